This is an optimization exercise on Yosys and OpenROAD, whose aim is small area, a short achievable clock period and few clock cycles, not a production implementation.
RTL that was checked went through simulation tests only; none was proved equivalent to the original.
Order is by start time. A run may have started before the one above it ended, and the first run may already hold edits.
Some runs may be left out. An edit can pass the tests and still lose a function that they never use.
Function not checked in runs 4 to 15, 18 to 24, 27, 28, 40 and 52 to 57: the RTL went through the layout flow alone.

==> flow/config.mk <==
export PLATFORM = sky130hd
export DESIGN_NAME = peak_finder_fp
export DESIGN_NICKNAME = peak_finder_fp
export VERILOG_FILES = /design/flow/design.v
export SDC_FILE = /design/flow/constraint.sdc
export NUM_CORES = 4
export LEC_CHECK = 0
export CAP_MARGIN = 20
export CORE_MARGIN = 2
export CORE_UTILIZATION = 40
export SLEW_MARGIN = 20
==> flow/constraint.sdc <==
create_clock -name core_clock -period 5.0 [get_ports {clk}]
set_input_delay 1.0000 -clock core_clock [delete_from_list [all_inputs] [get_ports {clk}]]
set_output_delay 1.0000 -clock core_clock [all_outputs]
set_load 0.01 [all_outputs]
==> flow/design.v <==
module fp_gt (
    input wire clk,
    input wire [31:0] a,
    input wire [31:0] b,
    input wire in_valid,
    output reg result
);
    wire a_nan = (a[30:23] == 8'hff) && (a[22:0] != 0);
    wire b_nan = (b[30:23] == 8'hff) && (b[22:0] != 0);
    wire a_zero = (a[30:23] == 8'h00);
    wire b_zero = (b[30:23] == 8'h00);
    wire [31:0] a_key = a_zero ? 32'h80000000 :
                        (a[31] ? ~a : {1'b1, a[30:0]});
    wire [31:0] b_key = b_zero ? 32'h80000000 :
                        (b[31] ? ~b : {1'b1, b[30:0]});
    wire gt_comb = !a_nan && !b_nan && (a_key > b_key);
    reg [2:0] v_pipe;
    reg [2:0] r_pipe;
    always @(posedge clk) begin
        v_pipe <= {v_pipe[1:0], in_valid};
        r_pipe <= {r_pipe[1:0], gt_comb};
        if (v_pipe[2])
            result <= r_pipe[2];
    end
endmodule
module peak_finder_fp (
    input clk,
    input rst_n,
    output reg [12:0] bram_addr,
    input wire [31 : 0] bram_data,
    output reg [0 : 0] web,
    output reg [6 : 0] addrb,
    output reg [44 : 0] dinb,
    input wire [31:0] threshold,
    input wire        start,
    output reg        done
);
    localparam IDLE = 4'd0, FETCH1 = 4'd1, FETCH2 = 4'd2, FETCH3 = 4'd3, WAIT_CMP = 4'd4,  CMP = 4'd5,
               STORE1 = 4'd6, STORE2 = 4'd7, NEXT = 4'd8, FINISH = 4'd9;
    reg [3:0] state;
    reg [5:0] peak_count;
    reg [13:0] a;
    reg [13:0] b;
    reg [2:0] offset;
    reg [2:0] load_bram_counter;
    reg [2:0] compare_counter;
    reg [12:0] current_index;
    reg [31:0] prev_val, curr_val, next_val;
    reg inputs_valid;
    wire gt1_result, gt2_result, gt_thresh_result;
    reg [2:0] ready;
    fp_gt cmp1 (.clk(clk), .a(curr_val), .b(prev_val), .in_valid(inputs_valid), .result(gt1_result));
    fp_gt cmp2 (.clk(clk), .a(curr_val), .b(next_val), .in_valid(inputs_valid), .result(gt2_result));
    fp_gt cmp3 (.clk(clk), .a(curr_val), .b(threshold), .in_valid(inputs_valid), .result(gt_thresh_result));
    always @(posedge clk) begin
        if (!rst_n) begin
            state <= IDLE;
            peak_count <= 0;
            a <= 14'd899;
            b <= 14'd904;
            prev_val <= 0;
            curr_val <= 0;
            next_val <= 0;
            offset <= 0;
            inputs_valid <=0;
            ready <= 3'b000;
            done <= 1'b0;
            load_bram_counter <= 0;
            compare_counter <= 0;
            web <= 1'b0;
            bram_addr <= 13'd0;
        end else begin
            case (state)
                IDLE: begin
                    peak_count <= 0;
                    a <= 14'd899;
                    b <= 14'd904;
                    prev_val <= 0;
                    curr_val <= 0;
                    next_val <= 0;
                    offset <= 0;
                    inputs_valid <=0;
                    ready <= 3'b000;
                    done <= 1'b0;
                    web <= 1'b0;
                    if (start) begin
                    current_index <= 13'd899;  
                    state <= FETCH1;
                    end
                end
                FETCH1: begin
                    if(load_bram_counter == 0) begin
                        bram_addr <= current_index -1;  
                        load_bram_counter <= load_bram_counter + 1'b1;
                    end 
                    else if(load_bram_counter == 1)
                        begin
                        load_bram_counter <= load_bram_counter + 1'b1;  
                        end
                    else if(load_bram_counter == 2)
                        begin
                        load_bram_counter <= load_bram_counter + 1'b1;  
                        end
                    else if(load_bram_counter == 3)
                        begin
                        prev_val <= bram_data;  
                        state <= FETCH2;  
                        load_bram_counter <= 0;  
                        end        
                end
                FETCH2: begin
                    if(load_bram_counter == 0) begin
                        bram_addr <= current_index;  
                        load_bram_counter <= load_bram_counter + 1'b1;
                    end 
                    else if(load_bram_counter == 1)
                        begin
                        load_bram_counter <= load_bram_counter + 1'b1;  
                        end
                    else if(load_bram_counter == 2)
                        begin
                        load_bram_counter <= load_bram_counter + 1'b1;  
                        end
                    else if(load_bram_counter == 3)
                        begin
                        curr_val <= bram_data;  
                        state <= FETCH3;  
                        load_bram_counter <= 0;  
                        end        
                end
                FETCH3: begin
                    if(load_bram_counter == 0) begin
                        bram_addr <= current_index+1;  
                        load_bram_counter <= load_bram_counter + 1'b1;
                    end 
                    else if(load_bram_counter == 1)
                        begin
                        load_bram_counter <= load_bram_counter + 1'b1;  
                        end
                    else if(load_bram_counter == 2)
                        begin
                        load_bram_counter <= load_bram_counter + 1'b1;  
                        end
                    else if(load_bram_counter == 3)
                        begin
                        next_val <= bram_data;  
                        load_bram_counter <= load_bram_counter + 1'b1;
                        end
                    else if(load_bram_counter == 4)
                        begin  
                        load_bram_counter <= 0;  
                        inputs_valid <= 1'b1;
                        ready <= 3'b111;
                        state <= WAIT_CMP;
                    end      
                end
                WAIT_CMP: begin
                    inputs_valid <= 1'b0;
                    if(compare_counter == 5) begin
                    compare_counter <= 0;
                    state <= CMP;
                    end
                    else begin
                    compare_counter <= compare_counter +1;
                    end
                end
                CMP: begin
                ready <= 3'b000;
                    if (gt1_result && gt2_result && gt_thresh_result) begin
                        inputs_valid <=0;
                        state <= STORE1;
                    end else begin
                        inputs_valid <=0;
                        state <= NEXT;
                        offset <= offset + 1;
                    end
                end
                STORE1: begin
                    addrb <= peak_count;
                    peak_count <= peak_count + 1;
                    if (peak_count == 6'd34) state <= FINISH;
                    else state <= STORE2;
                end
                STORE2: begin
                    dinb <= {current_index,curr_val};
                    web <= 1'b1;
                    state <= NEXT;
                    offset <= offset + 1;
                end
                NEXT: begin
                    web <= 1'b0;
                    if (a + offset == b) begin
                        a <= a + 14'd53;
                        b <= b + 14'd53;
                        current_index <= a;
                        offset <= 0;
                    end
                    if (a > 8187 || peak_count == 35) state <= FINISH;
                    else begin
                    current_index <= a + offset;
                    state <= FETCH1;
                    end
                end
                FINISH: begin
                        done <= 1'b1;
                        state <= IDLE;
                    end
            endcase
        end
    end
endmodule
==> flow/run.sh <==
#!/bin/bash
# synth_recipe.tcl (not shown) runs the flow's synth.tcl, then flattens the netlist and writes it again
# the make line also repeats each setting of config.mk as NAME=value (left out here)
make -C /OpenROAD-flow-scripts/flow DESIGN_CONFIG=/design/flow/config.mk WORK_HOME=/design/flow/orfs CLKGATE_MAP_FILE= SYNTH_SCRIPT=/design/flow/synth_recipe.tcl finish
==> flow_summary.ini, run 1 <==
[outcome]
status = complete, no violations

[setup_path]
rrSetupSlack_ps = 840
worstRegToRegCells = 12
cp_top_family = simple AND/OR/NAND/NOR gates
cp_cell_sequence = or4_1 -> nor2_2 -> buf_4 -> nor2_1 -> ha_1 -> nand4_1 -> nor3_1 -> nand4_1 -> or4_1 -> or2_2 -> o311ai_0 -> nor2_1
cp_data_arrival_time_ps = 4600
crit_type = reg -> reg
slowest_stage = or4_1
timing.rr.end = cmp2.r_pipe[0]
critPathMaxStageDelay_ps = 610
cp.required_ps = 5440
crit_path_max_fanout = 30
cp-start-kind = flip-flop
r2r_start = curr_val[27]
cp-end-kind = flip-flop
crit_buf_inv = 1

[hold_path]
min_path_type = reg -> reg
holdPathEnd = cmp1.v_pipe[2]
worstHoldPathCells = 0
min_from = cmp3.v_pipe[1]

[sta]
worstMarginPinSlew_ps = 1060
min_period_ps = 4160
finalSetupViolCount = 0
rsz0062_at_grt = false
finalSetupTns_ps = 0
max_freq_mhz = 241
finalHoldViolCount = 0
skew_ps = 14.4
timing.slew.headroom = 0.292
slew_viol_final = 0
fin_crit_sh = 0.831
setup_slack_ps = 845

[final_layout]
drive_above_1_share = 0.0601
multi_input_area_um2 = 8510
fillers = 3428
fin_util = 0.480
fin_area_um2 = 17100
nets = 1978
area_growth_pct = 18.3
seqCellArea_um2 = 5440

[clocking]
root_buffer = clkbuf_16
tritoncts = yes
cts_buffer_depth = 3
cts_sinks = 238
clk_latency_ps = 560
clk_pin_slew_ps = 70
numCtsBuffers = 27
h-tree-depth = 1
ctsHoldBuffers = 0
postCtsSetupBuffers = 0
cts_resized = 0

[drt]
post_drt_via_cell_ratio = 5.63
finalWirelength_um = 43400
drc = 0
wl_per_cell_um = 19.1
dr_total_vias = 12800
postRouteAntennaNets = 0
dr.pass1.iters = 5
first_iter_violations = 1046

[place]
place_area_um2 = 16200
place_ws_ps = 600
place_hpwl_um = 31700
numPortBuffers = 132
place_congestion = 0.893

[floorplan]
die_y_um = 194
row_count = 69
core_area_um2 = 35600
dieArea_um2 = 37600
io_pins = 134
initial_utilization = 0.406
die_w_um = 194

[yosys]
synth_nets = 1895
yosysUniqueCellTypes = 75
synth_area_um2 = 14400
synth.ff_latch_count = 238
synth.top_cell.area_share = 0.237
yosys.area.top_type = dfxtp_1
synth_edf_count = 67
ys_seq_area_frac = 0.377
ys.flop_type = dfxtp_1
netlist_instances = 1709
synthTopCellsByArea = dfxtp_1 24%, edfxtp_1 14%, ha_1 10%, nand2_1 6.7%, xor2_1 6.4%
syn_area_per_cell_um2 = 8.45
ys.warnings.count = 2
async_flop_share = 0

[run]
drv_cap = 0

[grt]
grt_pass1_wl_um = 68900
grt_pass1_vias = 12200
track_usage = 0.225
antenna_found_initial = 3
grt_max_degree = 99
grt_remaining_overflow = 0
## placed cells by master, fill, tap and decap left out, drive strengths merged, types with 45 or more instances in the layout
cell type and n:
nand3 129, o21ai 57, xor2 105, dfxtp 171, nand2 256, edfxtp 67
a21oi 180, clkdlybuf4s50 131, nor2 115, xnor2 59, ha 117, a21o 45
## worst max path at each step
stage,startpoint,end,slack (ps),depth (start not counted)
detailed placement,threshold[27],cmp3.r_pipe[0],600,14
CTS,curr_val[27],cmp2.r_pipe[0],870,12
floorplan,threshold[31],cmp3.r_pipe[0],1180,13
global placement,threshold[27],cmp3.r_pipe[0],670,14
finish,curr_val[27],cmp2.r_pipe[0],840,12
global route,curr_val[27],cmp2.r_pipe[0],650,12
## cell type report
| class | count | share of cell area |
|---|---|---|
| diodes | 3 | 0.000440 |
| clock buffers | 32 | 0.0418 |
| flip-flops and latches | 238 | 0.318 |
| multi-input cells | 1338 | 0.499 |
| well taps | 461 | 0.0338 |
| repair buffers | 158 | 0.0893 |
| inverters | 29 | 0.00652 |
| clock inverters | 18 | 0.0112 |
## synth_stat cells (all sizes together), types with 6 or more instances
| cell type | instances |
|---|---|
| a211oi | 12 |
| a21o | 45 |
| a21oi | 180 |
| a22o | 6 |
| a31oi | 19 |
| and2 | 10 |
| and3 | 13 |
| buf | 30 |
| clkbuf | 74 |
| dfxtp | 171 |
| edfxtp | 67 |
| ha | 117 |
| inv | 28 |
| mux2i | 7 |
| nand2 | 256 |
| nand2b | 7 |
| nand3 | 129 |
| nand4 | 39 |
| nor2 | 115 |
| nor2b | 7 |
| nor3 | 21 |
| nor4 | 37 |
| o21a | 11 |
| o21ai | 57 |
| or2 | 9 |
| xnor2 | 59 |
| xor2 | 105 |
## through the flow
| step | hold WS (ps) | std cells |
|---|---|---|
| 3_3_place_gp | 311 | 2224 |
| 3_5_place_dp | 312 | 2224 |
| 4_1_cts | 326 | 2274 |
| 6_report | 325 | 2277 |
| 2_1_floorplan | 310 | 1709 |
| 5_1_grt | 337 | 2275 |
## worst register-to-register path: stages, from the launching register on
cell,delay (ps)
dfxtp_1,350
or4_1,600
nor2_2,130
buf_4,330
nor2_1,190
ha_1,340
nand4_1,160
nor3_1,380
nand4_1,160
or4_1,610
or2_2,330
o311ai_0,390
nor2_1,70
## kinds of logic (layout without fill, tap and decap cells)
group,count (synthesis),count (layout),synth area share
AOI/OAI and AO/OA,381,381,0.161
muxes,8,8,0.00564
adders and majority gates,122,122,0.106
and+or+nand+nor,662,662,0.214
other,1,4,0.000260
buffers and inverters,133,237,0.0365
xor gates and xnor gates,164,164,0.0995
DFF,238,238,0.377
## per-layer routing
layer  up-vias  track usage  share of wire
met3        57       0.0320          0.057
met4         0       0.0609          0.021
li1       6265            -              -
met2       373        0.336           0.43
met1      6114        0.338           0.49
met5         -            0              0
## state kept, by name, summed over array words and instances (netlist names), 2 cells and up
name / cells
compare_counter: 3
next_val: 32
a: 14
load_bram_counter: 3
prev_val: 32
cmp2.r_pipe: 3
b: 14
bram_addr: 13
current_index: 13
cmp3.v_pipe: 2
addrb: 6
curr_val: 32
cmp3.r_pipe: 3
dinb: 45
cmp1.r_pipe: 3
offset: 3
state: 4
peak_count: 6
Testbench counts, summed over its fixed seeds: cycles 384,358.
Power of run 1 is not shown: the default activity estimate is doubtful for this run.
==> run 2, diff against run 1 <==
==> flow/design.v (replaced) <==
module fp_gt (
    input  wire [31:0] a,
    input  wire [31:0] b,
    output wire        a_gt_b,
    output wire        b_gt_a
);
    wire a_nan = (a[30:23] == 8'hff) && (a[22:0] != 0);
    wire b_nan = (b[30:23] == 8'hff) && (b[22:0] != 0);
    wire zz    = (a[30:23] == 8'h00) && (b[30:23] == 8'h00);
    wire ok    = !a_nan && !b_nan;
    wire mg = a[30:0] > b[30:0];
    wire ml = a[30:0] < b[30:0];
    wire mgt = mg && !zz;
    wire mlt = ml && !zz;
    wire sa = a[31], sb = b[31];
    assign a_gt_b = ok && ((!sa && !sb && mgt) || (!sa && sb && !zz) || (sa && sb && mlt));
    assign b_gt_a = ok && ((!sa && !sb && mlt) || (sa && !sb && !zz) || (sa && sb && mgt));
endmodule
module peak_finder_fp (
    input clk,
    input rst_n,
    output reg [12:0] bram_addr,
    input wire [31:0] bram_data,
    output reg [0:0]  web,
    output wire [6:0] addrb,
    output wire [44:0] dinb,
    input wire [31:0] threshold,
    input wire        start,
    output reg        done
);
    localparam T_NONE = 3'd0, T_BF = 3'd1, T_BM = 3'd2, T_BL = 3'd3,
               T_TS = 3'd4, T_TP = 3'd5, T_FIN = 3'd6;
    localparam S_IDLE = 3'd0, S_BASE = 3'd1, S_RR = 3'd2, S_RRT = 3'd3, S_FINW = 3'd4;
    reg [2:0] st;
    reg [2:0] tA, tB, tC;
    reg [2:0] bc;           
    reg [1:0] cd;           
    reg       fb, m0, pg0;  
    reg       last, phantom;
    reg [3:0] fo;           
    reg       rrt_last;     
    reg [31:0] r1;          
    reg [12:0] widx;
    reg [5:0]  cnt;         
    reg        cand;
    reg [4:0]  S;           
    reg        lastc;
    reg [4:0]  PS;          
    reg        PL;
    assign addrb = {1'b0, cnt};
    assign dinb  = {widx, r1};
    wire gwr, grw, gwt, gtw;
    fp_gt c_pair (.a(bram_data), .b(r1),        .a_gt_b(gwr), .b_gt_a(grw));
    fp_gt c_thr  (.a(bram_data), .b(threshold), .a_gt_b(gwt), .b_gt_a(gtw));
    wire is_tgt  = (tC == T_TS) || (tC == T_TP);
    wire confirm = (tC == T_TS) || ((tC == T_TP) && gwr);
    wire term    = confirm && (cnt == 6'd34);
    wire hasS = |PS;
    reg [2:0] j;
    always @(*) begin
        casez (PS)
            5'b1????: j = 3'd4;
            5'b01???: j = 3'd3;
            5'b001??: j = 3'd2;
            5'b0001?: j = 3'd1;
            default:  j = 3'd0;
        endcase
    end
    wire isfirst = (j == 3'd4) || ((j == 3'd3) && !pg0);
    reg signed [8:0] from_off;
    always @(*) begin
        case (fo)
            4'd0: from_off = 9'sd0;
            4'd1: from_off = -9'sd1;
            4'd2: from_off = -9'sd2;
            4'd3: from_off = -9'sd3;
            4'd4: from_off = -9'sd4;
            4'd5: from_off = -9'sd5;
            default: from_off = 9'sd53;
        endcase
    end
    reg signed [8:0] to_off;
    reg [2:0] op;  
    always @(*) begin
        op = 3'd0;
        to_off = 9'sd0;
        if (hasS) begin
            if (isfirst) begin
                to_off = -9'sd2 - {6'd0, j};
                if (cd <= 2'd1) op = 3'd1;
            end else begin
                to_off = -9'sd1 - {6'd0, j};
                if (cd == 2'd0) op = 3'd2;
            end
        end else if (PL) begin
            to_off = 9'sd1;
            if (cd <= 2'd1) op = 3'd3;
        end else if (phantom) begin
            op = 3'd5;
        end else begin
            to_off = 9'sd102;
            op = 3'd4;
        end
    end
    wire signed [8:0] delta = to_off - from_off;
    wire [12:0] jump_addr = bram_addr + {{4{delta[8]}}, delta};
    always @(posedge clk) begin
        r1 <= bram_data;
        if (!rst_n) begin
            st <= S_IDLE;
            tA <= T_NONE; tB <= T_NONE; tC <= T_NONE;
            web <= 1'b0;
            done <= 1'b0;
            bram_addr <= 13'd0;
            cd <= 2'd0;
        end else begin
            tB <= tA;
            tC <= tB;
            web <= 1'b0;
            done <= 1'b0;
            if (cd != 2'd0) cd <= cd - 2'd1;
            if (tA == T_TS || tA == T_TP) widx <= bram_addr;
            case (tC)
                T_BF: begin
                    PS <= S; PL <= lastc;
                    S <= 5'd0;
                    cand <= gwt;
                end
                T_BM: begin
                    S <= {S[3:0], cand & grw};
                    cand <= gwt & gwr;
                end
                T_BL: begin
                    S <= {S[3:0], cand & grw};
                    lastc <= gwt & gwr;
                end
                T_FIN: done <= 1'b1;
                default: ;
            endcase
            if (confirm) begin
                if (cnt == 6'd34) done <= 1'b1;
                else web <= 1'b1;
            end
            if (web) cnt <= cnt + 6'd1;
            tA <= T_NONE;
            case (st)
                S_IDLE: begin
                    if (start) begin
                        bram_addr <= 13'd899;
                        tA <= T_BF;
                        bc <= 3'd5;
                        st <= S_BASE;
                        fb <= 1'b1; m0 <= 1'b0; pg0 <= 1'b0;
                        last <= 1'b0; phantom <= 1'b0;
                        S <= 5'd0; lastc <= 1'b0; PS <= 5'd0; PL <= 1'b0;
                        cnt <= 6'd0;
                    end
                end
                S_BASE: begin
                    bram_addr <= bram_addr + 13'd1;
                    bc <= bc - 3'd1;
                    if (bc == 3'd1) begin
                        tA <= T_BL;
                        st <= S_RR;
                        fo <= 4'd8;
                        {pg0, m0} <= {m0, fb};
                        fb <= 1'b0;
                        if (bram_addr == 13'd8164) last <= 1'b1;
                    end else
                        tA <= T_BM;
                end
                S_RR: begin
                    case (op)
                        3'd1: begin  
                            bram_addr <= jump_addr;
                            PS[j] <= 1'b0;
                            rrt_last <= 1'b0;
                            fo <= {1'b0, j} + 4'd1;
                            st <= S_RRT;
                        end
                        3'd2: begin
                            bram_addr <= jump_addr;
                            PS[j] <= 1'b0;
                            tA <= T_TS;
                            cd <= 2'd2;
                            fo <= {1'b0, j} + 4'd1;
                        end
                        3'd3: begin  
                            bram_addr <= jump_addr;
                            PL <= 1'b0;
                            rrt_last <= 1'b1;
                            fo <= 4'd0;
                            st <= S_RRT;
                        end
                        3'd4: begin
                            bram_addr <= jump_addr;
                            tA <= T_BF;
                            bc <= 3'd4;
                            st <= S_BASE;
                            if (last) phantom <= 1'b1;
                        end
                        3'd5: begin
                            tA <= T_FIN;
                            st <= S_FINW;
                        end
                        default: ;
                    endcase
                end
                S_RRT: begin
                    bram_addr <= rrt_last ? bram_addr - 13'd1 : bram_addr + 13'd1;
                    tA <= T_TP;
                    cd <= 2'd2;
                    st <= S_RR;
                end
                S_FINW: begin
                    if (tC == T_FIN) st <= S_IDLE;
                end
                default: st <= S_IDLE;
            endcase
            if (term) begin
                st <= S_IDLE;
                tA <= T_NONE; tB <= T_NONE; tC <= T_NONE;
            end
        end
    end
endmodule
==> flow_summary.ini, run 2 <==
[setup_path]
cp_data_arrival_time_ps = 4860
cp_cell_sequence = or4_4 -> nor2_1 -> inv_1 -> o211ai_1 -> nand2_1 -> fa_1 -> nor2b_1 -> o21ai_0 -> a21oi_1 -> a21o_1 -> nor2_1 -> xnor2_1 -> ha_1 -> nor3_1 -> o2111ai_1 -> a31o_2 -> a21oi_1 -> xor2_1 -> nor2_1 -> o221a_1
timing.rr.end = bram_addr[9]
cp_top_family = compound AO/OA/AOI/OAI gates
cp-start-kind = flip-flop
cp-end-kind = flip-flop
crit_path_max_fanout = 7
path_depth = 20
worstRegToRegCells = 20
crit_buf_inv = 1
crit_end = bram_addr[9]
cp.required_ps = 5250
critPathMaxStageDelay_ps = 610
cp_common_cell = nor2_1
crit_start = PS[4]
rrSetupSlack_ps = 390
r2r_start = PS[4]
slowest_stage = or4_4
crit_type = reg -> reg

[sta]
min_period_ps = 4610
skew_ps = 8.40
setup_slack_ps = 389
finalHoldViolCount = 0
finalSetupTns_ps = 0
finalSetupViolCount = 0
slew_viol_final = 0
timing.slew.headroom = 0.414
worstMarginPinSlew_ps = 878
rsz0062_at_grt = false
max_freq_mhz = 217
fin_crit_sh = 0.922

[place]
place_ws_ps = 243
numPortBuffers = 132
place_hpwl_um = 16100
place_congestion = 0.864

[grt]
grt_pass1_wl_um = 33100
grt_remaining_overflow = 0
grt_pass1_vias = 6445
antenna_found_initial = 0
grt_max_degree = 29
track_usage = 0.210

[clocking]
clk_latency_ps = 360
h-tree-depth = 3
cts_sinks = 106
clk_pin_slew_ps = 80
cts_buffer_depth = 2
root_buffer = clkbuf_16
numCtsBuffers = 9
tritoncts = yes

[final_layout]
largestRegisters = r1: 32 flops, bram_addr: 13 flops, widx: 13 flops
top_register = r1
diodes = 0
drive_above_1_share = 0.0450
fillers = 1738
seqCellArea_um2 = 2570
mostFrequentLayoutCell = clkdlybuf4s50_1
final_cell_mix = 132 x clkdlybuf4s50_1, 96 x inv_1, 93 x ha_1, 72 x nand2_1, 61 x dfxtp_1
area_growth_pct = 25.6
largest_reg_flops = 32
nets = 1135
multi_input_area_um2 = 4330

[hold_path]
holdPathEnd = tC[0]
min_path_type = reg -> reg
worstHoldPathCells = 1
min_from = tB[0]

[yosys]
synth.cells.most_frequent = 97 x inv_1, 93 x ha_1, 72 x nand2_1
ys_seq_area_frac = 0.350
netlist_instances = 849
ys.flop_type = dfxtp_1
synth.ff_latch_count = 106
synth_area_um2 = 7350
synth.top_cell.area_share = 0.184
yosysUniqueCellTypes = 69
ys.warnings.count = 1
yosysMostFrequentCell = inv_1
synth_edf_count = 45
async_flop_share = 0
synth_nets = 1011
synthTopCellsByArea = edfxtp_1 18%, dfxtp_1 17%, ha_1 16%, inv_1 5.0%, a21oi_1 4.1%
syn_area_per_cell_um2 = 8.66
yosys.area.top_type = edfxtp_1

[floorplan]
initial_utilization = 0.408
dieArea_um2 = 19500
row_count = 49
die_w_um = 140
die_y_um = 140
io_pins = 134
core_area_um2 = 18000

[drt]
dr.pass1.iters = 5
first_iter_violations = 347
finalWirelength_um = 20600
post_drt_via_cell_ratio = 5.51
dr_total_vias = 6656
postRouteAntennaNets = 0
wl_per_cell_um = 17.1
drc = 0

[outcome]
status = complete, no violations

[run]
drv_cap = 0
-- run 2: worst reg2reg max path, stage by stage (launching register included) --
cell,delay [ps]
edfxtp_1,480
or4_4,610
nor2_1,240
inv_1,190
o211ai_1,130
nand2_1,120
fa_1,490
nor2b_1,120
o21ai_0,110
a21oi_1,210
a21o_1,150
nor2_1,60
xnor2_1,130
ha_1,230
nor3_1,210
o2111ai_1,170
a31o_2,270
a21oi_1,180
xor2_1,160
nor2_1,50
o221a_1,220
-- run 2: kinds of logic (layout without fill, tap and decap cells) --
| group | after synthesis | count (layout) | share of synthesized area |
|---|---|---|---|
| and+or+nand+nor | 296 | 296 | 0.209 |
| AOI/OAI and AO/OA | 193 | 193 | 0.169 |
| buffers and inverters | 122 | 251 | 0.0638 |
| DFF | 106 | 106 | 0.350 |
| adders and majority gates | 95 | 95 | 0.164 |
| xor gates and xnor gates | 31 | 31 | 0.0369 |
| muxes | 5 | 5 | 0.00681 |
| other | 1 | 1 | 0.000510 |
-- run 2: layout make-up --
cell class              instances  area share
clock inverters                 5     0.00393
clock buffers                  11      0.0298
multi-input cells             621       0.469
inverters                      97      0.0395
flip-flops and latches        106       0.279
well taps                     229      0.0310
repair buffers                138       0.148
-- run 2: routing by layer --
layer | part of all wire | track usage | wire length [µm] | vias up
met1 | 0.47 | 0.286 | 9730 | 3123
met5 | 0 | 0 | 0 | -
met2 | 0.47 | 0.350 | 9780 | 162
met4 | 0.015 | 0.0611 | 308 | 0
met3 | 0.040 | 0.0275 | 822 | 22
li1 | - | - | - | 3349
-- run 2: per-stage QoR --
stage | cells | instance area (µm²) | hold slack [ps] | util
after floorplan | 849 | 7350 | 406 | -
after global placement | 1189 | 8890 | 421 | 0.493
after detailed placement | 1189 | 8890 | 419 | 0.493
after CTS | 1205 | 9200 | 443 | 0.510
after global routing | 1207 | 9230 | 459 | 0.512
final | 1207 | 9230 | 440 | 0.512
-- run 2: timing repair --
action | CTS | global route
hold buffers | 0 | 0
endpoints found under the setup margin | 0 | 5
resized for setup | 0 | 6
setup buffers | 0 | 2
Testbench counts for the RTL of run 2, summed over its fixed seeds: cycles 19,939.
Power of run 2 is not shown: the default activity estimate is doubtful for this run.
==> run 3, diff against run 2 <==
--- a/flow/config.mk
+++ b/flow/config.mk
@@ -8,4 +8,5 @@
 export CAP_MARGIN = 20
 export CORE_MARGIN = 2
 export CORE_UTILIZATION = 40
+export SETUP_SLACK_MARGIN = 2.5
 export SLEW_MARGIN = 20
==> flow_summary.ini, run 3 <==
[grt]
grt_util_met2 = 0.391
grt_pass1_vias = 7045
use_met1 = 0.302
track_usage = 0.231
antenna_found_initial = 1
gr-max-usage-layer = met2
grt_use_met3 = 0.0420
grt_remaining_overflow = 0
grt_pass1_wl_um = 36300
grt_max_degree = 30

[drt]
postRouteAntennaNets = 0
post_drt_via_cell_ratio = 5.60
drc = 0
finalWirelength_um = 22800
wl_per_cell_um = 18.2
dr.pass1.iters = 5
first_iter_violations = 378
dr_total_vias = 7036

[setup_path]
timing.rr.end = bram_addr[9]
crit_type = reg -> reg
cp-end-kind = flip-flop
r2r_start = PS[1]
cp-start-kind = flip-flop
rrSetupSlack_ps = 870
crit_end = bram_addr[9]
crit_start = PS[1]
cp_data_arrival_time_ps = 4380
cp.required_ps = 5250
crit_path_max_fanout = 4
worstRegToRegCells = 20

[yosys]
ys_seq_area_frac = 0.350
synth_compound_area_frac = 0.169
synth_top_family_by_area = simple AND/OR/NAND/NOR gates
synth.ff_latch_count = 106
synth_area_um2 = 7350
syn_area_per_cell_um2 = 8.66
synth_nets = 1011
yosys.area_share.adder = 0.164
synthTopCellsByArea = edfxtp_1 18%, dfxtp_1 17%, ha_1 16%, inv_1 5.0%, a21oi_1 4.1%
synthXorXnorAreaFrac = 0.0369
ys.warnings.count = 1
async_flop_share = 0
synth_mux_area_frac = 0.00681
yosysUniqueCellTypes = 69
yosys.area.top_type = edfxtp_1
yosys.area_share.simple = 0.209
netlist_instances = 849
yosysMostFrequentCell = inv_1
synth_edf_count = 45
synth.top_cell.area_share = 0.184
ys.flop_type = dfxtp_1
synth.cells.most_frequent = 97 x inv_1, 93 x ha_1, 72 x nand2_1

[place]
place_congestion = 0.884
place_hpwl_um = 16600
numPortBuffers = 132

[hold_path]
worstHoldPathCells = 1
min_path_type = reg -> reg
min_from = tB[0]

[final_layout]
area_growth_pct = 45.5
mostFrequentLayoutCell = inv_1
top_register = r1
final_cell_mix = 85 x inv_1, 79 x clkdlybuf4s50_1, 63 x nand2_1, 53 x buf_4, 50 x nor2_1
nets = 1183
fillers = 1582
largest_reg_flops = 32
drive_above_1_share = 0.280
fin_util = 0.593
largestRegisters = r1: 32 flops, bram_addr: 13 flops, widx: 13 flops

[clocking]
cts_sinks = 106
clk_latency_ps = 350
h-tree-depth = 3
clk_pin_slew_ps = 80
cts_buffer_depth = 2
tritoncts = yes
root_buffer = clkbuf_16
numCtsBuffers = 9

[sta]
min_period_ps = 4130
timing.slew.headroom = 0.393
worstMarginPinSlew_ps = 909
skew_ps = 13.0
fin_crit_sh = 0.826
finalSetupViolCount = 0
finalHoldViolCount = 0
slew_viol_final = 0
finalSetupTns_ps = 0
rsz0062_at_grt = true
max_freq_mhz = 242

[run]
drv_cap = 0

[floorplan]
initial_utilization = 0.408
die_y_um = 140
die_w_um = 140
dieArea_um2 = 19500
row_count = 49
core_area_um2 = 18000
io_pins = 134

[outcome]
status = complete, no violations
[run 3: cell counts after synthesis]
No cell type changed its count.
[run 3: metrics by stage]
stage / cell area, µm² / hold WS [ps] / setup slack, ps / cells
floorplan: 7780 / 412 / 1050 / 849
global placement: 9300 / 423 / 718 / 1187
detailed placement: 9300 / 424 / 643 / 1187
CTS: 10400 / 435 / 931 / 1242
global route: 10700 / 466 / 628 / 1256
finish: 10700 / 435 / 868 / 1256
[run 3: timing repair]
action | CTS | global route
pin swaps | 68 | 33
cloned | 1 | 1
gates resized for setup | 264 | 53
setup endpoints to repair | 78 | 56
setup buffers | 38 | 12
hold buffers | 0 | 0
[run 3: kinds of logic after synthesis]
group           after synthesis
xor+xnor                     31
simple gates                296
other cells                   1
flops                       106
buf+inv                     122
fa+ha+maj                    95
mux                           5
compound gates              193
[run 3: critical path: stages, from the launching register on]
cell,delay [ps]
edfxtp_1,440
or4_4,590
nor2_4,180
nand2_1,80
a21boi_1,140
ha_2,200
fa_2,350
nor2b_2,140
o21ai_2,80
a21oi_2,150
a21o_1,180
nor2_2,50
xnor2_1,130
ha_2,220
nor3_1,210
nor2_1,90
a31o_2,260
a21oi_2,120
xor2_1,150
nor2_1,50
o221a_1,210
[run 3: cell type report]
cell class / instances / area, µm² / area share
Inverter: 97 / 368 / 0.0344
Multi-Input combinational cell: 622 / 5450 / 0.509
Timing Repair Buffer: 185 / 1710 / 0.160
Sequential cell: 106 / 2590 / 0.242
Tap cell: 229 / 287 / 0.0268
Antenna cell: 1 / 2.50 / 0.000234
Clock buffer: 12 / 259 / 0.0242
Clock inverter: 4 / 32.5 / 0.00304
[run 3: worst min path at each step]
stage | end | slack, ps
after floorplan | tB[0] | 410
after global placement | tC[0] | 420
after detailed placement | tC[2] | 420
after CTS | tC[0] | 440
after global routing | tC[0] | 470
final | tC[0] | 440
[run 3: metal layers]
layer | vias to the layer above | part of all wire | routed length, µm
met5 | - | 0 | 0
met4 | 0 | 0.018 | 415
met3 | 28 | 0.048 | 1110
met2 | 190 | 0.49 | 11200
met1 | 3371 | 0.44 | 10200
li1 | 3447 | - | -
Power of run 3 is not shown: the default activity estimate is doubtful for this run.
==> run 4, diff against run 3 <==
==> flow/design.v (replaced) <==
module fp_gt (
    input  wire [31:0] a,
    input  wire [31:0] b,
    output wire        a_gt_b,
    output wire        b_gt_a
);
    wire a_nan = (a[30:23] == 8'hff) && (a[22:0] != 0);
    wire b_nan = (b[30:23] == 8'hff) && (b[22:0] != 0);
    wire zz    = (a[30:23] == 8'h00) && (b[30:23] == 8'h00);
    wire ok    = !a_nan && !b_nan;
    wire mg = a[30:0] > b[30:0];
    wire ml = a[30:0] < b[30:0];
    wire mgt = mg && !zz;
    wire mlt = ml && !zz;
    wire sa = a[31], sb = b[31];
    assign a_gt_b = ok && ((!sa && !sb && mgt) || (!sa && sb && !zz) || (sa && sb && mlt));
    assign b_gt_a = ok && ((!sa && !sb && mlt) || (sa && !sb && !zz) || (sa && sb && mgt));
endmodule
module peak_finder_fp (
    input clk,
    input rst_n,
    output reg [12:0] bram_addr,
    input wire [31:0] bram_data,
    output reg [0:0]  web,
    output wire [6:0] addrb,
    output wire [44:0] dinb,
    input wire [31:0] threshold,
    input wire        start,
    output reg        done
);
    localparam T_NONE = 3'd0, T_BF = 3'd1, T_BM = 3'd2, T_BL = 3'd3,
               T_TS = 3'd4, T_TP = 3'd5, T_FIN = 3'd6;
    localparam S_IDLE = 3'd0, S_BASE = 3'd1, S_RR = 3'd2, S_RRT = 3'd3,
               S_REP = 3'd4, S_FINW = 3'd5;
    localparam D_NB = 3'd0, D_TS = 3'd1, D_LNB = 3'd2, D_BF = 3'd3, D_FIN = 3'd4;
    reg [2:0] st;
    reg [2:0] tA, tB, tC, tD;
    reg [2:0] bc;           
    reg [1:0] cd;           
    reg       fb, m0, pg0;  
    reg       last, phantom;
    reg [3:0] fo;           
    reg       rrt_last;
    reg [2:0] dt, dj;       
    reg [31:0] r1;          
    reg        f_wr, f_rw, f_wt;
    reg [12:0] widx;
    reg [5:0]  cnt;         
    reg        cand;
    reg [4:0]  S;           
    reg        lastc;
    reg [4:0]  PS;          
    reg        PL;
    assign addrb = {1'b0, cnt};
    assign dinb  = {widx, r1};
    wire gwr, grw, gwt, gtw;
    fp_gt c_pair (.a(bram_data), .b(r1),        .a_gt_b(gwr), .b_gt_a(grw));
    fp_gt c_thr  (.a(bram_data), .b(threshold), .a_gt_b(gwt), .b_gt_a(gtw));
    wire confirm = (tD == T_TS) || ((tD == T_TP) && f_wr);
    wire term    = confirm && (cnt == 6'd34);
    wire start_run = (st == S_IDLE) && start;
    wire bl_issue  = (st == S_BASE) && (bc == 3'd1);
    wire op_ok     = (dt == D_TS) ? (cd == 2'd0) :
                     (dt == D_NB || dt == D_LNB) ? (cd != 2'd2) : 1'b1;
    wire rr_go     = (st == S_RR) && op_ok;
    reg [4:0] PS_n;
    reg       PL_n;
    always @(*) begin
        PS_n = PS;
        PL_n = PL;
        if (tD == T_BF) begin
            PS_n = S;
            PL_n = lastc;
        end
        if (rr_go && (dt == D_NB || dt == D_TS)) PS_n[dj] = 1'b0;
        if (rr_go && dt == D_LNB) PL_n = 1'b0;
        if (start_run) begin
            PS_n = 5'd0;
            PL_n = 1'b0;
        end
    end
    wire pg0_n = bl_issue ? m0 : pg0;
    reg [2:0] j_n;
    always @(*) begin
        casez (PS_n)
            5'b1????: j_n = 3'd4;
            5'b01???: j_n = 3'd3;
            5'b001??: j_n = 3'd2;
            5'b0001?: j_n = 3'd1;
            default:  j_n = 3'd0;
        endcase
    end
    wire [2:0] dt_n = (|PS_n) ? (((j_n == 3'd4) || ((j_n == 3'd3) && !pg0_n)) ? D_NB : D_TS) :
                      PL_n ? D_LNB : phantom ? D_FIN : D_BF;
    reg signed [8:0] from_off, to_off;
    always @(*) begin
        case (fo)
            4'd0: from_off = 9'sd0;
            4'd1: from_off = -9'sd1;
            4'd2: from_off = -9'sd2;
            4'd3: from_off = -9'sd3;
            4'd4: from_off = -9'sd4;
            4'd5: from_off = -9'sd5;
            default: from_off = 9'sd53;
        endcase
        case (dt)
            D_NB:  to_off = -9'sd2 - {6'd0, dj};
            D_TS:  to_off = -9'sd1 - {6'd0, dj};
            D_LNB: to_off = 9'sd1;
            default: to_off = 9'sd102;
        endcase
    end
    wire signed [8:0] delta = to_off - from_off;
    wire [12:0] jump_addr = bram_addr + {{4{delta[8]}}, delta};
    always @(posedge clk) begin
        r1 <= bram_data;
        f_wr <= gwr;
        f_rw <= grw;
        f_wt <= gwt;
        PS <= PS_n;
        PL <= PL_n;
        pg0 <= pg0_n;
        dt <= dt_n;
        dj <= j_n;
        if (!rst_n) begin
            st <= S_IDLE;
            tA <= T_NONE; tB <= T_NONE; tC <= T_NONE; tD <= T_NONE;
            web <= 1'b0;
            done <= 1'b0;
            bram_addr <= 13'd0;
            cd <= 2'd0;
        end else begin
            tB <= tA;
            tC <= tB;
            tD <= tC;
            web <= 1'b0;
            done <= 1'b0;
            if (cd != 2'd0) cd <= cd - 2'd1;
            if (tB == T_TS || tB == T_TP) widx <= bram_addr;
            case (tD)
                T_BF: begin
                    S <= 5'd0;
                    cand <= f_wt;
                end
                T_BM: begin
                    S <= {S[3:0], cand & f_rw};
                    cand <= f_wt & f_wr;
                end
                T_BL: begin
                    S <= {S[3:0], cand & f_rw};
                    lastc <= f_wt & f_wr;
                end
                T_FIN: done <= 1'b1;
                default: ;
            endcase
            if (confirm) begin
                if (cnt == 6'd34) done <= 1'b1;
                else web <= 1'b1;
            end
            if (web) cnt <= cnt + 6'd1;
            tA <= T_NONE;
            case (st)
                S_IDLE: begin
                    if (start) begin
                        bram_addr <= 13'd899;
                        tA <= T_BF;
                        bc <= 3'd5;
                        st <= S_BASE;
                        fb <= 1'b1; m0 <= 1'b0;
                        last <= 1'b0; phantom <= 1'b0;
                        S <= 5'd0; lastc <= 1'b0;
                        cnt <= 6'd0;
                    end
                end
                S_BASE: begin
                    bram_addr <= bram_addr + 13'd1;
                    bc <= bc - 3'd1;
                    if (bc == 3'd1) begin
                        tA <= T_BL;
                        st <= S_RR;
                        fo <= 4'd8;
                        m0 <= fb;
                        fb <= 1'b0;
                        if (bram_addr == 13'd8164) last <= 1'b1;
                    end else
                        tA <= T_BM;
                end
                S_RR: begin
                    if (op_ok) begin
                        case (dt)
                            D_NB: begin  
                                bram_addr <= jump_addr;
                                rrt_last <= 1'b0;
                                fo <= {1'b0, dj} + 4'd1;
                                st <= S_RRT;
                            end
                            D_TS: begin
                                bram_addr <= jump_addr;
                                tA <= T_TS;
                                cd <= 2'd2;
                                fo <= {1'b0, dj} + 4'd1;
                                st <= S_REP;
                            end
                            D_LNB: begin  
                                bram_addr <= jump_addr;
                                rrt_last <= 1'b1;
                                fo <= 4'd0;
                                st <= S_RRT;
                            end
                            D_BF: begin
                                bram_addr <= jump_addr;
                                tA <= T_BF;
                                bc <= 3'd4;
                                st <= S_BASE;
                                if (last) phantom <= 1'b1;
                            end
                            default: begin
                                tA <= T_FIN;
                                st <= S_FINW;
                            end
                        endcase
                    end
                end
                S_RRT: begin
                    bram_addr <= rrt_last ? bram_addr - 13'd1 : bram_addr + 13'd1;
                    tA <= T_TP;
                    cd <= 2'd2;
                    st <= S_REP;
                end
                S_REP: st <= S_RR;
                S_FINW: begin
                    if (tD == T_FIN) st <= S_IDLE;
                end
                default: st <= S_IDLE;
            endcase
            if (term) begin
                st <= S_IDLE;
                tA <= T_NONE; tB <= T_NONE; tC <= T_NONE; tD <= T_NONE;
            end
        end
    end
endmodule
--- a/flow/config.mk
+++ b/flow/config.mk
@@ -8,5 +8,4 @@
 export CAP_MARGIN = 20
 export CORE_MARGIN = 2
 export CORE_UTILIZATION = 40
-export SETUP_SLACK_MARGIN = 2.5
 export SLEW_MARGIN = 20
==> flow_summary.ini, run 4 <==
[drt]
postRouteAntennaNets = 0
first_iter_violations = 475
finalWirelength_um = 20800
drc = 0
post_drt_via_cell_ratio = 5.49
dr.pass1.iters = 4
dr_total_vias = 6733
wl_per_cell_um = 17.0

[setup_path]
cp-end-kind = flip-flop
cp.required_ps = 5260
cp_data_arrival_time_ps = 4540
crit_type = reg -> reg
cp-start-kind = flip-flop
crit_path_max_fanout = 8

[sta]
max_freq_mhz = 234
slew_viol_final = 0
skew_ps = 9.95
min_period_ps = 4280
finalHoldViolCount = 0
timing.slew.headroom = 0.392
rsz0062_at_grt = false
worstMarginPinSlew_ps = 899
finalSetupViolCount = 0
fin_crit_sh = 0.856
finalSetupTns_ps = 0

[yosys]
synthXorXnorAreaFrac = 0.0403
synth_area_um2 = 7610
netlist_instances = 847
yosys.area_share.simple = 0.200
ys_seq_area_frac = 0.358
synth.ff_latch_count = 117
synth_mux_area_frac = 0.0145
ys.warnings.count = 1
synth.cells.most_frequent = 95 x ha_1, 85 x inv_1, 79 x dfxtp_1
yosys.area_share.adder = 0.161
yosysMostFrequentCell = ha_1
synth_nets = 1011
syn_area_per_cell_um2 = 8.98
async_flop_share = 0
synth.top_cell.area_share = 0.208
ys.flop_type = dfxtp_1
synth_top_family_by_area = simple AND/OR/NAND/NOR gates
yosysUniqueCellTypes = 79
yosys.area.top_type = dfxtp_1
synth_compound_area_frac = 0.167
synth_edf_count = 38
synthTopCellsByArea = dfxtp_1 21%, ha_1 16%, edfxtp_1 15%, inv_1 4.2%, a21oi_1 4.0%

[floorplan]
die_w_um = 142
initial_utilization = 0.407
io_pins = 134
core_area_um2 = 18700
row_count = 50
dieArea_um2 = 20100
die_y_um = 142

[place]
numPortBuffers = 132
place_congestion = 0.868
place_hpwl_um = 16000

[clocking]
cts_sinks = 117
cts_buffer_depth = 2
numCtsBuffers = 17
h-tree-depth = 4
postCtsSetupBuffers = 0
clk_pin_slew_ps = 60
root_buffer = clkbuf_16
clk_latency_ps = 420
cts_resized = 0
ctsHoldBuffers = 0
tritoncts = yes

[grt]
grt_pass1_vias = 6549
grt_max_degree = 26
track_usage = 0.212
grt_pass1_wl_um = 33500
grt_remaining_overflow = 0
antenna_found_initial = 0

[final_layout]
diodes = 0
area_growth_pct = 27.7
drive_above_1_share = 0.0544
mostFrequentLayoutCell = clkdlybuf4s50_1
largestRegisters = r1: 32 flops, bram_addr: 13 flops, widx: 13 flops
largest_reg_flops = 32
nets = 1143
fillers = 1717
final_cell_mix = 132 x clkdlybuf4s50_1, 95 x ha_1, 85 x inv_1, 79 x dfxtp_1, 61 x a21oi_1
top_register = r1

[outcome]
status = complete, no violations

[hold_path]
min_path_type = reg -> reg

[run]
drv_cap = 0
run 4: cell count changes after synthesis, sizes merged, moves of 6 or more:
cell	previous run	this run
inv	97	89
clkbuf	21	14
mux2i	5	11
nand2b	4	10
dfxtp	61	79
and3	3	9
edfxtp	45	38
a21o	7	18
nand2	72	47
run 4: path summary, 6_finish.rpt:
check             depth (start not counted)  startpoint  slack (ps)       endpoint
hold reg to reg                           1       tC[0]         420          tD[0]
setup reg to reg                         20       dj[0]         720  bram_addr[12]
setup / recovery                         20       dj[0]         720  bram_addr[12]
hold / removal                            1       tC[0]         420          tD[0]
run 4: critical path, stage by stage, from the launching register on:
cell	delay, ps
dfxtp_1	460
inv_1	100
ha_1	370
nor2_1	70
o22ai_1	140
nand2b_1	140
ha_1	310
a21o_1	180
a21o_1	190
a21oi_1	130
o21ai_0	140
a31oi_1	240
xnor2_1	190
ha_1	300
a21oi_1	220
nand2_1	70
o21ai_0	280
a31oi_1	150
xnor2_1	150
a221oi_1	240
a211oi_1	80
run 4: per-stage QoR:
stage	std cells	setup WS [ps]	util	area (µm²)	hold WS [ps]
after floorplan	847	1200	-	7610	406
after global placement	1194	831	0.488	9140	409
after detailed placement	1194	763	0.488	9140	414
after CTS	1226	733	0.520	9720	427
after global routing	1226	338	0.520	9720	435
final	1226	722	0.520	9720	423
run 4: layout make-up:
class	instances	area [µm²]	area share
inverters	89	334	0.0344
repair buffers	135	1340	0.138
flip-flops and latches	117	2720	0.280
well taps	234	293	0.0301
multi-input cells	619	4440	0.457
clock buffers	26	520	0.0536
clock inverters	6	63.8	0.00657
run 4: metal layers:
| metal | up-vias | GRT usage | share of wire |
|---|---|---|---|
| met4 | 0 | 0.0742 | 0.019 |
| met5 | - | 0 | 0 |
| met3 | 34 | 0.0510 | 0.049 |
| li1 | 3359 | - | - |
| met1 | 3170 | 0.275 | 0.46 |
| met2 | 170 | 0.348 | 0.47 |
Power of run 4 is not shown: the default activity estimate is doubtful for this run.
==> run 5, diff against run 4 <==
--- a/flow/design.v
+++ b/flow/design.v
@@ -8,13 +8,50 @@
     wire b_nan = (b[30:23] == 8'hff) && (b[22:0] != 0);
     wire zz    = (a[30:23] == 8'h00) && (b[30:23] == 8'h00);
     wire ok    = !a_nan && !b_nan;
-    wire mg = a[30:0] > b[30:0];
-    wire ml = a[30:0] < b[30:0];
+    wire mg, meq;
+    mag_cmp u_mag (.a(a[30:0]), .b(b[30:0]), .gt(mg), .eq(meq));
     wire mgt = mg && !zz;
-    wire mlt = ml && !zz;
+    wire mlt = !mg && !meq && !zz;
     wire sa = a[31], sb = b[31];
     assign a_gt_b = ok && ((!sa && !sb && mgt) || (!sa && sb && !zz) || (sa && sb && mlt));
     assign b_gt_a = ok && ((!sa && !sb && mlt) || (sa && !sb && !zz) || (sa && sb && mgt));
+endmodule
+module mag_cmp (
+    input  wire [30:0] a,
+    input  wire [30:0] b,
+    output wire gt,
+    output wire eq
+);
+    function [1:0] node(input [1:0] h, input [1:0] l);
+        node = {h[1] | (h[0] & l[1]), h[0] & l[0]};
+    endfunction
+    wire [1:0] lv0 [0:31];
+    wire [1:0] lv1 [0:15];
+    wire [1:0] lv2 [0:7];
+    wire [1:0] lv3 [0:3];
+    wire [1:0] lv4 [0:1];
+    genvar i;
+    generate
+        for (i = 0; i < 32; i = i + 1) begin : g0
+            if (i < 31) assign lv0[i] = {a[i] & ~b[i], ~(a[i] ^ b[i])};
+            else        assign lv0[i] = 2'b01;
+        end
+        for (i = 0; i < 16; i = i + 1) begin : g1
+            assign lv1[i] = node(lv0[2*i+1], lv0[2*i]);
+        end
+        for (i = 0; i < 8; i = i + 1) begin : g2
+            assign lv2[i] = node(lv1[2*i+1], lv1[2*i]);
+        end
+        for (i = 0; i < 4; i = i + 1) begin : g3
+            assign lv3[i] = node(lv2[2*i+1], lv2[2*i]);
+        end
+        for (i = 0; i < 2; i = i + 1) begin : g4
+            assign lv4[i] = node(lv3[2*i+1], lv3[2*i]);
+        end
+    endgenerate
+    wire [1:0] r = node(lv4[1], lv4[0]);
+    assign gt = r[1];
+    assign eq = r[0];
 endmodule
 module peak_finder_fp (
     input clk,
==> flow_summary.ini, run 5 <==
[final_layout]
largestRegisters = r1: 32 flops, bram_addr: 13 flops, widx: 13 flops
drive_above_1_share = 0.0603
layoutNonFillerInstCount = 1309
fin_util = 0.517
area_growth_pct = 26.6
mostFrequentLayoutCell = clkdlybuf4s50_1
final_cell_mix = 132 x clkdlybuf4s50_1, 95 x ha_1, 89 x inv_1, 79 x dfxtp_1, 64 x nand2_1
largest_reg_flops = 32
fin_area_um2 = 10100
top_register = r1
diodes = 0
nets = 1195

[drt]
wl_met1_um = 10500
wl_per_cell_um = 17.3
post_drt_via_cell_ratio = 5.56
dr_wl_met3_um = 1040
dr_total_vias = 7282
first_iter_violations = 322
drc = 0
finalWirelength_um = 22700
met2_length_um = 10500
dr.pass1.iters = 5
postRouteAntennaNets = 0
top_layer_used = met4

[yosys]
synth.ff_latch_count = 117
ys.flop_type = dfxtp_1
ys_seq_area_frac = 0.342
async_flop_share = 0
synth.cells.most_frequent = 95 x ha_1, 89 x inv_1, 79 x dfxtp_1
synth.top_cell.area_share = 0.198
synth_edf_count = 38
synth_nets = 1071
ys.warnings.count = 2
netlist_instances = 907
synth_area_um2 = 7970
yosysMostFrequentCell = ha_1
yosysUniqueCellTypes = 84
syn_area_per_cell_um2 = 8.79
synthTopCellsByArea = dfxtp_1 20%, ha_1 15%, edfxtp_1 14%, inv_1 4.2%, a21oi_1 3.6%
yosys.area.top_type = dfxtp_1

[floorplan]
dieArea_um2 = 21100
initial_utilization = 0.408
die_w_um = 145
row_count = 51
io_pins = 134
die_y_um = 145
core_area_um2 = 19500

[setup_path]
slowest_stage = dfxtp_1
cp_cell_sequence = inv_1 -> ha_1 -> nor3_1 -> a211o_1 -> fa_1 -> a21o_1 -> a221o_1 -> o21a_1 -> o21ai_0 -> buf_4 -> ha_1 -> a21o_1 -> a21oi_1 -> nand4_1 -> a41oi_1 -> xnor2_1 -> o32ai_1
crit_buf_inv = 2
cp.required_ps = 5270
cp-start-kind = flip-flop
critPathMaxStageDelay_ps = 530
cp_data_arrival_time_ps = 4720
cp_top_family = compound AO/OA/AOI/OAI gates
crit_type = reg -> reg
crit_path_max_fanout = 9
cp-end-kind = flip-flop

[clocking]
cts_sinks = 117
clk_latency_ps = 420
postCtsSetupBuffers = 0
cts_resized = 0
ctsHoldBuffers = 0
numCtsBuffers = 17
cts_buffer_depth = 2
root_buffer = clkbuf_16
tritoncts = yes
clk_pin_slew_ps = 60
h-tree-depth = 4

[sta]
max_freq_mhz = 225
worstMarginPinSlew_ps = 854
rsz0062_at_grt = false
fin_crit_sh = 0.889
slew_viol_final = 0
finalHoldViolCount = 0
skew_ps = 9.55
finalSetupTns_ps = 0
timing.slew.headroom = 0.430
finalSetupViolCount = 0
min_period_ps = 4450

[place]
numPortBuffers = 132
place_area_um2 = 9520
placed_cells = 1277
place_congestion = 0.845
place_hpwl_um = 17200

[outcome]
status = complete, no violations

[grt]
antenna_found_initial = 0
grt_pass1_vias = 7038
track_usage = 0.218
grt_pass1_wl_um = 36900
grt_max_degree = 24
grt_remaining_overflow = 0

[run]
drv_cap = 0

[hold_path]
min_path_type = reg -> reg
-- run 5: changes by cell type in the layout (fill, tap and decap cells not counted), sizes merged, moves of 5 or more --
cell,before,now
mux2i,11,5
o21ai,40,47
a221oi,6,11
a2111oi,1,6
nor3,19,26
a21o,18,8
nand2,47,64
or2,3,8
nor2,62,54
a21boi,1,6
-- run 5: layout make-up --
type	instances	area, µm²
clock buffer	23	510
clock inverter	9	61.3
fill	1883	9440
inverter	90	338
multi-input combinational	668	4770
sequential	117	2720
tap	265	332
timing repair buffer	137	1360
-- run 5: worst register-to-register path: cells and delay by family (launching register included) --
kind            cells  cell delay, ps
compound gates      9            2000
fa+ha+maj           3            1140
flops               1             530
xor+xnor            1             140
simple gates        2             230
buf+inv             2             250
-- run 5: worst paths after layout --
check,start,end,slack (ps),cells past startpoint
setup / recovery,dj[0],bram_addr[12],550,17
hold / removal,tA[2],tB[2],430,1
setup reg to reg,dj[0],bram_addr[12],550,17
hold reg to reg,tA[2],tB[2],430,1
-- run 5: logic make-up (layout without fill, tap and decap cells) --
family	Yosys count	count (layout)	share of synthesized area
AND/OR/NAND/NOR	316	316	0.216
AO/OA/AOI/OAI	219	219	0.187
buffers and inverters	122	259	0.0612
flip-flops	117	117	0.342
adder cells (fa/ha/maj)	97	97	0.154
XOR/XNOR	29	29	0.0319
multiplexers	6	6	0.00769
other	1	1	0.000470
-- run 5: stage by stage --
stage          worst slack [ps]  hold WS [ps]
2_1_floorplan               800           406
3_3_place_gp                708           412
3_5_place_dp                601           420
4_1_cts                     596           431
5_1_grt                     233           451
6_report                    554           426
-- run 5: metal layers --
metal  vias to the layer above  track usage
met3                        47       0.0384
met1                      3418        0.284
li1                       3612            -
met2                       205        0.357
met5                         -            0
met4                         0       0.0887
Power of run 5 is not shown: the default activity estimate is doubtful for this run.
==> run 6, diff against run 5 <==
==> flow/design.v (replaced) <==
module fp_gt_s1 (
    input  wire [31:0] a,
    input  wire [31:0] b,
    output wire [7:0]  p
);
    wire a_nan = (a[30:23] == 8'hff) && (a[22:0] != 0);
    wire b_nan = (b[30:23] == 8'hff) && (b[22:0] != 0);
    wire zz    = (a[30:23] == 8'h00) && (b[30:23] == 8'h00);
    wire ok    = !a_nan && !b_nan && !zz;
    wire sa = a[31], sb = b[31];
    wire gh = a[30:15] > b[30:15];
    wire lh = a[30:15] < b[30:15];
    wire gl = a[14:0] > b[14:0];
    wire ll = a[14:0] < b[14:0];
    assign p = {ok && !sa && !sb,    
                ok && sa && sb,      
                ok && !sa && sb,     
                ok && sa && !sb,     
                gh, lh, gl, ll};
endmodule
module fp_gt_s2 (
    input  wire [7:0] p,
    output wire       a_gt_b,
    output wire       b_gt_a
);
    wire pp = p[7], nn = p[6], pn = p[5], np = p[4];
    wire gh = p[3], lh = p[2], gl = p[1], ll = p[0];
    wire mg = gh || (!lh && gl);
    wire ml = lh || (!gh && ll);
    assign a_gt_b = pn || (pp && mg) || (nn && ml);
    assign b_gt_a = np || (pp && ml) || (nn && mg);
endmodule
module peak_finder_fp (
    input clk,
    input rst_n,
    output reg [12:0] bram_addr,
    input wire [31:0] bram_data,
    output reg [0:0]  web,
    output wire [6:0] addrb,
    output wire [44:0] dinb,
    input wire [31:0] threshold,
    input wire        start,
    output reg        done
);
    localparam T_NONE = 3'd0, T_BF = 3'd1, T_B1 = 3'd2, T_BM = 3'd3, T_BL = 3'd4,
               T_TS = 3'd5, T_TP = 3'd6, T_FIN = 3'd7;
    localparam S_IDLE = 3'd0, S_BASE = 3'd1, S_RR = 3'd2, S_RRT = 3'd3,
               S_REP = 3'd4, S_FINW = 3'd5;
    localparam D_NB = 3'd0, D_TS = 3'd1, D_LNB = 3'd2, D_BF = 3'd3, D_FIN = 3'd4;
    reg [2:0] st;
    reg [2:0] tA, tB, tC, tD;
    reg [2:0] bc;           
    reg [1:0] cd;           
    reg       fb, m0, pg0;  
    reg       last, phantom;
    reg       rrt_last;
    reg [2:0] dt, dj;       
    reg [6:0] off;          
    reg [12:0] E;           
    reg [31:0] r1;          
    reg [7:0]  pw, pt;      
    reg [12:0] widx;
    reg [5:0]  cnt;         
    reg        cand;
    reg        SF;          
    reg [4:0]  S;           
    reg        lastc;       
    reg        PF, PL;      
    reg [4:0]  PS;
    assign addrb = {1'b0, cnt};
    assign dinb  = {widx, r1};
    wire [7:0] pw_n, pt_n;
    fp_gt_s1 c1w (.a(bram_data), .b(r1),        .p(pw_n));
    fp_gt_s1 c1t (.a(bram_data), .b(threshold), .p(pt_n));
    wire f_wr, f_rw, f_wt, f_tw;
    fp_gt_s2 c2w (.p(pw), .a_gt_b(f_wr), .b_gt_a(f_rw));
    fp_gt_s2 c2t (.p(pt), .a_gt_b(f_wt), .b_gt_a(f_tw));
    wire confirm = (tD == T_TS) || ((tD == T_TP) && f_wr);
    wire term    = confirm && (cnt == 6'd34);
    wire bl_issue  = (st == S_BASE) && (bc == 3'd1);
    wire op_ok     = (dt == D_TS) ? (cd == 2'd0) :
                     (dt == D_NB || dt == D_LNB) ? (cd != 2'd2) : 1'b1;
    wire rr_go     = (st == S_RR) && op_ok;
    wire xfer      = (tD == T_BF);
    function [2:0] top5(input [4:0] x);
        casez (x)
            5'b1????: top5 = 3'd4;
            5'b01???: top5 = 3'd3;
            5'b001??: top5 = 3'd2;
            5'b0001?: top5 = 3'd1;
            default:  top5 = 3'd0;
        endcase
    endfunction
    function [2:0] optype(input f, input [4:0] s, input l, input ph);
        optype = f ? D_NB : (|s) ? D_TS : l ? D_LNB : ph ? D_FIN : D_BF;
    endfunction
    wire [4:0] PS_clr = PS & ~(5'd1 << dj);
    reg        PF_n, PL_n;
    reg [4:0]  PS_n;
    always @(*) begin
        PF_n = PF; PS_n = PS; PL_n = PL;
        if (xfer) begin
            PF_n = SF; PS_n = S; PL_n = lastc;
        end else if (rr_go) begin
            case (dt)
                D_NB:  PF_n = 1'b0;
                D_TS:  PS_n = PS_clr;
                D_LNB: PL_n = 1'b0;
                default: ;
            endcase
        end
    end
    wire [2:0] dt_x = optype(SF, S, lastc, phantom);
    wire [2:0] dj_x = top5(S);
    wire [4:0] PS_c = (dt == D_TS) ? PS_clr : PS;
    wire [2:0] dt_c = optype(1'b0, PS_c, (dt == D_LNB) ? 1'b0 : PL, phantom);
    wire [2:0] dj_c = top5(PS_c);
    wire [2:0] dt_n = xfer ? dt_x : rr_go ? dt_c : dt;
    wire [2:0] dj_n = xfer ? dj_x : rr_go ? dj_c : dj;
    wire pg0_n = bl_issue ? m0 : pg0;
    wire st_rrt_n = rr_go && (dt == D_NB || dt == D_LNB);
    reg [6:0] off_n;
    always @(*) begin
        if (st_rrt_n) off_n = -7'sd53;
        else case (dt_n)
            D_NB:  off_n = pg0_n ? -7'sd59 : -7'sd58;
            D_TS:  off_n = -7'sd54 - {4'd0, dj_n};
            D_LNB: off_n = -7'sd52;
            default: off_n = 7'sd49;
        endcase
    end
    wire [12:0] rel_addr = E + {{6{off[6]}}, off};
    wire [12:0] inc_addr = bram_addr + 13'd1;
    always @(posedge clk) begin
        r1 <= bram_data;
        pw <= pw_n;
        pt <= pt_n;
        PF <= PF_n;
        PS <= PS_n;
        PL <= PL_n;
        pg0 <= pg0_n;
        dt <= dt_n;
        dj <= dj_n;
        off <= off_n;
        if (!rst_n) begin
            st <= S_IDLE;
            tA <= T_NONE; tB <= T_NONE; tC <= T_NONE; tD <= T_NONE;
            web <= 1'b0;
            done <= 1'b0;
            bram_addr <= 13'd0;
            cd <= 2'd0;
        end else begin
            tB <= tA;
            tC <= tB;
            tD <= tC;
            web <= 1'b0;
            done <= 1'b0;
            if (cd != 2'd0) cd <= cd - 2'd1;
            if (tB == T_TS || tB == T_TP) widx <= bram_addr;
            case (tD)
                T_BF: begin
                    S <= 5'd0;
                    cand <= f_wt;
                end
                T_B1: begin
                    SF <= cand & f_rw;
                    cand <= f_wt & f_wr;
                end
                T_BM: begin
                    S <= {S[3:0], cand & f_rw};
                    cand <= f_wt & f_wr;
                end
                T_BL: begin
                    S <= {S[3:0], cand & f_rw};
                    lastc <= f_wt & f_wr;
                end
                T_FIN: done <= 1'b1;
                default: ;
            endcase
            if (confirm) begin
                if (cnt == 6'd34) done <= 1'b1;
                else web <= 1'b1;
            end
            if (web) cnt <= cnt + 6'd1;
            tA <= T_NONE;
            case (st)
                S_IDLE: begin
                    if (start) begin
                        bram_addr <= 13'd899;
                        tA <= T_BF;
                        bc <= 3'd5;
                        st <= S_BASE;
                        fb <= 1'b1; m0 <= 1'b0;
                        last <= 1'b0; phantom <= 1'b0;
                        SF <= 1'b0; S <= 5'd0; lastc <= 1'b0;
                        cnt <= 6'd0;
                    end
                end
                S_BASE: begin
                    bram_addr <= inc_addr;
                    bc <= bc - 3'd1;
                    tA <= (bc == 3'd1) ? T_BL : (tA == T_BF) ? T_B1 : T_BM;
                    if (bc == 3'd1) begin
                        st <= S_RR;
                        E <= inc_addr;
                        m0 <= fb;
                        fb <= 1'b0;
                        if (bram_addr == 13'd8164) last <= 1'b1;
                    end
                end
                S_RR: begin
                    if (op_ok) begin
                        case (dt)
                            D_NB: begin  
                                bram_addr <= rel_addr;
                                rrt_last <= 1'b0;
                                st <= S_RRT;
                            end
                            D_TS: begin
                                bram_addr <= rel_addr;
                                tA <= T_TS;
                                cd <= 2'd2;
                                st <= S_REP;
                            end
                            D_LNB: begin  
                                bram_addr <= rel_addr;
                                rrt_last <= 1'b1;
                                st <= S_RRT;
                            end
                            D_BF: begin
                                bram_addr <= rel_addr;
                                tA <= T_BF;
                                bc <= 3'd4;
                                st <= S_BASE;
                                if (last) phantom <= 1'b1;
                            end
                            default: begin
                                tA <= T_FIN;
                                st <= S_FINW;
                            end
                        endcase
                    end
                end
                S_RRT: begin
                    bram_addr <= rrt_last ? rel_addr : inc_addr;
                    tA <= T_TP;
                    cd <= 2'd2;
                    st <= S_REP;
                end
                S_REP: st <= S_RR;
                S_FINW: begin
                    if (tD == T_FIN) st <= S_IDLE;
                end
                default: st <= S_IDLE;
            endcase
            if (term) begin
                st <= S_IDLE;
                tA <= T_NONE; tB <= T_NONE; tC <= T_NONE; tD <= T_NONE;
            end
        end
    end
endmodule
==> flow_summary.ini, run 6 <==
[grt]
grt_max_degree = 22
track_usage = 0.205
grt_pass1_vias = 6834
antenna_found_initial = 0
grt_remaining_overflow = 0
grt_pass1_wl_um = 35100

[yosys]
ys_seq_area_frac = 0.425
synth_mux_area_frac = 0.0152
syn_area_per_cell_um2 = 9.34
synth.cells.most_frequent = 92 x dfxtp_1, 84 x inv_1, 81 x ha_1
synthTopCellsByArea = dfxtp_1 23%, edfxtp_1 20%, ha_1 12%, inv_1 3.9%, nand2_1 3.1%
yosysMostFrequentCell = dfxtp_1
synth_edf_count = 54
yosys.area_share.adder = 0.127
synth.top_cell.area_share = 0.226
synthXorXnorAreaFrac = 0.0312
synth.ff_latch_count = 146
async_flop_share = 0
synth_compound_area_frac = 0.160
synth_area_um2 = 8150
synth_top_family_by_area = simple AND/OR/NAND/NOR gates
ys.flop_type = dfxtp_1
ys.warnings.count = 1
netlist_instances = 872
synth_nets = 1021
yosys.area.top_type = dfxtp_1
yosys.area_share.simple = 0.191
yosysUniqueCellTypes = 77

[final_layout]
nets = 1153
diodes = 0
drive_above_1_share = 0.0501
fin_area_um2 = 10400
largest_reg_flops = 32
top_register = r1
area_growth_pct = 27.3
mostFrequentLayoutCell = clkdlybuf4s50_1
final_cell_mix = 132 x clkdlybuf4s50_1, 92 x dfxtp_1, 84 x inv_1, 81 x ha_1, 68 x nand2_1

[clocking]
postCtsSetupBuffers = 0
root_buffer = clkbuf_16
clk_pin_slew_ps = 60
cts_buffer_depth = 2
cts_resized = 0
clk_latency_ps = 420
cts_sinks = 146
ctsHoldBuffers = 0
numCtsBuffers = 17
h-tree-depth = 4
tritoncts = yes

[floorplan]
io_pins = 134
initial_utilization = 0.405
dieArea_um2 = 21500
core_area_um2 = 20100
die_w_um = 147
row_count = 52
die_y_um = 147

[sta]
rsz0062_at_grt = false
skew_ps = 10.2
max_freq_mhz = 332
finalSetupViolCount = 0
finalHoldViolCount = 0
fin_crit_sh = 0.602
finalSetupTns_ps = 0
hold_slack_ps = 464
slew_viol_final = 0
worstMarginPinSlew_ps = 779
timing.slew.headroom = 0.479
min_period_ps = 3010

[setup_path]
r2r_start = st[1]
cp-start-kind = flip-flop
crit_start = st[1]
crit_end = off[1]
cp-end-kind = flip-flop
rrSetupSlack_ps = 1990
cp.required_ps = 5330
worstRegToRegCells = 9
crit_path_max_fanout = 14
crit_type = reg -> reg
timing.rr.end = off[1]
cp_data_arrival_time_ps = 3340

[place]
place_hpwl_um = 16500
place_area_um2 = 9740
place_congestion = 0.885
numPortBuffers = 132

[drt]
post_drt_via_cell_ratio = 5.35
drc = 0
dr_total_vias = 6890
first_iter_violations = 338
dr.pass1.iters = 5
postRouteAntennaNets = 0
wl_per_cell_um = 16.6
finalWirelength_um = 21300

[hold_path]
min_path_type = reg -> reg

[run]
drv_cap = 0

[outcome]
status = complete, no violations
run 6: cell types whose count changed in the layout (fill, tap and decap cells not counted), moves of 5 or more:
cell      delta
or2_2        -5
edfxtp_1    +16
dfxtp_1     +13
inv_1        -5
nor2b_1      +6
ha_1        -14
nor2_1       +9
o22ai_1      -6
and3_1       +6
a21o_1       +9
nand3_1     -11
a21oi_1     -15
and2_1       -6
run 6: layer usage:
metal,vias up,track usage,share of wire
li1,3446,-,-
met1,3231,0.275,0.47
met2,193,0.327,0.46
met3,20,0.0500,0.055
met4,0,0.0621,0.015
met5,-,0,0
run 6: worst min path at each step:
stage	slack [ps]	cells after the start	to	from
floorplan	440	1	tD[0]	tC[0]
global placement	440	1	tD[2]	tC[2]
detailed placement	450	1	tD[0]	tC[0]
CTS	470	1	tD[0]	tC[0]
global route	490	1	tC[2]	tB[2]
finish	460	1	tD[0]	tC[0]
run 6: final cells by class:
class                   instances  area (µm²)
fillers                      1876        9730
inverters                      87         327
multi-input cells             618        4290
repair buffers                134        1340
clock buffers                  23         510
well taps                     270         338
flip-flops and latches        146        3460
clock inverters                 9         115
run 6: worst max-delay path, cell delays in order, from the launching register on:
cell,delay [ps]
dfxtp_1,590
and2b_1,330
nand2_1,150
inv_2,140
o31ai_4,140
or3_4,440
o221ai_1,350
ha_1,300
mux2_1,280
o31ai_1,210
run 6: cells by family (layout without fill, tap and decap cells):
kind of cell,count (synthesis),after routing
other cells,1,1
mux,12,12
fa+ha+maj,82,82
compound gates,194,194
simple gates,300,300
flops,146,146
xor+xnor,29,29
buf+inv,108,253
run 6: metrics by stage:
stage | setup WS [ps] | cells | util
global route | 1760 | 1287 | 0.516
CTS | 2000 | 1287 | 0.516
finish | 1990 | 1287 | 0.516
detailed placement | 1760 | 1255 | 0.484
floorplan | 2400 | 872 | -
global placement | 1810 | 1255 | 0.484
Power of run 6 is not shown: the default activity estimate is doubtful for this run.
==> run 7, diff against run 6 <==
==> flow/flow/run.sh (new file) <==
#!/bin/bash
# The standard layout (standard.sh, standard synthesis unchanged), with
# the port buffers that placement inserts made of sky130_fd_sc_hd__buf_1
# instead of the resizer's default pick. Every port still gets its buffer.
set -euo pipefail
bash standard.sh "BUFFER_PORTS_ARGS=-buffer_cell sky130_fd_sc_hd__buf_1" finish > standard.log 2>&1
==> flow/standard.sh (new file) <==
#!/bin/bash
# synth_recipe.tcl (not shown) runs the flow's synth.tcl, then flattens the netlist and writes it again
# the make line also repeats each setting of config.mk as NAME=value (left out here)
make -C /OpenROAD-flow-scripts/flow DESIGN_CONFIG=/design/flow/config.mk WORK_HOME=/design/flow/orfs CLKGATE_MAP_FILE= SYNTH_SCRIPT=/design/flow/synth_recipe.tcl "${@:-finish}"
removed: flow/run.sh
==> flow_summary.ini, run 7 <==
[yosys]
ys.flop_type = dfxtp_1
ys.warnings.count = 1
async_flop_share = 0
synth_edf_count = 54
netlist_instances = 872
synth.ff_latch_count = 146
yosys.area_share.simple = 0.191
yosys.area_share.adder = 0.127
synth.cells.most_frequent = 92 x dfxtp_1, 84 x inv_1, 81 x ha_1
synth_top_family_by_area = simple AND/OR/NAND/NOR gates
synth.top_cell.area_share = 0.226
synth_area_um2 = 8150
yosysMostFrequentCell = dfxtp_1
synth_nets = 1021
synth_compound_area_frac = 0.160
synthTopCellsByArea = dfxtp_1 23%, edfxtp_1 20%, ha_1 12%, inv_1 3.9%, nand2_1 3.1%
yosysUniqueCellTypes = 77
synthXorXnorAreaFrac = 0.0312
ys_seq_area_frac = 0.425
syn_area_per_cell_um2 = 9.34
synth_mux_area_frac = 0.0152
yosys.area.top_type = dfxtp_1

[drt]
top_layer_used = met4
first_iter_violations = 289
wl_met1_um = 9630
finalWirelength_um = 20800
postRouteAntennaNets = 0
dr_wl_met3_um = 1140
dr_total_vias = 6928
dr.pass1.iters = 4
drc = 0
post_drt_via_cell_ratio = 5.38
wl_per_cell_um = 16.2
met2_length_um = 9750

[hold_path]
min_path_type = reg -> reg
holdPathEnd = tD[1]
min_from = tC[1]
worstHoldPathCells = 1

[floorplan]
dieArea_um2 = 21500
die_y_um = 147
die_w_um = 147
initial_utilization = 0.405
row_count = 52
io_pins = 134
core_area_um2 = 20100

[sta]
timing.slew.headroom = 0.465
fin_crit_sh = 0.604
worstMarginPinSlew_ps = 793
skew_ps = 9.55
rsz0062_at_grt = false
finalSetupTns_ps = 0
min_period_ps = 3020
finalHoldViolCount = 0
hold_slack_ps = 460
max_freq_mhz = 331
slew_viol_final = 0
finalSetupViolCount = 0

[run]
drv_cap = 0

[setup_path]
cp_cell_sequence = and2b_1 -> nand2_1 -> inv_2 -> o31ai_4 -> or3_4 -> o311ai_4 -> ha_1 -> mux2_1 -> o31ai_1
slowest_stage = dfxtp_1
cp-start-kind = flip-flop
cp_data_arrival_time_ps = 3350
crit_type = reg -> reg
rrSetupSlack_ps = 1980
cp.required_ps = 5330
critPathMaxStageDelay_ps = 590
worstRegToRegCells = 9
timing.rr.end = off[1]
cp-end-kind = flip-flop
r2r_start = st[1]
crit_path_max_fanout = 14

[place]
numPortBuffers = 132
place_congestion = 0.868
place_hpwl_um = 16000
placed_cells = 1255
place_area_um2 = 8910

[clocking]
root_buffer = clkbuf_16
cts_sinks = 146
cts_resized = 0
postCtsSetupBuffers = 0
cts_buffer_depth = 2
clk_latency_ps = 430
clk_pin_slew_ps = 60
tritoncts = yes
h-tree-depth = 4
ctsHoldBuffers = 0
numCtsBuffers = 17

[final_layout]
final_cell_mix = 131 x buf_1, 92 x dfxtp_1, 84 x inv_1, 81 x ha_1, 68 x nand2_1
mostFrequentLayoutCell = buf_1
diodes = 0
area_growth_pct = 17.1
layoutNonFillerInstCount = 1287
largest_reg_flops = 32
nets = 1153
drive_above_1_share = 0.0511
fillers = 1930
top_register = r1
fin_area_um2 = 9540

[outcome]
status = complete, no violations

[grt]
grt_remaining_overflow = 0
grt_max_degree = 25
track_usage = 0.198
antenna_found_initial = 0
grt_pass1_wl_um = 34200
grt_pass1_vias = 6666
==> run 7: cell counts after synthesis <==
No cell type changed its count.
==> run 7: area by class of cell <==
class	instances	area (µm²)	share of cell area
clock buffer	18	429	0.0450
clock inverter	14	189	0.0198
timing repair buffer	134	512	0.0536
tap	270	338	0.0354
inverter	87	327	0.0342
multi-input combinational	618	4280	0.449
sequential	146	3460	0.363
==> run 7: logic make-up (layout without fill, tap and decap cells) <==
logic type / count (synthesis) / count (layout)
adders and majority gates: 82 / 82
AOI/OAI and AO/OA: 194 / 194
other: 1 / 1
DFF: 146 / 146
xor gates and xnor gates: 29 / 29
muxes: 12 / 12
buffers and inverters: 108 / 253
and+or+nand+nor: 300 / 300
==> run 7: worst max path at each step <==
stage,startpoint,to,cells after the start
3_3_place_gp,bram_data[24],pw[3],9
2_1_floorplan,dt[0],off[1],8
4_1_cts,st[1],off[1],9
5_1_grt,st[1],off[1],9
6_report,st[1],off[1],9
3_5_place_dp,st[1],off[1],9
==> run 7: critical path: cells and delay by family, from the launching register on <==
kind                     cells  cell delay [ps]
AND/OR/NAND/NOR              3              890
adder cells (fa/ha/maj)      1              300
flip-flops                   1              590
AO/OA/AOI/OAI                3              710
multiplexers                 1              290
buffers and inverters        1              140
==> run 7: per-stage QoR <==
stage,setup WS [ps],util
after CTS,2020,0.474
after floorplan,2400,-
after detailed placement,2050,0.443
after global placement,2170,0.443
after global routing,1780,0.474
final,1980,0.474
==> run 7: metal layers <==
| layer | track usage | vias up |
|---|---|---|
| met5 | 0 | - |
| met4 | 0.0670 | 0 |
| met3 | 0.0422 | 19 |
| met2 | 0.323 | 215 |
| met1 | 0.263 | 3249 |
| li1 | - | 3445 |
Power of run 7 is not shown: the default activity estimate is doubtful for this run.
==> run 8, diff against run 7 <==
==> flow/design.v (replaced) <==
module mag_cmp2 (
    input  wire [30:0] a,
    input  wire [30:0] b,
    output wire [3:0]  p       
);
    assign p = {a[30:15] > b[30:15], a[30:15] < b[30:15],
                a[14:0]  > b[14:0],  a[14:0]  < b[14:0]};
endmodule
module fp_class (
    input  wire [31:0] x,
    output wire [2:0]  c
);
    assign c = {x[31], (x[30:23] == 8'hff) && (x[22:0] != 0), x[30:23] == 8'h00};
endmodule
module fp_gt_s2 (
    input  wire [3:0] p,
    input  wire [2:0] ca,
    input  wire [2:0] cb,
    output wire       a_gt_b,
    output wire       b_gt_a
);
    wire gh = p[3], lh = p[2], gl = p[1], ll = p[0];
    wire mg = gh || (!lh && gl);
    wire ml = lh || (!gh && ll);
    wire sa = ca[2], sb = cb[2];
    wire ok = !ca[1] && !cb[1] && !(ca[0] && cb[0]);
    assign a_gt_b = ok && ((!sa && sb) || (!sa && !sb && mg) || (sa && sb && ml));
    assign b_gt_a = ok && ((sa && !sb) || (!sa && !sb && ml) || (sa && sb && mg));
endmodule
module peak_finder_fp (
    input clk,
    input rst_n,
    output reg [12:0] bram_addr,
    input wire [31:0] bram_data,
    output reg [0:0]  web,
    output wire [6:0] addrb,
    output wire [44:0] dinb,
    input wire [31:0] threshold,
    input wire        start,
    output reg        done
);
    localparam T_NONE = 3'd0, T_BF = 3'd1, T_B1 = 3'd2, T_BM = 3'd3, T_BL = 3'd4,
               T_TS = 3'd5, T_TP = 3'd6, T_FIN = 3'd7;
    localparam S_IDLE = 3'd0, S_BASE = 3'd1, S_RR = 3'd2, S_RRT = 3'd3,
               S_REP = 3'd4, S_FINW = 3'd5;
    localparam D_NB = 2'd0, D_TS = 2'd1, D_LNB = 2'd2, D_BF = 2'd3;
    reg [2:0] st;
    reg [2:0] tA, tB, tC, tD;
    reg [2:0] bc;           
    reg [1:0] cd;           
    reg       fb, m0, pg0;  
    reg       last, phantom;
    reg       rrt_last;
    reg [1:0] dt;           
    reg [6:0] off;          
    reg [12:0] E;           
    reg [31:0] r1;          
    reg [3:0]  pw, pt;      
    reg [2:0]  cp, ct;      
    reg [12:0] widx;
    reg [5:0]  cnt;         
    reg        cand;
    reg        SF;          
    reg [4:0]  S;           
    reg        lastc;       
    reg        PF, PL;      
    reg [4:0]  PS;
    assign addrb = {1'b0, cnt};
    assign dinb  = {widx, r1};
    wire [3:0] pw_n, pt_n;
    mag_cmp2 m1w (.a(bram_data[30:0]), .b(r1[30:0]),        .p(pw_n));
    mag_cmp2 m1t (.a(bram_data[30:0]), .b(threshold[30:0]), .p(pt_n));
    wire [2:0] cw, ct_n;
    fp_class kw (.x(r1), .c(cw));
    fp_class kt (.x(threshold), .c(ct_n));
    wire f_wr, f_rw, f_wt, f_tw;
    fp_gt_s2 c2w (.p(pw), .ca(cw), .cb(cp), .a_gt_b(f_wr), .b_gt_a(f_rw));
    fp_gt_s2 c2t (.p(pt), .ca(cw), .cb(ct), .a_gt_b(f_wt), .b_gt_a(f_tw));
    wire confirm = (tD == T_TS) || ((tD == T_TP) && f_wr);
    wire term    = confirm && (cnt == 6'd34);
    wire bl_issue = (st == S_BASE) && (bc == 3'd1);
    wire op_ok    = (dt == D_TS) ? (cd == 2'd0) :
                    (dt == D_NB || dt == D_LNB) ? (cd != 2'd2) : 1'b1;
    wire rr_go    = (st == S_RR) && op_ok;
    wire xfer     = (tD == T_BF);
    wire pg0_n    = bl_issue ? m0 : pg0;
    wire [4:0] PS_clr = {1'b0, PS[3] & PS[4], PS[2] & (|PS[4:3]),
                         PS[1] & (|PS[4:2]), PS[0] & (|PS[4:1])};
    function [8:0] desc(input f, input [4:0] s, input l, input g0);
        casez ({f, s, l})
            7'b1??????: desc = {D_NB, g0 ? -7'sd59 : -7'sd58};
            7'b01?????: desc = {D_TS, -7'sd58};
            7'b001????: desc = {D_TS, -7'sd57};
            7'b0001???: desc = {D_TS, -7'sd56};
            7'b00001??: desc = {D_TS, -7'sd55};
            7'b000001?: desc = {D_TS, -7'sd54};
            7'b0000001: desc = {D_LNB, -7'sd52};
            default:    desc = {D_BF, 7'sd49};
        endcase
    endfunction
    reg        PF_n, PL_n;
    reg [4:0]  PS_n;
    reg [1:0]  dt_n;
    reg [6:0]  off_n;
    always @(*) begin
        PF_n = PF; PS_n = PS; PL_n = PL;
        dt_n = dt; off_n = off;
        if (xfer) begin
            PF_n = SF; PS_n = S; PL_n = lastc;
            {dt_n, off_n} = desc(SF, S, lastc, pg0_n);
        end else if (rr_go) begin
            case (dt)
                D_NB: begin
                    PF_n = 1'b0;
                    dt_n = desc(1'b0, PS, PL, 1'b0) >> 7;
                    off_n = -7'sd53;
                end
                D_TS: begin
                    PS_n = PS_clr;
                    {dt_n, off_n} = desc(1'b0, PS_clr, PL, 1'b0);
                end
                D_LNB: begin
                    PL_n = 1'b0;
                    dt_n = D_BF;
                    off_n = -7'sd53;
                end
                default: ;
            endcase
        end else if (st == S_RRT) begin
            {dt_n, off_n} = desc(1'b0, PS, PL, 1'b0);
        end
    end
    wire [12:0] rel_addr = E + {{6{off[6]}}, off};
    wire [12:0] inc_addr = bram_addr + 13'd1;
    always @(posedge clk) begin
        r1 <= bram_data;
        pw <= pw_n;
        pt <= pt_n;
        cp <= cw;
        ct <= ct_n;
        PF <= PF_n;
        PS <= PS_n;
        PL <= PL_n;
        pg0 <= pg0_n;
        dt <= dt_n;
        off <= off_n;
        if (cd != 2'd0) cd <= cd - 2'd1;
        if (tB == T_TS || tB == T_TP) widx <= bram_addr;
        if (web) cnt <= cnt + 6'd1;
        case (tD)
            T_BF: begin
                S <= 5'd0;
                cand <= f_wt;
            end
            T_B1: begin
                SF <= cand & f_rw;
                cand <= f_wt & f_wr;
            end
            T_BM: begin
                S <= {S[3:0], cand & f_rw};
                cand <= f_wt & f_wr;
            end
            T_BL: begin
                S <= {S[3:0], cand & f_rw};
                lastc <= f_wt & f_wr;
            end
            default: ;
        endcase
        case (st)
            S_IDLE: begin
                if (start) begin
                    bram_addr <= 13'd899;
                    bc <= 3'd5;
                    fb <= 1'b1; m0 <= 1'b0;
                    last <= 1'b0; phantom <= 1'b0;
                    SF <= 1'b0; S <= 5'd0; lastc <= 1'b0;
                    cnt <= 6'd0;
                end
            end
            S_BASE: begin
                bram_addr <= inc_addr;
                bc <= bc - 3'd1;
                if (bc == 3'd1) begin
                    E <= inc_addr;
                    m0 <= fb;
                    fb <= 1'b0;
                    if (bram_addr == 13'd8164) last <= 1'b1;
                end
            end
            S_RR: begin
                if (op_ok) begin
                    case (dt)
                        D_NB: begin  
                            bram_addr <= rel_addr;
                            rrt_last <= 1'b0;
                        end
                        D_TS: begin
                            bram_addr <= rel_addr;
                            cd <= 2'd2;
                        end
                        D_LNB: begin  
                            bram_addr <= rel_addr;
                            rrt_last <= 1'b1;
                        end
                        default: begin
                            if (!phantom) begin
                                bram_addr <= rel_addr;
                                bc <= 3'd4;
                                if (last) phantom <= 1'b1;
                            end
                        end
                    endcase
                end
            end
            S_RRT: begin
                bram_addr <= rrt_last ? rel_addr : inc_addr;
                cd <= 2'd2;
            end
            default: ;
        endcase
        if (!rst_n) begin
            st <= S_IDLE;
            tA <= T_NONE; tB <= T_NONE; tC <= T_NONE; tD <= T_NONE;
            web <= 1'b0;
            done <= 1'b0;
        end else begin
            tB <= tA;
            tC <= tB;
            tD <= tC;
            web <= confirm && (cnt != 6'd34);
            done <= (tD == T_FIN) || term;
            tA <= T_NONE;
            case (st)
                S_IDLE: begin
                    if (start) begin
                        tA <= T_BF;
                        st <= S_BASE;
                    end
                end
                S_BASE: begin
                    tA <= (bc == 3'd1) ? T_BL : (tA == T_BF) ? T_B1 : T_BM;
                    if (bc == 3'd1) st <= S_RR;
                end
                S_RR: begin
                    if (op_ok) begin
                        case (dt)
                            D_NB:  st <= S_RRT;
                            D_TS: begin
                                tA <= T_TS;
                                st <= S_REP;
                            end
                            D_LNB: st <= S_RRT;
                            default: begin
                                if (phantom) begin
                                    tA <= T_FIN;
                                    st <= S_FINW;
                                end else begin
                                    tA <= T_BF;
                                    st <= S_BASE;
                                end
                            end
                        endcase
                    end
                end
                S_RRT: begin
                    tA <= T_TP;
                    st <= S_REP;
                end
                S_REP: st <= S_RR;
                S_FINW: begin
                    if (tD == T_FIN) st <= S_IDLE;
                end
                default: st <= S_IDLE;
            endcase
            if (term) begin
                st <= S_IDLE;
                tA <= T_NONE; tB <= T_NONE; tC <= T_NONE; tD <= T_NONE;
            end
        end
    end
endmodule
==> flow_summary.ini, run 8 <==
[final_layout]
area_growth_pct = 17.0
final_cell_mix = 132 x buf_1, 86 x inv_1, 85 x ha_1, 79 x dfxtp_1, 67 x nor2_1
mostFrequentLayoutCell = buf_1
drive_above_1_share = 0.0559
largest_reg_flops = 32
fillers = 1907
top_register = r1
diodes = 0
nets = 1124

[setup_path]
critPathMaxStageDelay_ps = 440
cp_cell_sequence = inv_1 -> ha_1 -> inv_1 -> a21o_1 -> nand2_1 -> a21oi_1 -> or4_1 -> a31o_1
cp.required_ps = 5180
slowest_stage = edfxtp_1
cp-start-kind = flip-flop
cp_common_cell = inv_1
crit_path_max_fanout = 8
cp-end-kind = flip-flop
cp_data_arrival_time_ps = 2640
crit_type = reg -> reg

[sta]
finalSetupViolCount = 0
fin_crit_sh = 0.493
hold_slack_ps = 423
timing.slew.headroom = 0.412
finalHoldViolCount = 0
max_freq_mhz = 405
finalSetupTns_ps = 0
min_period_ps = 2470
slew_viol_final = 0
worstMarginPinSlew_ps = 873
skew_ps = 11.3
rsz0062_at_grt = false

[grt]
antenna_found_initial = 0
grt_max_degree = 23
grt_remaining_overflow = 0
gr-max-usage-layer = met2
grt_pass1_wl_um = 31500
grt_pass1_vias = 6232
use_met1 = 0.244
track_usage = 0.184
grt_use_met3 = 0.0384
grt_util_met2 = 0.302

[floorplan]
io_pins = 134
dieArea_um2 = 21100
die_y_um = 145
row_count = 51
core_area_um2 = 19500
die_w_um = 145
initial_utilization = 0.408

[yosys]
ys.flop_type = dfxtp_1
synthXorXnorAreaFrac = 0.0275
ys_seq_area_frac = 0.432
synth_top_family_by_area = simple AND/OR/NAND/NOR gates
synth_mux_area_frac = 0.00832
synth.ff_latch_count = 141
async_flop_share = 0
synth_compound_area_frac = 0.162
yosys.area.top_type = edfxtp_1
yosys.area_share.simple = 0.176
synth_area_um2 = 7970
synth.cells.most_frequent = 86 x inv_1, 85 x ha_1, 79 x dfxtp_1
synth.top_cell.area_share = 0.234
yosysUniqueCellTypes = 77
yosys.area_share.adder = 0.137
netlist_instances = 842
syn_area_per_cell_um2 = 9.47
synth_edf_count = 62
yosysMostFrequentCell = inv_1
synth_nets = 995
ys.warnings.count = 1
synthTopCellsByArea = edfxtp_1 23%, dfxtp_1 20%, ha_1 13%, inv_1 4.0%, a21oi_1 3.2%

[drt]
finalWirelength_um = 18900
drc = 0
post_drt_via_cell_ratio = 5.16
postRouteAntennaNets = 0
dr_wl_met3_um = 968
wl_met1_um = 8860
dr_total_vias = 6450
dr.pass1.iters = 7
met2_length_um = 8720
top_layer_used = met4
wl_per_cell_um = 15.1
first_iter_violations = 416

[clocking]
clk_pin_slew_ps = 60
tritoncts = yes
clk_latency_ps = 430
h-tree-depth = 4
root_buffer = clkbuf_16
cts_sinks = 141
ctsHoldBuffers = 0
postCtsSetupBuffers = 0
numCtsBuffers = 17
cts_buffer_depth = 2
cts_resized = 0

[place]
numPortBuffers = 132
place_hpwl_um = 14800
place_congestion = 0.869

[outcome]
status = complete, no violations

[hold_path]
min_path_type = reg -> reg

[run]
drv_cap = 0
run 8: cell count changes after synthesis, sizes merged, moves of 6 or more:
cell | previous run | this run
nor4 | 27 | 15
o21ai | 52 | 45
dfxtp | 92 | 79
o21a | 8 | 16
nand2b | 12 | 5
a21oi | 43 | 51
edfxtp | 54 | 62
a21o | 17 | 11
nor3 | 27 | 20
nor2 | 62 | 68
xnor2 | 18 | 11
and2 | 9 | 16
and3 | 12 | 4
run 8: through the flow:
stage | util | instance area (µm²) | std cells | worst slack [ps]
floorplan | - | 7970 | 842 | 2440
global placement | 0.446 | 8700 | 1217 | 2330
detailed placement | 0.446 | 8700 | 1217 | 2190
CTS | 0.478 | 9330 | 1249 | 2470
global route | 0.478 | 9330 | 1249 | 2300
finish | 0.478 | 9330 | 1249 | 2530
run 8: cells by family (layout without fill, tap and decap cells):
| group | count (synthesis) | in the layout |
|---|---|---|
| AND/OR/NAND/NOR | 275 | 275 |
| other | 1 | 1 |
| multiplexers | 6 | 6 |
| flip-flops | 141 | 141 |
| XOR/XNOR | 25 | 25 |
| AO/OA/AOI/OAI | 195 | 195 |
| buffers and inverters | 112 | 254 |
| adder cells (fa/ha/maj) | 87 | 87 |
run 8: area by class of cell:
class / count / area [µm²] / share of cell area
Clock inverter: 10 / 95.1 / 0.0102
Clock buffer: 22 / 531 / 0.0569
Tap cell: 265 / 332 / 0.0355
Timing Repair Buffer: 134 / 510 / 0.0547
Multi-Input combinational cell: 589 / 4080 / 0.437
Sequential cell: 141 / 3440 / 0.369
Inverter: 88 / 338 / 0.0362
run 8: critical path: cells and delay by family (launching register included):
family	cells	cell delay, ps
AO/OA/AOI/OAI	3	560
adder cells (fa/ha/maj)	1	330
buffers and inverters	2	250
flip-flops	1	440
AND/OR/NAND/NOR	2	650
run 8: final timing paths:
kind / startpoint / endpoint / slack, ps / cells past startpoint
min: r1[31] / cp[2] / 420 / 0
max reg2reg: dt[1] / off[6] / 2530 / 8
min reg2reg: r1[31] / cp[2] / 420 / 0
max: dt[1] / off[6] / 2530 / 8
Power of run 8 is not shown: the default activity estimate is doubtful for this run.
==> run 9, diff against run 8 <==
--- a/flow/design.v
+++ b/flow/design.v
@@ -76,11 +76,11 @@
     wire f_wr, f_rw, f_wt, f_tw;
     fp_gt_s2 c2w (.p(pw), .ca(cw), .cb(cp), .a_gt_b(f_wr), .b_gt_a(f_rw));
     fp_gt_s2 c2t (.p(pt), .ca(cw), .cb(ct), .a_gt_b(f_wt), .b_gt_a(f_tw));
-    wire confirm = (tD == T_TS) || ((tD == T_TP) && f_wr);
+    wire confirm = (tC == T_TS) || ((tD == T_TP) && f_wr);
     wire term    = confirm && (cnt == 6'd34);
     wire bl_issue = (st == S_BASE) && (bc == 3'd1);
     wire op_ok    = (dt == D_TS) ? (cd == 2'd0) :
-                    (dt == D_NB || dt == D_LNB) ? (cd != 2'd2) : 1'b1;
+                    (dt == D_NB || dt == D_LNB) ? (cd[1] == 1'b0) : 1'b1;
     wire rr_go    = (st == S_RR) && op_ok;
     wire xfer     = (tD == T_BF);
     wire pg0_n    = bl_issue ? m0 : pg0;
@@ -145,7 +145,7 @@
         dt <= dt_n;
         off <= off_n;
         if (cd != 2'd0) cd <= cd - 2'd1;
-        if (tB == T_TS || tB == T_TP) widx <= bram_addr;
+        if (tA == T_TS || tB == T_TP) widx <= bram_addr;
         if (web) cnt <= cnt + 6'd1;
         case (tD)
             T_BF: begin
@@ -214,7 +214,7 @@
             end
             S_RRT: begin
                 bram_addr <= rrt_last ? rel_addr : inc_addr;
-                cd <= 2'd2;
+                cd <= 2'd3;
             end
             default: ;
         endcase
@@ -245,10 +245,7 @@
                     if (op_ok) begin
                         case (dt)
                             D_NB:  st <= S_RRT;
-                            D_TS: begin
-                                tA <= T_TS;
-                                st <= S_REP;
-                            end
+                            D_TS: tA <= T_TS;
                             D_LNB: st <= S_RRT;
                             default: begin
                                 if (phantom) begin
==> flow_summary.ini, run 9 <==
[floorplan]
die_y_um = 145
core_area_um2 = 19500
die_w_um = 145
dieArea_um2 = 21000
initial_utilization = 0.408
io_pins = 134
row_count = 51

[yosys]
synth_top_family_by_area = compound AO/OA/AOI/OAI gates
synthXorXnorAreaFrac = 0.0286
synth.cells.most_frequent = 90 x inv_1, 84 x ha_1, 79 x dfxtp_1
yosys.area_share.simple = 0.161
ys_seq_area_frac = 0.433
yosysUniqueCellTypes = 71
yosys.area_share.adder = 0.136
synth_nets = 992
ys.warnings.count = 1
async_flop_share = 0
synth.top_cell.area_share = 0.234
synthTopCellsByArea = edfxtp_1 23%, dfxtp_1 20%, ha_1 13%, inv_1 4.2%, o21ai_0 3.8%
synth_mux_area_frac = 0.00817
synth_area_um2 = 7960
synth_compound_area_frac = 0.174
syn_area_per_cell_um2 = 9.48
synth.ff_latch_count = 141
netlist_instances = 840
yosysMostFrequentCell = inv_1
ys.flop_type = dfxtp_1
synth_edf_count = 62
yosys.area.top_type = edfxtp_1

[clocking]
clk_latency_ps = 430
clk_pin_slew_ps = 60
numCtsBuffers = 17
root_buffer = clkbuf_16
cts_buffer_depth = 2
postCtsSetupBuffers = 0
ctsHoldBuffers = 0
cts_sinks = 141
h-tree-depth = 4
cts_resized = 0
tritoncts = yes

[final_layout]
diodes = 0
fin_util = 0.474
largest_reg_flops = 32
final_cell_mix = 132 x buf_1, 90 x inv_1, 84 x ha_1, 79 x dfxtp_1, 62 x edfxtp_1
top_register = r1
drive_above_1_share = 0.0530
mostFrequentLayoutCell = buf_1
fillers = 1911
area_growth_pct = 16.4
multi_input_area_um2 = 4040
seqCellArea_um2 = 3440
fin_area_um2 = 9270
nets = 1121

[drt]
postRouteAntennaNets = 0
drc = 0
dr_total_vias = 6467
wl_per_cell_um = 14.8
post_drt_via_cell_ratio = 5.19
first_iter_violations = 337
dr.pass1.iters = 5
finalWirelength_um = 18400

[setup_path]
worstRegToRegCells = 8
crit_path_max_fanout = 17
timing.rr.end = dt[0]
cp.required_ps = 5180
cp-end-kind = flip-flop
rrSetupSlack_ps = 2330
r2r_start = dt[0]
crit_type = reg -> reg
cp_data_arrival_time_ps = 2840
cp-start-kind = flip-flop

[sta]
rsz0062_at_grt = false
min_period_ps = 2670
fin_crit_sh = 0.533
skew_ps = 8.77
finalSetupViolCount = 0
worstMarginPinSlew_ps = 996
slew_viol_final = 0
finalHoldViolCount = 0
timing.slew.headroom = 0.333
max_freq_mhz = 375
finalSetupTns_ps = 0
setup_slack_ps = 2330

[hold_path]
worstHoldPathCells = 2
min_path_type = reg -> reg
holdPathEnd = tD[1]
min_from = tC[1]

[grt]
grt_max_degree = 20
grt_pass1_vias = 6066
grt_remaining_overflow = 0
antenna_found_initial = 0
grt_pass1_wl_um = 29800
track_usage = 0.175

[outcome]
status = complete, no violations

[place]
place_ws_ps = 2340
place_area_um2 = 8690
place_congestion = 0.839
numPortBuffers = 132
place_hpwl_um = 14300

[run]
drv_cap = 0
run 9: cell type report:
type | instances | area share
inverter | 91 | 0.0369
clock inverter | 8 | 0.00567
timing repair buffer | 137 | 0.0575
multi-input combinational | 581 | 0.436
tap | 265 | 0.0358
sequential | 141 | 0.372
clock buffer | 24 | 0.0566
run 9: per-layer routing:
layer	track usage	share of wire	up-vias
li1	-	-	3301
met5	0	0	-
met4	0.0569	0.017	0
met2	0.287	0.46	164
met3	0.0365	0.046	26
met1	0.231	0.47	2976
run 9: worst max path at each step:
| stage | start | to | slack, ps | cells after the start |
|---|---|---|---|---|
| floorplan | dt[0] | bram_addr[0] | 2610 | 6 |
| global placement | dt[0] | dt[0] | 2390 | 8 |
| detailed placement | dt[0] | dt[0] | 2340 | 8 |
| CTS | dt[0] | dt[0] | 2330 | 8 |
| global route | dt[0] | dt[0] | 2130 | 8 |
| finish | dt[0] | dt[0] | 2330 | 8 |
run 9: logic make-up after synthesis:
group | count (synthesis)
xor+xnor | 26
buf+inv | 118
compound gates | 209
simple gates | 253
fa+ha+maj | 86
mux | 6
other cells | 1
flops | 141
run 9: metrics by stage:
step	hold slack [ps]	std cells
5_1_grt	463	1247
3_3_place_gp	421	1215
4_1_cts	429	1247
2_1_floorplan	382	840
6_report	423	1247
3_5_place_dp	420	1215
run 9: critical path: stages, from the launching register on:
cell	delay [ps]
edfxtp_1	400
inv_1	80
ha_1	270
or2_1	320
a21oi_2	210
and2_1	510
nand2_1	140
a211o_1	280
a22o_1	210
Power of run 9 is not shown: the default activity estimate is doubtful for this run.
==> run 10, diff against run 9 <==
--- a/flow/config.mk
+++ b/flow/config.mk
@@ -8,4 +8,5 @@
 export CAP_MARGIN = 20
 export CORE_MARGIN = 2
 export CORE_UTILIZATION = 40
+export SETUP_SLACK_MARGIN = 2.8
 export SLEW_MARGIN = 20
==> flow_summary.ini, run 10 <==
[outcome]
status = complete, no violations

[final_layout]
nets = 1134
top_register = r1
drive_above_1_share = 0.109
fillers = 1876
largest_reg_flops = 32
area_growth_pct = 22.1
fin_area_um2 = 9720
layoutNonFillerInstCount = 1261
seqCellArea_um2 = 3450
final_cell_mix = 129 x buf_1, 84 x inv_1, 77 x dfxtp_1, 72 x ha_1, 62 x edfxtp_1
mostFrequentLayoutCell = buf_1
multi_input_area_um2 = 4260

[yosys]
synth.cells.most_frequent = 90 x inv_1, 84 x ha_1, 79 x dfxtp_1
syn_area_per_cell_um2 = 9.48
yosysMostFrequentCell = inv_1
synthTopCellsByArea = edfxtp_1 23%, dfxtp_1 20%, ha_1 13%, inv_1 4.2%, o21ai_0 3.8%
ys.warnings.count = 1
synth.ff_latch_count = 141
ys.flop_type = dfxtp_1
synth_edf_count = 62
synth_area_um2 = 7960
synth.top_cell.area_share = 0.234
netlist_instances = 840
yosys.area.top_type = edfxtp_1
yosysUniqueCellTypes = 71
synth_nets = 992
ys_seq_area_frac = 0.433
async_flop_share = 0

[drt]
drc = 0
post_drt_via_cell_ratio = 5.18
wl_per_cell_um = 14.8
first_iter_violations = 295
dr_total_vias = 6536
finalWirelength_um = 18700
dr.pass1.iters = 5
postRouteAntennaNets = 0

[place]
placed_cells = 1213
place_congestion = 0.892
numPortBuffers = 132
place_hpwl_um = 14200
place_area_um2 = 8770

[setup_path]
cp_top_family = compound AO/OA/AOI/OAI gates
cp.required_ps = 5160
crit_buf_inv = 1
slowest_stage = edfxtp_1
cp_cell_sequence = inv_2 -> ha_2 -> nand2b_4 -> or3_4 -> mux2_4 -> a211o_1 -> o21a_1
cp-start-kind = flip-flop
cp_data_arrival_time_ps = 2330
cp-end-kind = flip-flop
critPathMaxStageDelay_ps = 380
crit_path_max_fanout = 4
crit_type = reg -> reg

[sta]
max_freq_mhz = 462
finalSetupTns_ps = 0
finalSetupViolCount = 0
fin_crit_sh = 0.433
worstMarginPinSlew_ps = 881
min_period_ps = 2160
skew_ps = 8.35
finalHoldViolCount = 0
timing.slew.headroom = 0.410
slew_viol_final = 0
rsz0062_at_grt = true

[floorplan]
dieArea_um2 = 21000
initial_utilization = 0.408
io_pins = 134
die_y_um = 145
die_w_um = 145
row_count = 51
core_area_um2 = 19500

[clocking]
h-tree-depth = 4
numCtsBuffers = 17
cts_buffer_depth = 2
tritoncts = yes
clk_latency_ps = 420
clk_pin_slew_ps = 60
root_buffer = clkbuf_16
cts_sinks = 141

[run]
drv_cap = 0

[grt]
track_usage = 0.174
grt_pass1_vias = 6124
antenna_found_initial = 1
grt_remaining_overflow = 0
grt_max_degree = 20
grt_pass1_wl_um = 29800

[hold_path]
min_path_type = reg -> reg
-- run 10: cells by family after synthesis --
logic type | after synthesis | share of synthesized area
flops | 141 | 0.433
compound gates | 209 | 0.174
fa+ha+maj | 86 | 0.136
xor+xnor | 26 | 0.0286
buf+inv | 118 | 0.0600
mux | 6 | 0.00817
simple gates | 253 | 0.161
other cells | 1 | 0.000471
-- run 10: final timing paths --
check | start | to | slack [ps] | depth (start not counted)
worst max-delay path | bc[1] | off[0] | 2840 | 7
worst min-delay path | tC[1] | tD[1] | 430 | 2
worst max register to register | bc[1] | off[0] | 2840 | 7
worst min register to register | tC[1] | tD[1] | 430 | 2
-- run 10: metal layers --
layer | GRT usage | part of all wire | vias to the layer above
li1 | - | - | 3330
met2 | 0.300 | 0.48 | 171
met4 | 0.0436 | 0.013 | 0
met5 | 0 | 0 | -
met1 | 0.219 | 0.45 | 3013
met3 | 0.0447 | 0.053 | 22
-- run 10: final cells by class --
cell class	count	share of cell area
multi-input cells	581	0.438
flip-flops and latches	141	0.354
repair buffers	150	0.0665
clock buffers	18	0.0441
inverters	91	0.0377
well taps	265	0.0341
clock inverters	14	0.0246
diodes	1	0.000257
-- run 10: worst register-to-register path: stages, from the launching register on --
cell and delay (ps):
edfxtp_1 380, inv_2 70, ha_2 180, nand2b_4 70, or3_4 370, mux2_4 350, a211o_1 290, o21a_1 210
-- run 10: what timing repair did --
| action | CTS | global route |
|---|---|---|
| setup endpoints to repair | 42 | 39 |
| buffers inserted | 8 | 7 |
| resized for setup | 14 | 32 |
| hold buffers | 0 | 0 |
| pin swaps | 3 | 9 |
-- run 10: metrics by stage --
stage / util / worst slack (ps) / hold WS (ps)
final: 0.498 / 2840 / 434
after CTS: 0.488 / 2780 / 434
after detailed placement: 0.449 / 2320 / 422
after global placement: 0.449 / 2340 / 426
after global routing: 0.498 / 2760 / 447
after floorplan: - / 2730 / 382
Power of run 10 is not shown: the default activity estimate is doubtful for this run.
==> run 11, diff against run 10 <==
--- a/flow/config.mk
+++ b/flow/config.mk
@@ -8,5 +8,5 @@
 export CAP_MARGIN = 20
 export CORE_MARGIN = 2
 export CORE_UTILIZATION = 40
-export SETUP_SLACK_MARGIN = 2.8
+export SETUP_SLACK_MARGIN = 3.0
 export SLEW_MARGIN = 20
==> flow_summary.ini, run 11 <==
[setup_path]
cp_data_arrival_time_ps = 2330
slowest_stage = edfxtp_1
cp-end-kind = flip-flop
timing.rr.end = bram_addr[8]
crit_start = E[0]
crit_end = bram_addr[8]
critPathMaxStageDelay_ps = 360
crit_type = reg -> reg
cp-start-kind = flip-flop
rrSetupSlack_ps = 2840
r2r_start = E[0]
crit_path_max_fanout = 3
cp_cell_sequence = ha_2 -> inv_2 -> fa_2 -> nor2b_2 -> o31a_1 -> o211ai_1 -> and4b_1 -> a31oi_1 -> o21ai_1
worstRegToRegCells = 9
cp.required_ps = 5170

[clocking]
numCtsBuffers = 17
clk_pin_slew_ps = 60
root_buffer = clkbuf_16
cts_buffer_depth = 2
ctsHoldBuffers = 0
cts_sinks = 141
h-tree-depth = 4
clk_latency_ps = 430
tritoncts = yes

[grt]
grt_pass1_vias = 6559
grt_pass1_wl_um = 32600
grt_remaining_overflow = 0
grt_max_degree = 20
antenna_found_initial = 0
track_usage = 0.190

[yosys]
synth_edf_count = 62
synth_area_um2 = 7960
yosys.area_share.simple = 0.161
netlist_instances = 840
async_flop_share = 0
synth_compound_area_frac = 0.174
synth_nets = 992
yosysMostFrequentCell = inv_1
synthTopCellsByArea = edfxtp_1 23%, dfxtp_1 20%, ha_1 13%, inv_1 4.2%, o21ai_0 3.8%
ys_seq_area_frac = 0.433
syn_area_per_cell_um2 = 9.48
synth_top_family_by_area = compound AO/OA/AOI/OAI gates
synth.top_cell.area_share = 0.234
ys.flop_type = dfxtp_1
yosys.area_share.adder = 0.136
synthXorXnorAreaFrac = 0.0286
synth.ff_latch_count = 141
synth.cells.most_frequent = 90 x inv_1, 84 x ha_1, 79 x dfxtp_1
yosysUniqueCellTypes = 71
synth_mux_area_frac = 0.00817
ys.warnings.count = 1
yosys.area.top_type = edfxtp_1

[drt]
dr.pass1.iters = 4
post_drt_via_cell_ratio = 5.28
postRouteAntennaNets = 0
dr_total_vias = 6876
first_iter_violations = 353
drc = 0
finalWirelength_um = 20400
wl_per_cell_um = 15.7

[place]
place_area_um2 = 8950
place_hpwl_um = 14700
place_congestion = 0.824
numPortBuffers = 132

[sta]
finalSetupTns_ps = 0
worstMarginPinSlew_ps = 655
max_freq_mhz = 463
timing.slew.headroom = 0.562
skew_ps = 10.7
fin_crit_sh = 0.432
finalSetupViolCount = 0
finalHoldViolCount = 0
min_period_ps = 2160
rsz0062_at_grt = true
slew_viol_final = 0

[run]
drv_cap = 0

[floorplan]
row_count = 51
die_w_um = 145
io_pins = 134
die_y_um = 145
dieArea_um2 = 21000
initial_utilization = 0.408
core_area_um2 = 19500

[final_layout]
top_register = r1
nets = 1176
diodes = 0
fin_area_um2 = 10600
area_growth_pct = 32.7
largest_reg_flops = 32
drive_above_1_share = 0.255
mostFrequentLayoutCell = buf_1
final_cell_mix = 84 x buf_1, 78 x inv_1, 62 x edfxtp_1, 57 x nor2_1, 57 x ha_1

[outcome]
status = complete, no violations

[hold_path]
min_path_type = reg -> reg
-- run 11: changes by cell type in the layout (fill, tap and decap cells not counted), moves of 18 or more --
cell / change
clkbuf_2: +30
dfxtp_2: +22
dfxtp_1: -25
buf_1: -45
ha_4: +18
buf_4: +31
-- run 11: worst min-delay path by stage --
| stage | startpoint | to | depth (start not counted) |
|---|---|---|---|
| 2_1_floorplan | r1[31] | cp[2] | 0 |
| 3_3_place_gp | tC[1] | tD[1] | 2 |
| 3_5_place_dp | tC[1] | tD[1] | 2 |
| 4_1_cts | r1[31] | cp[2] | 0 |
| 5_1_grt | r1[31] | cp[2] | 0 |
| 6_report | r1[31] | cp[2] | 0 |
-- run 11: critical path, delay by kind of cell, from the launching register on --
| family | cells | cell delay, ps |
|---|---|---|
| AO/OA/AOI/OAI | 4 | 620 |
| adder cells (fa/ha/maj) | 2 | 540 |
| flip-flops | 1 | 360 |
| AND/OR/NAND/NOR | 2 | 340 |
| buffers and inverters | 1 | 40 |
-- run 11: layer usage --
metal	vias up	GRT usage	wire length (µm)
met5	-	0	0
met2	193	0.313	9840
met4	0	0.0623	281
met1	3236	0.250	9330
met3	27	0.0409	994
li1	3420	-	-
-- run 11: area by class of cell --
cell class	instances	area, µm²
clock buffer	20	468
multi-input combinational	582	4680
tap	265	332
timing repair buffer	191	1090
inverter	91	373
fill	1801	8960
clock inverter	12	143
sequential	141	3480
-- run 11: per-stage QoR --
stage               instances  utilization  hold WS [ps]  setup slack, ps
floorplan                 840            -           382             2730
global placement         1214        0.458           422             2340
detailed placement       1214        0.458           426             2320
CTS                      1288        0.520           414             2830
global route             1302        0.541           428             2740
finish                   1302        0.541           417             2840
-- run 11: cells by family after synthesis --
family,after synthesis
other,1
adder cells (fa/ha/maj),86
AO/OA/AOI/OAI,209
flip-flops,141
XOR/XNOR,26
AND/OR/NAND/NOR,253
multiplexers,6
buffers and inverters,118
-- run 11: repair_timing --
item | CTS | global route
endpoints found under the setup margin | 101 | 110
gates cloned | 2 | 0
setup buffers | 40 | 14
gates resized for setup | 74 | 104
hold endpoints to repair | 0 | 0
pin swaps | 21 | 33
Power of run 11 is not shown: the default activity estimate is doubtful for this run.
==> run 12, diff against run 11 <==
--- a/flow/config.mk
+++ b/flow/config.mk
@@ -8,5 +8,5 @@
 export CAP_MARGIN = 20
 export CORE_MARGIN = 2
 export CORE_UTILIZATION = 40
-export SETUP_SLACK_MARGIN = 3.0
+export SETUP_SLACK_MARGIN = 3.2
 export SLEW_MARGIN = 20
==> flow_summary.ini, run 12 <==
[drt]
met2_length_um = 11300
wl_met1_um = 9680
postRouteAntennaNets = 0
dr_wl_met3_um = 855
first_iter_violations = 347
post_drt_via_cell_ratio = 5.30
top_layer_used = met4
wl_per_cell_um = 16.6
dr_total_vias = 7144
drc = 0
dr.pass1.iters = 5
finalWirelength_um = 22300

[final_layout]
largest_reg_flops = 32
diodes = 0
final_cell_mix = 90 x buf_4, 77 x inv_1, 65 x buf_6, 62 x edfxtp_1, 53 x nor2_1
drive_above_1_share = 0.396
area_growth_pct = 48.6
mostFrequentLayoutCell = buf_4
fin_util = 0.606
top_register = r1
nets = 1222

[setup_path]
cp.required_ps = 5180
cp_data_arrival_time_ps = 2310
rrSetupSlack_ps = 2880
crit_type = reg -> reg
cp-start-kind = flip-flop
crit_path_max_fanout = 5
cp-end-kind = flip-flop

[outcome]
status = complete, no violations

[grt]
grt_pass1_wl_um = 35000
track_usage = 0.205
grt_remaining_overflow = 0
grt_max_degree = 20
antenna_found_initial = 0
grt_pass1_vias = 7169

[yosys]
yosys.area_share.simple = 0.161
synth_mux_area_frac = 0.00817
synth_edf_count = 62
ys.warnings.count = 1
ys.flop_type = dfxtp_1
netlist_instances = 840
ys_seq_area_frac = 0.433
syn_area_per_cell_um2 = 9.48
synthXorXnorAreaFrac = 0.0286
yosysUniqueCellTypes = 71
yosys.area_share.adder = 0.136
synth.cells.most_frequent = 90 x inv_1, 84 x ha_1, 79 x dfxtp_1
async_flop_share = 0
synth.top_cell.area_share = 0.234
synth_nets = 992
synthTopCellsByArea = edfxtp_1 23%, dfxtp_1 20%, ha_1 13%, inv_1 4.2%, o21ai_0 3.8%
yosysMostFrequentCell = inv_1
synth_area_um2 = 7960
synth_compound_area_frac = 0.174
synth.ff_latch_count = 141
yosys.area.top_type = edfxtp_1
synth_top_family_by_area = compound AO/OA/AOI/OAI gates

[place]
place_congestion = 0.830
numPortBuffers = 132
place_hpwl_um = 14800

[sta]
finalSetupViolCount = 0
skew_ps = 9.96
finalSetupTns_ps = 0
min_period_ps = 2120
finalHoldViolCount = 0
worstMarginPinSlew_ps = 642
timing.slew.headroom = 0.570
rsz0062_at_grt = true
hold_slack_ps = 434
slew_viol_final = 0
fin_crit_sh = 0.424
max_freq_mhz = 471

[hold_path]
min_path_type = reg -> reg

[floorplan]
die_y_um = 145
row_count = 51
io_pins = 134
core_area_um2 = 19500
die_w_um = 145
dieArea_um2 = 21000
initial_utilization = 0.408

[clocking]
cts_buffer_depth = 2
cts_sinks = 141
clk_pin_slew_ps = 60
ctsHoldBuffers = 0
h-tree-depth = 4
tritoncts = yes
root_buffer = clkbuf_16
numCtsBuffers = 17
clk_latency_ps = 430

[run]
drv_cap = 0
[run 12: changes by cell type in the layout (fill, tap and decap cells not counted), sizes merged]
cell and delta:
bufinv -3, clkbuf -5, clkinv -3, buf +54, clkinvlp -1, inv +3
[run 12: per-stage QoR]
stage | area (µm²) | std cells | worst slack [ps]
3_5_place_dp | 9070 | 1214 | 2320
2_1_floorplan | 8360 | 840 | 2730
5_1_grt | 11800 | 1347 | 2810
4_1_cts | 11200 | 1319 | 2900
6_report | 11800 | 1347 | 2880
3_3_place_gp | 9070 | 1214 | 2340
[run 12: cell families (layout without fill, tap and decap cells)]
kind of cell | after synthesis | count (layout)
and+or+nand+nor | 253 | 254
AOI/OAI and AO/OA | 209 | 209
DFF | 141 | 141
buffers and inverters | 118 | 359
adders and majority gates | 86 | 86
xor gates and xnor gates | 26 | 26
muxes | 6 | 6
other | 1 | 1
[run 12: area by class of cell]
class	count	area [µm²]
flip-flops and latches	141	3540
well taps	265	332
clock buffers	23	512
clock inverters	8	53.8
repair buffers	237	1890
fillers	1637	7690
multi-input cells	582	5140
inverters	91	373
[run 12: what timing repair did]
| item | 4_1_cts | 5_1_grt |
|---|---|---|
| resized for setup | 268 | 111 |
| endpoints found under the setup margin | 165 | 165 |
| pin swaps | 82 | 43 |
| buffers inserted | 73 | 27 |
| cloned | 1 | 1 |
[run 12: critical path, cell delays in order (launching register included)]
cell and delay, ps:
edfxtp_1 430, inv_2 90, ha_4 170, or2_4 240, a21oi_4 210, and2_4 240
nand2_2 60, a211o_1 220, a22o_1 210
[run 12: final timing paths]
| path | start | to | cells past startpoint |
|---|---|---|---|
| min reg2reg | tC[1] | tD[1] | 2 |
| max | dt[1] | dt[0] | 8 |
| min | tC[1] | tD[1] | 2 |
| max reg2reg | dt[1] | dt[0] | 8 |
[run 12: metal layers]
metal,track usage,vias to the layer above
li1,-,3516
met1,0.251,3410
met2,0.359,183
met3,0.0390,35
met4,0.0750,0
met5,0,-
Power of run 12 is not shown: the default activity estimate is doubtful for this run.
==> run 13, diff against run 12 <==
--- a/flow/design.v
+++ b/flow/design.v
@@ -47,7 +47,7 @@
     reg [2:0] st;
     reg [2:0] tA, tB, tC, tD;
     reg [2:0] bc;           
-    reg [1:0] cd;           
+    reg [2:0] cd;           
     reg       fb, m0, pg0;  
     reg       last, phantom;
     reg       rrt_last;
@@ -79,8 +79,8 @@
     wire confirm = (tC == T_TS) || ((tD == T_TP) && f_wr);
     wire term    = confirm && (cnt == 6'd34);
     wire bl_issue = (st == S_BASE) && (bc == 3'd1);
-    wire op_ok    = (dt == D_TS) ? (cd == 2'd0) :
-                    (dt == D_NB || dt == D_LNB) ? (cd[1] == 1'b0) : 1'b1;
+    wire op_ok    = (dt == D_TS) ? !cd[0] :
+                    (dt == D_NB || dt == D_LNB) ? !cd[1] : 1'b1;
     wire rr_go    = (st == S_RR) && op_ok;
     wire xfer     = (tD == T_BF);
     wire pg0_n    = bl_issue ? m0 : pg0;
@@ -144,7 +144,7 @@
         pg0 <= pg0_n;
         dt <= dt_n;
         off <= off_n;
-        if (cd != 2'd0) cd <= cd - 2'd1;
+        cd <= {1'b0, cd[2:1]};
         if (tA == T_TS || tB == T_TP) widx <= bram_addr;
         if (web) cnt <= cnt + 6'd1;
         case (tD)
@@ -196,7 +196,7 @@
                         end
                         D_TS: begin
                             bram_addr <= rel_addr;
-                            cd <= 2'd2;
+                            cd <= 3'b011;
                         end
                         D_LNB: begin  
                             bram_addr <= rel_addr;
@@ -214,7 +214,7 @@
             end
             S_RRT: begin
                 bram_addr <= rrt_last ? rel_addr : inc_addr;
-                cd <= 2'd3;
+                cd <= 3'b111;
             end
             default: ;
         endcase
@@ -224,11 +224,17 @@
             web <= 1'b0;
             done <= 1'b0;
         end else begin
-            tB <= tA;
-            tC <= tB;
-            tD <= tC;
+            if (st == S_IDLE) begin
+                tB <= T_NONE;
+                tC <= T_NONE;
+                tD <= T_NONE;
+            end else begin
+                tB <= tA;
+                tC <= tB;
+                tD <= tC;
+            end
             web <= confirm && (cnt != 6'd34);
-            done <= (tD == T_FIN) || term;
+            done <= ((st == S_FINW) && (tD == T_FIN)) || term;
             tA <= T_NONE;
             case (st)
                 S_IDLE: begin
@@ -271,7 +277,7 @@
             endcase
             if (term) begin
                 st <= S_IDLE;
-                tA <= T_NONE; tB <= T_NONE; tC <= T_NONE; tD <= T_NONE;
+                tA <= T_NONE;
             end
         end
     end
--- a/flow/config.mk
+++ b/flow/config.mk
@@ -8,5 +8,5 @@
 export CAP_MARGIN = 20
 export CORE_MARGIN = 2
 export CORE_UTILIZATION = 40
-export SETUP_SLACK_MARGIN = 3.2
+export SETUP_SLACK_MARGIN = 2.8
 export SLEW_MARGIN = 20
==> flow_summary.ini, run 13 <==
[place]
numPortBuffers = 132
place_congestion = 0.850
place_hpwl_um = 14400
placed_cells = 1203
place_area_um2 = 8700

[outcome]
status = complete, no violations

[final_layout]
layoutNonFillerInstCount = 1244
diodes = 0
fillers = 1881
mostFrequentLayoutCell = buf_1
top_register = r1
multi_input_area_um2 = 4230
area_growth_pct = 20.4
fin_area_um2 = 9520
final_cell_mix = 132 x buf_1, 81 x inv_1, 78 x ha_1, 77 x dfxtp_1
nets = 1118
seqCellArea_um2 = 3470
drive_above_1_share = 0.0919
largest_reg_flops = 32

[yosys]
synth_nets = 979
yosys.area.top_type = edfxtp_1
synth_edf_count = 62
async_flop_share = 0
synthTopCellsByArea = edfxtp_1 24%, dfxtp_1 20%, ha_1 13%, inv_1 3.9%, nand2_1 2.9%
ys.flop_type = dfxtp_1
synth.cells.most_frequent = 84 x ha_1, 83 x inv_1, 80 x dfxtp_1
netlist_instances = 827
yosysUniqueCellTypes = 73
syn_area_per_cell_um2 = 9.56
synth.ff_latch_count = 142
synth.top_cell.area_share = 0.235
synth_area_um2 = 7910
yosysMostFrequentCell = ha_1
ys.warnings.count = 1
ys_seq_area_frac = 0.438

[sta]
finalHoldViolCount = 0
timing.slew.headroom = 0.550
finalSetupTns_ps = 0
min_period_ps = 2170
worstMarginPinSlew_ps = 670
hold_slack_ps = 418
skew_ps = 12.1
fin_crit_sh = 0.434
max_freq_mhz = 460
slew_viol_final = 0
finalSetupViolCount = 0
rsz0062_at_grt = true

[grt]
antenna_found_initial = 0
grt_pass1_wl_um = 30400
grt_remaining_overflow = 0
grt_pass1_vias = 6260
track_usage = 0.185
grt_max_degree = 20

[drt]
post_drt_via_cell_ratio = 5.21
postRouteAntennaNets = 0
dr_total_vias = 6484
drc = 0
finalWirelength_um = 18600
first_iter_violations = 345
wl_per_cell_um = 15.0
dr.pass1.iters = 4

[clocking]
clk_latency_ps = 420
h-tree-depth = 4
numCtsBuffers = 17
ctsHoldBuffers = 0
cts_buffer_depth = 2
cts_sinks = 142
clk_pin_slew_ps = 60
tritoncts = yes
root_buffer = clkbuf_16

[setup_path]
crit_path_max_fanout = 3
cp-start-kind = flip-flop
crit_type = reg -> reg
cp_data_arrival_time_ps = 2350
rrSetupSlack_ps = 2830
cp-end-kind = flip-flop
cp.required_ps = 5180

[floorplan]
dieArea_um2 = 20900
row_count = 51
core_area_um2 = 19400
initial_utilization = 0.408
die_y_um = 145
io_pins = 134
die_w_um = 145

[hold_path]
min_path_type = reg -> reg

[run]
drv_cap = 0
run 13: cell count changes after synthesis, moves of 6 or more:
cell / previous run / this run
a2111oi_0: 7 / 1
o21ai_0: 60 / 37
nand2b_1: 7 / 15
o22ai_1: 1 / 9
inv_1: 90 / 83
nor2_1: 58 / 51
run 13: worst max-delay path: stages (launching register included):
cell and delay, ps:
edfxtp_1 380, ha_2 210, inv_2 60, fa_2 200, nand2b_4 140, a21oi_4 60
o41a_1 380, buf_4 170, xor2_2 150, o22ai_2 120, nand2b_1 60
run 13: path summary, 6_finish.rpt:
path | from | to | cells past startpoint
max | E[0] | bram_addr[8] | 10
min reg2reg | cd[2] | cd[1] | 1
min | cd[2] | cd[1] | 1
max reg2reg | E[0] | bram_addr[8] | 10
run 13: timing repair:
action | 4_1_cts | 5_1_grt
pin swaps | 11 | 7
endpoints found under the setup margin | 46 | 42
setup buffers | 5 | 4
resized for setup | 18 | 19
run 13: area by class of cell:
type | count | share of cell area
timing repair buffer | 144 | 0.0628
clock buffer | 19 | 0.0499
inverter | 84 | 0.0331
clock inverter | 13 | 0.0106
multi-input combinational | 577 | 0.444
sequential | 142 | 0.365
tap | 265 | 0.0348
run 13: routing by layer:
layer  wire [µm]  track usage  up-vias
li1            -            -     3291
met1        8720        0.240     3009
met2        8710        0.307      163
met3         872       0.0384       21
met4         345       0.0659        0
met5           0            0        -
run 13: cell families (layout without fill, tap and decap cells):
group / Yosys count / in the layout / synth area share
buffers and inverters: 108 / 260 / 0.0525
AOI/OAI and AO/OA: 194 / 194 / 0.164
muxes: 7 / 7 / 0.00981
and+or+nand+nor: 264 / 264 / 0.171
other: 1 / 1 / 0.000474
xor gates and xnor gates: 25 / 25 / 0.0277
DFF: 142 / 142 / 0.438
adders and majority gates: 86 / 86 / 0.137
run 13: stage by stage:
| stage | util | setup WS, ps |
|---|---|---|
| 5_1_grt | 0.491 | 2720 |
| 3_3_place_gp | 0.449 | 2480 |
| 2_1_floorplan | - | 2800 |
| 4_1_cts | 0.484 | 2750 |
| 6_report | 0.491 | 2830 |
| 3_5_place_dp | 0.449 | 2370 |
Power of run 13 is not shown: the default activity estimate is doubtful for this run.
==> run 14, diff against run 13 <==
--- a/flow/config.mk
+++ b/flow/config.mk
@@ -8,5 +8,5 @@
 export CAP_MARGIN = 20
 export CORE_MARGIN = 2
 export CORE_UTILIZATION = 40
-export SETUP_SLACK_MARGIN = 2.8
+export SETUP_SLACK_MARGIN = 3.0
 export SLEW_MARGIN = 20
==> flow_summary.ini, run 14 <==
[setup_path]
cp.required_ps = 5170
crit_path_max_fanout = 3
crit_type = reg -> reg
cp-end-kind = flip-flop
cp-start-kind = flip-flop
cp_data_arrival_time_ps = 2400
worstRegToRegCells = 9

[yosys]
synth.top_cell.area_share = 0.235
syn_area_per_cell_um2 = 9.56
async_flop_share = 0
netlist_instances = 827
synth_area_um2 = 7910
synth.cells.most_frequent = 84 x ha_1, 83 x inv_1, 80 x dfxtp_1
ys.flop_type = dfxtp_1
synthTopCellsByArea = edfxtp_1 24%, dfxtp_1 20%, ha_1 13%, inv_1 3.9%, nand2_1 2.9%
synth.ff_latch_count = 142
synth_edf_count = 62
ys.warnings.count = 1
yosysMostFrequentCell = ha_1
yosysUniqueCellTypes = 73
synth_nets = 979
ys_seq_area_frac = 0.438
yosys.area.top_type = edfxtp_1

[sta]
finalSetupTns_ps = 0
skew_ps = 11.1
hold_slack_ps = 401
fin_crit_sh = 0.447
finalSetupViolCount = 0
max_freq_mhz = 447
slew_viol_final = 0
worstMarginPinSlew_ps = 898
timing.slew.headroom = 0.398
finalHoldViolCount = 0
rsz0062_at_grt = true
min_period_ps = 2240

[floorplan]
row_count = 51
dieArea_um2 = 20900
initial_utilization = 0.408
die_w_um = 145
io_pins = 134
die_y_um = 145
core_area_um2 = 19400

[grt]
antenna_found_initial = 0
grt_pass1_wl_um = 33600
grt_pass1_vias = 6596
grt_max_degree = 20
grt_remaining_overflow = 0
track_usage = 0.207

[drt]
wl_per_cell_um = 16.3
dr_total_vias = 6765
finalWirelength_um = 21100
postRouteAntennaNets = 0
drc = 0
dr.pass1.iters = 4
first_iter_violations = 287
post_drt_via_cell_ratio = 5.24

[clocking]
tritoncts = yes
cts_buffer_depth = 2
numCtsBuffers = 17
clk_latency_ps = 430
cts_sinks = 142
root_buffer = clkbuf_16
h-tree-depth = 4
clk_pin_slew_ps = 60

[final_layout]
final_cell_mix = 70 x inv_1, 67 x buf_1, 62 x edfxtp_1, 62 x ha_1, 53 x clkbuf_2
fillers = 1817
drive_above_1_share = 0.285
nets = 1165
diodes = 0
mostFrequentLayoutCell = inv_1
fin_util = 0.544
area_growth_pct = 33.5
largest_reg_flops = 32
top_register = r1
layoutNonFillerInstCount = 1291

[place]
place_congestion = 0.862
numPortBuffers = 132
place_hpwl_um = 15200
placed_cells = 1202

[run]
drv_cap = 0

[hold_path]
min_path_type = reg -> reg
worstHoldPathCells = 0

[outcome]
status = complete, no violations
==> run 14: per-stage QoR <==
stage / setup slack [ps] / area (µm²)
2_1_floorplan: 2870 / 8220
3_3_place_gp: 2460 / 8950
3_5_place_dp: 2420 / 8950
4_1_cts: 2710 / 10100
5_1_grt: 2710 / 10600
6_report: 2760 / 10600
==> run 14: logic make-up after synthesis <==
logic type               share of synthesized area
flip-flops                                   0.438
adder cells (fa/ha/maj)                      0.137
buffers and inverters                       0.0525
other                                     0.000474
XOR/XNOR                                    0.0277
AND/OR/NAND/NOR                              0.171
multiplexers                               0.00981
AO/OA/AOI/OAI                                0.164
==> run 14: layout make-up <==
| cell class | count | area [µm²] | share of cell area |
|---|---|---|---|
| Clock buffer | 17 | 425 | 0.0403 |
| Inverter | 84 | 353 | 0.0334 |
| Multi-Input combinational cell | 577 | 4640 | 0.440 |
| Clock inverter | 15 | 194 | 0.0184 |
| Tap cell | 265 | 332 | 0.0314 |
| Timing Repair Buffer | 191 | 1100 | 0.104 |
| Sequential cell | 142 | 3510 | 0.333 |
==> run 14: what timing repair did <==
item,4_1_cts,5_1_grt
endpoints found under the setup margin,100,106
pin swaps,23,35
hold buffers,0,0
gates cloned,1,0
setup buffers,45,11
resized for setup,60,127
==> run 14: final timing paths <==
kind	start	to	slack, ps
max	E[0]	bram_addr[12]	2760
min	r1[31]	cp[2]	400
max reg2reg	E[0]	bram_addr[12]	2760
min reg2reg	r1[31]	cp[2]	400
==> run 14: layer usage <==
metal | global-route usage | part of all wire | vias to the layer above
met2 | 0.352 | 0.49 | 156
li1 | - | - | 3397
met5 | 0 | 0 | -
met3 | 0.0546 | 0.043 | 29
met4 | 0.0588 | 0.018 | 0
met1 | 0.260 | 0.45 | 3183
==> run 14: critical path, stage by stage (launching register included) <==
cell and delay, ps:
edfxtp_1 390, ha_2 210, inv_2 60, fa_2 200, nand2b_4 140, a21oi_4 50
o41a_1 390, a311oi_2 290, xnor2_1 170, o21ai_1 80
Power of run 14 is not shown: the default activity estimate is doubtful for this run.
==> run 15, diff against run 14 <==
--- a/flow/design.v
+++ b/flow/design.v
@@ -50,7 +50,6 @@
     reg [2:0] cd;           
     reg       fb, m0, pg0;  
     reg       last, phantom;
-    reg       rrt_last;
     reg [1:0] dt;           
     reg [6:0] off;          
     reg [12:0] E;           
@@ -113,7 +112,7 @@
                 D_NB: begin
                     PF_n = 1'b0;
                     dt_n = desc(1'b0, PS, PL, 1'b0) >> 7;
-                    off_n = -7'sd53;
+                    off_n = pg0 ? -7'sd58 : -7'sd57;
                 end
                 D_TS: begin
                     PS_n = PS_clr;
@@ -126,7 +125,7 @@
                 end
                 default: ;
             endcase
-        end else if (st == S_RRT) begin
+        end else if (st == S_REP) begin
             {dt_n, off_n} = desc(1'b0, PS, PL, 1'b0);
         end
     end
@@ -166,10 +165,10 @@
             end
             default: ;
         endcase
+        bram_addr <= (st == S_IDLE) ? 13'd899 : (st == S_BASE) ? inc_addr : rel_addr;
         case (st)
             S_IDLE: begin
                 if (start) begin
-                    bram_addr <= 13'd899;
                     bc <= 3'd5;
                     fb <= 1'b1; m0 <= 1'b0;
                     last <= 1'b0; phantom <= 1'b0;
@@ -178,7 +177,6 @@
                 end
             end
             S_BASE: begin
-                bram_addr <= inc_addr;
                 bc <= bc - 3'd1;
                 if (bc == 3'd1) begin
                     E <= inc_addr;
@@ -190,21 +188,9 @@
             S_RR: begin
                 if (op_ok) begin
                     case (dt)
-                        D_NB: begin  
-                            bram_addr <= rel_addr;
-                            rrt_last <= 1'b0;
-                        end
-                        D_TS: begin
-                            bram_addr <= rel_addr;
-                            cd <= 3'b011;
-                        end
-                        D_LNB: begin  
-                            bram_addr <= rel_addr;
-                            rrt_last <= 1'b1;
-                        end
-                        default: begin
+                        D_TS: cd <= 3'b011;
+                        D_BF: begin
                             if (!phantom) begin
-                                bram_addr <= rel_addr;
                                 bc <= 3'd4;
                                 if (last) phantom <= 1'b1;
                             end
@@ -212,10 +198,7 @@
                     endcase
                 end
             end
-            S_RRT: begin
-                bram_addr <= rrt_last ? rel_addr : inc_addr;
-                cd <= 3'b111;
-            end
+            S_RRT: cd <= 3'b111;
             default: ;
         endcase
         if (!rst_n) begin
--- a/flow/config.mk
+++ b/flow/config.mk
@@ -8,5 +8,5 @@
 export CAP_MARGIN = 20
 export CORE_MARGIN = 2
 export CORE_UTILIZATION = 40
-export SETUP_SLACK_MARGIN = 3.0
+export SETUP_SLACK_MARGIN = 2.8
 export SLEW_MARGIN = 20
==> flow_summary.ini, run 15 <==
[floorplan]
initial_utilization = 0.411
die_w_um = 143
core_area_um2 = 18900
die_y_um = 143
row_count = 50
dieArea_um2 = 20500
io_pins = 134

[setup_path]
r2r_start = dt[0]
cp.required_ps = 5160
crit_buf_inv = 1
cp_top_family = compound AO/OA/AOI/OAI gates
cp-end-kind = flip-flop
rrSetupSlack_ps = 2810
cp-start-kind = flip-flop
crit_path_max_fanout = 11
worstRegToRegCells = 7
timing.rr.end = dt[1]
crit_type = reg -> reg
cp_cell_sequence = ha_4 -> buf_4 -> a2111oi_4 -> nand2_2 -> or2_1 -> a31oi_1 -> o22ai_1
slowest_stage = edfxtp_1
critPathMaxStageDelay_ps = 470
cp_data_arrival_time_ps = 2350

[place]
place_congestion = 0.864
place_hpwl_um = 14000
numPortBuffers = 132

[clocking]
cts_sinks = 141
clk_latency_ps = 420
cts_buffer_depth = 2
root_buffer = clkbuf_16
clk_pin_slew_ps = 60
tritoncts = yes
numCtsBuffers = 17
h-tree-depth = 4
ctsHoldBuffers = 0

[sta]
slew_viol_final = 0
finalSetupViolCount = 0
timing.slew.headroom = 0.509
skew_ps = 6.61
min_period_ps = 2190
fin_crit_sh = 0.438
max_freq_mhz = 456
finalSetupTns_ps = 0
finalHoldViolCount = 0
worstMarginPinSlew_ps = 730
rsz0062_at_grt = true

[yosys]
ys.warnings.count = 1
synthTopCellsByArea = dfxtp_1 24%, edfxtp_1 19%, ha_1 14%, inv_1 3.9%, a21oi_1 3.1%
ys.flop_type = dfxtp_1
async_flop_share = 0
synth.ff_latch_count = 141
ys_seq_area_frac = 0.425
synth_edf_count = 48
yosysMostFrequentCell = dfxtp_1
synth.top_cell.area_share = 0.240
synth_area_um2 = 7760
synth_nets = 972
netlist_instances = 820
synth.cells.most_frequent = 93 x dfxtp_1, 84 x ha_1, 81 x inv_1
syn_area_per_cell_um2 = 9.47
yosys.area.top_type = dfxtp_1
yosysUniqueCellTypes = 75

[drt]
finalWirelength_um = 18200
first_iter_violations = 370
drc = 0
postRouteAntennaNets = 0
dr_total_vias = 6312
dr.pass1.iters = 5
wl_per_cell_um = 14.8
post_drt_via_cell_ratio = 5.13

[hold_path]
worstHoldPathCells = 1
min_from = cd[2]
min_path_type = reg -> reg
holdPathEnd = cd[1]

[final_layout]
top_register = r1
final_cell_mix = 130 x buf_1, 91 x dfxtp_1, 80 x inv_1, 76 x ha_1, 56 x nor2_1
largest_reg_flops = 32
diodes = 0
area_growth_pct = 19.5
nets = 1109
drive_above_1_share = 0.0794
fillers = 1830
mostFrequentLayoutCell = buf_1

[grt]
grt_pass1_vias = 5937
grt_pass1_wl_um = 28800
grt_max_degree = 22
grt_remaining_overflow = 0
antenna_found_initial = 1
track_usage = 0.178

[run]
drv_cap = 0

[outcome]
status = complete, no violations
==> run 15: cell types whose count changed in the layout (fill, tap and decap cells not counted), moves of 15 or more <==
cell and change:
dfxtp_1 +40, dfxtp_2 -22, ha_4 -15, clkbuf_2 -52, buf_4 -42, buf_1 +63
==> run 15: cells by family (layout without fill, tap and decap cells) <==
family          count (synthesis)  in the layout  share of synthesized area
flops                         141            141                      0.425
fa+ha+maj                      87             87                      0.141
xor+xnor                       25             25                     0.0282
mux                             9              9                     0.0122
buf+inv                       108            258                     0.0559
compound gates                187            187                      0.159
other cells                     1              1                   0.000483
simple gates                  262            262                      0.178
==> run 15: stage by stage <==
stage	util	instance area, µm²	hold WS, ps	worst slack [ps]	instances
2_1_floorplan	-	7830	386	2760	820
3_3_place_gp	0.452	8540	391	2250	1189
3_5_place_dp	0.452	8540	398	2150	1189
4_1_cts	0.486	9180	427	2770	1223
5_1_grt	0.491	9280	438	2730	1230
6_report	0.491	9280	421	2810	1230
==> run 15: layout make-up <==
type                            count  area [µm²]  area share
Clock buffer                       18         429      0.0463
Clock inverter                     14         176      0.0190
Inverter                           83         327      0.0352
Multi-Input combinational cell    571        4130       0.445
Sequential cell                   141        3310       0.356
Tap cell                          260         325      0.0351
Timing Repair Buffer              143         584      0.0630
==> run 15: worst max-delay path by stage <==
stage	slack, ps	end	depth (start not counted)	startpoint
2_1_floorplan	2760	pt[1]	8	threshold[1]
6_report	2810	dt[1]	7	dt[0]
3_3_place_gp	2250	dt[1]	8	dt[1]
4_1_cts	2770	dt[1]	8	dt[1]
5_1_grt	2730	dt[1]	7	dt[0]
3_5_place_dp	2150	dt[1]	8	dt[1]
==> run 15: per-layer routing <==
metal,vias up,GRT usage,routed length [µm]
li1,3228,-,-
met1,2879,0.236,8460
met2,177,0.289,8460
met3,26,0.0417,941
met4,2,0.0568,289
met5,-,0,15
==> run 15: repair_timing <==
item                                    4_1_cts  5_1_grt
setup buffers                                 2        7
resized for setup                             4       15
pin swaps                                     2        2
endpoints found under the setup margin       38       28
Power of run 15 is not shown: the default activity estimate is doubtful for this run.
==> run 16, diff against run 15 <==
--- a/flow/design.v
+++ b/flow/design.v
@@ -48,14 +48,12 @@
     reg [2:0] tA, tB, tC, tD;
     reg [2:0] bc;           
     reg [2:0] cd;           
-    reg       fb, m0, pg0;  
-    reg       last, phantom;
     reg [1:0] dt;           
     reg [6:0] off;          
     reg [12:0] E;           
     reg [31:0] r1;          
     reg [3:0]  pw, pt;      
-    reg [2:0]  cp, ct;      
+    reg [2:0]  cp;          
     reg [12:0] widx;
     reg [5:0]  cnt;         
     reg        cand;
@@ -69,9 +67,9 @@
     wire [3:0] pw_n, pt_n;
     mag_cmp2 m1w (.a(bram_data[30:0]), .b(r1[30:0]),        .p(pw_n));
     mag_cmp2 m1t (.a(bram_data[30:0]), .b(threshold[30:0]), .p(pt_n));
-    wire [2:0] cw, ct_n;
+    wire [2:0] cw, ct;
     fp_class kw (.x(r1), .c(cw));
-    fp_class kt (.x(threshold), .c(ct_n));
+    fp_class kt (.x(threshold), .c(ct));
     wire f_wr, f_rw, f_wt, f_tw;
     fp_gt_s2 c2w (.p(pw), .ca(cw), .cb(cp), .a_gt_b(f_wr), .b_gt_a(f_rw));
     fp_gt_s2 c2t (.p(pt), .ca(cw), .cb(ct), .a_gt_b(f_wt), .b_gt_a(f_tw));
@@ -82,7 +80,9 @@
                     (dt == D_NB || dt == D_LNB) ? !cd[1] : 1'b1;
     wire rr_go    = (st == S_RR) && op_ok;
     wire xfer     = (tD == T_BF);
-    wire pg0_n    = bl_issue ? m0 : pg0;
+    wire pg0      = (E == 13'd957);
+    wire pg0_n    = bl_issue ? (bram_addr == 13'd956) : pg0;
+    wire phantom  = (E == 13'd26);
     wire [4:0] PS_clr = {1'b0, PS[3] & PS[4], PS[2] & (|PS[4:3]),
                          PS[1] & (|PS[4:2]), PS[0] & (|PS[4:1])};
     function [8:0] desc(input f, input [4:0] s, input l, input g0);
@@ -136,11 +136,9 @@
         pw <= pw_n;
         pt <= pt_n;
         cp <= cw;
-        ct <= ct_n;
         PF <= PF_n;
         PS <= PS_n;
         PL <= PL_n;
-        pg0 <= pg0_n;
         dt <= dt_n;
         off <= off_n;
         cd <= {1'b0, cd[2:1]};
@@ -170,30 +168,20 @@
             S_IDLE: begin
                 if (start) begin
                     bc <= 3'd5;
-                    fb <= 1'b1; m0 <= 1'b0;
-                    last <= 1'b0; phantom <= 1'b0;
                     SF <= 1'b0; S <= 5'd0; lastc <= 1'b0;
                     cnt <= 6'd0;
                 end
             end
             S_BASE: begin
                 bc <= bc - 3'd1;
-                if (bc == 3'd1) begin
-                    E <= inc_addr;
-                    m0 <= fb;
-                    fb <= 1'b0;
-                    if (bram_addr == 13'd8164) last <= 1'b1;
-                end
+                if (bc == 3'd1) E <= inc_addr;
             end
             S_RR: begin
                 if (op_ok) begin
                     case (dt)
                         D_TS: cd <= 3'b011;
                         D_BF: begin
-                            if (!phantom) begin
-                                bc <= 3'd4;
-                                if (last) phantom <= 1'b1;
-                            end
+                            if (!phantom) bc <= 3'd4;
                         end
                     endcase
                 end
==> flow_summary.ini, run 16 <==
[grt]
grt_pass1_vias = 6265
grt_max_degree = 18
grt_pass1_wl_um = 31700
track_usage = 0.201
grt_remaining_overflow = 0
antenna_found_initial = 0

[final_layout]
final_cell_mix = 126 x buf_1, 87 x dfxtp_1, 74 x inv_1, 71 x ha_1, 55 x nand2_1
mostFrequentLayoutCell = buf_1
fin_util = 0.514
fillers = 1744
diodes = 0
largest_reg_flops = 32
drive_above_1_share = 0.129
area_growth_pct = 24.9
nets = 1115
top_register = r1

[yosys]
ys_seq_area_frac = 0.415
synth.cells.most_frequent = 89 x dfxtp_1, 85 x ha_1, 85 x inv_1
async_flop_share = 0
synth.ff_latch_count = 133
synth_nets = 965
ys.warnings.count = 1
ys.flop_type = dfxtp_1
yosysMostFrequentCell = dfxtp_1
yosysUniqueCellTypes = 72
synth_area_um2 = 7470
syn_area_per_cell_um2 = 9.20
synth.top_cell.area_share = 0.238
yosys.area.top_type = dfxtp_1
netlist_instances = 812
synthTopCellsByArea = dfxtp_1 24%, edfxtp_1 18%, ha_1 14%, inv_1 4.3%, a21oi_1 3.3%
synth_edf_count = 44

[clocking]
numCtsBuffers = 17
tritoncts = yes
h-tree-depth = 4
clk_latency_ps = 420
cts_buffer_depth = 2
clk_pin_slew_ps = 60
cts_sinks = 133
root_buffer = clkbuf_16
ctsHoldBuffers = 0

[drt]
dr.pass1.iters = 5
post_drt_via_cell_ratio = 5.48
postRouteAntennaNets = 0
first_iter_violations = 403
wl_per_cell_um = 16.4
finalWirelength_um = 19700
drc = 0
dr_total_vias = 6594

[setup_path]
cp.required_ps = 5150
crit_start = E[12]
r2r_start = E[12]
crit_type = reg -> reg
timing.rr.end = off[1]
cp-end-kind = flip-flop
cp_data_arrival_time_ps = 2330
cp-start-kind = flip-flop
crit_path_max_fanout = 2
cp_cell_sequence = nor4bb_1 -> nand4_1 -> nor2_1 -> a41oi_1 -> o21ai_1 -> o32ai_2
worstRegToRegCells = 6
critPathMaxStageDelay_ps = 540
slowest_stage = nor4bb_1
rrSetupSlack_ps = 2820
crit_end = off[1]

[hold_path]
min_from = cd[2]
min_path_type = reg -> reg

[outcome]
status = complete, no violations

[floorplan]
core_area_um2 = 18100
io_pins = 134
dieArea_um2 = 19800
die_w_um = 141
row_count = 49
initial_utilization = 0.412
die_y_um = 141

[place]
place_hpwl_um = 14800
place_congestion = 0.895
numPortBuffers = 132

[sta]
timing.slew.headroom = 0.560
slew_viol_final = 0
finalSetupTns_ps = 0
finalHoldViolCount = 0
finalSetupViolCount = 0
rsz0062_at_grt = true
skew_ps = 8.92
worstMarginPinSlew_ps = 659
min_period_ps = 2180
max_freq_mhz = 458
fin_crit_sh = 0.437

[run]
drv_cap = 0
==> run 16: cell types whose count changed in the layout (fill, tap and decap cells not counted), moves of 7 or more <==
| cell | before | now |
|---|---|---|
| ha_4 | 5 | 13 |
| nand3_1 | 12 | 21 |
| nor2_1 | 56 | 48 |
| o21ai_0 | 35 | 42 |
| and2_1 | 19 | 3 |
| and3_1 | 9 | 22 |
| buf_4 | 10 | 22 |
==> run 16: critical path, delay by kind of cell (launching register included) <==
kind | cells | cell delay (ps)
flip-flops | 1 | 430
AND/OR/NAND/NOR | 3 | 1020
AO/OA/AOI/OAI | 3 | 460
==> run 16: metal layers <==
metal,part of all wire,GRT usage,vias up
li1,-,-,3241
met1,0.45,0.260,3112
met2,0.48,0.331,212
met3,0.054,0.0472,29
met4,0.021,0.0684,0
met5,0,0,-
==> run 16: per-stage QoR <==
step,setup slack (ps),cell area (µm²),hold WS [ps],instances
after floorplan,2660,7640,386,812
after CTS,2800,9090,407,1188
after global placement,2250,8330,389,1151
final,2820,9330,408,1204
after global routing,2710,9330,408,1204
after detailed placement,2230,8330,394,1151
==> run 16: cell families after synthesis <==
logic type	synth area share
buffers and inverters	0.0564
multiplexers	0.00268
adder cells (fa/ha/maj)	0.146
flip-flops	0.415
AND/OR/NAND/NOR	0.191
other	0.000502
AO/OA/AOI/OAI	0.161
XOR/XNOR	0.0270
==> run 16: what timing repair did <==
action / CTS / global route
setup endpoints to repair: 28 / 17
buffers inserted: 5 / 16
resized for setup: 23 / 32
pin swaps: 4 / 17
hold endpoints to repair: 0 / 0
==> run 16: cell type report <==
type,instances,area (µm²),area share
sequential,133,3110,0.333
clock inverter,8,106,0.0114
clock buffer,24,534,0.0572
multi-input combinational,571,4280,0.458
timing repair buffer,154,677,0.0725
inverter,85,344,0.0369
tap,229,287,0.0307
==> run 16: worst min path at each step <==
stage	endpoint	slack [ps]	cells past startpoint
2_1_floorplan	cd[1]	390	1
3_3_place_gp	cd[1]	390	1
3_5_place_dp	cd[1]	390	1
4_1_cts	cd[1]	410	1
5_1_grt	cd[1]	410	1
6_report	cd[1]	410	1
Testbench counts for the RTL of run 16, summed over its fixed seeds: cycles 20,406.
Power of run 16 is not shown: the default activity estimate is doubtful for this run.
==> run 17, diff against run 16 <==
--- a/flow/config.mk
+++ b/flow/config.mk
@@ -8,5 +8,6 @@
 export CAP_MARGIN = 20
 export CORE_MARGIN = 2
 export CORE_UTILIZATION = 40
+export CTS_BUF_LIST = sky130_fd_sc_hd__clkbuf_8
 export SETUP_SLACK_MARGIN = 2.8
 export SLEW_MARGIN = 20
==> flow_summary.ini, run 17 <==
[setup_path]
cp-start-kind = primary input
critPathMaxStageDelay_ps = 370
cp-end-kind = flip-flop
cp_common_cell = nand4_1
crit_path_max_fanout = 2
cp.required_ps = 5380
cp_top_family = simple AND/OR/NAND/NOR gates
cp_data_arrival_time_ps = 2520
cp_cell_sequence = buf_1 -> nor4_1 -> nand4_1 -> o21ai_2 -> nand4_1 -> or3_1 -> a21oi_1
crit_buf_inv = 1
slowest_stage = or3_1
crit_type = in -> reg

[yosys]
syn_area_per_cell_um2 = 9.20
synth_area_um2 = 7470
synthTopCellsByArea = dfxtp_1 24%, edfxtp_1 18%, ha_1 14%, inv_1 4.3%, a21oi_1 3.3%
synth.cells.most_frequent = 89 x dfxtp_1, 85 x ha_1, 85 x inv_1
yosys.area.top_type = dfxtp_1
synth.ff_latch_count = 133
ys.flop_type = dfxtp_1
synth_edf_count = 44
ys_seq_area_frac = 0.415
netlist_instances = 812
synth.top_cell.area_share = 0.238
async_flop_share = 0
ys.warnings.count = 1
synth_nets = 965
yosysUniqueCellTypes = 72
yosysMostFrequentCell = dfxtp_1

[final_layout]
drive_above_1_share = 0.120
seqCellArea_um2 = 3110
multi_input_area_um2 = 4260
final_cell_mix = 126 x buf_1, 87 x dfxtp_1, 76 x inv_1, 72 x ha_1, 55 x nand2_1
fillers = 1776
mostFrequentLayoutCell = buf_1
top_register = r1
nets = 1111
largest_reg_flops = 32
diodes = 0
area_growth_pct = 21.7

[clocking]
h-tree-depth = 4
numCtsBuffers = 17
clk_pin_slew_ps = 80
tritoncts = yes
clk_latency_ps = 450
cts_buffer_depth = 2
cts_sinks = 133
root_buffer = clkbuf_8

[floorplan]
core_area_um2 = 18100
row_count = 49
dieArea_um2 = 19800
die_w_um = 141
initial_utilization = 0.412
io_pins = 134
die_y_um = 141

[drt]
dr.pass1.iters = 5
wl_per_cell_um = 16.3
drc = 0
first_iter_violations = 487
finalWirelength_um = 19500
postRouteAntennaNets = 0
post_drt_via_cell_ratio = 5.43
dr_total_vias = 6516

[sta]
finalSetupViolCount = 0
skew_ps = 14.6
hold_slack_ps = 412
finalHoldViolCount = 0
finalSetupTns_ps = 0
slew_viol_final = 0
timing.slew.headroom = 0.560
min_period_ps = 2140
rsz0062_at_grt = true
max_freq_mhz = 466
worstMarginPinSlew_ps = 659
fin_crit_sh = 0.429

[grt]
antenna_found_initial = 0
track_usage = 0.198
grt_max_degree = 18
grt_pass1_vias = 6221
grt_pass1_wl_um = 31400
grt_remaining_overflow = 0

[place]
place_hpwl_um = 14800
numPortBuffers = 132
place_congestion = 0.895

[hold_path]
min_path_type = reg -> reg

[run]
drv_cap = 0

[outcome]
status = complete, no violations
## run 17: logic make-up after synthesis
group / after synthesis / synth area share
simple gates: 269 / 0.191
compound gates: 189 / 0.161
flops: 133 / 0.415
buf+inv: 108 / 0.0564
fa+ha+maj: 87 / 0.146
xor+xnor: 23 / 0.0270
mux: 2 / 0.00268
other cells: 1 / 0.000502
## run 17: repair_timing
| item | CTS | global route |
|---|---|---|
| hold buffers | 0 | 0 |
| pin swaps | 3 | 8 |
| gates resized for setup | 18 | 27 |
| setup buffers | 5 | 12 |
| setup endpoints to repair | 28 | 18 |
## run 17: through the flow
stage                     instances  instance area (µm²)  worst slack (ps)   util
final                          1200                 9090              2860  0.501
after global routing           1200                 9090              2760  0.501
after CTS                      1188                 8880              2730  0.489
after detailed placement       1151                 8330              2230  0.459
after global placement         1151                 8330              2250  0.459
after floorplan                 812                 7640              2660      -
## run 17: worst paths after layout
path / start / to / slack (ps) / cells past startpoint
setup / recovery: threshold[6] / lastc / 2860 / 7
hold / removal: cd[2] / cd[1] / 410 / 1
setup reg to reg: dt[0] / off[1] / 2860 / 6
hold reg to reg: cd[2] / cd[1] / 410 / 1
## run 17: layer usage
layer	GRT usage	wire, µm	up-vias
met5	0	0	-
met4	0.0811	461	0
met3	0.0367	1020	29
met2	0.323	9130	193
met1	0.261	8900	3070
li1	-	-	3224
## run 17: final cells by class
class                   count  area share
clock inverters            11      0.0187
flip-flops and latches    133       0.342
clock buffers              21      0.0318
inverters                  85      0.0378
well taps                 229      0.0315
repair buffers            150      0.0704
multi-input cells         571       0.468
## run 17: worst reg2reg max path, stage by stage, from the launching register on
cell and delay, ps:
edfxtp_1 480, ha_4 260, nor3b_1 240, and3b_2 310
buf_4 170, a211oi_1 270, o32ai_2 140
Power of run 17 is not shown: the default activity estimate is doubtful for this run.
==> run 18, diff against run 17 <==
--- a/flow/design.v
+++ b/flow/design.v
@@ -46,7 +46,6 @@
     localparam D_NB = 2'd0, D_TS = 2'd1, D_LNB = 2'd2, D_BF = 2'd3;
     reg [2:0] st;
     reg [2:0] tA, tB, tC, tD;
-    reg [2:0] bc;           
     reg [2:0] cd;           
     reg [1:0] dt;           
     reg [6:0] off;          
@@ -75,13 +74,13 @@
     fp_gt_s2 c2t (.p(pt), .ca(cw), .cb(ct), .a_gt_b(f_wt), .b_gt_a(f_tw));
     wire confirm = (tC == T_TS) || ((tD == T_TP) && f_wr);
     wire term    = confirm && (cnt == 6'd34);
-    wire bl_issue = (st == S_BASE) && (bc == 3'd1);
+    wire bl_issue = (st == S_BASE) && (off == 7'd53);
     wire op_ok    = (dt == D_TS) ? !cd[0] :
                     (dt == D_NB || dt == D_LNB) ? !cd[1] : 1'b1;
     wire rr_go    = (st == S_RR) && op_ok;
     wire xfer     = (tD == T_BF);
     wire pg0      = (E == 13'd957);
-    wire pg0_n    = bl_issue ? (bram_addr == 13'd956) : pg0;
+    wire pg0_n    = bl_issue ? (E == 13'd904) : pg0;
     wire phantom  = (E == 13'd26);
     wire [4:0] PS_clr = {1'b0, PS[3] & PS[4], PS[2] & (|PS[4:3]),
                          PS[1] & (|PS[4:2]), PS[0] & (|PS[4:1])};
@@ -106,7 +105,12 @@
         dt_n = dt; off_n = off;
         if (xfer) begin
             PF_n = SF; PS_n = S; PL_n = lastc;
-            {dt_n, off_n} = desc(SF, S, lastc, pg0_n);
+        end
+        if (st == S_IDLE) begin
+            off_n = 7'd49;
+        end else if (st == S_BASE) begin
+            if (bl_issue) {dt_n, off_n} = xfer ? desc(SF, S, lastc, pg0_n) : {D_BF, 7'sd49};
+            else off_n = off + 7'd1;
         end else if (rr_go) begin
             case (dt)
                 D_NB: begin
@@ -123,14 +127,13 @@
                     dt_n = D_BF;
                     off_n = -7'sd53;
                 end
-                default: ;
+                default: off_n = off + 7'd1;
             endcase
         end else if (st == S_REP) begin
             {dt_n, off_n} = desc(1'b0, PS, PL, 1'b0);
         end
     end
     wire [12:0] rel_addr = E + {{6{off[6]}}, off};
-    wire [12:0] inc_addr = bram_addr + 13'd1;
     always @(posedge clk) begin
         r1 <= bram_data;
         pw <= pw_n;
@@ -163,26 +166,20 @@
             end
             default: ;
         endcase
-        bram_addr <= (st == S_IDLE) ? 13'd899 : (st == S_BASE) ? inc_addr : rel_addr;
+        bram_addr <= (st == S_IDLE) ? 13'd899 : rel_addr;
         case (st)
             S_IDLE: begin
                 if (start) begin
-                    bc <= 3'd5;
+                    E <= 13'd851;
                     SF <= 1'b0; S <= 5'd0; lastc <= 1'b0;
                     cnt <= 6'd0;
                 end
             end
-            S_BASE: begin
-                bc <= bc - 3'd1;
-                if (bc == 3'd1) E <= inc_addr;
-            end
+            S_BASE: if (bl_issue) E <= rel_addr;
             S_RR: begin
                 if (op_ok) begin
                     case (dt)
                         D_TS: cd <= 3'b011;
-                        D_BF: begin
-                            if (!phantom) bc <= 3'd4;
-                        end
                     endcase
                 end
             end
@@ -215,8 +212,8 @@
                     end
                 end
                 S_BASE: begin
-                    tA <= (bc == 3'd1) ? T_BL : (tA == T_BF) ? T_B1 : T_BM;
-                    if (bc == 3'd1) st <= S_RR;
+                    tA <= bl_issue ? T_BL : (tA == T_BF) ? T_B1 : T_BM;
+                    if (bl_issue) st <= S_RR;
                 end
                 S_RR: begin
                     if (op_ok) begin
==> flow_summary.ini, run 18 <==
[drt]
drc = 0
post_drt_via_cell_ratio = 5.46
first_iter_violations = 354
finalWirelength_um = 19400
dr_total_vias = 6604
wl_per_cell_um = 16.0
postRouteAntennaNets = 0
dr.pass1.iters = 5

[final_layout]
nets = 1113
largest_reg_flops = 32
drive_above_1_share = 0.102
top_register = r1
final_cell_mix = 130 x buf_1, 97 x dfxtp_1, 79 x inv_1, 71 x ha_1, 60 x nor2_1
fin_area_um2 = 8890
mostFrequentLayoutCell = buf_1
fin_util = 0.479
area_growth_pct = 17.8
diodes = 0

[setup_path]
crit_type = reg -> reg
rrSetupSlack_ps = 2740
r2r_start = E[0]
cp_top_family = compound AO/OA/AOI/OAI gates
cp_data_arrival_time_ps = 2440
crit_path_max_fanout = 3
worstRegToRegCells = 9
timing.rr.end = E[12]
cp-start-kind = flip-flop
critPathMaxStageDelay_ps = 360
cp-end-kind = flip-flop
crit_buf_inv = 1
cp.required_ps = 5180
cp_cell_sequence = ha_2 -> inv_2 -> fa_2 -> nor2b_2 -> o31a_1 -> o21a_1 -> o221a_4 -> mux2i_1 -> a21oi_1
slowest_stage = edfxtp_1

[clocking]
numCtsBuffers = 17
clk_pin_slew_ps = 90
clk_latency_ps = 450
tritoncts = yes
h-tree-depth = 4
cts_sinks = 131
cts_buffer_depth = 2
root_buffer = clkbuf_8
ctsHoldBuffers = 0

[grt]
antenna_found_initial = 0
grt_remaining_overflow = 0
grt_pass1_vias = 6414
grt_max_degree = 20
grt_pass1_wl_um = 31200
track_usage = 0.195

[floorplan]
die_w_um = 141
core_area_um2 = 18600
row_count = 50
io_pins = 134
die_y_um = 141
initial_utilization = 0.406
dieArea_um2 = 20000

[yosys]
ys.warnings.count = 1
yosys.area.top_type = dfxtp_1
yosysUniqueCellTypes = 73
netlist_instances = 835
synthTopCellsByArea = dfxtp_1 27%, ha_1 14%, edfxtp_1 12%, inv_1 4.0%, o21ai_0 3.2%
ys_seq_area_frac = 0.386
synth_nets = 985
synth.cells.most_frequent = 102 x dfxtp_1, 82 x ha_1, 80 x inv_1
async_flop_share = 0
synth_area_um2 = 7550
synth_edf_count = 29
synth.ff_latch_count = 131
syn_area_per_cell_um2 = 9.04
yosysMostFrequentCell = dfxtp_1
synth.top_cell.area_share = 0.271
ys.flop_type = dfxtp_1

[sta]
setup_slack_ps = 2740
slew_viol_final = 0
finalSetupTns_ps = 0
fin_crit_sh = 0.452
min_period_ps = 2260
worstMarginPinSlew_ps = 657
finalSetupViolCount = 0
skew_ps = 13.4
finalHoldViolCount = 0
rsz0062_at_grt = true
max_freq_mhz = 442
timing.slew.headroom = 0.561

[outcome]
status = complete, no violations

[place]
place_area_um2 = 8200
numPortBuffers = 132
place_ws_ps = 2390
place_congestion = 0.852
place_hpwl_um = 14900

[run]
drv_cap = 0

[hold_path]
holdPathEnd = cd[1]
min_from = cd[2]
worstHoldPathCells = 1
min_path_type = reg -> reg
run 18: how the worst max path moves through the flow:
stage,from,to,slack [ps],cells after the start
floorplan,threshold[20],pt[3],2730,8
global placement,bram_data[16],pt[3],2430,8
detailed placement,bram_data[16],pt[3],2390,8
CTS,E[0],E[12],2760,9
global route,E[0],E[12],2660,9
finish,E[0],E[12],2740,9
run 18: area by class of cell:
cell class              count  area [µm²]
multi-input cells         592        4390
fillers                  1816        9690
repair buffers            141         566
clock buffers              17         234
well taps                 234         293
clock inverters            15         181
inverters                  80         300
flip-flops and latches    131        2920
run 18: through the flow:
stage               hold WS [ps]  cells
floorplan                    391    835
global placement             394   1170
detailed placement           405   1170
CTS                          427   1207
global route                 445   1210
finish                       423   1210
run 18: routing by layer:
| metal | vias up | global-route usage | part of all wire |
|---|---|---|---|
| met5 | - | 0 | 0 |
| met4 | 0 | 0.0563 | 0.014 |
| met3 | 24 | 0.0442 | 0.048 |
| met2 | 177 | 0.336 | 0.49 |
| met1 | 3081 | 0.245 | 0.45 |
| li1 | 3322 | - | - |
run 18: what timing repair did:
item                                    CTS  global route
gates cloned                              0             0
resized for setup                        33            29
pin swaps                                 9             8
buffers inserted                          5             3
endpoints found under the setup margin   42            43
run 18: worst reg2reg max path: stages, from the launching register on:
cell and delay [ps]:
edfxtp_1 360, ha_2 200, inv_2 40, fa_2 350
nor2b_2 150, o31a_1 190, o21a_1 170, o221a_4 210
mux2i_1 230, a21oi_1 90
run 18: kinds of logic (layout without fill, tap and decap cells):
kind of cell               after synthesis  count (layout)  synth area share
and+or+nand+nor                        270             270             0.189
xor gates and xnor gates                19              19            0.0221
other                                    1               1          0.000497
DFF                                    131             131             0.386
muxes                                    8               8            0.0108
AOI/OAI and AO/OA                      210             210             0.187
adders and majority gates               84              84             0.140
buffers and inverters                  112             253            0.0652
Power of run 18 is not shown: the default activity estimate is doubtful for this run.
==> run 19, diff against run 18 <==
--- a/flow/design.v
+++ b/flow/design.v
@@ -52,7 +52,7 @@
     reg [12:0] E;           
     reg [31:0] r1;          
     reg [3:0]  pw, pt;      
-    reg [2:0]  cp;          
+    reg [2:0]  cw, cp;      
     reg [12:0] widx;
     reg [5:0]  cnt;         
     reg        cand;
@@ -66,8 +66,8 @@
     wire [3:0] pw_n, pt_n;
     mag_cmp2 m1w (.a(bram_data[30:0]), .b(r1[30:0]),        .p(pw_n));
     mag_cmp2 m1t (.a(bram_data[30:0]), .b(threshold[30:0]), .p(pt_n));
-    wire [2:0] cw, ct;
-    fp_class kw (.x(r1), .c(cw));
+    wire [2:0] cw_n, ct;
+    fp_class kw (.x(bram_data), .c(cw_n));
     fp_class kt (.x(threshold), .c(ct));
     wire f_wr, f_rw, f_wt, f_tw;
     fp_gt_s2 c2w (.p(pw), .ca(cw), .cb(cp), .a_gt_b(f_wr), .b_gt_a(f_rw));
@@ -138,6 +138,7 @@
         r1 <= bram_data;
         pw <= pw_n;
         pt <= pt_n;
+        cw <= cw_n;
         cp <= cw;
         PF <= PF_n;
         PS <= PS_n;
==> flow_summary.ini, run 19 <==
[grt]
antenna_found_initial = 0
grt_pass1_vias = 6295
grt_max_degree = 21
grt_pass1_wl_um = 31800
grt_remaining_overflow = 0
track_usage = 0.201

[clocking]
root_buffer = clkbuf_8
clk_latency_ps = 460
cts_sinks = 133
h-tree-depth = 4
cts_buffer_depth = 2
ctsHoldBuffers = 0
clk_pin_slew_ps = 80
numCtsBuffers = 17
tritoncts = yes

[place]
place_hpwl_um = 14500
place_congestion = 0.891
numPortBuffers = 132

[final_layout]
largest_reg_flops = 32
area_growth_pct = 20.3
top_register = r1
diodes = 0
drive_above_1_share = 0.120
nets = 1101
final_cell_mix = 129 x buf_1, 99 x dfxtp_1, 68 x inv_1, 65 x ha_1, 63 x nand2_1
mostFrequentLayoutCell = buf_1

[drt]
dr_total_vias = 6523
post_drt_via_cell_ratio = 5.47
finalWirelength_um = 19200
postRouteAntennaNets = 0
dr.pass1.iters = 17
first_iter_violations = 457
drc = 0
wl_per_cell_um = 16.1

[yosys]
netlist_instances = 818
ys_seq_area_frac = 0.399
yosysUniqueCellTypes = 72
synth_edf_count = 29
syn_area_per_cell_um2 = 9.06
synth_area_um2 = 7410
synth.cells.most_frequent = 104 x dfxtp_1, 82 x ha_1, 79 x inv_1
yosys.area.top_type = dfxtp_1
synthTopCellsByArea = dfxtp_1 28%, ha_1 14%, edfxtp_1 12%, inv_1 4.0%, a21oi_1 3.2%
ys.flop_type = dfxtp_1
synth.top_cell.area_share = 0.281
async_flop_share = 0
yosysMostFrequentCell = dfxtp_1
ys.warnings.count = 1
synth_nets = 968
synth.ff_latch_count = 133

[sta]
slew_viol_final = 0
rsz0062_at_grt = true
timing.slew.headroom = 0.490
finalSetupTns_ps = 0
fin_crit_sh = 0.449
finalSetupViolCount = 0
finalHoldViolCount = 0
min_period_ps = 2240
worstMarginPinSlew_ps = 762
max_freq_mhz = 446
skew_ps = 10.5

[setup_path]
cp_data_arrival_time_ps = 2540
timing.rr.end = E[12]
cp-end-kind = flip-flop
r2r_start = E[0]
path_depth = 9
cp.required_ps = 5300
cp_common_cell = a21oi_2
rrSetupSlack_ps = 2760
crit_start = E[0]
cp-start-kind = flip-flop
crit_end = E[12]
cp_cell_sequence = ha_2 -> inv_2 -> fa_2 -> nor2b_2 -> o31a_1 -> o2111ai_2 -> a21oi_2 -> or3_4 -> a21oi_2
cp_top_family = compound AO/OA/AOI/OAI gates
crit_type = reg -> reg
crit_buf_inv = 1
worstRegToRegCells = 9
critPathMaxStageDelay_ps = 400
crit_path_max_fanout = 2
slowest_stage = edfxtp_1

[floorplan]
dieArea_um2 = 19600
io_pins = 134
die_w_um = 140
initial_utilization = 0.410
core_area_um2 = 18100
row_count = 49
die_y_um = 140

[hold_path]
min_path_type = reg -> reg

[outcome]
status = complete, no violations

[run]
drv_cap = 0
-- run 19: logic make-up (layout without fill, tap and decap cells) --
kind of cell             after synthesis  count (layout)  synth area share
other                                  1               1          0.000506
adder cells (fa/ha/maj)               84              84             0.143
AND/OR/NAND/NOR                      258             258             0.178
AO/OA/AOI/OAI                        203             204             0.186
flip-flops                           133             133             0.399
buffers and inverters                112             257            0.0615
multiplexers                           6               6           0.00811
XOR/XNOR                              21              21            0.0248
-- run 19: final cells by class --
type                            count  area, µm²
Fill cell                        1758       9170
Clock inverter                     15        156
Timing Repair Buffer              145        597
Tap cell                          229        287
Inverter                           80        333
Clock buffer                       17        234
Sequential cell                   133       2960
Multi-Input combinational cell    574       4350
-- run 19: worst min path at each step --
stage	from	endpoint	cells past startpoint
floorplan	cw[1]	cp[1]	0
global placement	cw[1]	cp[1]	0
detailed placement	cw[0]	cp[0]	0
CTS	cw[0]	cp[0]	0
global route	cw[1]	cp[1]	0
finish	cw[1]	cp[1]	0
-- run 19: through the flow --
step	setup slack, ps	hold WS, ps	cells	area [µm²]	util
global route	2670	394	1193	8920	0.493
detailed placement	2330	376	1148	8260	0.457
floorplan	2730	350	818	7630	-
finish	2760	380	1193	8920	0.493
CTS	2780	382	1189	8820	0.488
global placement	2380	374	1148	8260	0.457
-- run 19: what timing repair did --
| item | in CTS | in global routing |
|---|---|---|
| endpoints found under the setup margin | 33 | 39 |
| pin swaps | 8 | 8 |
| buffers inserted | 8 | 4 |
| gates cloned | 1 | 0 |
| resized for setup | 24 | 22 |
-- run 19: metal layers --
| metal | track usage | up-vias | wire length (µm) |
|---|---|---|---|
| li1 | - | 3251 | - |
| met1 | 0.258 | 3064 | 8840 |
| met2 | 0.337 | 189 | 9200 |
| met3 | 0.0441 | 19 | 968 |
| met4 | 0.0627 | 0 | 201 |
| met5 | 0 | - | 0 |
Power of run 19 is not shown: the default activity estimate is doubtful for this run.
==> run 20, diff against run 19 <==
--- a/flow/design.v
+++ b/flow/design.v
@@ -52,7 +52,7 @@
     reg [12:0] E;           
     reg [31:0] r1;          
     reg [3:0]  pw, pt;      
-    reg [2:0]  cw, cp;      
+    reg [2:0]  cp;          
     reg [12:0] widx;
     reg [5:0]  cnt;         
     reg        cand;
@@ -66,8 +66,8 @@
     wire [3:0] pw_n, pt_n;
     mag_cmp2 m1w (.a(bram_data[30:0]), .b(r1[30:0]),        .p(pw_n));
     mag_cmp2 m1t (.a(bram_data[30:0]), .b(threshold[30:0]), .p(pt_n));
-    wire [2:0] cw_n, ct;
-    fp_class kw (.x(bram_data), .c(cw_n));
+    wire [2:0] cw, ct;
+    fp_class kw (.x(r1), .c(cw));
     fp_class kt (.x(threshold), .c(ct));
     wire f_wr, f_rw, f_wt, f_tw;
     fp_gt_s2 c2w (.p(pw), .ca(cw), .cb(cp), .a_gt_b(f_wr), .b_gt_a(f_rw));
@@ -138,7 +138,6 @@
         r1 <= bram_data;
         pw <= pw_n;
         pt <= pt_n;
-        cw <= cw_n;
         cp <= cw;
         PF <= PF_n;
         PS <= PS_n;
--- a/flow/config.mk
+++ b/flow/config.mk
@@ -7,7 +7,7 @@
 export LEC_CHECK = 0
 export CAP_MARGIN = 20
 export CORE_MARGIN = 2
-export CORE_UTILIZATION = 40
+export CORE_UTILIZATION = 60
 export CTS_BUF_LIST = sky130_fd_sc_hd__clkbuf_8
 export SETUP_SLACK_MARGIN = 2.8
 export SLEW_MARGIN = 20
==> flow_summary.ini, run 20 <==
[drt]
wl_per_cell_um = 17.3
dr_total_vias = 6945
post_drt_via_cell_ratio = 6.04
first_iter_violations = 598
drc = 0
dr.pass1.iters = 7
postRouteAntennaNets = 0
finalWirelength_um = 19900

[final_layout]
layoutNonFillerInstCount = 1150
area_growth_pct = 18.9
diodes = 0
largest_reg_flops = 32
drive_above_1_share = 0.115
final_cell_mix = 132 x buf_1, 96 x dfxtp_1, 80 x inv_1, 71 x ha_1, 59 x nor2_1
top_register = r1
mostFrequentLayoutCell = buf_1
nets = 1119

[yosys]
synth_compound_area_frac = 0.187
yosys.area.top_type = dfxtp_1
yosysMostFrequentCell = dfxtp_1
yosysUniqueCellTypes = 73
ys_seq_area_frac = 0.386
synth_edf_count = 29
synth_area_um2 = 7550
synth.ff_latch_count = 131
synth_top_family_by_area = simple AND/OR/NAND/NOR gates
ys.flop_type = dfxtp_1
netlist_instances = 835
synthTopCellsByArea = dfxtp_1 27%, ha_1 14%, edfxtp_1 12%, inv_1 4.0%, o21ai_0 3.2%
async_flop_share = 0
synth.cells.most_frequent = 102 x dfxtp_1, 82 x ha_1, 80 x inv_1
yosys.area_share.adder = 0.140
syn_area_per_cell_um2 = 9.04
ys.warnings.count = 1
synthXorXnorAreaFrac = 0.0221
synth_mux_area_frac = 0.0108
synth_nets = 985
synth.top_cell.area_share = 0.271
yosys.area_share.simple = 0.189

[sta]
skew_ps = 8.49
min_period_ps = 2270
finalSetupViolCount = 0
slew_viol_final = 0
max_freq_mhz = 440
setup_slack_ps = 2730
timing.slew.headroom = 0.608
finalHoldViolCount = 0
rsz0062_at_grt = true
finalSetupTns_ps = 0
hold_slack_ps = 418
worstMarginPinSlew_ps = 587
fin_crit_sh = 0.454

[outcome]
status = complete, no violations

[setup_path]
cp-end-kind = flip-flop
timing.rr.end = E[12]
critPathMaxStageDelay_ps = 360
cp_cell_sequence = ha_2 -> inv_2 -> fa_2 -> nor2b_2 -> o31a_1 -> o21a_1 -> o221a_4 -> mux2i_4 -> a21oi_2
rrSetupSlack_ps = 2730
r2r_start = E[0]
slowest_stage = edfxtp_1
cp_data_arrival_time_ps = 2460
crit_type = reg -> reg
cp-start-kind = flip-flop
crit_path_max_fanout = 3
worstRegToRegCells = 9
cp.required_ps = 5180

[floorplan]
die_y_um = 116
io_pins = 134
core_area_um2 = 12200
die_w_um = 116
row_count = 40
dieArea_um2 = 13500
initial_utilization = 0.620

[clocking]
clk_latency_ps = 450
cts_buffer_depth = 2
root_buffer = clkbuf_8
cts_sinks = 131
numCtsBuffers = 17
tritoncts = yes
h-tree-depth = 4
clk_pin_slew_ps = 80

[place]
numPortBuffers = 132
place_congestion = 0.911
placed_cells = 1104
place_hpwl_um = 14700
place_ws_ps = 2350

[hold_path]
holdPathEnd = cd[1]
min_from = cd[2]
min_path_type = reg -> reg
worstHoldPathCells = 1

[grt]
grt_pass1_wl_um = 31400
track_usage = 0.297
antenna_found_initial = 0
grt_max_degree = 20
grt_remaining_overflow = 0
grt_pass1_vias = 6663

[run]
drv_cap = 0
-- run 20: cell types whose count changed after synthesis, moves of 4 or more --
cell	change
a21oi_1	-8
xnor2_1	-5
nand3_1	+6
o21a_1	+11
nor4_1	+4
clkbuf_1	-5
clkbuf_8	+4
o21ai_1	-4
or3_1	+5
nor2_1	+4
a31oi_1	+6
o21ai_0	+10
nand2_1	-14
-- run 20: final cells by class --
type                            instances  area (µm²)
Clock buffer                           19         262
Clock inverter                         13         229
Fill cell                             924        3190
Inverter                               80         300
Multi-Input combinational cell        592        4430
Sequential cell                       131        2930
Tap cell                              168         210
Timing Repair Buffer                  147         608
-- run 20: how the worst max path moves through the flow --
stage,from,end,depth (start not counted)
finish,E[0],E[12],9
floorplan,threshold[20],pt[3],8
detailed placement,bram_data[20],pt[3],8
global placement,bram_data[16],pt[3],8
CTS,E[0],E[12],9
global route,E[0],E[12],9
-- run 20: worst max-delay path: cells and delay by family (launching register included) --
family | cells | cell delay [ps]
buffers and inverters | 1 | 40
muxes | 1 | 240
adders and majority gates | 2 | 550
AOI/OAI and AO/OA | 4 | 670
DFF | 1 | 360
and+or+nand+nor | 1 | 130
-- run 20: repair_timing --
action	CTS	global route
pin swaps	8	16
hold buffers	0	0
gates cloned	0	0
buffers inserted	8	6
resized for setup	28	38
setup endpoints to repair	40	38
-- run 20: stage by stage --
| stage | instance area [µm²] | utilization |
|---|---|---|
| detailed placement | 8110 | 0.667 |
| floorplan | 7590 | - |
| CTS | 8760 | 0.720 |
| global route | 8970 | 0.737 |
| finish | 8970 | 0.737 |
| global placement | 8110 | 0.667 |
-- run 20: per-layer routing --
| layer | part of all wire | vias to the layer above | GRT usage |
|---|---|---|---|
| met5 | 0 | - | 0 |
| met4 | 0.040 | 0 | 0.157 |
| met3 | 0.058 | 60 | 0.0602 |
| met2 | 0.50 | 288 | 0.512 |
| met1 | 0.41 | 3263 | 0.351 |
| li1 | - | 3334 | - |
Power of run 20 is not shown: the default activity estimate is doubtful for this run.
==> run 21, diff against run 20 <==
--- a/flow/design.v
+++ b/flow/design.v
@@ -52,7 +52,7 @@
     reg [12:0] E;           
     reg [31:0] r1;          
     reg [3:0]  pw, pt;      
-    reg [2:0]  cp;          
+    reg [2:0]  cw, cp;      
     reg [12:0] widx;
     reg [5:0]  cnt;         
     reg        cand;
@@ -66,8 +66,8 @@
     wire [3:0] pw_n, pt_n;
     mag_cmp2 m1w (.a(bram_data[30:0]), .b(r1[30:0]),        .p(pw_n));
     mag_cmp2 m1t (.a(bram_data[30:0]), .b(threshold[30:0]), .p(pt_n));
-    wire [2:0] cw, ct;
-    fp_class kw (.x(r1), .c(cw));
+    wire [2:0] cw_n, ct;
+    fp_class kw (.x(bram_data), .c(cw_n));
     fp_class kt (.x(threshold), .c(ct));
     wire f_wr, f_rw, f_wt, f_tw;
     fp_gt_s2 c2w (.p(pw), .ca(cw), .cb(cp), .a_gt_b(f_wr), .b_gt_a(f_rw));
@@ -138,6 +138,7 @@
         r1 <= bram_data;
         pw <= pw_n;
         pt <= pt_n;
+        cw <= cw_n;
         cp <= cw;
         PF <= PF_n;
         PS <= PS_n;
==> flow/flow/run.sh (replaced) <==
#!/bin/bash
# The standard layout (standard.sh) with two changes:
# - synthesis maps the combinational logic with flow/abc.script
#   (area-oriented) instead of ORFS's speed script; the rest of the
#   synthesis, registers included, is synth_recipe.tcl unchanged;
# - the port buffers that placement inserts are sky130_fd_sc_hd__buf_1.
#   Every port still gets its buffer.
set -euo pipefail
W=$PWD
bash standard.sh "BUFFER_PORTS_ARGS=-buffer_cell sky130_fd_sc_hd__buf_1" \
  "SYNTH_SCRIPT=$W/flow/my_synth.tcl" "FLOW_SYNTH=$W/synth_recipe.tcl" \
  "MYABC=$W/flow/abc.script" finish > standard.log 2>&1
==> flow/flow/abc.script (new file) <==
strash
&get -n
&fraig -x
&put
scorr
dc2
strash
&get -n
&dch -f
&nf -a
&put
==> flow/flow/my_synth.tcl (new file) <==
# Standard synthesis (synth_recipe.tcl) with a different ABC script for the
# combinational mapping: abc is called with MYABC as its -script. Registers
# are mapped before abc runs, so they are the standard synthesis's.
proc abc {args} {
  set i [lsearch -exact $args -script]
  if {$i >= 0} {
    lset args [expr {$i+1}] $::env(MYABC)
  }
  yosys abc {*}$args
}
source $::env(FLOW_SYNTH)
--- a/flow/config.mk
+++ b/flow/config.mk
@@ -7,7 +7,7 @@
 export LEC_CHECK = 0
 export CAP_MARGIN = 20
 export CORE_MARGIN = 2
-export CORE_UTILIZATION = 60
+export CORE_UTILIZATION = 40
 export CTS_BUF_LIST = sky130_fd_sc_hd__clkbuf_8
 export SETUP_SLACK_MARGIN = 2.8
 export SLEW_MARGIN = 20
==> flow_summary.ini, run 21 <==
[grt]
grt_pass1_vias = 6058
antenna_found_initial = 0
grt_remaining_overflow = 0
grt_max_degree = 21
track_usage = 0.210
grt_pass1_wl_um = 30200

[final_layout]
diodes = 0
largest_reg_flops = 32
area_growth_pct = 31.3
drive_above_1_share = 0.180
fin_area_um2 = 9050
nets = 1113
final_cell_mix = 119 x buf_1, 102 x dfxtp_1, 72 x clkinv_1, 62 x ha_1, 60 x nand2_1
mostFrequentLayoutCell = buf_1
top_register = r1
layoutNonFillerInstCount = 1196

[yosys]
synth.top_cell.area_share = 0.302
yosys.area.top_type = dfxtp_1
synth_nets = 921
yosysUniqueCellTypes = 52
syn_area_per_cell_um2 = 8.94
ys_seq_area_frac = 0.429
netlist_instances = 771
yosysMostFrequentCell = dfxtp_1
synth.cells.most_frequent = 104 x dfxtp_1, 84 x clkinv_1, 82 x ha_1
ys.flop_type = dfxtp_1
synthTopCellsByArea = dfxtp_1 30%, ha_1 15%, edfxtp_1 13%, a21oi_1 5.3%, clkinv_1 4.6%
synth.ff_latch_count = 133
synth_edf_count = 29
async_flop_share = 0
ys.warnings.count = 1
synth_area_um2 = 6890

[hold_path]
min_path_type = reg -> reg

[setup_path]
crit_buf_inv = 3
cp_data_arrival_time_ps = 2940
cp.required_ps = 5190
crit_type = reg -> reg
cp-start-kind = flip-flop
critPathMaxStageDelay_ps = 410
crit_path_max_fanout = 2
cp_top_family = compound AO/OA/AOI/OAI gates
cp_cell_sequence = ha_2 -> clkinv_2 -> fa_2 -> nor2b_1 -> o21ai_1 -> a21oi_2 -> o21ai_2 -> a21oi_2 -> o21ai_1 -> nand2b_1 -> a31o_1 -> buf_4 -> buf_4 -> xnor2_2 -> nor2_1
cp-end-kind = flip-flop
slowest_stage = edfxtp_1

[sta]
finalSetupTns_ps = 0
rsz0062_at_grt = true
skew_ps = 19.0
slew_viol_final = 0
finalSetupViolCount = 0
min_period_ps = 2750
fin_crit_sh = 0.550
timing.slew.headroom = 0.558
finalHoldViolCount = 0
worstMarginPinSlew_ps = 662
setup_slack_ps = 2250
max_freq_mhz = 364

[place]
placed_cells = 1124
numPortBuffers = 132
place_area_um2 = 7960
place_congestion = 0.905
place_hpwl_um = 13800
place_ws_ps = 2250

[clocking]
clk_latency_ps = 460
ctsHoldBuffers = 0
clk_pin_slew_ps = 80
cts_buffer_depth = 2
tritoncts = yes
h-tree-depth = 4
cts_sinks = 133
numCtsBuffers = 17
root_buffer = clkbuf_8

[floorplan]
die_w_um = 135
row_count = 47
initial_utilization = 0.413
io_pins = 134
dieArea_um2 = 18300
core_area_um2 = 16700
die_y_um = 135

[drt]
finalWirelength_um = 19000
wl_per_cell_um = 15.9
first_iter_violations = 407
dr.pass1.iters = 5
postRouteAntennaNets = 0
drc = 0
dr_total_vias = 6280
post_drt_via_cell_ratio = 5.25

[run]
drv_cap = 0

[outcome]
status = complete, no violations
-- run 21: cell types whose count changed after synthesis, sizes merged, moves of 9 or more --
cell,change
buf,-9
o21a,-20
a21oi,+33
nor3,+10
clkinv,+84
nand2,+12
inv,-80
nor2b,-9
clkbuf,-21
-- run 21: cell families after synthesis --
group,Yosys count,share of synthesized area
other cells,1,0.000544
buf+inv,86,0.0479
flops,133,0.429
simple gates,272,0.195
xor+xnor,16,0.0203
mux,3,0.00436
compound gates,177,0.151
fa+ha+maj,83,0.152
-- run 21: per-stage QoR --
step,hold WS (ps),utilization
2_1_floorplan,350,-
3_3_place_gp,363,0.477
3_5_place_dp,364,0.477
4_1_cts,376,0.518
5_1_grt,385,0.542
6_report,374,0.542
-- run 21: metal layers --
metal / vias up / global-route usage / routed length, µm
met5: - / 0 / 0
met4: 0 / 0.0602 / 267
met3: 27 / 0.0505 / 992
met2: 207 / 0.336 / 8910
met1: 2889 / 0.282 / 8800
li1: 3157 / - / -
-- run 21: repair_timing --
action,4_1_cts,5_1_grt
cloned,0,0
pin swaps,19,37
buffers inserted,29,11
setup endpoints to repair,41,59
endpoints found under the hold margin,0,0
gates resized for setup,26,82
-- run 21: final timing paths --
check	from	end	slack (ps)	cells past startpoint
setup / recovery	E[0]	E[10]	2250	15
hold / removal	cw[1]	cp[1]	370	0
setup reg to reg	E[0]	E[10]	2250	15
hold reg to reg	cw[1]	cp[1]	370	0
-- run 21: final cells by class --
cell class                      count  area, µm²
Clock inverter                     15        153
Fill cell                        1553       7650
Timing Repair Buffer              175        902
Inverter                           84        359
Tap cell                          220        275
Multi-Input combinational cell    552       4170
Sequential cell                   133       2960
Clock buffer                       17        234
-- run 21: worst register-to-register path: stages (launching register included) --
cell and delay (ps):
edfxtp_1 410, ha_2 210, clkinv_2 60, fa_2 200, nor2b_1 50, o21ai_1 240, a21oi_2 110, o21ai_2 190
a21oi_2 80, o21ai_1 140, nand2b_1 90, a31o_1 190, buf_4 130, buf_4 130, xnor2_2 210, nor2_1 70
Power of run 21 is not shown: the default activity estimate is doubtful for this run.
==> run 22, diff against run 21 <==
==> flow/flow/abc.script (replaced) <==
strash
&get -n
&fraig -x
&put
scorr
dc2
strash
&get -n
&dch -f
&nf -a -p
&put
==> flow_summary.ini, run 22 <==
[final_layout]
largest_reg_flops = 32
nets = 1121
diodes = 0
drive_above_1_share = 0.190
mostFrequentLayoutCell = buf_1
final_cell_mix = 120 x buf_1, 102 x dfxtp_1, 71 x clkinv_1, 64 x ha_1, 61 x nand2_1
area_growth_pct = 32.4
top_register = r1

[floorplan]
io_pins = 134
initial_utilization = 0.412
die_y_um = 135
dieArea_um2 = 18300
die_w_um = 135
row_count = 47
core_area_um2 = 16700

[setup_path]
crit_type = reg -> reg
critPathMaxStageDelay_ps = 380
cp_common_cell = a21oi_2
cp_cell_sequence = ha_2 -> clkinv_2 -> fa_2 -> clkinv_2 -> a21oi_2 -> o21ai_2 -> a21oi_2 -> o21ai_2 -> a21oi_1 -> o21bai_1 -> a31o_1 -> a21o_1 -> a21oi_2 -> xnor2_2 -> nor2_1
cp_data_arrival_time_ps = 2880
slowest_stage = fa_2
cp-end-kind = flip-flop
crit_path_max_fanout = 2
worstRegToRegCells = 15
cp-start-kind = flip-flop
cp.required_ps = 5200

[yosys]
synth.top_cell.area_share = 0.303
synth_nets = 918
synth.cells.most_frequent = 104 x dfxtp_1, 83 x clkinv_1, 82 x ha_1
synth_area_um2 = 6880
ys_seq_area_frac = 0.429
ys.warnings.count = 1
syn_area_per_cell_um2 = 8.95
synth.ff_latch_count = 133
netlist_instances = 768
ys.flop_type = dfxtp_1
yosys.area.top_type = dfxtp_1
yosysMostFrequentCell = dfxtp_1
async_flop_share = 0
yosysUniqueCellTypes = 53
synthTopCellsByArea = dfxtp_1 30%, ha_1 15%, edfxtp_1 13%, a21oi_1 5.4%, clkinv_1 4.5%
synth_edf_count = 29

[clocking]
cts_sinks = 133
tritoncts = yes
numCtsBuffers = 17
root_buffer = clkbuf_8
h-tree-depth = 4
clk_pin_slew_ps = 90
clk_latency_ps = 450
cts_buffer_depth = 2

[place]
numPortBuffers = 132
place_congestion = 0.930
place_hpwl_um = 13700

[sta]
timing.slew.headroom = 0.559
min_period_ps = 2690
skew_ps = 15.4
rsz0062_at_grt = true
fin_crit_sh = 0.537
finalHoldViolCount = 0
finalSetupTns_ps = 0
finalSetupViolCount = 0
slew_viol_final = 0
worstMarginPinSlew_ps = 662
max_freq_mhz = 372

[outcome]
status = complete, no violations

[drt]
postRouteAntennaNets = 0
wl_per_cell_um = 16.0
post_drt_via_cell_ratio = 5.27
first_iter_violations = 351
dr.pass1.iters = 5
dr_total_vias = 6348
finalWirelength_um = 19300
drc = 0

[run]
drv_cap = 0

[grt]
grt_remaining_overflow = 0
grt_pass1_vias = 6212
grt_max_degree = 21
antenna_found_initial = 0
track_usage = 0.213
grt_pass1_wl_um = 30700

[hold_path]
min_path_type = reg -> reg
worstHoldPathCells = 0
run 22: stage by stage:
stage / utilization / cell area, µm² / hold WS [ps] / instances / setup WS (ps)
4_1_cts: 0.524 / 8750 / 381 / 1190 / 2390
6_report: 0.545 / 9110 / 371 / 1204 / 2310
3_5_place_dp: 0.475 / 7940 / 370 / 1120 / 2170
2_1_floorplan: - / 7160 / 350 / 768 / 2390
5_1_grt: 0.545 / 9110 / 392 / 1204 / 2150
3_3_place_gp: 0.475 / 7940 / 366 / 1120 / 2240
run 22: what timing repair did:
item / in CTS / in global routing
hold buffers: 0 / 0
pin swaps: 21 / 26
buffers inserted: 37 / 14
setup endpoints to repair: 41 / 38
gates resized for setup: 33 / 69
cloned: 1 / 0
run 22: area by class of cell:
class,instances,area (µm²)
multi-input cells,551,4150
clock inverters,15,195
well taps,220,275
clock buffers,17,234
flip-flops and latches,133,2960
inverters,83,357
fillers,1575,7590
repair buffers,185,940
run 22: logic make-up after synthesis:
group                    synth area share
other                            0.000545
flip-flops                          0.429
adder cells (fa/ha/maj)             0.152
buffers and inverters              0.0475
multiplexers                      0.00437
XOR/XNOR                           0.0229
AND/OR/NAND/NOR                     0.191
AO/OA/AOI/OAI                       0.152
run 22: metal layers:
metal / wire length, µm / track usage
met5: 0 / 0
met4: 389 / 0.0683
met3: 1270 / 0.0571
met2: 9010 / 0.352
met1: 8640 / 0.273
run 22: path summary, 6_finish.rpt:
kind              startpoint     to  slack [ps]
setup reg to reg        E[0]  E[12]        2310
hold reg to reg        cw[0]  cp[0]         370
setup / recovery        E[0]  E[12]        2310
hold / removal         cw[0]  cp[0]         370
run 22: critical path: cells and delay by family, from the launching register on:
family	cells	cell delay [ps]
AOI/OAI and AO/OA	9	1170
adders and majority gates	2	580
and+or+nand+nor	1	50
DFF	1	370
xor gates and xnor gates	1	150
buffers and inverters	2	120
Power of run 22 is not shown: the default activity estimate is doubtful for this run.
==> run 23, diff against run 22 <==
--- a/flow/design.v
+++ b/flow/design.v
@@ -52,7 +52,7 @@
     reg [12:0] E;           
     reg [31:0] r1;          
     reg [3:0]  pw, pt;      
-    reg [2:0]  cw, cp;      
+    reg [2:0]  cw, cp, ct;  
     reg [12:0] widx;
     reg [5:0]  cnt;         
     reg        cand;
@@ -66,15 +66,16 @@
     wire [3:0] pw_n, pt_n;
     mag_cmp2 m1w (.a(bram_data[30:0]), .b(r1[30:0]),        .p(pw_n));
     mag_cmp2 m1t (.a(bram_data[30:0]), .b(threshold[30:0]), .p(pt_n));
-    wire [2:0] cw_n, ct;
+    wire [2:0] cw_n, ct_n;
     fp_class kw (.x(bram_data), .c(cw_n));
-    fp_class kt (.x(threshold), .c(ct));
+    fp_class kt (.x(threshold), .c(ct_n));
     wire f_wr, f_rw, f_wt, f_tw;
     fp_gt_s2 c2w (.p(pw), .ca(cw), .cb(cp), .a_gt_b(f_wr), .b_gt_a(f_rw));
     fp_gt_s2 c2t (.p(pt), .ca(cw), .cb(ct), .a_gt_b(f_wt), .b_gt_a(f_tw));
     wire confirm = (tC == T_TS) || ((tD == T_TP) && f_wr);
     wire term    = confirm && (cnt == 6'd34);
-    wire bl_issue = (st == S_BASE) && (off == 7'd53);
+    reg  at_bl;             
+    wire bl_issue = at_bl;
     wire op_ok    = (dt == D_TS) ? !cd[0] :
                     (dt == D_NB || dt == D_LNB) ? !cd[1] : 1'b1;
     wire rr_go    = (st == S_RR) && op_ok;
@@ -139,12 +140,14 @@
         pw <= pw_n;
         pt <= pt_n;
         cw <= cw_n;
+        ct <= ct_n;
         cp <= cw;
         PF <= PF_n;
         PS <= PS_n;
         PL <= PL_n;
         dt <= dt_n;
         off <= off_n;
+        at_bl <= (st == S_BASE) && (off == 7'd52);
         cd <= {1'b0, cd[2:1]};
         if (tA == T_TS || tB == T_TP) widx <= bram_addr;
         if (web) cnt <= cnt + 6'd1;
@@ -169,12 +172,10 @@
         endcase
         bram_addr <= (st == S_IDLE) ? 13'd899 : rel_addr;
         case (st)
-            S_IDLE: begin
-                if (start) begin
-                    E <= 13'd851;
-                    SF <= 1'b0; S <= 5'd0; lastc <= 1'b0;
-                    cnt <= 6'd0;
-                end
+            S_IDLE: begin  
+                E <= 13'd851;
+                SF <= 1'b0; S <= 5'd0; lastc <= 1'b0;
+                cnt <= 6'd0;
             end
             S_BASE: if (bl_issue) E <= rel_addr;
             S_RR: begin
==> flow/flow/run.sh (replaced) <==
#!/bin/bash
# The standard layout (standard.sh, standard synthesis unchanged), with
# the port buffers that placement inserts made of sky130_fd_sc_hd__buf_1
# instead of the resizer's default pick. Every port still gets its buffer.
set -euo pipefail
bash standard.sh "BUFFER_PORTS_ARGS=-buffer_cell sky130_fd_sc_hd__buf_1" finish > standard.log 2>&1
removed: flow/flow/abc.script
removed: flow/flow/my_synth.tcl
==> flow_summary.ini, run 23 <==
[place]
place_ws_ps = 2350
place_hpwl_um = 14000
place_area_um2 = 8250
place_congestion = 0.874
numPortBuffers = 132

[yosys]
synth_compound_area_frac = 0.174
synth.top_cell.area_share = 0.288
ys.warnings.count = 1
yosysMostFrequentCell = dfxtp_1
yosysUniqueCellTypes = 77
synth_nets = 977
yosys.area.top_type = dfxtp_1
async_flop_share = 0
synthTopCellsByArea = dfxtp_1 29%, ha_1 14%, edfxtp_1 12%, inv_1 3.7%, nor2_1 3.4%
syn_area_per_cell_um2 = 9.09
synth_area_um2 = 7510
ys_seq_area_frac = 0.404
synth.cells.most_frequent = 108 x dfxtp_1, 83 x ha_1, 74 x inv_1
yosys.area_share.adder = 0.142
synth_mux_area_frac = 0.00667
netlist_instances = 826
yosys.area_share.simple = 0.195
synth_top_family_by_area = simple AND/OR/NAND/NOR gates
ys.flop_type = dfxtp_1
synth.ff_latch_count = 137
synth_edf_count = 29
synthXorXnorAreaFrac = 0.0233

[sta]
finalSetupTns_ps = 0
worstMarginPinSlew_ps = 624
timing.slew.headroom = 0.583
rsz0062_at_grt = true
min_period_ps = 2420
skew_ps = 13.1
finalHoldViolCount = 0
fin_crit_sh = 0.484
slew_viol_final = 0
max_freq_mhz = 413
setup_slack_ps = 2580
finalSetupViolCount = 0

[clocking]
clk_pin_slew_ps = 90
clk_latency_ps = 460
h-tree-depth = 4
cts_buffer_depth = 2
numCtsBuffers = 17
tritoncts = yes
root_buffer = clkbuf_8
ctsHoldBuffers = 0
cts_sinks = 137

[drt]
wl_per_cell_um = 15.5
dr.pass1.iters = 5
finalWirelength_um = 18800
dr_total_vias = 6453
first_iter_violations = 405
postRouteAntennaNets = 0
drc = 0
post_drt_via_cell_ratio = 5.32

[setup_path]
cp_data_arrival_time_ps = 2730
crit_type = reg -> reg
cp-start-kind = flip-flop
cp.required_ps = 5310
cp-end-kind = flip-flop
crit_path_max_fanout = 4

[floorplan]
die_w_um = 141
core_area_um2 = 18600
row_count = 50
dieArea_um2 = 19900
io_pins = 134
die_y_um = 141
initial_utilization = 0.404

[final_layout]
largest_reg_flops = 32
mostFrequentLayoutCell = buf_1
area_growth_pct = 18.1
drive_above_1_share = 0.0941
fillers = 1793
top_register = r1
multi_input_area_um2 = 4240
fin_area_um2 = 8860
seqCellArea_um2 = 3040
final_cell_mix = 131 x buf_1, 102 x dfxtp_1, 77 x ha_1, 72 x inv_1, 67 x nor2_1
diodes = 0
nets = 1116

[grt]
grt_pass1_vias = 6205
grt_pass1_wl_um = 30300
antenna_found_initial = 0
gr-max-usage-layer = met2
grt_use_met3 = 0.0411
grt_remaining_overflow = 0
use_met1 = 0.246
grt_util_met2 = 0.309
track_usage = 0.189
grt_max_degree = 21

[outcome]
status = complete, no violations

[run]
drv_cap = 0

[hold_path]
min_path_type = reg -> reg
## run 23: cell count changes after synthesis, moves of 9 or more
| cell | previous run | this run |
|---|---|---|
| clkbuf_1 | 0 | 16 |
| nor3_1 | 33 | 17 |
| o21ai_1 | 0 | 13 |
| nand2_1 | 64 | 55 |
| nor2b_1 | 8 | 20 |
| clkinv_1 | 83 | 0 |
| a21oi_1 | 74 | 47 |
| o21ai_0 | 46 | 35 |
| o21a_1 | 0 | 13 |
| inv_1 | 0 | 74 |
## run 23: path summary, 6_finish.rpt
kind	from	to	slack, ps	cells after the start
max	E[0]	E[12]	2580	9
min	cw[0]	cp[0]	380	0
max reg2reg	E[0]	E[12]	2580	9
min reg2reg	cw[0]	cp[0]	380	0
## run 23: cell type report
cell class | count | share of cell area
Clock inverter | 15 | 0.0181
Tap cell | 234 | 0.0330
Multi-Input combinational cell | 587 | 0.478
Sequential cell | 137 | 0.343
Timing Repair Buffer | 148 | 0.0696
Inverter | 74 | 0.0319
Clock buffer | 17 | 0.0264
## run 23: metrics by stage
stage	std cells	hold WS, ps	util
after floorplan	826	351	-
after global placement	1167	363	0.444
after detailed placement	1167	367	0.444
after CTS	1205	389	0.470
after global routing	1212	389	0.477
final	1212	383	0.477
## run 23: routing by layer
layer | part of all wire | vias to the layer above
li1 | - | 3271
met2 | 0.46 | 158
met1 | 0.47 | 2999
met5 | 0 | -
met4 | 0.018 | 0
met3 | 0.043 | 25
## run 23: critical path: stages, from the launching register on
cell and delay [ps]:
edfxtp_1 440, ha_4 200, inv_2 50, fa_2 200, nor2b_2 50, o31a_1 360, o311ai_4 330, a31oi_2 160
or3_4 360, a21oi_2 120
## run 23: kinds of logic (layout without fill, tap and decap cells)
kind of cell	count (synthesis)	count (layout)
buffers and inverters	102	254
multiplexers	5	5
flip-flops	137	137
AND/OR/NAND/NOR	280	280
AO/OA/AOI/OAI	196	196
adder cells (fa/ha/maj)	85	85
XOR/XNOR	20	20
other	1	1
## run 23: timing repair
item,4_1_cts,5_1_grt
pin swaps,4,10
buffers inserted,6,7
gates resized for setup,15,15
cloned,0,0
endpoints found under the setup margin,42,35
Power of run 23 is not shown: the default activity estimate is doubtful for this run.
==> run 24, diff against run 23 <==
--- a/flow/config.mk
+++ b/flow/config.mk
@@ -9,5 +9,5 @@
 export CORE_MARGIN = 2
 export CORE_UTILIZATION = 40
 export CTS_BUF_LIST = sky130_fd_sc_hd__clkbuf_8
-export SETUP_SLACK_MARGIN = 2.8
+export SETUP_SLACK_MARGIN = 2.9
 export SLEW_MARGIN = 20
==> flow_summary.ini, run 24 <==
[sta]
min_period_ps = 2390
finalSetupViolCount = 0
skew_ps = 15.5
fin_crit_sh = 0.477
finalSetupTns_ps = 0
rsz0062_at_grt = true
max_freq_mhz = 419
hold_slack_ps = 374
setup_slack_ps = 2610
slew_viol_final = 0
finalHoldViolCount = 0
timing.slew.headroom = 0.563
worstMarginPinSlew_ps = 655

[floorplan]
io_pins = 134
die_w_um = 141
initial_utilization = 0.404
row_count = 50
core_area_um2 = 18600
dieArea_um2 = 19900
die_y_um = 141

[final_layout]
largest_reg_flops = 32
drive_above_1_share = 0.168
top_register = r1
nets = 1133
mostFrequentLayoutCell = buf_1
diodes = 0
layoutNonFillerInstCount = 1229
fillers = 1786
final_cell_mix = 116 x buf_1, 94 x dfxtp_1, 66 x nor2_1, 66 x ha_1, 61 x inv_1
area_growth_pct = 24.3

[yosys]
synth_compound_area_frac = 0.174
synth.cells.most_frequent = 108 x dfxtp_1, 83 x ha_1, 74 x inv_1
synth_area_um2 = 7510
async_flop_share = 0
ys.flop_type = dfxtp_1
yosys.area.top_type = dfxtp_1
synth_edf_count = 29
netlist_instances = 826
syn_area_per_cell_um2 = 9.09
yosysUniqueCellTypes = 77
synth_nets = 977
yosysMostFrequentCell = dfxtp_1
synthTopCellsByArea = dfxtp_1 29%, ha_1 14%, edfxtp_1 12%, inv_1 3.7%, nor2_1 3.4%
ys_seq_area_frac = 0.404
ys.warnings.count = 1
yosys.area_share.adder = 0.142
synth_top_family_by_area = simple AND/OR/NAND/NOR gates
synth_mux_area_frac = 0.00667
synth.ff_latch_count = 137
synthXorXnorAreaFrac = 0.0233
yosys.area_share.simple = 0.195
synth.top_cell.area_share = 0.288

[place]
placed_cells = 1167
place_congestion = 0.853
numPortBuffers = 132
place_hpwl_um = 14300
place_ws_ps = 2350

[drt]
dr_total_vias = 6560
finalWirelength_um = 19200
post_drt_via_cell_ratio = 5.34
first_iter_violations = 345
wl_per_cell_um = 15.7
dr.pass1.iters = 5
drc = 0
postRouteAntennaNets = 0

[clocking]
tritoncts = yes
clk_latency_ps = 460
cts_buffer_depth = 2
h-tree-depth = 4
clk_pin_slew_ps = 90
ctsHoldBuffers = 0
cts_sinks = 137
root_buffer = clkbuf_8
numCtsBuffers = 17

[grt]
use_met1 = 0.257
grt_util_met2 = 0.322
grt_remaining_overflow = 0
grt_max_degree = 21
gr-max-usage-layer = met2
antenna_found_initial = 0
grt_pass1_wl_um = 31100
grt_use_met3 = 0.0391
grt_pass1_vias = 6363
track_usage = 0.195

[setup_path]
cp-end-kind = flip-flop
rrSetupSlack_ps = 2610
crit_type = reg -> reg
r2r_start = E[0]
crit_path_max_fanout = 3
timing.rr.end = E[12]
worstRegToRegCells = 9
cp.required_ps = 5310
cp-start-kind = flip-flop
cp_data_arrival_time_ps = 2700

[outcome]
status = complete, no violations

[hold_path]
min_from = cw[1]
worstHoldPathCells = 0
holdPathEnd = cp[1]
min_path_type = reg -> reg

[run]
drv_cap = 0
-- run 24: cell counts after synthesis --
Identical to the previous run, type by type.
-- run 24: area by class of cell --
class / instances / area, µm² / share of cell area
clock buffers: 17 / 234 / 0.0251
clock inverters: 15 / 165 / 0.0177
inverters: 74 / 310 / 0.0332
multi-input cells: 587 / 4460 / 0.478
flip-flops and latches: 137 / 3060 / 0.327
well taps: 234 / 293 / 0.0314
repair buffers: 165 / 817 / 0.0875
-- run 24: worst max path at each step --
stage | start | end | slack, ps | depth (start not counted)
after floorplan | threshold[1] | pt[1] | 2770 | 8
after global placement | threshold[1] | pt[1] | 2370 | 9
after detailed placement | threshold[1] | pt[1] | 2350 | 9
after CTS | E[0] | E[12] | 2680 | 9
after global routing | E[0] | E[12] | 2540 | 9
final | E[0] | E[12] | 2610 | 9
-- run 24: what timing repair did --
| item | 4_1_cts | 5_1_grt |
|---|---|---|
| pin swaps | 5 | 22 |
| gates resized for setup | 25 | 74 |
| setup buffers | 16 | 14 |
| setup endpoints to repair | 48 | 46 |
-- run 24: logic make-up after synthesis --
group,Yosys count
flip-flops,137
XOR/XNOR,20
buffers and inverters,102
AND/OR/NAND/NOR,280
multiplexers,5
AO/OA/AOI/OAI,196
other,1
adder cells (fa/ha/maj),85
-- run 24: routing by layer --
layer	wire, µm	vias up
met2	8980	164
met5	0	-
met1	9140	3062
met4	371	0
li1	-	3305
met3	750	29
-- run 24: critical path: stages, from the launching register on --
cell and delay, ps:
edfxtp_1 430, ha_4 190, inv_2 50, fa_2 200, nor2b_2 50, o31a_1 340
o311ai_4 320, a31oi_2 150, or3_1 350, a21oi_1 160
-- run 24: through the flow --
step,util,cell area [µm²]
after global routing,0.502,9330
after detailed placement,0.453,8420
after floorplan,-,7740
after CTS,0.486,9040
after global placement,0.453,8420
final,0.502,9330
Power of run 24 is not shown: the default activity estimate is doubtful for this run.
==> run 25, diff against run 24 <==
==> flow/design.v: back to that of run 16 <==
--- a/flow/config.mk
+++ b/flow/config.mk
@@ -9,5 +9,5 @@
 export CORE_MARGIN = 2
 export CORE_UTILIZATION = 40
 export CTS_BUF_LIST = sky130_fd_sc_hd__clkbuf_8
-export SETUP_SLACK_MARGIN = 2.9
+export SETUP_SLACK_MARGIN = 2.85
 export SLEW_MARGIN = 20
==> flow_summary.ini, run 25 <==
[drt]
dr_total_vias = 6431
wl_per_cell_um = 16.1
first_iter_violations = 336
dr.pass1.iters = 7
finalWirelength_um = 19500
postRouteAntennaNets = 0
post_drt_via_cell_ratio = 5.30
drc = 0

[sta]
worstMarginPinSlew_ps = 704
skew_ps = 15.8
finalHoldViolCount = 0
max_freq_mhz = 464
slew_viol_final = 0
finalSetupViolCount = 0
rsz0062_at_grt = true
min_period_ps = 2150
timing.slew.headroom = 0.530
finalSetupTns_ps = 0
fin_crit_sh = 0.431

[floorplan]
die_w_um = 141
row_count = 49
die_y_um = 141
initial_utilization = 0.412
core_area_um2 = 18100
io_pins = 134
dieArea_um2 = 19800

[yosys]
synth.top_cell.area_share = 0.238
synthTopCellsByArea = dfxtp_1 24%, edfxtp_1 18%, ha_1 14%, inv_1 4.3%, a21oi_1 3.3%
synth.cells.most_frequent = 89 x dfxtp_1, 85 x ha_1, 85 x inv_1
syn_area_per_cell_um2 = 9.20
ys.warnings.count = 1
yosysMostFrequentCell = dfxtp_1
ys_seq_area_frac = 0.415
yosysUniqueCellTypes = 72
synth_nets = 965
synth_edf_count = 44
yosys.area.top_type = dfxtp_1
synth.ff_latch_count = 133
async_flop_share = 0
synth_area_um2 = 7470
netlist_instances = 812
ys.flop_type = dfxtp_1

[setup_path]
worstRegToRegCells = 9
cp_top_family = simple AND/OR/NAND/NOR gates
critPathMaxStageDelay_ps = 540
timing.rr.end = bram_addr[10]
cp_cell_sequence = buf_1 -> inv_2 -> ha_4 -> nand4_1 -> or4_1 -> a21boi_2 -> a31o_2
cp-end-kind = flip-flop
crit_path_max_fanout = 2
rrSetupSlack_ps = 2860
crit_type = in -> reg
crit_buf_inv = 2
r2r_start = E[0]
slowest_stage = or4_1
cp.required_ps = 5350
cp_data_arrival_time_ps = 2500
cp-start-kind = primary input

[final_layout]
area_growth_pct = 22.4
fillers = 1733
largest_reg_flops = 32
final_cell_mix = 122 x buf_1, 81 x dfxtp_1, 79 x inv_1, 68 x ha_1, 55 x nand2_1
fin_area_um2 = 9140
nets = 1124
top_register = r1
mostFrequentLayoutCell = buf_1
drive_above_1_share = 0.145
diodes = 0

[outcome]
status = complete, no violations

[grt]
grt_use_met3 = 0.0476
gr-max-usage-layer = met2
grt_max_degree = 18
grt_pass1_wl_um = 31000
antenna_found_initial = 0
use_met1 = 0.257
grt_pass1_vias = 6034
track_usage = 0.196
grt_remaining_overflow = 0
grt_util_met2 = 0.325

[clocking]
cts_buffer_depth = 2
tritoncts = yes
numCtsBuffers = 17
ctsHoldBuffers = 0
cts_sinks = 133
clk_pin_slew_ps = 80
root_buffer = clkbuf_8
clk_latency_ps = 450
h-tree-depth = 4

[place]
numPortBuffers = 132
place_congestion = 0.873
place_area_um2 = 8350
place_hpwl_um = 14700

[hold_path]
worstHoldPathCells = 1
min_from = cd[2]
min_path_type = reg -> reg
holdPathEnd = cd[1]

[run]
drv_cap = 0
run 25: cell types whose count changed in the layout (fill, tap and decap cells not counted), moves of 8 or more:
cell and delta:
inv_1 +18, dfxtp_1 -13, o21ai_1 -8, xnor2_1 +9, edfxtp_1 +15, nor2_1 -18
o21ai_0 +10, nand3_1 +9
run 25: per-stage QoR:
step	hold WS [ps]	util	instances	setup slack [ps]
floorplan	386	-	812	2660
global placement	389	0.460	1151	2250
detailed placement	395	0.460	1151	2230
CTS	411	0.488	1193	2830
global route	433	0.504	1213	2770
finish	417	0.504	1213	2850
run 25: worst max path at each step:
stage | from | endpoint | slack [ps] | depth (start not counted)
3_3_place_gp | threshold[25] | pt[3] | 2250 | 7
5_1_grt | E[0] | bram_addr[10] | 2770 | 9
6_report | threshold[17] | pt[3] | 2850 | 7
4_1_cts | st[1] | off[1] | 2830 | 5
3_5_place_dp | threshold[25] | pt[3] | 2230 | 7
2_1_floorplan | threshold[25] | pt[3] | 2660 | 6
run 25: cell type report:
class,instances,area (µm²),share of cell area
clock inverter,14,97.6,0.0107
inverter,85,357,0.0390
clock buffer,18,248,0.0271
tap,229,287,0.0313
sequential,133,3120,0.341
timing repair buffer,162,742,0.0811
multi-input combinational,572,4300,0.470
run 25: repair_timing:
action / in CTS / in global routing
pin swaps: 6 / 20
cloned: 0 / 1
setup buffers: 10 / 19
resized for setup: 26 / 40
setup endpoints to repair: 41 / 34
endpoints found under the hold margin: 0 / 0
run 25: kinds of logic (layout without fill, tap and decap cells):
kind of cell,count (synthesis),after routing,share of synthesized area
buffers and inverters,108,279,0.0564
muxes,2,2,0.00268
xor gates and xnor gates,23,23,0.0270
other,1,1,0.000502
and+or+nand+nor,269,270,0.191
AOI/OAI and AO/OA,189,189,0.161
DFF,133,133,0.415
adders and majority gates,87,87,0.146
run 25: routing by layer:
metal,up-vias,share of wire
met1,2975,0.45
met4,0,0.014
met5,-,0
li1,3258,-
met2,176,0.48
met3,22,0.050
Testbench counts for the RTL of run 25, summed over its fixed seeds: cycles 20,406.
Power of run 25 is not shown: the default activity estimate is doubtful for this run.
==> run 26, diff against run 25 <==
--- a/flow/config.mk
+++ b/flow/config.mk
@@ -9,5 +9,5 @@
 export CORE_MARGIN = 2
 export CORE_UTILIZATION = 40
 export CTS_BUF_LIST = sky130_fd_sc_hd__clkbuf_8
-export SETUP_SLACK_MARGIN = 2.85
+export SETUP_SLACK_MARGIN = 2.75
 export SLEW_MARGIN = 20
==> flow_summary.ini, run 26 <==
[setup_path]
rrSetupSlack_ps = 2780
worstRegToRegCells = 9
cp.required_ps = 5350
cp-end-kind = flip-flop
r2r_start = E[0]
cp-start-kind = flip-flop
cp_data_arrival_time_ps = 2580
timing.rr.end = bram_addr[10]
crit_type = reg -> reg
crit_path_max_fanout = 3

[clocking]
cts_sinks = 133
clk_pin_slew_ps = 90
h-tree-depth = 4
root_buffer = clkbuf_8
cts_resized = 12
ctsHoldBuffers = 0
cts_buffer_depth = 2
numCtsBuffers = 17
postCtsSetupBuffers = 3
tritoncts = yes
clk_latency_ps = 460

[sta]
min_period_ps = 2220
skew_ps = 15.4
max_freq_mhz = 450
finalSetupViolCount = 0
fin_crit_sh = 0.444
finalHoldViolCount = 0
hold_slack_ps = 417
worstMarginPinSlew_ps = 647
setup_slack_ps = 2780
slew_viol_final = 0
rsz0062_at_grt = true
finalSetupTns_ps = 0
timing.slew.headroom = 0.567

[drt]
finalWirelength_um = 18800
postRouteAntennaNets = 0
wl_per_cell_um = 15.9
drc = 0
dr.pass1.iters = 4
dr_total_vias = 6292
first_iter_violations = 374
post_drt_via_cell_ratio = 5.30

[run]
drv_cap = 0

[yosys]
synthTopCellsByArea = dfxtp_1 24%, edfxtp_1 18%, ha_1 14%, inv_1 4.3%, a21oi_1 3.3%
yosysMostFrequentCell = dfxtp_1
synth.cells.most_frequent = 89 x dfxtp_1, 85 x ha_1, 85 x inv_1
syn_area_per_cell_um2 = 9.20
synth.top_cell.area_share = 0.238
synth.ff_latch_count = 133
yosys.area.top_type = dfxtp_1
synth_area_um2 = 7470
ys.warnings.count = 1
async_flop_share = 0
netlist_instances = 812
ys_seq_area_frac = 0.415
yosysUniqueCellTypes = 72
ys.flop_type = dfxtp_1
synth_nets = 965
synth_edf_count = 44

[grt]
grt_pass1_vias = 6079
grt_pass1_wl_um = 30600
track_usage = 0.193
grt_remaining_overflow = 0
grt_max_degree = 18
antenna_found_initial = 0

[final_layout]
final_cell_mix = 127 x buf_1, 88 x dfxtp_1, 77 x inv_1, 74 x ha_1, 56 x nand2_1
diodes = 0
fillers = 1740
mostFrequentLayoutCell = buf_1
nets = 1099
seqCellArea_um2 = 3100
layoutNonFillerInstCount = 1188
area_growth_pct = 18.5
multi_input_area_um2 = 4170
drive_above_1_share = 0.0938
largest_reg_flops = 32
top_register = r1

[floorplan]
dieArea_um2 = 19800
die_w_um = 141
initial_utilization = 0.412
die_y_um = 141
row_count = 49
io_pins = 134
core_area_um2 = 18100

[place]
place_hpwl_um = 14600
placed_cells = 1152
place_ws_ps = 2210
place_congestion = 0.900
numPortBuffers = 132

[hold_path]
min_path_type = reg -> reg
min_from = cd[2]
holdPathEnd = cd[1]
worstHoldPathCells = 1

[outcome]
status = complete, no violations
[run 26: cell counts after synthesis]
Identical to the previous run, type by type.
[run 26: metrics by stage]
stage          area (µm²)   util
2_1_floorplan        7630      -
3_3_place_gp         8320  0.458
3_5_place_dp         8320  0.458
4_1_cts              8790  0.484
5_1_grt              8850  0.488
6_report             8850  0.488
[run 26: worst max-delay path by stage]
| stage | slack, ps | end | start |
|---|---|---|---|
| final | 2780 | bram_addr[10] | E[0] |
| after global routing | 2640 | bram_addr[6] | E[0] |
| after CTS | 2750 | off[3] | dt[0] |
| after detailed placement | 2210 | pt[3] | threshold[25] |
| after global placement | 2250 | pt[3] | threshold[25] |
| after floorplan | 2660 | pt[3] | threshold[25] |
[run 26: metal layers]
| metal | routed length (µm) | vias up | part of all wire | track usage |
|---|---|---|---|---|
| li1 | - | 3216 | - | - |
| met1 | 8740 | 2887 | 0.46 | 0.253 |
| met2 | 8870 | 162 | 0.47 | 0.319 |
| met3 | 905 | 27 | 0.048 | 0.0462 |
| met4 | 323 | 0 | 0.017 | 0.0579 |
| met5 | 0 | - | 0 | 0 |
[run 26: cell type report]
| type | count | share of cell area |
|---|---|---|
| clock buffer | 17 | 0.0264 |
| clock inverter | 15 | 0.0195 |
| inverter | 85 | 0.0389 |
| multi-input combinational | 571 | 0.470 |
| sequential | 133 | 0.351 |
| tap | 229 | 0.0324 |
| timing repair buffer | 138 | 0.0618 |
[run 26: cell families (layout without fill, tap and decap cells)]
kind of cell / after synthesis / in the layout / synth area share
AOI/OAI and AO/OA: 189 / 189 / 0.161
xor gates and xnor gates: 23 / 23 / 0.0270
adders and majority gates: 87 / 87 / 0.146
buffers and inverters: 108 / 255 / 0.0564
DFF: 133 / 133 / 0.415
muxes: 2 / 2 / 0.00268
other: 1 / 1 / 0.000502
and+or+nand+nor: 269 / 269 / 0.191
[run 26: critical path, stage by stage, from the launching register on]
cell and delay [ps]:
edfxtp_1 400, ha_2 220, inv_1 60, fa_1 380, nand2b_1 210, a21oi_2 210, o211ai_1 130, a21boi_1 170
o21ai_0 90, a32o_1 270
Power of run 26 is not shown: the default activity estimate is doubtful for this run.
==> run 27, diff against run 26 <==
--- a/flow/design.v
+++ b/flow/design.v
@@ -58,10 +58,10 @@
     reg [5:0]  cnt;         
     reg        cand;
     reg        SF;          
-    reg [4:0]  S;           
+    reg [3:0]  S;           
     reg        lastc;       
     reg        PF, PL;      
-    reg [4:0]  PS;
+    reg [3:0]  PS;
     assign addrb = {1'b0, cnt};
     assign dinb  = {widx, r1};
     wire [3:0] pw_n, pt_n;
@@ -83,22 +83,20 @@
     wire pg0      = (E == 13'd957);
     wire pg0_n    = bl_issue ? (bram_addr == 13'd956) : pg0;
     wire phantom  = (E == 13'd26);
-    wire [4:0] PS_clr = {1'b0, PS[3] & PS[4], PS[2] & (|PS[4:3]),
-                         PS[1] & (|PS[4:2]), PS[0] & (|PS[4:1])};
-    function [8:0] desc(input f, input [4:0] s, input l, input g0);
+    wire [3:0] PS_clr = {1'b0, PS[2] & PS[3], PS[1] & (|PS[3:2]), PS[0] & (|PS[3:1])};
+    function [8:0] desc(input f, input [3:0] s, input l, input g0);
         casez ({f, s, l})
-            7'b1??????: desc = {D_NB, g0 ? -7'sd59 : -7'sd58};
-            7'b01?????: desc = {D_TS, -7'sd58};
-            7'b001????: desc = {D_TS, -7'sd57};
-            7'b0001???: desc = {D_TS, -7'sd56};
-            7'b00001??: desc = {D_TS, -7'sd55};
-            7'b000001?: desc = {D_TS, -7'sd54};
-            7'b0000001: desc = {D_LNB, -7'sd52};
-            default:    desc = {D_BF, 7'sd49};
+            6'b1?????: desc = {D_NB, g0 ? -7'sd59 : -7'sd58};
+            6'b01????: desc = {D_TS, -7'sd57};
+            6'b001???: desc = {D_TS, -7'sd56};
+            6'b0001??: desc = {D_TS, -7'sd55};
+            6'b00001?: desc = {D_TS, -7'sd54};
+            6'b000001: desc = {D_LNB, -7'sd52};
+            default:   desc = {D_BF, 7'sd49};
         endcase
     endfunction
     reg        PF_n, PL_n;
-    reg [4:0]  PS_n;
+    reg [3:0]  PS_n;
     reg [1:0]  dt_n;
     reg [6:0]  off_n;
     always @(*) begin
@@ -146,7 +144,7 @@
         if (web) cnt <= cnt + 6'd1;
         case (tD)
             T_BF: begin
-                S <= 5'd0;
+                S <= 4'd0;
                 cand <= f_wt;
             end
             T_B1: begin
@@ -154,23 +152,21 @@
                 cand <= f_wt & f_wr;
             end
             T_BM: begin
-                S <= {S[3:0], cand & f_rw};
+                S <= {S[2:0], cand & f_rw};
                 cand <= f_wt & f_wr;
             end
             T_BL: begin
-                S <= {S[3:0], cand & f_rw};
+                S <= {S[2:0], cand & f_rw};
                 lastc <= f_wt & f_wr;
             end
             default: ;
         endcase
         bram_addr <= (st == S_IDLE) ? 13'd899 : (st == S_BASE) ? inc_addr : rel_addr;
         case (st)
-            S_IDLE: begin
-                if (start) begin
-                    bc <= 3'd5;
-                    SF <= 1'b0; S <= 5'd0; lastc <= 1'b0;
-                    cnt <= 6'd0;
-                end
+            S_IDLE: begin  
+                bc <= 3'd5;
+                SF <= 1'b0; S <= 4'd0; lastc <= 1'b0;
+                cnt <= 6'd0;
             end
             S_BASE: begin
                 bc <= bc - 3'd1;
--- a/flow/config.mk
+++ b/flow/config.mk
@@ -9,5 +9,5 @@
 export CORE_MARGIN = 2
 export CORE_UTILIZATION = 40
 export CTS_BUF_LIST = sky130_fd_sc_hd__clkbuf_8
-export SETUP_SLACK_MARGIN = 2.75
+export SETUP_SLACK_MARGIN = 2.8
 export SLEW_MARGIN = 20
==> flow_summary.ini, run 27 <==
[place]
numPortBuffers = 132
place_ws_ps = 2190
place_hpwl_um = 14500
place_congestion = 0.860

[sta]
max_freq_mhz = 450
timing.slew.headroom = 0.409
setup_slack_ps = 2780
worstMarginPinSlew_ps = 883
finalHoldViolCount = 0
finalSetupViolCount = 0
slew_viol_final = 0
fin_crit_sh = 0.444
min_period_ps = 2220
skew_ps = 13.3
finalSetupTns_ps = 0
rsz0062_at_grt = true

[setup_path]
cp-end-kind = flip-flop
timing.rr.end = bram_addr[10]
cp_data_arrival_time_ps = 2570
cp-start-kind = flip-flop
rrSetupSlack_ps = 2780
crit_path_max_fanout = 3
crit_type = reg -> reg
r2r_start = E[0]
cp.required_ps = 5350
worstRegToRegCells = 8

[floorplan]
dieArea_um2 = 19500
row_count = 49
io_pins = 134
core_area_um2 = 18000
initial_utilization = 0.409
die_w_um = 139
die_y_um = 139

[grt]
grt_pass1_wl_um = 29900
gr-max-usage-layer = met2
grt_util_met2 = 0.315
track_usage = 0.193
use_met1 = 0.254
grt_pass1_vias = 5921
grt_max_degree = 19
antenna_found_initial = 0
grt_remaining_overflow = 0
grt_use_met3 = 0.0475

[clocking]
clk_latency_ps = 470
root_buffer = clkbuf_8
cts_buffer_depth = 2
h-tree-depth = 4
tritoncts = yes
numCtsBuffers = 17
cts_sinks = 131
clk_pin_slew_ps = 90

[run]
drv_cap = 0

[yosys]
ys.flop_type = dfxtp_1
synth.ff_latch_count = 131
yosysMostFrequentCell = dfxtp_1
synthTopCellsByArea = dfxtp_1 24%, edfxtp_1 18%, ha_1 14%, inv_1 4.1%, o21ai_0 3.1%
synth.cells.most_frequent = 88 x dfxtp_1, 84 x ha_1, 81 x inv_1
synth_edf_count = 43
netlist_instances = 789
synth_area_um2 = 7340
yosys.area.top_type = dfxtp_1
yosysUniqueCellTypes = 68
synth.top_cell.area_share = 0.240
ys.warnings.count = 1
ys_seq_area_frac = 0.416
syn_area_per_cell_um2 = 9.31
synth_nets = 941
async_flop_share = 0

[drt]
wl_per_cell_um = 15.8
post_drt_via_cell_ratio = 5.25
first_iter_violations = 304
postRouteAntennaNets = 0
drc = 0
finalWirelength_um = 18700
wl_met1_um = 8490
met2_length_um = 8940
top_layer_used = met4
dr.pass1.iters = 5
dr_wl_met3_um = 996
dr_total_vias = 6203

[final_layout]
seqCellArea_um2 = 3060
nets = 1092
multi_input_area_um2 = 4200
final_cell_mix = 126 x buf_1, 85 x dfxtp_1, 77 x inv_1, 73 x ha_1, 55 x nand2_1
drive_above_1_share = 0.127
top_register = r1
diodes = 0
mostFrequentLayoutCell = buf_1
area_growth_pct = 21.7
largest_reg_flops = 32
fillers = 1726

[outcome]
status = complete, no violations

[hold_path]
min_path_type = reg -> reg
min_from = cd[2]
worstHoldPathCells = 1
holdPathEnd = cd[1]
-- run 27: cell types whose count changed in the layout (fill, tap and decap cells not counted), moves of 4 or more --
| cell | delta |
|---|---|
| buf_4 | +17 |
| a21oi_1 | -15 |
| and3_1 | -8 |
| o21ai_0 | -7 |
| a21o_1 | -6 |
| xor2_1 | +6 |
| o21a_1 | +5 |
| a31oi_1 | +4 |
-- run 27: metrics by stage --
step / utilization / hold slack, ps / area (µm²) / instances
5_1_grt: 0.497 / 444 / 8930 / 1182
4_1_cts: 0.485 / 420 / 8710 / 1171
3_3_place_gp: 0.456 / 389 / 8200 / 1129
2_1_floorplan: - / 386 / 7500 / 789
3_5_place_dp: 0.456 / 398 / 8200 / 1129
6_report: 0.497 / 419 / 8930 / 1182
-- run 27: how the worst max path moves through the flow --
stage                       startpoint  cells past startpoint       endpoint
after global routing              E[0]                      8  bram_addr[10]
after detailed placement  threshold[1]                      9          pt[1]
after global placement    threshold[1]                      9          pt[1]
after CTS                         E[0]                      8  bram_addr[10]
after floorplan           threshold[1]                      8          pt[1]
final                             E[0]                      8  bram_addr[10]
-- run 27: area by class of cell --
type | count | share of cell area
multi-input cells | 554 | 0.470
flip-flops and latches | 131 | 0.342
repair buffers | 155 | 0.0759
inverters | 81 | 0.0373
well taps | 229 | 0.0321
clock buffers | 17 | 0.0262
clock inverters | 15 | 0.0160
-- run 27: cells by family (layout without fill, tap and decap cells) --
logic type,after synthesis,in the layout,share of synthesized area
and+or+nand+nor,258,258,0.183
AOI/OAI and AO/OA,182,182,0.166
DFF,131,131,0.416
buffers and inverters,104,268,0.0554
adders and majority gates,86,86,0.147
xor gates and xnor gates,27,27,0.0322
other,1,1,0.000511
-- run 27: repair_timing --
action	4_1_cts	5_1_grt
hold buffers	0	0
resized for setup	17	35
pin swaps	7	12
buffers inserted	10	11
setup endpoints to repair	39	28
-- run 27: critical path, stage by stage, from the launching register on --
cell	delay [ps]
edfxtp_1	460
ha_4	200
fa_2	370
a211oi_4	260
o211ai_1	160
a31o_2	230
a21oi_2	130
xor2_1	210
o21ai_1	80
Power of run 27 is not shown: the default activity estimate is doubtful for this run.
==> run 28, diff against run 27 <==
--- a/flow/config.mk
+++ b/flow/config.mk
@@ -9,5 +9,5 @@
 export CORE_MARGIN = 2
 export CORE_UTILIZATION = 40
 export CTS_BUF_LIST = sky130_fd_sc_hd__clkbuf_8
-export SETUP_SLACK_MARGIN = 2.8
+export SETUP_SLACK_MARGIN = 2.85
 export SLEW_MARGIN = 20
==> flow_summary.ini, run 28 <==
[yosys]
ys_seq_area_frac = 0.416
syn_area_per_cell_um2 = 9.31
synth_area_um2 = 7340
synth.cells.most_frequent = 88 x dfxtp_1, 84 x ha_1, 81 x inv_1
synth_edf_count = 43
yosysUniqueCellTypes = 68
ys.flop_type = dfxtp_1
synth.ff_latch_count = 131
synth.top_cell.area_share = 0.240
netlist_instances = 789
ys.warnings.count = 1
synth_nets = 941
synthTopCellsByArea = dfxtp_1 24%, edfxtp_1 18%, ha_1 14%, inv_1 4.1%, o21ai_0 3.1%
yosys.area.top_type = dfxtp_1
async_flop_share = 0
yosysMostFrequentCell = dfxtp_1

[clocking]
clk_pin_slew_ps = 80
numCtsBuffers = 17
cts_sinks = 131
cts_buffer_depth = 2
tritoncts = yes
root_buffer = clkbuf_8
clk_latency_ps = 460
h-tree-depth = 4

[grt]
antenna_found_initial = 0
track_usage = 0.196
grt_pass1_vias = 6140
grt_pass1_wl_um = 30700
grt_remaining_overflow = 0
grt_max_degree = 19

[setup_path]
timing.rr.end = bram_addr[10]
cp.required_ps = 5310
cp_data_arrival_time_ps = 2600
rrSetupSlack_ps = 2710
worstRegToRegCells = 8
cp-end-kind = flip-flop
crit_type = reg -> reg
cp-start-kind = flip-flop
r2r_start = E[0]
crit_path_max_fanout = 2

[final_layout]
largest_reg_flops = 32
final_cell_mix = 121 x buf_1, 83 x dfxtp_1, 76 x inv_1, 72 x ha_1, 56 x nand2_1
mostFrequentLayoutCell = buf_1
nets = 1095
area_growth_pct = 22.8
diodes = 0
drive_above_1_share = 0.136
top_register = r1

[floorplan]
dieArea_um2 = 19500
die_w_um = 139
row_count = 49
io_pins = 134
die_y_um = 139
core_area_um2 = 18000
initial_utilization = 0.409

[sta]
worstMarginPinSlew_ps = 880
slew_viol_final = 0
fin_crit_sh = 0.457
skew_ps = 17.4
finalSetupTns_ps = 0
max_freq_mhz = 438
rsz0062_at_grt = true
finalSetupViolCount = 0
timing.slew.headroom = 0.411
finalHoldViolCount = 0
min_period_ps = 2290

[place]
place_congestion = 0.886
numPortBuffers = 132
place_hpwl_um = 14500

[drt]
dr.pass1.iters = 5
dr_total_vias = 6329
post_drt_via_cell_ratio = 5.34
drc = 0
finalWirelength_um = 18700
first_iter_violations = 350
wl_per_cell_um = 15.8
postRouteAntennaNets = 0

[hold_path]
min_from = cd[2]
holdPathEnd = cd[1]
min_path_type = reg -> reg
worstHoldPathCells = 1

[run]
drv_cap = 0

[outcome]
status = complete, no violations
## run 28: cell counts after synthesis
Identical to the previous run, type by type.
## run 28: worst max path at each step
stage | endpoint | start | slack [ps] | depth (start not counted)
finish | bram_addr[10] | E[0] | 2710 | 8
global route | bram_addr[10] | E[0] | 2670 | 8
global placement | pt[1] | threshold[1] | 2280 | 9
floorplan | pt[1] | threshold[1] | 2650 | 8
CTS | off[0] | dt[0] | 2740 | 8
detailed placement | off[0] | st[0] | 2200 | 7
## run 28: what timing repair did
action                                 4_1_cts  5_1_grt
gates resized for setup                     25       34
pin swaps                                   11       14
endpoints found under the hold margin        0        0
hold buffers                                 0        0
setup buffers                               17        7
setup endpoints to repair                   45       19
## run 28: logic make-up after synthesis
| kind of cell | count (synthesis) | share of synthesized area |
|---|---|---|
| compound gates | 182 | 0.166 |
| buf+inv | 104 | 0.0554 |
| other cells | 1 | 0.000511 |
| simple gates | 258 | 0.183 |
| flops | 131 | 0.416 |
| xor+xnor | 27 | 0.0322 |
| fa+ha+maj | 86 | 0.147 |
## run 28: final cells by class
cell class / count / area, µm²
Clock buffer: 18 / 248
Sequential cell: 131 / 3060
Multi-Input combinational cell: 554 / 4200
Tap cell: 229 / 287
Inverter: 81 / 333
Fill cell: 1713 / 8950
Timing Repair Buffer: 158 / 738
Clock inverter: 14 / 151
## run 28: worst max-delay path, stage by stage (launching register included)
cell      delay (ps)
edfxtp_1         450
ha_4             200
fa_2             360
a211oi_4         280
o211ai_1         170
a31o_2           240
a21oi_2          120
xor2_1           240
o21ai_1           80
## run 28: per-layer routing
metal  vias up  part of all wire  global-route usage
met5         -                 0                   0
met4         0             0.020              0.0654
met3        25             0.045              0.0385
met2       177              0.47               0.324
met1      2948              0.46               0.258
li1       3179                 -                   -
## run 28: per-stage QoR
stage	std cells	setup WS, ps	hold WS, ps	utilization	instance area [µm²]
after global placement	1129	2280	390	0.458	8220
after detailed placement	1129	2200	404	0.458	8220
after global routing	1185	2670	423	0.502	9020
after floorplan	789	2650	386	-	7530
after CTS	1178	2740	414	0.493	8850
final	1185	2710	412	0.502	9020
Power of run 28 is not shown: the default activity estimate is doubtful for this run.
==> run 29, diff against run 28 <==
--- a/flow/design.v
+++ b/flow/design.v
@@ -80,19 +80,19 @@
                     (dt == D_NB || dt == D_LNB) ? !cd[1] : 1'b1;
     wire rr_go    = (st == S_RR) && op_ok;
     wire xfer     = (tD == T_BF);
-    wire pg0      = (E == 13'd957);
+    wire pg0      = (E == 13'd893);
     wire pg0_n    = bl_issue ? (bram_addr == 13'd956) : pg0;
-    wire phantom  = (E == 13'd26);
+    wire phantom  = (E == 13'd8154);
     wire [3:0] PS_clr = {1'b0, PS[2] & PS[3], PS[1] & (|PS[3:2]), PS[0] & (|PS[3:1])};
     function [8:0] desc(input f, input [3:0] s, input l, input g0);
         casez ({f, s, l})
-            6'b1?????: desc = {D_NB, g0 ? -7'sd59 : -7'sd58};
-            6'b01????: desc = {D_TS, -7'sd57};
-            6'b001???: desc = {D_TS, -7'sd56};
-            6'b0001??: desc = {D_TS, -7'sd55};
-            6'b00001?: desc = {D_TS, -7'sd54};
-            6'b000001: desc = {D_LNB, -7'sd52};
-            default:   desc = {D_BF, 7'sd49};
+            6'b1?????: desc = {D_NB, g0 ? 7'd5 : 7'd6};
+            6'b01????: desc = {D_TS, 7'd7};
+            6'b001???: desc = {D_TS, 7'd8};
+            6'b0001??: desc = {D_TS, 7'd9};
+            6'b00001?: desc = {D_TS, 7'd10};
+            6'b000001: desc = {D_LNB, 7'd12};
+            default:   desc = {D_BF, 7'd113};
         endcase
     endfunction
     reg        PF_n, PL_n;
@@ -110,7 +110,7 @@
                 D_NB: begin
                     PF_n = 1'b0;
                     dt_n = desc(1'b0, PS, PL, 1'b0) >> 7;
-                    off_n = pg0 ? -7'sd58 : -7'sd57;
+                    off_n = pg0 ? 7'd6 : 7'd7;
                 end
                 D_TS: begin
                     PS_n = PS_clr;
@@ -119,7 +119,7 @@
                 D_LNB: begin
                     PL_n = 1'b0;
                     dt_n = D_BF;
-                    off_n = -7'sd53;
+                    off_n = 7'd11;
                 end
                 default: ;
             endcase
@@ -127,7 +127,7 @@
             {dt_n, off_n} = desc(1'b0, PS, PL, 1'b0);
         end
     end
-    wire [12:0] rel_addr = E + {{6{off[6]}}, off};
+    wire [12:0] rel_addr = E + {6'd0, off};
     wire [12:0] inc_addr = bram_addr + 13'd1;
     always @(posedge clk) begin
         r1 <= bram_data;
@@ -170,7 +170,7 @@
             end
             S_BASE: begin
                 bc <= bc - 3'd1;
-                if (bc == 3'd1) E <= inc_addr;
+                if (bc == 3'd1) E <= {inc_addr[12:6] - 7'd1, inc_addr[5:0]};
             end
             S_RR: begin
                 if (op_ok) begin
--- a/flow/config.mk
+++ b/flow/config.mk
@@ -9,5 +9,5 @@
 export CORE_MARGIN = 2
 export CORE_UTILIZATION = 40
 export CTS_BUF_LIST = sky130_fd_sc_hd__clkbuf_8
-export SETUP_SLACK_MARGIN = 2.85
+export SETUP_SLACK_MARGIN = 2.75
 export SLEW_MARGIN = 20
==> flow_summary.ini, run 29 <==
[final_layout]
mostFrequentLayoutCell = buf_1
layoutNonFillerInstCount = 1146
top_register = r1
drive_above_1_share = 0.100
fin_util = 0.482
diodes = 0
largest_reg_flops = 32
final_cell_mix = 128 x buf_1, 86 x dfxtp_1, 74 x inv_1, 71 x ha_1, 46 x nor2_1
nets = 1053
area_growth_pct = 19.4

[grt]
grt_pass1_wl_um = 29500
grt_remaining_overflow = 0
track_usage = 0.189
grt_pass1_vias = 5910
antenna_found_initial = 0
grt_max_degree = 20

[yosys]
synth_edf_count = 42
syn_area_per_cell_um2 = 9.47
synth.cells.most_frequent = 88 x dfxtp_1, 81 x ha_1, 78 x inv_1
synth_nets = 910
async_flop_share = 0
netlist_instances = 761
ys_seq_area_frac = 0.419
ys.flop_type = dfxtp_1
synth_area_um2 = 7210
yosysMostFrequentCell = dfxtp_1
yosysUniqueCellTypes = 67
yosys.area.top_type = dfxtp_1
synth.ff_latch_count = 130
synthTopCellsByArea = dfxtp_1 24%, edfxtp_1 18%, ha_1 14%, inv_1 4.1%, o21ai_0 2.6%
synth.top_cell.area_share = 0.244
ys.warnings.count = 1

[floorplan]
row_count = 49
core_area_um2 = 17800
die_w_um = 138
dieArea_um2 = 19100
io_pins = 134
initial_utilization = 0.404
die_y_um = 138

[setup_path]
cp_data_arrival_time_ps = 2650
cp.required_ps = 5390
crit_type = in -> reg
r2r_start = bram_addr[0]
worstRegToRegCells = 7
cp-end-kind = flip-flop
cp-start-kind = primary input
crit_path_max_fanout = 3
timing.rr.end = E[12]
rrSetupSlack_ps = 2830

[run]
drv_cap = 0

[outcome]
status = complete, no violations

[sta]
max_freq_mhz = 443
slew_viol_final = 0
rsz0062_at_grt = true
timing.slew.headroom = 0.575
setup_slack_ps = 2740
skew_ps = 14.2
finalSetupViolCount = 0
finalHoldViolCount = 0
finalSetupTns_ps = 0
fin_crit_sh = 0.451
min_period_ps = 2260
worstMarginPinSlew_ps = 637

[clocking]
root_buffer = clkbuf_8
clk_latency_ps = 440
numCtsBuffers = 17
ctsHoldBuffers = 0
h-tree-depth = 4
cts_sinks = 130
clk_pin_slew_ps = 80
cts_buffer_depth = 2
tritoncts = yes

[drt]
dr.pass1.iters = 4
first_iter_violations = 352
top_layer_used = met4
wl_per_cell_um = 15.6
dr_wl_met3_um = 762
postRouteAntennaNets = 0
drc = 0
finalWirelength_um = 17800
wl_met1_um = 8320
dr_total_vias = 6080
post_drt_via_cell_ratio = 5.31
met2_length_um = 8350

[place]
placed_cells = 1105
place_congestion = 0.856
numPortBuffers = 132
place_ws_ps = 2250
place_hpwl_um = 14100

[hold_path]
worstHoldPathCells = 1
min_from = cd[2]
min_path_type = reg -> reg
holdPathEnd = cd[1]
run 29: routing by layer:
layer / vias to the layer above / global-route usage
met5: - / 0
met4: 0 / 0.0666
met3: 20 / 0.0436
met2: 139 / 0.315
met1: 2872 / 0.242
li1: 3049 / -
run 29: final cells by class:
type | count | area (µm²)
fill | 1753 | 9240
multi-input combinational | 534 | 4020
sequential | 130 | 3030
timing repair buffer | 143 | 583
inverter | 78 | 325
tap | 229 | 287
clock buffer | 17 | 234
clock inverter | 15 | 130
run 29: how the worst max path moves through the flow:
stage | from | depth (start not counted) | end | slack [ps]
floorplan | threshold[9] | 8 | pt[1] | 2670
global placement | threshold[9] | 9 | pt[1] | 2290
detailed placement | threshold[9] | 9 | pt[1] | 2250
CTS | st[0] | 5 | tA[2] | 2760
global route | bram_addr[0] | 7 | E[12] | 2690
finish | bram_data[21] | 8 | pt[2] | 2740
run 29: kinds of logic (layout without fill, tap and decap cells):
| group | after synthesis | count (layout) | synth area share |
|---|---|---|---|
| and+or+nand+nor | 257 | 257 | 0.192 |
| AOI/OAI and AO/OA | 159 | 159 | 0.149 |
| DFF | 130 | 130 | 0.419 |
| buffers and inverters | 97 | 253 | 0.0519 |
| adders and majority gates | 83 | 83 | 0.145 |
| xor gates and xnor gates | 33 | 33 | 0.0401 |
| other | 1 | 1 | 0.000520 |
| muxes | 1 | 1 | 0.00139 |
run 29: metrics by stage:
| stage | area, µm² | hold slack [ps] |
|---|---|---|
| floorplan | 7400 | 386 |
| global placement | 8110 | 392 |
| detailed placement | 8110 | 392 |
| CTS | 8540 | 408 |
| global route | 8600 | 440 |
| finish | 8600 | 407 |
run 29: worst max-delay path: stages:
cell       delay (ps)
buf_1             220
ha_1              300
o21a_1            110
o21a_1            180
o221ai_1          170
a31oi_1            70
a2111oi_2         410
buf_4             180
run 29: what timing repair did:
| item | in CTS | in global routing |
|---|---|---|
| pin swaps | 1 | 3 |
| resized for setup | 9 | 9 |
| buffers inserted | 4 | 5 |
| hold endpoints to repair | 0 | 0 |
| endpoints found under the setup margin | 37 | 31 |
Testbench counts for the RTL of run 29, summed over its fixed seeds: cycles 20,406.
Power of run 29 is not shown: the default activity estimate is doubtful for this run.
==> run 30, diff against run 29 <==
--- a/flow/config.mk
+++ b/flow/config.mk
@@ -9,5 +9,5 @@
 export CORE_MARGIN = 2
 export CORE_UTILIZATION = 40
 export CTS_BUF_LIST = sky130_fd_sc_hd__clkbuf_8
-export SETUP_SLACK_MARGIN = 2.75
+export SETUP_SLACK_MARGIN = 2.8
 export SLEW_MARGIN = 20
==> flow_summary.ini, run 30 <==
[final_layout]
area_growth_pct = 20.0
top_register = r1
mostFrequentLayoutCell = buf_1
nets = 1056
drive_above_1_share = 0.114
largest_reg_flops = 32
final_cell_mix = 124 x buf_1, 84 x dfxtp_1, 73 x inv_1, 70 x ha_1, 46 x nor2_1
diodes = 0
fillers = 1738

[place]
numPortBuffers = 132
place_hpwl_um = 14100
place_congestion = 0.856

[yosys]
synth.top_cell.area_share = 0.244
synth.cells.most_frequent = 88 x dfxtp_1, 81 x ha_1, 78 x inv_1
ys.flop_type = dfxtp_1
synth_edf_count = 42
yosysMostFrequentCell = dfxtp_1
yosysUniqueCellTypes = 67
ys_seq_area_frac = 0.419
synth_area_um2 = 7210
netlist_instances = 761
synthTopCellsByArea = dfxtp_1 24%, edfxtp_1 18%, ha_1 14%, inv_1 4.1%, o21ai_0 2.6%
synth_nets = 910
synth.ff_latch_count = 130
async_flop_share = 0
syn_area_per_cell_um2 = 9.47
ys.warnings.count = 1
yosys.area.top_type = dfxtp_1

[floorplan]
row_count = 49
die_w_um = 138
initial_utilization = 0.404
dieArea_um2 = 19100
core_area_um2 = 17800
die_y_um = 138
io_pins = 134

[sta]
min_period_ps = 2250
finalSetupTns_ps = 0
finalSetupViolCount = 0
worstMarginPinSlew_ps = 601
fin_crit_sh = 0.449
skew_ps = 19.7
finalHoldViolCount = 0
rsz0062_at_grt = true
max_freq_mhz = 445
slew_viol_final = 0
timing.slew.headroom = 0.599

[grt]
grt_max_degree = 20
grt_pass1_vias = 5932
antenna_found_initial = 0
grt_pass1_wl_um = 29500
track_usage = 0.190
grt_remaining_overflow = 0

[drt]
post_drt_via_cell_ratio = 5.30
finalWirelength_um = 17900
dr.pass1.iters = 4
wl_per_cell_um = 15.6
postRouteAntennaNets = 0
dr_total_vias = 6094
drc = 0
first_iter_violations = 337

[setup_path]
cp.required_ps = 5390
cp-end-kind = flip-flop
crit_type = in -> reg
crit_path_max_fanout = 2
cp-start-kind = primary input
cp_data_arrival_time_ps = 2630

[clocking]
ctsHoldBuffers = 0
clk_pin_slew_ps = 80
numCtsBuffers = 17
root_buffer = clkbuf_8
clk_latency_ps = 450
tritoncts = yes
cts_sinks = 130
h-tree-depth = 4
cts_buffer_depth = 2

[run]
drv_cap = 0

[hold_path]
min_path_type = reg -> reg

[outcome]
status = complete, no violations
==> run 30: what timing repair did <==
| item | CTS | global route |
|---|---|---|
| endpoints found under the setup margin | 42 | 20 |
| gates resized for setup | 14 | 17 |
| pin swaps | 1 | 4 |
| buffers inserted | 7 | 5 |
==> run 30: path summary, 6_finish.rpt <==
path / start / end / slack (ps) / depth (start not counted)
setup reg to reg: dt[0] / off[1] / 2900 / 8
setup / recovery: threshold[20] / pt[2] / 2750 / 9
hold reg to reg: cd[2] / cd[1] / 410 / 1
hold / removal: cd[2] / cd[1] / 410 / 1
==> run 30: area by class of cell <==
cell class | count | area, µm² | area share
Clock inverter | 15 | 130 | 0.0150
Clock buffer | 17 | 234 | 0.0270
Sequential cell | 130 | 3030 | 0.350
Timing Repair Buffer | 146 | 613 | 0.0709
Inverter | 78 | 329 | 0.0380
Tap cell | 229 | 287 | 0.0331
Multi-Input combinational cell | 534 | 4030 | 0.466
==> run 30: per-stage QoR <==
step | instance area (µm²) | instances | worst slack, ps | utilization | hold WS [ps]
final | 8650 | 1149 | 2750 | 0.485 | 408
after global routing | 8650 | 1149 | 2750 | 0.485 | 440
after CTS | 8570 | 1144 | 2800 | 0.480 | 408
after detailed placement | 8110 | 1105 | 2250 | 0.455 | 392
after global placement | 8110 | 1105 | 2290 | 0.455 | 392
after floorplan | 7400 | 761 | 2670 | - | 386
==> run 30: routing by layer <==
metal	global-route usage	up-vias	share of wire
met4	0.0650	0	0.022
met1	0.244	2862	0.47
met2	0.316	151	0.47
met5	0	-	0
li1	-	3058	-
met3	0.0426	23	0.042
==> run 30: critical path: stages <==
cell,delay [ps]
buf_2,180
inv_12,30
ha_4,230
o21a_1,180
o21a_1,180
o221ai_1,170
a31oi_1,70
a2111oi_2,410
buf_4,180
==> run 30: kinds of logic (layout without fill, tap and decap cells) <==
logic type      after synthesis  in the layout  synth area share
mux                           1              1           0.00139
buf+inv                      97            256            0.0519
other cells                   1              1          0.000520
fa+ha+maj                    83             83             0.145
xor+xnor                     33             33            0.0401
flops                       130            130             0.419
compound gates              159            159             0.149
simple gates                257            257             0.192
Power of run 30 is not shown: the default activity estimate is doubtful for this run.
==> run 31, diff against run 30 <==
--- a/flow/config.mk
+++ b/flow/config.mk
@@ -9,5 +9,5 @@
 export CORE_MARGIN = 2
 export CORE_UTILIZATION = 40
 export CTS_BUF_LIST = sky130_fd_sc_hd__clkbuf_8
-export SETUP_SLACK_MARGIN = 2.8
+export SETUP_SLACK_MARGIN = 2.9
 export SLEW_MARGIN = 20
==> flow_summary.ini, run 31 <==
[outcome]
status = complete, no violations

[sta]
rsz0062_at_grt = true
finalHoldViolCount = 0
finalSetupTns_ps = 0
timing.slew.headroom = 0.563
slew_viol_final = 0
min_period_ps = 2080
skew_ps = 17.2
worstMarginPinSlew_ps = 639
fin_crit_sh = 0.417
max_freq_mhz = 480
finalSetupViolCount = 0
setup_slack_ps = 2920

[grt]
grt_pass1_wl_um = 29100
track_usage = 0.187
antenna_found_initial = 0
grt_pass1_vias = 5873
grt_remaining_overflow = 0
grt_max_degree = 20

[yosys]
synth.cells.most_frequent = 88 x dfxtp_1, 81 x ha_1, 78 x inv_1
yosys.area.top_type = dfxtp_1
synth.ff_latch_count = 130
synth.top_cell.area_share = 0.244
synth_nets = 910
async_flop_share = 0
ys_seq_area_frac = 0.419
synthTopCellsByArea = dfxtp_1 24%, edfxtp_1 18%, ha_1 14%, inv_1 4.1%, o21ai_0 2.6%
synth_area_um2 = 7210
ys.flop_type = dfxtp_1
yosysUniqueCellTypes = 67
syn_area_per_cell_um2 = 9.47
netlist_instances = 761
yosysMostFrequentCell = dfxtp_1
ys.warnings.count = 1
synth_edf_count = 42

[floorplan]
initial_utilization = 0.404
dieArea_um2 = 19100
io_pins = 134
row_count = 49
die_w_um = 138
core_area_um2 = 17800
die_y_um = 138

[drt]
wl_per_cell_um = 15.9
dr_total_vias = 6118
dr.pass1.iters = 5
finalWirelength_um = 18400
postRouteAntennaNets = 0
first_iter_violations = 317
drc = 0
post_drt_via_cell_ratio = 5.29

[hold_path]
worstHoldPathCells = 0
min_path_type = reg -> reg
min_from = r1[31]
holdPathEnd = cp[2]

[clocking]
cts_buffer_depth = 2
clk_pin_slew_ps = 90
root_buffer = clkbuf_8
tritoncts = yes
numCtsBuffers = 17
ctsHoldBuffers = 0
cts_sinks = 130
h-tree-depth = 4
clk_latency_ps = 450

[setup_path]
timing.rr.end = off[3]
crit_type = in -> reg
cp-end-kind = flip-flop
cp_data_arrival_time_ps = 2470
cp-start-kind = primary input
crit_path_max_fanout = 3
rrSetupSlack_ps = 2980
r2r_start = dt[1]
worstRegToRegCells = 6
cp.required_ps = 5380
crit_start = bram_data[9]

[place]
placed_cells = 1105
place_area_um2 = 8130
numPortBuffers = 132
place_congestion = 0.906
place_hpwl_um = 13900
place_ws_ps = 2270

[final_layout]
fin_area_um2 = 9050
mostFrequentLayoutCell = buf_1
top_register = r1
area_growth_pct = 25.6
nets = 1063
final_cell_mix = 111 x buf_1, 73 x dfxtp_1, 67 x inv_1, 60 x ha_1, 45 x nor2_1
layoutNonFillerInstCount = 1156
diodes = 0
largest_reg_flops = 32
drive_above_1_share = 0.175

[run]
drv_cap = 0
run 31: cell types whose count changed in the layout (fill, tap and decap cells not counted), moves of 7 or more:
| cell | before | now |
|---|---|---|
| buf_6 | 0 | 9 |
| ha_4 | 10 | 19 |
| buf_4 | 14 | 28 |
| dfxtp_2 | 4 | 11 |
| ha_1 | 70 | 60 |
| buf_1 | 124 | 111 |
| dfxtp_1 | 84 | 73 |
run 31: cells by family after synthesis:
| logic type | after synthesis | synth area share |
|---|---|---|
| AND/OR/NAND/NOR | 257 | 0.192 |
| AO/OA/AOI/OAI | 159 | 0.149 |
| flip-flops | 130 | 0.419 |
| buffers and inverters | 97 | 0.0519 |
| adder cells (fa/ha/maj) | 83 | 0.145 |
| XOR/XNOR | 33 | 0.0401 |
| other | 1 | 0.000520 |
| multiplexers | 1 | 0.00139 |
run 31: per-stage QoR:
step                       util  hold slack [ps]
final                     0.507              417
after global routing      0.507              427
after floorplan               -              386
after detailed placement  0.456              412
after CTS                 0.484              426
after global placement    0.456              403
run 31: timing repair:
action,CTS,global route
pin swaps,3,25
setup buffers,6,13
gates resized for setup,32,90
endpoints found under the setup margin,55,35
run 31: how the worst max path moves through the flow:
stage | end | slack [ps] | cells after the start
2_1_floorplan | pt[1] | 2670 | 8
3_3_place_gp | pt[3] | 2310 | 9
3_5_place_dp | pt[3] | 2270 | 9
4_1_cts | bram_addr[7] | 2900 | 1
6_report | pt[1] | 2920 | 8
5_1_grt | pt[1] | 2840 | 8
run 31: area by class of cell:
type	count	area (µm²)
clock inverter	15	159
clock buffer	17	234
timing repair buffer	153	753
inverter	78	329
multi-input combinational	534	4240
fill	1668	8790
sequential	130	3050
tap	229	287
run 31: per-layer routing:
metal,track usage,wire length (µm)
met2,0.317,8870
met1,0.237,8260
met3,0.0488,955
met4,0.0489,327
met5,0,0
run 31: worst max-delay path, stage by stage:
cell and delay [ps]:
buf_4 130, ha_4 260, and3_4 170, or3b_4 390
nor2_4 130, o221ai_2 90, nor3b_4 160, a31oi_1 130
Power of run 31 is not shown: the default activity estimate is doubtful for this run.
==> run 32, diff against run 31 <==
--- a/flow/config.mk
+++ b/flow/config.mk
@@ -9,5 +9,5 @@
 export CORE_MARGIN = 2
 export CORE_UTILIZATION = 40
 export CTS_BUF_LIST = sky130_fd_sc_hd__clkbuf_8
-export SETUP_SLACK_MARGIN = 2.9
+export SETUP_SLACK_MARGIN = 2.87
 export SLEW_MARGIN = 20
==> flow_summary.ini, run 32 <==
[outcome]
status = complete, no violations

[yosys]
synth_edf_count = 42
ys.flop_type = dfxtp_1
synthTopCellsByArea = dfxtp_1 24%, edfxtp_1 18%, ha_1 14%, inv_1 4.1%, o21ai_0 2.6%
ys.warnings.count = 1
yosys.area.top_type = dfxtp_1
yosysUniqueCellTypes = 67
yosysMostFrequentCell = dfxtp_1
synth.ff_latch_count = 130
netlist_instances = 761
synth.top_cell.area_share = 0.244
synth_area_um2 = 7210
ys_seq_area_frac = 0.419
synth.cells.most_frequent = 88 x dfxtp_1, 81 x ha_1, 78 x inv_1
syn_area_per_cell_um2 = 9.47
async_flop_share = 0
synth_nets = 910

[final_layout]
layoutNonFillerInstCount = 1149
area_growth_pct = 22.6
mostFrequentLayoutCell = buf_1
final_cell_mix = 115 x buf_1, 75 x dfxtp_1, 71 x inv_1, 66 x ha_1, 46 x nor2_1
diodes = 0
nets = 1056
top_register = r1
fin_area_um2 = 8840
largest_reg_flops = 32
fin_util = 0.495
drive_above_1_share = 0.145

[drt]
postRouteAntennaNets = 0
dr_total_vias = 6076
drc = 0
dr.pass1.iters = 5
finalWirelength_um = 17900
post_drt_via_cell_ratio = 5.29
first_iter_violations = 276
wl_per_cell_um = 15.6

[clocking]
cts_buffer_depth = 2
ctsHoldBuffers = 0
h-tree-depth = 4
numCtsBuffers = 17
clk_latency_ps = 450
cts_sinks = 130
root_buffer = clkbuf_8
tritoncts = yes
clk_pin_slew_ps = 80

[floorplan]
die_y_um = 138
initial_utilization = 0.404
row_count = 49
dieArea_um2 = 19100
core_area_um2 = 17800
die_w_um = 138
io_pins = 134

[hold_path]
min_path_type = reg -> reg

[setup_path]
crit_type = in -> reg
rrSetupSlack_ps = 2950
cp-end-kind = flip-flop
cp.required_ps = 5330
cp_data_arrival_time_ps = 2430
cp-start-kind = primary input
crit_path_max_fanout = 2

[sta]
slew_viol_final = 0
skew_ps = 17.4
timing.slew.headroom = 0.586
max_freq_mhz = 476
finalSetupTns_ps = 0
finalSetupViolCount = 0
rsz0062_at_grt = true
fin_crit_sh = 0.420
finalHoldViolCount = 0
min_period_ps = 2100
worstMarginPinSlew_ps = 605

[grt]
grt_pass1_vias = 5806
track_usage = 0.188
antenna_found_initial = 0
grt_remaining_overflow = 0
grt_max_degree = 20
grt_pass1_wl_um = 28900

[place]
place_hpwl_um = 13900
numPortBuffers = 132
place_area_um2 = 8130
place_congestion = 0.910
placed_cells = 1105

[run]
drv_cap = 0
[run 32: cell count changes in the layout (fill, tap and decap cells not counted), moves of 5 or more]
cell and delta:
buf_4 -12, ha_1 +6, inv_2 -5, clkbuf_2 +7, buf_6 -6, ha_4 -6
[run 32: cell families (layout without fill, tap and decap cells)]
group           Yosys count  after routing  synth area share
xor+xnor                 33             33            0.0401
simple gates            257            257             0.192
mux                       1              1           0.00139
fa+ha+maj                83             83             0.145
other cells               1              1          0.000520
compound gates          159            159             0.149
flops                   130            130             0.419
buf+inv                  97            256            0.0519
[run 32: layout make-up]
class                           instances  area, µm²
Clock buffer                           17        234
Clock inverter                         15        194
Fill cell                            1690       9000
Inverter                               78        332
Multi-Input combinational cell        534       4110
Sequential cell                       130       3040
Tap cell                              229        287
Timing Repair Buffer                  146        646
[run 32: layer usage]
metal  part of all wire  GRT usage  vias to the layer above
met4              0.012     0.0575                        0
met3              0.052     0.0409                       20
met5                  0          0                        -
li1                   -          -                     3061
met2               0.49      0.320                      172
met1               0.45      0.240                     2823
[run 32: worst paths after layout]
kind | end | from | cells past startpoint
max | pt[3] | threshold[20] | 9
min | cd[1] | cd[2] | 1
max reg2reg | bram_addr[11] | off[5] | 7
min reg2reg | cd[1] | cd[2] | 1
[run 32: worst max-delay path: stages]
cell	delay (ps)
buf_6	100
inv_12	30
ha_4	220
o21a_1	180
o21a_1	180
o221ai_1	160
a31oi_1	70
a2111oi_2	400
a21oi_1	70
[run 32: timing repair]
item | in CTS | in global routing
pin swaps | 2 | 13
resized for setup | 22 | 46
setup buffers | 6 | 6
endpoints found under the setup margin | 47 | 40
[run 32: metrics by stage]
stage / hold WS, ps / setup WS (ps)
detailed placement: 412 / 2270
floorplan: 386 / 2670
finish: 416 / 2900
global route: 428 / 2820
CTS: 424 / 2870
global placement: 402 / 2310
Power of run 32 is not shown: the default activity estimate is doubtful for this run.
==> run 33, diff against run 32 <==
--- a/flow/config.mk
+++ b/flow/config.mk
@@ -7,7 +7,7 @@
 export LEC_CHECK = 0
 export CAP_MARGIN = 20
 export CORE_MARGIN = 2
-export CORE_UTILIZATION = 40
+export CORE_UTILIZATION = 45
 export CTS_BUF_LIST = sky130_fd_sc_hd__clkbuf_8
-export SETUP_SLACK_MARGIN = 2.87
+export SETUP_SLACK_MARGIN = 2.85
 export SLEW_MARGIN = 20
==> flow_summary.ini, run 33 <==
[floorplan]
initial_utilization = 0.457
io_pins = 134
row_count = 46
die_w_um = 131
die_y_um = 131
core_area_um2 = 15800
dieArea_um2 = 17000

[final_layout]
mostFrequentLayoutCell = buf_1
fillers = 1489
nets = 1061
largest_reg_flops = 32
final_cell_mix = 115 x buf_1, 79 x dfxtp_1, 75 x inv_1, 65 x ha_1
top_register = r1
area_growth_pct = 23.3
diodes = 0
drive_above_1_share = 0.148
fin_area_um2 = 8880

[yosys]
synth_nets = 910
yosysUniqueCellTypes = 67
synth_mux_area_frac = 0.00139
ys_seq_area_frac = 0.419
yosysMostFrequentCell = dfxtp_1
synthTopCellsByArea = dfxtp_1 24%, edfxtp_1 18%, ha_1 14%, inv_1 4.1%, o21ai_0 2.6%
ys.warnings.count = 1
synth_compound_area_frac = 0.149
synthXorXnorAreaFrac = 0.0401
syn_area_per_cell_um2 = 9.47
yosys.area_share.simple = 0.192
async_flop_share = 0
netlist_instances = 761
synth.cells.most_frequent = 88 x dfxtp_1, 81 x ha_1, 78 x inv_1
synth_edf_count = 42
yosys.area_share.adder = 0.145
synth.top_cell.area_share = 0.244
synth_top_family_by_area = simple AND/OR/NAND/NOR gates
synth.ff_latch_count = 130
synth_area_um2 = 7210
ys.flop_type = dfxtp_1
yosys.area.top_type = dfxtp_1

[clocking]
root_buffer = clkbuf_8
clk_pin_slew_ps = 80
clk_latency_ps = 440
cts_sinks = 130
tritoncts = yes
numCtsBuffers = 17
cts_buffer_depth = 2
h-tree-depth = 4
ctsHoldBuffers = 0

[place]
numPortBuffers = 132
place_area_um2 = 8110
place_ws_ps = 2230
place_hpwl_um = 14600
place_congestion = 0.910

[grt]
grt_max_degree = 20
grt_pass1_wl_um = 30200
track_usage = 0.229
antenna_found_initial = 0
grt_pass1_vias = 6178
grt_remaining_overflow = 0

[sta]
worstMarginPinSlew_ps = 724
rsz0062_at_grt = true
finalSetupTns_ps = 0
slew_viol_final = 0
skew_ps = 13.8
timing.slew.headroom = 0.505
setup_slack_ps = 2880
fin_crit_sh = 0.425
finalSetupViolCount = 0
finalHoldViolCount = 0
min_period_ps = 2120
max_freq_mhz = 471

[drt]
finalWirelength_um = 19100
first_iter_violations = 342
dr_total_vias = 6204
postRouteAntennaNets = 0
dr.pass1.iters = 5
drc = 0
post_drt_via_cell_ratio = 5.44
wl_per_cell_um = 16.8

[setup_path]
cp-start-kind = primary input
crit_type = in -> reg
cp.required_ps = 5370
crit_path_max_fanout = 2
cp-end-kind = flip-flop
cp_data_arrival_time_ps = 2500

[outcome]
status = complete, no violations

[hold_path]
min_path_type = reg -> reg

[run]
drv_cap = 0
run 33: cell counts after synthesis:
Identical to the previous run, type by type.
run 33: what timing repair did:
item	CTS	global route
pin swaps	4	25
setup buffers	6	11
gates cloned	0	0
gates resized for setup	18	57
endpoints found under the setup margin	46	34
endpoints found under the hold margin	0	0
run 33: stage by stage:
stage          instances  hold slack (ps)   util
2_1_floorplan        761              386      -
3_3_place_gp        1092              391  0.514
3_5_place_dp        1092              403  0.514
4_1_cts             1130              420  0.544
5_1_grt             1141              447  0.563
6_report            1141              415  0.563
run 33: worst paths after layout:
check,start,end,slack [ps],depth (start not counted)
worst min-delay path,cd[2],cd[1],420,1
worst max-delay path,threshold[14],pt[1],2880,9
worst min register to register,cd[2],cd[1],420,1
worst max register to register,E[0],bram_addr[6],2930,8
run 33: area by class of cell:
cell class                 instances  area [µm²]  area share
tap                              216         270      0.0304
multi-input combinational        534        4170       0.469
clock inverter                    14         148      0.0166
timing repair buffer             151         684      0.0770
clock buffer                      18         248      0.0279
inverter                          78         328      0.0369
sequential                       130        3040       0.342
run 33: logic make-up after synthesis:
| group | after synthesis |
|---|---|
| AOI/OAI and AO/OA | 159 |
| xor gates and xnor gates | 33 |
| adders and majority gates | 83 |
| buffers and inverters | 97 |
| DFF | 130 |
| muxes | 1 |
| other | 1 |
| and+or+nand+nor | 257 |
run 33: metal layers:
metal	track usage	share of wire	up-vias
li1	-	-	3066
met1	0.284	0.44	2951
met2	0.391	0.49	157
met3	0.0493	0.043	30
met4	0.0876	0.022	0
met5	0	0	-
run 33: worst max-delay path, stage by stage:
cell and delay, ps:
clkbuf_2 100, inv_1 50, ha_1 280, nand4_1 130
or3b_4 440, nor2_4 100, o221ai_1 100, nor3b_2 170
a31oi_1 130
Power of run 33 is not shown: the default activity estimate is doubtful for this run.
==> run 34, diff against run 33 <==
--- a/flow/config.mk
+++ b/flow/config.mk
@@ -7,7 +7,7 @@
 export LEC_CHECK = 0
 export CAP_MARGIN = 20
 export CORE_MARGIN = 2
-export CORE_UTILIZATION = 45
+export CORE_UTILIZATION = 40
 export CTS_BUF_LIST = sky130_fd_sc_hd__clkbuf_8
 export SETUP_SLACK_MARGIN = 2.85
 export SLEW_MARGIN = 20
==> flow_summary.ini, run 34 <==
[yosys]
synth_area_um2 = 7210
synth_nets = 910
ys.warnings.count = 1
yosysMostFrequentCell = dfxtp_1
synth.cells.most_frequent = 88 x dfxtp_1, 81 x ha_1, 78 x inv_1
yosysUniqueCellTypes = 67
synth.ff_latch_count = 130
synth_edf_count = 42
synthTopCellsByArea = dfxtp_1 24%, edfxtp_1 18%, ha_1 14%, inv_1 4.1%, o21ai_0 2.6%
yosys.area.top_type = dfxtp_1
syn_area_per_cell_um2 = 9.47
synth.top_cell.area_share = 0.244
async_flop_share = 0
netlist_instances = 761
ys.flop_type = dfxtp_1
ys_seq_area_frac = 0.419

[floorplan]
die_w_um = 138
io_pins = 134
die_y_um = 138
dieArea_um2 = 19100
row_count = 49
core_area_um2 = 17800
initial_utilization = 0.404

[setup_path]
crit_path_max_fanout = 2
cp.required_ps = 5370
cp-start-kind = primary input
crit_type = in -> reg
cp-end-kind = flip-flop
cp_data_arrival_time_ps = 2480

[place]
numPortBuffers = 132
place_congestion = 0.899
place_hpwl_um = 13900

[clocking]
clk_latency_ps = 440
cts_sinks = 130
clk_pin_slew_ps = 80
tritoncts = yes
cts_buffer_depth = 2
ctsHoldBuffers = 0
root_buffer = clkbuf_8
numCtsBuffers = 17
h-tree-depth = 4

[grt]
grt_max_degree = 20
antenna_found_initial = 0
track_usage = 0.189
grt_pass1_wl_um = 29300
grt_remaining_overflow = 0
grt_pass1_vias = 5805

[sta]
skew_ps = 13.6
finalSetupViolCount = 0
max_freq_mhz = 474
timing.slew.headroom = 0.579
slew_viol_final = 0
rsz0062_at_grt = true
worstMarginPinSlew_ps = 631
fin_crit_sh = 0.422
finalSetupTns_ps = 0
finalHoldViolCount = 0
min_period_ps = 2110

[drt]
wl_per_cell_um = 15.8
post_drt_via_cell_ratio = 5.33
finalWirelength_um = 18100
wl_met1_um = 8080
dr_total_vias = 6105
top_layer_used = met4
dr_wl_met3_um = 816
met2_length_um = 8860
drc = 0
postRouteAntennaNets = 0
first_iter_violations = 279
dr.pass1.iters = 5

[run]
drv_cap = 0

[final_layout]
top_register = r1
drive_above_1_share = 0.148
largest_reg_flops = 32
area_growth_pct = 22.4
final_cell_mix = 111 x buf_1, 79 x dfxtp_1, 70 x inv_1, 63 x ha_1, 46 x nor2_1
nets = 1052
diodes = 0
mostFrequentLayoutCell = buf_1

[hold_path]
min_path_type = reg -> reg

[outcome]
status = complete, no violations
run 34: cell counts after synthesis:
No cell type changed its count.
run 34: metrics by stage:
| stage | setup WS (ps) | instance area (µm²) | utilization | cells | hold WS, ps |
|---|---|---|---|---|---|
| 6_report | 2890 | 8820 | 0.494 | 1145 | 414 |
| 5_1_grt | 2790 | 8820 | 0.494 | 1145 | 434 |
| 4_1_cts | 2810 | 8580 | 0.481 | 1141 | 419 |
| 3_5_place_dp | 2280 | 8130 | 0.456 | 1105 | 413 |
| 3_3_place_gp | 2310 | 8130 | 0.456 | 1105 | 407 |
| 2_1_floorplan | 2670 | 7410 | - | 761 | 386 |
run 34: per-layer routing:
metal  GRT usage  vias up
li1            -     3053
met1       0.243     2854
met2       0.320      173
met3      0.0384       25
met4      0.0618        0
met5           0        -
run 34: final timing paths:
check	startpoint	end	slack [ps]	cells past startpoint
max	threshold[9]	pt[1]	2890	9
min	cd[2]	cd[1]	410	1
max reg2reg	off[5]	bram_addr[11]	2920	7
min reg2reg	cd[2]	cd[1]	410	1
run 34: timing repair:
action                                  in CTS  in global routing
endpoints found under the setup margin      44                 36
gates resized for setup                     15                 59
pin swaps                                    2                 14
buffers inserted                             4                  4
run 34: cell type report:
cell class / count / area, µm²
fillers: 1698 / 9020
multi-input cells: 534 / 4160
flip-flops and latches: 130 / 3030
repair buffers: 142 / 627
inverters: 78 / 329
well taps: 229 / 287
clock buffers: 18 / 248
clock inverters: 14 / 141
run 34: logic make-up (layout without fill, tap and decap cells):
| kind of cell | after synthesis | count (layout) | synth area share |
|---|---|---|---|
| other cells | 1 | 1 | 0.000520 |
| mux | 1 | 1 | 0.00139 |
| buf+inv | 97 | 252 | 0.0519 |
| xor+xnor | 33 | 33 | 0.0401 |
| fa+ha+maj | 83 | 83 | 0.145 |
| simple gates | 257 | 257 | 0.192 |
| flops | 130 | 130 | 0.419 |
| compound gates | 159 | 159 | 0.149 |
run 34: critical path: stages:
cell	delay, ps
buf_4	140
inv_12	30
ha_4	250
and3_4	170
or3b_4	390
nor2_4	130
o221ai_2	80
nor3b_2	160
a31oi_1	130
Power of run 34 is not shown: the default activity estimate is doubtful for this run.
==> run 35, diff against run 34 <==
--- a/flow/config.mk
+++ b/flow/config.mk
@@ -9,5 +9,6 @@
 export CORE_MARGIN = 2
 export CORE_UTILIZATION = 40
 export CTS_BUF_LIST = sky130_fd_sc_hd__clkbuf_8
+export GPL_ROUTABILITY_DRIVEN = 0
 export SETUP_SLACK_MARGIN = 2.85
 export SLEW_MARGIN = 20
==> flow_summary.ini, run 35 <==
[grt]
antenna_found_initial = 0
grt_pass1_wl_um = 29300
grt_max_degree = 20
track_usage = 0.189
grt_remaining_overflow = 0
grt_pass1_vias = 5805

[drt]
dr_wl_met3_um = 816
wl_met1_um = 8080
top_layer_used = met4
met2_length_um = 8860
finalWirelength_um = 18100
first_iter_violations = 279
post_drt_via_cell_ratio = 5.33
postRouteAntennaNets = 0
drc = 0
dr.pass1.iters = 5
dr_total_vias = 6105
wl_per_cell_um = 15.8

[clocking]
root_buffer = clkbuf_8
numCtsBuffers = 17
h-tree-depth = 4
tritoncts = yes
cts_buffer_depth = 2
cts_sinks = 130
clk_latency_ps = 440
clk_pin_slew_ps = 80

[place]
numPortBuffers = 132
place_hpwl_um = 13900
placed_cells = 1105

[setup_path]
cp-end-kind = flip-flop
cp_data_arrival_time_ps = 2480
rrSetupSlack_ps = 2920
cp-start-kind = primary input
cp.required_ps = 5370
crit_type = in -> reg
timing.rr.end = bram_addr[11]
crit_path_max_fanout = 2
r2r_start = off[5]
worstRegToRegCells = 7

[yosys]
synth.cells.most_frequent = 88 x dfxtp_1, 81 x ha_1, 78 x inv_1
synthTopCellsByArea = dfxtp_1 24%, edfxtp_1 18%, ha_1 14%, inv_1 4.1%, o21ai_0 2.6%
synth_edf_count = 42
yosysMostFrequentCell = dfxtp_1
syn_area_per_cell_um2 = 9.47
synth.ff_latch_count = 130
async_flop_share = 0
ys.warnings.count = 1
netlist_instances = 761
synth_area_um2 = 7210
yosysUniqueCellTypes = 67
yosys.area.top_type = dfxtp_1
synth.top_cell.area_share = 0.244
ys_seq_area_frac = 0.419
ys.flop_type = dfxtp_1
synth_nets = 910

[floorplan]
initial_utilization = 0.404
io_pins = 134
core_area_um2 = 17800
dieArea_um2 = 19100
die_y_um = 138
row_count = 49
die_w_um = 138

[hold_path]
min_path_type = reg -> reg
holdPathEnd = cd[1]
min_from = cd[2]
worstHoldPathCells = 1

[final_layout]
diodes = 0
area_growth_pct = 22.4
nets = 1052
mostFrequentLayoutCell = buf_1
drive_above_1_share = 0.148
largest_reg_flops = 32
final_cell_mix = 111 x buf_1, 79 x dfxtp_1, 70 x inv_1, 63 x ha_1, 46 x nor2_1
layoutNonFillerInstCount = 1145
top_register = r1

[sta]
skew_ps = 13.6
finalSetupViolCount = 0
slew_viol_final = 0
finalSetupTns_ps = 0
rsz0062_at_grt = true
max_freq_mhz = 474
worstMarginPinSlew_ps = 631
fin_crit_sh = 0.422
hold_slack_ps = 414
min_period_ps = 2110
finalHoldViolCount = 0
timing.slew.headroom = 0.579

[run]
drv_cap = 0

[outcome]
status = complete, no violations
==> run 35: layer usage <==
metal  GRT usage  vias to the layer above
met1       0.243                     2854
li1            -                     3053
met4      0.0618                        0
met3      0.0384                       25
met2       0.320                      173
met5           0                        -
==> run 35: timing repair <==
action / in CTS / in global routing
setup endpoints to repair: 44 / 36
gates cloned: 0 / 0
pin swaps: 2 / 14
resized for setup: 15 / 59
setup buffers: 4 / 4
hold endpoints to repair: 0 / 0
hold buffers: 0 / 0
==> run 35: how the worst max path moves through the flow <==
stage                       from    end  slack [ps]  cells past startpoint
floorplan           threshold[9]  pt[1]        2670                      8
global placement    threshold[9]  pt[1]        2310                      9
detailed placement  threshold[9]  pt[1]        2280                      9
CTS                 threshold[8]  lastc        2810                      6
global route        threshold[8]  lastc        2790                      6
finish              threshold[9]  pt[1]        2890                      9
==> run 35: through the flow <==
step	utilization	setup WS (ps)	instance area, µm²
CTS	0.481	2810	8580
global placement	0.456	2310	8130
global route	0.494	2790	8820
floorplan	-	2670	7410
finish	0.494	2890	8820
detailed placement	0.456	2280	8130
==> run 35: cell families after synthesis <==
group / count (synthesis) / synth area share
AO/OA/AOI/OAI: 159 / 0.149
other: 1 / 0.000520
XOR/XNOR: 33 / 0.0401
buffers and inverters: 97 / 0.0519
AND/OR/NAND/NOR: 257 / 0.192
flip-flops: 130 / 0.419
multiplexers: 1 / 0.00139
adder cells (fa/ha/maj): 83 / 0.145
==> run 35: area by class of cell <==
class | instances | area, µm²
fill | 1698 | 9020
multi-input combinational | 534 | 4160
sequential | 130 | 3030
timing repair buffer | 142 | 627
inverter | 78 | 329
tap | 229 | 287
clock buffer | 18 | 248
clock inverter | 14 | 141
==> run 35: worst max-delay path, cell delays in order <==
cell and delay, ps:
buf_4 140, inv_12 30, ha_4 250, and3_4 170
or3b_4 390, nor2_4 130, o221ai_2 80, nor3b_2 160
a31oi_1 130
Power of run 35 is not shown: the default activity estimate is doubtful for this run.
==> run 36, diff against run 35 <==
--- a/flow/design.v
+++ b/flow/design.v
@@ -53,7 +53,7 @@
     reg [12:0] E;           
     reg [31:0] r1;          
     reg [3:0]  pw, pt;      
-    reg [2:0]  cp;          
+    reg [2:0]  cw, cp, ct;  
     reg [12:0] widx;
     reg [5:0]  cnt;         
     reg        cand;
@@ -67,9 +67,9 @@
     wire [3:0] pw_n, pt_n;
     mag_cmp2 m1w (.a(bram_data[30:0]), .b(r1[30:0]),        .p(pw_n));
     mag_cmp2 m1t (.a(bram_data[30:0]), .b(threshold[30:0]), .p(pt_n));
-    wire [2:0] cw, ct;
-    fp_class kw (.x(r1), .c(cw));
-    fp_class kt (.x(threshold), .c(ct));
+    wire [2:0] cw_n, ct_n;
+    fp_class kw (.x(bram_data), .c(cw_n));
+    fp_class kt (.x(threshold), .c(ct_n));
     wire f_wr, f_rw, f_wt, f_tw;
     fp_gt_s2 c2w (.p(pw), .ca(cw), .cb(cp), .a_gt_b(f_wr), .b_gt_a(f_rw));
     fp_gt_s2 c2t (.p(pt), .ca(cw), .cb(ct), .a_gt_b(f_wt), .b_gt_a(f_tw));
@@ -133,7 +133,9 @@
         r1 <= bram_data;
         pw <= pw_n;
         pt <= pt_n;
+        cw <= cw_n;
         cp <= cw;
+        ct <= ct_n;
         PF <= PF_n;
         PS <= PS_n;
         PL <= PL_n;
--- a/flow/config.mk
+++ b/flow/config.mk
@@ -9,6 +9,5 @@
 export CORE_MARGIN = 2
 export CORE_UTILIZATION = 40
 export CTS_BUF_LIST = sky130_fd_sc_hd__clkbuf_8
-export GPL_ROUTABILITY_DRIVEN = 0
 export SETUP_SLACK_MARGIN = 2.85
 export SLEW_MARGIN = 20
==> flow_summary.ini, run 36 <==
[outcome]
status = complete, no violations

[sta]
finalSetupViolCount = 0
skew_ps = 12.6
setup_slack_ps = 2920
timing.slew.headroom = 0.518
min_period_ps = 2080
finalHoldViolCount = 0
rsz0062_at_grt = true
worstMarginPinSlew_ps = 722
slew_viol_final = 0
max_freq_mhz = 480
finalSetupTns_ps = 0
fin_crit_sh = 0.416

[grt]
grt_pass1_wl_um = 28400
grt_pass1_vias = 5920
grt_max_degree = 18
antenna_found_initial = 0
track_usage = 0.183
grt_remaining_overflow = 0

[clocking]
root_buffer = clkbuf_8
numCtsBuffers = 17
clk_latency_ps = 460
cts_sinks = 135
clk_pin_slew_ps = 90
tritoncts = yes
h-tree-depth = 4
cts_buffer_depth = 2

[yosys]
syn_area_per_cell_um2 = 9.44
synth.ff_latch_count = 135
synth.cells.most_frequent = 93 x dfxtp_1, 81 x ha_1, 77 x inv_1
yosys.area.top_type = dfxtp_1
synth_edf_count = 42
ys.flop_type = dfxtp_1
synthTopCellsByArea = dfxtp_1 26%, edfxtp_1 17%, ha_1 14%, inv_1 4.0%, nor2_1 2.8%
yosysUniqueCellTypes = 67
yosysMostFrequentCell = dfxtp_1
synth.top_cell.area_share = 0.258
async_flop_share = 0
netlist_instances = 765
ys_seq_area_frac = 0.432
synth_area_um2 = 7220
synth_nets = 914
ys.warnings.count = 1

[final_layout]
diodes = 0
area_growth_pct = 19.0
drive_above_1_share = 0.111
nets = 1059
largest_reg_flops = 32
mostFrequentLayoutCell = buf_1
fin_util = 0.482
final_cell_mix = 130 x buf_1, 79 x dfxtp_1, 76 x inv_1, 73 x ha_1, 52 x nand2_1
top_register = r1
fillers = 1706

[floorplan]
die_y_um = 138
die_w_um = 138
dieArea_um2 = 19200
io_pins = 134
core_area_um2 = 17800
initial_utilization = 0.405
row_count = 49

[place]
place_ws_ps = 2440
place_congestion = 0.855
place_hpwl_um = 12900
numPortBuffers = 132

[setup_path]
cp-end-kind = flip-flop
crit_path_max_fanout = 11
cp_cell_sequence = maj3_1 -> o21ai_0 -> nand2_1 -> o221a_2 -> a21oi_1 -> a21o_1
critPathMaxStageDelay_ps = 540
crit_buf_inv = 0
cp-start-kind = flip-flop
cp_top_family = compound AO/OA/AOI/OAI gates
cp_data_arrival_time_ps = 2420
cp.required_ps = 5330
slowest_stage = edfxtp_1
crit_type = reg -> reg

[run]
drv_cap = 0

[drt]
post_drt_via_cell_ratio = 5.25
postRouteAntennaNets = 0
wl_per_cell_um = 14.9
dr_total_vias = 6052
drc = 0
dr.pass1.iters = 5
first_iter_violations = 300
finalWirelength_um = 17200

[hold_path]
min_path_type = reg -> reg
## run 36: area by class of cell
cell class / instances / area (µm²) / share of cell area
inverter: 77 / 289 / 0.0336
timing repair buffer: 146 / 603 / 0.0702
sequential: 135 / 3150 / 0.366
tap: 229 / 287 / 0.0333
clock inverter: 15 / 155 / 0.0181
clock buffer: 17 / 234 / 0.0272
multi-input combinational: 533 / 3880 / 0.452
## run 36: per-layer routing
layer,GRT usage,wire length [µm],vias to the layer above
li1,-,-,3049
met1,0.231,7810,2800
met4,0.0714,366,0
met5,0,0,-
met3,0.0412,802,32
met2,0.305,8170,171
## run 36: worst reg2reg max path, stage by stage (launching register included)
cell	delay [ps]
edfxtp_1	540
maj3_1	380
o21ai_0	320
nand2_1	180
o221a_2	250
a21oi_1	150
a21o_1	150
## run 36: cell families after synthesis
| group | synth area share |
|---|---|
| fa+ha+maj | 0.144 |
| compound gates | 0.135 |
| flops | 0.432 |
| xor+xnor | 0.0400 |
| other cells | 0.000519 |
| simple gates | 0.188 |
| mux | 0.00693 |
| buf+inv | 0.0532 |
## run 36: final timing paths
check                            from  slack [ps]     end  cells after the start
worst min-delay path            cw[1]         380   cp[1]                      0
worst max-delay path            PS[3]        2920  off[2]                      6
worst max register to register  PS[3]        2920  off[2]                      6
worst min register to register  cw[1]         380   cp[1]                      0
## run 36: metrics by stage
stage / area, µm² / hold WS [ps] / instances
3_5_place_dp: 7970 / 367 / 1107
3_3_place_gp: 7970 / 366 / 1107
6_report: 8590 / 377 / 1152
2_1_floorplan: 7280 / 351 / 765
5_1_grt: 8590 / 383 / 1152
4_1_cts: 8460 / 379 / 1145
## run 36: timing repair
| action | 4_1_cts | 5_1_grt |
|---|---|---|
| hold buffers | 0 | 0 |
| setup buffers | 6 | 7 |
| pin swaps | 3 | 1 |
| gates resized for setup | 18 | 29 |
| endpoints found under the setup margin | 35 | 41 |
Testbench counts for the RTL of run 36, summed over its fixed seeds: cycles 20,406.
Power of run 36 is not shown: the default activity estimate is doubtful for this run.
==> run 37, diff against run 36 <==
--- a/flow/config.mk
+++ b/flow/config.mk
@@ -9,5 +9,5 @@
 export CORE_MARGIN = 2
 export CORE_UTILIZATION = 40
 export CTS_BUF_LIST = sky130_fd_sc_hd__clkbuf_8
-export SETUP_SLACK_MARGIN = 2.85
+export SETUP_SLACK_MARGIN = 2.95
 export SLEW_MARGIN = 20
==> flow_summary.ini, run 37 <==
[grt]
antenna_found_initial = 0
grt_max_degree = 18
grt_remaining_overflow = 0
grt_pass1_wl_um = 28200
track_usage = 0.180
grt_pass1_vias = 5761

[final_layout]
fillers = 1668
largest_reg_flops = 32
layoutNonFillerInstCount = 1160
final_cell_mix = 109 x buf_1, 74 x inv_1, 71 x dfxtp_1, 65 x ha_1, 52 x nand2_1
fin_area_um2 = 8900
nets = 1067
drive_above_1_share = 0.165
mostFrequentLayoutCell = buf_1
diodes = 0
area_growth_pct = 23.1
top_register = r1

[sta]
rsz0062_at_grt = true
slew_viol_final = 0
fin_crit_sh = 0.403
finalHoldViolCount = 0
max_freq_mhz = 496
min_period_ps = 2020
finalSetupViolCount = 0
timing.slew.headroom = 0.543
worstMarginPinSlew_ps = 685
finalSetupTns_ps = 0
skew_ps = 17.7
setup_slack_ps = 2980

[yosys]
yosys.area_share.adder = 0.144
syn_area_per_cell_um2 = 9.44
synthTopCellsByArea = dfxtp_1 26%, edfxtp_1 17%, ha_1 14%, inv_1 4.0%, nor2_1 2.8%
synth_top_family_by_area = simple AND/OR/NAND/NOR gates
yosys.area_share.simple = 0.188
yosys.area.top_type = dfxtp_1
ys.warnings.count = 1
synth_compound_area_frac = 0.135
synth_nets = 914
synthXorXnorAreaFrac = 0.0400
async_flop_share = 0
ys_seq_area_frac = 0.432
yosysUniqueCellTypes = 67
synth_mux_area_frac = 0.00693
synth.cells.most_frequent = 93 x dfxtp_1, 81 x ha_1, 77 x inv_1
synth.ff_latch_count = 135
synth_edf_count = 42
synth_area_um2 = 7220
yosysMostFrequentCell = dfxtp_1
ys.flop_type = dfxtp_1
netlist_instances = 765
synth.top_cell.area_share = 0.258

[drt]
finalWirelength_um = 17400
dr.pass1.iters = 4
dr_total_vias = 6081
post_drt_via_cell_ratio = 5.24
drc = 0
wl_per_cell_um = 15.0
first_iter_violations = 283
postRouteAntennaNets = 0

[place]
numPortBuffers = 132
placed_cells = 1107
place_congestion = 0.848
place_area_um2 = 8010
place_hpwl_um = 13000
place_ws_ps = 2420

[clocking]
h-tree-depth = 4
clk_latency_ps = 450
clk_pin_slew_ps = 90
numCtsBuffers = 17
cts_sinks = 135
tritoncts = yes
ctsHoldBuffers = 0
root_buffer = clkbuf_8
cts_buffer_depth = 2

[floorplan]
die_y_um = 138
dieArea_um2 = 19200
io_pins = 134
core_area_um2 = 17800
row_count = 49
die_w_um = 138
initial_utilization = 0.405

[setup_path]
cp-start-kind = flip-flop
cp.required_ps = 5320
cp-end-kind = flip-flop
cp_data_arrival_time_ps = 2330
crit_path_max_fanout = 3
crit_type = reg -> reg

[hold_path]
min_path_type = reg -> reg

[outcome]
status = complete, no violations

[run]
drv_cap = 0
-- run 37: path summary, 6_finish.rpt --
kind                            startpoint       endpoint  slack [ps]  depth (start not counted)
worst max-delay path                off[5]  bram_addr[12]        2980                          7
worst min-delay path                 cw[1]          cp[1]         390                          0
worst max register to register      off[5]  bram_addr[12]        2980                          7
worst min register to register       cw[1]          cp[1]         390                          0
-- run 37: logic make-up after synthesis --
| group | after synthesis |
|---|---|
| AOI/OAI and AO/OA | 151 |
| xor gates and xnor gates | 33 |
| adders and majority gates | 83 |
| buffers and inverters | 97 |
| DFF | 135 |
| muxes | 5 |
| other | 1 |
| and+or+nand+nor | 260 |
-- run 37: layout make-up --
type	count	area [µm²]	area share
inverters	77	292	0.0328
well taps	229	287	0.0322
clock inverters	15	210	0.0236
multi-input cells	533	4000	0.450
flip-flops and latches	135	3180	0.358
clock buffers	17	234	0.0263
repair buffers	154	689	0.0775
-- run 37: worst max-delay path: stages, from the launching register on --
cell      delay, ps
edfxtp_1        510
buf_4           190
ha_1            210
or3_4           340
o21ba_2         280
nor3_1           70
xnor2_1         170
o22ai_1         110
-- run 37: metal layers --
metal	track usage	vias up	routed length, µm
li1	-	3060	-
met1	0.233	2823	7880
met2	0.302	177	8350
met3	0.0405	21	888
met4	0.0553	0	247
met5	0	-	0
-- run 37: through the flow --
stage / utilization / hold slack (ps)
floorplan: - / 351
global route: 0.499 / 402
detailed placement: 0.449 / 371
finish: 0.499 / 389
CTS: 0.485 / 387
global placement: 0.449 / 369
-- run 37: what timing repair did --
item                       4_1_cts  5_1_grt
hold endpoints to repair         0        0
setup endpoints to repair       66       50
buffers inserted                11       10
pin swaps                        6       13
gates resized for setup         45       55
Power of run 37 is not shown: the default activity estimate is doubtful for this run.
==> run 38, diff against run 37 <==
--- a/flow/config.mk
+++ b/flow/config.mk
@@ -9,5 +9,5 @@
 export CORE_MARGIN = 2
 export CORE_UTILIZATION = 40
 export CTS_BUF_LIST = sky130_fd_sc_hd__clkbuf_8
-export SETUP_SLACK_MARGIN = 2.95
+export SETUP_SLACK_MARGIN = 2.9
 export SLEW_MARGIN = 20
==> flow_summary.ini, run 38 <==
[outcome]
status = complete, no violations

[yosys]
netlist_instances = 765
ys_seq_area_frac = 0.432
synth_nets = 914
synth.ff_latch_count = 135
synthTopCellsByArea = dfxtp_1 26%, edfxtp_1 17%, ha_1 14%, inv_1 4.0%, nor2_1 2.8%
ys.flop_type = dfxtp_1
yosysMostFrequentCell = dfxtp_1
async_flop_share = 0
yosys.area.top_type = dfxtp_1
synth_edf_count = 42
synth_area_um2 = 7220
syn_area_per_cell_um2 = 9.44
yosysUniqueCellTypes = 67
synth.cells.most_frequent = 93 x dfxtp_1, 81 x ha_1, 77 x inv_1
synth.top_cell.area_share = 0.258
ys.warnings.count = 1

[setup_path]
cp-end-kind = primary output
cp-start-kind = flip-flop
slowest_stage = dfxtp_1
path_depth = 1
cp_data_arrival_time_ps = 1040
crit_start = bram_addr[11]
cp.required_ps = 4000
worstRegToRegCells = 6
crit_type = reg -> out
rrSetupSlack_ps = 2990
cp_cell_sequence = buf_1
r2r_start = st[1]
crit_path_max_fanout = 5
cp_top_family = flip-flops
critPathMaxStageDelay_ps = 410
crit_buf_inv = 1

[sta]
max_freq_mhz = 489
rsz0062_at_grt = true
slew_viol_final = 0
finalHoldViolCount = 0
skew_ps = 18.6
finalSetupTns_ps = 0
finalSetupViolCount = 0
worstMarginPinSlew_ps = 645
fin_crit_sh = 0.409
min_period_ps = 2040
timing.slew.headroom = 0.570

[hold_path]
min_path_type = reg -> reg
min_from = cw[0]
worstHoldPathCells = 0

[place]
place_congestion = 0.859
numPortBuffers = 132
place_hpwl_um = 13100

[final_layout]
drive_above_1_share = 0.118
top_register = r1
largest_reg_flops = 32
final_cell_mix = 129 x buf_1, 76 x inv_1, 75 x dfxtp_1, 73 x ha_1, 52 x nand2_1
area_growth_pct = 19.5
mostFrequentLayoutCell = buf_1
fin_util = 0.484
nets = 1062
diodes = 0

[drt]
postRouteAntennaNets = 0
post_drt_via_cell_ratio = 5.21
top_layer_used = met4
dr_total_vias = 6013
dr_wl_met3_um = 869
dr.pass1.iters = 4
first_iter_violations = 274
drc = 0
wl_per_cell_um = 15.0
wl_met1_um = 7910
finalWirelength_um = 17300
met2_length_um = 8220

[clocking]
clk_latency_ps = 460
h-tree-depth = 4
cts_sinks = 135
tritoncts = yes
ctsHoldBuffers = 0
cts_buffer_depth = 2
clk_pin_slew_ps = 90
numCtsBuffers = 17
root_buffer = clkbuf_8

[floorplan]
dieArea_um2 = 19200
initial_utilization = 0.405
die_w_um = 138
die_y_um = 138
row_count = 49
core_area_um2 = 17800
io_pins = 134

[grt]
grt_remaining_overflow = 0
grt_max_degree = 18
grt_pass1_vias = 5958
grt_pass1_wl_um = 28700
track_usage = 0.183
antenna_found_initial = 0

[run]
drv_cap = 0
==> run 38: cell counts after synthesis <==
No cell type changed its count.
==> run 38: what timing repair did <==
| item | CTS | global route |
|---|---|---|
| resized for setup | 23 | 36 |
| setup endpoints to repair | 41 | 41 |
| pin swaps | 3 | 7 |
| setup buffers | 7 | 9 |
| hold endpoints to repair | 0 | 0 |
==> run 38: cells by family after synthesis <==
logic type,after synthesis,synth area share
AO/OA/AOI/OAI,151,0.135
buffers and inverters,97,0.0532
multiplexers,5,0.00693
flip-flops,135,0.432
other,1,0.000519
AND/OR/NAND/NOR,260,0.188
adder cells (fa/ha/maj),83,0.144
XOR/XNOR,33,0.0400
==> run 38: path summary, 6_finish.rpt <==
path                         to
setup / recovery  bram_addr[11]
hold / removal            cp[0]
setup reg to reg          dt[1]
hold reg to reg           cp[0]
==> run 38: final cells by class <==
type / instances / area, µm²
Clock buffer: 17 / 234
Sequential cell: 135 / 3170
Timing Repair Buffer: 149 / 624
Clock inverter: 15 / 129
Fill cell: 1755 / 9210
Tap cell: 229 / 287
Multi-Input combinational cell: 533 / 3900
Inverter: 77 / 292
==> run 38: metrics by stage <==
| step | hold slack [ps] | instance area, µm² | setup slack (ps) | instances |
|---|---|---|---|---|
| after floorplan | 351 | 7290 | 2790 | 765 |
| after global placement | 368 | 7990 | 2460 | 1107 |
| after detailed placement | 376 | 7990 | 2390 | 1107 |
| after CTS | 388 | 8460 | 2800 | 1146 |
| after global routing | 400 | 8640 | 2870 | 1155 |
| final | 384 | 8640 | 2960 | 1155 |
==> run 38: metal layers <==
layer	global-route usage	vias up
li1	-	3049
met3	0.0457	24
met4	0.0687	0
met1	0.229	2788
met2	0.306	152
met5	0	-
Power of run 38 is not shown: the default activity estimate is doubtful for this run.
==> run 39, diff against run 38 <==
--- a/flow/config.mk
+++ b/flow/config.mk
@@ -9,5 +9,6 @@
 export CORE_MARGIN = 2
 export CORE_UTILIZATION = 40
 export CTS_BUF_LIST = sky130_fd_sc_hd__clkbuf_8
+export CTS_CLUSTER_SIZE = 30
 export SETUP_SLACK_MARGIN = 2.9
 export SLEW_MARGIN = 20
==> flow_summary.ini, run 39 <==
[place]
place_hpwl_um = 13100
place_ws_ps = 2390
place_congestion = 0.859
numPortBuffers = 132

[floorplan]
die_y_um = 138
die_w_um = 138
core_area_um2 = 17800
initial_utilization = 0.405
row_count = 49
dieArea_um2 = 19200
io_pins = 134

[clocking]
numCtsBuffers = 17
clk_pin_slew_ps = 90
tritoncts = yes
root_buffer = clkbuf_8
clk_latency_ps = 460
cts_sinks = 135
h-tree-depth = 4
cts_buffer_depth = 2

[sta]
min_period_ps = 2040
slew_viol_final = 0
setup_slack_ps = 2960
skew_ps = 18.6
worstMarginPinSlew_ps = 645
fin_crit_sh = 0.409
max_freq_mhz = 489
rsz0062_at_grt = true
finalSetupViolCount = 0
finalSetupTns_ps = 0
finalHoldViolCount = 0
timing.slew.headroom = 0.570
hold_slack_ps = 384

[setup_path]
cp_top_family = flip-flops
cp-start-kind = flip-flop
crit_type = reg -> out
cp_data_arrival_time_ps = 1040
critPathMaxStageDelay_ps = 410
cp-end-kind = primary output
slowest_stage = dfxtp_1
crit_buf_inv = 1
cp.required_ps = 4000
crit_path_max_fanout = 5
cp_cell_sequence = buf_1

[final_layout]
mostFrequentLayoutCell = buf_1
fin_util = 0.484
top_register = r1
drive_above_1_share = 0.118
final_cell_mix = 129 x buf_1, 76 x inv_1, 75 x dfxtp_1, 73 x ha_1, 52 x nand2_1
diodes = 0
area_growth_pct = 19.5
largest_reg_flops = 32
nets = 1062

[drt]
finalWirelength_um = 17300
first_iter_violations = 274
dr_total_vias = 6013
postRouteAntennaNets = 0
drc = 0
dr.pass1.iters = 4
wl_per_cell_um = 15.0
post_drt_via_cell_ratio = 5.21

[yosys]
ys.warnings.count = 1
yosys.area.top_type = dfxtp_1
syn_area_per_cell_um2 = 9.44
ys.flop_type = dfxtp_1
synth.ff_latch_count = 135
synth_nets = 914
synth.top_cell.area_share = 0.258
netlist_instances = 765
synth.cells.most_frequent = 93 x dfxtp_1, 81 x ha_1, 77 x inv_1
async_flop_share = 0
ys_seq_area_frac = 0.432
yosysMostFrequentCell = dfxtp_1
synth_area_um2 = 7220
synth_edf_count = 42
synthTopCellsByArea = dfxtp_1 26%, edfxtp_1 17%, ha_1 14%, inv_1 4.0%, nor2_1 2.8%
yosysUniqueCellTypes = 67

[run]
drv_cap = 0

[grt]
track_usage = 0.183
grt_pass1_vias = 5958
grt_remaining_overflow = 0
antenna_found_initial = 0
grt_max_degree = 18
grt_pass1_wl_um = 28700

[outcome]
status = complete, no violations

[hold_path]
min_path_type = reg -> reg
==> run 39: routing by layer <==
metal / vias up / wire length (µm) / track usage
li1: 3049 / - / -
met5: - / 0 / 0
met1: 2788 / 7910 / 0.229
met4: 0 / 291 / 0.0687
met2: 152 / 8220 / 0.306
met3: 24 / 869 / 0.0457
==> run 39: per-stage QoR <==
| step | std cells | cell area [µm²] |
|---|---|---|
| floorplan | 765 | 7290 |
| global placement | 1107 | 7990 |
| detailed placement | 1107 | 7990 |
| CTS | 1146 | 8460 |
| global route | 1155 | 8640 |
| finish | 1155 | 8640 |
==> run 39: path summary, 6_finish.rpt <==
kind / startpoint / slack, ps / to / cells after the start
max: bram_addr[11] / 2960 / bram_addr[11] / 1
min: cw[0] / 380 / cp[0] / 0
max reg2reg: st[1] / 2990 / dt[1] / 6
min reg2reg: cw[0] / 380 / cp[0] / 0
==> run 39: layout make-up <==
class / count / area (µm²)
multi-input cells: 533 / 3900
flip-flops and latches: 135 / 3170
fillers: 1755 / 9210
clock inverters: 15 / 129
repair buffers: 149 / 624
well taps: 229 / 287
inverters: 77 / 292
clock buffers: 17 / 234
==> run 39: logic make-up (layout without fill, tap and decap cells) <==
group                    after synthesis  in the layout  share of synthesized area
multiplexers                           5              5                    0.00693
flip-flops                           135            135                      0.432
XOR/XNOR                              33             33                     0.0400
AND/OR/NAND/NOR                      260            260                      0.188
buffers and inverters                 97            258                     0.0532
other                                  1              1                   0.000519
AO/OA/AOI/OAI                        151            151                      0.135
adder cells (fa/ha/maj)               83             83                      0.144
==> run 39: timing repair <==
item / CTS / global route
hold endpoints to repair: 0 / 0
gates resized for setup: 23 / 36
pin swaps: 3 / 7
hold buffers: 0 / 0
setup buffers: 7 / 9
endpoints found under the setup margin: 41 / 41
Power of run 39 is not shown: the default activity estimate is doubtful for this run.
==> run 40, diff against run 39 <==
--- a/flow/design.v
+++ b/flow/design.v
@@ -47,7 +47,6 @@
     reg [2:0] st;
     reg [2:0] tA, tB, tC, tD;
     reg [2:0] bc;           
-    reg [2:0] cd;           
     reg [1:0] dt;           
     reg [6:0] off;          
     reg [12:0] E;           
@@ -76,8 +75,10 @@
     wire confirm = (tC == T_TS) || ((tD == T_TP) && f_wr);
     wire term    = confirm && (cnt == 6'd34);
     wire bl_issue = (st == S_BASE) && (bc == 3'd1);
-    wire op_ok    = (dt == D_TS) ? !cd[0] :
-                    (dt == D_NB || dt == D_LNB) ? !cd[1] : 1'b1;
+    wire tgtA = (tA == T_TS) || (tA == T_TP);
+    wire tgtB = (tB == T_TS) || (tB == T_TP);
+    wire op_ok    = (dt == D_TS) ? !(tgtA || tgtB || (tC == T_TP)) :
+                    (dt == D_NB || dt == D_LNB) ? !(tgtA || (tB == T_TP)) : 1'b1;
     wire rr_go    = (st == S_RR) && op_ok;
     wire xfer     = (tD == T_BF);
     wire pg0      = (E == 13'd893);
@@ -141,7 +142,6 @@
         PL <= PL_n;
         dt <= dt_n;
         off <= off_n;
-        cd <= {1'b0, cd[2:1]};
         if (tA == T_TS || tB == T_TP) widx <= bram_addr;
         if (web) cnt <= cnt + 6'd1;
         case (tD)
@@ -176,15 +176,9 @@
             end
             S_RR: begin
                 if (op_ok) begin
-                    case (dt)
-                        D_TS: cd <= 3'b011;
-                        D_BF: begin
-                            if (!phantom) bc <= 3'd4;
-                        end
-                    endcase
-                end
-            end
-            S_RRT: cd <= 3'b111;
+                    if (dt == D_BF && !phantom) bc <= 3'd4;
+                end
+            end
             default: ;
         endcase
         if (!rst_n) begin
--- a/flow/config.mk
+++ b/flow/config.mk
@@ -9,6 +9,5 @@
 export CORE_MARGIN = 2
 export CORE_UTILIZATION = 40
 export CTS_BUF_LIST = sky130_fd_sc_hd__clkbuf_8
-export CTS_CLUSTER_SIZE = 30
 export SETUP_SLACK_MARGIN = 2.9
 export SLEW_MARGIN = 20
==> flow_summary.ini, run 40 <==
[yosys]
synth_area_um2 = 7290
synth_edf_count = 42
ys.flop_type = dfxtp_1
async_flop_share = 0
syn_area_per_cell_um2 = 9.49
yosysMostFrequentCell = dfxtp_1
synth.ff_latch_count = 132
synth.cells.most_frequent = 90 x dfxtp_1, 81 x ha_1, 80 x inv_1
netlist_instances = 768
ys_seq_area_frac = 0.420
synthTopCellsByArea = dfxtp_1 25%, edfxtp_1 17%, ha_1 14%, inv_1 4.1%, nand2_1 2.8%
ys.warnings.count = 1
synth_nets = 917
yosys.area.top_type = dfxtp_1
synth.top_cell.area_share = 0.247
yosysUniqueCellTypes = 70

[final_layout]
mostFrequentLayoutCell = buf_1
nets = 1082
multi_input_area_um2 = 4210
diodes = 0
area_growth_pct = 26.1
top_register = r1
largest_reg_flops = 32
fillers = 1695
final_cell_mix = 116 x buf_1, 76 x inv_1, 73 x dfxtp_1, 63 x ha_1, 55 x nand2_1
fin_util = 0.514
seqCellArea_um2 = 3100
drive_above_1_share = 0.175

[setup_path]
crit_type = reg -> reg
timing.rr.end = bram_addr[8]
cp-end-kind = flip-flop
cp-start-kind = flip-flop
crit_path_max_fanout = 3
rrSetupSlack_ps = 2780
cp_data_arrival_time_ps = 2540
worstRegToRegCells = 8
cp.required_ps = 5330
crit_start = off[0]
r2r_start = off[0]
crit_end = bram_addr[8]

[floorplan]
core_area_um2 = 17900
die_w_um = 139
row_count = 49
dieArea_um2 = 19300
die_y_um = 139
initial_utilization = 0.407
io_pins = 134

[sta]
worstMarginPinSlew_ps = 725
max_freq_mhz = 451
finalSetupTns_ps = 0
setup_slack_ps = 2780
finalSetupViolCount = 0
hold_slack_ps = 370
skew_ps = 14.1
fin_crit_sh = 0.444
rsz0062_at_grt = true
slew_viol_final = 0
min_period_ps = 2220
timing.slew.headroom = 0.511
finalHoldViolCount = 0

[grt]
track_usage = 0.183
grt_max_degree = 21
grt_pass1_wl_um = 28600
grt_remaining_overflow = 0
grt_pass1_vias = 5683
antenna_found_initial = 0

[place]
numPortBuffers = 132
place_ws_ps = 2220
place_hpwl_um = 13600
place_congestion = 0.857

[clocking]
ctsHoldBuffers = 0
numCtsBuffers = 17
cts_sinks = 132
cts_buffer_depth = 2
clk_latency_ps = 450
h-tree-depth = 4
clk_pin_slew_ps = 80
root_buffer = clkbuf_8
tritoncts = yes

[drt]
drc = 0
wl_per_cell_um = 15.6
first_iter_violations = 360
postRouteAntennaNets = 0
dr.pass1.iters = 5
finalWirelength_um = 18300
post_drt_via_cell_ratio = 5.31
dr_total_vias = 6239

[hold_path]
min_path_type = reg -> reg

[run]
drv_cap = 0

[outcome]
status = complete, no violations
-- run 40: area by class of cell --
cell class                 instances  share of cell area
clock buffer                      17              0.0254
inverter                          80              0.0357
timing repair buffer             169              0.0942
sequential                       132               0.337
multi-input combinational        533               0.458
clock inverter                    15              0.0186
tap                              229              0.0312
-- run 40: logic make-up (layout without fill, tap and decap cells) --
kind of cell               count (synthesis)  in the layout  share of synthesized area
buffers and inverters                    104            281                     0.0620
muxes                                      3              3                    0.00412
AOI/OAI and AO/OA                        161            162                      0.151
DFF                                      132            132                      0.420
xor gates and xnor gates                  31             31                     0.0373
and+or+nand+nor                          253            253                      0.181
other                                      1              1                   0.000515
adders and majority gates                 83             83                      0.143
-- run 40: repair_timing --
action                     in CTS  in global routing
gates resized for setup        29                 86
cloned                          1                  0
buffers inserted                7                 27
pin swaps                      10                 27
setup endpoints to repair      38                 44
-- run 40: metal layers --
layer / vias up / part of all wire / global-route usage
li1: 3128 / - / -
met1: 2899 / 0.46 / 0.246
met2: 185 / 0.47 / 0.293
met3: 27 / 0.054 / 0.0445
met4: 0 / 0.018 / 0.0537
met5: - / 0 / 0
-- run 40: critical path, stage by stage (launching register included) --
cell,delay (ps)
edfxtp_1,420
ha_2,210
fa_2,350
a211oi_2,240
o21a_1,200
o21ai_2,100
nand2_1,80
nor3_1,40
or4_1,460
-- run 40: worst min path at each step --
stage / cells after the start / to / from
after global placement: 0 / cp[1] / cw[1]
after CTS: 0 / cp[0] / cw[0]
after floorplan: 0 / cp[1] / cw[1]
final: 0 / cp[0] / cw[0]
after global routing: 0 / cp[0] / cw[0]
after detailed placement: 0 / cp[0] / cw[0]
-- run 40: metrics by stage --
stage,instance area (µm²),std cells
after floorplan,7430,768
after global placement,8090,1108
after detailed placement,8090,1108
after CTS,8640,1148
after global routing,9190,1175
final,9190,1175
Power of run 40 is not shown: the default activity estimate is doubtful for this run.
==> run 41, diff against run 40 <==
--- a/flow/design.v
+++ b/flow/design.v
@@ -47,6 +47,7 @@
     reg [2:0] st;
     reg [2:0] tA, tB, tC, tD;
     reg [2:0] bc;           
+    reg [2:0] cd;           
     reg [1:0] dt;           
     reg [6:0] off;          
     reg [12:0] E;           
@@ -75,10 +76,8 @@
     wire confirm = (tC == T_TS) || ((tD == T_TP) && f_wr);
     wire term    = confirm && (cnt == 6'd34);
     wire bl_issue = (st == S_BASE) && (bc == 3'd1);
-    wire tgtA = (tA == T_TS) || (tA == T_TP);
-    wire tgtB = (tB == T_TS) || (tB == T_TP);
-    wire op_ok    = (dt == D_TS) ? !(tgtA || tgtB || (tC == T_TP)) :
-                    (dt == D_NB || dt == D_LNB) ? !(tgtA || (tB == T_TP)) : 1'b1;
+    wire op_ok    = (dt == D_TS) ? !cd[0] :
+                    (dt == D_NB || dt == D_LNB) ? !cd[1] : 1'b1;
     wire rr_go    = (st == S_RR) && op_ok;
     wire xfer     = (tD == T_BF);
     wire pg0      = (E == 13'd893);
@@ -142,6 +141,7 @@
         PL <= PL_n;
         dt <= dt_n;
         off <= off_n;
+        cd <= {1'b0, cd[2:1]};
         if (tA == T_TS || tB == T_TP) widx <= bram_addr;
         if (web) cnt <= cnt + 6'd1;
         case (tD)
@@ -176,9 +176,15 @@
             end
             S_RR: begin
                 if (op_ok) begin
-                    if (dt == D_BF && !phantom) bc <= 3'd4;
-                end
-            end
+                    case (dt)
+                        D_TS: cd <= 3'b011;
+                        D_BF: begin
+                            if (!phantom) bc <= 3'd4;
+                        end
+                    endcase
+                end
+            end
+            S_RRT: cd <= 3'b111;
             default: ;
         endcase
         if (!rst_n) begin
--- a/flow/config.mk
+++ b/flow/config.mk
@@ -9,5 +9,6 @@
 export CORE_MARGIN = 2
 export CORE_UTILIZATION = 40
 export CTS_BUF_LIST = sky130_fd_sc_hd__clkbuf_8
+export PLACE_DENSITY = 0.7
 export SETUP_SLACK_MARGIN = 2.9
 export SLEW_MARGIN = 20
==> flow_summary.ini, run 41 <==
[floorplan]
die_y_um = 138
initial_utilization = 0.405
die_w_um = 138
dieArea_um2 = 19200
row_count = 49
core_area_um2 = 17800
io_pins = 134

[hold_path]
holdPathEnd = cp[0]
min_path_type = reg -> reg
worstHoldPathCells = 0
min_from = cw[0]

[yosys]
synth_edf_count = 42
synth_nets = 914
ys_seq_area_frac = 0.432
yosysMostFrequentCell = dfxtp_1
yosysUniqueCellTypes = 67
ys.flop_type = dfxtp_1
yosys.area.top_type = dfxtp_1
synth.top_cell.area_share = 0.258
netlist_instances = 765
async_flop_share = 0
ys.warnings.count = 1
synth_area_um2 = 7220
syn_area_per_cell_um2 = 9.44
synth.ff_latch_count = 135
synthTopCellsByArea = dfxtp_1 26%, edfxtp_1 17%, ha_1 14%, inv_1 4.0%, nor2_1 2.8%
synth.cells.most_frequent = 93 x dfxtp_1, 81 x ha_1, 77 x inv_1

[grt]
antenna_found_initial = 0
grt_pass1_wl_um = 27400
grt_remaining_overflow = 0
track_usage = 0.174
grt_pass1_vias = 5771
grt_max_degree = 18

[clocking]
numCtsBuffers = 17
cts_buffer_depth = 2
h-tree-depth = 4
cts_sinks = 135
clk_pin_slew_ps = 100
tritoncts = yes
root_buffer = clkbuf_8
clk_latency_ps = 460

[setup_path]
cp-start-kind = flip-flop
worstRegToRegCells = 7
rrSetupSlack_ps = 2980
r2r_start = E[5]
critPathMaxStageDelay_ps = 420
slowest_stage = dfxtp_2
cp_data_arrival_time_ps = 1050
crit_type = reg -> out
timing.rr.end = bram_addr[11]
crit_path_max_fanout = 6
cp_top_family = flip-flops
cp_cell_sequence = buf_1
cp-end-kind = primary output
crit_buf_inv = 1
cp.required_ps = 4000

[drt]
dr_total_vias = 6072
first_iter_violations = 307
postRouteAntennaNets = 0
post_drt_via_cell_ratio = 5.26
drc = 0
dr.pass1.iters = 7
finalWirelength_um = 16800
wl_per_cell_um = 14.6

[sta]
finalSetupTns_ps = 0
finalSetupViolCount = 0
fin_crit_sh = 0.410
timing.slew.headroom = 0.532
min_period_ps = 2050
slew_viol_final = 0
rsz0062_at_grt = true
max_freq_mhz = 488
worstMarginPinSlew_ps = 701
hold_slack_ps = 379
skew_ps = 18.4
finalHoldViolCount = 0

[place]
place_hpwl_um = 12700
numPortBuffers = 132
place_congestion = 0.843

[final_layout]
nets = 1061
fillers = 1667
drive_above_1_share = 0.118
mostFrequentLayoutCell = buf_1
area_growth_pct = 20.0
largest_reg_flops = 32
top_register = r1
diodes = 0
final_cell_mix = 129 x buf_1, 76 x inv_1, 73 x dfxtp_1, 73 x ha_1, 52 x nand2_1

[run]
drv_cap = 0

[outcome]
status = complete, no violations
[run 41: per-stage QoR]
stage | util | cells | setup slack [ps] | instance area [µm²]
detailed placement | 0.448 | 1107 | 2450 | 7990
global route | 0.486 | 1154 | 2890 | 8670
CTS | 0.477 | 1146 | 2900 | 8510
finish | 0.486 | 1154 | 2950 | 8670
global placement | 0.448 | 1107 | 2470 | 7990
floorplan | - | 765 | 2790 | 7290
[run 41: worst max-delay path by stage]
stage,from,end,slack (ps),cells past startpoint
floorplan,bram_data[9],pt[1],2790,7
global placement,bram_data[9],pt[1],2470,8
detailed placement,bram_data[9],pt[1],2450,8
CTS,bram_addr[6],bram_addr[6],2900,1
global route,bram_addr[2],E[12],2890,7
finish,bram_addr[9],bram_addr[9],2950,1
[run 41: repair_timing]
action,4_1_cts,5_1_grt
hold buffers,0,0
cloned,0,0
setup endpoints to repair,37,43
pin swaps,4,5
buffers inserted,7,8
resized for setup,21,33
[run 41: cell families (layout without fill, tap and decap cells)]
| logic type | count (synthesis) | after routing | synth area share |
|---|---|---|---|
| adders and majority gates | 83 | 83 | 0.144 |
| muxes | 5 | 5 | 0.00693 |
| buffers and inverters | 97 | 257 | 0.0532 |
| DFF | 135 | 135 | 0.432 |
| xor gates and xnor gates | 33 | 33 | 0.0400 |
| AOI/OAI and AO/OA | 151 | 151 | 0.135 |
| and+or+nand+nor | 260 | 260 | 0.188 |
| other | 1 | 1 | 0.000519 |
[run 41: routing by layer]
metal  part of all wire  track usage  wire length, µm  vias to the layer above
li1                   -            -                -                     3055
met1               0.46        0.223             7770                     2808
met2               0.47        0.292             7980                      183
met3              0.046       0.0371              774                       26
met4              0.019       0.0639              320                        0
met5                  0            0                0                        -
[run 41: layout make-up]
class / instances / area, µm² / share of cell area
flip-flops and latches: 135 / 3160 / 0.365
multi-input cells: 533 / 3900 / 0.450
clock buffers: 17 / 234 / 0.0270
well taps: 229 / 287 / 0.0330
inverters: 77 / 292 / 0.0336
repair buffers: 148 / 619 / 0.0714
clock inverters: 15 / 180 / 0.0208
Testbench counts for the RTL of run 41, summed over its fixed seeds: cycles 20,406.
Power of run 41 is not shown: the default activity estimate is doubtful for this run.
==> run 42, diff against run 41 <==
--- a/flow/config.mk
+++ b/flow/config.mk
@@ -9,6 +9,5 @@
 export CORE_MARGIN = 2
 export CORE_UTILIZATION = 40
 export CTS_BUF_LIST = sky130_fd_sc_hd__clkbuf_8
-export PLACE_DENSITY = 0.7
-export SETUP_SLACK_MARGIN = 2.9
+export SETUP_SLACK_MARGIN = 2.92
 export SLEW_MARGIN = 20
==> flow_summary.ini, run 42 <==
[drt]
wl_per_cell_um = 15.0
drc = 0
postRouteAntennaNets = 0
first_iter_violations = 298
post_drt_via_cell_ratio = 5.25
dr.pass1.iters = 5
finalWirelength_um = 17400
dr_total_vias = 6085

[final_layout]
largest_reg_flops = 32
top_register = r1
final_cell_mix = 117 x buf_1, 76 x inv_1, 72 x ha_1, 71 x dfxtp_1, 52 x nand2_1
diodes = 0
drive_above_1_share = 0.149
fin_area_um2 = 8780
nets = 1066
mostFrequentLayoutCell = buf_1
area_growth_pct = 21.5

[setup_path]
crit_path_max_fanout = 7
slowest_stage = dfxtp_2
cp.required_ps = 4000
cp-end-kind = primary output
cp_top_family = flip-flops
critPathMaxStageDelay_ps = 420
cp_data_arrival_time_ps = 1040
crit_type = reg -> out
cp-start-kind = flip-flop
crit_buf_inv = 1
cp_cell_sequence = buf_1

[floorplan]
core_area_um2 = 17800
die_y_um = 138
initial_utilization = 0.405
dieArea_um2 = 19200
die_w_um = 138
io_pins = 134
row_count = 49

[yosys]
synth.top_cell.area_share = 0.258
syn_area_per_cell_um2 = 9.44
synth.cells.most_frequent = 93 x dfxtp_1, 81 x ha_1, 77 x inv_1
synth_edf_count = 42
ys.flop_type = dfxtp_1
yosysMostFrequentCell = dfxtp_1
yosysUniqueCellTypes = 67
synthTopCellsByArea = dfxtp_1 26%, edfxtp_1 17%, ha_1 14%, inv_1 4.0%, nor2_1 2.8%
synth_nets = 914
ys_seq_area_frac = 0.432
synth.ff_latch_count = 135
yosys.area.top_type = dfxtp_1
ys.warnings.count = 1
async_flop_share = 0
netlist_instances = 765
synth_area_um2 = 7220

[sta]
slew_viol_final = 0
timing.slew.headroom = 0.550
finalSetupTns_ps = 0
fin_crit_sh = 0.408
finalHoldViolCount = 0
min_period_ps = 2040
worstMarginPinSlew_ps = 675
skew_ps = 20.8
setup_slack_ps = 2960
finalSetupViolCount = 0
rsz0062_at_grt = true
max_freq_mhz = 490
hold_slack_ps = 377

[grt]
grt_pass1_wl_um = 28100
grt_remaining_overflow = 0
grt_max_degree = 18
antenna_found_initial = 0
track_usage = 0.181
grt_pass1_vias = 5785

[place]
place_ws_ps = 2420
place_hpwl_um = 13100
place_area_um2 = 8000
place_congestion = 0.836
numPortBuffers = 132

[clocking]
ctsHoldBuffers = 0
cts_sinks = 135
numCtsBuffers = 17
clk_latency_ps = 470
h-tree-depth = 4
clk_pin_slew_ps = 80
tritoncts = yes
root_buffer = clkbuf_8
cts_buffer_depth = 2

[run]
drv_cap = 0

[hold_path]
min_path_type = reg -> reg

[outcome]
status = complete, no violations
[run 42: cell counts after synthesis]
Identical to the previous run, type by type.
[run 42: final cells by class]
type / count / area (µm²)
Timing Repair Buffer: 153 / 676
Multi-Input combinational cell: 533 / 3960
Clock inverter: 15 / 160
Inverter: 77 / 292
Fill cell: 1712 / 9060
Clock buffer: 17 / 234
Tap cell: 229 / 287
Sequential cell: 135 / 3180
[run 42: cell families (layout without fill, tap and decap cells)]
logic type,after synthesis,after routing,synth area share
xor gates and xnor gates,33,33,0.0400
DFF,135,135,0.432
other,1,1,0.000519
buffers and inverters,97,262,0.0532
and+or+nand+nor,260,260,0.188
AOI/OAI and AO/OA,151,151,0.135
muxes,5,5,0.00693
adders and majority gates,83,83,0.144
[run 42: metal layers]
metal | global-route usage | up-vias | routed length, µm
li1 | - | 3062 | -
met1 | 0.230 | 2839 | 7860
met2 | 0.306 | 172 | 8480
met3 | 0.0495 | 12 | 890
met4 | 0.0505 | 0 | 175
met5 | 0 | - | 0
[run 42: repair_timing]
action / CTS / global route
endpoints found under the hold margin: 0 / 0
buffers inserted: 7 / 13
resized for setup: 32 / 56
pin swaps: 5 / 4
endpoints found under the setup margin: 46 / 56
[run 42: path summary, 6_finish.rpt]
kind	end	slack (ps)	startpoint	depth (start not counted)
worst max-delay path	bram_addr[3]	2960	bram_addr[3]	1
worst max register to register	bram_addr[8]	2990	E[0]	8
worst min register to register	cp[0]	380	cw[0]	0
worst min-delay path	cp[0]	380	cw[0]	0
[run 42: stage by stage]
stage / instances / util
4_1_cts: 1146 / 0.478
3_5_place_dp: 1107 / 0.448
5_1_grt: 1159 / 0.492
2_1_floorplan: 765 / -
6_report: 1159 / 0.492
3_3_place_gp: 1107 / 0.448
Power of run 42 is not shown: the default activity estimate is doubtful for this run.
==> run 43, diff against run 42 <==
==> flow/config.mk (replaced) <==
export PLATFORM = sky130hd
export DESIGN_NAME = peak_finder_fp
export DESIGN_NICKNAME = peak_finder_fp
export VERILOG_FILES = /design/flow/design.v
export SDC_FILE = /design/flow/constraint.sdc
export NUM_CORES = 4
export LEC_CHECK = 0
export CAP_MARGIN = 10
export CORE_MARGIN = 2
export CORE_UTILIZATION = 40
export CTS_BUF_LIST = sky130_fd_sc_hd__clkbuf_8
export SETUP_SLACK_MARGIN = 2.9
export SLEW_MARGIN = 10
==> flow_summary.ini, run 43 <==
[outcome]
status = complete, no violations

[floorplan]
die_w_um = 138
die_y_um = 138
dieArea_um2 = 19200
core_area_um2 = 17800
io_pins = 134
initial_utilization = 0.405
row_count = 49

[final_layout]
area_growth_pct = 19.3
diodes = 0
mostFrequentLayoutCell = buf_1
final_cell_mix = 129 x buf_1, 76 x inv_1, 74 x dfxtp_1, 73 x ha_1, 52 x nand2_1
seqCellArea_um2 = 3170
multi_input_area_um2 = 3900
top_register = r1
largest_reg_flops = 32
fin_util = 0.483
layoutNonFillerInstCount = 1153
fillers = 1751
nets = 1060
drive_above_1_share = 0.117

[yosys]
synth.cells.most_frequent = 93 x dfxtp_1, 81 x ha_1, 77 x inv_1
ys.flop_type = dfxtp_1
async_flop_share = 0
synth_edf_count = 42
syn_area_per_cell_um2 = 9.44
ys_seq_area_frac = 0.432
yosysUniqueCellTypes = 67
yosys.area.top_type = dfxtp_1
synth_nets = 914
synth.ff_latch_count = 135
yosysMostFrequentCell = dfxtp_1
synth_area_um2 = 7220
ys.warnings.count = 1
netlist_instances = 765
synth.top_cell.area_share = 0.258
synthTopCellsByArea = dfxtp_1 26%, edfxtp_1 17%, ha_1 14%, inv_1 4.0%, nor2_1 2.8%

[drt]
wl_per_cell_um = 14.9
drc = 0
post_drt_via_cell_ratio = 5.22
first_iter_violations = 282
dr_total_vias = 6021
postRouteAntennaNets = 0
dr.pass1.iters = 5
finalWirelength_um = 17200

[setup_path]
cp_top_family = flip-flops
slowest_stage = dfxtp_4
crit_type = reg -> out
cp-end-kind = primary output
critPathMaxStageDelay_ps = 410
crit_path_max_fanout = 8
crit_buf_inv = 1
cp_cell_sequence = buf_1
crit_start = bram_addr[6]
cp.required_ps = 4000
cp_data_arrival_time_ps = 1030
r2r_start = st[0]
cp-start-kind = flip-flop

[sta]
fin_crit_sh = 0.406
rsz0062_at_grt = true
finalSetupViolCount = 0
finalHoldViolCount = 0
max_freq_mhz = 493
skew_ps = 18.0
timing.slew.headroom = 0.572
finalSetupTns_ps = 0
slew_viol_final = 0
worstMarginPinSlew_ps = 641
min_period_ps = 2030

[clocking]
clk_pin_slew_ps = 90
h-tree-depth = 4
cts_sinks = 135
cts_buffer_depth = 2
clk_latency_ps = 470
tritoncts = yes
root_buffer = clkbuf_8
numCtsBuffers = 17

[place]
place_congestion = 0.859
place_hpwl_um = 13100
placed_cells = 1107
numPortBuffers = 132

[hold_path]
min_path_type = reg -> reg
min_from = cw[0]

[grt]
antenna_found_initial = 0
track_usage = 0.183
grt_max_degree = 18
grt_remaining_overflow = 0
grt_pass1_vias = 5958
grt_pass1_wl_um = 28700

[run]
drv_cap = 0
[run 43: cell count changes in the layout (fill, tap and decap cells not counted), moves of 2 or more]
| cell | before | now |
|---|---|---|
| buf_4 | 20 | 15 |
| clkinvlp_4 | 0 | 2 |
| nor2b_2 | 2 | 0 |
| clkbuf_2 | 14 | 3 |
| dfxtp_1 | 71 | 74 |
| a21oi_1 | 35 | 37 |
| dfxtp_4 | 10 | 8 |
| nor2b_1 | 12 | 14 |
| buf_1 | 117 | 129 |
[run 43: kinds of logic (layout without fill, tap and decap cells)]
group / Yosys count / in the layout / share of synthesized area
other cells: 1 / 1 / 0.000519
compound gates: 151 / 151 / 0.135
xor+xnor: 33 / 33 / 0.0400
simple gates: 260 / 260 / 0.188
buf+inv: 97 / 256 / 0.0532
mux: 5 / 5 / 0.00693
fa+ha+maj: 83 / 83 / 0.144
flops: 135 / 135 / 0.432
[run 43: area by class of cell]
| class | count | area share |
|---|---|---|
| Clock inverter | 15 | 0.0149 |
| Inverter | 77 | 0.0338 |
| Timing Repair Buffer | 147 | 0.0710 |
| Tap cell | 229 | 0.0332 |
| Clock buffer | 17 | 0.0271 |
| Multi-Input combinational cell | 533 | 0.453 |
| Sequential cell | 135 | 0.367 |
[run 43: routing by layer]
layer,global-route usage,part of all wire
met1,0.229,0.45
met2,0.306,0.47
met3,0.0457,0.054
met4,0.0687,0.023
met5,0,0
[run 43: what timing repair did]
item / CTS / global route
pin swaps: 3 / 7
gates resized for setup: 23 / 37
hold buffers: 0 / 0
buffers inserted: 7 / 7
endpoints found under the setup margin: 41 / 41
[run 43: path summary, 6_finish.rpt]
| path | endpoint | slack, ps | cells after the start |
|---|---|---|---|
| setup / recovery | bram_addr[6] | 2970 | 1 |
| hold / removal | cp[0] | 380 | 0 |
| setup reg to reg | off[0] | 2980 | 6 |
| hold reg to reg | cp[0] | 380 | 0 |
[run 43: metrics by stage]
stage	setup WS [ps]	hold WS [ps]	cell area [µm²]
3_3_place_gp	2460	368	7990
3_5_place_dp	2390	376	7990
4_1_cts	2800	388	8460
6_report	2970	384	8620
5_1_grt	2850	400	8620
2_1_floorplan	2790	351	7290
Power of run 43 is not shown: the default activity estimate is doubtful for this run.
==> run 44, diff against run 43 <==
--- a/flow/config.mk
+++ b/flow/config.mk
@@ -5,9 +5,9 @@
 export SDC_FILE = /design/flow/constraint.sdc
 export NUM_CORES = 4
 export LEC_CHECK = 0
-export CAP_MARGIN = 10
+export CAP_MARGIN = 0
 export CORE_MARGIN = 2
-export CORE_UTILIZATION = 40
+export CORE_UTILIZATION = 43
 export CTS_BUF_LIST = sky130_fd_sc_hd__clkbuf_8
 export SETUP_SLACK_MARGIN = 2.9
-export SLEW_MARGIN = 10
+export SLEW_MARGIN = 0
==> flow_summary.ini, run 44 <==
[yosys]
synthTopCellsByArea = dfxtp_1 26%, edfxtp_1 17%, ha_1 14%, inv_1 4.0%, nor2_1 2.8%
synth_nets = 914
yosysUniqueCellTypes = 67
synthXorXnorAreaFrac = 0.0400
yosysMostFrequentCell = dfxtp_1
synth.top_cell.area_share = 0.258
netlist_instances = 765
synth.ff_latch_count = 135
synth_top_family_by_area = simple AND/OR/NAND/NOR gates
synth_mux_area_frac = 0.00693
ys.warnings.count = 1
syn_area_per_cell_um2 = 9.44
ys_seq_area_frac = 0.432
yosys.area_share.simple = 0.188
synth_edf_count = 42
synth_compound_area_frac = 0.135
yosys.area_share.adder = 0.144
synth.cells.most_frequent = 93 x dfxtp_1, 81 x ha_1, 77 x inv_1
ys.flop_type = dfxtp_1
yosys.area.top_type = dfxtp_1
async_flop_share = 0
synth_area_um2 = 7220

[grt]
gr-max-usage-layer = met2
grt_use_met3 = 0.0426
grt_util_met2 = 0.325
grt_pass1_vias = 5671
antenna_found_initial = 0
grt_remaining_overflow = 0
track_usage = 0.200
use_met1 = 0.266
grt_pass1_wl_um = 28200
grt_max_degree = 18

[clocking]
root_buffer = clkbuf_8
cts_sinks = 135
clk_latency_ps = 450
tritoncts = yes
numCtsBuffers = 17
clk_pin_slew_ps = 80
ctsHoldBuffers = 0
h-tree-depth = 4
cts_buffer_depth = 2

[sta]
min_period_ps = 2080
timing.slew.headroom = 0.227
rsz0062_at_grt = true
max_freq_mhz = 482
fin_crit_sh = 0.415
worstMarginPinSlew_ps = 1150
finalSetupTns_ps = 0
finalSetupViolCount = 0
slew_viol_final = 0
skew_ps = 11.5
finalHoldViolCount = 0
hold_slack_ps = 376

[setup_path]
cp-end-kind = flip-flop
critPathMaxStageDelay_ps = 440
cp-start-kind = flip-flop
cp_common_cell = a21oi_2
crit_type = reg -> reg
cp_top_family = compound AO/OA/AOI/OAI gates
crit_path_max_fanout = 3
crit_buf_inv = 0
cp_cell_sequence = ha_2 -> fa_2 -> a21o_1 -> a21oi_2 -> o21bai_1 -> a21oi_2 -> xor2_1 -> o22ai_1
slowest_stage = edfxtp_1
cp_data_arrival_time_ps = 2370
cp.required_ps = 5300

[floorplan]
die_y_um = 134
row_count = 47
die_w_um = 134
core_area_um2 = 16500
io_pins = 134
initial_utilization = 0.437
dieArea_um2 = 17900

[drt]
first_iter_violations = 233
wl_per_cell_um = 15.1
dr.pass1.iters = 4
dr_total_vias = 6073
finalWirelength_um = 17300
post_drt_via_cell_ratio = 5.29
drc = 0
postRouteAntennaNets = 0

[final_layout]
area_growth_pct = 19.9
largest_reg_flops = 32
fillers = 1571
diodes = 0
multi_input_area_um2 = 3910
drive_above_1_share = 0.119
mostFrequentLayoutCell = buf_1
nets = 1065
top_register = r1
final_cell_mix = 129 x buf_1, 78 x inv_1, 77 x dfxtp_1, 72 x ha_1, 52 x nand2_1
fin_util = 0.524
seqCellArea_um2 = 3150

[place]
place_hpwl_um = 13100
place_congestion = 0.830
numPortBuffers = 132

[outcome]
status = complete, no violations

[hold_path]
min_path_type = reg -> reg

[run]
drv_cap = 0
[run 44: layer usage]
layer | share of wire | wire length (µm)
met1 | 0.46 | 7920
met2 | 0.48 | 8340
met4 | 0.016 | 273
met5 | 0 | 0
met3 | 0.047 | 814
[run 44: area by class of cell]
class,instances,area share
clock inverters,14,0.0156
well taps,220,0.0318
inverters,77,0.0337
repair buffers,152,0.0750
clock buffers,18,0.0286
multi-input cells,533,0.452
flip-flops and latches,135,0.364
[run 44: path summary, 6_finish.rpt]
kind	startpoint	to	slack [ps]	cells after the start
max	E[0]	bram_addr[6]	2920	8
min reg2reg	cw[1]	cp[1]	380	0
max reg2reg	E[0]	bram_addr[6]	2920	8
min	cw[1]	cp[1]	380	0
[run 44: through the flow]
step	worst slack [ps]	cells	instance area (µm²)
after global routing	2790	1149	8660
after detailed placement	2440	1097	7970
after CTS	2900	1135	8460
after floorplan	2790	765	7290
after global placement	2440	1097	7970
final	2920	1149	8660
[run 44: logic make-up after synthesis]
kind of cell / Yosys count
xor+xnor: 33
mux: 5
compound gates: 151
fa+ha+maj: 83
buf+inv: 97
simple gates: 260
other cells: 1
flops: 135
[run 44: repair_timing]
item | 4_1_cts | 5_1_grt
setup buffers | 6 | 14
endpoints found under the hold margin | 0 | 0
setup endpoints to repair | 43 | 38
resized for setup | 25 | 28
pin swaps | 4 | 8
Power of run 44 is not shown: the default activity estimate is doubtful for this run.
==> run 45, diff against run 44 <==
--- a/flow/config.mk
+++ b/flow/config.mk
@@ -7,7 +7,7 @@
 export LEC_CHECK = 0
 export CAP_MARGIN = 0
 export CORE_MARGIN = 2
-export CORE_UTILIZATION = 43
+export CORE_UTILIZATION = 37
 export CTS_BUF_LIST = sky130_fd_sc_hd__clkbuf_8
 export SETUP_SLACK_MARGIN = 2.9
 export SLEW_MARGIN = 0
==> flow_summary.ini, run 45 <==
[outcome]
status = complete, no violations

[sta]
skew_ps = 17.1
finalSetupTns_ps = 0
max_freq_mhz = 491
worstMarginPinSlew_ps = 673
hold_slack_ps = 378
finalSetupViolCount = 0
finalHoldViolCount = 0
min_period_ps = 2040
rsz0062_at_grt = true
fin_crit_sh = 0.407
slew_viol_final = 0
timing.slew.headroom = 0.551

[floorplan]
dieArea_um2 = 20700
core_area_um2 = 19300
initial_utilization = 0.374
die_y_um = 144
io_pins = 134
die_w_um = 144
row_count = 51

[drt]
dr.pass1.iters = 4
dr_total_vias = 5983
drc = 0
postRouteAntennaNets = 0
wl_per_cell_um = 14.4
first_iter_violations = 231
finalWirelength_um = 17200
post_drt_via_cell_ratio = 5.01

[grt]
antenna_found_initial = 0
grt_max_degree = 18
grt_remaining_overflow = 0
grt_pass1_vias = 5743
track_usage = 0.171
grt_pass1_wl_um = 27900

[clocking]
h-tree-depth = 4
tritoncts = yes
cts_buffer_depth = 2
clk_pin_slew_ps = 90
numCtsBuffers = 17
ctsHoldBuffers = 0
cts_sinks = 135
clk_latency_ps = 450
root_buffer = clkbuf_8

[yosys]
synthTopCellsByArea = dfxtp_1 26%, edfxtp_1 17%, ha_1 14%, inv_1 4.0%, nor2_1 2.8%
ys_seq_area_frac = 0.432
synth_edf_count = 42
yosys.area.top_type = dfxtp_1
synth_nets = 914
syn_area_per_cell_um2 = 9.44
ys.warnings.count = 1
yosysUniqueCellTypes = 67
synth.top_cell.area_share = 0.258
synth_area_um2 = 7220
synth.cells.most_frequent = 93 x dfxtp_1, 81 x ha_1, 77 x inv_1
synth.ff_latch_count = 135
synth_mux_area_frac = 0.00693
netlist_instances = 765
synthXorXnorAreaFrac = 0.0400
synth_compound_area_frac = 0.135
async_flop_share = 0
yosysMostFrequentCell = dfxtp_1
ys.flop_type = dfxtp_1
yosys.area_share.simple = 0.188
synth_top_family_by_area = simple AND/OR/NAND/NOR gates
yosys.area_share.adder = 0.144

[setup_path]
cp-start-kind = flip-flop
cp_top_family = flip-flops
rrSetupSlack_ps = 2990
slowest_stage = dfxtp_2
cp_data_arrival_time_ps = 1040
cp.required_ps = 4000
r2r_start = E[0]
cp_cell_sequence = buf_1
timing.rr.end = bram_addr[6]
crit_path_max_fanout = 7
critPathMaxStageDelay_ps = 420
worstRegToRegCells = 8
crit_type = reg -> out
cp-end-kind = primary output
crit_buf_inv = 1

[final_layout]
final_cell_mix = 128 x buf_1, 76 x inv_1, 74 x dfxtp_1, 73 x ha_1, 52 x nand2_1
fillers = 1905
seqCellArea_um2 = 3160
diodes = 0
largest_reg_flops = 32
mostFrequentLayoutCell = buf_1
top_register = r1
nets = 1065
area_growth_pct = 20.9
multi_input_area_um2 = 3890
drive_above_1_share = 0.124

[place]
place_congestion = 0.825
numPortBuffers = 132
place_hpwl_um = 13100

[run]
drv_cap = 0

[hold_path]
worstHoldPathCells = 0
holdPathEnd = cp[1]
min_from = cw[1]
min_path_type = reg -> reg
run 45: changes by cell type in the layout (fill, tap and decap cells not counted), sizes merged:
cell,previous run,this run
buf,150,149
bufinv,2,1
clkinv,6,2
clkinvlp,3,2
inv,80,87
run 45: cell type report:
| cell class | instances | area share |
|---|---|---|
| multi-input combinational | 533 | 0.446 |
| sequential | 135 | 0.361 |
| timing repair buffer | 152 | 0.0745 |
| tap | 265 | 0.0380 |
| inverter | 77 | 0.0334 |
| clock buffer | 17 | 0.0268 |
| clock inverter | 15 | 0.0201 |
run 45: cells by family (layout without fill, tap and decap cells):
family,Yosys count,count (layout)
simple gates,260,260
compound gates,151,151
flops,135,135
buf+inv,97,261
fa+ha+maj,83,83
xor+xnor,33,33
mux,5,5
other cells,1,1
run 45: routing by layer:
layer | part of all wire | GRT usage | routed length [µm] | vias to the layer above
met5 | 0 | 0 | 0 | -
met4 | 0.014 | 0.0537 | 245 | 0
met3 | 0.053 | 0.0397 | 919 | 15
met2 | 0.47 | 0.290 | 8140 | 174
met1 | 0.46 | 0.216 | 7890 | 2747
li1 | - | - | - | 3047
run 45: per-stage QoR:
stage,worst slack (ps),instance area (µm²),std cells,utilization
final,2960,8730,1194,0.452
after global routing,2890,8730,1194,0.452
after CTS,2900,8560,1182,0.443
after detailed placement,2420,8030,1143,0.415
after global placement,2470,8030,1143,0.415
after floorplan,2790,7290,765,-
run 45: worst max-delay path by stage:
stage | from | to | cells past startpoint
5_1_grt | bram_addr[2] | bram_addr[2] | 1
2_1_floorplan | bram_data[9] | pt[1] | 7
3_3_place_gp | bram_data[9] | pt[1] | 8
4_1_cts | cnt[0] | addrb[0] | 1
3_5_place_dp | bram_data[10] | pt[1] | 7
6_report | r1[31] | dinb[31] | 1
run 45: timing repair:
action,4_1_cts,5_1_grt
pin swaps,4,8
resized for setup,25,31
endpoints found under the setup margin,42,39
buffers inserted,7,12
cloned,0,0
Power of run 45 is not shown: the default activity estimate is doubtful for this run.
==> run 46, diff against run 45 <==
--- a/flow/config.mk
+++ b/flow/config.mk
@@ -7,7 +7,7 @@
 export LEC_CHECK = 0
 export CAP_MARGIN = 0
 export CORE_MARGIN = 2
-export CORE_UTILIZATION = 37
+export CORE_UTILIZATION = 40
 export CTS_BUF_LIST = sky130_fd_sc_hd__clkbuf_8
-export SETUP_SLACK_MARGIN = 2.9
+export SETUP_SLACK_MARGIN = 2.95
 export SLEW_MARGIN = 0
==> flow_summary.ini, run 46 <==
[clocking]
numCtsBuffers = 17
cts_buffer_depth = 2
root_buffer = clkbuf_8
ctsHoldBuffers = 0
cts_sinks = 135
clk_latency_ps = 450
h-tree-depth = 4
clk_pin_slew_ps = 90
tritoncts = yes

[drt]
finalWirelength_um = 17500
drc = 0
dr.pass1.iters = 5
postRouteAntennaNets = 0
dr_total_vias = 6147
first_iter_violations = 332
wl_per_cell_um = 14.9
post_drt_via_cell_ratio = 5.25

[final_layout]
fillers = 1661
multi_input_area_um2 = 4000
largest_reg_flops = 32
mostFrequentLayoutCell = buf_1
drive_above_1_share = 0.174
fin_util = 0.503
nets = 1078
final_cell_mix = 109 x buf_1, 74 x inv_1, 71 x dfxtp_1, 65 x ha_1, 52 x nand2_1
seqCellArea_um2 = 3180
area_growth_pct = 24.2
top_register = r1
diodes = 0

[setup_path]
cp.required_ps = 5310
cp_data_arrival_time_ps = 2320
cp-end-kind = flip-flop
crit_type = reg -> reg
crit_path_max_fanout = 3
cp-start-kind = flip-flop

[floorplan]
io_pins = 134
die_y_um = 138
initial_utilization = 0.405
dieArea_um2 = 19200
core_area_um2 = 17800
die_w_um = 138
row_count = 49

[sta]
worstMarginPinSlew_ps = 688
max_freq_mhz = 499
finalHoldViolCount = 0
fin_crit_sh = 0.401
skew_ps = 17.9
slew_viol_final = 0
finalSetupViolCount = 0
timing.slew.headroom = 0.541
min_period_ps = 2000
setup_slack_ps = 3000
finalSetupTns_ps = 0
hold_slack_ps = 389
rsz0062_at_grt = true

[yosys]
synthXorXnorAreaFrac = 0.0400
synth_top_family_by_area = simple AND/OR/NAND/NOR gates
synth_mux_area_frac = 0.00693
ys.flop_type = dfxtp_1
synth.cells.most_frequent = 93 x dfxtp_1, 81 x ha_1, 77 x inv_1
synth_nets = 914
ys.warnings.count = 1
synthTopCellsByArea = dfxtp_1 26%, edfxtp_1 17%, ha_1 14%, inv_1 4.0%, nor2_1 2.8%
synth_area_um2 = 7220
syn_area_per_cell_um2 = 9.44
ys_seq_area_frac = 0.432
yosys.area_share.simple = 0.188
synth.top_cell.area_share = 0.258
synth.ff_latch_count = 135
yosys.area.top_type = dfxtp_1
yosys.area_share.adder = 0.144
async_flop_share = 0
yosysUniqueCellTypes = 67
netlist_instances = 765
synth_edf_count = 42
yosysMostFrequentCell = dfxtp_1
synth_compound_area_frac = 0.135

[grt]
grt_pass1_vias = 5761
grt_remaining_overflow = 0
antenna_found_initial = 0
grt_pass1_wl_um = 28200
grt_max_degree = 18
track_usage = 0.180

[place]
place_congestion = 0.848
numPortBuffers = 132
place_ws_ps = 2420
place_hpwl_um = 13000

[outcome]
status = complete, no violations

[hold_path]
min_path_type = reg -> reg

[run]
drv_cap = 0
[run 46: logic make-up after synthesis]
kind of cell | count (synthesis)
AO/OA/AOI/OAI | 151
XOR/XNOR | 33
adder cells (fa/ha/maj) | 83
AND/OR/NAND/NOR | 260
other | 1
multiplexers | 5
flip-flops | 135
buffers and inverters | 97
[run 46: worst paths after layout]
path	startpoint	to	slack [ps]	cells after the start
setup / recovery	off[5]	bram_addr[12]	3000	7
hold / removal	cw[1]	cp[1]	390	0
setup reg to reg	off[5]	bram_addr[12]	3000	7
hold reg to reg	cw[1]	cp[1]	390	0
[run 46: metal layers]
layer,track usage,part of all wire,vias up
met5,0,0,-
met4,0.0553,0.016,0
met3,0.0405,0.053,23
met2,0.302,0.48,188
met1,0.233,0.45,2855
li1,-,-,3081
[run 46: per-stage QoR]
stage | instances | cell area (µm²)
2_1_floorplan | 765 | 7320
3_3_place_gp | 1107 | 8010
3_5_place_dp | 1107 | 8010
4_1_cts | 1150 | 8650
5_1_grt | 1171 | 8970
6_report | 1171 | 8970
[run 46: what timing repair did]
| action | 4_1_cts | 5_1_grt |
|---|---|---|
| endpoints found under the setup margin | 66 | 51 |
| pin swaps | 6 | 14 |
| resized for setup | 45 | 54 |
| buffers inserted | 11 | 21 |
[run 46: critical path, cell delays in order, from the launching register on]
cell	delay (ps)
edfxtp_1	510
buf_4	190
ha_1	210
or3_4	340
o21ba_2	280
nor3_1	70
xnor2_1	150
o22ai_1	110
[run 46: layout make-up]
cell class	instances	share of cell area
Clock inverter	15	0.0234
Clock buffer	17	0.0261
Inverter	77	0.0325
Timing Repair Buffer	165	0.0860
Tap cell	229	0.0319
Sequential cell	135	0.354
Multi-Input combinational cell	533	0.446
Power of run 46 is not shown: the default activity estimate is doubtful for this run.
==> run 47, diff against run 46 <==
==> flow/flow/run.sh (replaced) <==
#!/bin/bash
# The standard layout (standard.sh, standard synthesis unchanged), with
# the port buffers that placement inserts made of sky130_fd_sc_hd__buf_2
# instead of the resizer's default pick. Every port still gets its buffer.
set -euo pipefail
bash standard.sh "BUFFER_PORTS_ARGS=-buffer_cell sky130_fd_sc_hd__buf_2" finish > standard.log 2>&1
==> flow_summary.ini, run 47 <==
[setup_path]
crit_path_max_fanout = 4
cp-start-kind = flip-flop
path_depth = 1
slowest_stage = dfxtp_1
cp-end-kind = primary output
worstRegToRegCells = 7
cp.required_ps = 4000
cp_data_arrival_time_ps = 1030
crit_type = reg -> out
crit_buf_inv = 1
crit_start = bram_addr[8]
cp_top_family = flip-flops
critPathMaxStageDelay_ps = 410
r2r_start = bram_addr[2]
cp_cell_sequence = buf_2

[yosys]
yosys.area.top_type = dfxtp_1
async_flop_share = 0
synth.ff_latch_count = 135
synth_area_um2 = 7220
synth.top_cell.area_share = 0.258
syn_area_per_cell_um2 = 9.44
synth.cells.most_frequent = 93 x dfxtp_1, 81 x ha_1, 77 x inv_1
synth_edf_count = 42
synthTopCellsByArea = dfxtp_1 26%, edfxtp_1 17%, ha_1 14%, inv_1 4.0%, nor2_1 2.8%
ys.flop_type = dfxtp_1
netlist_instances = 765
ys.warnings.count = 1
synth_top_family_by_area = simple AND/OR/NAND/NOR gates
yosysMostFrequentCell = dfxtp_1
synthXorXnorAreaFrac = 0.0400
synth_compound_area_frac = 0.135
synth_mux_area_frac = 0.00693
synth_nets = 914
yosysUniqueCellTypes = 67
yosys.area_share.adder = 0.144
ys_seq_area_frac = 0.432
yosys.area_share.simple = 0.188

[sta]
fin_crit_sh = 0.406
finalSetupViolCount = 0
max_freq_mhz = 493
min_period_ps = 2030
slew_viol_final = 0
timing.slew.headroom = 0.533
finalHoldViolCount = 0
skew_ps = 12.3
finalSetupTns_ps = 0
rsz0062_at_grt = true
worstMarginPinSlew_ps = 700

[clocking]
clk_pin_slew_ps = 80
tritoncts = yes
cts_sinks = 135
clk_latency_ps = 460
cts_buffer_depth = 2
numCtsBuffers = 17
root_buffer = clkbuf_8
h-tree-depth = 4

[floorplan]
die_y_um = 138
die_w_um = 138
initial_utilization = 0.405
io_pins = 134
core_area_um2 = 17800
dieArea_um2 = 19200
row_count = 49

[drt]
wl_per_cell_um = 15.1
drc = 0
first_iter_violations = 242
finalWirelength_um = 17500
dr.pass1.iters = 4
dr_total_vias = 6038
postRouteAntennaNets = 0
post_drt_via_cell_ratio = 5.21

[place]
placed_cells = 1107
place_congestion = 0.847
numPortBuffers = 132
place_hpwl_um = 13200

[grt]
grt_max_degree = 18
grt_pass1_vias = 5924
grt_pass1_wl_um = 28900
track_usage = 0.185
grt_remaining_overflow = 0
antenna_found_initial = 0

[final_layout]
drive_above_1_share = 0.278
fillers = 1724
area_growth_pct = 23.6
largest_reg_flops = 32
final_cell_mix = 132 x buf_2, 76 x inv_1, 72 x dfxtp_1, 68 x ha_1, 52 x nand2_1
diodes = 0
seqCellArea_um2 = 3180
layoutNonFillerInstCount = 1158
multi_input_area_um2 = 3990
top_register = r1
nets = 1065
mostFrequentLayoutCell = buf_2

[hold_path]
min_path_type = reg -> reg
worstHoldPathCells = 0
min_from = cw[1]

[run]
drv_cap = 0

[outcome]
status = complete, no violations
-- run 47: cell counts after synthesis --
Identical to the previous run, type by type.
-- run 47: final timing paths --
kind	end	slack, ps
hold / removal	cp[1]	380
hold reg to reg	cp[1]	380
setup / recovery	bram_addr[8]	2970
setup reg to reg	E[12]	2980
-- run 47: metrics by stage --
step / instance area, µm² / hold slack [ps] / setup WS [ps] / utilization
finish: 8930 / 378 / 2970 / 0.500
global route: 8930 / 388 / 2900 / 0.500
CTS: 8700 / 377 / 2950 / 0.488
detailed placement: 8180 / 365 / 2450 / 0.458
global placement: 8180 / 364 / 2470 / 0.458
floorplan: 7320 / 351 / 2790 / -
-- run 47: per-layer routing --
metal	GRT usage	vias up	share of wire	routed length (µm)
met1	0.237	2801	0.46	8030
met5	0	-	0	0
met4	0.0634	0	0.016	276
met2	0.311	155	0.48	8410
li1	-	3056	-	-
met3	0.0384	26	0.044	767
-- run 47: repair_timing --
action	4_1_cts	5_1_grt
gates resized for setup	39	34
setup buffers	8	11
hold buffers	0	0
pin swaps	6	14
hold endpoints to repair	0	0
setup endpoints to repair	49	42
-- run 47: final cells by class --
class,count,share of cell area
timing repair buffer,152,0.0908
tap,229,0.0321
clock inverter,15,0.0146
inverter,77,0.0327
clock buffer,17,0.0262
sequential,135,0.356
multi-input combinational,533,0.447
-- run 47: logic make-up after synthesis --
logic type | Yosys count
muxes | 5
buffers and inverters | 97
DFF | 135
AOI/OAI and AO/OA | 151
adders and majority gates | 83
other | 1
and+or+nand+nor | 260
xor gates and xnor gates | 33
Power of run 47 is not shown: the default activity estimate is doubtful for this run.
==> run 48, diff against run 47 <==
==> flow/flow/run.sh (replaced) <==
#!/bin/bash
# The standard layout (standard.sh, standard synthesis unchanged), with
# the port buffers that placement inserts made of sky130_fd_sc_hd__buf_1
# instead of the resizer's default pick. Every port still gets its buffer.
set -euo pipefail
bash standard.sh "BUFFER_PORTS_ARGS=-buffer_cell sky130_fd_sc_hd__buf_1" finish > standard.log 2>&1
--- a/flow/config.mk
+++ b/flow/config.mk
@@ -9,5 +9,5 @@
 export CORE_MARGIN = 2
 export CORE_UTILIZATION = 40
 export CTS_BUF_LIST = sky130_fd_sc_hd__clkbuf_8
-export SETUP_SLACK_MARGIN = 2.95
+export SETUP_SLACK_MARGIN = 2.9
 export SLEW_MARGIN = 0
==> flow_summary.ini, run 48 <==
[outcome]
status = complete, no violations

[final_layout]
largest_reg_flops = 32
mostFrequentLayoutCell = buf_1
drive_above_1_share = 0.117
area_growth_pct = 19.3
nets = 1060
top_register = r1
final_cell_mix = 129 x buf_1, 76 x inv_1, 74 x dfxtp_1, 73 x ha_1, 52 x nand2_1
diodes = 0

[yosys]
ys.warnings.count = 1
netlist_instances = 765
synth_nets = 914
ys_seq_area_frac = 0.432
synth_area_um2 = 7220
synthTopCellsByArea = dfxtp_1 26%, edfxtp_1 17%, ha_1 14%, inv_1 4.0%, nor2_1 2.8%
yosysUniqueCellTypes = 67
synth.ff_latch_count = 135
yosys.area.top_type = dfxtp_1
syn_area_per_cell_um2 = 9.44
synth_edf_count = 42
synth.top_cell.area_share = 0.258
synth.cells.most_frequent = 93 x dfxtp_1, 81 x ha_1, 77 x inv_1
ys.flop_type = dfxtp_1
yosysMostFrequentCell = dfxtp_1
async_flop_share = 0

[sta]
rsz0062_at_grt = true
min_period_ps = 2030
max_freq_mhz = 493
skew_ps = 18.0
worstMarginPinSlew_ps = 641
slew_viol_final = 0
finalSetupViolCount = 0
fin_crit_sh = 0.406
finalHoldViolCount = 0
finalSetupTns_ps = 0
timing.slew.headroom = 0.572

[setup_path]
timing.rr.end = off[0]
cp_top_family = flip-flops
slowest_stage = dfxtp_4
worstRegToRegCells = 6
cp_cell_sequence = buf_1
cp.required_ps = 4000
cp-end-kind = primary output
crit_path_max_fanout = 8
critPathMaxStageDelay_ps = 410
cp_data_arrival_time_ps = 1030
crit_buf_inv = 1
cp-start-kind = flip-flop
crit_type = reg -> out
rrSetupSlack_ps = 2980
r2r_start = st[0]

[grt]
grt_pass1_vias = 5958
track_usage = 0.183
grt_remaining_overflow = 0
antenna_found_initial = 0
grt_max_degree = 18
grt_pass1_wl_um = 28700

[drt]
dr.pass1.iters = 5
post_drt_via_cell_ratio = 5.22
postRouteAntennaNets = 0
dr_total_vias = 6021
first_iter_violations = 282
finalWirelength_um = 17200
drc = 0
wl_per_cell_um = 14.9

[hold_path]
holdPathEnd = cp[0]
worstHoldPathCells = 0
min_path_type = reg -> reg
min_from = cw[0]

[run]
drv_cap = 0

[clocking]
cts_buffer_depth = 2
tritoncts = yes
ctsHoldBuffers = 0
cts_sinks = 135
root_buffer = clkbuf_8
numCtsBuffers = 17
h-tree-depth = 4
clk_pin_slew_ps = 90
clk_latency_ps = 470

[place]
place_congestion = 0.859
numPortBuffers = 132
place_hpwl_um = 13100

[floorplan]
die_w_um = 138
core_area_um2 = 17800
io_pins = 134
dieArea_um2 = 19200
initial_utilization = 0.405
die_y_um = 138
row_count = 49
[run 48: cell count changes in the layout (fill, tap and decap cells not counted), moves of 3 or more]
cell / delta
nor2_1: +3
ha_1: +5
ha_4: -3
buf_4: -5
dfxtp_4: -4
buf_1: +129
nor2_2: -3
buf_2: -132
clkbuf_2: +3
[run 48: kinds of logic after synthesis]
family,Yosys count,synth area share
AOI/OAI and AO/OA,151,0.135
DFF,135,0.432
muxes,5,0.00693
adders and majority gates,83,0.144
xor gates and xnor gates,33,0.0400
buffers and inverters,97,0.0532
and+or+nand+nor,260,0.188
other,1,0.000519
[run 48: worst max path at each step]
| stage | slack [ps] | depth (start not counted) | from | to |
|---|---|---|---|---|
| global route | 2850 | 6 | st[0] | off[0] |
| CTS | 2800 | 6 | st[0] | off[0] |
| floorplan | 2790 | 7 | bram_data[9] | pt[1] |
| finish | 2970 | 1 | bram_addr[6] | bram_addr[6] |
| global placement | 2460 | 8 | bram_data[9] | pt[1] |
| detailed placement | 2390 | 6 | dt[1] | off[0] |
[run 48: layout make-up]
class / instances / area, µm²
flip-flops and latches: 135 / 3170
multi-input cells: 533 / 3900
inverters: 77 / 292
clock buffers: 17 / 234
clock inverters: 15 / 129
well taps: 229 / 287
fillers: 1751 / 9220
repair buffers: 147 / 612
[run 48: metal layers]
metal | up-vias | share of wire | GRT usage
met5 | - | 0 | 0
met3 | 35 | 0.054 | 0.0457
li1 | 3048 | - | -
met4 | 0 | 0.023 | 0.0687
met1 | 2763 | 0.45 | 0.229
met2 | 175 | 0.47 | 0.306
[run 48: repair_timing]
item                       CTS  global route
pin swaps                    3             7
buffers inserted             7             7
setup endpoints to repair   41            41
resized for setup           23            37
[run 48: through the flow]
stage / utilization / cells / hold WS (ps) / setup WS [ps] / instance area (µm²)
final: 0.483 / 1153 / 384 / 2970 / 8620
after detailed placement: 0.448 / 1107 / 376 / 2390 / 7990
after CTS: 0.474 / 1146 / 388 / 2800 / 8460
after floorplan: - / 765 / 351 / 2790 / 7290
after global placement: 0.448 / 1107 / 368 / 2460 / 7990
after global routing: 0.483 / 1153 / 400 / 2850 / 8620
Power of run 48 is not shown: the default activity estimate is doubtful for this run.
==> run 49, diff against run 48 <==
--- a/flow/config.mk
+++ b/flow/config.mk
@@ -9,5 +9,6 @@
 export CORE_MARGIN = 2
 export CORE_UTILIZATION = 40
 export CTS_BUF_LIST = sky130_fd_sc_hd__clkbuf_8
+export PLACE_DENSITY = 0.65
 export SETUP_SLACK_MARGIN = 2.9
 export SLEW_MARGIN = 0
==> flow_summary.ini, run 49 <==
[setup_path]
cp-end-kind = primary output
cp_top_family = flip-flops
cp.required_ps = 4000
cp_data_arrival_time_ps = 1060
critPathMaxStageDelay_ps = 440
cp_cell_sequence = buf_1
cp-start-kind = flip-flop
slowest_stage = dfxtp_2
crit_buf_inv = 1
crit_path_max_fanout = 8
crit_type = reg -> out

[floorplan]
dieArea_um2 = 19200
io_pins = 134
core_area_um2 = 17800
initial_utilization = 0.405
die_y_um = 138
row_count = 49
die_w_um = 138

[clocking]
clk_pin_slew_ps = 90
root_buffer = clkbuf_8
cts_sinks = 135
cts_buffer_depth = 2
ctsHoldBuffers = 0
clk_latency_ps = 450
numCtsBuffers = 17
h-tree-depth = 4
tritoncts = yes

[yosys]
yosys.area_share.adder = 0.144
synthXorXnorAreaFrac = 0.0400
ys.flop_type = dfxtp_1
netlist_instances = 765
syn_area_per_cell_um2 = 9.44
synth_top_family_by_area = simple AND/OR/NAND/NOR gates
yosysMostFrequentCell = dfxtp_1
synth_area_um2 = 7220
synth.top_cell.area_share = 0.258
yosys.area_share.simple = 0.188
ys_seq_area_frac = 0.432
async_flop_share = 0
synth_mux_area_frac = 0.00693
synth.cells.most_frequent = 93 x dfxtp_1, 81 x ha_1, 77 x inv_1
synth_nets = 914
yosys.area.top_type = dfxtp_1
synth_edf_count = 42
synth.ff_latch_count = 135
ys.warnings.count = 1
synth_compound_area_frac = 0.135
synthTopCellsByArea = dfxtp_1 26%, edfxtp_1 17%, ha_1 14%, inv_1 4.0%, nor2_1 2.8%
yosysUniqueCellTypes = 67

[place]
place_ws_ps = 2390
place_congestion = 0.877
place_hpwl_um = 12900
numPortBuffers = 132
place_area_um2 = 7990

[drt]
drc = 0
post_drt_via_cell_ratio = 5.20
dr.pass1.iters = 4
first_iter_violations = 275
wl_per_cell_um = 14.7
finalWirelength_um = 16900
dr_total_vias = 5966
postRouteAntennaNets = 0

[sta]
finalSetupTns_ps = 0
worstMarginPinSlew_ps = 686
timing.slew.headroom = 0.542
slew_viol_final = 0
fin_crit_sh = 0.413
finalSetupViolCount = 0
finalHoldViolCount = 0
max_freq_mhz = 484
setup_slack_ps = 2940
skew_ps = 12.0
rsz0062_at_grt = true
min_period_ps = 2060

[final_layout]
diodes = 0
final_cell_mix = 130 x buf_1, 79 x dfxtp_1, 76 x inv_1, 73 x ha_1, 52 x nand2_1
largest_reg_flops = 32
fin_area_um2 = 8610
nets = 1055
top_register = r1
drive_above_1_share = 0.102
fillers = 1685
fin_util = 0.482
area_growth_pct = 19.1
mostFrequentLayoutCell = buf_1

[grt]
grt_remaining_overflow = 0
antenna_found_initial = 0
grt_pass1_vias = 5729
grt_max_degree = 18
grt_pass1_wl_um = 27600
track_usage = 0.176

[outcome]
status = complete, no violations

[hold_path]
min_path_type = reg -> reg

[run]
drv_cap = 0
[run 49: cell counts after synthesis]
Identical to the previous run, type by type.
[run 49: through the flow]
step                      hold slack (ps)  instances
after floorplan                       351        765
after global placement                363       1107
after detailed placement              366       1107
after CTS                             384       1146
after global routing                  399       1148
final                                 380       1148
[run 49: final cells by class]
class                           instances  area, µm²  area share
Clock buffer                           17        234      0.0272
Inverter                               77        292      0.0339
Tap cell                              229        287      0.0333
Multi-Input combinational cell        533       3890       0.453
Timing Repair Buffer                  142        586      0.0680
Clock inverter                         15        169      0.0196
Sequential cell                       135       3150       0.365
[run 49: worst paths after layout]
check | depth (start not counted) | endpoint | slack [ps] | startpoint
setup reg to reg | 8 | E[12] | 2950 | bram_addr[0]
setup / recovery | 1 | bram_addr[6] | 2940 | bram_addr[6]
hold / removal | 0 | cp[0] | 380 | cw[0]
hold reg to reg | 0 | cp[0] | 380 | cw[0]
[run 49: what timing repair did]
| item | CTS | global route |
|---|---|---|
| gates resized for setup | 19 | 27 |
| endpoints found under the hold margin | 0 | 0 |
| setup endpoints to repair | 37 | 41 |
| setup buffers | 7 | 2 |
| pin swaps | 4 | 8 |
[run 49: logic make-up (layout without fill, tap and decap cells)]
group	after synthesis	in the layout
flops	135	135
xor+xnor	33	33
fa+ha+maj	83	83
mux	5	5
other cells	1	1
compound gates	151	151
buf+inv	97	251
simple gates	260	260
[run 49: layer usage]
metal	track usage	routed length, µm	vias up
li1	-	-	3029
met1	0.227	7720	2734
met2	0.295	7920	175
met3	0.0343	862	28
met4	0.0650	364	0
met5	0	0	-
Power of run 49 is not shown: the default activity estimate is doubtful for this run.
==> run 50, diff against run 49 <==
--- a/flow/config.mk
+++ b/flow/config.mk
@@ -8,7 +8,6 @@
 export CAP_MARGIN = 0
 export CORE_MARGIN = 2
 export CORE_UTILIZATION = 40
-export CTS_BUF_LIST = sky130_fd_sc_hd__clkbuf_8
-export PLACE_DENSITY = 0.65
+export CTS_BUF_LIST = sky130_fd_sc_hd__clkbuf_8 sky130_fd_sc_hd__clkbuf_16
 export SETUP_SLACK_MARGIN = 2.9
 export SLEW_MARGIN = 0
==> flow_summary.ini, run 50 <==
[drt]
dr_total_vias = 6031
post_drt_via_cell_ratio = 5.22
dr.pass1.iters = 6
postRouteAntennaNets = 0
drc = 0
wl_per_cell_um = 15.1
finalWirelength_um = 17400
first_iter_violations = 289

[outcome]
status = complete, no violations

[yosys]
synth.top_cell.area_share = 0.258
synth_area_um2 = 7220
ys_seq_area_frac = 0.432
synth_mux_area_frac = 0.00693
netlist_instances = 765
synth_compound_area_frac = 0.135
yosysMostFrequentCell = dfxtp_1
yosysUniqueCellTypes = 67
synth_nets = 914
synth.cells.most_frequent = 93 x dfxtp_1, 81 x ha_1, 77 x inv_1
yosys.area_share.simple = 0.188
synth_top_family_by_area = simple AND/OR/NAND/NOR gates
yosys.area_share.adder = 0.144
async_flop_share = 0
synth.ff_latch_count = 135
ys.warnings.count = 1
synthTopCellsByArea = dfxtp_1 26%, edfxtp_1 17%, ha_1 14%, inv_1 4.0%, nor2_1 2.8%
synthXorXnorAreaFrac = 0.0400
yosys.area.top_type = dfxtp_1
synth_edf_count = 42
syn_area_per_cell_um2 = 9.44
ys.flop_type = dfxtp_1

[floorplan]
die_y_um = 138
initial_utilization = 0.405
dieArea_um2 = 19200
row_count = 49
core_area_um2 = 17800
io_pins = 134
die_w_um = 138

[clocking]
ctsHoldBuffers = 0
h-tree-depth = 4
tritoncts = yes
clk_latency_ps = 430
cts_buffer_depth = 2
numCtsBuffers = 17
root_buffer = clkbuf_16
cts_sinks = 135
clk_pin_slew_ps = 60

[setup_path]
critPathMaxStageDelay_ps = 350
crit_start = bram_data[8]
crit_buf_inv = 1
cp_top_family = compound AO/OA/AOI/OAI gates
timing.rr.end = dt[1]
cp.required_ps = 5310
crit_type = in -> reg
cp-end-kind = flip-flop
slowest_stage = o41ai_2
worstRegToRegCells = 6
path_depth = 7
cp-start-kind = primary input
crit_path_max_fanout = 4
r2r_start = st[0]
crit_end = pt[1]
rrSetupSlack_ps = 2960
cp_data_arrival_time_ps = 2370
cp_cell_sequence = buf_1 -> ha_4 -> a41oi_2 -> a21oi_1 -> o41ai_2 -> o31a_1 -> nor2_1

[sta]
timing.slew.headroom = 0.556
finalSetupViolCount = 0
rsz0062_at_grt = true
fin_crit_sh = 0.412
max_freq_mhz = 485
slew_viol_final = 0
skew_ps = 9.83
finalHoldViolCount = 0
worstMarginPinSlew_ps = 665
min_period_ps = 2060
finalSetupTns_ps = 0

[final_layout]
nets = 1063
seqCellArea_um2 = 3140
largest_reg_flops = 32
diodes = 0
fillers = 1717
final_cell_mix = 128 x buf_1, 82 x dfxtp_1, 76 x inv_1, 73 x ha_1, 52 x nand2_1
multi_input_area_um2 = 3920
mostFrequentLayoutCell = buf_1
drive_above_1_share = 0.113
area_growth_pct = 22.1
top_register = r1

[grt]
grt_pass1_wl_um = 28900
grt_pass1_vias = 6018
grt_max_degree = 18
antenna_found_initial = 0
grt_remaining_overflow = 0
track_usage = 0.185

[place]
place_congestion = 0.859
place_hpwl_um = 13100
numPortBuffers = 132

[run]
drv_cap = 0

[hold_path]
min_path_type = reg -> reg
-- run 50: worst min-delay path by stage --
stage	end	slack [ps]	from	depth (start not counted)
after floorplan	cp[1]	350	cw[1]	0
after global placement	cp[1]	370	cw[1]	0
after detailed placement	cp[0]	380	cw[0]	0
after CTS	cp[0]	380	cw[0]	0
after global routing	cp[0]	400	cw[0]	0
final	cp[0]	380	cw[0]	0
-- run 50: cell families after synthesis --
logic type,count (synthesis)
AOI/OAI and AO/OA,151
xor gates and xnor gates,33
adders and majority gates,83
buffers and inverters,97
DFF,135
muxes,5
other,1
and+or+nand+nor,260
-- run 50: final cells by class --
| cell class | count | area share |
|---|---|---|
| multi-input combinational | 533 | 0.444 |
| sequential | 135 | 0.356 |
| timing repair buffer | 150 | 0.0720 |
| clock buffer | 17 | 0.0482 |
| inverter | 77 | 0.0330 |
| tap | 229 | 0.0325 |
| clock inverter | 15 | 0.0146 |
-- run 50: layer usage --
layer | global-route usage | vias to the layer above | wire [µm]
met2 | 0.310 | 171 | 8250
met1 | 0.230 | 2771 | 7960
met5 | 0 | - | 0
met3 | 0.0443 | 32 | 848
met4 | 0.0752 | 0 | 346
li1 | - | 3057 | -
-- run 50: timing repair --
item | CTS | global route
buffers inserted | 9 | 8
resized for setup | 24 | 24
setup endpoints to repair | 39 | 29
hold endpoints to repair | 0 | 0
pin swaps | 5 | 7
-- run 50: worst reg2reg max path: cells and delay by family, from the launching register on --
kind,cells,cell delay (ps)
AO/OA/AOI/OAI,3,620
flip-flops,1,410
AND/OR/NAND/NOR,3,730
-- run 50: per-stage QoR --
step,util,std cells,setup WS [ps],hold WS [ps],area [µm²]
2_1_floorplan,-,765,2790,351,7290
3_3_place_gp,0.448,1107,2460,368,7990
3_5_place_dp,0.448,1107,2390,376,7990
4_1_cts,0.486,1148,2910,385,8670
5_1_grt,0.495,1156,2840,396,8820
6_report,0.495,1156,2940,380,8820
Power of run 50 is not shown: the default activity estimate is doubtful for this run.
==> run 51, diff against run 50 <==
--- a/flow/config.mk
+++ b/flow/config.mk
@@ -8,6 +8,7 @@
 export CAP_MARGIN = 0
 export CORE_MARGIN = 2
 export CORE_UTILIZATION = 40
-export CTS_BUF_LIST = sky130_fd_sc_hd__clkbuf_8 sky130_fd_sc_hd__clkbuf_16
+export CTS_BUF_LIST = sky130_fd_sc_hd__clkbuf_8
+export GPL_TIMING_DRIVEN = 0
 export SETUP_SLACK_MARGIN = 2.9
 export SLEW_MARGIN = 0
==> flow_summary.ini, run 51 <==
[floorplan]
core_area_um2 = 17800
initial_utilization = 0.405
dieArea_um2 = 19200
io_pins = 134
die_y_um = 138
row_count = 49
die_w_um = 138

[grt]
antenna_found_initial = 0
grt_pass1_wl_um = 28300
grt_max_degree = 17
grt_pass1_vias = 5908
track_usage = 0.181
grt_remaining_overflow = 0

[sta]
finalHoldViolCount = 0
rsz0062_at_grt = true
worstMarginPinSlew_ps = 520
max_freq_mhz = 491
setup_slack_ps = 2960
timing.slew.headroom = 0.653
finalSetupViolCount = 0
fin_crit_sh = 0.408
finalSetupTns_ps = 0
hold_slack_ps = 372
slew_viol_final = 0
min_period_ps = 2040
skew_ps = 15.0

[setup_path]
worstRegToRegCells = 8
r2r_start = bram_addr[0]
slowest_stage = dfxtp_4
critPathMaxStageDelay_ps = 390
cp-end-kind = flip-flop
crit_path_max_fanout = 7
cp_common_cell = ha_2
cp_top_family = simple AND/OR/NAND/NOR gates
crit_buf_inv = 0
rrSetupSlack_ps = 2960
cp_data_arrival_time_ps = 2240
cp.required_ps = 5200
timing.rr.end = E[12]
cp_cell_sequence = ha_2 -> nand3_2 -> nor2_2 -> xnor2_2 -> ha_2 -> and3_4 -> nand3_1 -> xor2_1
crit_type = reg -> reg
cp-start-kind = flip-flop

[clocking]
h-tree-depth = 4
root_buffer = clkbuf_8
ctsHoldBuffers = 0
tritoncts = yes
cts_sinks = 135
clk_latency_ps = 450
cts_buffer_depth = 2
clk_pin_slew_ps = 90
numCtsBuffers = 17

[drt]
wl_per_cell_um = 14.5
finalWirelength_um = 17100
drc = 0
dr.pass1.iters = 4
post_drt_via_cell_ratio = 5.19
dr_total_vias = 6092
postRouteAntennaNets = 0
first_iter_violations = 233

[final_layout]
diodes = 0
drive_above_1_share = 0.124
fillers = 1729
area_growth_pct = 20.9
nets = 1080
mostFrequentLayoutCell = buf_1
largest_reg_flops = 32
final_cell_mix = 126 x buf_1, 76 x inv_1, 75 x dfxtp_1, 71 x ha_1, 53 x nor2_1
top_register = r1
layoutNonFillerInstCount = 1173

[yosys]
synth.top_cell.area_share = 0.258
yosysMostFrequentCell = dfxtp_1
async_flop_share = 0
synth.ff_latch_count = 135
yosys.area.top_type = dfxtp_1
synth.cells.most_frequent = 93 x dfxtp_1, 81 x ha_1, 77 x inv_1
ys.warnings.count = 1
netlist_instances = 765
syn_area_per_cell_um2 = 9.44
synth_nets = 914
synth_area_um2 = 7220
ys.flop_type = dfxtp_1
synthTopCellsByArea = dfxtp_1 26%, edfxtp_1 17%, ha_1 14%, inv_1 4.0%, nor2_1 2.8%
synth_edf_count = 42
yosysUniqueCellTypes = 67
ys_seq_area_frac = 0.432

[hold_path]
min_from = cw[1]
holdPathEnd = cp[1]
worstHoldPathCells = 0
min_path_type = reg -> reg

[outcome]
status = complete, no violations

[place]
place_ws_ps = 2340
placed_cells = 1127
place_congestion = 0.859
numPortBuffers = 132
place_hpwl_um = 13100

[run]
drv_cap = 0
[run 51: through the flow]
stage / area [µm²] / utilization
after global placement: 8070 / 0.452
after global routing: 8730 / 0.489
after floorplan: 7290 / -
after detailed placement: 8080 / 0.453
final: 8730 / 0.489
after CTS: 8530 / 0.478
[run 51: how the worst max path moves through the flow]
stage               depth (start not counted)  slack (ps)  endpoint           from
floorplan                                   7        2790     pt[1]   bram_data[9]
global placement                            8        2340     pw[1]  bram_data[10]
detailed placement                          8        2340     pw[1]  bram_data[10]
CTS                                         5        2840      done          cw[0]
global route                                5        2850      done          cw[0]
finish                                      8        2960     E[12]   bram_addr[0]
[run 51: kinds of logic after synthesis]
kind of cell,count (synthesis),share of synthesized area
AOI/OAI and AO/OA,151,0.135
xor gates and xnor gates,33,0.0400
adders and majority gates,83,0.144
buffers and inverters,97,0.0532
DFF,135,0.432
muxes,5,0.00693
other,1,0.000519
and+or+nand+nor,260,0.188
[run 51: final cells by class]
| cell class | instances | area [µm²] | share of cell area |
|---|---|---|---|
| repair buffers | 147 | 616 | 0.0705 |
| flip-flops and latches | 135 | 3160 | 0.362 |
| clock buffers | 18 | 248 | 0.0284 |
| well taps | 229 | 287 | 0.0328 |
| clock inverters | 14 | 101 | 0.0116 |
| plain buffers | 20 | 96.3 | 0.0110 |
| multi-input cells | 533 | 3930 | 0.450 |
| inverters | 77 | 292 | 0.0334 |
[run 51: metal layers]
metal / part of all wire / vias up / GRT usage / routed length [µm]
met3: 0.045 / 21 / 0.0450 / 772
met2: 0.48 / 161 / 0.303 / 8180
met1: 0.46 / 2827 / 0.227 / 7800
met5: 0 / - / 0 / 0
li1: - / 3083 / - / -
met4: 0.018 / 0 / 0.0650 / 307
[run 51: what timing repair did]
| item | 4_1_cts | 5_1_grt |
|---|---|---|
| pin swaps | 4 | 13 |
| setup endpoints to repair | 43 | 48 |
| gates cloned | 0 | 0 |
| resized for setup | 25 | 40 |
| hold endpoints to repair | 0 | 0 |
| buffers inserted | 6 | 8 |
Power of run 51 is not shown: the default activity estimate is doubtful for this run.
==> run 52, diff against run 51 <==
--- a/flow/design.v
+++ b/flow/design.v
@@ -95,6 +95,10 @@
             default:   desc = {D_BF, 7'd113};
         endcase
     endfunction
+    wire       d_f = xfer && SF;
+    wire [3:0] d_s = xfer ? S : (rr_go && dt == D_TS) ? PS_clr : PS;
+    wire       d_l = xfer ? lastc : PL;
+    wire [8:0] d   = desc(d_f, d_s, d_l, pg0_n);
     reg        PF_n, PL_n;
     reg [3:0]  PS_n;
     reg [1:0]  dt_n;
@@ -104,17 +108,17 @@
         dt_n = dt; off_n = off;
         if (xfer) begin
             PF_n = SF; PS_n = S; PL_n = lastc;
-            {dt_n, off_n} = desc(SF, S, lastc, pg0_n);
+            {dt_n, off_n} = d;
         end else if (rr_go) begin
             case (dt)
                 D_NB: begin
                     PF_n = 1'b0;
-                    dt_n = desc(1'b0, PS, PL, 1'b0) >> 7;
+                    dt_n = d[8:7];
                     off_n = pg0 ? 7'd6 : 7'd7;
                 end
                 D_TS: begin
                     PS_n = PS_clr;
-                    {dt_n, off_n} = desc(1'b0, PS_clr, PL, 1'b0);
+                    {dt_n, off_n} = d;
                 end
                 D_LNB: begin
                     PL_n = 1'b0;
@@ -124,7 +128,7 @@
                 default: ;
             endcase
         end else if (st == S_REP) begin
-            {dt_n, off_n} = desc(1'b0, PS, PL, 1'b0);
+            {dt_n, off_n} = d;
         end
     end
     wire [12:0] rel_addr = E + {6'd0, off};
--- a/flow/config.mk
+++ b/flow/config.mk
@@ -9,6 +9,5 @@
 export CORE_MARGIN = 2
 export CORE_UTILIZATION = 40
 export CTS_BUF_LIST = sky130_fd_sc_hd__clkbuf_8
-export GPL_TIMING_DRIVEN = 0
-export SETUP_SLACK_MARGIN = 2.9
+export SETUP_SLACK_MARGIN = 2.85
 export SLEW_MARGIN = 0
==> flow_summary.ini, run 52 <==
[run]
drv_cap = 0

[sta]
skew_ps = 11.7
worstMarginPinSlew_ps = 538
max_freq_mhz = 448
finalHoldViolCount = 0
slew_viol_final = 0
rsz0062_at_grt = true
fin_crit_sh = 0.446
min_period_ps = 2230
timing.slew.headroom = 0.640
finalSetupTns_ps = 0
hold_slack_ps = 377
finalSetupViolCount = 0

[setup_path]
cp-start-kind = flip-flop
cp_data_arrival_time_ps = 2440
crit_buf_inv = 1
cp.required_ps = 5210
cp_top_family = compound AO/OA/AOI/OAI gates
crit_type = reg -> reg
cp_cell_sequence = inv_2 -> ha_4 -> nand2b_4 -> o311a_4 -> a2111oi_4 -> and2b_1 -> a21oi_2 -> or2_1
slowest_stage = edfxtp_1
cp-end-kind = flip-flop
crit_path_max_fanout = 6
critPathMaxStageDelay_ps = 440

[place]
place_congestion = 0.855
numPortBuffers = 132
place_hpwl_um = 13200
placed_cells = 1104

[floorplan]
die_y_um = 138
initial_utilization = 0.404
core_area_um2 = 17800
die_w_um = 138
dieArea_um2 = 19100
row_count = 49
io_pins = 134

[yosys]
synth_nets = 908
synth_edf_count = 42
ys_seq_area_frac = 0.435
synth.top_cell.area_share = 0.259
async_flop_share = 0
synthTopCellsByArea = dfxtp_1 26%, edfxtp_1 18%, ha_1 14%, inv_1 4.0%, a21oi_1 3.2%
synth.ff_latch_count = 135
ys.warnings.count = 1
yosysUniqueCellTypes = 64
yosysMostFrequentCell = dfxtp_1
synth.cells.most_frequent = 93 x dfxtp_1, 80 x ha_1, 76 x inv_1
yosys.area.top_type = dfxtp_1
netlist_instances = 760
ys.flop_type = dfxtp_1
synth_area_um2 = 7190
syn_area_per_cell_um2 = 9.46

[final_layout]
layoutNonFillerInstCount = 1159
mostFrequentLayoutCell = buf_1
top_register = r1
fin_util = 0.493
largest_reg_flops = 32
drive_above_1_share = 0.138
diodes = 0
area_growth_pct = 22.0
final_cell_mix = 129 x buf_1, 81 x dfxtp_1, 69 x ha_1, 67 x inv_1, 52 x nand2_1
nets = 1065

[grt]
track_usage = 0.181
grt_max_degree = 17
grt_pass1_wl_um = 28300
antenna_found_initial = 0
grt_pass1_vias = 5823
grt_remaining_overflow = 0

[outcome]
status = complete, no violations

[drt]
finalWirelength_um = 17300
first_iter_violations = 279
post_drt_via_cell_ratio = 5.20
postRouteAntennaNets = 0
drc = 0
dr.pass1.iters = 5
wl_per_cell_um = 14.9
dr_total_vias = 6028

[hold_path]
min_path_type = reg -> reg

[clocking]
h-tree-depth = 4
clk_latency_ps = 450
cts_sinks = 135
root_buffer = clkbuf_8
tritoncts = yes
cts_buffer_depth = 2
clk_pin_slew_ps = 90
numCtsBuffers = 17
[run 52: cell types whose count changed after synthesis, sizes merged, moves of 5 or more]
cell	previous run	this run
xnor2	20	15
or2	2	8
nand2b	4	10
o21ai	38	29
o21bai	5	0
a21oi	40	46
[run 52: repair_timing]
item | 4_1_cts | 5_1_grt
endpoints found under the setup margin | 22 | 24
buffers inserted | 9 | 14
hold buffers | 0 | 0
resized for setup | 21 | 28
pin swaps | 4 | 10
hold endpoints to repair | 0 | 0
[run 52: metal layers]
metal | vias to the layer above | track usage | routed length [µm]
met2 | 150 | 0.293 | 7980
met5 | - | 0 | 0
met3 | 19 | 0.0423 | 744
li1 | 3047 | - | -
met1 | 2812 | 0.243 | 8320
met4 | 0 | 0.0521 | 224
[run 52: cells by family (layout without fill, tap and decap cells)]
kind of cell | count (synthesis) | count (layout) | synth area share
multiplexers | 6 | 6 | 0.00853
flip-flops | 135 | 135 | 0.435
XOR/XNOR | 30 | 30 | 0.0366
adder cells (fa/ha/maj) | 81 | 81 | 0.142
AND/OR/NAND/NOR | 270 | 270 | 0.198
buffers and inverters | 95 | 265 | 0.0510
AO/OA/AOI/OAI | 142 | 142 | 0.128
other | 1 | 1 | 0.000522
[run 52: final cells by class]
cell class              instances  area [µm²]
clock inverters                15         155
inverters                      76         310
well taps                     229         287
repair buffers                157         691
clock buffers                  17         234
multi-input cells             530        3950
flip-flops and latches        135        3140
fillers                      1714        9010
[run 52: final timing paths]
check / slack [ps] / cells past startpoint / endpoint / from
setup / recovery: 2770 / 8 / dt[0] / dt[1]
hold / removal: 380 / 0 / cp[0] / cw[0]
setup reg to reg: 2770 / 8 / dt[0] / dt[1]
hold reg to reg: 380 / 0 / cp[0] / cw[0]
[run 52: through the flow]
step,worst slack (ps),cell area (µm²)
floorplan,2730,7360
global placement,2370,8060
detailed placement,2340,8060
CTS,2760,8580
global route,2700,8770
finish,2770,8770
Power of run 52 is not shown: the default activity estimate is doubtful for this run.
==> run 53, diff against run 52 <==
--- a/flow/config.mk
+++ b/flow/config.mk
@@ -9,5 +9,5 @@
 export CORE_MARGIN = 2
 export CORE_UTILIZATION = 40
 export CTS_BUF_LIST = sky130_fd_sc_hd__clkbuf_8
-export SETUP_SLACK_MARGIN = 2.85
+export SETUP_SLACK_MARGIN = 2.9
 export SLEW_MARGIN = 0
==> flow_summary.ini, run 53 <==
[sta]
rsz0062_at_grt = true
timing.slew.headroom = 0.645
finalSetupTns_ps = 0
fin_crit_sh = 0.459
finalHoldViolCount = 0
skew_ps = 11.1
finalSetupViolCount = 0
worstMarginPinSlew_ps = 530
min_period_ps = 2290
slew_viol_final = 0
max_freq_mhz = 436

[setup_path]
cp-end-kind = flip-flop
timing.rr.end = dt[0]
cp-start-kind = flip-flop
worstRegToRegCells = 7
slowest_stage = or3b_4
crit_type = reg -> reg
cp_top_family = simple AND/OR/NAND/NOR gates
crit_path_max_fanout = 6
path_depth = 7
cp_data_arrival_time_ps = 2510
cp_cell_sequence = or3b_4 -> buf_6 -> o311a_4 -> a2111oi_4 -> and2b_1 -> a21oi_2 -> or2_1
crit_buf_inv = 1
r2r_start = st[0]
cp.required_ps = 5220
critPathMaxStageDelay_ps = 400
rrSetupSlack_ps = 2710

[drt]
finalWirelength_um = 17800
drc = 0
post_drt_via_cell_ratio = 5.22
first_iter_violations = 302
dr.pass1.iters = 4
dr_total_vias = 6060
wl_per_cell_um = 15.3
postRouteAntennaNets = 0

[yosys]
netlist_instances = 760
syn_area_per_cell_um2 = 9.46
synth_nets = 908
yosysMostFrequentCell = dfxtp_1
ys.flop_type = dfxtp_1
yosys.area.top_type = dfxtp_1
synthTopCellsByArea = dfxtp_1 26%, edfxtp_1 18%, ha_1 14%, inv_1 4.0%, a21oi_1 3.2%
ys_seq_area_frac = 0.435
synth_edf_count = 42
async_flop_share = 0
synth.top_cell.area_share = 0.259
ys.warnings.count = 1
synth_area_um2 = 7190
synth.ff_latch_count = 135
yosysUniqueCellTypes = 64
synth.cells.most_frequent = 93 x dfxtp_1, 80 x ha_1, 76 x inv_1

[grt]
grt_pass1_vias = 5784
grt_max_degree = 17
grt_pass1_wl_um = 28600
grt_remaining_overflow = 0
track_usage = 0.184
antenna_found_initial = 0

[clocking]
tritoncts = yes
root_buffer = clkbuf_8
h-tree-depth = 4
clk_pin_slew_ps = 90
ctsHoldBuffers = 0
cts_buffer_depth = 2
clk_latency_ps = 460
cts_sinks = 135
numCtsBuffers = 17

[hold_path]
holdPathEnd = cp[1]
worstHoldPathCells = 0
min_path_type = reg -> reg
min_from = cw[1]

[final_layout]
final_cell_mix = 126 x buf_1, 71 x dfxtp_1, 69 x ha_1, 68 x inv_1, 52 x nand2_1
top_register = r1
area_growth_pct = 23.8
drive_above_1_share = 0.159
multi_input_area_um2 = 3980
largest_reg_flops = 32
seqCellArea_um2 = 3160
nets = 1067
diodes = 0
fillers = 1737
mostFrequentLayoutCell = buf_1

[place]
place_hpwl_um = 13300
place_congestion = 0.832
numPortBuffers = 132

[floorplan]
core_area_um2 = 17800
row_count = 49
die_y_um = 138
io_pins = 134
dieArea_um2 = 19100
initial_utilization = 0.404
die_w_um = 138

[outcome]
status = complete, no violations

[run]
drv_cap = 0
-- run 53: cell types whose count changed in the layout (fill, tap and decap cells not counted), moves of 3 or more --
cell / previous run / this run
dfxtp_1: 81 / 71
dfxtp_2: 10 / 17
buf_1: 129 / 126
bufinv_16: 1 / 4
dfxtp_4: 2 / 5
-- run 53: layer usage --
| metal | GRT usage | wire length (µm) |
|---|---|---|
| met3 | 0.0346 | 677 |
| met2 | 0.300 | 8290 |
| met4 | 0.0575 | 243 |
| met1 | 0.248 | 8550 |
| met5 | 0 | 0 |
-- run 53: what timing repair did --
item,4_1_cts,5_1_grt
cloned,0,0
setup buffers,13,12
pin swaps,11,15
setup endpoints to repair,29,38
gates resized for setup,37,35
-- run 53: kinds of logic (layout without fill, tap and decap cells) --
family	Yosys count	in the layout	synth area share
AOI/OAI and AO/OA	142	142	0.128
xor gates and xnor gates	30	30	0.0366
adders and majority gates	81	81	0.142
buffers and inverters	95	267	0.0510
DFF	135	135	0.435
muxes	6	6	0.00853
other	1	1	0.000522
and+or+nand+nor	270	270	0.198
-- run 53: area by class of cell --
type / count / share of cell area
Sequential cell: 135 / 0.355
Clock inverter: 15 / 0.0245
Clock buffer: 17 / 0.0263
Inverter: 76 / 0.0349
Multi-Input combinational cell: 530 / 0.447
Tap cell: 229 / 0.0322
Timing Repair Buffer: 159 / 0.0797
-- run 53: per-stage QoR --
stage | cells | util | hold slack (ps) | setup WS, ps | area, µm²
after detailed placement | 1104 | 0.453 | 364 | 2340 | 8060
after global placement | 1104 | 0.453 | 365 | 2370 | 8060
final | 1161 | 0.500 | 376 | 2710 | 8900
after floorplan | 760 | - | 351 | 2730 | 7360
after CTS | 1149 | 0.490 | 378 | 2770 | 8700
after global routing | 1161 | 0.500 | 402 | 2670 | 8900
-- run 53: worst max path at each step --
| stage | from | to |
|---|---|---|
| CTS | st[0] | dt[0] |
| detailed placement | threshold[26] | pt[3] |
| global placement | threshold[26] | pt[3] |
| finish | st[0] | dt[0] |
| global route | st[0] | dt[0] |
| floorplan | threshold[26] | pt[3] |
Power of run 53 is not shown: the default activity estimate is doubtful for this run.
==> run 54, diff against run 53 <==
--- a/flow/design.v
+++ b/flow/design.v
@@ -80,19 +80,19 @@
                     (dt == D_NB || dt == D_LNB) ? !cd[1] : 1'b1;
     wire rr_go    = (st == S_RR) && op_ok;
     wire xfer     = (tD == T_BF);
-    wire pg0      = (E == 13'd893);
+    wire pg0      = (E == 13'd892);
     wire pg0_n    = bl_issue ? (bram_addr == 13'd956) : pg0;
-    wire phantom  = (E == 13'd8154);
+    wire phantom  = (E == 13'd8153);
     wire [3:0] PS_clr = {1'b0, PS[2] & PS[3], PS[1] & (|PS[3:2]), PS[0] & (|PS[3:1])};
     function [8:0] desc(input f, input [3:0] s, input l, input g0);
         casez ({f, s, l})
-            6'b1?????: desc = {D_NB, g0 ? 7'd5 : 7'd6};
-            6'b01????: desc = {D_TS, 7'd7};
-            6'b001???: desc = {D_TS, 7'd8};
-            6'b0001??: desc = {D_TS, 7'd9};
-            6'b00001?: desc = {D_TS, 7'd10};
-            6'b000001: desc = {D_LNB, 7'd12};
-            default:   desc = {D_BF, 7'd113};
+            6'b1?????: desc = {D_NB, g0 ? 7'd6 : 7'd7};
+            6'b01????: desc = {D_TS, 7'd8};
+            6'b001???: desc = {D_TS, 7'd9};
+            6'b0001??: desc = {D_TS, 7'd10};
+            6'b00001?: desc = {D_TS, 7'd11};
+            6'b000001: desc = {D_LNB, 7'd13};
+            default:   desc = {D_BF, 7'd114};
         endcase
     endfunction
     wire       d_f = xfer && SF;
@@ -114,7 +114,7 @@
                 D_NB: begin
                     PF_n = 1'b0;
                     dt_n = d[8:7];
-                    off_n = pg0 ? 7'd6 : 7'd7;
+                    off_n = pg0 ? 7'd7 : 7'd8;
                 end
                 D_TS: begin
                     PS_n = PS_clr;
@@ -123,7 +123,7 @@
                 D_LNB: begin
                     PL_n = 1'b0;
                     dt_n = D_BF;
-                    off_n = 7'd11;
+                    off_n = 7'd12;
                 end
                 default: ;
             endcase
@@ -176,7 +176,7 @@
             end
             S_BASE: begin
                 bc <= bc - 3'd1;
-                if (bc == 3'd1) E <= {inc_addr[12:6] - 7'd1, inc_addr[5:0]};
+                if (bc == 3'd1) E <= {bram_addr[12:6] - 7'd1, bram_addr[5:0]};
             end
             S_RR: begin
                 if (op_ok) begin
==> flow_summary.ini, run 54 <==
[final_layout]
final_cell_mix = 126 x buf_1, 83 x inv_1, 77 x ha_1, 73 x dfxtp_1, 45 x nor2_1
mostFrequentLayoutCell = buf_1
diodes = 0
area_growth_pct = 19.5
fillers = 1704
nets = 1045
layoutNonFillerInstCount = 1137
top_register = r1
largest_reg_flops = 32
drive_above_1_share = 0.123

[yosys]
synth_area_um2 = 7220
synthTopCellsByArea = dfxtp_1 26%, edfxtp_1 17%, ha_1 14%, inv_1 4.4%, a21oi_1 2.8%
ys.warnings.count = 1
synth_edf_count = 42
netlist_instances = 746
synth.ff_latch_count = 135
ys.flop_type = dfxtp_1
synth_nets = 896
yosys.area.top_type = dfxtp_1
syn_area_per_cell_um2 = 9.68
ys_seq_area_frac = 0.433
yosysMostFrequentCell = dfxtp_1
synth.top_cell.area_share = 0.258
synth.cells.most_frequent = 93 x dfxtp_1, 84 x inv_1, 82 x ha_1
async_flop_share = 0
yosysUniqueCellTypes = 71

[hold_path]
min_from = cw[1]
min_path_type = reg -> reg

[floorplan]
die_w_um = 138
io_pins = 134
initial_utilization = 0.405
dieArea_um2 = 19100
row_count = 49
die_y_um = 138
core_area_um2 = 17800

[drt]
post_drt_via_cell_ratio = 5.18
first_iter_violations = 212
finalWirelength_um = 16800
dr.pass1.iters = 5
drc = 0
dr_total_vias = 5888
wl_per_cell_um = 14.8
postRouteAntennaNets = 0

[run]
drv_cap = 0

[sta]
fin_crit_sh = 0.424
max_freq_mhz = 472
finalHoldViolCount = 0
setup_slack_ps = 2880
skew_ps = 16.5
finalSetupTns_ps = 0
rsz0062_at_grt = true
slew_viol_final = 0
timing.slew.headroom = 0.454
min_period_ps = 2120
worstMarginPinSlew_ps = 811
finalSetupViolCount = 0

[place]
placed_cells = 1092
numPortBuffers = 132
place_hpwl_um = 12900
place_congestion = 0.837
place_ws_ps = 2360

[grt]
grt_max_degree = 18
track_usage = 0.178
grt_pass1_vias = 5633
antenna_found_initial = 0
grt_pass1_wl_um = 27800
grt_remaining_overflow = 0

[setup_path]
rrSetupSlack_ps = 2880
cp-end-kind = flip-flop
cp.required_ps = 5200
cp_data_arrival_time_ps = 2320
worstRegToRegCells = 6
timing.rr.end = off[0]
crit_start = st[0]
cp-start-kind = flip-flop
crit_type = reg -> reg
crit_end = off[0]
crit_path_max_fanout = 17
r2r_start = st[0]

[clocking]
tritoncts = yes
clk_pin_slew_ps = 80
cts_sinks = 135
h-tree-depth = 4
cts_buffer_depth = 2
ctsHoldBuffers = 0
numCtsBuffers = 17
clk_latency_ps = 450
root_buffer = clkbuf_8

[outcome]
status = complete, no violations
## run 54: worst min path at each step
stage            end  slack [ps]  depth (start not counted)
6_report       cp[1]         370                          0
5_1_grt        cp[1]         380                          0
4_1_cts        cp[1]         380                          0
3_5_place_dp   cp[1]         370                          0
3_3_place_gp   cp[1]         360                          0
2_1_floorplan  cp[1]         350                          0
## run 54: cell type report
type                       count  area [µm²]  share of cell area
multi-input combinational    509        3820               0.443
tap                          229         287              0.0332
clock buffer                  17         234              0.0271
timing repair buffer         147         653              0.0757
sequential                   135        3170               0.367
inverter                      85         332              0.0384
clock inverter                15         130              0.0151
## run 54: what timing repair did
action                                 in CTS  in global routing
setup endpoints to repair                  30                 30
resized for setup                          31                 23
endpoints found under the hold margin       0                  0
pin swaps                                   4                  5
setup buffers                              11                  2
cloned                                      0                  0
## run 54: cells by family (layout without fill, tap and decap cells)
group / count (synthesis) / in the layout / share of synthesized area
xor+xnor: 31 / 31 / 0.0376
fa+ha+maj: 83 / 83 / 0.145
compound gates: 156 / 156 / 0.140
simple gates: 233 / 233 / 0.179
other cells: 1 / 1 / 0.000520
buf+inv: 102 / 264 / 0.0582
mux: 5 / 5 / 0.00711
flops: 135 / 135 / 0.433
## run 54: metal layers
metal / track usage / wire, µm / vias to the layer above / part of all wire
met1: 0.222 / 7500 / 2718 / 0.45
li1: - / - / 2991 / -
met2: 0.308 / 8190 / 165 / 0.49
met4: 0.0456 / 189 / 0 / 0.011
met3: 0.0464 / 914 / 14 / 0.054
met5: 0 / 0 / - / 0
## run 54: per-stage QoR
step	hold slack [ps]	instance area [µm²]	util
finish	375	8620	0.483
global placement	364	7990	0.448
CTS	378	8560	0.480
global route	382	8620	0.483
floorplan	350	7300	-
detailed placement	366	7990	0.448
## run 54: critical path, stage by stage, from the launching register on
cell      delay, ps
dfxtp_4         450
or3b_4          490
nor2_4          180
mux2_4          320
a221oi_2        220
o21a_1          130
o22ai_1          70
Power of run 54 is not shown: the default activity estimate is doubtful for this run.
==> run 55, diff against run 54 <==
--- a/flow/config.mk
+++ b/flow/config.mk
@@ -9,5 +9,5 @@
 export CORE_MARGIN = 2
 export CORE_UTILIZATION = 40
 export CTS_BUF_LIST = sky130_fd_sc_hd__clkbuf_8
-export SETUP_SLACK_MARGIN = 2.9
+export SETUP_SLACK_MARGIN = 2.85
 export SLEW_MARGIN = 0
==> flow_summary.ini, run 55 <==
[clocking]
cts_sinks = 135
numCtsBuffers = 17
cts_buffer_depth = 2
clk_pin_slew_ps = 80
ctsHoldBuffers = 0
clk_latency_ps = 440
h-tree-depth = 4
tritoncts = yes
root_buffer = clkbuf_8

[yosys]
synth_area_um2 = 7220
yosysMostFrequentCell = dfxtp_1
ys.flop_type = dfxtp_1
synth.cells.most_frequent = 93 x dfxtp_1, 84 x inv_1, 82 x ha_1
syn_area_per_cell_um2 = 9.68
synth_compound_area_frac = 0.140
synth_top_family_by_area = simple AND/OR/NAND/NOR gates
synthTopCellsByArea = dfxtp_1 26%, edfxtp_1 17%, ha_1 14%, inv_1 4.4%, a21oi_1 2.8%
synth.ff_latch_count = 135
synthXorXnorAreaFrac = 0.0376
yosysUniqueCellTypes = 71
synth_edf_count = 42
synth_mux_area_frac = 0.00711
ys_seq_area_frac = 0.433
yosys.area.top_type = dfxtp_1
ys.warnings.count = 1
async_flop_share = 0
yosys.area_share.simple = 0.179
synth.top_cell.area_share = 0.258
yosys.area_share.adder = 0.145
netlist_instances = 746
synth_nets = 896

[place]
place_ws_ps = 2340
numPortBuffers = 132
placed_cells = 1092
place_congestion = 0.827
place_hpwl_um = 12700

[grt]
track_usage = 0.178
grt_pass1_vias = 5691
grt_pass1_wl_um = 27800
grt_max_degree = 18
grt_remaining_overflow = 0
antenna_found_initial = 0

[setup_path]
critPathMaxStageDelay_ps = 250
crit_path_max_fanout = 4
crit_type = in -> reg
cp.required_ps = 5320
cp_common_cell = o21a_1
cp_data_arrival_time_ps = 2430
cp-start-kind = primary input
cp-end-kind = flip-flop
cp_cell_sequence = buf_1 -> ha_4 -> nor2b_1 -> o21a_1 -> o21a_1 -> o221a_2 -> nor4_2 -> a31oi_1
slowest_stage = ha_4

[drt]
drc = 0
post_drt_via_cell_ratio = 5.12
first_iter_violations = 206
finalWirelength_um = 16700
dr_total_vias = 5820
postRouteAntennaNets = 0
dr.pass1.iters = 5
wl_per_cell_um = 14.7

[sta]
skew_ps = 17.2
setup_slack_ps = 2900
min_period_ps = 2100
finalHoldViolCount = 0
fin_crit_sh = 0.421
timing.slew.headroom = 0.589
finalSetupTns_ps = 0
max_freq_mhz = 475
slew_viol_final = 0
worstMarginPinSlew_ps = 614
rsz0062_at_grt = true
finalSetupViolCount = 0

[final_layout]
drive_above_1_share = 0.108
fillers = 1734
area_growth_pct = 19.3
nets = 1045
top_register = r1
final_cell_mix = 130 x buf_1, 82 x inv_1, 79 x dfxtp_1, 79 x ha_1, 46 x nor2_1
mostFrequentLayoutCell = buf_1
largest_reg_flops = 32
layoutNonFillerInstCount = 1137
diodes = 0

[run]
drv_cap = 0

[floorplan]
initial_utilization = 0.405
core_area_um2 = 17800
io_pins = 134
row_count = 49
dieArea_um2 = 19100
die_y_um = 138
die_w_um = 138

[hold_path]
min_path_type = reg -> reg

[outcome]
status = complete, no violations
[run 55: cell counts after synthesis]
Identical to the previous run, type by type.
[run 55: logic make-up (layout without fill, tap and decap cells)]
group,Yosys count,in the layout
xor gates and xnor gates,31,31
other,1,1
buffers and inverters,102,264
muxes,5,5
DFF,135,135
AOI/OAI and AO/OA,156,156
and+or+nand+nor,233,233
adders and majority gates,83,83
[run 55: path summary, 6_finish.rpt]
kind | slack (ps) | endpoint | start | depth (start not counted)
max | 2900 | pt[1] | bram_data[1] | 8
max reg2reg | 2930 | off[2] | st[2] | 7
min reg2reg | 390 | cp[1] | cw[1] | 0
min | 390 | cp[1] | cw[1] | 0
[run 55: area by class of cell]
type                    count  area, µm²  area share
flip-flops and latches    135       3140       0.365
clock buffers              17        234      0.0272
inverters                  85        332      0.0385
well taps                 229        287      0.0333
multi-input cells         509       3790       0.441
clock inverters            15        200      0.0232
repair buffers            147        623      0.0724
[run 55: metrics by stage]
step,cell area (µm²),util,hold WS (ps)
detailed placement,7970,0.447,368
global placement,7970,0.447,363
floorplan,7280,-,350
finish,8610,0.483,388
global route,8610,0.483,397
CTS,8510,0.477,389
[run 55: worst max-delay path, delay by kind of cell]
kind | cells | cell delay (ps)
compound gates | 4 | 660
fa+ha+maj | 1 | 250
buf+inv | 1 | 220
simple gates | 2 | 300
[run 55: layer usage]
layer | GRT usage | share of wire
met1 | 0.231 | 0.47
met2 | 0.306 | 0.48
met3 | 0.0405 | 0.043
met4 | 0.0381 | 0.0032
met5 | 0 | 0
[run 55: what timing repair did]
action	in CTS	in global routing
gates resized for setup	20	15
setup endpoints to repair	22	28
hold endpoints to repair	0	0
pin swaps	1	3
setup buffers	7	6
Power of run 55 is not shown: the default activity estimate is doubtful for this run.
==> run 56, diff against run 55 <==
--- a/flow/design.v
+++ b/flow/design.v
@@ -95,10 +95,6 @@
             default:   desc = {D_BF, 7'd114};
         endcase
     endfunction
-    wire       d_f = xfer && SF;
-    wire [3:0] d_s = xfer ? S : (rr_go && dt == D_TS) ? PS_clr : PS;
-    wire       d_l = xfer ? lastc : PL;
-    wire [8:0] d   = desc(d_f, d_s, d_l, pg0_n);
     reg        PF_n, PL_n;
     reg [3:0]  PS_n;
     reg [1:0]  dt_n;
@@ -108,17 +104,17 @@
         dt_n = dt; off_n = off;
         if (xfer) begin
             PF_n = SF; PS_n = S; PL_n = lastc;
-            {dt_n, off_n} = d;
+            {dt_n, off_n} = desc(SF, S, lastc, pg0_n);
         end else if (rr_go) begin
             case (dt)
                 D_NB: begin
                     PF_n = 1'b0;
-                    dt_n = d[8:7];
+                    dt_n = desc(1'b0, PS, PL, 1'b0) >> 7;
                     off_n = pg0 ? 7'd7 : 7'd8;
                 end
                 D_TS: begin
                     PS_n = PS_clr;
-                    {dt_n, off_n} = d;
+                    {dt_n, off_n} = desc(1'b0, PS_clr, PL, 1'b0);
                 end
                 D_LNB: begin
                     PL_n = 1'b0;
@@ -128,7 +124,7 @@
                 default: ;
             endcase
         end else if (st == S_REP) begin
-            {dt_n, off_n} = d;
+            {dt_n, off_n} = desc(1'b0, PS, PL, 1'b0);
         end
     end
     wire [12:0] rel_addr = E + {6'd0, off};
--- a/flow/config.mk
+++ b/flow/config.mk
@@ -9,5 +9,5 @@
 export CORE_MARGIN = 2
 export CORE_UTILIZATION = 40
 export CTS_BUF_LIST = sky130_fd_sc_hd__clkbuf_8
-export SETUP_SLACK_MARGIN = 2.85
+export SETUP_SLACK_MARGIN = 2.93
 export SLEW_MARGIN = 0
==> flow_summary.ini, run 56 <==
[outcome]
status = complete, no violations

[final_layout]
largest_reg_flops = 32
top_register = r1
layoutNonFillerInstCount = 1158
final_cell_mix = 107 x buf_1, 71 x dfxtp_1, 71 x inv_1, 66 x ha_1, 61 x nor2_1
diodes = 0
nets = 1067
drive_above_1_share = 0.166
mostFrequentLayoutCell = buf_1
area_growth_pct = 24.0

[grt]
track_usage = 0.186
antenna_found_initial = 0
grt_remaining_overflow = 0
grt_pass1_vias = 5870
grt_pass1_wl_um = 29200
grt_max_degree = 24

[clocking]
clk_pin_slew_ps = 90
numCtsBuffers = 17
clk_latency_ps = 460
cts_buffer_depth = 2
tritoncts = yes
ctsHoldBuffers = 0
cts_sinks = 135
root_buffer = clkbuf_8
h-tree-depth = 4

[setup_path]
cp.required_ps = 5260
cp-end-kind = flip-flop
cp_cell_sequence = buf_4 -> or4_4 -> nor4_4 -> nand2b_1 -> nand2_1 -> a2111oi_0 -> a311oi_1
crit_path_max_fanout = 3
slowest_stage = or4_4
critPathMaxStageDelay_ps = 540
cp-start-kind = flip-flop
crit_type = reg -> reg
cp_data_arrival_time_ps = 2380

[drt]
post_drt_via_cell_ratio = 5.23
finalWirelength_um = 17600
dr.pass1.iters = 4
wl_per_cell_um = 15.2
dr_total_vias = 6054
drc = 0
first_iter_violations = 201
postRouteAntennaNets = 0

[yosys]
synth.ff_latch_count = 135
ys_seq_area_frac = 0.429
ys.flop_type = dfxtp_1
ys.warnings.count = 1
yosysMostFrequentCell = dfxtp_1
yosysUniqueCellTypes = 65
synth_nets = 920
syn_area_per_cell_um2 = 9.46
synth.top_cell.area_share = 0.256
synth.cells.most_frequent = 93 x dfxtp_1, 83 x ha_1, 76 x inv_1
netlist_instances = 769
async_flop_share = 0
synth_edf_count = 42
synthTopCellsByArea = dfxtp_1 26%, edfxtp_1 17%, ha_1 14%, inv_1 3.9%, nor2_1 3.4%
yosys.area.top_type = dfxtp_1
synth_area_um2 = 7280

[sta]
hold_slack_ps = 375
rsz0062_at_grt = true
slew_viol_final = 0
fin_crit_sh = 0.424
worstMarginPinSlew_ps = 598
max_freq_mhz = 471
finalHoldViolCount = 0
setup_slack_ps = 2880
skew_ps = 13.3
finalSetupTns_ps = 0
timing.slew.headroom = 0.601
finalSetupViolCount = 0
min_period_ps = 2120

[place]
place_ws_ps = 2320
place_hpwl_um = 13400
numPortBuffers = 132
place_congestion = 0.868
placed_cells = 1109

[floorplan]
initial_utilization = 0.406
die_w_um = 139
core_area_um2 = 17900
row_count = 49
io_pins = 134
die_y_um = 139
dieArea_um2 = 19300

[run]
drv_cap = 0

[hold_path]
min_path_type = reg -> reg
==> run 56: changes by cell type after synthesis, moves of 8 or more <==
cell / delta
nand2_1: +9
o21ai_0: -9
and3_1: +8
inv_1: -8
clkbuf_1: +11
nor2_1: +19
==> run 56: cells by family (layout without fill, tap and decap cells) <==
group                      after synthesis  after routing  share of synthesized area
adders and majority gates               85             85                      0.147
muxes                                    6              6                    0.00894
buffers and inverters                   98            258                     0.0526
xor gates and xnor gates                31             31                     0.0373
other                                    1              1                   0.000515
AOI/OAI and AO/OA                      153            153                      0.141
and+or+nand+nor                        260            260                      0.184
DFF                                    135            135                      0.429
==> run 56: stage by stage <==
stage | area [µm²] | util
final | 9030 | 0.504
after global routing | 9030 | 0.504
after CTS | 8840 | 0.494
after detailed placement | 8240 | 0.460
after global placement | 8240 | 0.460
after floorplan | 7550 | -
==> run 56: repair_timing <==
| item | CTS | global route |
|---|---|---|
| pin swaps | 10 | 13 |
| gates resized for setup | 51 | 45 |
| setup buffers | 7 | 10 |
| setup endpoints to repair | 67 | 44 |
==> run 56: final timing paths <==
kind | start | to | slack, ps | cells after the start
setup reg to reg | E[0] | off[2] | 2880 | 7
hold / removal | cw[0] | cp[0] | 370 | 0
hold reg to reg | cw[0] | cp[0] | 370 | 0
setup / recovery | E[0] | off[2] | 2880 | 7
==> run 56: cell type report <==
cell class | count | area, µm²
clock buffers | 17 | 234
repair buffers | 150 | 701
flip-flops and latches | 135 | 3170
well taps | 229 | 287
multi-input cells | 536 | 4130
inverters | 76 | 313
clock inverters | 15 | 195
fillers | 1733 | 8880
==> run 56: metal layers <==
layer,GRT usage,wire (µm),up-vias,share of wire
met5,0,0,-,0
met2,0.305,8190,176,0.46
met3,0.0363,852,24,0.048
met1,0.245,8250,2772,0.47
li1,-,-,3082,-
met4,0.0691,333,0,0.019
==> run 56: worst max-delay path: cells and delay by family, from the launching register on <==
family                 cells  cell delay [ps]
and+or+nand+nor            4             1020
DFF                        1              410
AOI/OAI and AO/OA          2              330
buffers and inverters      1              150
Power of run 56 is not shown: the default activity estimate is doubtful for this run.
==> run 57, diff against run 56 <==
--- a/flow/config.mk
+++ b/flow/config.mk
@@ -9,5 +9,5 @@
 export CORE_MARGIN = 2
 export CORE_UTILIZATION = 40
 export CTS_BUF_LIST = sky130_fd_sc_hd__clkbuf_8
-export SETUP_SLACK_MARGIN = 2.93
+export SETUP_SLACK_MARGIN = 2.9
 export SLEW_MARGIN = 0
==> flow_summary.ini, run 57 <==
[outcome]
status = complete, no violations

[setup_path]
critPathMaxStageDelay_ps = 400
crit_type = reg -> reg
worstRegToRegCells = 8
cp-end-kind = flip-flop
cp_data_arrival_time_ps = 2550
r2r_start = E[0]
cp-start-kind = flip-flop
crit_path_max_fanout = 3
rrSetupSlack_ps = 2790
cp.required_ps = 5340
slowest_stage = edfxtp_1
timing.rr.end = bram_addr[10]
cp_cell_sequence = ha_2 -> fa_2 -> a211oi_2 -> nor2_2 -> o41a_1 -> nand4_1 -> xor2_1 -> mux2i_1

[final_layout]
mostFrequentLayoutCell = buf_1
final_cell_mix = 114 x buf_1, 75 x dfxtp_1, 71 x inv_1, 65 x ha_1, 61 x nor2_1
layoutNonFillerInstCount = 1150
area_growth_pct = 22.1
top_register = r1
largest_reg_flops = 32
drive_above_1_share = 0.150
diodes = 0
fin_area_um2 = 8880
fin_util = 0.496
fillers = 1718
nets = 1059

[sta]
worstMarginPinSlew_ps = 918
finalHoldViolCount = 0
hold_slack_ps = 372
finalSetupViolCount = 0
timing.slew.headroom = 0.388
slew_viol_final = 0
fin_crit_sh = 0.442
max_freq_mhz = 453
skew_ps = 12.0
finalSetupTns_ps = 0
min_period_ps = 2210
setup_slack_ps = 2790
rsz0062_at_grt = true

[place]
place_hpwl_um = 13500
place_congestion = 0.848
place_ws_ps = 2290
placed_cells = 1108
place_area_um2 = 8230
numPortBuffers = 132

[drt]
post_drt_via_cell_ratio = 5.37
wl_per_cell_um = 15.8
postRouteAntennaNets = 0
dr_total_vias = 6173
dr.pass1.iters = 5
finalWirelength_um = 18200
drc = 0
first_iter_violations = 285

[floorplan]
core_area_um2 = 17900
io_pins = 134
dieArea_um2 = 19300
die_w_um = 139
initial_utilization = 0.406
die_y_um = 139
row_count = 49

[yosys]
synth.cells.most_frequent = 93 x dfxtp_1, 83 x ha_1, 76 x inv_1
yosys.area.top_type = dfxtp_1
ys.warnings.count = 1
netlist_instances = 769
ys_seq_area_frac = 0.429
yosysMostFrequentCell = dfxtp_1
synth_area_um2 = 7280
synth_nets = 920
syn_area_per_cell_um2 = 9.46
synthTopCellsByArea = dfxtp_1 26%, edfxtp_1 17%, ha_1 14%, inv_1 3.9%, nor2_1 3.4%
synth.top_cell.area_share = 0.256
synth_edf_count = 42
synth.ff_latch_count = 135
async_flop_share = 0
ys.flop_type = dfxtp_1
yosysUniqueCellTypes = 65

[clocking]
h-tree-depth = 4
cts_buffer_depth = 2
root_buffer = clkbuf_8
cts_sinks = 135
clk_pin_slew_ps = 90
tritoncts = yes
ctsHoldBuffers = 0
clk_latency_ps = 450
numCtsBuffers = 17

[hold_path]
min_from = cw[1]
min_path_type = reg -> reg
holdPathEnd = cp[1]
worstHoldPathCells = 0

[grt]
grt_max_degree = 24
grt_pass1_vias = 6096
track_usage = 0.191
grt_remaining_overflow = 0
antenna_found_initial = 0
grt_pass1_wl_um = 30000

[run]
drv_cap = 0
## run 57: cell types whose count changed in the layout (fill, tap and decap cells not counted), sizes merged
cell      previous run  this run
buf                136       135
clkbuf              31        25
bufinv               3         1
clkinvlp             2         3
## run 57: what timing repair did
action	in CTS	in global routing
setup endpoints to repair	62	42
cloned	0	0
buffers inserted	3	7
pin swaps	10	6
gates resized for setup	41	30
## run 57: logic make-up after synthesis
logic type / Yosys count / share of synthesized area
other: 1 / 0.000515
adder cells (fa/ha/maj): 85 / 0.147
XOR/XNOR: 31 / 0.0373
AND/OR/NAND/NOR: 260 / 0.184
buffers and inverters: 98 / 0.0526
AO/OA/AOI/OAI: 153 / 0.141
flip-flops: 135 / 0.429
multiplexers: 6 / 0.00894
## run 57: per-layer routing
metal	GRT usage	vias to the layer above	share of wire
met3	0.0442	18	0.056
met2	0.319	195	0.48
met1	0.249	2898	0.45
met5	0	-	0
met4	0.0569	0	0.012
li1	-	3062	-
## run 57: worst max-delay path: cells and delay by family, from the launching register on
kind	cells	cell delay, ps
flip-flops	1	400
AO/OA/AOI/OAI	2	600
AND/OR/NAND/NOR	2	210
multiplexers	1	100
XOR/XNOR	1	200
adder cells (fa/ha/maj)	2	600
## run 57: area by class of cell
| cell class | count | area, µm² | area share |
|---|---|---|---|
| multi-input cells | 536 | 4150 | 0.468 |
| flip-flops and latches | 135 | 3150 | 0.355 |
| repair buffers | 142 | 608 | 0.0684 |
| inverters | 76 | 313 | 0.0352 |
| well taps | 229 | 287 | 0.0322 |
| clock buffers | 18 | 248 | 0.0279 |
| clock inverters | 14 | 123 | 0.0138 |
## run 57: how the worst max path moves through the flow
| stage | start | to | cells after the start |
|---|---|---|---|
| after floorplan | bram_data[8] | pw[1] | 7 |
| after global placement | bram_data[8] | pw[1] | 8 |
| after detailed placement | bram_data[8] | pw[1] | 8 |
| after CTS | E[0] | bram_addr[10] | 8 |
| after global routing | E[0] | bram_addr[10] | 8 |
| final | E[0] | bram_addr[10] | 8 |
Power of run 57 is not shown: the default activity estimate is doubtful for this run.
==> run 58, diff against run 57 <==
--- a/flow/design.v
+++ b/flow/design.v
@@ -80,19 +80,19 @@
                     (dt == D_NB || dt == D_LNB) ? !cd[1] : 1'b1;
     wire rr_go    = (st == S_RR) && op_ok;
     wire xfer     = (tD == T_BF);
-    wire pg0      = (E == 13'd892);
+    wire pg0      = (E == 13'd893);
     wire pg0_n    = bl_issue ? (bram_addr == 13'd956) : pg0;
-    wire phantom  = (E == 13'd8153);
+    wire phantom  = (E == 13'd8154);
     wire [3:0] PS_clr = {1'b0, PS[2] & PS[3], PS[1] & (|PS[3:2]), PS[0] & (|PS[3:1])};
     function [8:0] desc(input f, input [3:0] s, input l, input g0);
         casez ({f, s, l})
-            6'b1?????: desc = {D_NB, g0 ? 7'd6 : 7'd7};
-            6'b01????: desc = {D_TS, 7'd8};
-            6'b001???: desc = {D_TS, 7'd9};
-            6'b0001??: desc = {D_TS, 7'd10};
-            6'b00001?: desc = {D_TS, 7'd11};
-            6'b000001: desc = {D_LNB, 7'd13};
-            default:   desc = {D_BF, 7'd114};
+            6'b1?????: desc = {D_NB, g0 ? 7'd5 : 7'd6};
+            6'b01????: desc = {D_TS, 7'd7};
+            6'b001???: desc = {D_TS, 7'd8};
+            6'b0001??: desc = {D_TS, 7'd9};
+            6'b00001?: desc = {D_TS, 7'd10};
+            6'b000001: desc = {D_LNB, 7'd12};
+            default:   desc = {D_BF, 7'd113};
         endcase
     endfunction
     reg        PF_n, PL_n;
@@ -110,7 +110,7 @@
                 D_NB: begin
                     PF_n = 1'b0;
                     dt_n = desc(1'b0, PS, PL, 1'b0) >> 7;
-                    off_n = pg0 ? 7'd7 : 7'd8;
+                    off_n = pg0 ? 7'd6 : 7'd7;
                 end
                 D_TS: begin
                     PS_n = PS_clr;
@@ -119,7 +119,7 @@
                 D_LNB: begin
                     PL_n = 1'b0;
                     dt_n = D_BF;
-                    off_n = 7'd12;
+                    off_n = 7'd11;
                 end
                 default: ;
             endcase
@@ -172,7 +172,7 @@
             end
             S_BASE: begin
                 bc <= bc - 3'd1;
-                if (bc == 3'd1) E <= {bram_addr[12:6] - 7'd1, bram_addr[5:0]};
+                if (bc == 3'd1) E <= {inc_addr[12:6] - 7'd1, inc_addr[5:0]};
             end
             S_RR: begin
                 if (op_ok) begin
--- a/flow/config.mk
+++ b/flow/config.mk
@@ -9,5 +9,5 @@
 export CORE_MARGIN = 2
 export CORE_UTILIZATION = 40
 export CTS_BUF_LIST = sky130_fd_sc_hd__clkbuf_8
-export SETUP_SLACK_MARGIN = 2.9
+export SETUP_SLACK_MARGIN = 2.88
 export SLEW_MARGIN = 0
==> flow_summary.ini, run 58 <==
[place]
place_hpwl_um = 13100
numPortBuffers = 132
place_congestion = 0.859
place_area_um2 = 7990

[yosys]
synth.cells.most_frequent = 93 x dfxtp_1, 81 x ha_1, 77 x inv_1
synth_edf_count = 42
ys.warnings.count = 1
yosysMostFrequentCell = dfxtp_1
synth.ff_latch_count = 135
yosysUniqueCellTypes = 67
async_flop_share = 0
netlist_instances = 765
synth_nets = 914
synth.top_cell.area_share = 0.258
syn_area_per_cell_um2 = 9.44
ys_seq_area_frac = 0.432
ys.flop_type = dfxtp_1
synthTopCellsByArea = dfxtp_1 26%, edfxtp_1 17%, ha_1 14%, inv_1 4.0%, nor2_1 2.8%
yosys.area.top_type = dfxtp_1
synth_area_um2 = 7220

[floorplan]
initial_utilization = 0.405
dieArea_um2 = 19200
core_area_um2 = 17800
die_w_um = 138
row_count = 49
die_y_um = 138
io_pins = 134

[sta]
skew_ps = 16.5
rsz0062_at_grt = true
timing.slew.headroom = 0.567
finalSetupViolCount = 0
max_freq_mhz = 488
slew_viol_final = 0
fin_crit_sh = 0.410
finalSetupTns_ps = 0
min_period_ps = 2050
worstMarginPinSlew_ps = 648
finalHoldViolCount = 0

[final_layout]
area_growth_pct = 18.8
largest_reg_flops = 32
drive_above_1_share = 0.106
fin_area_um2 = 8580
top_register = r1
final_cell_mix = 130 x buf_1, 79 x dfxtp_1, 76 x inv_1, 73 x ha_1, 52 x nand2_1
diodes = 0
mostFrequentLayoutCell = buf_1
nets = 1059

[setup_path]
cp-end-kind = primary output
crit_path_max_fanout = 8
crit_start = bram_addr[4]
cp-start-kind = flip-flop
crit_buf_inv = 1
critPathMaxStageDelay_ps = 420
slowest_stage = dfxtp_2
crit_type = reg -> out
r2r_start = dt[0]
cp_top_family = flip-flops
cp_cell_sequence = buf_1
cp_data_arrival_time_ps = 1050
rrSetupSlack_ps = 2970
cp.required_ps = 4000

[clocking]
cts_sinks = 135
clk_latency_ps = 460
cts_buffer_depth = 2
h-tree-depth = 4
ctsHoldBuffers = 0
root_buffer = clkbuf_8
tritoncts = yes
clk_pin_slew_ps = 90
numCtsBuffers = 17

[drt]
drc = 0
finalWirelength_um = 17100
first_iter_violations = 279
postRouteAntennaNets = 0
wl_per_cell_um = 14.9
post_drt_via_cell_ratio = 5.20
dr_total_vias = 5996
dr.pass1.iters = 5

[hold_path]
min_path_type = reg -> reg
min_from = cw[0]

[grt]
grt_max_degree = 18
grt_pass1_wl_um = 28700
track_usage = 0.183
grt_pass1_vias = 5954
antenna_found_initial = 0
grt_remaining_overflow = 0

[outcome]
status = complete, no violations

[run]
drv_cap = 0
==> run 58: cell types whose count changed after synthesis, moves of 6 or more <==
cell	delta
nor2_1	-11
nand3_1	+6
o21ai_0	+10
xnor2_1	+6
a21oi_1	+6
o22ai_1	-6
==> run 58: cell type report <==
type | instances | area (µm²)
fill | 1750 | 9260
inverter | 77 | 292
multi-input combinational | 533 | 3880
clock buffer | 17 | 234
sequential | 135 | 3150
clock inverter | 15 | 129
tap | 229 | 287
timing repair buffer | 146 | 603
==> run 58: logic make-up (layout without fill, tap and decap cells) <==
kind of cell / count (synthesis) / in the layout / synth area share
xor+xnor: 33 / 33 / 0.0400
other cells: 1 / 1 / 0.000519
buf+inv: 97 / 255 / 0.0532
compound gates: 151 / 151 / 0.135
fa+ha+maj: 83 / 83 / 0.144
simple gates: 260 / 260 / 0.188
flops: 135 / 135 / 0.432
mux: 5 / 5 / 0.00693
==> run 58: metal layers <==
metal / vias to the layer above / share of wire / GRT usage
met5: - / 0 / 0
met4: 0 / 0.022 / 0.0687
met3: 34 / 0.052 / 0.0457
met2: 171 / 0.47 / 0.306
met1: 2745 / 0.46 / 0.229
li1: 3046 / - / -
==> run 58: what timing repair did <==
action / 4_1_cts / 5_1_grt
buffers inserted: 7 / 6
endpoints found under the setup margin: 37 / 30
resized for setup: 20 / 27
pin swaps: 3 / 7
==> run 58: worst paths after layout <==
kind / to / cells after the start
setup reg to reg: off[0] / 6
setup / recovery: bram_addr[4] / 1
hold reg to reg: cp[0] / 0
hold / removal: cp[0] / 0
==> run 58: through the flow <==
stage	cells	hold slack (ps)	worst slack, ps	utilization
detailed placement	1107	376	2390	0.448
global route	1152	400	2850	0.481
CTS	1146	388	2800	0.474
floorplan	765	351	2790	-
global placement	1107	368	2460	0.448
finish	1152	384	2950	0.481
Testbench counts for the RTL of run 58, summed over its fixed seeds: cycles 20,406.
Power of run 58 is not shown: the default activity estimate is doubtful for this run.
==> run 59, diff against run 58 <==
--- a/flow/config.mk
+++ b/flow/config.mk
@@ -9,5 +9,5 @@
 export CORE_MARGIN = 2
 export CORE_UTILIZATION = 40
 export CTS_BUF_LIST = sky130_fd_sc_hd__clkbuf_8
-export SETUP_SLACK_MARGIN = 2.88
+export SETUP_SLACK_MARGIN = 2.91
 export SLEW_MARGIN = 0
==> flow_summary.ini, run 59 <==
[outcome]
status = complete, no violations

[final_layout]
largest_reg_flops = 32
final_cell_mix = 130 x buf_1, 76 x inv_1, 74 x dfxtp_1, 73 x ha_1, 52 x nand2_1
top_register = r1
diodes = 0
fillers = 1661
area_growth_pct = 20.1
mostFrequentLayoutCell = buf_1
drive_above_1_share = 0.118
nets = 1063

[clocking]
tritoncts = yes
cts_buffer_depth = 2
numCtsBuffers = 17
clk_latency_ps = 460
h-tree-depth = 4
clk_pin_slew_ps = 90
root_buffer = clkbuf_8
cts_sinks = 135
ctsHoldBuffers = 0

[run]
drv_cap = 0

[yosys]
yosys.area.top_type = dfxtp_1
yosysUniqueCellTypes = 67
synth_edf_count = 42
synth_nets = 914
netlist_instances = 765
ys_seq_area_frac = 0.432
synth.cells.most_frequent = 93 x dfxtp_1, 81 x ha_1, 77 x inv_1
synth_area_um2 = 7220
syn_area_per_cell_um2 = 9.44
synth.top_cell.area_share = 0.258
synth.ff_latch_count = 135
ys.flop_type = dfxtp_1
ys.warnings.count = 1
yosysMostFrequentCell = dfxtp_1
synthTopCellsByArea = dfxtp_1 26%, edfxtp_1 17%, ha_1 14%, inv_1 4.0%, nor2_1 2.8%
async_flop_share = 0

[grt]
antenna_found_initial = 0
grt_remaining_overflow = 0
track_usage = 0.180
grt_pass1_vias = 5842
grt_max_degree = 18
grt_pass1_wl_um = 28200

[sta]
skew_ps = 19.8
min_period_ps = 2080
max_freq_mhz = 481
rsz0062_at_grt = true
fin_crit_sh = 0.416
finalSetupViolCount = 0
slew_viol_final = 0
hold_slack_ps = 373
finalSetupTns_ps = 0
worstMarginPinSlew_ps = 667
finalHoldViolCount = 0
timing.slew.headroom = 0.555

[drt]
first_iter_violations = 291
wl_per_cell_um = 14.8
dr_total_vias = 6007
drc = 0
finalWirelength_um = 17100
post_drt_via_cell_ratio = 5.20
dr.pass1.iters = 4
postRouteAntennaNets = 0

[place]
place_congestion = 0.879
numPortBuffers = 132
place_hpwl_um = 12900

[floorplan]
die_w_um = 138
dieArea_um2 = 19200
io_pins = 134
core_area_um2 = 17800
row_count = 49
initial_utilization = 0.405
die_y_um = 138

[setup_path]
cp_data_arrival_time_ps = 1080
cp-end-kind = primary output
cp.required_ps = 4000
crit_type = reg -> out
slowest_stage = dfxtp_1
cp_top_family = flip-flops
crit_buf_inv = 1
critPathMaxStageDelay_ps = 450
cp-start-kind = flip-flop
crit_path_max_fanout = 5
cp_cell_sequence = buf_1

[hold_path]
min_path_type = reg -> reg
==> run 59: cell counts after synthesis <==
Identical to the previous run, type by type.
==> run 59: path summary, 6_finish.rpt <==
check / to / slack (ps) / cells after the start / from
max: bram_addr[7] / 2920 / 1 / bram_addr[7]
min: cp[1] / 370 / 0 / cw[1]
max reg2reg: E[12] / 2960 / 8 / bram_addr[0]
min reg2reg: cp[1] / 370 / 0 / cw[1]
==> run 59: cells by family after synthesis <==
logic type               Yosys count  share of synthesized area
XOR/XNOR                          33                     0.0400
flip-flops                       135                      0.432
adder cells (fa/ha/maj)           83                      0.144
buffers and inverters             97                     0.0532
AO/OA/AOI/OAI                    151                      0.135
AND/OR/NAND/NOR                  260                      0.188
multiplexers                       5                    0.00693
other                              1                   0.000519
==> run 59: repair_timing <==
| action | 4_1_cts | 5_1_grt |
|---|---|---|
| setup buffers | 6 | 11 |
| gates cloned | 0 | 0 |
| pin swaps | 3 | 7 |
| resized for setup | 20 | 31 |
| hold endpoints to repair | 0 | 0 |
| setup endpoints to repair | 40 | 49 |
==> run 59: final cells by class <==
class,count,area (µm²),share of cell area
clock inverter,15,176,0.0203
tap,229,287,0.0330
multi-input combinational,533,3900,0.449
clock buffer,17,234,0.0270
inverter,77,292,0.0336
timing repair buffer,150,633,0.0729
sequential,135,3160,0.364
==> run 59: stage by stage <==
step	utilization	worst slack [ps]	instances	area (µm²)
3_5_place_dp	0.448	2390	1107	7990
2_1_floorplan	-	2790	765	7300
5_1_grt	0.487	2830	1156	8680
4_1_cts	0.477	2790	1145	8500
3_3_place_gp	0.448	2440	1107	7990
6_report	0.487	2920	1156	8680
==> run 59: layer usage <==
metal,GRT usage,wire [µm]
met1,0.230,7840
met2,0.304,8110
met3,0.0357,829
met4,0.0628,291
met5,0,0
Power of run 59 is not shown: the default activity estimate is doubtful for this run.

## port drivers added, routing unchanged
No port has a modelled driver above. Below, the same layouts with a new extraction and two added sets of constraints. Step 1, drivers: a clkbuf_16 drives clk and a buf_2 each remaining input, both assumed. Step 2 moves the port delays by t, midway between the first and last clock arrival at a register: inputs arrive t later, outputs are due t later. That takes back most of the time a late clock gives input paths. Slacks: no drivers / after step 1 / after step 2; pairs: no drivers / after step 1.
run	shift t [ns]	setup slack, ns	slew at the worst register clock pin (ns)	pins driven straight from the clock port
run 1	0.610	0.845 / 0.845 / 0.629	0.07 / 0.07	1
run 2	0.399	0.389 / 0.389 / 0.389	0.08 / 0.08	1
run 3	0.392	0.868 / 0.868 / 0.868	0.08 / 0.08	1
run 4	0.454	0.722 / 0.722 / 0.722	0.06 / 0.06	1
run 5	0.461	0.554 / 0.554 / 0.554	0.06 / 0.06	1
run 6	0.462	1.992 / 1.992 / 1.748	0.06 / 0.06	1
run 7	0.469	1.980 / 1.980 / 1.980	0.07 / 0.07	1
run 8	0.468	2.533 / 2.533 / 2.156	0.07 / 0.07	1
run 9	0.463	2.333 / 2.333 / 2.333	0.06 / 0.06	1
run 10	0.460	2.836 / 2.836 / 2.450	0.06 / 0.06	1
run 11	0.465	2.841 / 2.841 / 2.530	0.06 / 0.06	1
run 12	0.472	2.879 / 2.879 / 2.570	0.06 / 0.06	1
run 13	0.463	2.828 / 2.828 / 2.450	0.07 / 0.07	1
run 14	0.472	2.764 / 2.764 / 2.539	0.07 / 0.07	1
run 15	0.457	2.808 / 2.808 / 2.450	0.06 / 0.06	1
run 16	0.465	2.815 / 2.815 / 2.376	0.06 / 0.06	1
run 17	0.484	2.856 / 2.832 / 2.393	0.08 / 0.08	1
run 18	0.480	2.739 / 2.739 / 2.461	0.09 / 0.09	1
run 19	0.491	2.757 / 2.757 / 2.396	0.09 / 0.09	1
run 20	0.478	2.729 / 2.729 / 2.433	0.08 / 0.08	1
run 21	0.484	2.251 / 2.251 / 2.251	0.09 / 0.09	1
run 22	0.478	2.315 / 2.315 / 2.315	0.09 / 0.09	1
run 23	0.487	2.580 / 2.580 / 2.414	0.09 / 0.09	1
run 24	0.489	2.614 / 2.614 / 2.473	0.09 / 0.09	1
run 25	0.486	2.847 / 2.859 / 2.377	0.08 / 0.08	1
run 26	0.488	2.778 / 2.778 / 2.361	0.09 / 0.09	1
run 27	0.500	2.780 / 2.780 / 2.348	0.09 / 0.09	1
run 28	0.487	2.715 / 2.715 / 2.445	0.09 / 0.09	1
run 29	0.472	2.743 / 2.751 / 2.279	0.08 / 0.08	1
run 30	0.473	2.753 / 2.770 / 2.297	0.09 / 0.09	1
run 31	0.479	2.916 / 2.913 / 2.452	0.09 / 0.09	1
run 32	0.481	2.899 / 2.891 / 2.421	0.09 / 0.09	1
run 33	0.474	2.876 / 2.860 / 2.415	0.08 / 0.08	1
run 34	0.473	2.889 / 2.880 / 2.426	0.09 / 0.09	1
run 35	0.473	2.889 / 2.880 / 2.426	0.09 / 0.09	1
run 36	0.495	2.918 / 2.894 / 2.462	0.09 / 0.09	1
run 37	0.482	2.983 / 2.955 / 2.540	0.09 / 0.09	1
run 38	0.490	2.956 / 2.914 / 2.510	0.09 / 0.09	1
run 39	0.490	2.956 / 2.914 / 2.510	0.09 / 0.09	1
run 40	0.479	2.782 / 2.782 / 2.406	0.08 / 0.08	1
run 41	0.485	2.951 / 2.913 / 2.514	0.10 / 0.10	1
run 42	0.497	2.961 / 2.921 / 2.522	0.10 / 0.10	1
run 43	0.497	2.971 / 2.930 / 2.509	0.09 / 0.09	1
run 44	0.479	2.924 / 2.921 / 2.533	0.08 / 0.08	1
run 45	0.480	2.963 / 2.923 / 2.580	0.10 / 0.10	1
run 46	0.486	2.995 / 2.955 / 2.538	0.09 / 0.09	1
run 47	0.492	2.972 / 2.932 / 2.569	0.09 / 0.09	1
run 48	0.497	2.971 / 2.930 / 2.509	0.09 / 0.09	1
run 49	0.483	2.935 / 2.897 / 2.548	0.09 / 0.09	1
run 50	0.469	2.939 / 2.910 / 2.495	0.07 / 0.07	1
run 51	0.476	2.961 / 2.933 / 2.514	0.09 / 0.09	1
run 52	0.481	2.770 / 2.770 / 2.444	0.09 / 0.09	1
run 53	0.488	2.706 / 2.706 / 2.461	0.09 / 0.09	1
run 54	0.482	2.882 / 2.882 / 2.472	0.09 / 0.09	1
run 55	0.471	2.896 / 2.870 / 2.436	0.09 / 0.09	1
run 56	0.495	2.878 / 2.878 / 2.443	0.09 / 0.09	1
run 57	0.489	2.792 / 2.792 / 2.459	0.09 / 0.09	1
run 58	0.492	2.949 / 2.908 / 2.492	0.09 / 0.09	1
run 59	0.486	2.919 / 2.882 / 2.567	0.10 / 0.10	1
After both steps every run listed still meets setup and hold. The setup slack of run 32, which loses most, moves by -0.008 ns with the drivers and by -0.478 ns with both steps.
